Background: an optimization exercise with open tools, aiming at small area and a short achievable clock period. Do not read the settings as production practice. RTL that was checked went through simulation tests only; none was proved equivalent to the original. Runs are listed by start time; runs that overlapped did not see each other's results, and the first one shown may already differ from the original design. Some runs may be left out. An edit can pass the tests and still lose a function that they never use. The RTL of runs 5 and 7 was laid out without a check of its function. No driver is modelled on the clock port, so clocking that relies on it looks cheaper here than on a real chip. Power and IR drop assume default switching activity.

**design/flow/design.v**
```verilog
module axi_stream_insert_header #(
    parameter DATA_WD = 128,
    parameter DATA_BYTE_WD = DATA_WD / 8
) (
    input clk,
    input rst_n,
    input valid_in,
    input [DATA_WD-1 : 0] data_in,
    input [DATA_BYTE_WD-1 : 0] keep_in,
    input last_in,
    output reg ready_in,
    output reg valid_out,
    output reg [DATA_WD-1 : 0] data_out,
    output reg [DATA_BYTE_WD-1 : 0] keep_out,
    output reg last_out,
    input ready_out,
    input valid_insert,
    input [DATA_WD-1 : 0] header_insert,
    input [DATA_BYTE_WD-1 : 0] keep_insert,
    output reg ready_insert
);
function integer clog2;
input integer n;
begin
    for (clog2 = 0; n > 0; clog2 = clog2 + 1)
        n = n >> 1;
end
endfunction
reg [DATA_WD-1:0] data_in_d;
reg ready_in_d;
wire ready_in_rise;
reg last_in_d;
wire [DATA_WD*2-1:0] header_r;
wire [DATA_WD*2-1:0] data_r;
localparam ZEROS_WD = clog2(DATA_BYTE_WD);
wire [ZEROS_WD-1:0] header_zeros;
reg [ZEROS_WD-1:0] header_zeros_d;
wire [ZEROS_WD-1:0] final_zeros;
wire [ZEROS_WD-1:0] cur_header_zeros;
wire [ZEROS_WD-1:0] total_zeros;
reg [ZEROS_WD-1:0] total_zeros_d;
wire last_fits;
wire [DATA_WD-1 : 0] data_out_header;
wire [DATA_WD-1:0] data_out_payload;
assign ready_in_rise = ready_in & ~ready_in_d;
assign header_r = {header_insert, data_in};
assign data_r = {data_in_d, data_in};
function [ZEROS_WD-1:0] cal_zeros;
    input [DATA_BYTE_WD-1:0] keep;
    integer i;
begin
    cal_zeros = {ZEROS_WD{1'b0}};
    for(i=0; i<DATA_BYTE_WD; i=i+1)begin
        if(~keep[i])
            cal_zeros = cal_zeros + 1'b1;
        else
            cal_zeros = cal_zeros;
    end
end
endfunction
assign header_zeros = $unsigned(cal_zeros(keep_insert));
assign final_zeros = $unsigned(cal_zeros(keep_in));
assign cur_header_zeros = ready_in_rise ? header_zeros : header_zeros_d;
assign total_zeros = final_zeros + cur_header_zeros;
assign last_fits = (total_zeros >= DATA_BYTE_WD);
assign data_out_header = header_r[DATA_WD*2-1-(header_zeros*8) -: DATA_WD];
assign data_out_payload = data_r[DATA_WD*2-1-(header_zeros_d*8) -: DATA_WD];
always @(posedge clk or negedge rst_n) begin 
    if(~rst_n) begin
        ready_in_d <= 0;
    end
    else begin
        ready_in_d <= ready_in;
    end
end
always @(posedge clk or negedge rst_n) begin
    if(~rst_n)
        ready_in <= 0;
    else if(~ready_in & ~valid_out & ready_out & valid_insert & valid_in)			
        ready_in <= 1;
    else if(ready_in & last_in)
        ready_in <= 0;
    else
        ready_in <= ready_in;
end
always @(posedge clk or negedge rst_n) begin 
    if(~rst_n)
        ready_insert <= 0;
    else if (ready_in)
        ready_insert <= 0;
    else if (~valid_out & ready_out & valid_insert & valid_in)
        ready_insert <= 1;
    else
        ready_insert <= ready_insert;
end
always @(posedge clk or negedge rst_n) begin 
    if(~rst_n)
        last_in_d <= 0;
    else if(ready_in)
        last_in_d <= last_in & ~last_fits;
    else
        last_in_d <= 0;
end
always @(posedge clk or negedge rst_n) begin 
    if(~rst_n)
        total_zeros_d <= 0;
    else if(ready_in)
        total_zeros_d <= total_zeros;
    else
        total_zeros_d <= total_zeros_d;
end
always @(posedge clk or negedge rst_n) begin 
    if(~rst_n)
        data_in_d <= 0;
    else if (valid_in)
        data_in_d <= data_in;
    else
        data_in_d <= data_in_d;
end
always @(posedge clk or negedge rst_n) begin 
    if(~rst_n) begin
        data_out <= 0;
        keep_out <= 0;
        last_out <= 0;
        valid_out <= 0;
        header_zeros_d <= 0;
    end
    else if (ready_in_rise) begin
        data_out <= data_out_header;
        valid_out <= 1;
        if (last_in & last_fits) begin
            keep_out <= {DATA_BYTE_WD{1'b1}} << (total_zeros - DATA_BYTE_WD);
            last_out <= 1;
        end
        else begin
            keep_out <= {DATA_BYTE_WD{1'b1}};
            last_out <= 0;
        end
        header_zeros_d <= header_zeros;
    end
    else if (last_in_d) begin
        data_out <= data_out_payload;
        keep_out <= {DATA_BYTE_WD{1'b1}} << total_zeros_d;
        valid_out <= 1;
        last_out <= 1;
    end
    else if(ready_in) begin
        data_out  <= data_out_payload;
        valid_out <= 1;
        if (last_in & last_fits) begin
            keep_out <= {DATA_BYTE_WD{1'b1}} << (total_zeros - DATA_BYTE_WD);
            last_out <= 1;
        end
        else begin
            keep_out <= {DATA_BYTE_WD{1'b1}};
            last_out <= 0;
        end
    end
    else begin
        data_out <= {DATA_WD{1'b0}};
        keep_out <= {DATA_BYTE_WD{1'b0}};
        last_out <= 0;
        valid_out <= 0;
    end
end
endmodule
```
**design/flow/run.sh**
```bash
#!/bin/bash
# synth_recipe.tcl (not shown) runs the flow's synth.tcl, then flattens the netlist and writes it again
# the make line also repeats each setting of config.mk as NAME=value (left out here)
make -C /OpenROAD-flow-scripts/flow DESIGN_CONFIG=/design/flow/config.mk WORK_HOME=/design/flow/orfs CLKGATE_MAP_FILE= SYNTH_SCRIPT=/design/flow/synth_recipe.tcl finish
```
**design/flow/config.mk**
```make
export PLATFORM = sky130hd
export DESIGN_NAME = axi_stream_insert_header
export DESIGN_NICKNAME = axi_stream_insert_header
export VERILOG_FILES = /design/flow/design.v
export SDC_FILE = /design/flow/constraint.sdc
export NUM_CORES = 4
export LEC_CHECK = 0
export CAP_MARGIN = 20
export CORE_MARGIN = 2
export CORE_UTILIZATION = 30
export SETUP_SLACK_MARGIN = 1.0
export SLEW_MARGIN = 20
```
**design/flow/constraint.sdc**
```tcl
create_clock -name core_clock -period 14.0 [get_ports {clk}]
set_input_delay 2.8000 -clock core_clock [delete_from_list [all_inputs] [get_ports {clk}]]
set_output_delay 2.8000 -clock core_clock [all_outputs]
set_load 0.01 [all_outputs]
```
==> impl_metrics.py, run 1 <==
metrics = {
    "timing": {
        "slew_violations": 0,
        "finalSetupViolations": 0,
        "relSlewSlack": 0.185,
        "finClkSkew_ns": 0.0478,
        "hold_violations": 0,
        "fin_crit_ns": 12.59,
        "rsz0062_at_grt": "false",
        "period_share": 0.899,
        "max_freq_ghz": 0.0794,
        "worst_pin_slew_ns": 1.22,
    },
    "detailed_routing": {
        "antenna_left": 0,
        "vias": 41717,
        "first_pass_iters": 6,
        "post_drt_via_cell_ratio": 6.35,
        "first_iter_violations": 5846,
        "wl_per_cell_um": 33.9,
        "route.detailed.drc": 0,
        "finalWirelength_um": 222000,
    },
    "worst_setup_path": {
        "end_kind": "register",
        "r2r_cells": 14,
        "crit_path_top_delay_cell": "o21ai_2",
        "cp_top_family": "compound AO/OA/AOI/OAI gates",
        "required_ns": 14.44,
        "path_buf_inv": 7,
        "cp.depth": 47,
        "max_stage_delay_ns": 0.64,
        "critPathKind": "input port to register",
        "start_kind": "input port",
        "crit_fanout": 9,
        "arrival_ns": 13.03,
    },
    "floorplan": {
        "die_width_um": 357,
        "io_pins": 442,
        "core_area_um2": 124000,
        "start_util": 0.302,
        "die_h_um": 357,
        "die-area_um2": 127000,
        "rows": 129,
    },
    "hold_path": {
        "hp-class": "register to register",
        "whs_path_depth": 2,
    },
    "synthesis": {
        "avgSynthCellArea_um2": 7.99,
        "synth-main-ff-cell": "dfrtp_1",
        "seq_area_frac_synth": 0.193,
        "synth.distinct_cells": 93,
        "ys_warn_count": 1,
        "yosys-top-cells-area": "mux2i_1 22%, dfrtp_1 19%, mux2_2 7.1%",
        "synth_common_cells": "816 x mux2i_1, 598 x nand2_1, 402 x a21oi_1, 301 x nor2_1, 288 x dfrtp_1",
        "yosysTopAreaCellShare": 0.219,
        "synthCells": 4671,
        "syn_area_um2": 37300,
        "async_flop_share": 1.00,
        "synth_nets": 5003,
        "yosysTopAreaCell": "mux2i_1",
        "synth_most_common_cell": "mux2i_1",
        "synth_edf_count": 0,
        "ys_seq_elements": 288,
    },
    "placement": {
        "dp_cells": 6453,
        "dp_hpwl_um": 172000,
        "gp_congestion": 1.06,
        "portBuffers": 441,
    },
    "layout": {
        "final_nets": 5219,
        "area_growth_pct": 22.1,
        "nFillCells": 12818,
        "fin_cells": 6566,
        "drive_gt1_frac": 0.141,
    },
    "grt": {
        "grt_pass1_vias": 39052,
        "grt_usage": 0.335,
        "gr-total-overflow": 0,
        "grt_max_degree": 157,
        "antenna_found_initial": 28,
        "grt_first_pass_wirelength_um": 307000,
    },
    "clock_tree": {
        "cts_tree": "done",
        "clock_sinks": 288,
        "clkLatencyLatePin_ns": 0.65,
        "cts.clk_slew.worst_paths_ns": 0.06,
        "cts_buffers": 40,
        "h-tree-depth": 2,
        "hold_buffers": 0,
        "root_buffer": "clkbuf_16",
        "clock_path_buffers": 3,
    },
    "run": {
        "cap_viol_max_count": 0,
    },
    "run_status": {
        "status": "timing/DRC/antenna clean",
    },
}
==> cell usage in the layout (no fill, tap or decap), drive strengths merged, types with 28 or more instances in the layout <==
cell / netlist / layout
a211oi: 78 / 78
a21oi: 402 / 402
a221o: 35 / 35
a221oi: 28 / 28
a22oi: 54 / 54
a31oi: 63 / 63
and2: 30 / 30
buf: 163 / 177
clkbuf: 279 / 52
clkdlybuf4s50: 0 / 432
dfrtp: 288 / 288
ha: 37 / 37
inv: 48 / 56
mux2: 236 / 236
mux2i: 818 / 818
mux4: 61 / 61
nand2: 599 / 599
nand2b: 28 / 28
nand3: 123 / 123
nor2: 304 / 304
nor2b: 60 / 60
nor3: 58 / 58
o211ai: 61 / 61
o21ai: 314 / 314
o221ai: 59 / 59
o22ai: 108 / 108
xnor2: 77 / 77
xor2: 30 / 30
==> area by class of cell <==
type	count	area (µm²)	share of cell area
Multi-Input combinational cell	3893	28700	0.630
Inverter	48	190	0.00417
Sequential cell	288	7210	0.158
Antenna cell	11	27.5	0.000604
Timing Repair Buffer	616	5970	0.131
Clock inverter	25	298	0.00654
Clock buffer	48	1090	0.0240
Tap cell	1637	2050	0.0450
==> routing by layer <==
metal	vias to the layer above	share of wire	track usage
met2	2766	0.43	0.502
met1	20381	0.39	0.421
met4	16	0.090	0.250
met3	672	0.094	0.0737
met5	-	0.00046	0
li1	17882	-	-
==> worst reg2reg max path, delay by kind of cell (launching register included) <==
family,cells,cell delay [ns]
buffers and inverters,3,1.95
muxes,1,0.45
DFF,1,0.92
AOI/OAI and AO/OA,8,2.26
adders and majority gates,1,0.76
and+or+nand+nor,1,0.06
==> metrics by stage <==
| stage | setup slack (ns) | TNS [ns] | utilization | hold WS, ns | instance area (µm²) |
|---|---|---|---|---|---|
| 3_5_place_dp | -0.154 | -1.05 | 0.353 | 0.508 | 43600 |
| 5_1_grt | 0.895 | 0 | 0.368 | 0.540 | 45500 |
| 2_1_floorplan | 1.02 | 0 | - | 0.472 | 37400 |
| 6_report | 1.41 | 0 | 0.369 | 0.517 | 45600 |
| 4_1_cts | 1.01 | 0 | 0.366 | 0.519 | 45200 |
| 3_3_place_gp | -0.0297 | -0.0363 | 0.353 | 0.492 | 43600 |
==> state kept, by name, summed over array words and instances, names as in the netlist <==
name	count
total_zeros_d	5
ready_in	1
data_out	128
ready_insert	1
keep_out	16
data_in_d	128
last_out	1
header_zeros_d	5
ready_in_d	1
valid_out	1
last_in_d	1
==> worst paths after layout <==
kind | slack (ns) | endpoint | from
worst max-delay path | 1.41 | data_out[96] | keep_insert[0]
worst min-delay path | 0.52 | ready_insert | ready_insert
worst max register to register | 7.41 | data_out[74] | header_zeros_d[0]
worst min register to register | 0.52 | ready_insert | ready_insert
max in group asynchronous | 9.79 | data_out[53] | rst_n
min in group asynchronous | 2.12 | data_in_d[42] | rst_n
==> repair_timing <==
action,4_1_cts,5_1_grt
pin swaps,17,28
gates resized for setup,23,44
endpoints found under the setup margin,70,146
setup buffers,12,15
cloned,0,0
==> kinds of logic (layout without fill, tap and decap cells) <==
kind of cell	Yosys count	after routing	synth area share
other	0	11	0
AOI/OAI and AO/OA	1354	1354	0.229
xor gates and xnor gates	114	114	0.0340
muxes	1115	1115	0.328
and+or+nand+nor	1270	1270	0.149
DFF	288	288	0.193
buffers and inverters	490	737	0.0530
adders and majority gates	40	40	0.0135
Power of run 1 is left out: the tool's default activity adds up to more than one toggle a clock period on the data nets, which glitch-free logic cannot reach.
==> run 2, diff against run 1 <==
==> design/flow/design.v (replaced) <==
module axi_stream_insert_header #(
    parameter DATA_WD = 128,
    parameter DATA_BYTE_WD = DATA_WD / 8
) (
    input clk,
    input rst_n,
    input valid_in,
    input [DATA_WD-1 : 0] data_in,
    input [DATA_BYTE_WD-1 : 0] keep_in,
    input last_in,
    output reg ready_in,
    output reg valid_out,
    output reg [DATA_WD-1 : 0] data_out,
    output reg [DATA_BYTE_WD-1 : 0] keep_out,
    output reg last_out,
    input ready_out,
    input valid_insert,
    input [DATA_WD-1 : 0] header_insert,
    input [DATA_BYTE_WD-1 : 0] keep_insert,
    output reg ready_insert
);
function integer clog2;
input integer n;
begin
    for (clog2 = 0; n > 0; clog2 = clog2 + 1)
        n = n >> 1;
end
endfunction
localparam BW = DATA_BYTE_WD;
localparam ZW = clog2(BW);
function hz_ge;
    input [BW-1:0] keep;
    input integer k;
begin
    if (k <= 0)
        hz_ge = 1'b1;
    else if (k >= BW)
        hz_ge = 1'b0;
    else
        hz_ge = ~keep[BW-k];
end
endfunction
function [ZW-1:0] therm_zeros;
    input [BW-1:0] keep;
    integer i, m;
    reg acc;
begin
    for (i = 0; i < ZW; i = i + 1) begin
        acc = 1'b0;
        for (m = (1 << i); m < BW; m = m + (2 << i))
            acc = acc | (hz_ge(keep, m) & ~hz_ge(keep, m + (1 << i)));
        therm_zeros[i] = acc;
    end
end
endfunction
reg [DATA_WD-1:0] prev;         
reg [ZW-1:0] hz;                
reg [BW-1:0] keep_tail;         
reg pend;                       
wire start = ~ready_in & ~valid_out & ready_out & valid_insert & valid_in;
wire [2*DATA_WD-1:0] win0 = {prev, data_in};
wire [2*DATA_WD-1:0] win1 = hz[3] ? {win0[2*DATA_WD-1-64:0], 64'b0} : win0;
wire [2*DATA_WD-1:0] win2 = hz[2] ? {win1[2*DATA_WD-1-32:0], 32'b0} : win1;
wire [2*DATA_WD-1:0] win3 = hz[1] ? {win2[2*DATA_WD-1-16:0], 16'b0} : win2;
wire [2*DATA_WD-1:0] win4 = hz[0] ? {win3[2*DATA_WD-1-8:0], 8'b0} : win3;
wire [2*BW-1:0] kr0 = {keep_in, keep_in};
wire [2*BW-1:0] kr1 = hz[3] ? {kr0[2*BW-1-8:0], 8'b0} : kr0;
wire [2*BW-1:0] kr2 = hz[2] ? {kr1[2*BW-1-4:0], 4'b0} : kr1;
wire [2*BW-1:0] kr3 = hz[1] ? {kr2[2*BW-1-2:0], 2'b0} : kr2;
wire [2*BW-1:0] kr4 = hz[0] ? {kr3[2*BW-1-1:0], 1'b0} : kr3;
wire [BW-1:0] krot = kr4[2*BW-1:BW];
wire [BW-1:0] hmask = {BW{1'b1}} << hz;
wire spill = krot[BW-1];
always @(posedge clk or negedge rst_n) begin
    if (~rst_n) begin
        ready_in <= 1'b0;
        ready_insert <= 1'b0;
        valid_out <= 1'b0;
        pend <= 1'b0;
    end
    else begin
        ready_in <= start | (ready_in & ~last_in);
        ready_insert <= start;
        valid_out <= ready_in | pend;
        pend <= ready_in & last_in & spill;
    end
end
always @(posedge clk) begin
    if (~ready_in & ~valid_out)
        hz <= therm_zeros(keep_insert);
    prev <= ready_in ? data_in : header_insert;
    data_out <= win4[2*DATA_WD-1:DATA_WD];
    keep_tail <= krot & hmask;
    keep_out <= pend ? keep_tail : (krot | hmask);
    last_out <= pend | (ready_in & last_in & ~spill);
end
endmodule
==> impl_metrics.py, run 2 <==
metrics = {
    "run_status": {
        "status": "timing/DRC/antenna clean",
    },
    "layout": {
        "final_nets": 1768,
        "fin_util": 0.416,
        "area_growth_pct": 37.8,
        "final_common_cell": "clkdlybuf4s50_1",
        "drive_gt1_frac": 0.312,
        "layout_common_cells": "440 x clkdlybuf4s50_1, 289 x dfxtp_1, 227 x mux4_2, 172 x mux2_2, 131 x mux2i_1",
        "reg_top3": "data_out (128), prev (128)",
    },
    "floorplan": {
        "rows": 84,
        "core_area_um2": 52300,
        "start_util": 0.302,
        "die-area_um2": 54500,
        "die_h_um": 234,
        "io_pins": 442,
        "die_width_um": 234,
    },
    "worst_setup_path": {
        "start_kind": "register",
        "end_kind": "primary output",
        "crit_fanout": 18,
        "critPathKind": "register to primary output",
        "cp_top_family": "buffers and inverters",
        "crit_path_top_delay_cell": "clkdlybuf4s50_1",
        "max_stage_delay_ns": 0.60,
        "path_buf_inv": 1,
        "required_ns": 11.20,
        "arrival_ns": 1.73,
        "critical_path.cell_chain": "clkdlybuf4s50_1",
    },
    "synthesis": {
        "synth_most_common_cell": "dfxtp_1",
        "yosysTopAreaCellShare": 0.366,
        "yosysTopAreaCell": "dfxtp_1",
        "yosys-top-cells-area": "dfxtp_1 37%, mux4_2 32%, mux2_2 12%",
        "ys_warn_count": 1,
        "synthCells": 1086,
        "synth.distinct_cells": 49,
        "syn_area_um2": 15800,
        "ys_seq_elements": 297,
        "synth_edf_count": 4,
        "synth_nets": 1380,
        "avgSynthCellArea_um2": 14.6,
        "async_flop_share": 0.0135,
        "synth-main-ff-cell": "dfxtp_1",
        "synth_common_cells": "289 x dfxtp_1, 227 x mux4_2, 172 x mux2_2, 131 x mux2i_1, 40 x buf_2",
        "seq_area_frac_synth": 0.380,
    },
    "timing": {
        "slew_violations": 0,
        "finalSetupViolations": 0,
        "period_share": 0.324,
        "fin_ws_ns": 9.47,
        "worst_pin_slew_ns": 1.18,
        "hold_violations": 0,
        "finClkSkew_ns": 0.0214,
        "rsz0062_at_grt": "false",
        "fin_crit_ns": 4.53,
        "max_freq_ghz": 0.221,
        "relSlewSlack": 0.213,
        "fin_tns_setup_ns": 0,
    },
    "clock_tree": {
        "hold_buffers": 0,
        "cts_setup_buffers": 0,
        "cts_buffers": 37,
        "clkLatencyLatePin_ns": 0.56,
        "root_buffer": "clkbuf_16",
        "h-tree-depth": 2,
        "cts_tree": "done",
        "clock_path_buffers": 3,
        "cts.clk_slew.worst_paths_ns": 0.06,
        "clock_sinks": 297,
        "post_cts_resized": 0,
    },
    "placement": {
        "dp_hpwl_um": 41900,
        "portBuffers": 440,
        "dp_slack_ns": 9.23,
        "gp_congestion": 0.874,
    },
    "power_and_ir_drop": {
        "p_leak_nw": 8.44,
        "pwr-share-seq": 0.351,
        "power_density_nw_per_um2": 141,
        "p_total_mw": 3.07,
        "swShare": 0.300,
        "netSwitchingPower_mw": 0.922,
        "combPwrFrac": 0.347,
        "clkPwrFrac": 0.302,
        "p_int_mw": 2.15,
        "peakVddDrop_v": 0.0000928,
    },
    "detailed_routing": {
        "first_pass_iters": 4,
        "first_iter_violations": 551,
        "post_drt_via_cell_ratio": 5.24,
        "antenna_left": 0,
        "wl_per_cell_um": 25.1,
        "route.detailed.drc": 0,
        "vias": 11491,
        "finalWirelength_um": 55000,
    },
    "grt": {
        "grt_usage": 0.197,
        "grt_pass1_vias": 12038,
        "grt_first_pass_wirelength_um": 78400,
        "antenna_found_initial": 4,
        "gr-total-overflow": 0,
        "grt_max_degree": 158,
    },
    "run": {
        "cap_viol_max_count": 0,
    },
    "hold_path": {
        "hp-class": "register to register",
    },
}
==> run 2: changes by cell type after synthesis, moves of 264 or more <==
cell	change
dfxtp_1	+289
o21ai_0	-264
mux2i_1	-685
dfrtp_1	-284
nor2_1	-277
a21oi_1	-383
nand2_1	-571
==> run 2: power groups by stage <==
| stage | Combinational, mW | Clock (mW) | Sequential (mW) |
|---|---|---|---|
| 6_report | 1.07 | 0.926 | 1.08 |
| 5_1_grt | 1.13 | 0.984 | 1.09 |
| 4_1_cts | 1.09 | 0.955 | 1.08 |
| 3_5_place_dp | 1.08 | 0 | 1.10 |
| 3_3_place_gp | 1.07 | 0 | 1.09 |
| 2_1_floorplan | 0.537 | 0 | 1.12 |
==> run 2: metal layers <==
layer  vias to the layer above  part of all wire  GRT usage
li1                       5099                 -          -
met1                      5926              0.36      0.216
met2                       385              0.54      0.371
met3                        77             0.060     0.0377
met4                         4             0.037     0.0773
met5                         -           0.00053          0
==> run 2: layout make-up <==
type                       instances  area (µm²)
antenna                            2        5.00
clock buffer                      54        1050
sequential                       297        6010
multi-input combinational        676        9180
clock inverter                    12         115
tap                              688         861
fill                            4872       30600
timing repair buffer             450        4520
inverter                          12        45.0
==> run 2: final timing paths <==
path	from	end	slack [ns]	depth (start not counted)
worst max-delay path	ready_in	ready_in	9.47	1
worst min-delay path	keep_tail[15]	keep_out[15]	0.40	1
min in group asynchronous	rst_n	valid_out	2.46	1
worst max register to register	hz[3]	data_out[116]	10.75	6
worst min register to register	keep_tail[15]	keep_out[15]	0.40	1
max in group asynchronous	rst_n	ready_in	11.35	1
==> run 2: logic make-up (layout without fill, tap and decap cells) <==
kind of cell	Yosys count	count (layout)	synth area share
compound gates	75	75	0.0318
buf+inv	113	528	0.0394
flops	297	297	0.380
mux	530	530	0.529
other cells	0	2	0
simple gates	71	71	0.0199
==> run 2: metrics by stage <==
stage | instance area [µm²] | std cells | hold WS [ns]
2_1_floorplan | 15800 | 1086 | 0.386
5_1_grt | 21800 | 2191 | 0.440
6_report | 21800 | 2191 | 0.404
4_1_cts | 21800 | 2189 | 0.411
3_5_place_dp | 20600 | 2123 | 0.396
3_3_place_gp | 20600 | 2123 | 0.400
==> run 2: worst register-to-register path, delay by kind of cell, from the launching register on <==
| kind | cells | cell delay, ns |
|---|---|---|
| buf+inv | 2 | 1.46 |
| compound gates | 1 | 0.05 |
| simple gates | 1 | 0.12 |
| flops | 1 | 0.32 |
| mux | 2 | 1.13 |
==> run 3, diff against run 2 <==
--- a/design/flow/design.v
+++ b/design/flow/design.v
@@ -29,3 +29,3 @@
 localparam BW = DATA_BYTE_WD;
-localparam ZW = clog2(BW);
+localparam ZW = clog2(BW - 1);
 function hz_ge;
@@ -59,3 +59,4 @@
 reg pend;                       
-wire start = ~ready_in & ~valid_out & ready_out & valid_insert & valid_in;
+reg rin;                        
+wire start = ~rin & ~valid_out & ready_out & valid_insert & valid_in;
 wire [2*DATA_WD-1:0] win0 = {prev, data_in};
@@ -76,2 +77,3 @@
         ready_in <= 1'b0;
+        rin <= 1'b0;
         ready_insert <= 1'b0;
@@ -82,5 +84,6 @@
         ready_in <= start | (ready_in & ~last_in);
+        rin <= start | (rin & ~last_in);
         ready_insert <= start;
-        valid_out <= ready_in | pend;
-        pend <= ready_in & last_in & spill;
+        valid_out <= rin | pend;
+        pend <= rin & last_in & spill;
     end
@@ -88,5 +91,5 @@
 always @(posedge clk) begin
-    if (~ready_in & ~valid_out)
+    if (~rin & ~valid_out)
         hz <= therm_zeros(keep_insert);
-    prev <= ready_in ? data_in : header_insert;
+    prev <= rin ? data_in : header_insert;
     data_out <= win4[2*DATA_WD-1:DATA_WD];
@@ -94,3 +97,3 @@
     keep_out <= pend ? keep_tail : (krot | hmask);
-    last_out <= pend | (ready_in & last_in & ~spill);
+    last_out <= pend | (rin & last_in & ~spill);
 end
==> design/flow/flow/run.sh (new file) <==
#!/bin/bash
# Standard ORFS layout, but with plain buf_1 cells as the port buffers.
set -euo pipefail
export BUFFER_PORTS_ARGS="-buffer_cell sky130_fd_sc_hd__buf_1"
bash standard.sh > standard_flow.log 2>&1
==> design/flow/standard.sh (new file) <==
#!/bin/bash
# synth_recipe.tcl (not shown) runs the flow's synth.tcl, then flattens the netlist and writes it again
# the make line also repeats each setting of config.mk as NAME=value (left out here)
make -C /OpenROAD-flow-scripts/flow DESIGN_CONFIG=/design/flow/config.mk WORK_HOME=/design/flow/orfs CLKGATE_MAP_FILE= SYNTH_SCRIPT=/design/flow/synth_recipe.tcl "${@:-finish}"
removed: design/flow/run.sh
==> impl_metrics.py, run 3 <==
metrics = {
    "detailed_routing": {
        "post_drt_via_cell_ratio": 5.23,
        "first_iter_violations": 543,
        "vias": 11466,
        "first_pass_iters": 5,
        "antenna_left": 0,
        "route.detailed.drc": 0,
        "finalWirelength_um": 53200,
        "wl_per_cell_um": 24.2,
    },
    "synthesis": {
        "synth_edf_count": 4,
        "yosysTopAreaCellShare": 0.365,
        "yosysTopAreaCell": "dfxtp_1",
        "synth_most_common_cell": "dfxtp_1",
        "synth_common_cells": "289 x dfxtp_1, 227 x mux4_2, 172 x mux2_2, 131 x mux2i_1, 39 x buf_2",
        "yosys-top-cells-area": "dfxtp_1 37%, mux4_2 32%, mux2_2 12%",
        "synthCells": 1090,
        "ys_seq_elements": 298,
        "synth_nets": 1384,
        "ys_warn_count": 1,
        "synth.distinct_cells": 48,
        "seq_area_frac_synth": 0.381,
        "synth-main-ff-cell": "dfxtp_1",
        "syn_area_um2": 15800,
        "avgSynthCellArea_um2": 14.5,
        "async_flop_share": 0.0168,
    },
    "floorplan": {
        "io_pins": 442,
        "rows": 84,
        "die_width_um": 234,
        "start_util": 0.303,
        "die_h_um": 234,
        "die-area_um2": 54700,
        "core_area_um2": 52300,
    },
    "hold_path": {
        "min_to": "keep_out[15]",
        "hp-start": "keep_tail[15]",
        "whs_path_depth": 1,
        "hp-class": "register to register",
    },
    "placement": {
        "dp_hpwl_um": 40400,
        "dp_cells": 2126,
        "gp_congestion": 0.857,
        "portBuffers": 440,
    },
    "layout": {
        "layout_common_cells": "440 x buf_1, 289 x dfxtp_1, 227 x mux4_2, 172 x mux2_2, 131 x mux2i_1",
        "drive_gt1_frac": 0.313,
        "area_growth_pct": 21.2,
        "fin_cells": 2193,
        "reg_top3": "data_out (128), prev (128)",
        "fin_util": 0.367,
        "final_common_cell": "buf_1",
        "final_nets": 1770,
    },
    "worst_setup_path": {
        "required_ns": 11.20,
        "critical_path.cell_chain": "buf_1",
        "cp.depth": 1,
        "r2r_slack_ns": 11.24,
        "critPathKind": "register to primary output",
        "crit_path_top_delay_cell": "buf_1",
        "r2r_cells": 5,
        "start_kind": "register",
        "arrival_ns": 1.19,
        "max_stage_delay_ns": 0.33,
        "path_buf_inv": 1,
        "cp_top_family": "buffers and inverters",
        "r2r_end": "data_out[114]",
        "r2r_start": "hz[1]",
        "crit_fanout": 1,
        "end_kind": "primary output",
    },
    "timing": {
        "finClkSkew_ns": 0.0189,
        "max_freq_ghz": 0.251,
        "hold_violations": 0,
        "fin_crit_ns": 3.99,
        "finalSetupViolations": 0,
        "fin_tns_setup_ns": 0,
        "rsz0062_at_grt": "false",
        "slew_violations": 0,
        "period_share": 0.285,
        "worst_pin_slew_ns": 1.01,
        "relSlewSlack": 0.328,
    },
    "power_and_ir_drop": {
        "power_density_nw_per_um2": 156,
        "p_total_mw": 2.99,
        "peakVddDrop_v": 0.000102,
        "p_leak_nw": 7.33,
    },
    "clock_tree": {
        "clock_sinks": 298,
        "cts_tree": "done",
        "clock_path_buffers": 3,
        "h-tree-depth": 2,
        "post_cts_resized": 0,
        "hold_buffers": 0,
        "cts_setup_buffers": 0,
        "clkLatencyLatePin_ns": 0.55,
        "cts_buffers": 36,
        "cts.clk_slew.worst_paths_ns": 0.06,
        "root_buffer": "clkbuf_16",
    },
    "run": {
        "cap_viol_max_count": 0,
    },
    "grt": {
        "gr-total-overflow": 0,
        "grt_max_degree": 158,
        "grt_usage": 0.189,
        "antenna_found_initial": 2,
        "grt_pass1_vias": 11675,
        "grt_first_pass_wirelength_um": 75500,
    },
    "run_status": {
        "status": "timing/DRC/antenna clean",
    },
}
[run 3: kinds of logic after synthesis]
| logic type | count (synthesis) | synth area share |
|---|---|---|
| AOI/OAI and AO/OA | 76 | 0.0319 |
| DFF | 298 | 0.381 |
| muxes | 530 | 0.528 |
| buffers and inverters | 115 | 0.0399 |
| and+or+nand+nor | 71 | 0.0197 |
[run 3: worst max-delay path by stage]
| stage | slack [ns] | end | startpoint |
|---|---|---|---|
| 4_1_cts | 9.97 | data_out[58] | data_out[58] |
| 6_report | 10.01 | data_out[58] | data_out[58] |
| 3_3_place_gp | 9.63 | last_out | keep_in[15] |
| 2_1_floorplan | 10.05 | last_out | keep_in[2] |
| 3_5_place_dp | 9.60 | last_out | keep_in[15] |
| 5_1_grt | 9.97 | data_out[56] | data_out[56] |
[run 3: final cells by class]
| type | instances | area (µm²) |
|---|---|---|
| Multi-Input combinational cell | 677 | 9180 |
| Tap cell | 688 | 861 |
| Timing Repair Buffer | 449 | 1770 |
| Antenna cell | 1 | 2.50 |
| Fill cell | 5078 | 33100 |
| Clock inverter | 14 | 234 |
| Sequential cell | 298 | 6030 |
| Inverter | 14 | 52.6 |
| Clock buffer | 52 | 1060 |
[run 3: power breakdown]
part / internal (mW) / switching, mW / total [mW]
sequential: 1.01 / 0.0724 / 1.08
combinational: 0.411 / 0.466 / 0.877
clock: 0.642 / 0.385 / 1.03
total: 2.06 / 0.924 / 2.99
[run 3: layer usage]
metal / track usage / share of wire
met5: 0 / 0
met3: 0.0385 / 0.064
met4: 0.0803 / 0.039
met1: 0.206 / 0.36
met2: 0.353 / 0.54
[run 3: per-stage QoR]
step                      hold slack (ns)  setup WS, ns  cell area [µm²]
after floorplan                     0.386         10.05            15800
after global placement              0.392          9.63            17900
after detailed placement            0.397          9.60            17900
after CTS                           0.411          9.97            19200
after global routing                0.431          9.97            19200
final                               0.409         10.01            19200
==> run 4, diff against run 3 <==
--- a/design/flow/config.mk
+++ b/design/flow/config.mk
@@ -9,3 +9,4 @@
 export CORE_MARGIN = 2
-export CORE_UTILIZATION = 30
+export CORE_UTILIZATION = 50
+export CTS_BUF_LIST = sky130_fd_sc_hd__clkbuf_4 sky130_fd_sc_hd__clkbuf_8
 export SETUP_SLACK_MARGIN = 1.0
==> impl_metrics.py, run 4 <==
metrics = {
    "clock_tree": {
        "post_cts_resized": 0,
        "h-tree-depth": 2,
        "cts.clk_slew.worst_paths_ns": 0.06,
        "cts_setup_buffers": 0,
        "clkLatencyLatePin_ns": 0.61,
        "hold_buffers": 0,
        "clock_sinks": 298,
        "clock_path_buffers": 3,
        "root_buffer": "clkbuf_8",
        "cts_buffers": 53,
        "cts_tree": "done",
    },
    "timing": {
        "finalSetupViolations": 0,
        "rsz0062_at_grt": "false",
        "finClkSkew_ns": 0.0259,
        "whs_ns": 0.409,
        "hold_violations": 0,
        "max_freq_ghz": 0.247,
        "slew_violations": 0,
        "period_share": 0.289,
        "relSlewSlack": 0.340,
        "fin_tns_setup_ns": 0,
        "worst_pin_slew_ns": 0.990,
        "fin_crit_ns": 4.05,
    },
    "synthesis": {
        "seq_area_frac_synth": 0.381,
        "synth.distinct_cells": 48,
        "yosys-top-cells-area": "dfxtp_1 37%, mux4_2 32%, mux2_2 12%",
        "avgSynthCellArea_um2": 14.5,
        "yosysTopAreaCell": "dfxtp_1",
        "synth_common_cells": "289 x dfxtp_1, 227 x mux4_2, 172 x mux2_2, 131 x mux2i_1, 39 x buf_2",
        "ys_seq_elements": 298,
        "synth_nets": 1384,
        "synth-main-ff-cell": "dfxtp_1",
        "yosysTopAreaCellShare": 0.365,
        "synth_most_common_cell": "dfxtp_1",
        "synth_edf_count": 4,
        "synthCells": 1090,
        "async_flop_share": 0.0168,
        "syn_area_um2": 15800,
        "ys_warn_count": 1,
    },
    "floorplan": {
        "core_area_um2": 31400,
        "start_util": 0.505,
        "die-area_um2": 33100,
        "io_pins": 442,
        "die_width_um": 182,
        "die_h_um": 182,
        "rows": 65,
    },
    "worst_setup_path": {
        "critPathKind": "register to primary output",
        "cp_top_family": "flip-flops",
        "critical_path.cell_chain": "buf_1",
        "required_ns": 11.20,
        "end_kind": "primary output",
        "start_kind": "register",
        "max_stage_delay_ns": 0.44,
        "crit_fanout": 1,
        "arrival_ns": 1.25,
        "crit_path_top_delay_cell": "dfxtp_1",
        "path_buf_inv": 1,
    },
    "placement": {
        "portBuffers": 440,
        "dp_cells": 1842,
        "gp_congestion": 0.891,
        "dpl_cell_area_um2": 17500,
        "dp_hpwl_um": 35100,
    },
    "power_and_ir_drop": {
        "peakVddDrop_v": 0.0000981,
        "p_total_mw": 2.78,
        "power_density_nw_per_um2": 149,
        "swShare": 0.309,
        "pwr-share-seq": 0.389,
        "clkPwrFrac": 0.311,
        "p_int_mw": 1.92,
        "netSwitchingPower_mw": 0.860,
        "combPwrFrac": 0.300,
        "p_leak_nw": 7.31,
    },
    "detailed_routing": {
        "post_drt_via_cell_ratio": 5.95,
        "first_iter_violations": 403,
        "antenna_left": 0,
        "first_pass_iters": 5,
        "route.detailed.drc": 0,
        "wl_per_cell_um": 23.8,
        "finalWirelength_um": 46200,
        "vias": 11534,
    },
    "grt": {
        "grt_usage": 0.278,
        "grt_max_degree": 158,
        "grt_first_pass_wirelength_um": 69200,
        "grt_pass1_vias": 11985,
        "gr-total-overflow": 0,
        "antenna_found_initial": 3,
    },
    "layout": {
        "nFillCells": 2672,
        "final_common_cell": "buf_1",
        "final_nets": 1789,
        "area_growth_pct": 18.0,
        "layout_common_cells": "440 x buf_1, 289 x dfxtp_1, 227 x mux4_2, 172 x mux2_2, 131 x mux2i_1",
        "final_area_um2": 18700,
        "fin_cells": 1940,
        "drive_gt1_frac": 0.332,
        "reg_top3": "data_out (128), prev (128)",
    },
    "hold_path": {
        "hp-class": "register to register",
    },
    "run": {
        "cap_viol_max_count": 0,
    },
    "run_status": {
        "status": "timing/DRC/antenna clean",
    },
}
-- run 4: cell counts after synthesis --
Identical to the previous run, type by type.
-- run 4: area by class of cell --
class                      count  area (µm²)  area share
antenna                        3        7.51    0.000402
sequential                   298        6030       0.323
timing repair buffer         451        1760      0.0943
multi-input combinational    677        9180       0.491
clock buffer                  91        1130      0.0606
clock inverter                 4        25.0     0.00134
tap                          402         503      0.0269
inverter                      14        52.6     0.00281
-- run 4: through the flow --
step	worst slack, ns	utilization
3_3_place_gp	9.68	0.558
6_report	9.95	0.596
4_1_cts	9.89	0.595
3_5_place_dp	9.66	0.558
2_1_floorplan	10.05	-
5_1_grt	9.90	0.595
-- run 4: power by group through the flow --
stage | Clock (mW) | Sequential, mW | Combinational, mW
6_report | 0.865 | 1.08 | 0.834
5_1_grt | 0.924 | 1.10 | 0.894
4_1_cts | 0.887 | 1.09 | 0.843
3_5_place_dp | 0 | 1.10 | 0.840
3_3_place_gp | 0 | 1.10 | 0.833
2_1_floorplan | 0 | 1.13 | 0.537
-- run 4: path summary, 6_finish.rpt --
check / endpoint / slack (ns) / start / cells after the start
max: data_out[82] / 9.95 / data_out[82] / 1
min: keep_out[15] / 0.41 / keep_tail[15] / 1
max reg2reg: keep_out[7] / 10.77 / hz[0] / 5
min reg2reg: keep_out[15] / 0.41 / keep_tail[15] / 1
max in group asynchronous: rin / 11.72 / rst_n / 1
min in group asynchronous: valid_out / 2.03 / rst_n / 1
-- run 4: routing by layer --
metal,track usage,share of wire
met1,0.283,0.34
met2,0.517,0.53
met3,0.0710,0.071
met4,0.159,0.055
met5,0,0
-- run 4: cells by family (layout without fill, tap and decap cells) --
| family | after synthesis | in the layout | share of synthesized area |
|---|---|---|---|
| buffers and inverters | 115 | 560 | 0.0399 |
| other | 0 | 3 | 0 |
| and+or+nand+nor | 71 | 71 | 0.0197 |
| AOI/OAI and AO/OA | 76 | 76 | 0.0319 |
| DFF | 298 | 298 | 0.381 |
| muxes | 530 | 530 | 0.528 |
==> run 5, diff against run 4 <==
--- a/design/flow/design.v
+++ b/design/flow/design.v
@@ -57,3 +57,2 @@
 reg [ZW-1:0] hz;                
-reg [BW-1:0] keep_tail;         
 reg pend;                       
@@ -66,10 +65,16 @@
 wire [2*DATA_WD-1:0] win4 = hz[0] ? {win3[2*DATA_WD-1-8:0], 8'b0} : win3;
-wire [2*BW-1:0] kr0 = {keep_in, keep_in};
-wire [2*BW-1:0] kr1 = hz[3] ? {kr0[2*BW-1-8:0], 8'b0} : kr0;
-wire [2*BW-1:0] kr2 = hz[2] ? {kr1[2*BW-1-4:0], 4'b0} : kr1;
-wire [2*BW-1:0] kr3 = hz[1] ? {kr2[2*BW-1-2:0], 2'b0} : kr2;
-wire [2*BW-1:0] kr4 = hz[0] ? {kr3[2*BW-1-1:0], 1'b0} : kr3;
-wire [BW-1:0] krot = kr4[2*BW-1:BW];
-wire [BW-1:0] hmask = {BW{1'b1}} << hz;
-wire spill = krot[BW-1];
+reg [BW-1:0] prevk;
+wire [BW-1:0] curk = {rin, keep_in[BW-2:0] & {(BW-1){rin}}};
+wire [2*BW-1:0] wk0 = {prevk, curk};
+wire [2*BW-1:0] wk1 = hz[3] ? {wk0[2*BW-1-8:0], 8'b0} : wk0;
+wire [2*BW-1:0] wk2 = hz[2] ? {wk1[2*BW-1-4:0], 4'b0} : wk1;
+wire [2*BW-1:0] wk3 = hz[1] ? {wk2[2*BW-1-2:0], 2'b0} : wk2;
+wire [2*BW-1:0] wk4 = hz[0] ? {wk3[2*BW-1-1:0], 1'b0} : wk3;
+reg spill;
+integer k;
+always @(*) begin
+    spill = 1'b1;
+    for (k = 1; k < BW; k = k + 1)
+        spill = spill & ((hz < k) | keep_in[BW-1-k]);
+end
 always @(posedge clk or negedge rst_n) begin
@@ -95,4 +100,4 @@
     data_out <= win4[2*DATA_WD-1:DATA_WD];
-    keep_tail <= krot & hmask;
-    keep_out <= pend ? keep_tail : (krot | hmask);
+    prevk <= keep_in | {BW{~rin}};
+    keep_out <= wk4[2*BW-1:BW];
     last_out <= pend | (rin & last_in & ~spill);
==> design/flow/flow/run.sh (replaced) <==
#!/bin/bash
# The standard ORFS layout (standard.sh), with these changes made through
# ORFS's own hooks and variables:
#  - the port buffers are buf_1 cells, resized after placement (post_gp.tcl)
#  - clock tree synthesis without dummy loads, from clkbuf_8 cells
set -euo pipefail
here=$(pwd)
export BUFFER_PORTS_ARGS="-buffer_cell sky130_fd_sc_hd__buf_1"
export POST_GLOBAL_PLACE_TCL="$here/flow/post_gp.tcl"
export CTS_ARGS="-sink_clustering_enable -repair_clock_nets -dont_use_dummy_load -buf_list sky130_fd_sc_hd__clkbuf_8"
bash standard.sh > standard_flow.log 2>&1
==> design/flow/flow/post_gp.tcl (new file) <==
# Give the output ports a stronger buffer than the buf_1 that buffer_ports inserted.
set out_buf [get_lib_cells sky130_fd_sc_hd__buf_2]
foreach port [get_ports -filter "direction == output"] {
  set net [get_nets -of_objects $port]
  foreach pin [get_pins -of_objects $net -filter "direction == output"] {
    set inst [get_cells -of_objects $pin]
    if {[get_property [get_lib_cells -of_objects $inst] name] == "sky130_fd_sc_hd__buf_1"} {
      replace_cell $inst $out_buf
    }
  }
}
--- a/design/flow/config.mk
+++ b/design/flow/config.mk
@@ -10,3 +10,2 @@
 export CORE_UTILIZATION = 50
-export CTS_BUF_LIST = sky130_fd_sc_hd__clkbuf_4 sky130_fd_sc_hd__clkbuf_8
 export SETUP_SLACK_MARGIN = 1.0
==> impl_metrics.py, run 5 <==
metrics = {
    "synthesis": {
        "yosys-top-cells-area": "dfxtp_1 36%, mux4_2 17%, mux2i_1 13%",
        "yosysTopAreaCell": "dfxtp_1",
        "async_flop_share": 0.0168,
        "yosysTopAreaCellShare": 0.362,
        "synth_most_common_cell": "dfxtp_1",
        "synth-main-ff-cell": "dfxtp_1",
        "seq_area_frac_synth": 0.378,
        "syn_area_um2": 16000,
        "ys_seq_elements": 298,
        "avgSynthCellArea_um2": 11.7,
        "synth_nets": 1663,
        "ys_warn_count": 1,
        "synth_edf_count": 4,
        "synth.distinct_cells": 47,
        "synthCells": 1369,
        "synth_common_cells": "289 x dfxtp_1, 207 x mux2i_1, 179 x mux2_2, 118 x mux4_2, 84 x nand2_1",
    },
    "run_status": {
        "status": "did not finish",
        "error": "[ERROR STA-0100] unsupported object type Port.",
        "failing_step": "3_3_place_gp",
    },
    "floorplan": {
        "start_util": 0.508,
        "die_width_um": 183,
        "die_h_um": 183,
        "rows": 65,
        "io_pins": 442,
    },
    "placement": {
        "portBuffers": 440,
    },
}
run 5: cell types whose count changed after synthesis, moves of 24 or more:
| cell | previous run | this run |
|---|---|---|
| o21ai_1 | 9 | 36 |
| nor2_1 | 24 | 48 |
| nor2b_1 | 1 | 28 |
| inv_1 | 13 | 39 |
| mux2i_1 | 131 | 207 |
| a21oi_1 | 19 | 73 |
| nand2_1 | 27 | 84 |
| mux4_2 | 227 | 118 |
| a211oi_1 | 3 | 34 |
run 5: kinds of logic after synthesis:
family,synth area share
AND/OR/NAND/NOR,0.0575
multiplexers,0.431
buffers and inverters,0.0581
AO/OA/AOI/OAI,0.0755
flip-flops,0.378
==> run 6, diff against run 5 <==
--- a/design/flow/design.v
+++ b/design/flow/design.v
@@ -57,2 +57,3 @@
 reg [ZW-1:0] hz;                
+reg [BW-1:0] keep_tail;         
 reg pend;                       
@@ -65,16 +66,10 @@
 wire [2*DATA_WD-1:0] win4 = hz[0] ? {win3[2*DATA_WD-1-8:0], 8'b0} : win3;
-reg [BW-1:0] prevk;
-wire [BW-1:0] curk = {rin, keep_in[BW-2:0] & {(BW-1){rin}}};
-wire [2*BW-1:0] wk0 = {prevk, curk};
-wire [2*BW-1:0] wk1 = hz[3] ? {wk0[2*BW-1-8:0], 8'b0} : wk0;
-wire [2*BW-1:0] wk2 = hz[2] ? {wk1[2*BW-1-4:0], 4'b0} : wk1;
-wire [2*BW-1:0] wk3 = hz[1] ? {wk2[2*BW-1-2:0], 2'b0} : wk2;
-wire [2*BW-1:0] wk4 = hz[0] ? {wk3[2*BW-1-1:0], 1'b0} : wk3;
-reg spill;
-integer k;
-always @(*) begin
-    spill = 1'b1;
-    for (k = 1; k < BW; k = k + 1)
-        spill = spill & ((hz < k) | keep_in[BW-1-k]);
-end
+wire [2*BW-1:0] kr0 = {keep_in, keep_in};
+wire [2*BW-1:0] kr1 = hz[3] ? {kr0[2*BW-1-8:0], 8'b0} : kr0;
+wire [2*BW-1:0] kr2 = hz[2] ? {kr1[2*BW-1-4:0], 4'b0} : kr1;
+wire [2*BW-1:0] kr3 = hz[1] ? {kr2[2*BW-1-2:0], 2'b0} : kr2;
+wire [2*BW-1:0] kr4 = hz[0] ? {kr3[2*BW-1-1:0], 1'b0} : kr3;
+wire [BW-1:0] krot = kr4[2*BW-1:BW];
+wire [BW-1:0] hmask = {BW{1'b1}} << hz;
+wire spill = krot[BW-1];
 always @(posedge clk or negedge rst_n) begin
@@ -100,4 +95,4 @@
     data_out <= win4[2*DATA_WD-1:DATA_WD];
-    prevk <= keep_in | {BW{~rin}};
-    keep_out <= wk4[2*BW-1:BW];
+    keep_tail <= krot & hmask;
+    keep_out <= pend ? keep_tail : (krot | hmask);
     last_out <= pend | (rin & last_in & ~spill);
==> impl_metrics.py, run 6 <==
metrics = {
    "synthesis": {
        "yosysTopAreaCell": "dfxtp_1",
        "synth_common_cells": "289 x dfxtp_1, 227 x mux4_2, 172 x mux2_2, 131 x mux2i_1, 39 x buf_2",
        "synth_nets": 1384,
        "synth_edf_count": 4,
        "yosys-top-cells-area": "dfxtp_1 37%, mux4_2 32%, mux2_2 12%",
        "syn_area_um2": 15800,
        "seq_area_frac_synth": 0.381,
        "async_flop_share": 0.0168,
        "synth.distinct_cells": 48,
        "ys_seq_elements": 298,
        "synth_most_common_cell": "dfxtp_1",
        "synth-main-ff-cell": "dfxtp_1",
        "ys_warn_count": 1,
        "yosysTopAreaCellShare": 0.365,
        "avgSynthCellArea_um2": 14.5,
        "synthCells": 1090,
    },
    "floorplan": {
        "rows": 65,
        "io_pins": 442,
        "die_width_um": 182,
        "start_util": 0.505,
        "die_h_um": 182,
    },
    "placement": {
        "portBuffers": 440,
    },
    "run_status": {
        "failing_step": "3_3_place_gp",
        "status": "did not finish",
        "error": "[ERROR STA-0100] unsupported object type Port.",
    },
}
[run 6: changes by cell type after synthesis, moves of 15 or more]
| cell | previous run | this run |
|---|---|---|
| a211oi_1 | 34 | 3 |
| a21oi_1 | 73 | 19 |
| buf_6 | 23 | 8 |
| inv_1 | 39 | 13 |
| mux2i_1 | 207 | 131 |
| mux4_2 | 118 | 227 |
| nand2_1 | 84 | 27 |
| nand2b_1 | 19 | 4 |
| nor2_1 | 48 | 24 |
| nor2b_1 | 28 | 1 |
| o21ai_1 | 36 | 9 |
[run 6: kinds of logic after synthesis]
logic type / count (synthesis) / synth area share
flops: 298 / 0.381
simple gates: 71 / 0.0197
buf+inv: 115 / 0.0399
mux: 530 / 0.528
compound gates: 76 / 0.0319
==> run 7, diff against run 6 <==
--- a/design/flow/design.v
+++ b/design/flow/design.v
@@ -57,3 +57,2 @@
 reg [ZW-1:0] hz;                
-reg [BW-1:0] keep_tail;         
 reg pend;                       
@@ -66,10 +65,16 @@
 wire [2*DATA_WD-1:0] win4 = hz[0] ? {win3[2*DATA_WD-1-8:0], 8'b0} : win3;
-wire [2*BW-1:0] kr0 = {keep_in, keep_in};
-wire [2*BW-1:0] kr1 = hz[3] ? {kr0[2*BW-1-8:0], 8'b0} : kr0;
-wire [2*BW-1:0] kr2 = hz[2] ? {kr1[2*BW-1-4:0], 4'b0} : kr1;
-wire [2*BW-1:0] kr3 = hz[1] ? {kr2[2*BW-1-2:0], 2'b0} : kr2;
-wire [2*BW-1:0] kr4 = hz[0] ? {kr3[2*BW-1-1:0], 1'b0} : kr3;
-wire [BW-1:0] krot = kr4[2*BW-1:BW];
-wire [BW-1:0] hmask = {BW{1'b1}} << hz;
-wire spill = krot[BW-1];
+reg [BW-1:0] prevk;
+wire [BW-1:0] curk = {rin, keep_in[BW-2:0] & {(BW-1){rin}}};
+wire [2*BW-1:0] wk0 = {prevk, curk};
+wire [2*BW-1:0] wk1 = hz[3] ? {wk0[2*BW-1-8:0], 8'b0} : wk0;
+wire [2*BW-1:0] wk2 = hz[2] ? {wk1[2*BW-1-4:0], 4'b0} : wk1;
+wire [2*BW-1:0] wk3 = hz[1] ? {wk2[2*BW-1-2:0], 2'b0} : wk2;
+wire [2*BW-1:0] wk4 = hz[0] ? {wk3[2*BW-1-1:0], 1'b0} : wk3;
+reg spill;
+integer k;
+always @(*) begin
+    spill = 1'b1;
+    for (k = 1; k < BW; k = k + 1)
+        spill = spill & ((hz < k) | keep_in[BW-1-k]);
+end
 always @(posedge clk or negedge rst_n) begin
@@ -95,4 +100,4 @@
     data_out <= win4[2*DATA_WD-1:DATA_WD];
-    keep_tail <= krot & hmask;
-    keep_out <= pend ? keep_tail : (krot | hmask);
+    prevk <= keep_in | {BW{~rin}};
+    keep_out <= wk4[2*BW-1:BW];
     last_out <= pend | (rin & last_in & ~spill);
==> design/flow/flow/post_gp.tcl (replaced) <==
# Give the output ports a stronger buffer than the buf_1 that buffer_ports inserted.
set out_buf sky130_fd_sc_hd__buf_2
set n 0
foreach bterm [[ord::get_db_block] getBTerms] {
  if {[$bterm getIoType] != "OUTPUT"} { continue }
  set net [$bterm getNet]
  if {$net == "NULL"} { continue }
  foreach iterm [$net getITerms] {
    if {![$iterm isOutputSignal]} { continue }
    set inst [$iterm getInst]
    if {[[$inst getMaster] getName] == "sky130_fd_sc_hd__buf_1"} {
      replace_cell [get_cells [$inst getName]] [get_lib_cells $out_buf]
      incr n
    }
  }
}
puts "post_gp.tcl: $n output buffers now $out_buf"
==> impl_metrics.py, run 7 <==
metrics = {
    "floorplan": {
        "start_util": 0.508,
        "die_h_um": 183,
        "core_area_um2": 31500,
        "die_width_um": 183,
        "io_pins": 442,
        "rows": 65,
        "die-area_um2": 33400,
    },
    "layout": {
        "multiInputGateArea_um2": 9020,
        "layout_common_cells": "292 x buf_1, 289 x dfxtp_1, 207 x mux2i_1, 179 x mux2_2, 148 x buf_2",
        "area_growth_pct": 15.0,
        "final_nets": 2053,
        "reg_top3": "data_out (128), prev (128)",
        "final_common_cell": "buf_1",
        "fin_util": 0.584,
        "nFillCells": 2801,
        "register_area_um2": 6030,
        "drive_gt1_frac": 0.306,
    },
    "synthesis": {
        "syn_area_um2": 16000,
        "seq_area_frac_synth": 0.378,
        "async_flop_share": 0.0168,
        "yosysTopAreaCellShare": 0.362,
        "yosys-top-cells-area": "dfxtp_1 36%, mux4_2 17%, mux2i_1 13%",
        "yosysTopAreaCell": "dfxtp_1",
        "synth_most_common_cell": "dfxtp_1",
        "synthCells": 1369,
        "synth_nets": 1663,
        "synth.distinct_cells": 47,
        "avgSynthCellArea_um2": 11.7,
        "ys_seq_elements": 298,
        "synth_common_cells": "289 x dfxtp_1, 207 x mux2i_1, 179 x mux2_2, 118 x mux4_2, 84 x nand2_1",
        "synth_edf_count": 4,
        "ys_warn_count": 1,
        "synth-main-ff-cell": "dfxtp_1",
    },
    "placement": {
        "dp_hpwl_um": 43100,
        "portBuffers": 440,
    },
    "power_and_ir_drop": {
        "combPwrFrac": 0.337,
        "peakVddDrop_v": 0.0000721,
        "clkPwrFrac": 0.245,
        "p_total_mw": 2.52,
        "netSwitchingPower_mw": 0.855,
        "swShare": 0.339,
        "power_density_nw_per_um2": 137,
        "p_int_mw": 1.67,
        "p_leak_nw": 8.02,
        "pwr-share-seq": 0.419,
    },
    "grt": {
        "grt_pass1_vias": 11922,
        "antenna_found_initial": 5,
        "grt_max_degree": 176,
        "grt_first_pass_wirelength_um": 77700,
        "grt_usage": 0.319,
        "gr-total-overflow": 0,
    },
    "clock_tree": {
        "root_buffer": "clkbuf_8",
        "cts.clk_slew.worst_paths_ns": 0.06,
        "cts_tree": "done",
        "clock_sinks": 298,
        "post_cts_resized": 0,
        "cts_setup_buffers": 0,
        "clkLatencyLatePin_ns": 0.58,
        "hold_buffers": 0,
        "h-tree-depth": 2,
        "clock_path_buffers": 3,
        "cts_buffers": 49,
    },
    "worst_setup_path": {
        "max_stage_delay_ns": 0.79,
        "cp_top_family": "buffers and inverters",
        "end_kind": "register",
        "required_ns": 14.40,
        "startpoint": "hz[3]",
        "cpMostUsedCell": "buf_4",
        "path_buf_inv": 3,
        "critical_path.cell_chain": "buf_4 > buf_4 > buf_4 > mux4_2 > mux2i_1 > mux2i_1",
        "critPathKind": "register to register",
        "r2r_start": "hz[3]",
        "crit_path_top_delay_cell": "buf_4",
        "r2r_slack_ns": 9.81,
        "start_kind": "register",
        "arrival_ns": 4.59,
        "crit_fanout": 69,
    },
    "timing": {
        "period_share": 0.299,
        "rsz0062_at_grt": "false",
        "max_freq_ghz": 0.239,
        "worst_pin_slew_ns": 1.06,
        "finalSetupViolations": 0,
        "finClkSkew_ns": 0.0522,
        "slew_violations": 0,
        "fin_crit_ns": 4.19,
        "fin_tns_setup_ns": 0,
        "hold_violations": 0,
        "relSlewSlack": 0.294,
    },
    "detailed_routing": {
        "first_iter_violations": 1288,
        "route.detailed.drc": 0,
        "first_pass_iters": 5,
        "vias": 12558,
        "finalWirelength_um": 54500,
        "antenna_left": 0,
        "post_drt_via_cell_ratio": 5.80,
        "wl_per_cell_um": 25.2,
    },
    "run": {
        "cap_viol_max_count": 0,
    },
    "hold_path": {
        "hp-class": "register to register",
        "hp-start": "pend",
    },
    "run_status": {
        "status": "timing/DRC/antenna clean",
    },
}
run 7: cell types whose count changed after synthesis, moves of 15 or more:
cell | before | now
mux4_2 | 227 | 118
mux2i_1 | 131 | 207
nand2_1 | 27 | 84
a21oi_1 | 19 | 73
a211oi_1 | 3 | 34
nor2b_1 | 1 | 28
o21ai_1 | 9 | 36
inv_1 | 13 | 39
nor2_1 | 24 | 48
buf_6 | 8 | 23
nand2b_1 | 4 | 19
run 7: cell type report:
cell class              count  share of cell area
inverters                  45             0.00919
repair buffers            455               0.107
flip-flops and latches    298               0.328
diodes                      5            0.000681
multi-input cells         910               0.491
well taps                 402              0.0274
clock buffers              49              0.0367
run 7: stage by stage:
stage,cells,setup WS (ns),hold slack (ns),instance area (µm²)
after global routing,2164,9.55,0.539,18400
after floorplan,1369,10.14,0.462,16000
after detailed placement,2110,9.68,0.492,17700
after CTS,2159,9.79,0.520,18400
after global placement,2110,9.66,0.498,17500
final,2164,9.81,0.519,18400
run 7: worst paths after layout:
check	end	depth (start not counted)
worst min-delay path	valid_out	1
worst max register to register	data_out[100]	6
worst min register to register	valid_out	1
max in group asynchronous	rin	1
min in group asynchronous	ready_insert	1
worst max-delay path	data_out[100]	6
run 7: cell families (layout without fill, tap and decap cells):
kind of cell           count (synthesis)  after routing  share of synthesized area
muxes                                514            514                      0.431
DFF                                  298            298                      0.378
and+or+nand+nor                      201            201                     0.0575
AOI/OAI and AO/OA                    195            195                     0.0755
buffers and inverters                161            549                     0.0581
other                                  0              5                          0
run 7: routing by layer:
layer | wire length [µm] | track usage | vias up
met2 | 23000 | 0.462 | 636
met3 | 4970 | 0.0580 | 70
met4 | 1130 | 0.0794 | 0
li1 | - | - | 5814
met5 | 0 | 0 | -
met1 | 25400 | 0.491 | 6038
run 7: power by group through the flow:
stage / Clock [mW] / Sequential, mW / Combinational [mW]
CTS: 0.632 / 1.06 / 0.836
finish: 0.618 / 1.06 / 0.849
global placement: 0 / 1.07 / 0.801
global route: 0.662 / 1.07 / 0.899
floorplan: 0 / 1.10 / 0.490
detailed placement: 0 / 1.07 / 0.833
==> run 8, diff against run 7 <==
--- a/design/flow/design.v
+++ b/design/flow/design.v
@@ -57,2 +57,3 @@
 reg [ZW-1:0] hz;                
+reg [BW-1:0] keep_tail;         
 reg pend;                       
@@ -65,16 +66,10 @@
 wire [2*DATA_WD-1:0] win4 = hz[0] ? {win3[2*DATA_WD-1-8:0], 8'b0} : win3;
-reg [BW-1:0] prevk;
-wire [BW-1:0] curk = {rin, keep_in[BW-2:0] & {(BW-1){rin}}};
-wire [2*BW-1:0] wk0 = {prevk, curk};
-wire [2*BW-1:0] wk1 = hz[3] ? {wk0[2*BW-1-8:0], 8'b0} : wk0;
-wire [2*BW-1:0] wk2 = hz[2] ? {wk1[2*BW-1-4:0], 4'b0} : wk1;
-wire [2*BW-1:0] wk3 = hz[1] ? {wk2[2*BW-1-2:0], 2'b0} : wk2;
-wire [2*BW-1:0] wk4 = hz[0] ? {wk3[2*BW-1-1:0], 1'b0} : wk3;
-reg spill;
-integer k;
-always @(*) begin
-    spill = 1'b1;
-    for (k = 1; k < BW; k = k + 1)
-        spill = spill & ((hz < k) | keep_in[BW-1-k]);
-end
+wire [2*BW-1:0] kr0 = {keep_in, keep_in};
+wire [2*BW-1:0] kr1 = hz[3] ? {kr0[2*BW-1-8:0], 8'b0} : kr0;
+wire [2*BW-1:0] kr2 = hz[2] ? {kr1[2*BW-1-4:0], 4'b0} : kr1;
+wire [2*BW-1:0] kr3 = hz[1] ? {kr2[2*BW-1-2:0], 2'b0} : kr2;
+wire [2*BW-1:0] kr4 = hz[0] ? {kr3[2*BW-1-1:0], 1'b0} : kr3;
+wire [BW-1:0] krot = kr4[2*BW-1:BW];
+wire [BW-1:0] hmask = {BW{1'b1}} << hz;
+wire spill = krot[BW-1];
 always @(posedge clk or negedge rst_n) begin
@@ -100,4 +95,4 @@
     data_out <= win4[2*DATA_WD-1:DATA_WD];
-    prevk <= keep_in | {BW{~rin}};
-    keep_out <= wk4[2*BW-1:BW];
+    keep_tail <= krot & hmask;
+    keep_out <= pend ? keep_tail : (krot | hmask);
     last_out <= pend | (rin & last_in & ~spill);
==> impl_metrics.py, run 8 <==
metrics = {
    "worst_setup_path": {
        "critPathKind": "register to primary output",
        "required_ns": 11.20,
        "arrival_ns": 1.16,
        "crit_path_end": "data_out[82]",
        "critical_path.cell_chain": "buf_2",
        "r2r_slack_ns": 10.78,
        "r2r_end": "keep_out[7]",
        "path_buf_inv": 1,
        "r2r_start": "hz[0]",
        "r2r_cells": 5,
        "start_kind": "register",
        "end_kind": "primary output",
        "max_stage_delay_ns": 0.43,
        "crit_path_top_delay_cell": "dfxtp_1",
        "cp.depth": 1,
        "startpoint": "data_out[82]",
        "crit_fanout": 1,
        "cp_top_family": "flip-flops",
    },
    "layout": {
        "layout_common_cells": "292 x buf_1, 289 x dfxtp_1, 227 x mux4_2, 172 x mux2_2, 148 x buf_2",
        "final_area_um2": 18400,
        "register_area_um2": 6030,
        "area_growth_pct": 16.4,
        "multiInputGateArea_um2": 9180,
        "nFillCells": 2641,
        "fin_util": 0.587,
        "drive_gt1_frac": 0.412,
        "final_nets": 1788,
        "reg_top3": "data_out (128), prev (128)",
        "final_common_cell": "buf_1",
    },
    "grt": {
        "gr-total-overflow": 0,
        "antenna_found_initial": 7,
        "grt_max_degree": 158,
        "grt_first_pass_wirelength_um": 68800,
        "grt_usage": 0.275,
        "grt_pass1_vias": 11843,
    },
    "synthesis": {
        "synth_edf_count": 4,
        "yosys-top-cells-area": "dfxtp_1 37%, mux4_2 32%, mux2_2 12%",
        "yosysTopAreaCell": "dfxtp_1",
        "syn_area_um2": 15800,
        "synth_common_cells": "289 x dfxtp_1, 227 x mux4_2, 172 x mux2_2, 131 x mux2i_1, 39 x buf_2",
        "synth_nets": 1384,
        "ys_seq_elements": 298,
        "synth_most_common_cell": "dfxtp_1",
        "avgSynthCellArea_um2": 14.5,
        "synth-main-ff-cell": "dfxtp_1",
        "async_flop_share": 0.0168,
        "synth.distinct_cells": 48,
        "synthCells": 1090,
        "ys_warn_count": 1,
        "seq_area_frac_synth": 0.381,
        "yosysTopAreaCellShare": 0.365,
    },
    "detailed_routing": {
        "antenna_left": 0,
        "post_drt_via_cell_ratio": 6.01,
        "first_pass_iters": 5,
        "wl_per_cell_um": 24.2,
        "finalWirelength_um": 45900,
        "first_iter_violations": 503,
        "vias": 11393,
        "route.detailed.drc": 0,
    },
    "power_and_ir_drop": {
        "power_density_nw_per_um2": 140,
        "p_leak_nw": 7.47,
        "peakVddDrop_v": 0.0000930,
    },
    "timing": {
        "fin_tns_setup_ns": 0,
        "max_freq_ghz": 0.253,
        "relSlewSlack": 0.338,
        "finalSetupViolations": 0,
        "slew_violations": 0,
        "worst_pin_slew_ns": 0.993,
        "whs_ns": 0.403,
        "finClkSkew_ns": 0.0375,
        "rsz0062_at_grt": "false",
        "fin_crit_ns": 3.96,
        "hold_violations": 0,
        "period_share": 0.283,
    },
    "run": {
        "cap_viol_max_count": 0,
    },
    "hold_path": {
        "hp-class": "register to register",
        "hp-start": "keep_tail[15]",
    },
    "clock_tree": {
        "hold_buffers": 0,
        "h-tree-depth": 2,
        "clkLatencyLatePin_ns": 0.57,
        "clock_path_buffers": 3,
        "cts_setup_buffers": 0,
        "cts.clk_slew.worst_paths_ns": 0.05,
        "clock_sinks": 298,
        "post_cts_resized": 0,
        "root_buffer": "clkbuf_8",
        "cts_buffers": 52,
        "cts_tree": "done",
    },
    "placement": {
        "portBuffers": 440,
        "dp_hpwl_um": 34900,
        "dpl_cell_area_um2": 17700,
    },
    "run_status": {
        "status": "timing/DRC/antenna clean",
    },
    "floorplan": {
        "io_pins": 442,
        "start_util": 0.505,
        "core_area_um2": 31400,
        "rows": 65,
        "die_width_um": 182,
        "die_h_um": 182,
        "die-area_um2": 33100,
    },
}
[run 8: cell count changes in the layout (fill, tap and decap cells not counted), moves of 27 or more]
cell and change:
nand2_1 -57, mux2i_1 -76, mux4_2 +109, a21oi_1 -54, nor2b_1 -27, o21ai_1 -27, a211oi_1 -31
[run 8: stage by stage]
stage / power, mW / worst slack, ns / std cells
after floorplan: 1.67 / 10.05 / 1090
after global placement: 1.93 / 9.68 / 1842
after detailed placement: 1.97 / 9.65 / 1842
after CTS: 2.61 / 9.98 / 1894
after global routing: 2.71 / 9.99 / 1895
final: 2.58 / 10.04 / 1897
[run 8: final cells by class]
| class | instances | area share |
|---|---|---|
| Antenna cell | 3 | 0.000407 |
| Clock buffer | 52 | 0.0388 |
| Inverter | 14 | 0.00285 |
| Multi-Input combinational cell | 677 | 0.498 |
| Sequential cell | 298 | 0.327 |
| Tap cell | 402 | 0.0273 |
| Timing Repair Buffer | 451 | 0.106 |
[run 8: logic make-up (layout without fill, tap and decap cells)]
family / count (synthesis) / after routing / synth area share
DFF: 298 / 298 / 0.381
and+or+nand+nor: 71 / 71 / 0.0197
buffers and inverters: 115 / 517 / 0.0399
AOI/OAI and AO/OA: 76 / 76 / 0.0319
muxes: 530 / 530 / 0.528
other: 0 / 3 / 0
[run 8: worst min path at each step]
stage | to | slack, ns | cells after the start
finish | keep_out[15] | 0.40 | 1
global route | keep_out[15] | 0.45 | 1
CTS | keep_out[15] | 0.41 | 1
detailed placement | keep_out[15] | 0.39 | 1
global placement | keep_out[15] | 0.40 | 1
floorplan | keep_out[15] | 0.39 | 1
[run 8: where the power goes]
part | switching, mW | internal, mW
Combinational | 0.424 | 0.438
Sequential | 0.0704 | 1.01
Clock | 0.316 | 0.325
Total | 0.811 | 1.77
[run 8: layer usage]
metal  part of all wire  global-route usage  vias up
met5            0.00087                   0        -
met4              0.051               0.138        8
met3              0.070              0.0690      104
met2               0.54               0.517      465
met1               0.34               0.285     5700
li1                   -                   -     5116
==> run 9, diff against run 8 <==
--- a/design/flow/flow/run.sh
+++ b/design/flow/flow/run.sh
@@ -10,2 +10,3 @@
 export CTS_ARGS="-sink_clustering_enable -repair_clock_nets -dont_use_dummy_load -buf_list sky130_fd_sc_hd__clkbuf_8"
+export POST_CTS_TCL="$here/flow/post_cts.tcl"
 bash standard.sh > standard_flow.log 2>&1
==> design/flow/flow/post_cts.tcl (new file) <==
# Push setup timing past what the 14 ns clock asks for, so that the paths that set
# the achieved period get buffered and sized like critical paths.
repair_timing -setup -setup_margin 10.0 -skip_last_gasp
detailed_placement
check_placement -verbose
==> impl_metrics.py, run 9 <==
metrics = {
    "run_status": {
        "status": "timing/DRC/antenna clean",
    },
    "timing": {
        "worst_pin_slew_ns": 0.993,
        "finalSetupViolations": 0,
        "rsz0062_at_grt": "false",
        "period_share": 0.277,
        "finClkSkew_ns": 0.0375,
        "max_freq_ghz": 0.258,
        "fin_crit_ns": 3.88,
        "fin_tns_setup_ns": 0,
        "slew_violations": 0,
        "relSlewSlack": 0.338,
        "hold_violations": 0,
    },
    "synthesis": {
        "synth-main-ff-cell": "dfxtp_1",
        "synth_most_common_cell": "dfxtp_1",
        "synthCells": 1090,
        "seq_area_frac_synth": 0.381,
        "yosys-top-cells-area": "dfxtp_1 37%, mux4_2 32%, mux2_2 12%",
        "synth_nets": 1384,
        "synth.distinct_cells": 48,
        "synth_edf_count": 4,
        "avgSynthCellArea_um2": 14.5,
        "yosysTopAreaCellShare": 0.365,
        "ys_warn_count": 1,
        "synth_common_cells": "289 x dfxtp_1, 227 x mux4_2, 172 x mux2_2, 131 x mux2i_1, 39 x buf_2",
        "yosysTopAreaCell": "dfxtp_1",
        "ys_seq_elements": 298,
        "async_flop_share": 0.0168,
        "syn_area_um2": 15800,
    },
    "clock_tree": {
        "clock_sinks": 298,
        "clkLatencyLatePin_ns": 0.57,
        "cts_tree": "done",
        "cts.clk_slew.worst_paths_ns": 0.05,
    },
    "worst_setup_path": {
        "cp_top_family": "flip-flops",
        "crit_fanout": 1,
        "crit_path_top_delay_cell": "dfxtp_2",
        "critical_path.cell_chain": "buf_2",
        "arrival_ns": 1.08,
        "required_ns": 11.20,
        "startpoint": "data_out[82]",
        "end_kind": "primary output",
        "start_kind": "register",
        "path_buf_inv": 1,
        "max_stage_delay_ns": 0.38,
        "critPathKind": "register to primary output",
        "r2r_start": "hz[0]",
    },
    "power_and_ir_drop": {
        "power_density_nw_per_um2": 140,
        "p_leak_nw": 7.47,
        "peakVddDrop_v": 0.0000930,
        "p_total_mw": 2.59,
    },
    "layout": {
        "area_growth_pct": 16.4,
        "final_nets": 1788,
        "final_common_cell": "buf_1",
        "drive_gt1_frac": 0.413,
        "layout_common_cells": "292 x buf_1, 288 x dfxtp_1, 227 x mux4_2, 172 x mux2_2, 148 x buf_2",
        "reg_top3": "data_out (128), prev (128)",
    },
    "floorplan": {
        "start_util": 0.505,
        "die-area_um2": 33100,
        "io_pins": 442,
        "rows": 65,
        "die_width_um": 182,
        "die_h_um": 182,
        "core_area_um2": 31400,
    },
    "grt": {
        "grt_usage": 0.275,
        "antenna_found_initial": 7,
        "grt_first_pass_wirelength_um": 68800,
        "grt_pass1_vias": 11843,
        "grt_max_degree": 158,
        "gr-total-overflow": 0,
    },
    "detailed_routing": {
        "route.detailed.drc": 0,
        "first_iter_violations": 503,
        "antenna_left": 0,
        "first_pass_iters": 5,
        "finalWirelength_um": 45900,
        "vias": 11393,
        "wl_per_cell_um": 24.2,
        "post_drt_via_cell_ratio": 6.01,
    },
    "run": {
        "cap_viol_max_count": 0,
    },
    "placement": {
        "portBuffers": 440,
        "dp_hpwl_um": 34900,
    },
    "hold_path": {
        "hp-start": "keep_tail[15]",
        "hp-class": "register to register",
    },
}
==> run 9: routing by layer <==
layer	share of wire	routed length (µm)	GRT usage
met5	0.00087	40	0
met4	0.051	2360	0.138
met3	0.070	3230	0.0690
met2	0.54	24700	0.517
met1	0.34	15600	0.285
==> run 9: report_power, final <==
| part | total, mW | internal [mW] | switching, mW |
|---|---|---|---|
| Combinational | 0.863 | 0.438 | 0.424 |
| Sequential | 1.08 | 1.01 | 0.0704 |
| Clock | 0.641 | 0.325 | 0.316 |
==> run 9: cell families after synthesis <==
group	Yosys count	synth area share
buffers and inverters	115	0.0399
and+or+nand+nor	71	0.0197
muxes	530	0.528
AOI/OAI and AO/OA	76	0.0319
DFF	298	0.381
==> run 9: final cells by class <==
type	instances	area, µm²
fillers	2641	13000
well taps	402	503
inverters	14	52.6
flip-flops and latches	298	6040
repair buffers	451	1950
multi-input cells	677	9180
diodes	3	7.51
clock buffers	52	716
==> run 9: through the flow <==
stage	instances	setup slack [ns]	instance area (µm²)	hold WS, ns	util
after floorplan	1090	10.05	15800	0.386	-
after global placement	1842	9.68	17500	0.397	0.558
after detailed placement	1842	9.65	17700	0.394	0.564
after global routing	1895	10.08	18400	0.448	0.587
final	1897	10.12	18400	0.403	0.587
==> run 9: final timing paths <==
check                                    end  slack [ns]  cells after the start
min in group asynchronous          valid_out        2.10                      1
worst min-delay path            keep_out[15]        0.40                      1
worst min register to register  keep_out[15]        0.40                      1
max in group asynchronous                rin       11.65                      1
worst max-delay path            data_out[82]       10.12                      1
worst max register to register   keep_out[7]       10.78                      5
==> run 10, diff against run 9 <==
==> design/flow/flow/post_cts.tcl (replaced) <==
# Push setup timing past what the 14 ns clock asks for, so that the paths that set
# the achieved period get buffered and sized like critical paths.
repair_timing -setup -setup_margin 10.3 -skip_last_gasp
detailed_placement
check_placement -verbose
==> impl_metrics.py, run 10 <==
metrics = {
    "synthesis": {
        "seq_area_frac_synth": 0.381,
        "ys_seq_elements": 298,
        "synthCells": 1090,
        "async_flop_share": 0.0168,
        "ys_warn_count": 1,
        "avgSynthCellArea_um2": 14.5,
        "synth_common_cells": "289 x dfxtp_1, 227 x mux4_2, 172 x mux2_2, 131 x mux2i_1, 39 x buf_2",
        "syn_area_um2": 15800,
        "synth-main-ff-cell": "dfxtp_1",
        "synth_nets": 1384,
        "synth.distinct_cells": 48,
        "yosysTopAreaCell": "dfxtp_1",
        "yosysTopAreaCellShare": 0.365,
        "synth_most_common_cell": "dfxtp_1",
        "yosys-top-cells-area": "dfxtp_1 37%, mux4_2 32%, mux2_2 12%",
        "synth_edf_count": 4,
    },
    "power_and_ir_drop": {
        "p_total_mw": 2.70,
        "p_leak_nw": 7.67,
        "peakVddDrop_v": 0.0000935,
        "power_density_nw_per_um2": 141,
    },
    "floorplan": {
        "core_area_um2": 31400,
        "rows": 65,
        "die-area_um2": 33100,
        "start_util": 0.505,
        "die_width_um": 182,
        "die_h_um": 182,
        "io_pins": 442,
    },
    "worst_setup_path": {
        "start_kind": "register",
        "path_buf_inv": 1,
        "critical_path.cell_chain": "buf_2",
        "max_stage_delay_ns": 0.38,
        "crit_fanout": 2,
        "critPathKind": "register to primary output",
        "r2r_slack_ns": 10.79,
        "arrival_ns": 1.06,
        "cp_top_family": "flip-flops",
        "end_kind": "primary output",
        "crit_path_top_delay_cell": "dfrtp_1",
        "required_ns": 11.20,
    },
    "grt": {
        "gr-total-overflow": 0,
        "antenna_found_initial": 7,
        "grt_first_pass_wirelength_um": 69600,
        "grt_usage": 0.278,
        "grt_pass1_vias": 11976,
        "grt_max_degree": 158,
    },
    "run": {
        "cap_viol_max_count": 0,
    },
    "detailed_routing": {
        "first_iter_violations": 499,
        "wl_per_cell_um": 24.3,
        "post_drt_via_cell_ratio": 6.03,
        "first_pass_iters": 6,
        "antenna_left": 0,
        "route.detailed.drc": 0,
        "vias": 11454,
        "finalWirelength_um": 46200,
    },
    "layout": {
        "area_growth_pct": 20.8,
        "final_nets": 1788,
        "final_area_um2": 19100,
        "fin_util": 0.610,
        "final_common_cell": "buf_1",
        "nFillCells": 2551,
        "layout_common_cells": "292 x buf_1, 227 x mux4_2, 199 x dfxtp_1, 172 x mux2_2, 130 x mux2i_1",
        "drive_gt1_frac": 0.473,
        "reg_top3": "data_out (128), prev (128)",
        "fin_cells": 1898,
    },
    "timing": {
        "slew_violations": 0,
        "fin_ws_ns": 10.14,
        "finalSetupViolations": 0,
        "whs_ns": 0.405,
        "finClkSkew_ns": 0.0339,
        "period_share": 0.276,
        "hold_violations": 0,
        "fin_crit_ns": 3.86,
        "worst_pin_slew_ns": 1.02,
        "fin_tns_setup_ns": 0,
        "max_freq_ghz": 0.259,
        "rsz0062_at_grt": "false",
        "relSlewSlack": 0.319,
    },
    "run_status": {
        "status": "timing/DRC/antenna clean",
    },
    "clock_tree": {
        "cts.clk_slew.worst_paths_ns": 0.05,
        "cts_tree": "done",
        "clock_sinks": 298,
        "clkLatencyLatePin_ns": 0.57,
    },
    "hold_path": {
        "hp-class": "register to register",
    },
    "placement": {
        "dpl_cell_area_um2": 17700,
        "dp_cells": 1842,
        "dp_slack_ns": 9.65,
        "dp_hpwl_um": 34900,
        "portBuffers": 440,
    },
}
run 10: cell counts after synthesis:
Identical to the previous run, type by type.
run 10: layout make-up:
class | count | area (µm²) | share of cell area
clock buffer | 52 | 716 | 0.0374
sequential | 298 | 6150 | 0.321
inverter | 14 | 52.6 | 0.00275
multi-input combinational | 677 | 9190 | 0.480
tap | 402 | 503 | 0.0263
antenna | 4 | 10.0 | 0.000523
timing repair buffer | 451 | 2520 | 0.132
run 10: cell families (layout without fill, tap and decap cells):
group,after synthesis,after routing,synth area share
other,0,4,0
muxes,530,530,0.528
and+or+nand+nor,71,71,0.0197
DFF,298,298,0.381
buffers and inverters,115,517,0.0399
AOI/OAI and AO/OA,76,76,0.0319
run 10: path summary, 6_finish.rpt:
check,startpoint,endpoint,cells after the start
worst max-delay path,ready_in,ready_in,1
worst min-delay path,keep_tail[15],keep_out[15],1
worst max register to register,hz[0],keep_out[7],5
worst min register to register,keep_tail[15],keep_out[15],1
max in group asynchronous,rst_n,rin,1
min in group asynchronous,rst_n,ready_insert,1
run 10: metal layers:
| layer | global-route usage | share of wire |
|---|---|---|
| met1 | 0.289 | 0.34 |
| met2 | 0.522 | 0.54 |
| met3 | 0.0680 | 0.069 |
| met4 | 0.137 | 0.052 |
| met5 | 0 | 0.00067 |
run 10: where the power goes:
| group | switching (mW) | internal [mW] |
|---|---|---|
| logic | 0.427 | 0.516 |
| registers | 0.0860 | 1.03 |
| clock network | 0.316 | 0.325 |
| total | 0.829 | 1.87 |
==> run 11, diff against run 10 <==
==> design/flow/flow/post_cts.tcl (replaced) <==
# Push setup timing past what the 14 ns clock asks for, so that the paths that set
# the achieved period get buffered and sized like critical paths.
repair_timing -setup -setup_margin 10.0 -skip_last_gasp
detailed_placement
check_placement -verbose
--- a/design/flow/config.mk
+++ b/design/flow/config.mk
@@ -7,2 +7,3 @@
 export LEC_CHECK = 0
+export ABC_AREA = 1
 export CAP_MARGIN = 20
==> impl_metrics.py, run 11 <==
metrics = {
    "synthesis": {
        "avgSynthCellArea_um2": 6.13,
        "synth_common_cells": "1,235 x nand2_1, 329 x nand3_1, 289 x dfxtp_1, 184 x o21ai_0, 88 x clkbuf_1",
        "synthCells": 2536,
        "async_flop_share": 0.0168,
        "yosysTopAreaCellShare": 0.372,
        "yosysTopAreaCell": "dfxtp_1",
        "ys_seq_elements": 298,
        "synth_most_common_cell": "nand2_1",
        "synth_nets": 2830,
        "synth.distinct_cells": 30,
        "synth-main-ff-cell": "dfxtp_1",
        "syn_area_um2": 15600,
        "synth_edf_count": 4,
        "seq_area_frac_synth": 0.388,
        "ys_warn_count": 1,
        "yosys-top-cells-area": "dfxtp_1 37%, nand2_1 30%, nand3_1 11%",
    },
    "layout": {
        "final_common_cell": "nand2_1",
        "area_growth_pct": 15.0,
        "nFillCells": 2971,
        "reg_top3": "data_out (128), prev (128)",
        "drive_gt1_frac": 0.0904,
        "register_area_um2": 6030,
        "final_nets": 3162,
        "final_area_um2": 17900,
        "fin_util": 0.585,
        "antenna_cells": 0,
        "multiInputGateArea_um2": 8490,
        "layout_common_cells": "1,235 x nand2_1, 329 x nand3_1, 292 x buf_1, 289 x dfxtp_1, 184 x o21ai_0",
    },
    "grt": {
        "grt_pass1_vias": 16055,
        "antenna_found_initial": 0,
        "gr-total-overflow": 0,
        "grt_max_degree": 114,
        "grt_usage": 0.407,
        "grt_first_pass_wirelength_um": 99300,
    },
    "floorplan": {
        "die-area_um2": 32500,
        "die_width_um": 180,
        "die_h_um": 180,
        "io_pins": 442,
        "core_area_um2": 30600,
        "rows": 64,
        "start_util": 0.508,
    },
    "run_status": {
        "status": "timing/DRC/antenna clean",
    },
    "clock_tree": {
        "cts_tree": "done",
        "cts.clk_slew.worst_paths_ns": 0.06,
        "clkLatencyLatePin_ns": 0.56,
        "clock_sinks": 298,
    },
    "worst_setup_path": {
        "r2r_start": "hz[3]",
        "startpoint": "hz[3]",
        "end_kind": "register",
        "r2r_slack_ns": 9.76,
        "crit_path_end": "data_out[20]",
        "r2r_cells": 9,
        "required_ns": 14.48,
        "critPathKind": "register to register",
        "crit_fanout": 103,
        "arrival_ns": 4.72,
        "r2r_end": "data_out[20]",
        "start_kind": "register",
    },
    "placement": {
        "dp_hpwl_um": 55000,
        "dpl_cell_area_um2": 17200,
        "portBuffers": 440,
    },
    "timing": {
        "finalSetupViolations": 0,
        "slew_violations": 0,
        "max_freq_ghz": 0.236,
        "relSlewSlack": 0.170,
        "rsz0062_at_grt": "false",
        "whs_ns": 0.413,
        "fin_tns_setup_ns": 0,
        "worst_pin_slew_ns": 1.23,
        "fin_crit_ns": 4.24,
        "hold_violations": 0,
        "period_share": 0.303,
        "finClkSkew_ns": 0.0314,
    },
    "detailed_routing": {
        "first_pass_iters": 6,
        "post_drt_via_cell_ratio": 5.72,
        "route.detailed.drc": 0,
        "first_iter_violations": 2736,
        "wl_per_cell_um": 21.5,
        "finalWirelength_um": 70000,
        "antenna_left": 0,
        "vias": 18647,
    },
    "hold_path": {
        "hp-class": "register to register",
    },
    "power_and_ir_drop": {
        "p_leak_nw": 8.99,
        "power_density_nw_per_um2": 149,
        "peakVddDrop_v": 0.0000741,
    },
    "run": {
        "cap_viol_max_count": 0,
    },
}
-- run 11: changes by cell type in the layout (fill, tap and decap cells not counted), sizes merged, moves of 8 or more --
cell	previous run	this run
nand2	27	1236
nand3	0	329
mux4	227	0
o21ai	17	238
mux2	172	0
mux2i	131	8
nor2	24	78
inv	14	66
or2	1	42
a21oi	19	40
o21a	8	0
-- run 11: worst min-delay path by stage --
stage	startpoint	endpoint	slack, ns	cells after the start
6_report	keep_tail[15]	keep_out[15]	0.41	1
5_1_grt	keep_tail[15]	keep_out[15]	0.42	1
3_5_place_dp	keep_tail[15]	keep_out[15]	0.40	1
3_3_place_gp	keep_tail[15]	keep_out[15]	0.40	1
2_1_floorplan	keep_tail[15]	keep_out[15]	0.39	1
-- run 11: power breakdown --
part           internal, mW  switching [mW]  leakage (nW)  total, mW
registers              1.01          0.0564          2.54       1.07
clock network         0.289           0.306         0.331      0.596
logic                 0.282           0.714          6.13      0.996
total                  1.58            1.08          8.99       2.66
-- run 11: layout make-up --
| type | instances | area share |
|---|---|---|
| inverters | 69 | 0.0152 |
| multi-input cells | 1996 | 0.475 |
| repair buffers | 457 | 0.110 |
| flip-flops and latches | 298 | 0.337 |
| clock buffers | 46 | 0.0354 |
| well taps | 396 | 0.0277 |
-- run 11: critical path, stage by stage (launching register included) --
cell and delay, ns:
edfxtp_1 0.33, buf_4 0.52, buf_4 0.71, buf_4 0.80, nand2_1 0.19, nand2_1 0.11
o21ai_0 0.26, o21ai_0 0.85, nand2_1 0.12, nand2_1 0.10
-- run 11: logic make-up (layout without fill, tap and decap cells) --
logic type,count (synthesis),in the layout,synth area share
flip-flops,298,298,0.388
AND/OR/NAND/NOR,1699,1699,0.446
AO/OA/AOI/OAI,289,289,0.0945
multiplexers,8,8,0.00515
buffers and inverters,242,572,0.0666
-- run 11: layer usage --
metal / global-route usage / share of wire / wire length (µm) / vias up
met4: 0.147 / 0.041 / 2850 / 0
met1: 0.587 / 0.41 / 28800 / 8466
li1: - / - / - / 8690
met3: 0.0643 / 0.12 / 8390 / 151
met2: 0.615 / 0.43 / 30000 / 1340
met5: 0 / 0 / 0 / -
-- run 11: stage by stage --
step	std cells	power (mW)	worst slack, ns
after floorplan	2536	1.63	10.41
after global placement	3215	2.00	9.59
after detailed placement	3215	2.04	9.58
after global routing	3262	2.76	9.75
final	3262	2.66	9.76
==> run 12, diff against run 11 <==
--- a/design/flow/flow/run.sh
+++ b/design/flow/flow/run.sh
@@ -9,3 +9,3 @@
 export POST_GLOBAL_PLACE_TCL="$here/flow/post_gp.tcl"
-export CTS_ARGS="-sink_clustering_enable -repair_clock_nets -dont_use_dummy_load -buf_list sky130_fd_sc_hd__clkbuf_8"
+export CTS_ARGS="-sink_clustering_enable -repair_clock_nets -dont_use_dummy_load -buf_list sky130_fd_sc_hd__clkbuf_8 -sink_clustering_size 16 -sink_clustering_max_diameter 60"
 export POST_CTS_TCL="$here/flow/post_cts.tcl"
--- a/design/flow/config.mk
+++ b/design/flow/config.mk
@@ -7,3 +7,2 @@
 export LEC_CHECK = 0
-export ABC_AREA = 1
 export CAP_MARGIN = 20
==> impl_metrics.py, run 12 <==
metrics = {
    "layout": {
        "layout_common_cells": "292 x buf_1, 288 x dfxtp_1, 227 x mux4_2, 172 x mux2_2, 148 x buf_2",
        "reg_top3": "data_out (128), prev (128)",
        "nFillCells": 2662,
        "multiInputGateArea_um2": 9180,
        "final_common_cell": "buf_1",
        "register_area_um2": 6040,
        "fin_util": 0.577,
        "area_growth_pct": 14.4,
        "drive_gt1_frac": 0.404,
        "final_nets": 1765,
    },
    "grt": {
        "antenna_found_initial": 7,
        "grt_max_degree": 158,
        "gr-total-overflow": 0,
        "grt_usage": 0.271,
        "grt_first_pass_wirelength_um": 67900,
        "grt_pass1_vias": 11570,
    },
    "floorplan": {
        "die_h_um": 182,
        "die_width_um": 182,
        "io_pins": 442,
        "start_util": 0.505,
        "die-area_um2": 33100,
        "rows": 65,
        "core_area_um2": 31400,
    },
    "clock_tree": {
        "cts_tree": "done",
        "clock_sinks": 298,
        "cts.clk_slew.worst_paths_ns": 0.09,
        "clkLatencyLatePin_ns": 0.60,
    },
    "worst_setup_path": {
        "critical_path.cell_chain": "buf_2",
        "critPathKind": "register to primary output",
        "crit_path_top_delay_cell": "dfrtp_1",
        "cp.depth": 1,
        "required_ns": 11.20,
        "r2r_end": "keep_out[7]",
        "crit_path_end": "ready_in",
        "cp_top_family": "flip-flops",
        "end_kind": "primary output",
        "r2r_start": "hz[0]",
        "start_kind": "register",
        "arrival_ns": 1.13,
        "r2r_slack_ns": 10.79,
        "startpoint": "ready_in",
        "path_buf_inv": 1,
        "max_stage_delay_ns": 0.39,
        "crit_fanout": 2,
        "r2r_cells": 5,
    },
    "hold_path": {
        "hp-class": "register to register",
        "hp-start": "keep_tail[15]",
    },
    "power_and_ir_drop": {
        "power_density_nw_per_um2": 133,
        "p_leak_nw": 7.30,
        "peakVddDrop_v": 0.0000805,
    },
    "synthesis": {
        "ys_seq_elements": 298,
        "seq_area_frac_synth": 0.381,
        "ys_warn_count": 1,
        "avgSynthCellArea_um2": 14.5,
        "yosysTopAreaCellShare": 0.365,
        "syn_area_um2": 15800,
        "synth_common_cells": "289 x dfxtp_1, 227 x mux4_2, 172 x mux2_2, 131 x mux2i_1, 39 x buf_2",
        "async_flop_share": 0.0168,
        "synth_edf_count": 4,
        "synth_nets": 1384,
        "synth.distinct_cells": 48,
        "synth-main-ff-cell": "dfxtp_1",
        "synth_most_common_cell": "dfxtp_1",
        "yosysTopAreaCell": "dfxtp_1",
        "yosys-top-cells-area": "dfxtp_1 37%, mux4_2 32%, mux2_2 12%",
        "synthCells": 1090,
    },
    "timing": {
        "period_share": 0.280,
        "finalSetupViolations": 0,
        "slew_violations": 0,
        "fin_tns_setup_ns": 0,
        "finClkSkew_ns": 0.0555,
        "rsz0062_at_grt": "false",
        "hold_violations": 0,
        "relSlewSlack": 0.342,
        "worst_pin_slew_ns": 0.986,
        "fin_crit_ns": 3.93,
        "max_freq_ghz": 0.255,
    },
    "placement": {
        "dp_hpwl_um": 34900,
        "portBuffers": 440,
    },
    "detailed_routing": {
        "post_drt_via_cell_ratio": 6.03,
        "first_pass_iters": 5,
        "first_iter_violations": 471,
        "vias": 11294,
        "antenna_left": 0,
        "finalWirelength_um": 45400,
        "route.detailed.drc": 0,
        "wl_per_cell_um": 24.2,
    },
    "run": {
        "cap_viol_max_count": 0,
    },
    "run_status": {
        "status": "timing/DRC/antenna clean",
    },
}
[run 12: cell type report]
class                   instances  area share
diodes                          3    0.000414
clock buffers                  29      0.0220
inverters                      14     0.00290
multi-input cells             677       0.506
flip-flops and latches        298       0.333
well taps                     402      0.0278
repair buffers                451       0.107
[run 12: worst min-delay path by stage]
| stage | endpoint | slack, ns | depth (start not counted) |
|---|---|---|---|
| floorplan | keep_out[15] | 0.39 | 1 |
| global placement | keep_out[15] | 0.40 | 1 |
| detailed placement | keep_out[15] | 0.39 | 1 |
| global route | keep_out[15] | 0.46 | 1 |
| finish | keep_out[15] | 0.42 | 1 |
[run 12: power breakdown]
group / switching, mW / leakage [nW] / internal (mW) / total, mW
Sequential: 0.0702 / 2.54 / 1.01 / 1.08
Combinational: 0.424 / 4.56 / 0.438 / 0.863
Clock: 0.279 / 0.209 / 0.183 / 0.462
[run 12: worst register-to-register path, cell delays in order, from the launching register on]
cell	delay, ns
edfxtp_1	0.94
buf_4	0.85
mux4_2	0.64
mux2_2	0.30
mux2i_1	0.21
a31oi_1	0.11
[run 12: logic make-up after synthesis]
logic type,synth area share
AO/OA/AOI/OAI,0.0319
buffers and inverters,0.0399
flip-flops,0.381
multiplexers,0.528
AND/OR/NAND/NOR,0.0197
[run 12: metrics by stage]
stage               power, mW  instances  hold slack, ns  worst slack [ns]  cell area [µm²]
global route             2.52       1872           0.458             10.03            18100
global placement         1.93       1842           0.397              9.68            17500
finish                   2.40       1874           0.416             10.07            18100
detailed placement       1.97       1842           0.394              9.65            17700
floorplan                1.67       1090           0.386             10.05            15800
[run 12: routing by layer]
layer  GRT usage  share of wire  wire, µm
met1       0.284           0.34     15600
met2       0.507           0.53     24200
met3      0.0590          0.063      2870
met4       0.142          0.059      2680
met5           0        0.00099        45
==> run 13, diff against run 12 <==
--- a/design/flow/flow/run.sh
+++ b/design/flow/flow/run.sh
@@ -9,3 +9,3 @@
 export POST_GLOBAL_PLACE_TCL="$here/flow/post_gp.tcl"
-export CTS_ARGS="-sink_clustering_enable -repair_clock_nets -dont_use_dummy_load -buf_list sky130_fd_sc_hd__clkbuf_8 -sink_clustering_size 16 -sink_clustering_max_diameter 60"
+export CTS_ARGS="-sink_clustering_enable -repair_clock_nets -dont_use_dummy_load -buf_list sky130_fd_sc_hd__clkbuf_16 -sink_clustering_size 24 -sink_clustering_max_diameter 80"
 export POST_CTS_TCL="$here/flow/post_cts.tcl"
==> impl_metrics.py, run 13 <==
metrics = {
    "run_status": {
        "status": "timing/DRC/antenna clean",
    },
    "synthesis": {
        "syn_area_um2": 15800,
        "synth_common_cells": "289 x dfxtp_1, 227 x mux4_2, 172 x mux2_2, 131 x mux2i_1, 39 x buf_2",
        "avgSynthCellArea_um2": 14.5,
        "synth_nets": 1384,
        "synth-main-ff-cell": "dfxtp_1",
        "synth.distinct_cells": 48,
        "ys_seq_elements": 298,
        "yosys-top-cells-area": "dfxtp_1 37%, mux4_2 32%, mux2_2 12%",
        "synth_fa_ha_area_frac": 0,
        "synth_most_common_cell": "dfxtp_1",
        "seq_area_frac_synth": 0.381,
        "synth_edf_count": 4,
        "yosysTopAreaCellShare": 0.365,
        "synth_compound_area_frac": 0.0319,
        "synth_mux_area_frac": 0.528,
        "yosysTopAreaCell": "dfxtp_1",
        "synthCells": 1090,
        "synth_top_family_by_area": "multiplexers",
        "async_flop_share": 0.0168,
        "synth_xor_area_frac": 0,
        "yosys.area_share.simple": 0.0197,
        "ys_warn_count": 1,
    },
    "layout": {
        "fin_util": 0.579,
        "area_growth_pct": 14.7,
        "final_common_cell": "buf_1",
        "layout_common_cells": "292 x buf_1, 289 x dfxtp_1, 227 x mux4_2, 172 x mux2_2, 148 x buf_2",
        "nFillCells": 2652,
        "final_nets": 1754,
        "drive_gt1_frac": 0.398,
        "reg_top3": "data_out (128), prev (128)",
    },
    "detailed_routing": {
        "route.detailed.drc": 0,
        "finalWirelength_um": 45600,
        "post_drt_via_cell_ratio": 6.05,
        "vias": 11271,
        "antenna_left": 0,
        "first_pass_iters": 4,
        "first_iter_violations": 490,
        "wl_per_cell_um": 24.5,
    },
    "floorplan": {
        "die-area_um2": 33100,
        "die_h_um": 182,
        "io_pins": 442,
        "core_area_um2": 31400,
        "rows": 65,
        "start_util": 0.505,
        "die_width_um": 182,
    },
    "timing": {
        "fin_tns_setup_ns": 0,
        "hold_violations": 0,
        "rsz0062_at_grt": "false",
        "worst_pin_slew_ns": 0.976,
        "fin_crit_ns": 3.93,
        "relSlewSlack": 0.349,
        "max_freq_ghz": 0.255,
        "period_share": 0.280,
        "slew_violations": 0,
        "finalSetupViolations": 0,
        "finClkSkew_ns": 0.0475,
    },
    "worst_setup_path": {
        "path_buf_inv": 1,
        "startpoint": "data_out[82]",
        "crit_fanout": 1,
        "r2r_start": "hz[0]",
        "critical_path.cell_chain": "buf_2",
        "cp_top_family": "flip-flops",
        "required_ns": 11.20,
        "max_stage_delay_ns": 0.45,
        "critPathKind": "register to primary output",
        "arrival_ns": 1.13,
        "end_kind": "primary output",
        "crit_path_top_delay_cell": "dfxtp_1",
        "start_kind": "register",
    },
    "clock_tree": {
        "cts_tree": "done",
        "clkLatencyLatePin_ns": 0.51,
        "clock_sinks": 298,
        "cts.clk_slew.worst_paths_ns": 0.09,
    },
    "grt": {
        "grt_pass1_vias": 11521,
        "grt_max_degree": 158,
        "gr-total-overflow": 0,
        "antenna_found_initial": 8,
        "grt_usage": 0.272,
        "grt_first_pass_wirelength_um": 68000,
    },
    "hold_path": {
        "hp-class": "register to register",
        "hp-start": "keep_tail[15]",
    },
    "placement": {
        "portBuffers": 440,
        "dp_hpwl_um": 34900,
    },
    "power_and_ir_drop": {
        "p_leak_nw": 7.32,
        "power_density_nw_per_um2": 135,
        "peakVddDrop_v": 0.0000901,
    },
    "run": {
        "cap_viol_max_count": 0,
    },
}
## run 13: cell counts after synthesis
No cell type changed its count.
## run 13: final timing paths
kind | endpoint | slack (ns) | cells past startpoint
max | data_out[82] | 10.07 | 1
min | keep_out[15] | 0.41 | 1
max reg2reg | keep_out[7] | 10.78 | 5
min reg2reg | keep_out[15] | 0.41 | 1
max in group asynchronous | rin | 11.63 | 1
min in group asynchronous | pend | 2.13 | 1
## run 13: per-layer routing
layer  global-route usage  up-vias  wire length [µm]
met1                0.285     5656             15300
met3               0.0604      105              3190
met4                0.141       10              2710
met2                0.509      455             24300
li1                     -     5045                 -
met5                    0        -                56
## run 13: cells by family (layout without fill, tap and decap cells)
kind of cell,after synthesis,count (layout)
and+or+nand+nor,71,71
muxes,530,530
other,0,2
buffers and inverters,115,483
AOI/OAI and AO/OA,76,76
DFF,298,298
## run 13: stage by stage
stage               total power [mW]  hold slack (ns)  worst slack (ns)  std cells  instance area [µm²]
floorplan                       1.67            0.386             10.05       1090                15800
global placement                1.93            0.397              9.68       1842                17500
detailed placement              1.97            0.394              9.65       1842                17700
global route                    2.57            0.453             10.03       1861                18200
finish                          2.45            0.413             10.07       1862                18200
## run 13: final cells by class
type | instances | area [µm²] | share of cell area
clock buffer | 18 | 450 | 0.0248
timing repair buffer | 451 | 1950 | 0.107
tap | 402 | 503 | 0.0277
multi-input combinational | 677 | 9180 | 0.505
inverter | 14 | 52.6 | 0.00289
antenna | 2 | 5.00 | 0.000275
sequential | 298 | 6030 | 0.332
## run 13: report_power, final
group / internal, mW / leakage, nW / switching (mW)
Clock: 0.230 / 0.222 / 0.280
Sequential: 1.01 / 2.54 / 0.0705
Combinational: 0.438 / 4.56 / 0.425
==> run 14, diff against run 13 <==
--- a/design/flow/flow/run.sh
+++ b/design/flow/flow/run.sh
@@ -9,3 +9,4 @@
 export POST_GLOBAL_PLACE_TCL="$here/flow/post_gp.tcl"
-export CTS_ARGS="-sink_clustering_enable -repair_clock_nets -dont_use_dummy_load -buf_list sky130_fd_sc_hd__clkbuf_16 -sink_clustering_size 24 -sink_clustering_max_diameter 80"
+export CTS_ARGS="-sink_clustering_enable -repair_clock_nets -dont_use_dummy_load -buf_list sky130_fd_sc_hd__clkbuf_8"
+export POST_FLOORPLAN_TCL="$here/flow/post_fp.tcl"
 export POST_CTS_TCL="$here/flow/post_cts.tcl"
==> design/flow/flow/post_fp.tcl (new file) <==
# Cap the fanout that repair_design leaves on any net, so that the few nets with a
# very large fanout (the byte-shift selects) get balanced buffer trees.
set_max_fanout 16 [current_design]
==> impl_metrics.py, run 14 <==
metrics = {
    "run_status": {
        "status": "timing/DRC/antenna clean",
    },
    "timing": {
        "worst_pin_slew_ns": 0.694,
        "whs_ns": 0.411,
        "fin_crit_ns": 3.89,
        "relSlewSlack": 0.537,
        "period_share": 0.278,
        "fin_ws_ns": 10.11,
        "hold_violations": 0,
        "rsz0062_at_grt": "false",
        "finalSetupViolations": 0,
        "fin_tns_setup_ns": 0,
        "slew_violations": 0,
        "max_freq_ghz": 0.257,
        "finClkSkew_ns": 0.0266,
    },
    "layout": {
        "register_area_um2": 6030,
        "layout_common_cells": "292 x buf_1, 289 x dfxtp_1, 227 x mux4_2, 172 x mux2_2, 148 x buf_2",
        "final_common_cell": "buf_1",
        "nFillCells": 2680,
        "drive_gt1_frac": 0.432,
        "reg_top3": "data_out (128), prev (128)",
        "multiInputGateArea_um2": 9180,
        "area_growth_pct": 18.6,
        "final_nets": 1841,
    },
    "detailed_routing": {
        "finalWirelength_um": 47300,
        "vias": 11700,
        "antenna_left": 0,
        "route.detailed.drc": 0,
        "first_pass_iters": 5,
        "first_iter_violations": 582,
        "wl_per_cell_um": 24.3,
        "post_drt_via_cell_ratio": 6.01,
    },
    "worst_setup_path": {
        "max_stage_delay_ns": 0.36,
        "crit_path_top_delay_cell": "dfxtp_1",
        "end_kind": "primary output",
        "arrival_ns": 1.09,
        "r2r_cells": 8,
        "cp_top_family": "flip-flops",
        "path_buf_inv": 1,
        "start_kind": "register",
        "critical_path.cell_chain": "buf_2",
        "r2r_slack_ns": 10.64,
        "r2r_start": "hz[3]",
        "r2r_end": "data_out[76]",
        "critPathKind": "register to primary output",
        "required_ns": 11.20,
        "crit_fanout": 1,
    },
    "grt": {
        "gr-total-overflow": 0,
        "antenna_found_initial": 6,
        "grt_pass1_vias": 12103,
        "grt_max_degree": 17,
        "grt_usage": 0.283,
        "grt_first_pass_wirelength_um": 69900,
    },
    "run": {
        "cap_viol_max_count": 0,
    },
    "power_and_ir_drop": {
        "swShare": 0.315,
        "p_total_mw": 2.59,
        "power_density_nw_per_um2": 138,
        "combPwrFrac": 0.343,
        "p_leak_nw": 7.70,
        "clkPwrFrac": 0.239,
        "netSwitchingPower_mw": 0.817,
        "p_int_mw": 1.78,
        "peakVddDrop_v": 0.0000772,
        "pwr-share-seq": 0.418,
    },
    "synthesis": {
        "ys_warn_count": 1,
        "yosysTopAreaCellShare": 0.365,
        "syn_area_um2": 15800,
        "synth_nets": 1384,
        "yosys-top-cells-area": "dfxtp_1 37%, mux4_2 32%, mux2_2 12%",
        "avgSynthCellArea_um2": 14.5,
        "synth_common_cells": "289 x dfxtp_1, 227 x mux4_2, 172 x mux2_2, 131 x mux2i_1, 39 x buf_2",
        "synth-main-ff-cell": "dfxtp_1",
        "synthCells": 1090,
        "async_flop_share": 0.0168,
        "yosysTopAreaCell": "dfxtp_1",
        "synth_most_common_cell": "dfxtp_1",
        "ys_seq_elements": 298,
        "synth.distinct_cells": 48,
        "synth_edf_count": 4,
        "seq_area_frac_synth": 0.381,
    },
    "hold_path": {
        "hp-class": "register to register",
        "whs_path_depth": 1,
        "min_to": "keep_out[15]",
        "hp-start": "keep_tail[15]",
    },
    "floorplan": {
        "die_h_um": 182,
        "rows": 65,
        "io_pins": 442,
        "die_width_um": 182,
        "start_util": 0.505,
        "die-area_um2": 33100,
        "core_area_um2": 31400,
    },
    "placement": {
        "dp_hpwl_um": 38400,
        "dp_slack_ns": 9.68,
        "portBuffers": 440,
    },
    "clock_tree": {
        "cts_tree": "done",
        "clkLatencyLatePin_ns": 0.57,
        "clock_sinks": 298,
        "cts.clk_slew.worst_paths_ns": 0.05,
    },
}
==> run 14: kinds of logic (layout without fill, tap and decap cells) <==
family	after synthesis	after routing	share of synthesized area
and+or+nand+nor	71	71	0.0197
buffers and inverters	115	570	0.0399
AOI/OAI and AO/OA	76	76	0.0319
DFF	298	298	0.381
other	0	1	0
muxes	530	530	0.528
==> run 14: power by group through the flow <==
stage                     Combinational (mW)  Sequential [mW]  Clock, mW
final                                  0.889             1.08      0.619
after global routing                   0.947             1.10      0.671
after detailed placement               0.891             1.10          0
after global placement                 0.854             1.10          0
after floorplan                        0.537             1.13          0
==> run 14: how the worst max path moves through the flow <==
stage | from | to | slack, ns | depth (start not counted)
2_1_floorplan | keep_in[2] | last_out | 10.05 | 4
3_3_place_gp | keep_in[15] | last_out | 9.65 | 5
3_5_place_dp | keep_in[15] | last_out | 9.68 | 5
5_1_grt | data_out[82] | data_out[82] | 10.07 | 1
6_report | data_out[82] | data_out[82] | 10.11 | 1
==> run 14: layout make-up <==
cell class | instances | area share
multi-input combinational | 677 | 0.489
sequential | 298 | 0.321
timing repair buffer | 506 | 0.124
clock buffer | 50 | 0.0366
tap | 402 | 0.0268
inverter | 14 | 0.00280
antenna | 1 | 0.000133
==> run 14: metal layers <==
metal | track usage | routed length, µm | vias up
met4 | 0.142 | 2460 | 8
met5 | 0 | 51 | -
met3 | 0.0598 | 3030 | 112
met1 | 0.298 | 16500 | 5897
li1 | - | - | 5211
met2 | 0.531 | 25300 | 472
==> run 14: per-stage QoR <==
stage	cells	cell area, µm²	utilization
floorplan	1090	15800	-
global placement	1897	17900	0.571
detailed placement	1897	18100	0.576
global route	1948	18800	0.598
finish	1948	18800	0.598
==> run 15, diff against run 14 <==
--- a/design/flow/config.mk
+++ b/design/flow/config.mk
@@ -7,2 +7,3 @@
 export LEC_CHECK = 0
+export ABC_AREA = 1
 export CAP_MARGIN = 20
==> impl_metrics.py, run 15 <==
metrics = {
    "synthesis": {
        "yosysTopAreaCellShare": 0.372,
        "synthCells": 2536,
        "async_flop_share": 0.0168,
        "synth_edf_count": 4,
        "yosysTopAreaCell": "dfxtp_1",
        "seq_area_frac_synth": 0.388,
        "yosys-top-cells-area": "dfxtp_1 37%, nand2_1 30%, nand3_1 11%",
        "synth.distinct_cells": 30,
        "synth-main-ff-cell": "dfxtp_1",
        "synth_most_common_cell": "nand2_1",
        "ys_warn_count": 1,
        "syn_area_um2": 15600,
        "avgSynthCellArea_um2": 6.13,
        "synth_common_cells": "1,235 x nand2_1, 329 x nand3_1, 289 x dfxtp_1, 184 x o21ai_0, 88 x clkbuf_1",
        "synth_nets": 2830,
        "ys_seq_elements": 298,
    },
    "placement": {
        "portBuffers": 440,
        "dp_hpwl_um": 59500,
        "dpl_cell_area_um2": 18000,
    },
    "detailed_routing": {
        "wl_per_cell_um": 21.3,
        "vias": 19099,
        "finalWirelength_um": 71400,
        "first_iter_violations": 2897,
        "route.met2.wl_um": 30500,
        "maxUsedRoutingLayer": "met4",
        "route.detailed.drc": 0,
        "antenna_left": 0,
        "met1_length_um": 29000,
        "route.met3.wl_um": 8290,
        "post_drt_via_cell_ratio": 5.68,
        "first_pass_iters": 6,
    },
    "grt": {
        "grt_max_degree": 17,
        "gr-total-overflow": 0,
        "grt_first_pass_wirelength_um": 103000,
        "antenna_found_initial": 2,
        "grt_usage": 0.420,
        "grt_pass1_vias": 17114,
    },
    "layout": {
        "final_common_cell": "nand2_1",
        "fin_util": 0.608,
        "drive_gt1_frac": 0.119,
        "area_growth_pct": 19.6,
        "reg_top3": "data_out (128), prev (128)",
        "final_nets": 3260,
        "layout_common_cells": "1,235 x nand2_1, 329 x nand3_1, 292 x buf_1, 289 x dfxtp_1, 183 x o21ai_0",
        "final_area_um2": 18600,
    },
    "timing": {
        "max_freq_ghz": 0.242,
        "rsz0062_at_grt": "false",
        "finClkSkew_ns": 0.0604,
        "relSlewSlack": 0.157,
        "fin_tns_setup_ns": 0,
        "period_share": 0.295,
        "hold_violations": 0,
        "slew_violations": 0,
        "fin_crit_ns": 4.13,
        "finalSetupViolations": 0,
        "worst_pin_slew_ns": 1.25,
    },
    "floorplan": {
        "die_width_um": 180,
        "die-area_um2": 32500,
        "io_pins": 442,
        "start_util": 0.508,
        "rows": 64,
        "die_h_um": 180,
        "core_area_um2": 30600,
    },
    "clock_tree": {
        "clkLatencyLatePin_ns": 0.58,
        "cts.clk_slew.worst_paths_ns": 0.06,
        "cts_tree": "done",
        "clock_sinks": 298,
    },
    "power_and_ir_drop": {
        "swShare": 0.403,
        "p_int_mw": 1.61,
        "combPwrFrac": 0.389,
        "power_density_nw_per_um2": 145,
        "p_leak_nw": 9.47,
        "pwr-share-seq": 0.395,
        "clkPwrFrac": 0.216,
        "netSwitchingPower_mw": 1.09,
        "peakVddDrop_v": 0.0000939,
    },
    "worst_setup_path": {
        "arrival_ns": 4.54,
        "crit_fanout": 3,
        "end_kind": "register",
        "critPathKind": "input port to register",
        "required_ns": 14.41,
        "start_kind": "input port",
    },
    "run_status": {
        "status": "timing/DRC/antenna clean",
    },
    "run": {
        "cap_viol_max_count": 0,
    },
    "hold_path": {
        "hp-class": "register to register",
    },
}
run 15: per-stage QoR:
stage | hold WS, ns | setup slack, ns | total power, mW | std cells
final | 0.427 | 9.87 | 2.70 | 3361
after global routing | 0.451 | 9.99 | 2.81 | 3360
after detailed placement | 0.405 | 9.51 | 2.09 | 3315
after global placement | 0.394 | 9.52 | 2.05 | 3315
after floorplan | 0.393 | 10.41 | 1.63 | 2536
run 15: cell families (layout without fill, tap and decap cells):
family / count (synthesis) / after routing / share of synthesized area
mux: 8 / 8 / 0.00515
simple gates: 1699 / 1699 / 0.446
buf+inv: 242 / 670 / 0.0666
compound gates: 289 / 289 / 0.0945
flops: 298 / 298 / 0.388
other cells: 0 / 1 / 0
run 15: area by class of cell:
| cell class | count | area (µm²) |
|---|---|---|
| fillers | 2820 | 12000 |
| clock buffers | 45 | 619 |
| diodes | 1 | 2.50 |
| multi-input cells | 1996 | 8490 |
| inverters | 69 | 259 |
| flip-flops and latches | 298 | 6030 |
| repair buffers | 556 | 2710 |
| well taps | 396 | 495 |
run 15: worst paths after layout:
kind / start / endpoint / slack, ns / depth (start not counted)
max: data_in[126] / data_out[22] / 9.87 / 7
min reg2reg: keep_tail[15] / keep_out[15] / 0.43 / 1
max in group asynchronous: rst_n / pend / 11.62 / 1
min in group asynchronous: rst_n / ready_insert / 2.11 / 1
min: keep_tail[15] / keep_out[15] / 0.43 / 1
max reg2reg: hz[3] / data_out[9] / 10.68 / 14
run 15: per-layer routing:
layer / vias to the layer above / track usage
met5: - / 0
met4: 0 / 0.189
met3: 180 / 0.0655
met2: 1352 / 0.641
met1: 8668 / 0.588
li1: 8899 / -
run 15: power groups by stage:
| stage | sequential (mW) | clock (mW) | combinational (mW) |
|---|---|---|---|
| 3_5_place_dp | 1.08 | 0 | 1.01 |
| 3_3_place_gp | 1.08 | 0 | 0.975 |
| 6_report | 1.07 | 0.584 | 1.05 |
| 2_1_floorplan | 1.12 | 0 | 0.505 |
| 5_1_grt | 1.08 | 0.617 | 1.12 |
run 15: critical path, cell delays in order:
cell     delay (ns)
buf_1          0.12
nand2_1        0.10
nand2_1        0.05
o21ai_0        0.64
o21ai_0        0.51
nand2_1        0.20
nand2_1        0.12
==> run 16, diff against run 15 <==
--- a/design/flow/design.v
+++ b/design/flow/design.v
@@ -57,3 +57,2 @@
 reg [ZW-1:0] hz;                
-reg [BW-1:0] keep_tail;         
 reg pend;                       
@@ -66,10 +65,50 @@
 wire [2*DATA_WD-1:0] win4 = hz[0] ? {win3[2*DATA_WD-1-8:0], 8'b0} : win3;
-wire [2*BW-1:0] kr0 = {keep_in, keep_in};
-wire [2*BW-1:0] kr1 = hz[3] ? {kr0[2*BW-1-8:0], 8'b0} : kr0;
-wire [2*BW-1:0] kr2 = hz[2] ? {kr1[2*BW-1-4:0], 4'b0} : kr1;
-wire [2*BW-1:0] kr3 = hz[1] ? {kr2[2*BW-1-2:0], 2'b0} : kr2;
-wire [2*BW-1:0] kr4 = hz[0] ? {kr3[2*BW-1-1:0], 1'b0} : kr3;
-wire [BW-1:0] krot = kr4[2*BW-1:BW];
-wire [BW-1:0] hmask = {BW{1'b1}} << hz;
-wire spill = krot[BW-1];
+wire [BW-1:0] kin = {1'b1, keep_in[BW-2:0]};
+wire [BW:0] hz_at;
+genvar g;
+generate
+    for (g = 0; g <= BW; g = g + 1) begin : g_hz_at
+        assign hz_at[g] = (hz >= g);
+    end
+endgenerate
+function fz_ge;
+    input [BW-1:0] keep;
+    input integer m;
+begin
+    if (m <= 0)
+        fz_ge = 1'b1;
+    else if (m >= BW)
+        fz_ge = 1'b0;
+    else
+        fz_ge = ~keep[m-1];
+end
+endfunction
+function [ZW-1:0] fz_of;
+    input [BW-1:0] keep;
+    integer i, m;
+    reg acc;
+begin
+    for (i = 0; i < ZW; i = i + 1) begin
+        acc = 1'b0;
+        for (m = (1 << i); m < BW; m = m + (2 << i))
+            acc = acc | (fz_ge(keep, m) & ~fz_ge(keep, m + (1 << i)));
+        fz_of[i] = acc;
+    end
+end
+endfunction
+reg [ZW-1:0] fzd;               
+wire [ZW-1:0] tz = hz + fzd;    
+reg [BW-1:0] keep_cur;
+reg spill;
+integer b, k;
+always @(*) begin
+    for (b = 0; b < BW; b = b + 1) begin
+        keep_cur[b] = 1'b1;
+        for (k = b + 1; k < BW; k = k + 1)
+            keep_cur[b] = keep_cur[b] & (~hz_at[k] | kin[b+BW-k]);
+    end
+    spill = 1'b1;
+    for (k = 1; k < BW; k = k + 1)
+        spill = spill & (~hz_at[k] | kin[BW-1-k]);
+end
 always @(posedge clk or negedge rst_n) begin
@@ -95,4 +134,4 @@
     data_out <= win4[2*DATA_WD-1:DATA_WD];
-    keep_tail <= krot & hmask;
-    keep_out <= pend ? keep_tail : (krot | hmask);
+    fzd <= fz_of(keep_in);
+    keep_out <= pend ? ({BW{1'b1}} << tz) : keep_cur;
     last_out <= pend | (rin & last_in & ~spill);
--- a/design/flow/flow/run.sh
+++ b/design/flow/flow/run.sh
@@ -9,4 +9,3 @@
 export POST_GLOBAL_PLACE_TCL="$here/flow/post_gp.tcl"
-export CTS_ARGS="-sink_clustering_enable -repair_clock_nets -dont_use_dummy_load -buf_list sky130_fd_sc_hd__clkbuf_8"
-export POST_FLOORPLAN_TCL="$here/flow/post_fp.tcl"
+export CTS_ARGS="-sink_clustering_enable -repair_clock_nets -dont_use_dummy_load -buf_list sky130_fd_sc_hd__clkbuf_8 -sink_clustering_size 16 -sink_clustering_max_diameter 60"
 export POST_CTS_TCL="$here/flow/post_cts.tcl"
--- a/design/flow/config.mk
+++ b/design/flow/config.mk
@@ -7,3 +7,2 @@
 export LEC_CHECK = 0
-export ABC_AREA = 1
 export CAP_MARGIN = 20
removed: design/flow/flow/post_fp.tcl
==> impl_metrics.py, run 16 <==
metrics = {
    "run_status": {
        "status": "timing/DRC/antenna clean",
    },
    "synthesis": {
        "ys_warn_count": 1,
        "yosys.area_share.simple": 0.0476,
        "syn_area_um2": 15400,
        "seq_area_frac_synth": 0.374,
        "avgSynthCellArea_um2": 12.5,
        "synth_mux_area_frac": 0.434,
        "ys_seq_elements": 285,
        "synth_top_family_by_area": "multiplexers",
        "synth.distinct_cells": 62,
        "async_flop_share": 0.0175,
        "yosys-top-cells-area": "dfxtp_1 36%, mux4_2 29%, mux2_2 10%",
        "yosysTopAreaCell": "dfxtp_1",
        "synth-main-ff-cell": "dfxtp_1",
        "synth_common_cells": "276 x dfxtp_1, 200 x mux4_2, 138 x mux2_2, 103 x a21oi_1, 72 x nor2_1",
        "synth_compound_area_frac": 0.0913,
        "synth_nets": 1534,
        "yosysTopAreaCellShare": 0.358,
        "synthCells": 1236,
        "synth_fa_ha_area_frac": 0.00438,
        "synth_edf_count": 4,
        "synth_xor_area_frac": 0.00170,
        "synth_most_common_cell": "dfxtp_1",
    },
    "clock_tree": {
        "cts.clk_slew.worst_paths_ns": 0.10,
        "clkLatencyLatePin_ns": 0.60,
        "clock_sinks": 285,
        "cts_tree": "done",
    },
    "power_and_ir_drop": {
        "netSwitchingPower_mw": 0.752,
        "power_density_nw_per_um2": 127,
        "swShare": 0.334,
        "p_total_mw": 2.25,
        "clkPwrFrac": 0.203,
        "combPwrFrac": 0.349,
        "p_int_mw": 1.50,
        "pwr-share-seq": 0.448,
        "peakVddDrop_v": 0.0000817,
        "p_leak_nw": 6.79,
    },
    "floorplan": {
        "die-area_um2": 32300,
        "start_util": 0.506,
        "die_width_um": 180,
        "rows": 64,
        "core_area_um2": 30500,
        "io_pins": 442,
        "die_h_um": 180,
    },
    "grt": {
        "grt.met1_usage": 0.472,
        "gr-max-usage-layer": "met1",
        "grt_use_met2": 0.417,
        "grt_first_pass_wirelength_um": 75200,
        "grt_pass1_vias": 11847,
        "antenna_found_initial": 10,
        "grt_usage": 0.304,
        "grt_max_degree": 140,
        "gr-total-overflow": 0,
        "grt_use_met3": 0.0788,
    },
    "timing": {
        "fin_tns_setup_ns": 0,
        "fin_ws_ns": 10.02,
        "relSlewSlack": 0.355,
        "max_freq_ghz": 0.251,
        "fin_crit_ns": 3.98,
        "slew_violations": 0,
        "finalSetupViolations": 0,
        "worst_pin_slew_ns": 0.967,
        "finClkSkew_ns": 0.0471,
        "rsz0062_at_grt": "false",
        "hold_violations": 0,
        "period_share": 0.284,
    },
    "layout": {
        "reg_top3": "data_out (128), prev (128), keep_out (15)",
        "layout_common_cells": "291 x buf_1, 276 x dfxtp_1, 200 x mux4_2, 147 x buf_2, 138 x mux2_2",
        "fin_util": 0.579,
        "final_common_cell": "buf_1",
        "area_growth_pct": 14.6,
        "drive_gt1_frac": 0.335,
        "final_nets": 1898,
        "final_area_um2": 17700,
    },
    "detailed_routing": {
        "first_pass_iters": 5,
        "first_iter_violations": 1125,
        "antenna_left": 0,
        "finalWirelength_um": 49700,
        "post_drt_via_cell_ratio": 6.16,
        "vias": 12336,
        "route.detailed.drc": 0,
        "wl_per_cell_um": 24.8,
    },
    "worst_setup_path": {
        "start_kind": "input port",
        "path_buf_inv": 2,
        "critPathKind": "input port to register",
        "required_ns": 14.47,
        "arrival_ns": 4.46,
        "end_kind": "register",
        "critical_path.cell_chain": "buf_1 > inv_1 > o21ai_0 > o2111ai_1 > a22o_1 > nor4_2 > o21ai_0",
        "cp_top_family": "compound AO/OA/AOI/OAI gates",
        "max_stage_delay_ns": 0.36,
        "crit_fanout": 10,
        "crit_path_top_delay_cell": "nor4_2",
        "cpMostUsedCell": "o21ai_0",
    },
    "placement": {
        "dp_hpwl_um": 37900,
        "dpl_cell_area_um2": 17200,
        "portBuffers": 438,
        "dp_slack_ns": 9.46,
    },
    "hold_path": {
        "hp-class": "register to register",
    },
    "run": {
        "cap_viol_max_count": 0,
    },
}
-- run 16: per-layer routing --
| layer | vias up | wire, µm |
|---|---|---|
| met1 | 6073 | 22500 |
| met4 | 2 | 1460 |
| met5 | - | 16 |
| met2 | 689 | 20700 |
| li1 | 5489 | - |
| met3 | 83 | 5010 |
-- run 16: final cells by class --
class                      count  area, µm²
fill                        2669      12800
antenna                        9       22.5
timing repair buffer         450       1950
multi-input combinational    810       8940
inverter                      24       92.6
tap                          396        495
clock buffer                  29        399
sequential                   285       5770
-- run 16: power groups by stage --
stage | logic, mW | clock network, mW | registers, mW
global placement | 0.744 | 0 | 1.03
detailed placement | 0.776 | 0 | 1.03
floorplan | 0.466 | 0 | 1.05
finish | 0.787 | 0.457 | 1.01
global route | 0.839 | 0.497 | 1.02
-- run 16: tightest hold or removal path, cell delays in order, from the launching register on --
cell	delay, ns
dfrtp_1	0.38
inv_1	0.05
o21ai_0	0.06
-- run 16: path summary, 6_finish.rpt --
path	from	to	cells past startpoint	slack, ns
max	keep_in[10]	last_out	7	10.02
min	ready_in	ready_in	2	0.53
max reg2reg	hz[2]	data_out[119]	8	10.08
min reg2reg	ready_in	ready_in	2	0.53
max in group asynchronous	rst_n	rin	1	11.71
min in group asynchronous	rst_n	valid_out	1	2.04
-- run 16: logic make-up after synthesis --
family                   Yosys count
AO/OA/AOI/OAI                    233
XOR/XNOR                           3
adder cells (fa/ha/maj)            5
buffers and inverters            141
flip-flops                       285
multiplexers                     400
other                              1
AND/OR/NAND/NOR                  168
-- run 16: metrics by stage --
stage | hold WS [ns] | std cells
6_report | 0.525 | 2003
5_1_grt | 0.570 | 2001
3_5_place_dp | 0.514 | 1965
3_3_place_gp | 0.511 | 1965
2_1_floorplan | 0.543 | 1236
==> run 17, diff against run 16 <==
--- a/design/flow/config.mk
+++ b/design/flow/config.mk
@@ -9,3 +9,3 @@
 export CORE_MARGIN = 2
-export CORE_UTILIZATION = 50
+export CORE_UTILIZATION = 70
 export SETUP_SLACK_MARGIN = 1.0
==> impl_metrics.py, run 17 <==
metrics = {
    "run_status": {
        "status": "timing/DRC/antenna clean",
    },
    "floorplan": {
        "die-area_um2": 23200,
        "die_h_um": 152,
        "core_area_um2": 21800,
        "start_util": 0.709,
        "die_width_um": 152,
        "io_pins": 442,
        "rows": 54,
    },
    "placement": {
        "dp_hpwl_um": 36500,
        "portBuffers": 438,
        "dpl_cell_area_um2": 17100,
    },
    "layout": {
        "area_growth_pct": 13.0,
        "final_nets": 1894,
        "final_common_cell": "buf_1",
        "drive_gt1_frac": 0.335,
        "multiInputGateArea_um2": 8940,
        "register_area_um2": 5770,
        "reg_top3": "data_out (128), prev (128), keep_out (15)",
        "layout_common_cells": "288 x buf_1, 276 x dfxtp_1, 200 x mux4_2, 147 x buf_2, 138 x mux2_2",
        "final_area_um2": 17400,
        "nFillCells": 1376,
        "fin_util": 0.802,
    },
    "detailed_routing": {
        "first_pass_iters": 6,
        "antenna_left": 0,
        "first_iter_violations": 1641,
        "finalWirelength_um": 48200,
        "wl_per_cell_um": 25.6,
        "route.detailed.drc": 0,
        "vias": 12950,
        "post_drt_via_cell_ratio": 6.88,
    },
    "synthesis": {
        "yosysTopAreaCell": "dfxtp_1",
        "ys_seq_elements": 285,
        "synth_top_family_by_area": "multiplexers",
        "syn_area_um2": 15400,
        "async_flop_share": 0.0175,
        "synth_nets": 1534,
        "synthCells": 1236,
        "avgSynthCellArea_um2": 12.5,
        "synth-main-ff-cell": "dfxtp_1",
        "synth_fa_ha_area_frac": 0.00438,
        "synth_edf_count": 4,
        "yosys.area_share.simple": 0.0476,
        "yosysTopAreaCellShare": 0.358,
        "synth_most_common_cell": "dfxtp_1",
        "synth_common_cells": "276 x dfxtp_1, 200 x mux4_2, 138 x mux2_2, 103 x a21oi_1, 72 x nor2_1",
        "ys_warn_count": 1,
        "yosys-top-cells-area": "dfxtp_1 36%, mux4_2 29%, mux2_2 10%",
        "synth_xor_area_frac": 0.00170,
        "synth_compound_area_frac": 0.0913,
        "synth.distinct_cells": 62,
        "synth_mux_area_frac": 0.434,
        "seq_area_frac_synth": 0.374,
    },
    "worst_setup_path": {
        "crit_fanout": 14,
        "critPathKind": "input port to register",
        "start_kind": "input port",
        "required_ns": 14.43,
        "r2r_start": "hz[2]",
        "end_kind": "register",
        "r2r_cells": 8,
        "r2r_end": "data_out[112]",
        "arrival_ns": 4.52,
        "r2r_slack_ns": 9.92,
    },
    "timing": {
        "slew_violations": 0,
        "hold_violations": 0,
        "finClkSkew_ns": 0.0247,
        "relSlewSlack": 0.305,
        "rsz0062_at_grt": "false",
        "fin_tns_setup_ns": 0,
        "worst_pin_slew_ns": 1.04,
        "max_freq_ghz": 0.244,
        "period_share": 0.292,
        "finalSetupViolations": 0,
        "fin_crit_ns": 4.09,
    },
    "grt": {
        "gr-total-overflow": 0,
        "grt_pass1_vias": 12312,
        "antenna_found_initial": 8,
        "grt_usage": 0.405,
        "grt_max_degree": 91,
        "grt_first_pass_wirelength_um": 72100,
    },
    "clock_tree": {
        "clock_sinks": 285,
        "clkLatencyLatePin_ns": 0.58,
        "cts.clk_slew.worst_paths_ns": 0.08,
        "cts_tree": "done",
    },
    "hold_path": {
        "whs_path_depth": 2,
        "hp-start": "ready_in",
        "min_to": "ready_in",
        "hp-class": "register to register",
    },
    "run": {
        "cap_viol_max_count": 0,
    },
    "power_and_ir_drop": {
        "peakVddDrop_v": 0.0000813,
        "power_density_nw_per_um2": 127,
        "p_leak_nw": 6.75,
    },
}
[run 17: cell counts after synthesis]
Identical to the previous run, type by type.
[run 17: logic make-up (layout without fill, tap and decap cells)]
group | count (synthesis) | in the layout
AOI/OAI and AO/OA | 233 | 233
xor gates and xnor gates | 3 | 3
adders and majority gates | 5 | 5
buffers and inverters | 141 | 499
DFF | 285 | 285
muxes | 400 | 400
other | 1 | 9
and+or+nand+nor | 168 | 168
[run 17: per-layer routing]
| metal | wire, µm | track usage |
|---|---|---|
| met1 | 17500 | 0.572 |
| met2 | 21400 | 0.594 |
| met5 | 71 | 0 |
| met4 | 2020 | 0.142 |
| met3 | 7240 | 0.140 |
[run 17: layout make-up]
cell class                 count  share of cell area
multi-input combinational    810               0.513
sequential                   285               0.331
timing repair buffer         452               0.112
clock buffer                  23              0.0182
inverter                      24             0.00524
antenna                        8             0.00115
tap                          280              0.0201
[run 17: per-stage QoR]
step | power [mW] | std cells | hold WS, ns | setup slack [ns]
after floorplan | 1.52 | 1236 | 0.543 | 9.92
final | 2.21 | 1882 | 0.549 | 9.91
after detailed placement | 1.79 | 1851 | 0.544 | 9.32
after global placement | 1.75 | 1851 | 0.513 | 9.35
after global routing | 2.28 | 1881 | 0.627 | 9.65
[run 17: report_power, final]
part,switching (mW),total (mW),internal [mW]
combinational,0.415,0.785,0.370
clock,0.262,0.409,0.147
sequential,0.0664,1.01,0.947
total,0.743,2.21,1.46
[run 17: how the worst max path moves through the flow]
stage / from / to / slack [ns] / cells past startpoint
floorplan: keep_in[10] / last_out / 9.92 / 7
global placement: keep_in[10] / last_out / 9.35 / 7
detailed placement: keep_in[10] / last_out / 9.32 / 7
global route: hz[2] / data_out[116] / 9.65 / 8
finish: keep_in[11] / last_out / 9.91 / 6
[run 17: worst max-delay path, cell delays in order]
cell and delay [ns]:
buf_1 0.52, nand2_1 0.23, nor3_1 0.26, o22ai_1 0.14
nor4_2 0.41, o21ai_0 0.16
==> run 18, diff against run 17 <==
==> design/flow/flow/run.sh (replaced) <==
#!/bin/bash
# The standard ORFS layout (standard.sh), with these changes made through
# ORFS's own hooks and variables:
#  - the port buffers are buf_1 cells; the output ones become buf_2 after global
#    placement (post_gp.tcl)
#  - clock tree synthesis without dummy loads, from clkbuf_8 cells in larger clusters
#  - repair_timing after CTS and after global routing aims at a setup slack of
#    FLOW_FLOW_MARGIN ns (margin.tcl)
set -euo pipefail
here=$(pwd)
export FLOW_FLOW_MARGIN=10.1
export BUFFER_PORTS_ARGS="-buffer_cell sky130_fd_sc_hd__buf_1"
export POST_GLOBAL_PLACE_TCL="$here/flow/post_gp.tcl"
export CTS_ARGS="-sink_clustering_enable -repair_clock_nets -dont_use_dummy_load -buf_list sky130_fd_sc_hd__clkbuf_8 -sink_clustering_size 16 -sink_clustering_max_diameter 60"
export PRE_CTS_TCL="$here/flow/margin.tcl"
export PRE_GLOBAL_ROUTE_TCL="$here/flow/margin.tcl"
bash standard.sh > standard_flow.log 2>&1
==> design/flow/flow/margin.tcl (new file) <==
# Have this step's repair_timing aim at a setup slack of FLOW_FLOW_MARGIN ns
# instead of the configured margin, so that the paths that set the achieved
# period get sized and buffered as critical paths.
set ::env(SETUP_SLACK_MARGIN) $::env(FLOW_FLOW_MARGIN)
--- a/design/flow/config.mk
+++ b/design/flow/config.mk
@@ -9,3 +9,3 @@
 export CORE_MARGIN = 2
-export CORE_UTILIZATION = 70
+export CORE_UTILIZATION = 50
 export SETUP_SLACK_MARGIN = 1.0
removed: design/flow/flow/post_cts.tcl
==> impl_metrics.py, run 18 <==
metrics = {
    "worst_setup_path": {
        "crit_path_top_delay_cell": "dfrtp_1",
        "cp_top_family": "flip-flops",
        "r2r_slack_ns": 10.45,
        "arrival_ns": 1.14,
        "required_ns": 11.20,
        "r2r_cells": 8,
        "start_kind": "register",
        "r2r_start": "hz[2]",
        "r2r_end": "data_out[111]",
        "critical_path.cell_chain": "buf_2",
        "critPathKind": "register to primary output",
        "crit_fanout": 2,
        "end_kind": "primary output",
        "path_buf_inv": 1,
        "max_stage_delay_ns": 0.39,
    },
    "timing": {
        "worst_pin_slew_ns": 0.972,
        "rsz0062_at_grt": "true",
        "max_freq_ghz": 0.254,
        "finalSetupViolations": 0,
        "fin_crit_ns": 3.94,
        "slew_violations": 0,
        "relSlewSlack": 0.352,
        "period_share": 0.281,
        "hold_violations": 0,
        "whs_ns": 0.525,
        "finClkSkew_ns": 0.0450,
        "fin_tns_setup_ns": 0,
    },
    "detailed_routing": {
        "route.met2.wl_um": 20800,
        "antenna_left": 0,
        "route.met3.wl_um": 4860,
        "finalWirelength_um": 49900,
        "met1_length_um": 22700,
        "post_drt_via_cell_ratio": 6.17,
        "first_iter_violations": 1070,
        "first_pass_iters": 5,
        "maxUsedRoutingLayer": "met5",
        "wl_per_cell_um": 24.9,
        "route.detailed.drc": 0,
        "vias": 12352,
    },
    "power_and_ir_drop": {
        "pwr-share-seq": 0.446,
        "netSwitchingPower_mw": 0.756,
        "p_leak_nw": 6.88,
        "combPwrFrac": 0.355,
        "clkPwrFrac": 0.199,
        "p_total_mw": 2.29,
        "peakVddDrop_v": 0.0000815,
        "p_int_mw": 1.53,
        "swShare": 0.331,
        "power_density_nw_per_um2": 128,
    },
    "clock_tree": {
        "cts_tree": "done",
        "cts.clk_slew.worst_paths_ns": 0.10,
        "hold_buffers": 0,
        "cts_buffers": 29,
        "cts_setup_buffers": 0,
        "clock_sinks": 285,
        "clkLatencyLatePin_ns": 0.60,
        "post_cts_resized": 62,
    },
    "placement": {
        "dp_hpwl_um": 37900,
        "portBuffers": 438,
    },
    "grt": {
        "antenna_found_initial": 10,
        "grt_first_pass_wirelength_um": 75300,
        "grt_pass1_vias": 11839,
        "grt_max_degree": 140,
        "gr-total-overflow": 0,
        "grt_usage": 0.304,
    },
    "synthesis": {
        "synth_edf_count": 4,
        "yosysTopAreaCellShare": 0.358,
        "synthCells": 1236,
        "synth_common_cells": "276 x dfxtp_1, 200 x mux4_2, 138 x mux2_2, 103 x a21oi_1, 72 x nor2_1",
        "synth_most_common_cell": "dfxtp_1",
        "async_flop_share": 0.0175,
        "syn_area_um2": 15400,
        "yosysTopAreaCell": "dfxtp_1",
        "ys_warn_count": 1,
        "avgSynthCellArea_um2": 12.5,
        "synth_nets": 1534,
        "synth-main-ff-cell": "dfxtp_1",
        "synth.distinct_cells": 62,
        "ys_seq_elements": 285,
        "seq_area_frac_synth": 0.374,
        "yosys-top-cells-area": "dfxtp_1 36%, mux4_2 29%, mux2_2 10%",
    },
    "floorplan": {
        "start_util": 0.506,
        "io_pins": 442,
        "rows": 64,
        "core_area_um2": 30500,
        "die_width_um": 180,
        "die_h_um": 180,
        "die-area_um2": 32300,
    },
    "hold_path": {
        "hp-class": "register to register",
        "whs_path_depth": 2,
        "hp-start": "ready_in",
        "min_to": "ready_in",
    },
    "layout": {
        "drive_gt1_frac": 0.365,
        "nFillCells": 2640,
        "final_common_cell": "buf_1",
        "layout_common_cells": "286 x buf_1, 233 x dfxtp_1, 200 x mux4_2, 138 x mux2_2, 113 x buf_2",
        "final_nets": 1898,
        "reg_top3": "data_out (128), prev (128), keep_out (15)",
        "area_growth_pct": 16.3,
    },
    "run": {
        "cap_viol_max_count": 0,
    },
    "run_status": {
        "status": "timing/DRC/antenna clean",
    },
}
-- run 18: cell counts after synthesis --
No cell type changed its count.
-- run 18: kinds of logic after synthesis --
family / count (synthesis) / synth area share
adder cells (fa/ha/maj): 5 / 0.00438
XOR/XNOR: 3 / 0.00170
buffers and inverters: 141 / 0.0463
other: 1 / 0.000243
AND/OR/NAND/NOR: 168 / 0.0476
flip-flops: 285 / 0.374
AO/OA/AOI/OAI: 233 / 0.0913
multiplexers: 400 / 0.434
-- run 18: cell type report --
type	count	area [µm²]	share of cell area
Antenna cell	9	22.5	0.00126
Clock buffer	29	399	0.0222
Timing Repair Buffer	450	2160	0.120
Tap cell	396	495	0.0276
Sequential cell	285	5830	0.325
Inverter	24	92.6	0.00516
Multi-Input combinational cell	810	8940	0.498
-- run 18: how the worst max path moves through the flow --
stage / startpoint / depth (start not counted) / to
final: valid_out / 1 / valid_out
after global routing: valid_out / 1 / valid_out
after CTS: valid_out / 1 / valid_out
after detailed placement: keep_in[10] / 7 / last_out
after global placement: keep_in[10] / 7 / last_out
after floorplan: keep_in[10] / 7 / last_out
-- run 18: stage by stage --
step	area, µm²	util	worst slack [ns]	cells
6_report	17900	0.588	10.06	2003
4_1_cts	17800	0.585	10.03	1994
5_1_grt	17900	0.588	10.01	2001
3_3_place_gp	17100	0.559	9.43	1965
3_5_place_dp	17200	0.565	9.46	1965
2_1_floorplan	15400	-	9.92	1236
-- run 18: power groups by stage --
stage | clock network, mW | logic, mW | registers (mW)
floorplan | 0 | 0.466 | 1.05
detailed placement | 0 | 0.776 | 1.03
global route | 0.497 | 0.864 | 1.03
finish | 0.456 | 0.813 | 1.02
global placement | 0 | 0.744 | 1.03
CTS | 0.468 | 0.797 | 1.02
-- run 18: worst register-to-register path: stages (launching register included) --
cell and delay (ns):
edfxtp_1 0.34, buf_6 0.47, buf_6 0.59, clkbuf_8 0.67, mux2_2 0.47, a21oi_1 0.22
nor2_1 0.06, a21oi_1 0.43, mux2i_1 0.17
-- run 18: per-layer routing --
metal | GRT usage | vias up
li1 | - | 5492
met1 | 0.473 | 6066
met2 | 0.418 | 700
met3 | 0.0758 | 92
met4 | 0.0878 | 2
met5 | 0 | -
==> run 19, diff against run 18 <==
--- a/design/flow/flow/run.sh
+++ b/design/flow/flow/run.sh
@@ -10,3 +10,3 @@
 here=$(pwd)
-export FLOW_FLOW_MARGIN=10.1
+export FLOW_FLOW_MARGIN=10.2
 export BUFFER_PORTS_ARGS="-buffer_cell sky130_fd_sc_hd__buf_1"
==> impl_metrics.py, run 19 <==
metrics = {
    "worst_setup_path": {
        "critical_path.cell_chain": "buf_2",
        "end_kind": "primary output",
        "crit_fanout": 2,
        "crit_path_top_delay_cell": "dfrtp_1",
        "r2r_cells": 8,
        "cp.depth": 1,
        "cp_top_family": "flip-flops",
        "path_buf_inv": 1,
        "r2r_start": "hz[2]",
        "r2r_end": "data_out[104]",
        "r2r_slack_ns": 10.55,
        "start_kind": "register",
        "startpoint": "valid_out",
        "arrival_ns": 1.14,
        "max_stage_delay_ns": 0.39,
        "required_ns": 11.20,
        "critPathKind": "register to primary output",
    },
    "power_and_ir_drop": {
        "netSwitchingPower_mw": 0.773,
        "clkPwrFrac": 0.193,
        "pwr-share-seq": 0.439,
        "combPwrFrac": 0.367,
        "power_density_nw_per_um2": 128,
        "p_leak_nw": 7.05,
        "peakVddDrop_v": 0.0000813,
        "p_int_mw": 1.60,
        "swShare": 0.326,
    },
    "hold_path": {
        "whs_path_depth": 2,
        "hp-start": "ready_in",
        "hp-class": "register to register",
        "min_to": "ready_in",
    },
    "clock_tree": {
        "cts_buffers": 29,
        "clkLatencyLatePin_ns": 0.61,
        "cts_setup_buffers": 0,
        "cts.clk_slew.worst_paths_ns": 0.10,
        "hold_buffers": 0,
        "cts_tree": "done",
        "clock_sinks": 285,
    },
    "grt": {
        "grt_pass1_vias": 11900,
        "antenna_found_initial": 7,
        "grt_usage": 0.306,
        "grt_max_degree": 140,
        "gr-total-overflow": 0,
        "grt_first_pass_wirelength_um": 75700,
    },
    "timing": {
        "rsz0062_at_grt": "true",
        "max_freq_ghz": 0.254,
        "worst_pin_slew_ns": 0.975,
        "period_share": 0.282,
        "relSlewSlack": 0.350,
        "fin_crit_ns": 3.94,
        "finClkSkew_ns": 0.0464,
        "slew_violations": 0,
        "hold_violations": 0,
        "fin_tns_setup_ns": 0,
        "fin_ws_ns": 10.06,
        "finalSetupViolations": 0,
    },
    "synthesis": {
        "ys_seq_elements": 285,
        "syn_area_um2": 15400,
        "ys_warn_count": 1,
        "yosysTopAreaCell": "dfxtp_1",
        "synth-main-ff-cell": "dfxtp_1",
        "synthCells": 1236,
        "seq_area_frac_synth": 0.374,
        "synth_nets": 1534,
        "yosys-top-cells-area": "dfxtp_1 36%, mux4_2 29%, mux2_2 10%",
        "avgSynthCellArea_um2": 12.5,
        "synth_most_common_cell": "dfxtp_1",
        "synth_edf_count": 4,
        "yosysTopAreaCellShare": 0.358,
        "synth_common_cells": "276 x dfxtp_1, 200 x mux4_2, 138 x mux2_2, 103 x a21oi_1, 72 x nor2_1",
        "async_flop_share": 0.0175,
        "synth.distinct_cells": 62,
    },
    "layout": {
        "final_nets": 1898,
        "drive_gt1_frac": 0.407,
        "reg_top3": "data_out (128), prev (128), keep_out (15)",
        "area_growth_pct": 19.8,
        "final_common_cell": "buf_1",
        "nFillCells": 2576,
        "layout_common_cells": "282 x buf_1, 200 x mux4_2, 172 x dfxtp_1, 138 x mux2_2, 106 x buf_6",
    },
    "run_status": {
        "status": "timing/DRC/antenna clean",
    },
    "detailed_routing": {
        "vias": 12329,
        "first_iter_violations": 1142,
        "post_drt_via_cell_ratio": 6.16,
        "wl_per_cell_um": 25.1,
        "first_pass_iters": 5,
        "route.detailed.drc": 0,
        "finalWirelength_um": 50200,
        "antenna_left": 0,
    },
    "floorplan": {
        "core_area_um2": 30500,
        "io_pins": 442,
        "rows": 64,
        "start_util": 0.506,
        "die_h_um": 180,
        "die-area_um2": 32300,
        "die_width_um": 180,
    },
    "placement": {
        "dp_slack_ns": 9.46,
        "dp_hpwl_um": 37900,
        "portBuffers": 438,
    },
    "run": {
        "cap_viol_max_count": 0,
    },
}
## run 19: cell counts after synthesis
No cell type changed its count.
## run 19: how the worst max path moves through the flow
stage | endpoint | slack, ns
detailed placement | last_out | 9.46
CTS | valid_out | 10.03
floorplan | last_out | 9.92
global route | valid_out | 10.01
global placement | last_out | 9.43
finish | valid_out | 10.06
## run 19: stage by stage
step           std cells  hold slack [ns]  power (mW)  instance area (µm²)  utilization
2_1_floorplan       1236            0.543        1.52                15400            -
4_1_cts             1994            0.531        2.34                18300        0.599
6_report            2001            0.525        2.37                18500        0.606
3_5_place_dp        1965            0.514        1.80                17200        0.565
3_3_place_gp        1965            0.511        1.77                17100        0.559
5_1_grt             1998            0.570        2.47                18500        0.606
## run 19: kinds of logic after synthesis
kind of cell | synth area share
mux | 0.434
flops | 0.374
simple gates | 0.0476
xor+xnor | 0.00170
fa+ha+maj | 0.00438
compound gates | 0.0913
buf+inv | 0.0463
other cells | 0.000243
## run 19: timing repair
item / in CTS / in global routing
gates resized for setup: 189 / 60
endpoints found under the setup margin: 232 / 199
hold endpoints to repair: 0 / 0
## run 19: area by class of cell
class,instances,area [µm²],share of cell area
sequential,285,5910,0.320
timing repair buffer,450,2620,0.142
antenna,7,17.5,0.000948
clock buffer,29,399,0.0216
tap,396,495,0.0268
multi-input combinational,810,8950,0.484
inverter,24,92.6,0.00501
## run 19: power groups by stage
| stage | clock (mW) | sequential [mW] | combinational (mW) |
|---|---|---|---|
| finish | 0.458 | 1.04 | 0.869 |
| global route | 0.498 | 1.05 | 0.920 |
| CTS | 0.468 | 1.03 | 0.842 |
| detailed placement | 0 | 1.03 | 0.776 |
| global placement | 0 | 1.03 | 0.744 |
| floorplan | 0 | 1.05 | 0.466 |
## run 19: per-layer routing
metal | GRT usage | wire (µm) | up-vias
li1 | - | - | 5492
met1 | 0.483 | 23200 | 6088
met2 | 0.423 | 21100 | 672
met3 | 0.0602 | 4380 | 75
met4 | 0.0862 | 1460 | 2
met5 | 0 | 16 | -
==> run 20, diff against run 19 <==
--- a/design/flow/flow/run.sh
+++ b/design/flow/flow/run.sh
@@ -3,2 +3,4 @@
 # ORFS's own hooks and variables:
+#  - synthesis is the standard synthesis with an area-oriented ABC mapping
+#    script (synth_abc.tcl, abc_map.script)
 #  - the port buffers are buf_1 cells; the output ones become buf_2 after global
@@ -10,3 +12,5 @@
 here=$(pwd)
-export FLOW_FLOW_MARGIN=10.2
+export FLOW_STD_SYNTH="$here/synth_recipe.tcl"
+export FLOW_ABC_SCRIPT="$here/flow/abc_map.script"
+export FLOW_FLOW_MARGIN=10.1
 export BUFFER_PORTS_ARGS="-buffer_cell sky130_fd_sc_hd__buf_1"
@@ -16,2 +20,2 @@
 export PRE_GLOBAL_ROUTE_TCL="$here/flow/margin.tcl"
-bash standard.sh > standard_flow.log 2>&1
+bash standard.sh SYNTH_SCRIPT="$here/flow/synth_abc.tcl" finish > standard_flow.log 2>&1
==> design/flow/flow/abc_map.script (new file) <==
&get -n
&st
&dch
&nf
&put
==> design/flow/flow/synth_abc.tcl (new file) <==
# The standard synthesis (synth_recipe.tcl, sourced below), with one change:
# ABC maps the logic with flow/abc_map.script (an area-oriented &nf mapping)
# instead of ORFS's abc_speed.script. Flip-flops are mapped before ABC runs, so
# the registers, their names and cell types are those of the standard synthesis.
proc abc {args} {
  set i [lsearch -exact $args -script]
  if {$i >= 0} {
    lset args [expr {$i + 1}] $::env(FLOW_ABC_SCRIPT)
  }
  yosys abc {*}$args
}
source $::env(FLOW_STD_SYNTH)
==> impl_metrics.py, run 20 <==
metrics = {
    "clock_tree": {
        "cts_tree": "done",
        "clock_sinks": 285,
        "cts_buffers": 28,
        "cts.clk_slew.worst_paths_ns": 0.10,
        "hold_buffers": 0,
        "clkLatencyLatePin_ns": 0.61,
        "cts_setup_buffers": 0,
    },
    "timing": {
        "finClkSkew_ns": 0.0846,
        "relSlewSlack": 0.260,
        "worst_pin_slew_ns": 1.10,
        "hold_violations": 0,
        "period_share": 0.279,
        "slew_violations": 0,
        "fin_crit_ns": 3.91,
        "finalSetupViolations": 0,
        "max_freq_ghz": 0.256,
        "fin_tns_setup_ns": 0,
        "rsz0062_at_grt": "true",
    },
    "detailed_routing": {
        "antenna_left": 0,
        "wl_per_cell_um": 20.3,
        "finalWirelength_um": 45900,
        "route.detailed.drc": 0,
        "first_iter_violations": 933,
        "first_pass_iters": 6,
        "post_drt_via_cell_ratio": 5.69,
        "vias": 12903,
    },
    "layout": {
        "drive_gt1_frac": 0.134,
        "antenna_cells": 0,
        "nFillCells": 2555,
        "multiInputGateArea_um2": 8060,
        "area_growth_pct": 22.0,
        "layout_common_cells": "289 x buf_1, 243 x dfxtp_1, 240 x mux2_1, 151 x nor2_1, 133 x o21ai_0",
        "final_common_cell": "buf_1",
        "final_nets": 2189,
        "register_area_um2": 5820,
        "reg_top3": "data_out (128), prev (128), keep_out (15)",
        "final_area_um2": 17000,
    },
    "hold_path": {
        "hp-class": "register to register",
        "hp-start": "ready_in",
    },
    "synthesis": {
        "synth_nets": 1704,
        "seq_area_frac_synth": 0.413,
        "synth_common_cells": "276 x dfxtp_1, 240 x mux2_1, 153 x nor2_1, 134 x o21ai_0, 122 x mux2i_1",
        "synth_edf_count": 4,
        "async_flop_share": 0.0175,
        "yosys-top-cells-area": "dfxtp_1 40%, mux2_1 19%, mux2i_1 8.7%",
        "synth_most_common_cell": "dfxtp_1",
        "ys_warn_count": 1,
        "yosysTopAreaCell": "dfxtp_1",
        "syn_area_um2": 14000,
        "synth-main-ff-cell": "dfxtp_1",
        "synth.distinct_cells": 44,
        "synthCells": 1406,
        "yosysTopAreaCellShare": 0.396,
        "ys_seq_elements": 285,
        "avgSynthCellArea_um2": 9.93,
    },
    "grt": {
        "grt_usage": 0.301,
        "gr-total-overflow": 0,
        "antenna_found_initial": 1,
        "grt_first_pass_wirelength_um": 68400,
        "grt_max_degree": 200,
        "grt_pass1_vias": 12250,
    },
    "power_and_ir_drop": {
        "power_density_nw_per_um2": 128,
        "p_leak_nw": 6.98,
        "peakVddDrop_v": 0.0000647,
    },
    "worst_setup_path": {
        "end_kind": "primary output",
        "r2r_start": "hz[2]",
        "required_ns": 11.20,
        "crit_path_top_delay_cell": "dfxtp_2",
        "cp_top_family": "flip-flops",
        "max_stage_delay_ns": 0.38,
        "crit_fanout": 1,
        "critPathKind": "register to primary output",
        "start_kind": "register",
        "critical_path.cell_chain": "buf_6",
        "startpoint": "data_out[60]",
        "path_buf_inv": 1,
        "arrival_ns": 1.11,
        "r2r_slack_ns": 10.58,
    },
    "placement": {
        "dp_hpwl_um": 32300,
        "dpl_cell_area_um2": 16400,
        "portBuffers": 438,
    },
    "floorplan": {
        "die_width_um": 171,
        "rows": 61,
        "start_util": 0.505,
        "core_area_um2": 27600,
        "io_pins": 442,
        "die-area_um2": 29300,
        "die_h_um": 171,
    },
    "run": {
        "cap_viol_max_count": 0,
    },
    "run_status": {
        "status": "timing/DRC/antenna clean",
    },
}
-- run 20: final timing paths --
path,endpoint,cells past startpoint
max,data_out[60],1
min,ready_in,2
max reg2reg,last_out,8
min reg2reg,ready_in,2
max in group asynchronous,rin,1
min in group asynchronous,pend,1
-- run 20: through the flow --
step	util	power, mW	instances	setup WS [ns]	hold WS, ns
6_report	0.616	2.18	2267	10.09	0.514
5_1_grt	0.616	2.30	2267	10.06	0.555
4_1_cts	0.614	2.18	2267	10.07	0.518
3_5_place_dp	0.594	1.71	2238	9.26	0.507
3_3_place_gp	0.588	1.69	2238	9.22	0.508
2_1_floorplan	-	1.47	1406	5.91	0.490
-- run 20: repair_timing --
| item | in CTS | in global routing |
|---|---|---|
| gates resized for setup | 45 | 30 |
| endpoints found under the setup margin | 57 | 34 |
| gates cloned | 1 | 0 |
| pin swaps | 1 | 0 |
-- run 20: area by class of cell --
type / instances / area share
clock buffer: 28 / 0.0226
inverter: 45 / 0.0101
multi-input combinational: 1076 / 0.473
sequential: 285 / 0.342
tap: 378 / 0.0278
timing repair buffer: 455 / 0.125
-- run 20: power by group --
group	internal [mW]	switching, mW
Combinational	0.313	0.412
Sequential	0.950	0.0592
Clock	0.177	0.270
-- run 20: cell families after synthesis --
group / Yosys count / synth area share
AND/OR/NAND/NOR: 309 / 0.0904
buffers and inverters: 46 / 0.0126
multiplexers: 379 / 0.308
flip-flops: 285 / 0.413
adder cells (fa/ha/maj): 4 / 0.00412
AO/OA/AOI/OAI: 378 / 0.168
other: 1 / 0.000269
XOR/XNOR: 4 / 0.00251
-- run 20: routing by layer --
| metal | part of all wire | GRT usage |
|---|---|---|
| met1 | 0.42 | 0.391 |
| met5 | 0.00028 | 0 |
| met3 | 0.086 | 0.0662 |
| met2 | 0.46 | 0.494 |
| met4 | 0.034 | 0.102 |
==> run 21, diff against run 20 <==
--- a/design/flow/design.v
+++ b/design/flow/design.v
@@ -100,11 +100,11 @@
 wire [ZW-1:0] tz = hz + fzd;    
-reg [BW-1:0] keep_cur;
+wire [2*BW-1:0] kw0 = {{BW{1'b1}}, kin};
+wire [2*BW-1:0] kw1 = hz[3] ? {kw0[2*BW-1-8:0], 8'b0} : kw0;
+wire [2*BW-1:0] kw2 = hz[2] ? {kw1[2*BW-1-4:0], 4'b0} : kw1;
+wire [2*BW-1:0] kw3 = hz[1] ? {kw2[2*BW-1-2:0], 2'b0} : kw2;
+wire [2*BW-1:0] kw4 = hz[0] ? {kw3[2*BW-1-1:0], 1'b0} : kw3;
+wire [BW-1:0] keep_cur = kw4[2*BW-1:BW];
 reg spill;
-integer b, k;
+integer k;
 always @(*) begin
-    for (b = 0; b < BW; b = b + 1) begin
-        keep_cur[b] = 1'b1;
-        for (k = b + 1; k < BW; k = k + 1)
-            keep_cur[b] = keep_cur[b] & (~hz_at[k] | kin[b+BW-k]);
-    end
     spill = 1'b1;
--- a/design/flow/flow/run.sh
+++ b/design/flow/flow/run.sh
@@ -3,4 +3,2 @@
 # ORFS's own hooks and variables:
-#  - synthesis is the standard synthesis with an area-oriented ABC mapping
-#    script (synth_abc.tcl, abc_map.script)
 #  - the port buffers are buf_1 cells; the output ones become buf_2 after global
@@ -12,4 +10,2 @@
 here=$(pwd)
-export FLOW_STD_SYNTH="$here/synth_recipe.tcl"
-export FLOW_ABC_SCRIPT="$here/flow/abc_map.script"
 export FLOW_FLOW_MARGIN=10.1
@@ -20,2 +16,2 @@
 export PRE_GLOBAL_ROUTE_TCL="$here/flow/margin.tcl"
-bash standard.sh SYNTH_SCRIPT="$here/flow/synth_abc.tcl" finish > standard_flow.log 2>&1
+bash standard.sh > standard_flow.log 2>&1
removed: design/flow/flow/abc_map.script
removed: design/flow/flow/synth_abc.tcl
==> impl_metrics.py, run 21 <==
metrics = {
    "hold_path": {
        "hp-class": "register to register",
    },
    "worst_setup_path": {
        "arrival_ns": 1.13,
        "critPathKind": "register to primary output",
        "required_ns": 11.20,
        "critical_path.cell_chain": "buf_2",
        "end_kind": "primary output",
        "cp_top_family": "flip-flops",
        "crit_path_top_delay_cell": "dfrtp_1",
        "path_buf_inv": 1,
        "start_kind": "register",
        "max_stage_delay_ns": 0.39,
        "crit_fanout": 2,
    },
    "timing": {
        "worst_pin_slew_ns": 0.995,
        "fin_ws_ns": 10.07,
        "finalSetupViolations": 0,
        "rsz0062_at_grt": "true",
        "slew_violations": 0,
        "fin_crit_ns": 3.93,
        "relSlewSlack": 0.336,
        "hold_violations": 0,
        "period_share": 0.281,
        "fin_tns_setup_ns": 0,
        "max_freq_ghz": 0.254,
        "finClkSkew_ns": 0.0634,
        "whs_ns": 0.568,
    },
    "clock_tree": {
        "clkLatencyLatePin_ns": 0.60,
        "cts_buffers": 29,
        "clock_sinks": 285,
        "cts_tree": "done",
        "cts.clk_slew.worst_paths_ns": 0.10,
    },
    "power_and_ir_drop": {
        "pwr-share-seq": 0.447,
        "p_int_mw": 1.53,
        "clkPwrFrac": 0.201,
        "p_leak_nw": 6.78,
        "swShare": 0.326,
        "p_total_mw": 2.28,
        "peakVddDrop_v": 0.0000794,
        "netSwitchingPower_mw": 0.743,
        "power_density_nw_per_um2": 129,
        "combPwrFrac": 0.352,
    },
    "synthesis": {
        "syn_area_um2": 15300,
        "synth_nets": 1375,
        "avgSynthCellArea_um2": 14.2,
        "yosys-top-cells-area": "dfxtp_1 36%, mux4_2 34%, mux2_2 10%",
        "seq_area_frac_synth": 0.378,
        "synth_most_common_cell": "dfxtp_1",
        "synth.distinct_cells": 56,
        "synth_edf_count": 4,
        "ys_seq_elements": 285,
        "synthCells": 1077,
        "synth_common_cells": "276 x dfxtp_1, 228 x mux4_2, 137 x mux2_2, 83 x mux2i_1, 41 x buf_2",
        "async_flop_share": 0.0175,
        "synth-main-ff-cell": "dfxtp_1",
        "yosysTopAreaCell": "dfxtp_1",
        "ys_warn_count": 1,
        "yosysTopAreaCellShare": 0.362,
    },
    "layout": {
        "fin_util": 0.591,
        "layout_common_cells": "291 x buf_1, 246 x dfxtp_1, 228 x mux4_2, 137 x mux2_2, 129 x buf_2",
        "area_growth_pct": 15.8,
        "final_common_cell": "buf_1",
        "drive_gt1_frac": 0.404,
        "final_area_um2": 17700,
        "final_nets": 1758,
        "reg_top3": "data_out (128), prev (128), keep_out (15)",
        "fin_cells": 1854,
    },
    "floorplan": {
        "die_h_um": 179,
        "io_pins": 442,
        "rows": 63,
        "die_width_um": 179,
        "die-area_um2": 31900,
        "core_area_um2": 29900,
        "start_util": 0.511,
    },
    "placement": {
        "dp_hpwl_um": 36300,
        "dpl_cell_area_um2": 17100,
        "dp_slack_ns": 9.76,
        "dp_cells": 1819,
        "portBuffers": 438,
    },
    "grt": {
        "grt_max_degree": 148,
        "antenna_found_initial": 6,
        "grt_use_met2": 0.413,
        "grt_first_pass_wirelength_um": 69400,
        "grt_use_met3": 0.0662,
        "grt.met1_usage": 0.468,
        "grt_usage": 0.295,
        "gr-total-overflow": 0,
        "grt_pass1_vias": 10928,
        "gr-max-usage-layer": "met1",
    },
    "detailed_routing": {
        "finalWirelength_um": 47700,
        "first_iter_violations": 965,
        "wl_per_cell_um": 25.7,
        "post_drt_via_cell_ratio": 6.17,
        "vias": 11431,
        "antenna_left": 0,
        "route.detailed.drc": 0,
        "first_pass_iters": 5,
    },
    "run": {
        "cap_viol_max_count": 0,
    },
    "run_status": {
        "status": "timing/DRC/antenna clean",
    },
}
-- run 21: cells by family (layout without fill, tap and decap cells) --
family / count (synthesis) / count (layout) / share of synthesized area
AO/OA/AOI/OAI: 117 / 117 / 0.0486
XOR/XNOR: 3 / 3 / 0.00172
adder cells (fa/ha/maj): 5 / 5 / 0.00443
buffers and inverters: 120 / 501 / 0.0442
flip-flops: 285 / 285 / 0.378
multiplexers: 448 / 448 / 0.492
other: 1 / 7 / 0.000246
AND/OR/NAND/NOR: 98 / 98 / 0.0302
-- run 21: final cells by class --
cell class	instances	area, µm²
antenna	6	15.0
clock buffer	29	399
fill	2480	12200
inverter	21	80.1
multi-input combinational	672	8810
sequential	285	5820
tap	390	488
timing repair buffer	451	2050
-- run 21: per-layer routing --
| metal | share of wire | up-vias |
|---|---|---|
| met5 | 0.00057 | - |
| met4 | 0.020 | 4 |
| met3 | 0.097 | 52 |
| met2 | 0.42 | 599 |
| met1 | 0.46 | 5759 |
| li1 | - | 5017 |
-- run 21: timing repair --
action                                  4_1_cts  5_1_grt
buffers inserted                              0        0
resized for setup                            30       22
hold buffers                                  0        0
gates cloned                                  0        0
endpoints found under the setup margin       22       26
-- run 21: path summary, 6_finish.rpt --
check,end,start,cells after the start,slack [ns]
worst min register to register,ready_in,ready_in,2,0.57
worst max register to register,keep_out[4],hz[2],6,10.81
worst min-delay path,ready_in,ready_in,2,0.57
max in group asynchronous,rin,rst_n,1,11.74
min in group asynchronous,ready_insert,rst_n,1,2.03
worst max-delay path,valid_out,valid_out,1,10.07
-- run 21: power by group through the flow --
stage          combinational (mW)  sequential [mW]  clock [mW]
3_5_place_dp                0.781             1.03           0
5_1_grt                     0.856             1.03       0.495
2_1_floorplan               0.467             1.06           0
6_report                    0.801             1.02       0.458
4_1_cts                     0.791             1.01       0.469
3_3_place_gp                0.747             1.03           0
==> run 22, diff against run 21 <==
--- a/design/flow/flow/run.sh
+++ b/design/flow/flow/run.sh
@@ -13,3 +13,3 @@
 export POST_GLOBAL_PLACE_TCL="$here/flow/post_gp.tcl"
-export CTS_ARGS="-sink_clustering_enable -repair_clock_nets -dont_use_dummy_load -buf_list sky130_fd_sc_hd__clkbuf_8 -sink_clustering_size 16 -sink_clustering_max_diameter 60"
+export CTS_ARGS="-sink_clustering_enable -repair_clock_nets -dont_use_dummy_load -buf_list sky130_fd_sc_hd__clkbuf_8 -root_buf sky130_fd_sc_hd__clkbuf_16 -sink_clustering_size 16 -sink_clustering_max_diameter 60"
 export PRE_CTS_TCL="$here/flow/margin.tcl"
==> impl_metrics.py, run 22 <==
metrics = {
    "synthesis": {
        "synth-main-ff-cell": "dfxtp_1",
        "synthCells": 1077,
        "yosysTopAreaCell": "dfxtp_1",
        "yosysTopAreaCellShare": 0.362,
        "yosys-top-cells-area": "dfxtp_1 36%, mux4_2 34%, mux2_2 10%",
        "avgSynthCellArea_um2": 14.2,
        "synth_nets": 1375,
        "ys_seq_elements": 285,
        "synth_most_common_cell": "dfxtp_1",
        "ys_warn_count": 1,
        "synth.distinct_cells": 56,
        "syn_area_um2": 15300,
        "seq_area_frac_synth": 0.378,
        "async_flop_share": 0.0175,
        "synth_edf_count": 4,
        "synth_common_cells": "276 x dfxtp_1, 228 x mux4_2, 137 x mux2_2, 83 x mux2i_1, 41 x buf_2",
    },
    "worst_setup_path": {
        "required_ns": 11.20,
        "arrival_ns": 1.06,
        "end_kind": "primary output",
        "cp_top_family": "flip-flops",
        "crit_fanout": 1,
        "start_kind": "register",
        "crit_path_top_delay_cell": "dfxtp_1",
        "path_buf_inv": 1,
        "critPathKind": "register to primary output",
        "critical_path.cell_chain": "buf_2",
        "max_stage_delay_ns": 0.39,
    },
    "detailed_routing": {
        "antenna_left": 0,
        "finalWirelength_um": 47700,
        "first_pass_iters": 5,
        "wl_per_cell_um": 25.7,
        "first_iter_violations": 942,
        "vias": 11458,
        "post_drt_via_cell_ratio": 6.17,
        "route.detailed.drc": 0,
    },
    "run": {
        "cap_viol_max_count": 0,
    },
    "clock_tree": {
        "cts_setup_buffers": 0,
        "cts.clk_slew.worst_paths_ns": 0.10,
        "cts_buffers": 29,
        "cts_tree": "done",
        "clock_sinks": 285,
        "clkLatencyLatePin_ns": 0.52,
        "hold_buffers": 0,
    },
    "timing": {
        "fin_tns_setup_ns": 0,
        "rsz0062_at_grt": "true",
        "hold_violations": 0,
        "max_freq_ghz": 0.259,
        "worst_pin_slew_ns": 0.998,
        "slew_violations": 0,
        "period_share": 0.275,
        "finClkSkew_ns": 0.0658,
        "fin_crit_ns": 3.86,
        "relSlewSlack": 0.335,
        "finalSetupViolations": 0,
    },
    "placement": {
        "portBuffers": 438,
        "dp_hpwl_um": 36300,
        "dp_cells": 1819,
    },
    "floorplan": {
        "start_util": 0.511,
        "io_pins": 442,
        "die_h_um": 179,
        "die-area_um2": 31900,
        "core_area_um2": 29900,
        "rows": 63,
        "die_width_um": 179,
    },
    "run_status": {
        "status": "timing/DRC/antenna clean",
    },
    "grt": {
        "grt_pass1_vias": 10900,
        "grt_first_pass_wirelength_um": 69400,
        "gr-total-overflow": 0,
        "antenna_found_initial": 6,
        "grt_max_degree": 148,
        "grt_usage": 0.295,
    },
    "power_and_ir_drop": {
        "p_total_mw": 2.28,
        "peakVddDrop_v": 0.0000796,
        "p_leak_nw": 6.77,
        "power_density_nw_per_um2": 130,
    },
    "layout": {
        "area_growth_pct": 15.1,
        "fin_cells": 1856,
        "layout_common_cells": "291 x buf_1, 272 x dfxtp_1, 228 x mux4_2, 147 x buf_2, 137 x mux2_2",
        "final_nets": 1758,
        "reg_top3": "data_out (128), prev (128), keep_out (15)",
        "final_common_cell": "buf_1",
        "drive_gt1_frac": 0.386,
    },
    "hold_path": {
        "hp-class": "register to register",
    },
}
[run 22: cell counts after synthesis]
No cell type changed its count.
[run 22: timing repair]
action,4_1_cts,5_1_grt
gates resized for setup,4,0
hold endpoints to repair,0,0
setup endpoints to repair,4,1
gates cloned,0,0
[run 22: per-layer routing]
layer / up-vias / wire [µm] / GRT usage
li1: 5025 / - / -
met1: 5734 / 21800 / 0.468
met2: 641 / 20000 / 0.413
met3: 54 / 4950 / 0.0666
met4: 4 / 919 / 0.0596
met5: - / 24 / 0
[run 22: cell families (layout without fill, tap and decap cells)]
kind of cell               after synthesis  count (layout)  synth area share
adders and majority gates                5               5           0.00443
muxes                                  448             448             0.492
DFF                                    285             285             0.378
xor gates and xnor gates                 3               3           0.00172
and+or+nand+nor                         98              98            0.0302
AOI/OAI and AO/OA                      117             117            0.0486
buffers and inverters                  120             501            0.0442
other                                    1               9          0.000246
[run 22: worst reg2reg max path, stage by stage, from the launching register on]
cell and delay [ns]:
edfxtp_1 0.32, buf_4 0.61, buf_12 0.69, ha_1 0.49, xor2_1 0.58, o21a_1 0.24
o221ai_1 0.13
[run 22: stage by stage]
stage	setup slack, ns	utilization	hold WS [ns]	area, µm²
finish	10.14	0.588	0.568	17600
global route	10.10	0.587	0.590	17500
CTS	10.12	0.587	0.569	17500
detailed placement	9.76	0.572	0.560	17100
global placement	9.78	0.566	0.512	16900
floorplan	10.09	-	0.549	15300
[run 22: worst paths after layout]
kind	slack (ns)	cells after the start	to	start
worst max-delay path	10.14	1	data_out[30]	data_out[30]
worst min-delay path	0.57	2	ready_in	ready_in
worst max register to register	10.81	6	keep_out[4]	hz[2]
worst min register to register	0.57	2	ready_in	ready_in
max in group asynchronous	11.66	1	rin	rst_n
min in group asynchronous	2.11	1	ready_insert	rst_n
[run 22: report_power, final]
part / leakage, nW / total, mW / internal [mW] / switching (mW)
Sequential: 2.43 / 1.01 / 0.951 / 0.0611
Combinational: 4.11 / 0.789 / 0.384 / 0.405
Clock: 0.224 / 0.480 / 0.204 / 0.276
Total: 6.77 / 2.28 / 1.54 / 0.742
[run 22: layout make-up]
type	count	area, µm²
Timing Repair Buffer	451	1950
Inverter	21	80.1
Multi-Input combinational cell	672	8810
Sequential cell	285	5780
Fill cell	2489	12300
Tap cell	390	488
Antenna cell	8	20.0
Clock buffer	29	433
==> run 23, diff against run 22 <==
--- a/design/flow/flow/run.sh
+++ b/design/flow/flow/run.sh
@@ -3,2 +3,4 @@
 # ORFS's own hooks and variables:
+#  - synthesis is the standard synthesis with an area-oriented ABC mapping
+#    script (synth_abc.tcl, abc_map.script)
 #  - the port buffers are buf_1 cells; the output ones become buf_2 after global
@@ -10,2 +12,4 @@
 here=$(pwd)
+export FLOW_STD_SYNTH="$here/synth_recipe.tcl"
+export FLOW_ABC_SCRIPT="$here/flow/abc_map.script"
 export FLOW_FLOW_MARGIN=10.1
@@ -16,2 +20,2 @@
 export PRE_GLOBAL_ROUTE_TCL="$here/flow/margin.tcl"
-bash standard.sh > standard_flow.log 2>&1
+bash standard.sh SYNTH_SCRIPT="$here/flow/synth_abc.tcl" finish > standard_flow.log 2>&1
==> design/flow/flow/abc_map.script (new file) <==
&get -n
&st
&dch
&nf
&put
==> design/flow/flow/synth_abc.tcl (new file) <==
# The standard synthesis (synth_recipe.tcl, sourced below), with one change:
# ABC maps the logic with flow/abc_map.script (an area-oriented &nf mapping)
# instead of ORFS's abc_speed.script. Flip-flops are mapped before ABC runs, so
# the registers, their names and cell types are those of the standard synthesis.
proc abc {args} {
  set i [lsearch -exact $args -script]
  if {$i >= 0} {
    lset args [expr {$i + 1}] $::env(FLOW_ABC_SCRIPT)
  }
  yosys abc {*}$args
}
source $::env(FLOW_STD_SYNTH)
==> impl_metrics.py, run 23 <==
metrics = {
    "run_status": {
        "status": "timing/DRC/antenna clean",
    },
    "timing": {
        "slew_violations": 0,
        "finClkSkew_ns": 0.0372,
        "fin_ws_ns": 9.76,
        "max_freq_ghz": 0.236,
        "hold_violations": 0,
        "finalSetupViolations": 0,
        "relSlewSlack": 0.223,
        "fin_tns_setup_ns": 0,
        "period_share": 0.303,
        "worst_pin_slew_ns": 1.16,
        "fin_crit_ns": 4.24,
        "rsz0062_at_grt": "true",
    },
    "worst_setup_path": {
        "r2r_cells": 8,
        "critPathKind": "input port to register",
        "crit_path_end": "pend",
        "r2r_start": "hz[3]",
        "r2r_slack_ns": 10.48,
        "r2r_end": "keep_out[1]",
        "end_kind": "register",
        "startpoint": "keep_in[13]",
        "arrival_ns": 4.65,
        "required_ns": 14.41,
        "start_kind": "input port",
        "crit_fanout": 2,
    },
    "synthesis": {
        "avgSynthCellArea_um2": 9.55,
        "synth-main-ff-cell": "dfxtp_1",
        "async_flop_share": 0.0175,
        "synth_edf_count": 4,
        "yosysTopAreaCellShare": 0.404,
        "synth_most_common_cell": "dfxtp_1",
        "yosys-top-cells-area": "dfxtp_1 40%, mux2_1 15%, o21ai_0 9.0%",
        "synth_fa_ha_area_frac": 0.00421,
        "synthCells": 1431,
        "synth_top_family_by_area": "multiplexers",
        "synth_xor_area_frac": 0.00320,
        "ys_warn_count": 1,
        "ys_seq_elements": 285,
        "syn_area_um2": 13700,
        "yosysTopAreaCell": "dfxtp_1",
        "yosys.area_share.simple": 0.0948,
        "synth_common_cells": "276 x dfxtp_1, 245 x o21ai_0, 186 x mux2_1, 181 x nand2_1, 122 x mux2i_1",
        "synth.distinct_cells": 47,
        "seq_area_frac_synth": 0.422,
        "synth_mux_area_frac": 0.267,
        "synth_compound_area_frac": 0.196,
        "synth_nets": 1729,
    },
    "layout": {
        "area_growth_pct": 21.3,
        "final_area_um2": 16600,
        "final_nets": 2210,
        "reg_top3": "data_out (128), prev (128), keep_out (15)",
        "layout_common_cells": "288 x buf_1, 276 x dfxtp_1, 244 x o21ai_0, 186 x mux2_1, 181 x nand2_1",
        "final_common_cell": "buf_1",
        "drive_gt1_frac": 0.116,
    },
    "grt": {
        "grt_usage": 0.293,
        "antenna_found_initial": 9,
        "grt_first_pass_wirelength_um": 65800,
        "grt_pass1_vias": 12180,
        "grt_max_degree": 193,
        "gr-total-overflow": 0,
    },
    "placement": {
        "dpl_cell_area_um2": 16100,
        "dp_hpwl_um": 30400,
        "dp_slack_ns": 8.92,
        "portBuffers": 438,
    },
    "floorplan": {
        "die-area_um2": 28700,
        "die_width_um": 169,
        "die_h_um": 169,
        "start_util": 0.509,
        "io_pins": 442,
        "core_area_um2": 26900,
        "rows": 60,
    },
    "detailed_routing": {
        "route.detailed.drc": 0,
        "post_drt_via_cell_ratio": 5.67,
        "wl_per_cell_um": 19.3,
        "vias": 12830,
        "first_pass_iters": 6,
        "finalWirelength_um": 43700,
        "first_iter_violations": 1021,
        "antenna_left": 0,
    },
    "clock_tree": {
        "cts_tree": "done",
        "clkLatencyLatePin_ns": 0.51,
        "cts_buffers": 25,
        "cts.clk_slew.worst_paths_ns": 0.09,
        "hold_buffers": 0,
        "clock_sinks": 285,
    },
    "run": {
        "cap_viol_max_count": 0,
    },
    "hold_path": {
        "hp-class": "register to register",
    },
    "power_and_ir_drop": {
        "power_density_nw_per_um2": 128,
        "p_leak_nw": 6.82,
        "peakVddDrop_v": 0.0000843,
    },
}
run 23: how the worst min path moves through the flow:
| stage | startpoint | cells after the start | slack (ns) | endpoint |
|---|---|---|---|---|
| floorplan | ready_in | 2 | 0.54 | ready_in |
| global placement | ready_in | 2 | 0.51 | ready_in |
| detailed placement | ready_in | 2 | 0.51 | ready_in |
| CTS | ready_in | 2 | 0.52 | ready_in |
| global route | ready_in | 2 | 0.54 | ready_in |
| finish | ready_in | 2 | 0.52 | ready_in |
run 23: per-stage QoR:
step           hold slack [ns]  utilization  total power, mW  instances
2_1_floorplan            0.544            -             1.45       1431
3_3_place_gp             0.507        0.592             1.66       2223
3_5_place_dp             0.509        0.599             1.68       2223
4_1_cts                  0.524        0.615             2.13       2251
5_1_grt                  0.543        0.616             2.24       2256
6_report                 0.518        0.617             2.12       2262
run 23: cells by family after synthesis:
logic type      after synthesis
compound gates              455
xor+xnor                      5
fa+ha+maj                     4
buf+inv                      42
flops                       285
mux                         323
other cells                   1
simple gates                316
run 23: area by class of cell:
cell class | count | area [µm²]
Antenna cell | 11 | 27.5
Clock buffer | 25 | 378
Fill cell | 2491 | 10300
Inverter | 41 | 166
Multi-Input combinational cell | 1104 | 7780
Sequential cell | 285 | 5770
Tap cell | 341 | 427
Timing Repair Buffer | 455 | 2020
run 23: report_power, final:
group          total [mW]  internal, mW  switching (mW)
Combinational       0.684         0.276           0.408
Clock               0.444         0.180           0.264
Sequential          0.992         0.944          0.0475
Total                2.12          1.40           0.720
run 23: per-layer routing:
metal / routed length [µm] / part of all wire / global-route usage / up-vias
met1: 18600 / 0.43 / 0.377 / 5928
met2: 20100 / 0.46 / 0.478 / 503
li1: - / - / - / 6312
met4: 1290 / 0.029 / 0.104 / 2
met5: 13 / 0.00030 / 0 / -
met3: 3670 / 0.084 / 0.0742 / 85
run 23: timing repair:
item | in CTS | in global routing
gates resized for setup | 16 | 4
pin swaps | 6 | 5
setup buffers | 3 | 0
setup endpoints to repair | 9 | 6
endpoints found under the hold margin | 0 | 0
run 23: worst max-delay path: stages:
cell	delay (ns)
buf_8	0.08
clkinv_4	0.04
a222oi_1	0.30
o2111ai_1	0.14
or4_1	0.43
or4_4	0.51
nor4_4	0.17
and3_1	0.18
==> run 24, diff against run 23 <==
==> design/flow/flow/abc_map.script (replaced) <==
strash
dch
map -a
topo
==> impl_metrics.py, run 24 <==
metrics = {
    "run_status": {
        "status": "timing/DRC/antenna clean",
    },
    "power_and_ir_drop": {
        "peakVddDrop_v": 0.0000859,
        "pwr-share-seq": 0.457,
        "power_density_nw_per_um2": 133,
        "netSwitchingPower_mw": 0.780,
        "swShare": 0.355,
        "p_int_mw": 1.42,
        "clkPwrFrac": 0.218,
        "p_leak_nw": 7.58,
        "combPwrFrac": 0.325,
    },
    "detailed_routing": {
        "route.detailed.drc": 0,
        "wl_per_cell_um": 18.6,
        "first_iter_violations": 1076,
        "post_drt_via_cell_ratio": 5.53,
        "finalWirelength_um": 48000,
        "first_pass_iters": 5,
        "vias": 14282,
        "antenna_left": 0,
    },
    "synthesis": {
        "synthCells": 1748,
        "synth_edf_count": 4,
        "ys_seq_elements": 285,
        "synth.distinct_cells": 31,
        "yosysTopAreaCellShare": 0.407,
        "async_flop_share": 0.0175,
        "synth_most_common_cell": "nand2_1",
        "seq_area_frac_synth": 0.425,
        "yosys-top-cells-area": "dfxtp_1 41%, nand2_1 16%, mux2i_1 15%",
        "avgSynthCellArea_um2": 7.77,
        "ys_warn_count": 1,
        "synth-main-ff-cell": "dfxtp_1",
        "synth_nets": 2046,
        "synth_common_cells": "586 x nand2_1, 276 x dfxtp_1, 266 x o21ai_0, 202 x mux2i_1, 105 x nor2_1",
        "yosysTopAreaCell": "dfxtp_1",
        "syn_area_um2": 13600,
    },
    "layout": {
        "fin_util": 0.615,
        "drive_gt1_frac": 0.108,
        "final_nets": 2532,
        "area_growth_pct": 21.4,
        "final_common_cell": "nand2_1",
        "layout_common_cells": "586 x nand2_1, 291 x buf_1, 276 x dfxtp_1, 266 x o21ai_0, 202 x mux2i_1",
        "reg_top3": "data_out (128), prev (128), keep_out (15)",
    },
    "grt": {
        "grt_first_pass_wirelength_um": 72300,
        "gr-total-overflow": 0,
        "grt_usage": 0.322,
        "grt_pass1_vias": 13362,
        "antenna_found_initial": 10,
        "grt_max_degree": 144,
    },
    "timing": {
        "relSlewSlack": 0.241,
        "fin_crit_ns": 3.87,
        "fin_ws_ns": 10.13,
        "rsz0062_at_grt": "true",
        "slew_violations": 0,
        "period_share": 0.276,
        "worst_pin_slew_ns": 1.14,
        "fin_tns_setup_ns": 0,
        "finalSetupViolations": 0,
        "hold_violations": 0,
        "max_freq_ghz": 0.259,
        "finClkSkew_ns": 0.0526,
    },
    "worst_setup_path": {
        "r2r_cells": 8,
        "arrival_ns": 1.07,
        "critical_path.cell_chain": "buf_2",
        "crit_fanout": 2,
        "max_stage_delay_ns": 0.39,
        "cp.depth": 1,
        "end_kind": "primary output",
        "crit_path_top_delay_cell": "dfrtp_1",
        "required_ns": 11.20,
        "cp_top_family": "flip-flops",
        "critPathKind": "register to primary output",
        "path_buf_inv": 1,
        "start_kind": "register",
    },
    "clock_tree": {
        "cts_setup_buffers": 0,
        "cts_tree": "done",
        "post_cts_resized": 0,
        "cts_buffers": 29,
        "clock_sinks": 285,
        "clkLatencyLatePin_ns": 0.53,
        "cts.clk_slew.worst_paths_ns": 0.10,
        "hold_buffers": 0,
    },
    "placement": {
        "dp_slack_ns": 9.74,
        "portBuffers": 438,
        "dp_hpwl_um": 33200,
    },
    "floorplan": {
        "core_area_um2": 26800,
        "die_h_um": 169,
        "io_pins": 442,
        "die_width_um": 169,
        "start_util": 0.507,
        "die-area_um2": 28500,
        "rows": 60,
    },
    "hold_path": {
        "hp-class": "register to register",
        "whs_path_depth": 2,
    },
    "run": {
        "cap_viol_max_count": 0,
    },
}
## run 24: changes by cell type after synthesis, moves of 16 or more
cell | before | now
nand2_1 | 181 | 586
mux2_1 | 186 | 0
mux2i_1 | 122 | 202
a221oi_1 | 4 | 47
clkinv_1 | 41 | 80
or2_2 | 0 | 31
a22oi_1 | 60 | 36
a21oi_1 | 72 | 50
o21ai_0 | 245 | 266
nor2_1 | 87 | 105
o211ai_1 | 17 | 1
## run 24: power by group through the flow
stage                     sequential (mW)  clock [mW]  combinational [mW]
after floorplan                      1.10           0               0.361
after global placement               1.02           0               0.673
after detailed placement             1.02           0               0.706
after CTS                            1.01       0.488               0.708
after global routing                 1.02       0.516               0.788
final                                1.01       0.479               0.715
## run 24: final timing paths
kind	start	end	slack, ns
min	ready_in	ready_in	0.53
max in group asynchronous	rst_n	rin	11.68
max	ready_in	ready_in	10.13
max reg2reg	hz[0]	keep_out[0]	10.77
min in group asynchronous	rst_n	ready_in	2.09
min reg2reg	ready_in	ready_in	0.53
## run 24: final cells by class
cell class	instances	area (µm²)
repair buffers	456	1980
fillers	2634	10300
flip-flops and latches	285	5770
diodes	8	20.0
multi-input cells	1382	7550
clock buffers	29	433
inverters	80	308
well taps	341	427
## run 24: logic make-up (layout without fill, tap and decap cells)
group / after synthesis / count (layout) / share of synthesized area
AND/OR/NAND/NOR: 739 / 739 / 0.212
AO/OA/AOI/OAI: 434 / 434 / 0.186
flip-flops: 285 / 285 / 0.425
multiplexers: 202 / 202 / 0.149
buffers and inverters: 81 / 565 / 0.0227
adder cells (fa/ha/maj): 4 / 4 / 0.00424
XOR/XNOR: 2 / 2 / 0.00129
other: 1 / 9 / 0.000276
## run 24: stage by stage
stage / cells / hold WS, ns / area [µm²] / power, mW
6_report: 2581 / 0.529 / 16500 / 2.20
5_1_grt: 2580 / 0.576 / 16500 / 2.32
4_1_cts: 2573 / 0.532 / 16500 / 2.20
3_5_place_dp: 2544 / 0.517 / 16000 / 1.73
3_3_place_gp: 2544 / 0.507 / 15800 / 1.70
2_1_floorplan: 1748 / 0.510 / 13600 / 1.46
## run 24: per-layer routing
layer	global-route usage	up-vias	share of wire
met3	0.0610	103	0.081
met2	0.536	630	0.46
li1	-	7038	-
met4	0.130	4	0.035
met1	0.411	6507	0.42
met5	0	-	0.00060
==> run 25, diff against run 24 <==
--- a/design/flow/flow/synth_abc.tcl
+++ b/design/flow/flow/synth_abc.tcl
@@ -1,3 +1,3 @@
 # The standard synthesis (synth_recipe.tcl, sourced below), with one change:
-# ABC maps the logic with flow/abc_map.script (an area-oriented &nf mapping)
+# ABC maps the logic with flow/abc_map.script (an area-oriented mapping: strash; dch; map -a)
 # instead of ORFS's abc_speed.script. Flip-flops are mapped before ABC runs, so
==> impl_metrics.py, run 25 <==
metrics = {
    "grt": {
        "grt_usage": 0.322,
        "gr-total-overflow": 0,
        "antenna_found_initial": 10,
        "grt_max_degree": 144,
        "grt_pass1_vias": 13362,
        "grt_first_pass_wirelength_um": 72300,
    },
    "layout": {
        "fin_util": 0.615,
        "final_common_cell": "nand2_1",
        "area_growth_pct": 21.4,
        "drive_gt1_frac": 0.108,
        "final_nets": 2532,
        "layout_common_cells": "586 x nand2_1, 291 x buf_1, 276 x dfxtp_1, 266 x o21ai_0, 202 x mux2i_1",
        "fin_cells": 2581,
        "reg_top3": "data_out (128), prev (128), keep_out (15)",
    },
    "worst_setup_path": {
        "arrival_ns": 1.07,
        "crit_path_top_delay_cell": "dfrtp_1",
        "cp_top_family": "flip-flops",
        "required_ns": 11.20,
        "end_kind": "primary output",
        "max_stage_delay_ns": 0.39,
        "crit_fanout": 2,
        "r2r_end": "keep_out[0]",
        "r2r_slack_ns": 10.77,
        "critical_path.cell_chain": "buf_2",
        "start_kind": "register",
        "r2r_start": "hz[0]",
        "path_buf_inv": 1,
        "r2r_cells": 8,
        "critPathKind": "register to primary output",
    },
    "timing": {
        "finClkSkew_ns": 0.0526,
        "finalSetupViolations": 0,
        "max_freq_ghz": 0.259,
        "hold_violations": 0,
        "fin_crit_ns": 3.87,
        "period_share": 0.276,
        "worst_pin_slew_ns": 1.14,
        "rsz0062_at_grt": "true",
        "whs_ns": 0.529,
        "fin_tns_setup_ns": 0,
        "slew_violations": 0,
        "relSlewSlack": 0.241,
    },
    "synthesis": {
        "yosysTopAreaCellShare": 0.407,
        "synthCells": 1748,
        "yosys-top-cells-area": "dfxtp_1 41%, nand2_1 16%, mux2i_1 15%",
        "synth-main-ff-cell": "dfxtp_1",
        "synth_common_cells": "586 x nand2_1, 276 x dfxtp_1, 266 x o21ai_0, 202 x mux2i_1, 105 x nor2_1",
        "synth_edf_count": 4,
        "synth_most_common_cell": "nand2_1",
        "syn_area_um2": 13600,
        "avgSynthCellArea_um2": 7.77,
        "async_flop_share": 0.0175,
        "synth.distinct_cells": 31,
        "ys_warn_count": 1,
        "ys_seq_elements": 285,
        "yosysTopAreaCell": "dfxtp_1",
        "synth_nets": 2046,
        "seq_area_frac_synth": 0.425,
    },
    "run_status": {
        "status": "timing/DRC/antenna clean",
    },
    "clock_tree": {
        "cts_tree": "done",
        "clkLatencyLatePin_ns": 0.53,
        "hold_buffers": 0,
        "cts_setup_buffers": 0,
        "cts_buffers": 29,
        "post_cts_resized": 0,
        "cts.clk_slew.worst_paths_ns": 0.10,
        "clock_sinks": 285,
    },
    "detailed_routing": {
        "first_iter_violations": 1076,
        "antenna_left": 0,
        "finalWirelength_um": 48000,
        "route.detailed.drc": 0,
        "wl_per_cell_um": 18.6,
        "first_pass_iters": 5,
        "vias": 14282,
        "post_drt_via_cell_ratio": 5.53,
    },
    "floorplan": {
        "rows": 60,
        "start_util": 0.507,
        "core_area_um2": 26800,
        "die_h_um": 169,
        "die-area_um2": 28500,
        "die_width_um": 169,
        "io_pins": 442,
    },
    "placement": {
        "dp_cells": 2544,
        "dp_hpwl_um": 33200,
        "portBuffers": 438,
    },
    "run": {
        "cap_viol_max_count": 0,
    },
    "power_and_ir_drop": {
        "power_density_nw_per_um2": 133,
        "p_total_mw": 2.20,
        "peakVddDrop_v": 0.0000859,
        "p_leak_nw": 7.58,
    },
    "hold_path": {
        "hp-class": "register to register",
        "min_to": "ready_in",
        "hp-start": "ready_in",
        "whs_path_depth": 2,
    },
}
==> run 25: cell counts after synthesis <==
Identical to the previous run, type by type.
==> run 25: through the flow <==
| step | area, µm² | setup WS (ns) |
|---|---|---|
| 2_1_floorplan | 13600 | 5.87 |
| 3_3_place_gp | 15800 | 9.75 |
| 3_5_place_dp | 16000 | 9.74 |
| 4_1_cts | 16500 | 10.12 |
| 5_1_grt | 16500 | 10.10 |
| 6_report | 16500 | 10.13 |
==> run 25: area by class of cell <==
cell class,count,area (µm²)
multi-input cells,1382,7550
fillers,2634,10300
repair buffers,456,1980
well taps,341,427
inverters,80,308
flip-flops and latches,285,5770
diodes,8,20.0
clock buffers,29,433
==> run 25: worst max path at each step <==
stage                            from     endpoint  cells after the start  slack (ns)
after floorplan                 hz[2]  keep_out[6]                      9        5.87
after global placement    data_in[61]  data_out[5]                      8        9.75
after detailed placement  data_in[60]  data_out[4]                      8        9.74
after CTS                    ready_in     ready_in                      1       10.12
after global routing        valid_out    valid_out                      1       10.10
final                        ready_in     ready_in                      1       10.13
==> run 25: logic make-up after synthesis <==
group	after synthesis	share of synthesized area
XOR/XNOR	2	0.00129
AO/OA/AOI/OAI	434	0.186
flip-flops	285	0.425
adder cells (fa/ha/maj)	4	0.00424
buffers and inverters	81	0.0227
AND/OR/NAND/NOR	739	0.212
multiplexers	202	0.149
other	1	0.000276
==> run 25: worst min-delay path: stages (launching register included) <==
cell	delay, ns
dfrtp_1	0.39
clkinv_1	0.04
o21ai_0	0.06
==> run 25: power by group <==
group          leakage [nW]  total (mW)  internal, mW  switching (mW)
registers              2.43        1.01         0.956          0.0500
clock network         0.224       0.479         0.204           0.274
logic                  4.93       0.715         0.260           0.455
==> run 25: metal layers <==
metal / wire, µm / global-route usage
met3: 3870 / 0.0610
met2: 22300 / 0.536
met4: 1700 / 0.130
met5: 29 / 0
met1: 20100 / 0.411
==> run 26, diff against run 25 <==
--- a/design/flow/design.v
+++ b/design/flow/design.v
@@ -66,9 +66,2 @@
 wire [BW-1:0] kin = {1'b1, keep_in[BW-2:0]};
-wire [BW:0] hz_at;
-genvar g;
-generate
-    for (g = 0; g <= BW; g = g + 1) begin : g_hz_at
-        assign hz_at[g] = (hz >= g);
-    end
-endgenerate
 function fz_ge;
@@ -106,9 +99,3 @@
 wire [BW-1:0] keep_cur = kw4[2*BW-1:BW];
-reg spill;
-integer k;
-always @(*) begin
-    spill = 1'b1;
-    for (k = 1; k < BW; k = k + 1)
-        spill = spill & (~hz_at[k] | kin[BW-1-k]);
-end
+wire spill = kw4[BW-1];
 always @(posedge clk or negedge rst_n) begin
==> impl_metrics.py, run 26 <==
metrics = {
    "timing": {
        "hold_violations": 0,
        "period_share": 0.275,
        "fin_crit_ns": 3.84,
        "rsz0062_at_grt": "false",
        "finalSetupViolations": 0,
        "fin_tns_setup_ns": 0,
        "slew_violations": 0,
        "relSlewSlack": 0.292,
        "max_freq_ghz": 0.260,
        "finClkSkew_ns": 0.0436,
        "worst_pin_slew_ns": 1.06,
    },
    "floorplan": {
        "rows": 60,
        "die_width_um": 170,
        "die-area_um2": 28900,
        "core_area_um2": 27000,
        "die_h_um": 170,
        "start_util": 0.511,
        "io_pins": 442,
    },
    "synthesis": {
        "synth_most_common_cell": "nand2_1",
        "yosysTopAreaCell": "dfxtp_1",
        "seq_area_frac_synth": 0.418,
        "synth_edf_count": 4,
        "synth.distinct_cells": 30,
        "ys_seq_elements": 285,
        "synth_common_cells": "521 x nand2_1, 289 x mux2i_1, 276 x dfxtp_1, 247 x o21ai_0, 109 x a21oi_1",
        "synth-main-ff-cell": "dfxtp_1",
        "yosysTopAreaCellShare": 0.400,
        "syn_area_um2": 13800,
        "synth_nets": 2021,
        "avgSynthCellArea_um2": 8.01,
        "synthCells": 1723,
        "async_flop_share": 0.0175,
        "yosys-top-cells-area": "dfxtp_1 40%, mux2i_1 21%, nand2_1 14%",
        "ys_warn_count": 1,
    },
    "grt": {
        "grt_usage": 0.291,
        "grt_pass1_vias": 13115,
        "grt_max_degree": 242,
        "gr-total-overflow": 0,
        "antenna_found_initial": 9,
        "grt_first_pass_wirelength_um": 67300,
    },
    "worst_setup_path": {
        "r2r_end": "pend",
        "path_buf_inv": 1,
        "start_kind": "register",
        "crit_fanout": 1,
        "required_ns": 11.20,
        "arrival_ns": 1.04,
        "critPathKind": "register to primary output",
        "cp_top_family": "flip-flops",
        "r2r_slack_ns": 10.63,
        "max_stage_delay_ns": 0.38,
        "r2r_cells": 9,
        "critical_path.cell_chain": "buf_2",
        "r2r_start": "hz[2]",
        "end_kind": "primary output",
        "crit_path_top_delay_cell": "dfxtp_1",
    },
    "clock_tree": {
        "cts_buffers": 27,
        "cts_setup_buffers": 0,
        "cts.clk_slew.worst_paths_ns": 0.09,
        "clkLatencyLatePin_ns": 0.53,
        "hold_buffers": 0,
        "clock_sinks": 285,
        "cts_tree": "done",
        "post_cts_resized": 0,
    },
    "layout": {
        "final_nets": 2501,
        "nFillCells": 2612,
        "layout_common_cells": "521 x nand2_1, 291 x buf_1, 289 x mux2i_1, 276 x dfxtp_1, 247 x o21ai_0",
        "reg_top3": "data_out (128), prev (128), keep_out (15)",
        "final_common_cell": "nand2_1",
        "multiInputGateArea_um2": 7710,
        "register_area_um2": 5770,
        "area_growth_pct": 20.4,
        "drive_gt1_frac": 0.0936,
        "final_area_um2": 16600,
    },
    "hold_path": {
        "hp-class": "register to register",
        "min_to": "ready_in",
        "hp-start": "ready_in",
        "whs_path_depth": 2,
    },
    "detailed_routing": {
        "route.detailed.drc": 0,
        "post_drt_via_cell_ratio": 5.42,
        "finalWirelength_um": 43700,
        "first_iter_violations": 977,
        "vias": 13826,
        "first_pass_iters": 5,
        "wl_per_cell_um": 17.1,
        "antenna_left": 0,
    },
    "run_status": {
        "status": "timing/DRC/antenna clean",
    },
    "placement": {
        "portBuffers": 438,
        "dpl_cell_area_um2": 16200,
        "dp_hpwl_um": 31000,
    },
    "power_and_ir_drop": {
        "combPwrFrac": 0.343,
        "netSwitchingPower_mw": 0.814,
        "peakVddDrop_v": 0.0000833,
        "pwr-share-seq": 0.453,
        "swShare": 0.358,
        "power_density_nw_per_um2": 137,
        "p_leak_nw": 7.81,
        "clkPwrFrac": 0.204,
        "p_int_mw": 1.46,
    },
    "run": {
        "cap_viol_max_count": 0,
    },
}
-- run 26: cell count changes in the layout (fill, tap and decap cells not counted), moves of 4 or more --
cell | previous run | this run
a21oi_1 | 50 | 109
a221oi_1 | 45 | 0
a22o_2 | 0 | 8
a22oi_1 | 36 | 13
buf_4 | 17 | 12
mux2i_1 | 202 | 289
nand2_1 | 586 | 521
nand3_1 | 10 | 3
nor2_4 | 4 | 0
o211ai_1 | 1 | 10
o21ai_0 | 266 | 247
o311ai_0 | 0 | 8
or2_2 | 31 | 2
-- run 26: kinds of logic (layout without fill, tap and decap cells) --
logic type,Yosys count,after routing,share of synthesized area
AO/OA/AOI/OAI,429,429,0.171
XOR/XNOR,2,2,0.00127
flip-flops,285,285,0.418
other,1,8,0.000272
buffers and inverters,84,562,0.0231
multiplexers,289,289,0.210
adder cells (fa/ha/maj),4,4,0.00417
AND/OR/NAND/NOR,629,629,0.173
-- run 26: worst max-delay path by stage --
stage | from | endpoint | slack (ns) | cells after the start
2_1_floorplan | hz[3] | pend | 4.15 | 7
3_3_place_gp | keep_in[11] | pend | 9.76 | 8
3_5_place_dp | keep_in[11] | pend | 9.74 | 8
4_1_cts | valid_out | valid_out | 10.16 | 1
5_1_grt | valid_out | valid_out | 10.11 | 1
6_report | data_out[111] | data_out[111] | 10.16 | 1
-- run 26: power groups by stage --
stage,Combinational (mW),Sequential (mW),Clock (mW)
floorplan,0.416,1.15,0
global placement,0.736,1.05,0
detailed placement,0.775,1.05,0
CTS,0.777,1.03,0.473
global route,0.866,1.04,0.503
finish,0.780,1.03,0.463
-- run 26: cell type report --
type                            instances  area share
Antenna cell                            7     0.00105
Clock buffer                           27      0.0244
Inverter                               83      0.0192
Multi-Input combinational cell       1354       0.464
Sequential cell                       285       0.348
Tap cell                              341      0.0257
Timing Repair Buffer                  452       0.118
-- run 26: stage by stage --
stage          power [mW]  worst slack (ns)  std cells   util  hold WS (ns)
3_5_place_dp         1.82              9.74       2514  0.599         0.474
2_1_floorplan        1.56              4.15       1723      -         0.513
3_3_place_gp         1.79              9.76       2514  0.592         0.465
6_report             2.27             10.16       2549  0.615         0.499
5_1_grt              2.41             10.11       2546  0.614         0.539
4_1_cts              2.28             10.16       2541  0.614         0.498
-- run 26: per-layer routing --
layer,wire [µm],GRT usage,vias to the layer above,share of wire
li1,-,-,6935,-
met1,19000,0.370,6305,0.44
met2,20200,0.493,492,0.46
met3,3040,0.0549,90,0.070
met4,1430,0.103,4,0.033
met5,30,0,-,0.00069
==> run 27, diff against run 26 <==
==> design/flow/flow/abc_map.script (replaced) <==
strash
dch
amap
topo
==> impl_metrics.py, run 27 <==
metrics = {
    "run_status": {
        "status": "timing/DRC/antenna clean",
    },
    "synthesis": {
        "ys_seq_elements": 285,
        "syn_area_um2": 12400,
        "synth-main-ff-cell": "dfxtp_1",
        "synth_edf_count": 4,
        "yosys-top-cells-area": "dfxtp_1 45%, o22ai_1 14%, o22a_1 14%",
        "synth_compound_area_frac": 0.452,
        "synth_fa_ha_area_frac": 0.00464,
        "yosys.area_share.simple": 0.0547,
        "synth_xor_area_frac": 0,
        "synthCells": 1317,
        "async_flop_share": 0.0175,
        "synth_nets": 1615,
        "seq_area_frac_synth": 0.465,
        "synth_common_cells": "286 x o22ai_1, 276 x dfxtp_1, 204 x o22a_1, 88 x nor2_1, 80 x a22o_1",
        "synth_mux_area_frac": 0,
        "yosysTopAreaCellShare": 0.445,
        "ys_warn_count": 1,
        "avgSynthCellArea_um2": 9.42,
        "synth.distinct_cells": 32,
        "yosysTopAreaCell": "dfxtp_1",
        "synth_top_family_by_area": "compound AO/OA/AOI/OAI gates",
        "synth_most_common_cell": "o22ai_1",
    },
    "grt": {
        "grt_max_degree": 119,
        "grt_first_pass_wirelength_um": 64300,
        "antenna_found_initial": 9,
        "gr-total-overflow": 0,
        "grt_usage": 0.302,
        "grt_pass1_vias": 12155,
    },
    "layout": {
        "fin_util": 0.624,
        "layout_common_cells": "291 x buf_1, 286 x o22ai_1, 276 x dfxtp_1, 204 x o22a_1, 147 x buf_2",
        "final_nets": 2094,
        "final_common_cell": "buf_1",
        "area_growth_pct": 22.3,
        "nFillCells": 2288,
        "reg_top3": "data_out (128), prev (128), keep_out (15)",
        "drive_gt1_frac": 0.108,
    },
    "power_and_ir_drop": {
        "netSwitchingPower_mw": 0.788,
        "combPwrFrac": 0.359,
        "p_leak_nw": 5.88,
        "peakVddDrop_v": 0.000101,
        "pwr-share-seq": 0.445,
        "power_density_nw_per_um2": 151,
        "p_total_mw": 2.28,
        "clkPwrFrac": 0.196,
        "p_int_mw": 1.50,
        "swShare": 0.345,
    },
    "timing": {
        "hold_violations": 0,
        "fin_tns_setup_ns": 0,
        "fin_crit_ns": 3.85,
        "relSlewSlack": 0.252,
        "worst_pin_slew_ns": 1.12,
        "finClkSkew_ns": 0.0305,
        "max_freq_ghz": 0.260,
        "rsz0062_at_grt": "false",
        "period_share": 0.275,
        "finalSetupViolations": 0,
        "whs_ns": 0.493,
        "slew_violations": 0,
    },
    "hold_path": {
        "min_to": "ready_in",
        "whs_path_depth": 2,
        "hp-class": "register to register",
        "hp-start": "ready_in",
    },
    "detailed_routing": {
        "first_iter_violations": 1165,
        "post_drt_via_cell_ratio": 6.19,
        "vias": 13145,
        "first_pass_iters": 5,
        "antenna_left": 0,
        "wl_per_cell_um": 19.7,
        "finalWirelength_um": 41900,
        "route.detailed.drc": 0,
    },
    "worst_setup_path": {
        "critPathKind": "register to primary output",
        "crit_path_top_delay_cell": "dfrtp_1",
        "r2r_end": "data_out[63]",
        "critical_path.cell_chain": "buf_2",
        "r2r_start": "hz[3]",
        "r2r_cells": 6,
        "end_kind": "primary output",
        "required_ns": 11.20,
        "max_stage_delay_ns": 0.40,
        "crit_fanout": 2,
        "cp_top_family": "flip-flops",
        "path_buf_inv": 1,
        "r2r_slack_ns": 11.02,
        "arrival_ns": 1.05,
        "start_kind": "register",
    },
    "floorplan": {
        "die_h_um": 162,
        "start_util": 0.510,
        "rows": 57,
        "die_width_um": 162,
        "io_pins": 442,
        "die-area_um2": 26100,
        "core_area_um2": 24300,
    },
    "clock_tree": {
        "hold_buffers": 0,
        "cts.clk_slew.worst_paths_ns": 0.10,
        "cts_tree": "done",
        "cts_setup_buffers": 0,
        "clock_sinks": 285,
        "cts_buffers": 26,
        "post_cts_resized": 0,
        "clkLatencyLatePin_ns": 0.51,
    },
    "placement": {
        "dp_hpwl_um": 29000,
        "portBuffers": 438,
    },
    "run": {
        "cap_viol_max_count": 0,
    },
}
[run 27: changes by cell type in the layout (fill, tap and decap cells not counted), sizes merged, moves of 55 or more]
cell / previous run / this run
o22a: 0 / 204
o21ai: 247 / 69
a22o: 8 / 80
nand2: 521 / 68
a21oi: 109 / 54
mux2i: 289 / 0
o22ai: 17 / 286
[run 27: logic make-up (layout without fill, tap and decap cells)]
| kind of cell | count (synthesis) | after routing |
|---|---|---|
| other cells | 1 | 8 |
| simple gates | 174 | 174 |
| fa+ha+maj | 4 | 4 |
| compound gates | 777 | 777 |
| flops | 285 | 285 |
| buf+inv | 76 | 553 |
[run 27: final cells by class]
cell class / count / area, µm² / share of cell area
well taps: 324 / 405 / 0.0267
flip-flops and latches: 285 / 5770 / 0.380
inverters: 75 / 299 / 0.0197
multi-input cells: 956 / 6350 / 0.419
repair buffers: 452 / 1940 / 0.128
diodes: 7 / 17.5 / 0.00115
clock buffers: 26 / 392 / 0.0258
[run 27: per-stage QoR]
stage,cells,cell area (µm²),setup WS [ns]
6_report,2125,15200,10.15
5_1_grt,2123,15200,10.11
4_1_cts,2118,15200,10.13
3_5_place_dp,2092,14800,9.92
3_3_place_gp,2092,14600,9.89
2_1_floorplan,1317,12400,4.60
[run 27: worst max path at each step]
stage	from	endpoint	slack (ns)	depth (start not counted)
6_report	ready_in	ready_in	10.15	1
5_1_grt	ready_in	ready_in	10.11	1
2_1_floorplan	hz[3]	last_out	4.60	7
3_3_place_gp	keep_in[11]	keep_out[4]	9.89	6
3_5_place_dp	keep_in[13]	last_out	9.92	7
4_1_cts	ready_in	ready_in	10.13	1
[run 27: layer usage]
| metal | track usage | up-vias | share of wire |
|---|---|---|---|
| met5 | 0 | - | 0.0010 |
| li1 | - | 6434 | - |
| met2 | 0.503 | 521 | 0.47 |
| met1 | 0.391 | 6107 | 0.43 |
| met3 | 0.0639 | 77 | 0.075 |
| met4 | 0.103 | 6 | 0.032 |
[run 27: worst register-to-register path: cells and delay by family (launching register included)]
family                 cells  cell delay [ns]
AOI/OAI and AO/OA          4             1.02
buffers and inverters      2             1.42
DFF                        1             0.47
[run 27: power groups by stage]
stage	Combinational, mW	Clock (mW)	Sequential (mW)
2_1_floorplan	0.450	0	1.12
3_3_place_gp	0.777	0	1.03
3_5_place_dp	0.807	0	1.03
4_1_cts	0.813	0.456	1.02
5_1_grt	0.889	0.488	1.03
6_report	0.820	0.449	1.02
==> run 28, diff against run 27 <==
--- a/design/flow/flow/synth_abc.tcl
+++ b/design/flow/flow/synth_abc.tcl
@@ -1,3 +1,3 @@
 # The standard synthesis (synth_recipe.tcl, sourced below), with one change:
-# ABC maps the logic with flow/abc_map.script (an area-oriented mapping: strash; dch; map -a)
+# ABC maps the logic with flow/abc_map.script (an area-oriented mapping: strash; dch; amap)
 # instead of ORFS's abc_speed.script. Flip-flops are mapped before ABC runs, so
==> impl_metrics.py, run 28 <==
metrics = {
    "floorplan": {
        "die-area_um2": 26100,
        "io_pins": 442,
        "die_width_um": 162,
        "start_util": 0.510,
        "rows": 57,
        "die_h_um": 162,
        "core_area_um2": 24300,
    },
    "synthesis": {
        "seq_area_frac_synth": 0.465,
        "async_flop_share": 0.0175,
        "synth_nets": 1615,
        "synthCells": 1317,
        "synth.distinct_cells": 32,
        "synth_edf_count": 4,
        "ys_seq_elements": 285,
        "avgSynthCellArea_um2": 9.42,
        "syn_area_um2": 12400,
        "yosys-top-cells-area": "dfxtp_1 45%, o22ai_1 14%, o22a_1 14%",
        "yosysTopAreaCell": "dfxtp_1",
        "synth-main-ff-cell": "dfxtp_1",
        "ys_warn_count": 1,
        "synth_most_common_cell": "o22ai_1",
        "synth_common_cells": "286 x o22ai_1, 276 x dfxtp_1, 204 x o22a_1, 88 x nor2_1, 80 x a22o_1",
        "yosysTopAreaCellShare": 0.445,
    },
    "worst_setup_path": {
        "required_ns": 11.20,
        "arrival_ns": 1.05,
        "critPathKind": "register to primary output",
        "end_kind": "primary output",
        "path_buf_inv": 1,
        "cp_top_family": "flip-flops",
        "crit_path_top_delay_cell": "dfrtp_1",
        "critical_path.cell_chain": "buf_2",
        "crit_fanout": 2,
        "start_kind": "register",
        "r2r_slack_ns": 11.02,
        "max_stage_delay_ns": 0.40,
    },
    "clock_tree": {
        "post_cts_resized": 0,
        "cts_buffers": 26,
        "cts.clk_slew.worst_paths_ns": 0.10,
        "cts_setup_buffers": 0,
        "clock_sinks": 285,
        "hold_buffers": 0,
        "cts_tree": "done",
        "clkLatencyLatePin_ns": 0.51,
    },
    "timing": {
        "relSlewSlack": 0.252,
        "slew_violations": 0,
        "rsz0062_at_grt": "false",
        "fin_crit_ns": 3.85,
        "whs_ns": 0.493,
        "finClkSkew_ns": 0.0305,
        "period_share": 0.275,
        "hold_violations": 0,
        "fin_tns_setup_ns": 0,
        "worst_pin_slew_ns": 1.12,
        "max_freq_ghz": 0.260,
        "finalSetupViolations": 0,
    },
    "layout": {
        "area_growth_pct": 22.3,
        "multiInputGateArea_um2": 6350,
        "drive_gt1_frac": 0.108,
        "register_area_um2": 5770,
        "final_nets": 2094,
        "reg_top3": "data_out (128), prev (128), keep_out (15)",
        "layout_common_cells": "291 x buf_1, 286 x o22ai_1, 276 x dfxtp_1, 204 x o22a_1, 147 x buf_2",
        "nFillCells": 2288,
        "final_common_cell": "buf_1",
        "fin_util": 0.624,
    },
    "run": {
        "cap_viol_max_count": 0,
    },
    "detailed_routing": {
        "first_iter_violations": 1165,
        "first_pass_iters": 5,
        "antenna_left": 0,
        "wl_per_cell_um": 19.7,
        "finalWirelength_um": 41900,
        "route.detailed.drc": 0,
        "post_drt_via_cell_ratio": 6.19,
        "vias": 13145,
    },
    "power_and_ir_drop": {
        "peakVddDrop_v": 0.000101,
        "power_density_nw_per_um2": 151,
        "p_total_mw": 2.28,
        "p_leak_nw": 5.88,
    },
    "grt": {
        "antenna_found_initial": 9,
        "gr-total-overflow": 0,
        "grt_usage": 0.302,
        "grt_max_degree": 119,
        "grt_first_pass_wirelength_um": 64300,
        "grt_pass1_vias": 12155,
    },
    "run_status": {
        "status": "timing/DRC/antenna clean",
    },
    "placement": {
        "portBuffers": 438,
        "dp_hpwl_um": 29000,
    },
    "hold_path": {
        "hp-class": "register to register",
    },
}
run 28: cell counts in the layout (fill, tap and decap cells not counted):
Identical to the previous run, type by type.
run 28: metal layers:
layer / GRT usage / up-vias / wire [µm]
li1: - / 6434 / -
met1: 0.391 / 6107 / 17900
met2: 0.503 / 521 / 19500
met3: 0.0639 / 77 / 3130
met4: 0.103 / 6 / 1340
met5: 0 / - / 43
run 28: logic make-up after synthesis:
kind of cell               Yosys count  synth area share
AOI/OAI and AO/OA                  777             0.452
adders and majority gates            4           0.00464
buffers and inverters               76            0.0233
DFF                                285             0.465
other                                1          0.000302
and+or+nand+nor                    174            0.0547
run 28: through the flow:
stage | setup WS (ns) | area, µm² | std cells
final | 10.15 | 15200 | 2125
after global routing | 10.11 | 15200 | 2123
after global placement | 9.89 | 14600 | 2092
after floorplan | 4.60 | 12400 | 1317
after detailed placement | 9.92 | 14800 | 2092
after CTS | 10.13 | 15200 | 2118
run 28: final timing paths:
path / startpoint / end / cells past startpoint
setup / recovery: ready_in / ready_in / 1
hold / removal: ready_in / ready_in / 2
setup reg to reg: hz[3] / data_out[63] / 6
hold reg to reg: ready_in / ready_in / 2
max in group asynchronous: rst_n / rin / 1
min in group asynchronous: rst_n / ready_insert / 1
run 28: area by class of cell:
class / count / share of cell area
Antenna cell: 7 / 0.00115
Clock buffer: 26 / 0.0258
Inverter: 75 / 0.0197
Multi-Input combinational cell: 956 / 0.419
Sequential cell: 285 / 0.380
Tap cell: 324 / 0.0267
Timing Repair Buffer: 452 / 0.128
run 28: where the power goes:
part / leakage [nW] / switching [mW] / total [mW] / internal [mW]
Clock: 0.202 / 0.263 / 0.449 / 0.186
Sequential: 2.43 / 0.0501 / 1.02 / 0.966
Combinational: 3.25 / 0.476 / 0.820 / 0.344
==> run 29, diff against run 28 <==
--- a/design/flow/flow/run.sh
+++ b/design/flow/flow/run.sh
@@ -16,3 +16,2 @@
 export BUFFER_PORTS_ARGS="-buffer_cell sky130_fd_sc_hd__buf_1"
-export POST_GLOBAL_PLACE_TCL="$here/flow/post_gp.tcl"
 export CTS_ARGS="-sink_clustering_enable -repair_clock_nets -dont_use_dummy_load -buf_list sky130_fd_sc_hd__clkbuf_8 -root_buf sky130_fd_sc_hd__clkbuf_16 -sink_clustering_size 16 -sink_clustering_max_diameter 60"
removed: design/flow/flow/post_gp.tcl
==> impl_metrics.py, run 29 <==
metrics = {
    "synthesis": {
        "synthCells": 1317,
        "ys_seq_elements": 285,
        "yosysTopAreaCell": "dfxtp_1",
        "seq_area_frac_synth": 0.465,
        "synth_nets": 1615,
        "syn_area_um2": 12400,
        "synth_most_common_cell": "o22ai_1",
        "yosys-top-cells-area": "dfxtp_1 45%, o22ai_1 14%, o22a_1 14%",
        "async_flop_share": 0.0175,
        "synth.distinct_cells": 32,
        "ys_warn_count": 1,
        "synth_edf_count": 4,
        "synth-main-ff-cell": "dfxtp_1",
        "yosysTopAreaCellShare": 0.445,
        "synth_common_cells": "286 x o22ai_1, 276 x dfxtp_1, 204 x o22a_1, 88 x nor2_1, 80 x a22o_1",
        "avgSynthCellArea_um2": 9.42,
    },
    "detailed_routing": {
        "first_iter_violations": 1113,
        "finalWirelength_um": 41800,
        "route.detailed.drc": 0,
        "antenna_left": 0,
        "first_pass_iters": 5,
        "post_drt_via_cell_ratio": 6.17,
        "vias": 13144,
        "wl_per_cell_um": 19.6,
    },
    "grt": {
        "grt_pass1_vias": 12032,
        "grt_usage": 0.303,
        "antenna_found_initial": 10,
        "grt_max_degree": 119,
        "grt_first_pass_wirelength_um": 64200,
        "gr-total-overflow": 0,
    },
    "run": {
        "cap_viol_max_count": 0,
    },
    "power_and_ir_drop": {
        "clkPwrFrac": 0.198,
        "p_int_mw": 1.47,
        "p_total_mw": 2.26,
        "peakVddDrop_v": 0.0000971,
        "power_density_nw_per_um2": 150,
        "p_leak_nw": 5.47,
        "netSwitchingPower_mw": 0.790,
        "combPwrFrac": 0.351,
        "swShare": 0.350,
        "pwr-share-seq": 0.451,
    },
    "worst_setup_path": {
        "end_kind": "primary output",
        "arrival_ns": 1.08,
        "critical_path.cell_chain": "buf_1",
        "required_ns": 11.20,
        "start_kind": "register",
        "crit_fanout": 1,
        "cp_top_family": "flip-flops",
        "max_stage_delay_ns": 0.31,
        "crit_path_top_delay_cell": "dfxtp_1",
        "path_buf_inv": 1,
        "critPathKind": "register to primary output",
    },
    "floorplan": {
        "core_area_um2": 24300,
        "die_h_um": 162,
        "io_pins": 442,
        "die-area_um2": 26100,
        "die_width_um": 162,
        "start_util": 0.510,
        "rows": 57,
    },
    "placement": {
        "portBuffers": 438,
        "dp_hpwl_um": 28900,
        "gp_congestion": 0.913,
        "dp_slack_ns": 9.93,
    },
    "layout": {
        "drive_gt1_frac": 0.0284,
        "final_common_cell": "buf_1",
        "area_growth_pct": 21.1,
        "final_nets": 2095,
        "layout_common_cells": "434 x buf_1, 286 x o22ai_1, 276 x dfxtp_1, 204 x o22a_1, 88 x nor2_1",
        "reg_top3": "data_out (128), prev (128), keep_out (15)",
    },
    "timing": {
        "slew_violations": 0,
        "finClkSkew_ns": 0.0367,
        "max_freq_ghz": 0.258,
        "fin_crit_ns": 3.88,
        "hold_violations": 0,
        "whs_ns": 0.501,
        "fin_tns_setup_ns": 0,
        "worst_pin_slew_ns": 1.06,
        "fin_ws_ns": 10.12,
        "relSlewSlack": 0.297,
        "period_share": 0.277,
        "rsz0062_at_grt": "false",
        "finalSetupViolations": 0,
    },
    "clock_tree": {
        "clkLatencyLatePin_ns": 0.52,
        "cts_buffers": 26,
        "cts.clk_slew.worst_paths_ns": 0.09,
        "hold_buffers": 0,
        "cts_tree": "done",
        "clock_sinks": 285,
    },
    "hold_path": {
        "hp-class": "register to register",
    },
    "run_status": {
        "status": "timing/DRC/antenna clean",
    },
}
-- run 29: metal layers --
layer | share of wire | routed length, µm | global-route usage | up-vias
met4 | 0.031 | 1290 | 0.106 | 4
li1 | - | - | - | 6432
met3 | 0.082 | 3420 | 0.0663 | 73
met1 | 0.42 | 17500 | 0.391 | 6065
met5 | 0.00067 | 28 | 0 | -
met2 | 0.47 | 19600 | 0.504 | 570
-- run 29: through the flow --
| step | utilization | instance area, µm² | instances |
|---|---|---|---|
| 6_report | 0.618 | 15000 | 2129 |
| 5_1_grt | 0.618 | 15000 | 2125 |
| 4_1_cts | 0.616 | 15000 | 2118 |
| 3_5_place_dp | 0.600 | 14600 | 2092 |
| 3_3_place_gp | 0.600 | 14600 | 2092 |
| 2_1_floorplan | - | 12400 | 1317 |
-- run 29: kinds of logic after synthesis --
kind of cell / after synthesis / share of synthesized area
flip-flops: 285 / 0.465
AND/OR/NAND/NOR: 174 / 0.0547
other: 1 / 0.000302
adder cells (fa/ha/maj): 4 / 0.00464
buffers and inverters: 76 / 0.0233
AO/OA/AOI/OAI: 777 / 0.452
-- run 29: final timing paths --
path | start | to | slack, ns | cells after the start
max | data_out[43] | data_out[43] | 10.12 | 1
min in group asynchronous | rst_n | valid_out | 2.13 | 1
min | ready_in | ready_in | 0.50 | 2
max in group asynchronous | rst_n | rin | 11.60 | 1
min reg2reg | ready_in | ready_in | 0.50 | 2
max reg2reg | hz[3] | data_out[39] | 10.97 | 6
-- run 29: power by group through the flow --
stage	clock network, mW	registers (mW)	logic, mW
4_1_cts	0.458	1.02	0.784
6_report	0.448	1.02	0.793
2_1_floorplan	0	1.12	0.450
5_1_grt	0.490	1.03	0.864
3_3_place_gp	0	1.03	0.777
3_5_place_dp	0	1.04	0.779
-- run 29: cell type report --
class                   count  area, µm²
inverters                  75        299
well taps                 324        405
repair buffers            453       1790
multi-input cells         956       6350
clock buffers              26        392
flip-flops and latches    285       5770
fillers                  2295       9290
diodes                     10       25.0
-- run 29: tightest hold or removal path, cell delays in order, from the launching register on --
cell	delay (ns)
dfrtp_1	0.37
nand2_1	0.05
nand2_1	0.05
-- run 29: repair_timing --
| action | CTS | global route |
|---|---|---|
| setup endpoints to repair | 1 | 3 |
| buffers inserted | 0 | 0 |
| resized for setup | 1 | 3 |
==> run 30, diff against run 29 <==
==> design/flow/flow/abc_map.script (replaced) <==
strash
dch
amap -Q 0.1
topo
==> impl_metrics.py, run 30 <==
metrics = {
    "run_status": {
        "status": "timing/DRC/antenna clean",
    },
    "layout": {
        "final_common_cell": "buf_1",
        "drive_gt1_frac": 0.0316,
        "reg_top3": "data_out (128), prev (128), keep_out (15)",
        "layout_common_cells": "434 x buf_1, 306 x o22ai_1, 274 x dfxtp_1, 211 x o22a_1, 136 x a22o_1",
        "area_growth_pct": 21.3,
        "final_nets": 1944,
        "final_area_um2": 14800,
    },
    "worst_setup_path": {
        "arrival_ns": 1.08,
        "r2r_start": "hz[2]",
        "r2r_slack_ns": 10.89,
        "crit_fanout": 1,
        "r2r_end": "data_out[2]",
        "end_kind": "primary output",
        "r2r_cells": 7,
        "critical_path.cell_chain": "buf_1",
        "start_kind": "register",
        "crit_path_top_delay_cell": "dfxtp_1",
        "cp_top_family": "flip-flops",
        "max_stage_delay_ns": 0.40,
        "path_buf_inv": 1,
        "critPathKind": "register to primary output",
        "required_ns": 11.20,
    },
    "synthesis": {
        "yosys-top-cells-area": "dfxtp_1 45%, o22ai_1 16%, o22a_1 15%",
        "synth_nets": 1465,
        "synth-main-ff-cell": "dfxtp_1",
        "yosysTopAreaCellShare": 0.451,
        "avgSynthCellArea_um2": 10.5,
        "yosysTopAreaCell": "dfxtp_1",
        "synth_common_cells": "306 x o22ai_1, 276 x dfxtp_1, 211 x o22a_1, 136 x a22o_1, 29 x nor2_1",
        "ys_seq_elements": 285,
        "ys_warn_count": 1,
        "synth_edf_count": 4,
        "syn_area_um2": 12200,
        "synth_most_common_cell": "o22ai_1",
        "synthCells": 1167,
        "synth.distinct_cells": 36,
        "seq_area_frac_synth": 0.472,
        "async_flop_share": 0.0175,
    },
    "clock_tree": {
        "clock_sinks": 285,
        "cts.clk_slew.worst_paths_ns": 0.08,
        "hold_buffers": 0,
        "cts_buffers": 26,
        "cts_tree": "done",
        "clkLatencyLatePin_ns": 0.52,
    },
    "power_and_ir_drop": {
        "swShare": 0.349,
        "power_density_nw_per_um2": 154,
        "netSwitchingPower_mw": 0.798,
        "p_int_mw": 1.49,
        "clkPwrFrac": 0.198,
        "combPwrFrac": 0.351,
        "peakVddDrop_v": 0.000120,
        "pwr-share-seq": 0.450,
        "p_leak_nw": 5.37,
    },
    "floorplan": {
        "die_width_um": 160,
        "die_h_um": 160,
        "start_util": 0.506,
        "core_area_um2": 24200,
        "die-area_um2": 25700,
        "io_pins": 442,
        "rows": 57,
    },
    "hold_path": {
        "whs_path_depth": 2,
        "min_to": "ready_in",
        "hp-class": "register to register",
        "hp-start": "ready_in",
    },
    "placement": {
        "portBuffers": 438,
        "dp_hpwl_um": 29300,
        "dp_slack_ns": 9.89,
        "dpl_cell_area_um2": 14400,
        "gp_congestion": 0.889,
    },
    "timing": {
        "hold_violations": 0,
        "finalSetupViolations": 0,
        "finClkSkew_ns": 0.0381,
        "slew_violations": 0,
        "rsz0062_at_grt": "false",
        "fin_ws_ns": 10.12,
        "worst_pin_slew_ns": 1.06,
        "fin_tns_setup_ns": 0,
        "period_share": 0.277,
        "max_freq_ghz": 0.258,
        "fin_crit_ns": 3.88,
        "relSlewSlack": 0.294,
    },
    "detailed_routing": {
        "route.detailed.drc": 0,
        "first_pass_iters": 5,
        "vias": 12774,
        "wl_per_cell_um": 21.4,
        "first_iter_violations": 1020,
        "post_drt_via_cell_ratio": 6.46,
        "finalWirelength_um": 42200,
        "antenna_left": 0,
    },
    "grt": {
        "grt.met1_usage": 0.393,
        "grt_pass1_vias": 12014,
        "grt_use_met3": 0.0775,
        "grt_usage": 0.311,
        "grt_max_degree": 195,
        "antenna_found_initial": 12,
        "gr-max-usage-layer": "met2",
        "grt_use_met2": 0.513,
        "gr-total-overflow": 0,
        "grt_first_pass_wirelength_um": 64800,
    },
    "run": {
        "cap_viol_max_count": 0,
    },
}
run 30: cell types whose count changed in the layout (fill, tap and decap cells not counted), moves of 19 or more:
cell       before  now
a21oi_1        54   20
clkinv_1       70   23
a22o_1         80  136
o2bb2ai_1       0   19
nor2_1         88   29
nand2_1        68   10
o22ai_1       286  306
o21ai_0        69   13
run 30: cells by family after synthesis:
kind of cell / Yosys count / synth area share
AO/OA/AOI/OAI: 800 / 0.498
adder cells (fa/ha/maj): 4 / 0.00470
buffers and inverters: 29 / 0.00920
flip-flops: 285 / 0.472
other: 1 / 0.000306
AND/OR/NAND/NOR: 48 / 0.0162
run 30: repair_timing:
action                     4_1_cts  5_1_grt
setup endpoints to repair        3        3
resized for setup                3        3
buffers inserted                 0        0
run 30: power by group through the flow:
stage | Combinational, mW | Sequential, mW | Clock [mW]
after floorplan | 0.456 | 1.12 | 0
after global placement | 0.786 | 1.04 | 0
after detailed placement | 0.789 | 1.04 | 0
after CTS | 0.794 | 1.03 | 0.462
after global routing | 0.872 | 1.04 | 0.493
final | 0.802 | 1.03 | 0.452
run 30: worst max path at each step:
stage / from / end / slack [ns] / depth (start not counted)
final: data_out[28] / data_out[28] / 10.12 / 1
after global routing: data_out[107] / data_out[107] / 10.10 / 1
after CTS: data_out[11] / data_out[11] / 10.11 / 1
after detailed placement: keep_in[9] / keep_out[0] / 9.89 / 6
after global placement: keep_in[9] / keep_out[0] / 9.93 / 6
after floorplan: hz[3] / keep_out[2] / 4.59 / 7
run 30: metrics by stage:
step / cells / power, mW / hold slack [ns] / utilization
after global placement: 1942 / 1.83 / 0.475 / 0.596
after global routing: 1970 / 2.40 / 0.513 / 0.613
after detailed placement: 1942 / 1.83 / 0.476 / 0.596
final: 1977 / 2.28 / 0.489 / 0.614
after CTS: 1968 / 2.28 / 0.498 / 0.613
after floorplan: 1167 / 1.58 / 0.508 / -
run 30: final cells by class:
class,count,area (µm²)
antenna,9,22.5
clock buffer,26,392
inverter,28,123
sequential,285,5780
timing repair buffer,452,1770
tap,324,405
multi-input combinational,853,6350
fill,2213,9330
run 30: per-layer routing:
layer	vias up	routed length, µm
met5	-	85
met4	12	1530
met3	103	3650
met2	529	19600
met1	5999	17300
li1	6131	-
==> run 31, diff against run 30 <==
==> design/flow/flow/abc_map.script (replaced) <==
strash
dch
amap
topo
--- a/design/flow/config.mk
+++ b/design/flow/config.mk
@@ -9,3 +9,3 @@
 export CORE_MARGIN = 2
-export CORE_UTILIZATION = 50
+export CORE_UTILIZATION = 60
 export SETUP_SLACK_MARGIN = 1.0
==> impl_metrics.py, run 31 <==
metrics = {
    "synthesis": {
        "avgSynthCellArea_um2": 9.42,
        "yosys-top-cells-area": "dfxtp_1 45%, o22ai_1 14%, o22a_1 14%",
        "synthCells": 1317,
        "synth.distinct_cells": 32,
        "syn_area_um2": 12400,
        "yosysTopAreaCellShare": 0.445,
        "ys_warn_count": 1,
        "synth_edf_count": 4,
        "synth_common_cells": "286 x o22ai_1, 276 x dfxtp_1, 204 x o22a_1, 88 x nor2_1, 80 x a22o_1",
        "synth-main-ff-cell": "dfxtp_1",
        "async_flop_share": 0.0175,
        "seq_area_frac_synth": 0.465,
        "synth_most_common_cell": "o22ai_1",
        "yosysTopAreaCell": "dfxtp_1",
        "synth_nets": 1615,
        "ys_seq_elements": 285,
    },
    "placement": {
        "dp_cells": 2037,
        "gp_congestion": 0.906,
        "portBuffers": 438,
        "dpl_cell_area_um2": 14500,
        "dp_slack_ns": 9.96,
        "dp_hpwl_um": 28500,
    },
    "timing": {
        "slew_violations": 0,
        "finalSetupViolations": 0,
        "worst_pin_slew_ns": 1.11,
        "finClkSkew_ns": 0.0477,
        "fin_ws_ns": 10.13,
        "period_share": 0.277,
        "hold_violations": 0,
        "whs_ns": 0.513,
        "max_freq_ghz": 0.258,
        "rsz0062_at_grt": "true",
        "relSlewSlack": 0.259,
        "fin_crit_ns": 3.87,
        "fin_tns_setup_ns": 0,
    },
    "floorplan": {
        "rows": 52,
        "core_area_um2": 20300,
        "die_width_um": 148,
        "die_h_um": 148,
        "io_pins": 442,
        "start_util": 0.611,
        "die-area_um2": 21900,
    },
    "worst_setup_path": {
        "start_kind": "register",
        "max_stage_delay_ns": 0.42,
        "arrival_ns": 1.07,
        "cp_top_family": "flip-flops",
        "critPathKind": "register to primary output",
        "crit_path_top_delay_cell": "dfrtp_1",
        "required_ns": 11.20,
        "crit_fanout": 2,
        "path_buf_inv": 1,
        "critical_path.cell_chain": "clkbuf_2",
        "end_kind": "primary output",
    },
    "grt": {
        "grt_usage": 0.356,
        "antenna_found_initial": 4,
        "grt_pass1_vias": 12267,
        "grt_first_pass_wirelength_um": 63400,
        "gr-total-overflow": 0,
        "grt_max_degree": 196,
    },
    "clock_tree": {
        "post_cts_resized": 4,
        "clock_sinks": 285,
        "cts_buffers": 24,
        "hold_buffers": 0,
        "cts_setup_buffers": 0,
        "cts.clk_slew.worst_paths_ns": 0.10,
        "clkLatencyLatePin_ns": 0.51,
        "cts_tree": "done",
    },
    "detailed_routing": {
        "first_pass_iters": 7,
        "first_iter_violations": 1009,
        "wl_per_cell_um": 20.3,
        "finalWirelength_um": 41900,
        "antenna_left": 0,
        "vias": 13479,
        "post_drt_via_cell_ratio": 6.53,
        "route.detailed.drc": 0,
    },
    "power_and_ir_drop": {
        "peakVddDrop_v": 0.000121,
        "p_leak_nw": 5.45,
        "p_int_mw": 1.46,
        "netSwitchingPower_mw": 0.799,
        "swShare": 0.354,
        "combPwrFrac": 0.351,
        "pwr-share-seq": 0.457,
        "p_total_mw": 2.26,
        "power_density_nw_per_um2": 151,
        "clkPwrFrac": 0.192,
    },
    "layout": {
        "layout_common_cells": "429 x buf_1, 286 x o22ai_1, 276 x dfxtp_1, 204 x o22a_1, 88 x nor2_1",
        "final_area_um2": 14900,
        "fin_util": 0.734,
        "drive_gt1_frac": 0.0290,
        "area_growth_pct": 20.1,
        "nFillCells": 1654,
        "final_nets": 2091,
        "final_common_cell": "buf_1",
        "reg_top3": "data_out (128), prev (128), keep_out (15)",
        "fin_cells": 2065,
    },
    "run": {
        "cap_viol_max_count": 0,
    },
    "hold_path": {
        "hp-class": "register to register",
    },
    "run_status": {
        "status": "timing/DRC/antenna clean",
    },
}
## run 31: worst paths after layout
path	from	endpoint	slack, ns	cells past startpoint
max	valid_out	valid_out	10.13	1
min	ready_in	ready_in	0.51	2
max reg2reg	hz[3]	data_out[45]	10.45	7
min reg2reg	ready_in	ready_in	0.51	2
max in group asynchronous	rst_n	rin	11.61	1
min in group asynchronous	rst_n	ready_insert	2.13	1
## run 31: metal layers
layer | part of all wire | track usage | up-vias
li1 | - | - | 6408
met1 | 0.41 | 0.461 | 6284
met2 | 0.46 | 0.590 | 677
met3 | 0.090 | 0.0719 | 108
met4 | 0.039 | 0.137 | 2
met5 | 0.00031 | 0 | -
## run 31: logic make-up after synthesis
family | count (synthesis) | synth area share
buffers and inverters | 76 | 0.0233
AO/OA/AOI/OAI | 777 | 0.452
other | 1 | 0.000302
adder cells (fa/ha/maj) | 4 | 0.00464
AND/OR/NAND/NOR | 174 | 0.0547
flip-flops | 285 | 0.465
## run 31: cell type report
| cell class | instances | area [µm²] | area share |
|---|---|---|---|
| clock buffer | 24 | 364 | 0.0244 |
| tap | 270 | 338 | 0.0227 |
| inverter | 75 | 297 | 0.0199 |
| multi-input combinational | 956 | 6350 | 0.426 |
| timing repair buffer | 451 | 1770 | 0.118 |
| sequential | 285 | 5770 | 0.388 |
| antenna | 4 | 10.0 | 0.000672 |
## run 31: power by group through the flow
stage,sequential [mW],clock (mW),combinational [mW]
4_1_cts,1.03,0.435,0.779
3_5_place_dp,1.05,0,0.771
6_report,1.03,0.432,0.792
2_1_floorplan,1.12,0,0.450
5_1_grt,1.04,0.465,0.856
3_3_place_gp,1.05,0,0.764
==> run 32, diff against run 31 <==
--- a/design/flow/flow/run.sh
+++ b/design/flow/flow/run.sh
@@ -14,3 +14,3 @@
 export FLOW_ABC_SCRIPT="$here/flow/abc_map.script"
-export FLOW_FLOW_MARGIN=10.1
+export FLOW_FLOW_MARGIN=10.2
 export BUFFER_PORTS_ARGS="-buffer_cell sky130_fd_sc_hd__buf_1"
==> design/flow/flow/abc_map.script (replaced) <==
strash
dch
amap -Q 0.1
topo
--- a/design/flow/config.mk
+++ b/design/flow/config.mk
@@ -9,3 +9,3 @@
 export CORE_MARGIN = 2
-export CORE_UTILIZATION = 60
+export CORE_UTILIZATION = 50
 export SETUP_SLACK_MARGIN = 1.0
==> impl_metrics.py, run 32 <==
metrics = {
    "run_status": {
        "status": "timing/DRC/antenna clean",
    },
    "timing": {
        "finalSetupViolations": 0,
        "period_share": 0.275,
        "finClkSkew_ns": 0.0404,
        "slew_violations": 0,
        "hold_violations": 0,
        "rsz0062_at_grt": "true",
        "fin_ws_ns": 10.15,
        "fin_crit_ns": 3.85,
        "relSlewSlack": 0.298,
        "max_freq_ghz": 0.260,
        "fin_tns_setup_ns": 0,
        "worst_pin_slew_ns": 1.05,
    },
    "clock_tree": {
        "cts_buffers": 26,
        "cts_setup_buffers": 0,
        "clock_sinks": 285,
        "cts.clk_slew.worst_paths_ns": 0.09,
        "cts_tree": "done",
        "clkLatencyLatePin_ns": 0.52,
    },
    "detailed_routing": {
        "first_iter_violations": 1005,
        "route.detailed.drc": 0,
        "post_drt_via_cell_ratio": 6.47,
        "finalWirelength_um": 42400,
        "first_pass_iters": 7,
        "wl_per_cell_um": 21.4,
        "vias": 12784,
        "antenna_left": 0,
    },
    "worst_setup_path": {
        "r2r_end": "data_out[2]",
        "r2r_cells": 7,
        "end_kind": "primary output",
        "r2r_start": "hz[2]",
        "r2r_slack_ns": 10.90,
        "arrival_ns": 1.05,
        "start_kind": "register",
        "startpoint": "valid_out",
        "cp_top_family": "flip-flops",
        "max_stage_delay_ns": 0.41,
        "critical_path.cell_chain": "clkbuf_2",
        "crit_path_end": "valid_out",
        "critPathKind": "register to primary output",
        "path_buf_inv": 1,
        "crit_path_top_delay_cell": "dfrtp_1",
        "required_ns": 11.20,
        "cp.depth": 1,
        "crit_fanout": 2,
    },
    "floorplan": {
        "core_area_um2": 24200,
        "die_width_um": 160,
        "start_util": 0.506,
        "die-area_um2": 25700,
        "io_pins": 442,
        "rows": 57,
        "die_h_um": 160,
    },
    "power_and_ir_drop": {
        "power_density_nw_per_um2": 154,
        "netSwitchingPower_mw": 0.805,
        "p_total_mw": 2.36,
        "swShare": 0.340,
        "peakVddDrop_v": 0.000120,
        "p_int_mw": 1.56,
        "pwr-share-seq": 0.441,
        "combPwrFrac": 0.368,
        "clkPwrFrac": 0.191,
        "p_leak_nw": 5.83,
    },
    "grt": {
        "grt_usage": 0.312,
        "grt_first_pass_wirelength_um": 65000,
        "grt_pass1_vias": 12020,
        "gr-total-overflow": 0,
        "antenna_found_initial": 12,
        "grt_max_degree": 195,
    },
    "synthesis": {
        "synthCells": 1167,
        "yosys-top-cells-area": "dfxtp_1 45%, o22ai_1 16%, o22a_1 15%",
        "syn_area_um2": 12200,
        "seq_area_frac_synth": 0.472,
        "synth-main-ff-cell": "dfxtp_1",
        "ys_seq_elements": 285,
        "avgSynthCellArea_um2": 10.5,
        "synth_nets": 1465,
        "yosysTopAreaCell": "dfxtp_1",
        "async_flop_share": 0.0175,
        "yosysTopAreaCellShare": 0.451,
        "synth_common_cells": "306 x o22ai_1, 276 x dfxtp_1, 211 x o22a_1, 136 x a22o_1, 29 x nor2_1",
        "synth_most_common_cell": "o22ai_1",
        "synth_edf_count": 4,
        "ys_warn_count": 1,
        "synth.distinct_cells": 36,
    },
    "placement": {
        "dp_slack_ns": 9.89,
        "gp_congestion": 0.889,
        "dpl_cell_area_um2": 14400,
        "portBuffers": 438,
        "dp_hpwl_um": 29300,
    },
    "run": {
        "cap_viol_max_count": 0,
    },
    "layout": {
        "final_area_um2": 15400,
        "area_growth_pct": 25.7,
        "drive_gt1_frac": 0.137,
        "final_common_cell": "buf_1",
        "fin_util": 0.636,
        "register_area_um2": 5850,
        "nFillCells": 2124,
        "reg_top3": "data_out (128), prev (128), keep_out (15)",
        "multiInputGateArea_um2": 6350,
        "final_nets": 1944,
        "layout_common_cells": "312 x buf_1, 306 x o22ai_1, 222 x dfxtp_1, 211 x o22a_1, 136 x a22o_1",
    },
    "hold_path": {
        "hp-class": "register to register",
    },
}
[run 32: power groups by stage]
stage	combinational [mW]	clock [mW]	sequential (mW)
detailed placement	0.789	0	1.04
CTS	0.829	0.462	1.03
global placement	0.786	0	1.04
finish	0.869	0.452	1.04
floorplan	0.456	0	1.12
global route	0.938	0.493	1.06
[run 32: kinds of logic after synthesis]
group                    share of synthesized area
AO/OA/AOI/OAI                                0.498
flip-flops                                   0.472
adder cells (fa/ha/maj)                    0.00470
other                                     0.000306
AND/OR/NAND/NOR                             0.0162
buffers and inverters                      0.00920
[run 32: timing repair]
item,4_1_cts,5_1_grt
hold buffers,0,0
endpoints found under the setup margin,102,81
cloned,0,0
pin swaps,0,0
gates resized for setup,153,98
[run 32: worst min-delay path by stage]
stage / startpoint / depth (start not counted) / to / slack [ns]
after floorplan: ready_in / 2 / ready_in / 0.51
final: ready_in / 2 / ready_in / 0.49
after global placement: ready_in / 2 / ready_in / 0.47
after global routing: ready_in / 2 / ready_in / 0.51
after CTS: ready_in / 2 / ready_in / 0.50
after detailed placement: ready_in / 2 / ready_in / 0.48
[run 32: layout make-up]
type,count,share of cell area
Tap cell,324,0.0263
Antenna cell,9,0.00146
Clock buffer,26,0.0255
Timing Repair Buffer,452,0.145
Inverter,28,0.00797
Multi-Input combinational cell,853,0.413
Sequential cell,285,0.380
[run 32: stage by stage]
| step | hold slack (ns) | instances |
|---|---|---|
| 5_1_grt | 0.514 | 1970 |
| 3_3_place_gp | 0.475 | 1942 |
| 2_1_floorplan | 0.508 | 1167 |
| 6_report | 0.490 | 1977 |
| 4_1_cts | 0.498 | 1968 |
| 3_5_place_dp | 0.476 | 1942 |
[run 32: per-layer routing]
layer	wire length, µm	vias to the layer above	GRT usage
met5	85	-	0
met4	1370	12	0.118
met3	3600	97	0.0754
met2	19900	549	0.517
met1	17400	5998	0.395
li1	-	6128	-
[run 32: worst register-to-register path, stage by stage (launching register included)]
cell and delay (ns):
edfxtp_1 0.35, buf_4 0.36, inv_6 0.54, buf_4 0.87, a221oi_1 0.18, a21oi_1 0.25, o22ai_1 0.15, o22ai_1 0.31
==> run 33, diff against run 32 <==
--- a/design/flow/flow/run.sh
+++ b/design/flow/flow/run.sh
@@ -14,3 +14,3 @@
 export FLOW_ABC_SCRIPT="$here/flow/abc_map.script"
-export FLOW_FLOW_MARGIN=10.2
+export FLOW_FLOW_MARGIN=10.5
 export BUFFER_PORTS_ARGS="-buffer_cell sky130_fd_sc_hd__buf_1"
==> impl_metrics.py, run 33 <==
metrics = {
    "run_status": {
        "status": "timing/DRC/antenna clean",
    },
    "synthesis": {
        "seq_area_frac_synth": 0.472,
        "yosysTopAreaCell": "dfxtp_1",
        "synth_edf_count": 4,
        "synth_fa_ha_area_frac": 0.00470,
        "yosysTopAreaCellShare": 0.451,
        "async_flop_share": 0.0175,
        "synth_nets": 1465,
        "synth_top_family_by_area": "compound AO/OA/AOI/OAI gates",
        "synth_most_common_cell": "o22ai_1",
        "ys_warn_count": 1,
        "yosys.area_share.simple": 0.0162,
        "synth_common_cells": "306 x o22ai_1, 276 x dfxtp_1, 211 x o22a_1, 136 x a22o_1, 29 x nor2_1",
        "yosys-top-cells-area": "dfxtp_1 45%, o22ai_1 16%, o22a_1 15%",
        "synth.distinct_cells": 36,
        "synth_xor_area_frac": 0,
        "avgSynthCellArea_um2": 10.5,
        "ys_seq_elements": 285,
        "syn_area_um2": 12200,
        "synth-main-ff-cell": "dfxtp_1",
        "synth_compound_area_frac": 0.498,
        "synthCells": 1167,
        "synth_mux_area_frac": 0,
    },
    "grt": {
        "grt_first_pass_wirelength_um": 65800,
        "gr-total-overflow": 0,
        "antenna_found_initial": 13,
        "grt_max_degree": 195,
        "grt_pass1_vias": 12137,
        "grt_usage": 0.315,
    },
    "worst_setup_path": {
        "r2r_slack_ns": 10.87,
        "max_stage_delay_ns": 0.41,
        "start_kind": "register",
        "required_ns": 11.20,
        "end_kind": "primary output",
        "critical_path.cell_chain": "clkbuf_2",
        "crit_fanout": 2,
        "cp_top_family": "flip-flops",
        "r2r_cells": 7,
        "path_buf_inv": 1,
        "arrival_ns": 1.06,
        "crit_path_top_delay_cell": "dfrtp_1",
        "critPathKind": "register to primary output",
        "r2r_start": "hz[2]",
        "r2r_end": "data_out[2]",
    },
    "power_and_ir_drop": {
        "peakVddDrop_v": 0.0000984,
        "combPwrFrac": 0.380,
        "swShare": 0.336,
        "netSwitchingPower_mw": 0.821,
        "clkPwrFrac": 0.186,
        "pwr-share-seq": 0.434,
        "p_int_mw": 1.62,
        "p_leak_nw": 6.05,
        "power_density_nw_per_um2": 153,
    },
    "floorplan": {
        "die-area_um2": 25700,
        "io_pins": 442,
        "start_util": 0.506,
        "die_width_um": 160,
        "rows": 57,
        "die_h_um": 160,
        "core_area_um2": 24200,
    },
    "timing": {
        "whs_ns": 0.497,
        "max_freq_ghz": 0.259,
        "hold_violations": 0,
        "finalSetupViolations": 0,
        "worst_pin_slew_ns": 1.08,
        "fin_tns_setup_ns": 0,
        "period_share": 0.276,
        "rsz0062_at_grt": "true",
        "fin_crit_ns": 3.86,
        "relSlewSlack": 0.281,
        "slew_violations": 0,
        "finClkSkew_ns": 0.0421,
    },
    "placement": {
        "portBuffers": 438,
        "gp_congestion": 0.889,
        "dpl_cell_area_um2": 14400,
        "dp_cells": 1942,
        "dp_hpwl_um": 29300,
    },
    "detailed_routing": {
        "post_drt_via_cell_ratio": 6.46,
        "first_iter_violations": 854,
        "route.detailed.drc": 0,
        "first_pass_iters": 5,
        "wl_per_cell_um": 21.6,
        "finalWirelength_um": 42800,
        "vias": 12771,
        "antenna_left": 0,
    },
    "clock_tree": {
        "cts_tree": "done",
        "cts_setup_buffers": 0,
        "cts_buffers": 26,
        "hold_buffers": 0,
        "cts.clk_slew.worst_paths_ns": 0.10,
        "clkLatencyLatePin_ns": 0.52,
        "clock_sinks": 285,
    },
    "layout": {
        "drive_gt1_frac": 0.193,
        "final_nets": 1944,
        "layout_common_cells": "300 x o22ai_1, 287 x buf_1, 211 x o22a_1, 169 x dfxtp_1, 136 x a22o_1",
        "reg_top3": "data_out (128), prev (128), keep_out (15)",
        "area_growth_pct": 30.1,
        "final_common_cell": "o22ai_1",
        "fin_util": 0.659,
        "fin_cells": 1977,
        "final_area_um2": 15900,
    },
    "hold_path": {
        "hp-start": "ready_in",
        "hp-class": "register to register",
        "min_to": "ready_in",
        "whs_path_depth": 2,
    },
    "run": {
        "cap_viol_max_count": 0,
    },
}
## run 33: cell types whose count changed in the layout (fill, tap and decap cells not counted), sizes merged
cell and change:
clkbuf -19, inv +1, clkinv -1, buf +19
## run 33: area by class of cell
class | instances | area, µm²
fillers | 2055 | 8250
multi-input cells | 853 | 6430
flip-flops and latches | 285 | 5920
repair buffers | 452 | 2630
well taps | 324 | 405
clock buffers | 26 | 392
inverters | 28 | 124
diodes | 9 | 22.5
## run 33: worst max-delay path by stage
stage	startpoint	endpoint	slack, ns	depth (start not counted)
after floorplan	hz[3]	keep_out[2]	4.59	7
after global placement	keep_in[9]	keep_out[0]	9.93	6
after detailed placement	keep_in[9]	keep_out[0]	9.89	6
after CTS	valid_out	valid_out	10.13	1
after global routing	valid_out	valid_out	10.11	1
final	valid_out	valid_out	10.14	1
## run 33: per-stage QoR
stage	setup WS, ns	power, mW
finish	10.14	2.44
CTS	10.13	2.41
global route	10.11	2.57
detailed placement	9.89	1.83
floorplan	4.59	1.58
global placement	9.93	1.83
## run 33: power by group through the flow
stage	logic [mW]	clock network, mW	registers, mW
global placement	0.786	0	1.04
detailed placement	0.789	0	1.04
finish	0.927	0.455	1.06
floorplan	0.456	0	1.12
global route	0.998	0.494	1.07
CTS	0.897	0.462	1.05
## run 33: cell families (layout without fill, tap and decap cells)
logic type | after synthesis | after routing
simple gates | 48 | 48
other cells | 1 | 10
compound gates | 800 | 800
flops | 285 | 285
buf+inv | 29 | 506
fa+ha+maj | 4 | 4
## run 33: layer usage
metal / global-route usage / wire (µm)
met1: 0.397 / 17500
met2: 0.524 / 20200
met3: 0.0767 / 3500
met4: 0.120 / 1530
met5: 0 / 83
## run 33: timing repair
action	in CTS	in global routing
gates cloned	0	0
pin swaps	2	4
gates resized for setup	354	63
setup endpoints to repair	150	157
==> run 34, diff against run 33 <==
--- a/design/flow/flow/run.sh
+++ b/design/flow/flow/run.sh
@@ -14,3 +14,3 @@
 export FLOW_ABC_SCRIPT="$here/flow/abc_map.script"
-export FLOW_FLOW_MARGIN=10.5
+export FLOW_FLOW_MARGIN=10.0
 export BUFFER_PORTS_ARGS="-buffer_cell sky130_fd_sc_hd__buf_1"
==> impl_metrics.py, run 34 <==
metrics = {
    "detailed_routing": {
        "first_iter_violations": 997,
        "wl_per_cell_um": 21.4,
        "post_drt_via_cell_ratio": 6.48,
        "first_pass_iters": 6,
        "vias": 12816,
        "finalWirelength_um": 42200,
        "antenna_left": 0,
        "route.detailed.drc": 0,
    },
    "placement": {
        "gp_congestion": 0.889,
        "dpl_cell_area_um2": 14400,
        "dp_cells": 1942,
        "dp_hpwl_um": 29300,
        "dp_slack_ns": 9.89,
        "portBuffers": 438,
    },
    "timing": {
        "finalSetupViolations": 0,
        "rsz0062_at_grt": "false",
        "slew_violations": 0,
        "max_freq_ghz": 0.256,
        "hold_violations": 0,
        "relSlewSlack": 0.298,
        "fin_crit_ns": 3.90,
        "whs_ns": 0.490,
        "fin_tns_setup_ns": 0,
        "worst_pin_slew_ns": 1.05,
        "period_share": 0.279,
        "finClkSkew_ns": 0.0390,
        "fin_ws_ns": 10.10,
    },
    "synthesis": {
        "ys_warn_count": 1,
        "yosysTopAreaCellShare": 0.451,
        "syn_area_um2": 12200,
        "yosysTopAreaCell": "dfxtp_1",
        "synth_xor_area_frac": 0,
        "synth.distinct_cells": 36,
        "yosys.area_share.simple": 0.0162,
        "async_flop_share": 0.0175,
        "synth-main-ff-cell": "dfxtp_1",
        "synth_fa_ha_area_frac": 0.00470,
        "synth_compound_area_frac": 0.498,
        "ys_seq_elements": 285,
        "seq_area_frac_synth": 0.472,
        "synth_top_family_by_area": "compound AO/OA/AOI/OAI gates",
        "synth_nets": 1465,
        "avgSynthCellArea_um2": 10.5,
        "yosys-top-cells-area": "dfxtp_1 45%, o22ai_1 16%, o22a_1 15%",
        "synthCells": 1167,
        "synth_most_common_cell": "o22ai_1",
        "synth_mux_area_frac": 0,
        "synth_common_cells": "306 x o22ai_1, 276 x dfxtp_1, 211 x o22a_1, 136 x a22o_1, 29 x nor2_1",
        "synth_edf_count": 4,
    },
    "layout": {
        "fin_util": 0.614,
        "area_growth_pct": 21.2,
        "fin_cells": 1977,
        "final_common_cell": "buf_1",
        "drive_gt1_frac": 0.0280,
        "reg_top3": "data_out (128), prev (128), keep_out (15)",
        "final_area_um2": 14800,
        "final_nets": 1944,
        "layout_common_cells": "438 x buf_1, 306 x o22ai_1, 276 x dfxtp_1, 211 x o22a_1, 136 x a22o_1",
    },
    "grt": {
        "grt_first_pass_wirelength_um": 64800,
        "gr-total-overflow": 0,
        "grt_max_degree": 195,
        "grt_usage": 0.311,
        "grt_pass1_vias": 12014,
        "antenna_found_initial": 12,
    },
    "hold_path": {
        "min_to": "ready_in",
        "hp-start": "ready_in",
        "hp-class": "register to register",
        "whs_path_depth": 2,
    },
    "power_and_ir_drop": {
        "peakVddDrop_v": 0.000120,
        "power_density_nw_per_um2": 154,
        "combPwrFrac": 0.351,
        "p_int_mw": 1.48,
        "p_leak_nw": 5.36,
        "p_total_mw": 2.28,
        "clkPwrFrac": 0.198,
        "swShare": 0.349,
        "netSwitchingPower_mw": 0.796,
        "pwr-share-seq": 0.451,
    },
    "floorplan": {
        "core_area_um2": 24200,
        "die-area_um2": 25700,
        "die_h_um": 160,
        "rows": 57,
        "die_width_um": 160,
        "io_pins": 442,
        "start_util": 0.506,
    },
    "clock_tree": {
        "cts_buffers": 26,
        "cts_setup_buffers": 0,
        "cts.clk_slew.worst_paths_ns": 0.10,
        "clkLatencyLatePin_ns": 0.52,
        "cts_tree": "done",
        "clock_sinks": 285,
        "hold_buffers": 0,
        "post_cts_resized": 0,
    },
    "worst_setup_path": {
        "r2r_slack_ns": 10.89,
        "critical_path.cell_chain": "buf_1",
        "r2r_end": "data_out[2]",
        "max_stage_delay_ns": 0.33,
        "crit_path_top_delay_cell": "dfxtp_1",
        "required_ns": 11.20,
        "path_buf_inv": 1,
        "arrival_ns": 1.10,
        "r2r_cells": 7,
        "r2r_start": "hz[2]",
        "cp_top_family": "flip-flops",
        "crit_fanout": 1,
        "critPathKind": "register to primary output",
        "start_kind": "register",
        "end_kind": "primary output",
    },
    "run": {
        "cap_viol_max_count": 0,
    },
    "run_status": {
        "status": "timing/DRC/antenna clean",
    },
}
[run 34: cell types whose count changed in the layout (fill, tap and decap cells not counted), moves of 4 or more]
cell | previous run | this run
buf_1 | 287 | 438
buf_6 | 109 | 1
dfxtp_1 | 169 | 276
dfxtp_2 | 104 | 0
buf_2 | 36 | 0
clkbuf_2 | 7 | 0
o22ai_1 | 300 | 306
o22ai_2 | 6 | 0
o32ai_1 | 0 | 4
o32ai_2 | 4 | 0
[run 34: worst max-delay path by stage]
stage                        startpoint       endpoint  slack, ns  cells past startpoint
after global placement       keep_in[9]    keep_out[0]       9.93                      6
after floorplan                   hz[3]    keep_out[2]       4.59                      7
after detailed placement     keep_in[9]    keep_out[0]       9.89                      6
after global routing       data_out[99]   data_out[99]      10.05                      1
final                     data_out[103]  data_out[103]      10.10                      1
after CTS                 data_out[103]  data_out[103]      10.07                      1
[run 34: power by group through the flow]
| stage | sequential [mW] | clock, mW | combinational (mW) |
|---|---|---|---|
| final | 1.03 | 0.451 | 0.801 |
| after global routing | 1.04 | 0.493 | 0.871 |
| after CTS | 1.03 | 0.462 | 0.794 |
| after detailed placement | 1.04 | 0 | 0.789 |
| after global placement | 1.04 | 0 | 0.786 |
| after floorplan | 1.12 | 0 | 0.456 |
[run 34: cell type report]
| type | count | area (µm²) |
|---|---|---|
| Multi-Input combinational cell | 853 | 6350 |
| Sequential cell | 285 | 5770 |
| Antenna cell | 9 | 22.5 |
| Timing Repair Buffer | 452 | 1770 |
| Fill cell | 2209 | 9340 |
| Inverter | 28 | 123 |
| Tap cell | 324 | 405 |
| Clock buffer | 26 | 392 |
[run 34: logic make-up after synthesis]
| kind of cell | count (synthesis) |
|---|---|
| compound gates | 800 |
| flops | 285 |
| simple gates | 48 |
| buf+inv | 29 |
| fa+ha+maj | 4 |
| other cells | 1 |
[run 34: metal layers]
layer,up-vias,wire length (µm),track usage
met5,-,85,0
met4,12,1540,0.120
met3,107,3670,0.0775
met2,547,19600,0.513
met1,6024,17300,0.393
li1,6126,-,-
[run 34: worst reg2reg max path: stages (launching register included)]
cell,delay [ns]
edfxtp_1,0.35
buf_4,0.36
inv_6,0.54
buf_4,0.87
a221oi_1,0.18
a21oi_1,0.25
o22ai_1,0.14
o22ai_1,0.31
==> run 35, diff against run 34 <==
--- a/design/flow/flow/run.sh
+++ b/design/flow/flow/run.sh
@@ -14,3 +14,3 @@
 export FLOW_ABC_SCRIPT="$here/flow/abc_map.script"
-export FLOW_FLOW_MARGIN=10.0
+export FLOW_FLOW_MARGIN=9.9
 export BUFFER_PORTS_ARGS="-buffer_cell sky130_fd_sc_hd__buf_1"
==> impl_metrics.py, run 35 <==
metrics = {
    "layout": {
        "drive_gt1_frac": 0.0280,
        "final_nets": 1944,
        "reg_top3": "data_out (128), prev (128), keep_out (15)",
        "final_common_cell": "buf_1",
        "layout_common_cells": "438 x buf_1, 306 x o22ai_1, 276 x dfxtp_1, 211 x o22a_1, 136 x a22o_1",
        "area_growth_pct": 21.2,
        "final_area_um2": 14800,
        "nFillCells": 2209,
    },
    "placement": {
        "dp_hpwl_um": 29300,
        "gp_congestion": 0.889,
        "portBuffers": 438,
        "dpl_cell_area_um2": 14400,
    },
    "clock_tree": {
        "cts_buffers": 26,
        "clock_sinks": 285,
        "post_cts_resized": 0,
        "clkLatencyLatePin_ns": 0.52,
        "hold_buffers": 0,
        "cts_setup_buffers": 0,
        "cts.clk_slew.worst_paths_ns": 0.10,
        "cts_tree": "done",
    },
    "timing": {
        "hold_violations": 0,
        "slew_violations": 0,
        "rsz0062_at_grt": "false",
        "fin_crit_ns": 3.90,
        "fin_tns_setup_ns": 0,
        "relSlewSlack": 0.298,
        "finalSetupViolations": 0,
        "max_freq_ghz": 0.256,
        "whs_ns": 0.490,
        "period_share": 0.279,
        "worst_pin_slew_ns": 1.05,
        "finClkSkew_ns": 0.0390,
    },
    "synthesis": {
        "seq_area_frac_synth": 0.472,
        "ys_warn_count": 1,
        "syn_area_um2": 12200,
        "ys_seq_elements": 285,
        "avgSynthCellArea_um2": 10.5,
        "synth.distinct_cells": 36,
        "synth_nets": 1465,
        "synth_most_common_cell": "o22ai_1",
        "async_flop_share": 0.0175,
        "yosys-top-cells-area": "dfxtp_1 45%, o22ai_1 16%, o22a_1 15%",
        "yosysTopAreaCellShare": 0.451,
        "synth_edf_count": 4,
        "synthCells": 1167,
        "yosysTopAreaCell": "dfxtp_1",
        "synth_common_cells": "306 x o22ai_1, 276 x dfxtp_1, 211 x o22a_1, 136 x a22o_1, 29 x nor2_1",
        "synth-main-ff-cell": "dfxtp_1",
    },
    "hold_path": {
        "hp-class": "register to register",
        "hp-start": "ready_in",
    },
    "detailed_routing": {
        "first_iter_violations": 997,
        "post_drt_via_cell_ratio": 6.48,
        "antenna_left": 0,
        "vias": 12816,
        "route.detailed.drc": 0,
        "first_pass_iters": 6,
        "wl_per_cell_um": 21.4,
        "finalWirelength_um": 42200,
    },
    "worst_setup_path": {
        "start_kind": "register",
        "crit_fanout": 1,
        "max_stage_delay_ns": 0.33,
        "startpoint": "data_out[103]",
        "end_kind": "primary output",
        "path_buf_inv": 1,
        "r2r_start": "hz[2]",
        "required_ns": 11.20,
        "critical_path.cell_chain": "buf_1",
        "critPathKind": "register to primary output",
        "cp_top_family": "flip-flops",
        "arrival_ns": 1.10,
        "crit_path_top_delay_cell": "dfxtp_1",
    },
    "power_and_ir_drop": {
        "p_leak_nw": 5.36,
        "peakVddDrop_v": 0.000120,
        "p_total_mw": 2.28,
        "power_density_nw_per_um2": 154,
    },
    "run_status": {
        "status": "timing/DRC/antenna clean",
    },
    "run": {
        "cap_viol_max_count": 0,
    },
    "floorplan": {
        "start_util": 0.506,
        "die_h_um": 160,
        "die_width_um": 160,
        "die-area_um2": 25700,
        "rows": 57,
        "core_area_um2": 24200,
        "io_pins": 442,
    },
    "grt": {
        "antenna_found_initial": 12,
        "gr-total-overflow": 0,
        "grt_pass1_vias": 12014,
        "grt_usage": 0.311,
        "grt_first_pass_wirelength_um": 64800,
        "grt_max_degree": 195,
    },
}
[run 35: final cells by class]
class                   count  area (µm²)  share of cell area
well taps                 324         405              0.0273
multi-input cells         853        6350               0.428
inverters                  28         123             0.00826
flip-flops and latches    285        5770               0.389
clock buffers              26         392              0.0264
repair buffers            452        1770               0.119
diodes                      9        22.5             0.00152
[run 35: worst min-delay path, cell delays in order, from the launching register on]
cell and delay, ns:
dfrtp_1 0.35, nand2_1 0.05, nand2_1 0.05
[run 35: cells by family after synthesis]
kind of cell | Yosys count | synth area share
AOI/OAI and AO/OA | 800 | 0.498
adders and majority gates | 4 | 0.00470
buffers and inverters | 29 | 0.00920
DFF | 285 | 0.472
other | 1 | 0.000306
and+or+nand+nor | 48 | 0.0162
[run 35: final timing paths]
path                                  to  slack (ns)  depth (start not counted)
setup / recovery           data_out[103]       10.10                          1
hold / removal                  ready_in        0.49                          2
setup reg to reg             data_out[2]       10.89                          7
hold reg to reg                 ready_in        0.49                          2
max in group asynchronous            rin       11.57                          1
min in group asynchronous      valid_out        2.14                          1
[run 35: through the flow]
stage	cells	utilization	setup slack [ns]
global placement	1942	0.596	9.93
finish	1977	0.614	10.10
detailed placement	1942	0.596	9.89
global route	1970	0.613	10.05
CTS	1968	0.613	10.07
floorplan	1167	-	4.59
[run 35: layer usage]
layer,global-route usage,up-vias,share of wire
met4,0.120,12,0.036
met5,0,-,0.0020
met2,0.513,547,0.47
met1,0.393,6024,0.41
li1,-,6126,-
met3,0.0775,107,0.087
[run 35: report_power, final]
part / leakage (nW) / total, mW / internal (mW) / switching [mW]
registers: 2.43 / 1.03 / 0.967 / 0.0611
clock network: 0.202 / 0.451 / 0.186 / 0.265
logic: 2.73 / 0.801 / 0.331 / 0.470
total: 5.36 / 2.28 / 1.48 / 0.796
==> run 36, diff against run 35 <==
--- a/design/flow/flow/run.sh
+++ b/design/flow/flow/run.sh
@@ -5,4 +5,3 @@
 #    script (synth_abc.tcl, abc_map.script)
-#  - the port buffers are buf_1 cells; the output ones become buf_2 after global
-#    placement (post_gp.tcl)
+#  - the port buffers are buf_1 cells
 #  - clock tree synthesis without dummy loads, from clkbuf_8 cells in larger clusters
@@ -14,3 +13,3 @@
 export FLOW_ABC_SCRIPT="$here/flow/abc_map.script"
-export FLOW_FLOW_MARGIN=9.9
+export FLOW_FLOW_MARGIN=10.1
 export BUFFER_PORTS_ARGS="-buffer_cell sky130_fd_sc_hd__buf_1"
--- a/design/flow/flow/synth_abc.tcl
+++ b/design/flow/flow/synth_abc.tcl
@@ -1,3 +1,3 @@
 # The standard synthesis (synth_recipe.tcl, sourced below), with one change:
-# ABC maps the logic with flow/abc_map.script (an area-oriented mapping: strash; dch; amap)
+# ABC maps the logic with flow/abc_map.script (an area-oriented mapping: strash; dch; amap -Q 0.1)
 # instead of ORFS's abc_speed.script. Flip-flops are mapped before ABC runs, so
==> impl_metrics.py, run 36 <==
metrics = {
    "run_status": {
        "status": "timing/DRC/antenna clean",
    },
    "worst_setup_path": {
        "cp_top_family": "flip-flops",
        "critPathKind": "register to primary output",
        "arrival_ns": 1.08,
        "end_kind": "primary output",
        "max_stage_delay_ns": 0.40,
        "crit_fanout": 1,
        "critical_path.cell_chain": "buf_1",
        "path_buf_inv": 1,
        "crit_path_top_delay_cell": "dfxtp_1",
        "required_ns": 11.20,
        "start_kind": "register",
    },
    "run": {
        "cap_viol_max_count": 0,
    },
    "layout": {
        "reg_top3": "data_out (128), prev (128), keep_out (15)",
        "nFillCells": 2213,
        "final_common_cell": "buf_1",
        "layout_common_cells": "434 x buf_1, 306 x o22ai_1, 274 x dfxtp_1, 211 x o22a_1, 136 x a22o_1",
        "drive_gt1_frac": 0.0316,
        "area_growth_pct": 21.3,
        "final_nets": 1944,
    },
    "synthesis": {
        "synth_most_common_cell": "o22ai_1",
        "synth_mux_area_frac": 0,
        "synth_edf_count": 4,
        "yosys.area_share.simple": 0.0162,
        "synth_compound_area_frac": 0.498,
        "async_flop_share": 0.0175,
        "ys_seq_elements": 285,
        "synth_fa_ha_area_frac": 0.00470,
        "yosysTopAreaCell": "dfxtp_1",
        "seq_area_frac_synth": 0.472,
        "synth_common_cells": "306 x o22ai_1, 276 x dfxtp_1, 211 x o22a_1, 136 x a22o_1, 29 x nor2_1",
        "yosys-top-cells-area": "dfxtp_1 45%, o22ai_1 16%, o22a_1 15%",
        "avgSynthCellArea_um2": 10.5,
        "synth_xor_area_frac": 0,
        "ys_warn_count": 1,
        "yosysTopAreaCellShare": 0.451,
        "synth_top_family_by_area": "compound AO/OA/AOI/OAI gates",
        "synth-main-ff-cell": "dfxtp_1",
        "syn_area_um2": 12200,
        "synth.distinct_cells": 36,
        "synth_nets": 1465,
        "synthCells": 1167,
    },
    "floorplan": {
        "rows": 57,
        "io_pins": 442,
        "die_h_um": 160,
        "start_util": 0.506,
        "core_area_um2": 24200,
        "die-area_um2": 25700,
        "die_width_um": 160,
    },
    "detailed_routing": {
        "route.detailed.drc": 0,
        "wl_per_cell_um": 21.4,
        "first_iter_violations": 1020,
        "antenna_left": 0,
        "vias": 12774,
        "post_drt_via_cell_ratio": 6.46,
        "first_pass_iters": 5,
        "finalWirelength_um": 42200,
    },
    "clock_tree": {
        "cts_buffers": 26,
        "cts_tree": "done",
        "clkLatencyLatePin_ns": 0.52,
        "cts.clk_slew.worst_paths_ns": 0.08,
        "clock_sinks": 285,
        "cts_setup_buffers": 0,
    },
    "grt": {
        "grt_max_degree": 195,
        "antenna_found_initial": 12,
        "grt_first_pass_wirelength_um": 64800,
        "grt_pass1_vias": 12014,
        "grt_usage": 0.311,
        "gr-total-overflow": 0,
    },
    "placement": {
        "dp_hpwl_um": 29300,
        "gp_congestion": 0.889,
        "portBuffers": 438,
    },
    "timing": {
        "rsz0062_at_grt": "false",
        "slew_violations": 0,
        "worst_pin_slew_ns": 1.06,
        "finalSetupViolations": 0,
        "fin_crit_ns": 3.88,
        "hold_violations": 0,
        "max_freq_ghz": 0.258,
        "whs_ns": 0.489,
        "finClkSkew_ns": 0.0381,
        "period_share": 0.277,
        "relSlewSlack": 0.294,
        "fin_tns_setup_ns": 0,
    },
    "power_and_ir_drop": {
        "peakVddDrop_v": 0.000120,
        "power_density_nw_per_um2": 154,
        "p_leak_nw": 5.37,
    },
    "hold_path": {
        "hp-class": "register to register",
    },
}
==> run 36: cell counts after synthesis <==
Identical to the previous run, type by type.
==> run 36: area by class of cell <==
cell class                      count  area, µm²  share of cell area
Antenna cell                        9       22.5             0.00152
Timing Repair Buffer              452       1770               0.119
Inverter                           28        123             0.00826
Multi-Input combinational cell    853       6350               0.428
Tap cell                          324        405              0.0273
Sequential cell                   285       5780               0.389
Clock buffer                       26        392              0.0264
==> run 36: layer usage <==
metal  track usage  part of all wire
met1         0.393              0.41
met2         0.513              0.47
met3        0.0775             0.086
met4         0.120             0.036
met5             0            0.0020
==> run 36: worst paths after layout <==
path,startpoint,end,slack [ns],depth (start not counted)
worst min-delay path,ready_in,ready_in,0.49,2
worst min register to register,ready_in,ready_in,0.49,2
worst max register to register,hz[2],data_out[2],10.89,7
max in group asynchronous,rst_n,rin,11.58,1
worst max-delay path,data_out[28],data_out[28],10.12,1
min in group asynchronous,rst_n,valid_out,2.14,1
==> run 36: where the power goes <==
group	internal (mW)	switching, mW
Sequential	0.967	0.0611
Clock	0.186	0.266
Combinational	0.332	0.470
==> run 36: stage by stage <==
step / setup WS (ns) / cell area (µm²) / total power [mW] / cells / utilization
detailed placement: 9.89 / 14400 / 1.83 / 1942 / 0.596
global placement: 9.93 / 14400 / 1.83 / 1942 / 0.596
finish: 10.12 / 14800 / 2.28 / 1977 / 0.614
global route: 10.10 / 14800 / 2.40 / 1970 / 0.613
CTS: 10.11 / 14800 / 2.28 / 1968 / 0.613
floorplan: 4.59 / 12200 / 1.58 / 1167 / -
==> run 36: cells by family (layout without fill, tap and decap cells) <==
| logic type | after synthesis | after routing |
|---|---|---|
| fa+ha+maj | 4 | 4 |
| compound gates | 800 | 800 |
| buf+inv | 29 | 506 |
| simple gates | 48 | 48 |
| other cells | 1 | 10 |
| flops | 285 | 285 |
==> run 36: timing repair <==
action,in CTS,in global routing
endpoints found under the setup margin,3,3
pin swaps,0,0
hold buffers,0,0
gates resized for setup,3,3
==> run 37, diff against run 36 <==
--- a/design/flow/flow/run.sh
+++ b/design/flow/flow/run.sh
@@ -13,2 +13,3 @@
 export FLOW_ABC_SCRIPT="$here/flow/abc_map.script"
+export FLOW_ABC_DONT_USE="sky130_fd_sc_hd__o22a_1 sky130_fd_sc_hd__o22a_2 sky130_fd_sc_hd__o22a_4 sky130_fd_sc_hd__a22o_1 sky130_fd_sc_hd__a22o_2 sky130_fd_sc_hd__a22o_4"
 export FLOW_FLOW_MARGIN=10.1
--- a/design/flow/flow/synth_abc.tcl
+++ b/design/flow/flow/synth_abc.tcl
@@ -9,2 +9,5 @@
   }
+  foreach cell $::env(FLOW_ABC_DONT_USE) {
+    lappend args -dont_use $cell
+  }
   yosys abc {*}$args
==> impl_metrics.py, run 37 <==
metrics = {
    "placement": {
        "dp_hpwl_um": 28500,
        "gp_congestion": 0.893,
        "dp_slack_ns": 9.87,
        "portBuffers": 438,
    },
    "timing": {
        "period_share": 0.277,
        "finClkSkew_ns": 0.0474,
        "slew_violations": 0,
        "fin_tns_setup_ns": 0,
        "fin_ws_ns": 10.13,
        "finalSetupViolations": 0,
        "fin_crit_ns": 3.87,
        "worst_pin_slew_ns": 1.10,
        "relSlewSlack": 0.266,
        "rsz0062_at_grt": "false",
        "hold_violations": 0,
        "max_freq_ghz": 0.258,
        "whs_ns": 0.482,
    },
    "grt": {
        "antenna_found_initial": 8,
        "grt_pass1_vias": 12198,
        "grt_first_pass_wirelength_um": 63800,
        "gr-total-overflow": 0,
        "grt_usage": 0.308,
        "grt_max_degree": 201,
    },
    "worst_setup_path": {
        "critical_path.cell_chain": "buf_1",
        "crit_path_top_delay_cell": "dfxtp_1",
        "end_kind": "primary output",
        "arrival_ns": 1.07,
        "path_buf_inv": 1,
        "cp_top_family": "flip-flops",
        "crit_fanout": 1,
        "critPathKind": "register to primary output",
        "start_kind": "register",
        "required_ns": 11.20,
        "max_stage_delay_ns": 0.32,
    },
    "synthesis": {
        "yosysTopAreaCellShare": 0.461,
        "synth_nets": 1607,
        "ys_warn_count": 1,
        "synth-main-ff-cell": "dfxtp_1",
        "yosys-top-cells-area": "dfxtp_1 46%, o22ai_1 32%, clkinv_1 5.1%",
        "seq_area_frac_synth": 0.482,
        "synth.distinct_cells": 34,
        "yosysTopAreaCell": "dfxtp_1",
        "synth_common_cells": "608 x o22ai_1, 276 x dfxtp_1, 164 x clkinv_1, 55 x a2bb2oi_1, 38 x nor2_1",
        "synth_most_common_cell": "o22ai_1",
        "synthCells": 1309,
        "avgSynthCellArea_um2": 9.15,
        "async_flop_share": 0.0175,
        "synth_edf_count": 4,
        "ys_seq_elements": 285,
        "syn_area_um2": 12000,
    },
    "run_status": {
        "status": "timing/DRC/antenna clean",
    },
    "floorplan": {
        "io_pins": 442,
        "core_area_um2": 23500,
        "die_width_um": 159,
        "die_h_um": 159,
        "die-area_um2": 25200,
        "start_util": 0.510,
        "rows": 56,
    },
    "detailed_routing": {
        "vias": 13192,
        "antenna_left": 0,
        "finalWirelength_um": 41000,
        "post_drt_via_cell_ratio": 6.25,
        "route.detailed.drc": 0,
        "first_pass_iters": 5,
        "wl_per_cell_um": 19.4,
        "first_iter_violations": 946,
    },
    "power_and_ir_drop": {
        "p_leak_nw": 4.82,
        "power_density_nw_per_um2": 153,
        "peakVddDrop_v": 0.0000963,
        "p_total_mw": 2.22,
    },
    "layout": {
        "area_growth_pct": 21.4,
        "drive_gt1_frac": 0.0263,
        "reg_top3": "data_out (128), prev (128), keep_out (15)",
        "layout_common_cells": "608 x o22ai_1, 435 x buf_1, 276 x dfxtp_1, 159 x clkinv_1, 55 x a2bb2oi_1",
        "final_nets": 2084,
        "final_common_cell": "o22ai_1",
        "fin_util": 0.620,
    },
    "hold_path": {
        "hp-class": "register to register",
    },
    "clock_tree": {
        "hold_buffers": 0,
        "cts_tree": "done",
        "cts.clk_slew.worst_paths_ns": 0.10,
        "clock_sinks": 285,
        "post_cts_resized": 0,
        "clkLatencyLatePin_ns": 0.52,
        "cts_buffers": 25,
        "cts_setup_buffers": 0,
    },
    "run": {
        "cap_viol_max_count": 0,
    },
}
-- run 37: changes by cell type in the layout (fill, tap and decap cells not counted), sizes merged, moves of 15 or more --
cell	previous run	this run
a2bb2oi	15	55
o22a	211	0
o22ai	306	608
a22o	136	0
clkinv	23	160
a221oi	26	11
-- run 37: cell type report --
type | instances | area, µm²
Antenna cell | 7 | 17.5
Clock buffer | 25 | 378
Fill cell | 2214 | 8930
Inverter | 164 | 632
Multi-Input combinational cell | 859 | 5580
Sequential cell | 285 | 5770
Tap cell | 319 | 399
Timing Repair Buffer | 451 | 1760
-- run 37: power breakdown --
group,internal [mW],switching [mW]
combinational,0.279,0.472
clock,0.180,0.260
sequential,0.966,0.0607
-- run 37: worst paths after layout --
kind / start / to / slack (ns) / cells past startpoint
max in group asynchronous: rst_n / rin / 11.60 / 1
min in group asynchronous: rst_n / ready_insert / 2.14 / 1
max: data_out[117] / data_out[117] / 10.13 / 1
min reg2reg: ready_in / ready_in / 0.48 / 2
max reg2reg: hz[3] / keep_out[3] / 10.44 / 8
min: ready_in / ready_in / 0.48 / 2
-- run 37: per-layer routing --
metal | up-vias | GRT usage | wire [µm]
li1 | 6434 | - | -
met1 | 6028 | 0.396 | 16900
met2 | 626 | 0.505 | 19100
met3 | 102 | 0.0643 | 3330
met4 | 2 | 0.123 | 1600
met5 | - | 0 | 11
-- run 37: cell families after synthesis --
kind of cell,share of synthesized area
fa+ha+maj,0.00481
simple gates,0.0185
compound gates,0.443
buf+inv,0.0520
other cells,0.000313
flops,0.482
-- run 37: per-stage QoR --
step           instances  area [µm²]
5_1_grt             2109       14500
4_1_cts             2103       14500
3_5_place_dp        2078       14100
6_report            2110       14500
3_3_place_gp        2078       14100
2_1_floorplan       1309       12000
==> run 38, diff against run 37 <==
--- a/design/flow/flow/run.sh
+++ b/design/flow/flow/run.sh
@@ -4,5 +4,6 @@
 #  - synthesis is the standard synthesis with an area-oriented ABC mapping
-#    script (synth_abc.tcl, abc_map.script)
+#    script and a smaller cell list for ABC (synth_abc.tcl, abc_map.script)
 #  - the port buffers are buf_1 cells
-#  - clock tree synthesis without dummy loads, from clkbuf_8 cells in larger clusters
+#  - clock tree synthesis without dummy loads, from a clkbuf_16 root and clkbuf_8
+#    cells in larger clusters
 #  - repair_timing after CTS and after global routing aims at a setup slack of
==> design/flow/flow/synth_abc.tcl (replaced) <==
# The standard synthesis (synth_recipe.tcl, sourced below), with one change:
# ABC maps the logic with flow/abc_map.script (an area-oriented mapping: strash; dch;
# amap -Q 0.1) instead of ORFS's abc_speed.script, and without the cells listed in
# FLOW_ABC_DONT_USE (o22a and a22o, so that the byte-shift muxes map to o22ai).
# Flip-flops are mapped before ABC runs, so the registers, their names and cell
# types are those of the standard synthesis.
proc abc {args} {
  set i [lsearch -exact $args -script]
  if {$i >= 0} {
    lset args [expr {$i + 1}] $::env(FLOW_ABC_SCRIPT)
  }
  foreach cell $::env(FLOW_ABC_DONT_USE) {
    lappend args -dont_use $cell
  }
  yosys abc {*}$args
}
source $::env(FLOW_STD_SYNTH)
==> impl_metrics.py, run 38 <==
metrics = {
    "detailed_routing": {
        "antenna_left": 0,
        "vias": 13192,
        "first_iter_violations": 946,
        "route.detailed.drc": 0,
        "wl_per_cell_um": 19.4,
        "post_drt_via_cell_ratio": 6.25,
        "first_pass_iters": 5,
        "finalWirelength_um": 41000,
    },
    "clock_tree": {
        "clock_sinks": 285,
        "cts.clk_slew.worst_paths_ns": 0.10,
        "hold_buffers": 0,
        "cts_setup_buffers": 0,
        "clkLatencyLatePin_ns": 0.52,
        "cts_buffers": 25,
        "cts_tree": "done",
    },
    "worst_setup_path": {
        "r2r_slack_ns": 10.44,
        "cp_top_family": "flip-flops",
        "required_ns": 11.20,
        "r2r_end": "keep_out[3]",
        "path_buf_inv": 1,
        "startpoint": "data_out[117]",
        "max_stage_delay_ns": 0.32,
        "end_kind": "primary output",
        "critical_path.cell_chain": "buf_1",
        "r2r_start": "hz[3]",
        "start_kind": "register",
        "crit_fanout": 1,
        "crit_path_top_delay_cell": "dfxtp_1",
        "arrival_ns": 1.07,
        "r2r_cells": 8,
        "critPathKind": "register to primary output",
    },
    "timing": {
        "rsz0062_at_grt": "false",
        "max_freq_ghz": 0.258,
        "slew_violations": 0,
        "fin_crit_ns": 3.87,
        "relSlewSlack": 0.266,
        "period_share": 0.277,
        "hold_violations": 0,
        "fin_tns_setup_ns": 0,
        "worst_pin_slew_ns": 1.10,
        "fin_ws_ns": 10.13,
        "finalSetupViolations": 0,
        "finClkSkew_ns": 0.0474,
    },
    "synthesis": {
        "synth_nets": 1607,
        "syn_area_um2": 12000,
        "synth-main-ff-cell": "dfxtp_1",
        "synth_common_cells": "608 x o22ai_1, 276 x dfxtp_1, 164 x clkinv_1, 55 x a2bb2oi_1, 38 x nor2_1",
        "async_flop_share": 0.0175,
        "ys_warn_count": 1,
        "avgSynthCellArea_um2": 9.15,
        "synthCells": 1309,
        "yosys-top-cells-area": "dfxtp_1 46%, o22ai_1 32%, clkinv_1 5.1%",
        "seq_area_frac_synth": 0.482,
        "synth_most_common_cell": "o22ai_1",
        "yosysTopAreaCellShare": 0.461,
        "synth_edf_count": 4,
        "yosysTopAreaCell": "dfxtp_1",
        "synth.distinct_cells": 34,
        "ys_seq_elements": 285,
    },
    "layout": {
        "final_common_cell": "o22ai_1",
        "reg_top3": "data_out (128), prev (128), keep_out (15)",
        "nFillCells": 2214,
        "area_growth_pct": 21.4,
        "layout_common_cells": "608 x o22ai_1, 435 x buf_1, 276 x dfxtp_1, 159 x clkinv_1, 55 x a2bb2oi_1",
        "final_nets": 2084,
        "drive_gt1_frac": 0.0263,
    },
    "grt": {
        "grt_use_met3": 0.0643,
        "gr-max-usage-layer": "met2",
        "grt_usage": 0.308,
        "antenna_found_initial": 8,
        "grt_use_met2": 0.505,
        "grt_max_degree": 201,
        "gr-total-overflow": 0,
        "grt.met1_usage": 0.396,
        "grt_pass1_vias": 12198,
        "grt_first_pass_wirelength_um": 63800,
    },
    "run": {
        "cap_viol_max_count": 0,
    },
    "run_status": {
        "status": "timing/DRC/antenna clean",
    },
    "placement": {
        "dp_slack_ns": 9.87,
        "dp_hpwl_um": 28500,
        "portBuffers": 438,
        "gp_congestion": 0.893,
    },
    "hold_path": {
        "hp-class": "register to register",
        "hp-start": "ready_in",
        "min_to": "ready_in",
        "whs_path_depth": 2,
    },
    "floorplan": {
        "core_area_um2": 23500,
        "die-area_um2": 25200,
        "start_util": 0.510,
        "die_width_um": 159,
        "io_pins": 442,
        "die_h_um": 159,
        "rows": 56,
    },
    "power_and_ir_drop": {
        "p_leak_nw": 4.82,
        "peakVddDrop_v": 0.0000963,
        "power_density_nw_per_um2": 153,
    },
}
==> run 38: cell counts in the layout (fill, tap and decap cells not counted) <==
No cell type changed its count.
==> run 38: stage by stage <==
step | total power [mW] | hold WS, ns | area (µm²) | utilization | std cells
floorplan | 1.54 | 0.508 | 12000 | - | 1309
global placement | 1.78 | 0.459 | 14100 | 0.603 | 2078
detailed placement | 1.78 | 0.461 | 14100 | 0.603 | 2078
CTS | 2.22 | 0.486 | 14500 | 0.619 | 2103
global route | 2.34 | 0.523 | 14500 | 0.620 | 2109
finish | 2.22 | 0.482 | 14500 | 0.620 | 2110
==> run 38: layout make-up <==
cell class                 instances  area (µm²)  area share
sequential                       285        5770       0.397
clock buffer                      25         378      0.0260
multi-input combinational        859        5580       0.384
antenna                            7        17.5     0.00120
inverter                         164         632      0.0434
timing repair buffer             451        1760       0.121
tap                              319         399      0.0274
==> run 38: cell families (layout without fill, tap and decap cells) <==
| family | count (synthesis) | after routing | share of synthesized area |
|---|---|---|---|
| other | 1 | 8 | 0.000313 |
| DFF | 285 | 285 | 0.482 |
| and+or+nand+nor | 55 | 55 | 0.0185 |
| AOI/OAI and AO/OA | 799 | 799 | 0.443 |
| adders and majority gates | 4 | 4 | 0.00481 |
| buffers and inverters | 165 | 640 | 0.0520 |
==> run 38: how the worst max path moves through the flow <==
| stage | end | slack, ns | depth (start not counted) |
|---|---|---|---|
| 5_1_grt | data_out[117] | 10.10 | 1 |
| 2_1_floorplan | data_out[102] | 4.58 | 5 |
| 3_3_place_gp | last_out | 9.91 | 6 |
| 3_5_place_dp | last_out | 9.87 | 6 |
| 6_report | data_out[117] | 10.13 | 1 |
| 4_1_cts | data_out[13] | 10.11 | 1 |
==> run 38: timing repair <==
action                                  CTS  global route
hold endpoints to repair                  0             0
resized for setup                         0             3
endpoints found under the setup margin    0             3
==> run 38: power breakdown <==
group          total [mW]  switching [mW]  internal, mW
clock               0.440           0.260         0.180
sequential           1.03          0.0607         0.966
combinational       0.751           0.472         0.279
total                2.22           0.794          1.42
==> run 38: routing by layer <==
layer / vias to the layer above / part of all wire
met5: - / 0.00027
met4: 2 / 0.039
met3: 102 / 0.081
met2: 626 / 0.47
met1: 6028 / 0.41
li1: 6434 / -
==> run 39, diff against run 38 <==
--- a/design/flow/config.mk
+++ b/design/flow/config.mk
@@ -9,3 +9,3 @@
 export CORE_MARGIN = 2
-export CORE_UTILIZATION = 50
+export CORE_UTILIZATION = 55
 export SETUP_SLACK_MARGIN = 1.0
==> impl_metrics.py, run 39 <==
metrics = {
    "detailed_routing": {
        "vias": 13324,
        "first_pass_iters": 5,
        "wl_per_cell_um": 20.2,
        "route.detailed.drc": 0,
        "finalWirelength_um": 41700,
        "post_drt_via_cell_ratio": 6.46,
        "first_iter_violations": 834,
        "antenna_left": 0,
    },
    "synthesis": {
        "yosys-top-cells-area": "dfxtp_1 46%, o22ai_1 32%, clkinv_1 5.1%",
        "synth-main-ff-cell": "dfxtp_1",
        "synth.distinct_cells": 34,
        "synth_nets": 1607,
        "synthCells": 1309,
        "yosysTopAreaCellShare": 0.461,
        "yosysTopAreaCell": "dfxtp_1",
        "synth_common_cells": "608 x o22ai_1, 276 x dfxtp_1, 164 x clkinv_1, 55 x a2bb2oi_1, 38 x nor2_1",
        "synth_edf_count": 4,
        "synth_most_common_cell": "o22ai_1",
        "ys_warn_count": 1,
        "seq_area_frac_synth": 0.482,
        "async_flop_share": 0.0175,
        "syn_area_um2": 12000,
        "avgSynthCellArea_um2": 9.15,
        "ys_seq_elements": 285,
    },
    "timing": {
        "rsz0062_at_grt": "true",
        "fin_crit_ns": 3.87,
        "whs_ns": 0.519,
        "max_freq_ghz": 0.259,
        "finalSetupViolations": 0,
        "hold_violations": 0,
        "period_share": 0.276,
        "worst_pin_slew_ns": 1.12,
        "relSlewSlack": 0.254,
        "fin_tns_setup_ns": 0,
        "slew_violations": 0,
        "finClkSkew_ns": 0.0300,
    },
    "clock_tree": {
        "cts.clk_slew.worst_paths_ns": 0.10,
        "cts_tree": "done",
        "clock_sinks": 285,
        "clkLatencyLatePin_ns": 0.51,
        "cts_buffers": 23,
    },
    "worst_setup_path": {
        "crit_fanout": 1,
        "start_kind": "register",
        "cp_top_family": "flip-flops",
        "critical_path.cell_chain": "buf_1",
        "r2r_start": "hz[3]",
        "required_ns": 11.20,
        "arrival_ns": 1.07,
        "max_stage_delay_ns": 0.39,
        "r2r_end": "keep_out[4]",
        "crit_path_top_delay_cell": "dfxtp_1",
        "path_buf_inv": 1,
        "end_kind": "primary output",
        "r2r_slack_ns": 10.78,
        "critPathKind": "register to primary output",
        "r2r_cells": 7,
    },
    "power_and_ir_drop": {
        "p_leak_nw": 4.83,
        "power_density_nw_per_um2": 153,
        "peakVddDrop_v": 0.000101,
    },
    "placement": {
        "gp_congestion": 0.895,
        "dp_hpwl_um": 28700,
        "portBuffers": 438,
    },
    "hold_path": {
        "hp-class": "register to register",
        "min_to": "ready_in",
        "whs_path_depth": 2,
        "hp-start": "ready_in",
    },
    "floorplan": {
        "start_util": 0.564,
        "die-area_um2": 23000,
        "rows": 53,
        "io_pins": 442,
        "core_area_um2": 21200,
        "die_width_um": 152,
        "die_h_um": 152,
    },
    "grt": {
        "grt_first_pass_wirelength_um": 63000,
        "gr-total-overflow": 0,
        "grt_pass1_vias": 12184,
        "antenna_found_initial": 2,
        "grt_max_degree": 121,
        "grt_usage": 0.344,
    },
    "layout": {
        "reg_top3": "data_out (128), prev (128), keep_out (15)",
        "area_growth_pct": 20.8,
        "final_nets": 2084,
        "final_common_cell": "o22ai_1",
        "layout_common_cells": "608 x o22ai_1, 431 x buf_1, 275 x dfxtp_1, 159 x clkinv_1, 55 x a2bb2oi_1",
        "drive_gt1_frac": 0.0291,
    },
    "run": {
        "cap_viol_max_count": 0,
    },
    "run_status": {
        "status": "timing/DRC/antenna clean",
    },
}
## run 39: cell counts after synthesis
Identical to the previous run, type by type.
## run 39: timing repair
item | 4_1_cts | 5_1_grt
endpoints found under the setup margin | 0 | 8
hold buffers | 0 | 0
resized for setup | 0 | 8
buffers inserted | 0 | 0
## run 39: worst max path at each step
stage / start / to / cells past startpoint
after floorplan: hz[3] / data_out[102] / 5
after global routing: data_out[29] / data_out[29] / 1
after CTS: data_out[32] / data_out[32] / 1
after global placement: keep_in[9] / keep_out[0] / 6
final: data_out[37] / data_out[37] / 1
after detailed placement: keep_in[9] / keep_out[0] / 6
## run 39: per-stage QoR
stage                     instances  setup WS [ns]   util  power [mW]  area [µm²]
after floorplan                1309           4.58      -        1.54       12000
after CTS                      2058          10.10  0.680        2.20       14400
final                          2061          10.13  0.682        2.21       14500
after global placement         2035           9.89  0.664        1.77       14100
after global routing           2059          10.09  0.682        2.33       14500
after detailed placement       2035           9.86  0.664        1.78       14100
## run 39: cells by family (layout without fill, tap and decap cells)
group,count (synthesis),count (layout),synth area share
AO/OA/AOI/OAI,799,799,0.443
adder cells (fa/ha/maj),4,4,0.00481
buffers and inverters,165,640,0.0520
flip-flops,285,285,0.482
other,1,3,0.000313
AND/OR/NAND/NOR,55,55,0.0185
## run 39: area by class of cell
class                           instances  area (µm²)
Sequential cell                       285        5780
Fill cell                            1883        6750
Antenna cell                            2        5.00
Timing Repair Buffer                  453        1780
Tap cell                              275         344
Multi-Input combinational cell        859        5580
Clock buffer                           23         350
Inverter                              164         629
## run 39: power breakdown
group	switching [mW]	internal [mW]	leakage (nW)	total, mW
Clock	0.257	0.168	0.181	0.424
Combinational	0.474	0.280	2.22	0.754
Sequential	0.0619	0.966	2.43	1.03
Total	0.793	1.41	4.83	2.21
## run 39: routing by layer
layer	vias to the layer above	track usage	wire length [µm]
met1	6153	0.440	16700
met3	111	0.0802	4030
met5	-	0	18
met4	2	0.156	2000
met2	637	0.556	18900
li1	6421	-	-
==> run 40, diff against run 39 <==
--- a/design/flow/flow/run.sh
+++ b/design/flow/flow/run.sh
@@ -17,2 +17,3 @@
 export BUFFER_PORTS_ARGS="-buffer_cell sky130_fd_sc_hd__buf_1"
+export POST_GLOBAL_PLACE_TCL="$here/flow/post_gp.tcl"
 export CTS_ARGS="-sink_clustering_enable -repair_clock_nets -dont_use_dummy_load -buf_list sky130_fd_sc_hd__clkbuf_8 -root_buf sky130_fd_sc_hd__clkbuf_16 -sink_clustering_size 16 -sink_clustering_max_diameter 60"
==> design/flow/flow/post_gp.tcl (new file) <==
# Give the output ports a stronger buffer than the buf_1 that buffer_ports inserted.
set out_buf sky130_fd_sc_hd__buf_2
set n 0
foreach bterm [[ord::get_db_block] getBTerms] {
  if {[$bterm getIoType] != "OUTPUT"} { continue }
  set net [$bterm getNet]
  if {$net == "NULL"} { continue }
  foreach iterm [$net getITerms] {
    if {![$iterm isOutputSignal]} { continue }
    set inst [$iterm getInst]
    if {[[$inst getMaster] getName] == "sky130_fd_sc_hd__buf_1"} {
      replace_cell [get_cells [$inst getName]] [get_lib_cells $out_buf]
      incr n
    }
  }
}
puts "post_gp.tcl: $n output buffers now $out_buf"
--- a/design/flow/config.mk
+++ b/design/flow/config.mk
@@ -9,3 +9,3 @@
 export CORE_MARGIN = 2
-export CORE_UTILIZATION = 55
+export CORE_UTILIZATION = 50
 export SETUP_SLACK_MARGIN = 1.0
==> impl_metrics.py, run 40 <==
metrics = {
    "power_and_ir_drop": {
        "peakVddDrop_v": 0.0000885,
        "p_leak_nw": 5.21,
        "netSwitchingPower_mw": 0.789,
        "power_density_nw_per_um2": 152,
        "combPwrFrac": 0.349,
        "pwr-share-seq": 0.458,
        "swShare": 0.353,
        "clkPwrFrac": 0.193,
        "p_int_mw": 1.45,
    },
    "detailed_routing": {
        "antenna_left": 0,
        "route.detailed.drc": 0,
        "first_pass_iters": 5,
        "post_drt_via_cell_ratio": 6.24,
        "finalWirelength_um": 41300,
        "vias": 13155,
        "wl_per_cell_um": 19.6,
        "first_iter_violations": 889,
    },
    "synthesis": {
        "yosysTopAreaCell": "dfxtp_1",
        "seq_area_frac_synth": 0.482,
        "synth-main-ff-cell": "dfxtp_1",
        "yosys-top-cells-area": "dfxtp_1 46%, o22ai_1 32%, clkinv_1 5.1%",
        "avgSynthCellArea_um2": 9.15,
        "synth_edf_count": 4,
        "synth_most_common_cell": "o22ai_1",
        "synth.distinct_cells": 34,
        "ys_seq_elements": 285,
        "async_flop_share": 0.0175,
        "synth_nets": 1607,
        "ys_warn_count": 1,
        "synth_common_cells": "608 x o22ai_1, 276 x dfxtp_1, 164 x clkinv_1, 55 x a2bb2oi_1, 38 x nor2_1",
        "syn_area_um2": 12000,
        "yosysTopAreaCellShare": 0.461,
        "synthCells": 1309,
    },
    "worst_setup_path": {
        "required_ns": 11.20,
        "end_kind": "primary output",
        "start_kind": "register",
        "cp_top_family": "flip-flops",
        "max_stage_delay_ns": 0.39,
        "critPathKind": "register to primary output",
        "path_buf_inv": 1,
        "crit_path_top_delay_cell": "dfxtp_1",
        "critical_path.cell_chain": "buf_2",
        "arrival_ns": 1.05,
        "crit_fanout": 1,
    },
    "run_status": {
        "status": "timing/DRC/antenna clean",
    },
    "run": {
        "cap_viol_max_count": 0,
    },
    "layout": {
        "reg_top3": "data_out (128), prev (128), keep_out (15)",
        "area_growth_pct": 22.8,
        "layout_common_cells": "608 x o22ai_1, 291 x buf_1, 276 x dfxtp_1, 159 x clkinv_1, 147 x buf_2",
        "fin_cells": 2109,
        "final_common_cell": "o22ai_1",
        "final_nets": 2083,
        "drive_gt1_frac": 0.107,
    },
    "clock_tree": {
        "clkLatencyLatePin_ns": 0.50,
        "cts_buffers": 24,
        "hold_buffers": 0,
        "cts_tree": "done",
        "cts.clk_slew.worst_paths_ns": 0.10,
        "post_cts_resized": 0,
        "cts_setup_buffers": 0,
        "clock_sinks": 285,
    },
    "placement": {
        "portBuffers": 438,
        "dp_cells": 2078,
        "dp_hpwl_um": 28600,
    },
    "timing": {
        "slew_violations": 0,
        "fin_tns_setup_ns": 0,
        "rsz0062_at_grt": "false",
        "period_share": 0.275,
        "max_freq_ghz": 0.260,
        "finalSetupViolations": 0,
        "worst_pin_slew_ns": 1.10,
        "relSlewSlack": 0.269,
        "hold_violations": 0,
        "finClkSkew_ns": 0.0351,
        "fin_crit_ns": 3.85,
    },
    "grt": {
        "antenna_found_initial": 7,
        "grt_pass1_vias": 12131,
        "gr-total-overflow": 0,
        "grt_max_degree": 201,
        "grt_usage": 0.310,
        "grt_first_pass_wirelength_um": 64300,
    },
    "hold_path": {
        "hp-class": "register to register",
    },
    "floorplan": {
        "io_pins": 442,
        "die-area_um2": 25200,
        "rows": 56,
        "core_area_um2": 23500,
        "die_width_um": 159,
        "start_util": 0.510,
        "die_h_um": 159,
    },
}
[run 40: worst paths after layout]
check                           cells after the start          start  slack (ns)            end
worst max-delay path                                1  data_out[108]       10.15  data_out[108]
worst min-delay path                                2       ready_in        0.48       ready_in
worst max register to register                      8          hz[3]       10.53    keep_out[3]
worst min register to register                      2       ready_in        0.48       ready_in
max in group asynchronous                           1          rst_n       11.60            rin
min in group asynchronous                           1          rst_n        2.15   ready_insert
[run 40: power groups by stage]
stage | sequential [mW] | clock, mW | combinational (mW)
2_1_floorplan | 1.12 | 0 | 0.412
3_3_place_gp | 1.04 | 0 | 0.735
3_5_place_dp | 1.04 | 0 | 0.768
4_1_cts | 1.02 | 0.442 | 0.771
5_1_grt | 1.04 | 0.474 | 0.847
6_report | 1.02 | 0.432 | 0.779
[run 40: layout make-up]
class,count,area [µm²]
antenna,7,17.5
multi-input combinational,859,5580
inverter,164,632
tap,319,399
clock buffer,24,364
timing repair buffer,451,1940
fill,2193,8760
sequential,285,5770
[run 40: logic make-up (layout without fill, tap and decap cells)]
kind of cell,count (synthesis),after routing,synth area share
AOI/OAI and AO/OA,799,799,0.443
adders and majority gates,4,4,0.00481
buffers and inverters,165,639,0.0520
DFF,285,285,0.482
other,1,8,0.000313
and+or+nand+nor,55,55,0.0185
[run 40: metal layers]
metal / routed length (µm) / track usage / up-vias
li1: - / - / 6442
met1: 17100 / 0.404 / 5997
met2: 19300 / 0.517 / 639
met3: 3510 / 0.0580 / 75
met4: 1310 / 0.106 / 2
met5: 14 / 0 / -
[run 40: metrics by stage]
| stage | power (mW) | area [µm²] | worst slack (ns) | hold slack [ns] | util |
|---|---|---|---|---|---|
| after detailed placement | 1.81 | 14300 | 9.92 | 0.459 | 0.610 |
| after global routing | 2.36 | 14700 | 10.13 | 0.538 | 0.627 |
| final | 2.24 | 14700 | 10.15 | 0.478 | 0.627 |
| after CTS | 2.24 | 14700 | 10.13 | 0.483 | 0.626 |
| after floorplan | 1.54 | 12000 | 4.58 | 0.508 | - |
| after global placement | 1.78 | 14100 | 9.91 | 0.459 | 0.603 |
==> run 41, diff against run 40 <==
--- a/design/flow/flow/run.sh
+++ b/design/flow/flow/run.sh
@@ -14,6 +14,5 @@
 export FLOW_ABC_SCRIPT="$here/flow/abc_map.script"
-export FLOW_ABC_DONT_USE="sky130_fd_sc_hd__o22a_1 sky130_fd_sc_hd__o22a_2 sky130_fd_sc_hd__o22a_4 sky130_fd_sc_hd__a22o_1 sky130_fd_sc_hd__a22o_2 sky130_fd_sc_hd__a22o_4"
+export FLOW_ABC_DONT_USE="sky130_fd_sc_hd__o22a_1 sky130_fd_sc_hd__o22a_2 sky130_fd_sc_hd__o22a_4 sky130_fd_sc_hd__a22o_1 sky130_fd_sc_hd__a22o_2 sky130_fd_sc_hd__a22o_4 sky130_fd_sc_hd__o2bb2ai_1 sky130_fd_sc_hd__o2bb2ai_2 sky130_fd_sc_hd__o2bb2ai_4 sky130_fd_sc_hd__a2bb2oi_1 sky130_fd_sc_hd__a2bb2oi_2 sky130_fd_sc_hd__a2bb2oi_4"
 export FLOW_FLOW_MARGIN=10.1
 export BUFFER_PORTS_ARGS="-buffer_cell sky130_fd_sc_hd__buf_1"
-export POST_GLOBAL_PLACE_TCL="$here/flow/post_gp.tcl"
 export CTS_ARGS="-sink_clustering_enable -repair_clock_nets -dont_use_dummy_load -buf_list sky130_fd_sc_hd__clkbuf_8 -root_buf sky130_fd_sc_hd__clkbuf_16 -sink_clustering_size 16 -sink_clustering_max_diameter 60"
removed: design/flow/flow/post_gp.tcl
==> impl_metrics.py, run 41 <==
metrics = {
    "floorplan": {
        "die_width_um": 159,
        "die_h_um": 159,
        "die-area_um2": 25200,
        "io_pins": 442,
        "rows": 56,
        "core_area_um2": 23500,
        "start_util": 0.509,
    },
    "layout": {
        "final_nets": 2153,
        "reg_top3": "data_out (128), prev (128), keep_out (15)",
        "register_area_um2": 5780,
        "nFillCells": 2260,
        "drive_gt1_frac": 0.0286,
        "area_growth_pct": 21.5,
        "final_common_cell": "o22ai_1",
        "fin_util": 0.619,
        "fin_cells": 2178,
        "multiInputGateArea_um2": 5580,
        "layout_common_cells": "613 x o22ai_1, 432 x buf_1, 275 x dfxtp_1, 154 x clkinv_1, 73 x nor2_1",
    },
    "power_and_ir_drop": {
        "power_density_nw_per_um2": 153,
        "p_int_mw": 1.42,
        "p_leak_nw": 4.90,
        "peakVddDrop_v": 0.0000731,
        "netSwitchingPower_mw": 0.802,
        "combPwrFrac": 0.338,
        "pwr-share-seq": 0.462,
        "swShare": 0.361,
        "clkPwrFrac": 0.200,
    },
    "hold_path": {
        "hp-class": "register to register",
    },
    "timing": {
        "period_share": 0.277,
        "slew_violations": 0,
        "finalSetupViolations": 0,
        "fin_tns_setup_ns": 0,
        "worst_pin_slew_ns": 1.10,
        "finClkSkew_ns": 0.0572,
        "whs_ns": 0.521,
        "relSlewSlack": 0.268,
        "hold_violations": 0,
        "fin_crit_ns": 3.88,
        "max_freq_ghz": 0.258,
        "rsz0062_at_grt": "false",
    },
    "synthesis": {
        "ys_warn_count": 1,
        "synth_most_common_cell": "o22ai_1",
        "avgSynthCellArea_um2": 8.69,
        "syn_area_um2": 12000,
        "synth_edf_count": 4,
        "synthCells": 1376,
        "synth_nets": 1674,
        "synth-main-ff-cell": "dfxtp_1",
        "yosysTopAreaCellShare": 0.462,
        "synth.distinct_cells": 33,
        "seq_area_frac_synth": 0.483,
        "ys_seq_elements": 285,
        "yosys-top-cells-area": "dfxtp_1 46%, o22ai_1 32%, clkinv_1 5.0%",
        "async_flop_share": 0.0175,
        "yosysTopAreaCell": "dfxtp_1",
        "synth_common_cells": "613 x o22ai_1, 276 x dfxtp_1, 159 x clkinv_1, 73 x nor2_1, 67 x a21oi_1",
    },
    "worst_setup_path": {
        "crit_path_top_delay_cell": "dfxtp_1",
        "path_buf_inv": 1,
        "start_kind": "register",
        "max_stage_delay_ns": 0.32,
        "arrival_ns": 1.08,
        "crit_fanout": 1,
        "required_ns": 11.20,
        "end_kind": "primary output",
        "cp_top_family": "flip-flops",
        "critical_path.cell_chain": "buf_1",
        "critPathKind": "register to primary output",
    },
    "detailed_routing": {
        "first_pass_iters": 5,
        "post_drt_via_cell_ratio": 6.19,
        "route.detailed.drc": 0,
        "vias": 13475,
        "wl_per_cell_um": 19.2,
        "antenna_left": 0,
        "first_iter_violations": 1066,
        "finalWirelength_um": 41900,
    },
    "clock_tree": {
        "cts_buffers": 25,
        "clock_sinks": 285,
        "cts_tree": "done",
        "cts.clk_slew.worst_paths_ns": 0.10,
        "clkLatencyLatePin_ns": 0.52,
        "cts_setup_buffers": 0,
    },
    "run_status": {
        "status": "timing/DRC/antenna clean",
    },
    "grt": {
        "gr-total-overflow": 0,
        "grt.met1_usage": 0.422,
        "antenna_found_initial": 5,
        "gr-max-usage-layer": "met2",
        "grt_max_degree": 112,
        "grt_first_pass_wirelength_um": 62500,
        "grt_use_met2": 0.496,
        "grt_use_met3": 0.0623,
        "grt_pass1_vias": 11820,
        "grt_usage": 0.311,
    },
    "placement": {
        "dp_cells": 2147,
        "portBuffers": 438,
        "gp_congestion": 0.877,
        "dp_hpwl_um": 28500,
    },
    "run": {
        "cap_viol_max_count": 0,
    },
}
[run 41: tightest hold or removal path, cell delays in order, from the launching register on]
cell and delay (ns):
dfrtp_1 0.36, nand2_1 0.06, nand2_1 0.07
[run 41: path summary, 6_finish.rpt]
check	start	to	slack, ns	cells past startpoint
max	data_out[52]	data_out[52]	10.12	1
min	ready_in	ready_in	0.52	2
max reg2reg	hz[3]	keep_out[3]	10.62	8
min reg2reg	ready_in	ready_in	0.52	2
max in group asynchronous	rst_n	ready_insert	11.57	1
min in group asynchronous	rst_n	rin	2.12	1
[run 41: repair_timing]
action / CTS / global route
setup endpoints to repair: 1 / 6
gates resized for setup: 1 / 6
pin swaps: 0 / 0
hold buffers: 0 / 0
[run 41: metrics by stage]
step                power (mW)  area (µm²)  setup slack (ns)
floorplan                 1.53       12000              4.50
global placement          1.77       14100              9.90
detailed placement        1.78       14100              9.90
CTS                       2.21       14500             10.11
global route              2.34       14500             10.10
finish                    2.22       14500             10.12
[run 41: kinds of logic after synthesis]
kind of cell | synth area share
AND/OR/NAND/NOR | 0.0397
XOR/XNOR | 0.00220
buffers and inverters | 0.0505
AO/OA/AOI/OAI | 0.420
flip-flops | 0.483
adder cells (fa/ha/maj) | 0.00481
other | 0.000314
[run 41: power groups by stage]
| stage | clock network (mW) | registers, mW | logic [mW] |
|---|---|---|---|
| 2_1_floorplan | 0 | 1.12 | 0.407 |
| 3_3_place_gp | 0 | 1.04 | 0.729 |
| 3_5_place_dp | 0 | 1.04 | 0.734 |
| 4_1_cts | 0.452 | 1.02 | 0.739 |
| 5_1_grt | 0.480 | 1.04 | 0.826 |
| 6_report | 0.443 | 1.03 | 0.750 |
[run 41: per-layer routing]
metal | vias to the layer above | share of wire
met5 | - | 0.00031
met4 | 2 | 0.031
met3 | 77 | 0.085
met2 | 659 | 0.46
met1 | 6191 | 0.43
li1 | 6546 | -
[run 41: cell type report]
class	count	share of cell area
flip-flops and latches	285	0.398
multi-input cells	931	0.384
repair buffers	453	0.121
inverters	159	0.0421
well taps	319	0.0275
clock buffers	25	0.0260
diodes	6	0.00103
==> run 42, diff against run 41 <==
--- a/design/flow/flow/run.sh
+++ b/design/flow/flow/run.sh
@@ -14,3 +14,3 @@
 export FLOW_ABC_SCRIPT="$here/flow/abc_map.script"
-export FLOW_ABC_DONT_USE="sky130_fd_sc_hd__o22a_1 sky130_fd_sc_hd__o22a_2 sky130_fd_sc_hd__o22a_4 sky130_fd_sc_hd__a22o_1 sky130_fd_sc_hd__a22o_2 sky130_fd_sc_hd__a22o_4 sky130_fd_sc_hd__o2bb2ai_1 sky130_fd_sc_hd__o2bb2ai_2 sky130_fd_sc_hd__o2bb2ai_4 sky130_fd_sc_hd__a2bb2oi_1 sky130_fd_sc_hd__a2bb2oi_2 sky130_fd_sc_hd__a2bb2oi_4"
+export FLOW_ABC_DONT_USE="sky130_fd_sc_hd__o22a_1 sky130_fd_sc_hd__o22a_2 sky130_fd_sc_hd__o22a_4 sky130_fd_sc_hd__a22o_1 sky130_fd_sc_hd__a22o_2 sky130_fd_sc_hd__a22o_4"
 export FLOW_FLOW_MARGIN=10.1
--- a/design/flow/config.mk
+++ b/design/flow/config.mk
@@ -10,2 +10,3 @@
 export CORE_UTILIZATION = 50
+export PLACE_DENSITY = 0.75
 export SETUP_SLACK_MARGIN = 1.0
==> impl_metrics.py, run 42 <==
metrics = {
    "run_status": {
        "status": "timing/DRC/antenna clean",
    },
    "synthesis": {
        "yosys-top-cells-area": "dfxtp_1 46%, o22ai_1 32%, clkinv_1 5.1%",
        "synth_most_common_cell": "o22ai_1",
        "yosysTopAreaCellShare": 0.461,
        "synth.distinct_cells": 34,
        "avgSynthCellArea_um2": 9.15,
        "synth_edf_count": 4,
        "async_flop_share": 0.0175,
        "yosysTopAreaCell": "dfxtp_1",
        "ys_seq_elements": 285,
        "ys_warn_count": 1,
        "synth-main-ff-cell": "dfxtp_1",
        "seq_area_frac_synth": 0.482,
        "syn_area_um2": 12000,
        "synth_nets": 1607,
        "synth_common_cells": "608 x o22ai_1, 276 x dfxtp_1, 164 x clkinv_1, 55 x a2bb2oi_1, 38 x nor2_1",
        "synthCells": 1309,
    },
    "worst_setup_path": {
        "max_stage_delay_ns": 0.33,
        "arrival_ns": 1.07,
        "crit_path_top_delay_cell": "dfxtp_1",
        "crit_fanout": 1,
        "path_buf_inv": 1,
        "required_ns": 11.20,
        "critPathKind": "register to primary output",
        "critical_path.cell_chain": "buf_1",
        "startpoint": "data_out[45]",
        "start_kind": "register",
        "cp_top_family": "flip-flops",
        "r2r_start": "hz[3]",
        "end_kind": "primary output",
    },
    "power_and_ir_drop": {
        "combPwrFrac": 0.338,
        "p_int_mw": 1.42,
        "power_density_nw_per_um2": 153,
        "peakVddDrop_v": 0.0000954,
        "clkPwrFrac": 0.197,
        "swShare": 0.358,
        "pwr-share-seq": 0.464,
        "netSwitchingPower_mw": 0.794,
        "p_leak_nw": 4.83,
    },
    "layout": {
        "final_area_um2": 14500,
        "drive_gt1_frac": 0.0275,
        "final_common_cell": "o22ai_1",
        "area_growth_pct": 21.3,
        "final_nets": 2084,
        "antenna_cells": 0,
        "reg_top3": "data_out (128), prev (128), keep_out (15)",
        "layout_common_cells": "608 x o22ai_1, 433 x buf_1, 276 x dfxtp_1, 159 x clkinv_1, 55 x a2bb2oi_1",
    },
    "clock_tree": {
        "clock_sinks": 285,
        "cts_tree": "done",
        "cts_buffers": 25,
        "hold_buffers": 0,
        "cts.clk_slew.worst_paths_ns": 0.10,
        "clkLatencyLatePin_ns": 0.51,
    },
    "timing": {
        "rsz0062_at_grt": "false",
        "max_freq_ghz": 0.258,
        "fin_tns_setup_ns": 0,
        "hold_violations": 0,
        "relSlewSlack": 0.243,
        "period_share": 0.277,
        "worst_pin_slew_ns": 1.14,
        "finalSetupViolations": 0,
        "fin_crit_ns": 3.87,
        "finClkSkew_ns": 0.0452,
        "slew_violations": 0,
    },
    "placement": {
        "gp_congestion": 0.903,
        "portBuffers": 438,
        "dp_hpwl_um": 28600,
        "dpl_cell_area_um2": 14100,
    },
    "detailed_routing": {
        "post_drt_via_cell_ratio": 6.37,
        "route.detailed.drc": 0,
        "wl_per_cell_um": 19.7,
        "first_iter_violations": 1135,
        "vias": 13396,
        "finalWirelength_um": 41500,
        "first_pass_iters": 7,
        "antenna_left": 0,
    },
    "floorplan": {
        "io_pins": 442,
        "die_h_um": 159,
        "start_util": 0.510,
        "rows": 56,
        "die_width_um": 159,
        "die-area_um2": 25200,
        "core_area_um2": 23500,
    },
    "grt": {
        "antenna_found_initial": 0,
        "grt_usage": 0.306,
        "grt_pass1_vias": 12051,
        "grt_first_pass_wirelength_um": 63400,
        "grt_max_degree": 201,
        "gr-total-overflow": 0,
    },
    "hold_path": {
        "hp-class": "register to register",
        "hp-start": "ready_in",
    },
    "run": {
        "cap_viol_max_count": 0,
    },
}
==> run 42: cell count changes after synthesis, sizes merged, moves of 19 or more <==
cell	before	now
a21oi	67	26
a2bb2oi	0	55
nand2	42	9
nor2	73	38
o21ai	52	17
o2bb2ai	0	19
==> run 42: worst paths after layout <==
| path | endpoint | slack, ns | cells after the start |
|---|---|---|---|
| worst max-delay path | data_out[45] | 10.13 | 1 |
| worst min-delay path | ready_in | 0.51 | 2 |
| max in group asynchronous | rin | 11.60 | 1 |
| min in group asynchronous | rin | 2.14 | 1 |
| worst min register to register | ready_in | 0.51 | 2 |
| worst max register to register | data_out[59] | 10.43 | 7 |
==> run 42: metrics by stage <==
| step | util | power (mW) | cells | setup slack (ns) | hold slack [ns] |
|---|---|---|---|---|---|
| floorplan | - | 1.54 | 1309 | 4.58 | 0.508 |
| global placement | 0.602 | 1.77 | 2078 | 9.88 | 0.459 |
| detailed placement | 0.602 | 1.78 | 2078 | 9.86 | 0.476 |
| CTS | 0.619 | 2.22 | 2103 | 10.11 | 0.500 |
| global route | 0.619 | 2.33 | 2103 | 10.10 | 0.550 |
| finish | 0.619 | 2.22 | 2103 | 10.13 | 0.512 |
==> run 42: power by group through the flow <==
stage / sequential, mW / clock [mW] / combinational [mW]
6_report: 1.03 / 0.438 / 0.751
5_1_grt: 1.04 / 0.475 / 0.816
4_1_cts: 1.03 / 0.446 / 0.740
3_5_place_dp: 1.05 / 0 / 0.736
3_3_place_gp: 1.05 / 0 / 0.729
2_1_floorplan: 1.12 / 0 / 0.412
==> run 42: metal layers <==
layer | GRT usage | vias up | part of all wire
met5 | 0 | - | 0
met3 | 0.0551 | 116 | 0.089
met4 | 0.131 | 0 | 0.047
li1 | - | 6429 | -
met1 | 0.398 | 6120 | 0.41
met2 | 0.502 | 731 | 0.46
==> run 42: layout make-up <==
| cell class | count | area (µm²) |
|---|---|---|
| Timing Repair Buffer | 451 | 1760 |
| Inverter | 164 | 629 |
| Clock buffer | 25 | 378 |
| Fill cell | 2177 | 8940 |
| Sequential cell | 285 | 5770 |
| Multi-Input combinational cell | 859 | 5580 |
| Tap cell | 319 | 399 |
==> run 42: what timing repair did <==
item                                   in CTS  in global routing
resized for setup                           1                  4
buffers inserted                            0                  0
setup endpoints to repair                   1                  4
endpoints found under the hold margin       0                  0
==> run 42: logic make-up (layout without fill, tap and decap cells) <==
logic type / Yosys count / count (layout) / share of synthesized area
buf+inv: 165 / 640 / 0.0520
flops: 285 / 285 / 0.482
other cells: 1 / 1 / 0.000313
simple gates: 55 / 55 / 0.0185
compound gates: 799 / 799 / 0.443
fa+ha+maj: 4 / 4 / 0.00481
==> run 42: worst min-delay path: stages (launching register included) <==
cell and delay (ns):
dfrtp_1 0.37, nand2_1 0.06, nand2_1 0.06
==> run 43, diff against run 42 <==
--- a/design/flow/config.mk
+++ b/design/flow/config.mk
@@ -10,3 +10,3 @@
 export CORE_UTILIZATION = 50
-export PLACE_DENSITY = 0.75
+export GPL_ROUTABILITY_DRIVEN = 0
 export SETUP_SLACK_MARGIN = 1.0
==> impl_metrics.py, run 43 <==
metrics = {
    "run_status": {
        "status": "timing/DRC/antenna clean",
    },
    "floorplan": {
        "rows": 56,
        "start_util": 0.510,
        "die-area_um2": 25200,
        "core_area_um2": 23500,
        "die_width_um": 159,
        "io_pins": 442,
        "die_h_um": 159,
    },
    "clock_tree": {
        "clkLatencyLatePin_ns": 0.52,
        "cts_buffers": 25,
        "cts_setup_buffers": 0,
        "cts.clk_slew.worst_paths_ns": 0.10,
        "cts_tree": "done",
        "clock_sinks": 285,
    },
    "placement": {
        "portBuffers": 438,
        "dp_cells": 2078,
        "dp_hpwl_um": 28500,
    },
    "worst_setup_path": {
        "critical_path.cell_chain": "buf_1",
        "cp.depth": 1,
        "required_ns": 11.20,
        "crit_fanout": 1,
        "path_buf_inv": 1,
        "max_stage_delay_ns": 0.32,
        "crit_path_top_delay_cell": "dfxtp_1",
        "arrival_ns": 1.07,
        "r2r_cells": 8,
        "end_kind": "primary output",
        "critPathKind": "register to primary output",
        "cp_top_family": "flip-flops",
        "start_kind": "register",
    },
    "synthesis": {
        "synth_most_common_cell": "o22ai_1",
        "synth.distinct_cells": 34,
        "syn_area_um2": 12000,
        "synth-main-ff-cell": "dfxtp_1",
        "synth_nets": 1607,
        "synth_common_cells": "608 x o22ai_1, 276 x dfxtp_1, 164 x clkinv_1, 55 x a2bb2oi_1, 38 x nor2_1",
        "synth_fa_ha_area_frac": 0.00481,
        "seq_area_frac_synth": 0.482,
        "synth_mux_area_frac": 0,
        "yosys-top-cells-area": "dfxtp_1 46%, o22ai_1 32%, clkinv_1 5.1%",
        "synthCells": 1309,
        "yosysTopAreaCell": "dfxtp_1",
        "avgSynthCellArea_um2": 9.15,
        "synth_xor_area_frac": 0,
        "synth_compound_area_frac": 0.443,
        "ys_warn_count": 1,
        "synth_edf_count": 4,
        "ys_seq_elements": 285,
        "yosys.area_share.simple": 0.0185,
        "async_flop_share": 0.0175,
        "synth_top_family_by_area": "compound AO/OA/AOI/OAI gates",
        "yosysTopAreaCellShare": 0.461,
    },
    "power_and_ir_drop": {
        "swShare": 0.358,
        "peakVddDrop_v": 0.0000963,
        "p_leak_nw": 4.82,
        "netSwitchingPower_mw": 0.794,
        "p_int_mw": 1.42,
        "pwr-share-seq": 0.463,
        "clkPwrFrac": 0.198,
        "combPwrFrac": 0.339,
        "power_density_nw_per_um2": 153,
    },
    "detailed_routing": {
        "route.detailed.drc": 0,
        "first_pass_iters": 5,
        "vias": 13192,
        "first_iter_violations": 946,
        "post_drt_via_cell_ratio": 6.25,
        "antenna_left": 0,
        "finalWirelength_um": 41000,
        "wl_per_cell_um": 19.4,
    },
    "grt": {
        "grt_max_degree": 201,
        "grt_first_pass_wirelength_um": 63800,
        "grt_pass1_vias": 12198,
        "gr-total-overflow": 0,
        "antenna_found_initial": 8,
        "grt_usage": 0.308,
    },
    "timing": {
        "rsz0062_at_grt": "false",
        "worst_pin_slew_ns": 1.10,
        "fin_tns_setup_ns": 0,
        "slew_violations": 0,
        "max_freq_ghz": 0.258,
        "fin_crit_ns": 3.87,
        "finClkSkew_ns": 0.0474,
        "finalSetupViolations": 0,
        "period_share": 0.277,
        "hold_violations": 0,
        "relSlewSlack": 0.266,
    },
    "layout": {
        "reg_top3": "data_out (128), prev (128), keep_out (15)",
        "layout_common_cells": "608 x o22ai_1, 435 x buf_1, 276 x dfxtp_1, 159 x clkinv_1, 55 x a2bb2oi_1",
        "drive_gt1_frac": 0.0263,
        "fin_cells": 2110,
        "area_growth_pct": 21.4,
        "final_nets": 2084,
        "final_common_cell": "o22ai_1",
    },
    "hold_path": {
        "whs_path_depth": 2,
        "hp-class": "register to register",
    },
    "run": {
        "cap_viol_max_count": 0,
    },
}
run 43: cell counts after synthesis:
Identical to the previous run, type by type.
run 43: final timing paths:
path / startpoint / endpoint / slack [ns]
setup / recovery: data_out[117] / data_out[117] / 10.13
hold / removal: ready_in / ready_in / 0.48
hold reg to reg: ready_in / ready_in / 0.48
max in group asynchronous: rst_n / rin / 11.60
min in group asynchronous: rst_n / ready_insert / 2.14
setup reg to reg: hz[3] / keep_out[3] / 10.44
run 43: metal layers:
layer / vias to the layer above / track usage / wire length [µm]
met4: 2 / 0.123 / 1600
li1: 6434 / - / -
met1: 6028 / 0.396 / 16900
met3: 102 / 0.0643 / 3330
met5: - / 0 / 11
met2: 626 / 0.505 / 19100
run 43: through the flow:
step / utilization / setup WS [ns] / total power [mW] / hold slack, ns / cell area, µm²
3_3_place_gp: 0.603 / 9.91 / 1.78 / 0.459 / 14100
3_5_place_dp: 0.603 / 9.87 / 1.78 / 0.461 / 14100
6_report: 0.620 / 10.13 / 2.22 / 0.482 / 14500
2_1_floorplan: - / 4.58 / 1.54 / 0.508 / 12000
4_1_cts: 0.619 / 10.11 / 2.22 / 0.486 / 14500
5_1_grt: 0.620 / 10.10 / 2.34 / 0.523 / 14500
run 43: area by class of cell:
cell class	instances	area (µm²)
flip-flops and latches	285	5770
fillers	2214	8930
multi-input cells	859	5580
well taps	319	399
repair buffers	451	1760
inverters	164	632
clock buffers	25	378
diodes	7	17.5
run 43: power by group through the flow:
stage / Sequential, mW / Combinational [mW] / Clock, mW
2_1_floorplan: 1.12 / 0.412 / 0
3_3_place_gp: 1.04 / 0.735 / 0
3_5_place_dp: 1.04 / 0.739 / 0
4_1_cts: 1.03 / 0.743 / 0.451
5_1_grt: 1.04 / 0.820 / 0.479
6_report: 1.03 / 0.751 / 0.440
run 43: repair_timing:
action,in CTS,in global routing
hold buffers,0,0
gates resized for setup,0,3
setup endpoints to repair,0,3
run 43: kinds of logic (layout without fill, tap and decap cells):
family / after synthesis / count (layout)
buffers and inverters: 165 / 640
adder cells (fa/ha/maj): 4 / 4
AND/OR/NAND/NOR: 55 / 55
AO/OA/AOI/OAI: 799 / 799
other: 1 / 8
flip-flops: 285 / 285
==> run 44, diff against run 43 <==
--- a/design/flow/design.v
+++ b/design/flow/design.v
@@ -59,4 +59,5 @@
 reg rin;                        
+reg first;                      
 wire start = ~rin & ~valid_out & ready_out & valid_insert & valid_in;
-wire [2*DATA_WD-1:0] win0 = {prev, data_in};
+wire [2*DATA_WD-1:0] win0 = {first ? header_insert : prev, data_in};
 wire [2*DATA_WD-1:0] win1 = hz[3] ? {win0[2*DATA_WD-1-64:0], 64'b0} : win0;
@@ -119,3 +120,4 @@
         hz <= therm_zeros(keep_insert);
-    prev <= rin ? data_in : header_insert;
+    first <= start;
+    prev <= data_in;
     data_out <= win4[2*DATA_WD-1:DATA_WD];
--- a/design/flow/config.mk
+++ b/design/flow/config.mk
@@ -10,3 +10,3 @@
 export CORE_UTILIZATION = 50
-export GPL_ROUTABILITY_DRIVEN = 0
+export PLACE_DENSITY = 0.75
 export SETUP_SLACK_MARGIN = 1.0
==> impl_metrics.py, run 44 <==
metrics = {
    "run_status": {
        "status": "timing/DRC/antenna clean",
    },
    "synthesis": {
        "synth_compound_area_frac": 0.462,
        "synth_fa_ha_area_frac": 0.00487,
        "ys_seq_elements": 286,
        "synth.distinct_cells": 34,
        "async_flop_share": 0.0175,
        "yosys.area_share.simple": 0.0235,
        "synth_edf_count": 4,
        "synth_nets": 1514,
        "syn_area_um2": 11800,
        "synth_most_common_cell": "o22ai_1",
        "synthCells": 1216,
        "synth_xor_area_frac": 0,
        "synth_mux_area_frac": 0,
        "yosys-top-cells-area": "dfxtp_1 47%, o22ai_1 27%, o2bb2ai_1 7.4%",
        "synth-main-ff-cell": "dfxtp_1",
        "seq_area_frac_synth": 0.490,
        "ys_warn_count": 1,
        "avgSynthCellArea_um2": 9.71,
        "yosysTopAreaCell": "dfxtp_1",
        "yosysTopAreaCellShare": 0.469,
        "synth_top_family_by_area": "compound AO/OA/AOI/OAI gates",
        "synth_common_cells": "519 x o22ai_1, 277 x dfxtp_1, 100 x o2bb2ai_1, 57 x clkinv_1, 42 x nor2_1",
    },
    "timing": {
        "fin_tns_setup_ns": 0,
        "hold_violations": 0,
        "relSlewSlack": 0.324,
        "fin_crit_ns": 3.86,
        "rsz0062_at_grt": "false",
        "finClkSkew_ns": 0.0538,
        "period_share": 0.276,
        "whs_ns": 0.494,
        "slew_violations": 0,
        "max_freq_ghz": 0.259,
        "finalSetupViolations": 0,
        "worst_pin_slew_ns": 1.01,
    },
    "detailed_routing": {
        "first_iter_violations": 887,
        "antenna_left": 0,
        "vias": 12881,
        "route.detailed.drc": 0,
        "post_drt_via_cell_ratio": 6.40,
        "first_pass_iters": 5,
        "finalWirelength_um": 41100,
        "wl_per_cell_um": 20.4,
    },
    "worst_setup_path": {
        "cp_top_family": "flip-flops",
        "r2r_start": "hz[3]",
        "r2r_slack_ns": 10.57,
        "end_kind": "primary output",
        "crit_path_top_delay_cell": "dfxtp_1",
        "r2r_end": "data_out[121]",
        "critPathKind": "register to primary output",
        "crit_fanout": 1,
        "max_stage_delay_ns": 0.40,
        "start_kind": "register",
        "required_ns": 11.20,
        "r2r_cells": 7,
        "path_buf_inv": 1,
        "arrival_ns": 1.06,
        "critical_path.cell_chain": "buf_1",
    },
    "clock_tree": {
        "clock_sinks": 286,
        "cts.clk_slew.worst_paths_ns": 0.09,
        "cts_tree": "done",
        "cts_buffers": 25,
        "clkLatencyLatePin_ns": 0.51,
        "cts_setup_buffers": 0,
    },
    "layout": {
        "nFillCells": 2140,
        "layout_common_cells": "519 x o22ai_1, 436 x buf_1, 276 x dfxtp_1, 100 x o2bb2ai_1, 52 x clkinv_1",
        "drive_gt1_frac": 0.0278,
        "multiInputGateArea_um2": 5800,
        "area_growth_pct": 21.6,
        "reg_top3": "data_out (128), prev (128), keep_out (15)",
        "final_area_um2": 14400,
        "register_area_um2": 5790,
        "fin_util": 0.616,
        "final_common_cell": "o22ai_1",
        "final_nets": 1992,
    },
    "placement": {
        "dp_hpwl_um": 28500,
        "dpl_cell_area_um2": 14000,
        "gp_congestion": 0.900,
        "portBuffers": 438,
    },
    "hold_path": {
        "hp-class": "register to register",
        "hp-start": "ready_in",
        "min_to": "ready_in",
        "whs_path_depth": 2,
    },
    "grt": {
        "gr-total-overflow": 0,
        "grt_first_pass_wirelength_um": 61200,
        "grt_max_degree": 127,
        "antenna_found_initial": 4,
        "grt_usage": 0.307,
        "grt_pass1_vias": 11477,
    },
    "power_and_ir_drop": {
        "peakVddDrop_v": 0.0000925,
        "p_leak_nw": 4.75,
        "power_density_nw_per_um2": 149,
        "p_total_mw": 2.14,
    },
    "floorplan": {
        "io_pins": 442,
        "core_area_um2": 23300,
        "start_util": 0.506,
        "rows": 56,
        "die_h_um": 158,
        "die-area_um2": 24900,
        "die_width_um": 158,
    },
    "run": {
        "cap_viol_max_count": 0,
    },
}
==> run 44: changes by cell type after synthesis, moves of 7 or more <==
cell and delta:
a221oi_1 +9, nand2_1 +14, o21ai_0 +9, a22oi_1 +7, a21o_1 +8, o2bb2ai_1 +81
o22ai_1 -89, clkinv_1 -107, a2bb2oi_1 -25
==> run 44: power breakdown <==
group          leakage (nW)  total, mW  internal [mW]  switching (mW)
Clock                 0.195      0.440          0.180           0.261
Combinational          2.11      0.719          0.263           0.455
Sequential             2.44      0.983          0.941          0.0417
==> run 44: area by class of cell <==
| cell class | count | area share |
|---|---|---|
| multi-input combinational | 872 | 0.404 |
| sequential | 286 | 0.403 |
| timing repair buffer | 452 | 0.122 |
| tap | 319 | 0.0278 |
| clock buffer | 25 | 0.0263 |
| inverter | 57 | 0.0161 |
| antenna | 3 | 0.000522 |
==> run 44: how the worst max path moves through the flow <==
stage | startpoint | cells after the start | endpoint | slack (ns)
final | data_out[121] | 1 | data_out[121] | 10.14
after global routing | data_out[87] | 1 | data_out[87] | 10.10
after CTS | data_out[121] | 1 | data_out[121] | 10.11
after detailed placement | keep_in[10] | 6 | last_out | 9.83
after global placement | keep_in[10] | 6 | last_out | 9.89
after floorplan | hz[3] | 5 | data_out[70] | 4.96
==> run 44: metrics by stage <==
stage	setup WS [ns]	instances
2_1_floorplan	4.96	1216
3_3_place_gp	9.89	1986
3_5_place_dp	9.83	1986
4_1_cts	10.11	2011
5_1_grt	10.10	2014
6_report	10.14	2014
==> run 44: what timing repair did <==
item	4_1_cts	5_1_grt
hold buffers	0	0
resized for setup	0	2
endpoints found under the setup margin	0	2
==> run 44: cells by family after synthesis <==
family          count (synthesis)
other cells                     1
compound gates                796
fa+ha+maj                       4
flops                         286
buf+inv                        58
simple gates                   71
==> run 44: routing by layer <==
layer  vias to the layer above  share of wire  track usage
li1                       6222              -            -
met1                      5937           0.40        0.386
met4                         0          0.039        0.119
met5                         -              0            0
met3                        94          0.087       0.0673
met2                       628           0.47        0.515
==> run 45, diff against run 44 <==
--- a/design/flow/config.mk
+++ b/design/flow/config.mk
@@ -10,3 +10,2 @@
 export CORE_UTILIZATION = 50
-export PLACE_DENSITY = 0.75
 export SETUP_SLACK_MARGIN = 1.0
==> impl_metrics.py, run 45 <==
metrics = {
    "placement": {
        "dp_cells": 1987,
        "dpl_cell_area_um2": 14000,
        "portBuffers": 438,
        "dp_hpwl_um": 28500,
        "dp_slack_ns": 9.80,
        "gp_congestion": 0.893,
    },
    "timing": {
        "finalSetupViolations": 0,
        "rsz0062_at_grt": "false",
        "fin_crit_ns": 3.86,
        "max_freq_ghz": 0.259,
        "fin_ws_ns": 10.14,
        "worst_pin_slew_ns": 0.968,
        "hold_violations": 0,
        "slew_violations": 0,
        "fin_tns_setup_ns": 0,
        "whs_ns": 0.534,
        "relSlewSlack": 0.355,
        "finClkSkew_ns": 0.0513,
        "period_share": 0.276,
    },
    "detailed_routing": {
        "post_drt_via_cell_ratio": 6.31,
        "first_pass_iters": 5,
        "route.detailed.drc": 0,
        "first_iter_violations": 849,
        "antenna_left": 0,
        "wl_per_cell_um": 20.6,
        "vias": 12744,
        "finalWirelength_um": 41700,
    },
    "floorplan": {
        "core_area_um2": 23300,
        "die-area_um2": 24900,
        "die_width_um": 158,
        "die_h_um": 158,
        "io_pins": 442,
        "start_util": 0.506,
        "rows": 56,
    },
    "layout": {
        "area_growth_pct": 21.8,
        "nFillCells": 2264,
        "fin_util": 0.616,
        "final_area_um2": 14400,
        "fin_cells": 2019,
        "reg_top3": "data_out (128), prev (128), keep_out (15)",
        "drive_gt1_frac": 0.0296,
        "layout_common_cells": "519 x o22ai_1, 433 x buf_1, 276 x dfxtp_1, 100 x o2bb2ai_1, 52 x clkinv_1",
        "final_common_cell": "o22ai_1",
        "final_nets": 1992,
    },
    "synthesis": {
        "synth_edf_count": 4,
        "ys_warn_count": 1,
        "async_flop_share": 0.0175,
        "yosysTopAreaCell": "dfxtp_1",
        "seq_area_frac_synth": 0.490,
        "synth_nets": 1514,
        "ys_seq_elements": 286,
        "yosysTopAreaCellShare": 0.469,
        "avgSynthCellArea_um2": 9.71,
        "syn_area_um2": 11800,
        "synth.distinct_cells": 34,
        "yosys-top-cells-area": "dfxtp_1 47%, o22ai_1 27%, o2bb2ai_1 7.4%",
        "synth_common_cells": "519 x o22ai_1, 277 x dfxtp_1, 100 x o2bb2ai_1, 57 x clkinv_1, 42 x nor2_1",
        "synth-main-ff-cell": "dfxtp_1",
        "synth_most_common_cell": "o22ai_1",
        "synthCells": 1216,
    },
    "grt": {
        "grt_first_pass_wirelength_um": 62100,
        "gr-total-overflow": 0,
        "antenna_found_initial": 4,
        "grt_pass1_vias": 11551,
        "grt_usage": 0.312,
        "grt_max_degree": 166,
    },
    "clock_tree": {
        "clock_sinks": 286,
        "cts_buffers": 24,
        "cts.clk_slew.worst_paths_ns": 0.10,
        "cts_tree": "done",
        "clkLatencyLatePin_ns": 0.52,
    },
    "power_and_ir_drop": {
        "clkPwrFrac": 0.204,
        "p_leak_nw": 4.76,
        "p_total_mw": 2.14,
        "combPwrFrac": 0.337,
        "netSwitchingPower_mw": 0.762,
        "swShare": 0.356,
        "peakVddDrop_v": 0.000133,
        "p_int_mw": 1.38,
        "power_density_nw_per_um2": 149,
        "pwr-share-seq": 0.459,
    },
    "worst_setup_path": {
        "path_buf_inv": 1,
        "start_kind": "register",
        "crit_fanout": 2,
        "arrival_ns": 1.06,
        "required_ns": 11.20,
        "critical_path.cell_chain": "buf_2",
        "crit_path_top_delay_cell": "dfrtp_1",
        "cp_top_family": "flip-flops",
        "critPathKind": "register to primary output",
        "max_stage_delay_ns": 0.39,
        "end_kind": "primary output",
    },
    "run": {
        "cap_viol_max_count": 0,
    },
    "hold_path": {
        "hp-class": "register to register",
    },
    "run_status": {
        "status": "timing/DRC/antenna clean",
    },
}
-- run 45: cell counts after synthesis --
No cell type changed its count.
-- run 45: layer usage --
| metal | wire length, µm | GRT usage | vias up |
|---|---|---|---|
| li1 | - | - | 6238 |
| met2 | 19300 | 0.507 | 487 |
| met4 | 1240 | 0.113 | 0 |
| met5 | 0 | 0 | - |
| met1 | 17600 | 0.405 | 5952 |
| met3 | 3500 | 0.0736 | 67 |
-- run 45: repair_timing --
| item | 4_1_cts | 5_1_grt |
|---|---|---|
| setup buffers | 0 | 0 |
| gates resized for setup | 2 | 3 |
| setup endpoints to repair | 2 | 3 |
| hold buffers | 0 | 0 |
-- run 45: path summary, 6_finish.rpt --
| kind | depth (start not counted) | slack, ns | end | startpoint |
|---|---|---|---|---|
| min in group asynchronous | 1 | 2.11 | ready_in | rst_n |
| max | 1 | 10.14 | ready_in | ready_in |
| min | 2 | 0.53 | ready_in | ready_in |
| max in group asynchronous | 1 | 11.64 | valid_out | rst_n |
| min reg2reg | 2 | 0.53 | ready_in | ready_in |
| max reg2reg | 8 | 10.99 | keep_out[13] | hz[3] |
-- run 45: kinds of logic after synthesis --
group           synth area share
buf+inv                   0.0187
fa+ha+maj                0.00487
compound gates             0.462
other cells             0.000317
simple gates              0.0235
flops                      0.490
-- run 45: worst min-delay path, stage by stage, from the launching register on --
cell     delay (ns)
dfrtp_1        0.36
nand2_1        0.08
nand2_1        0.07
-- run 45: final cells by class --
type	instances	area, µm²	share of cell area
diodes	8	20.0	0.00139
multi-input cells	872	5800	0.403
clock buffers	24	364	0.0253
repair buffers	453	1770	0.123
flip-flops and latches	286	5790	0.403
well taps	319	399	0.0278
inverters	57	234	0.0163
-- run 45: power groups by stage --
stage / Sequential, mW / Clock (mW) / Combinational [mW]
floorplan: 1.08 / 0 / 0.393
global placement: 0.999 / 0 / 0.705
finish: 0.983 / 0.437 / 0.722
CTS: 0.982 / 0.444 / 0.712
detailed placement: 1.00 / 0 / 0.708
global route: 0.993 / 0.472 / 0.791

static timing again, ports no longer ideal:
Ports are ideal in the flow. The routed layouts listed here were re-timed in OpenROAD. Step 1: set_driving_cell puts a clkbuf_16 on clk and a buf_2 on each other input, an assumption about the parent block. Step 2, shift: input delay + t, output delay - t, t = (earliest + latest rising clock arrival at the registers) / 2. This alone moves slack from input paths to output paths. Slacks: ideal ports / drivers / drivers and shift; pairs: ideal ports / drivers.
run | t (ns) | slack for setup (ns) | worst slew at a driven data input, ns
run 1 | 0.705 | 1.410 / 1.471 / 0.766 | 0.20
run 2 | 0.602 | 9.471 / 9.415 / 9.172 | 0.11
run 3 | 0.597 | 10.012 / 9.956 / 9.599 | 0.09
run 4 | 0.648 | 9.954 / 9.907 / 9.646 | 0.11
run 7 | 0.608 | 9.809 / 9.809 / 9.597 | 0.09
run 8 | 0.604 | 10.044 / 9.996 / 9.621 | 0.10
run 9 | 0.604 | 10.124 / 10.076 / 9.621 | 0.10
run 10 | 0.601 | 10.140 / 10.094 / 9.667 | 0.11
run 11 | 0.597 | 9.759 / 9.759 / 9.405 | 0.08
run 12 | 0.619 | 10.073 / 10.023 / 9.657 | 0.11
run 13 | 0.543 | 10.074 / 10.025 / 9.647 | 0.11
run 14 | 0.601 | 10.111 / 10.062 / 9.616 | 0.12
run 15 | 0.601 | 9.866 / 9.897 / 9.295 | 0.07
run 16 | 0.626 | 10.017 / 9.992 / 9.413 | 0.09
run 17 | 0.617 | 9.910 / 9.916 / 9.313 | 0.09
run 18 | 0.627 | 10.062 / 10.015 / 9.542 | 0.09
run 19 | 0.632 | 10.059 / 10.010 / 9.657 | 0.09
run 20 | 0.618 | 10.090 / 10.042 / 9.551 | 0.10
run 21 | 0.614 | 10.069 / 10.021 / 9.720 | 0.11
run 22 | 0.540 | 10.144 / 10.092 / 9.739 | 0.11
run 23 | 0.548 | 9.759 / 9.742 / 9.193 | 0.09
run 24 | 0.560 | 10.132 / 10.079 / 9.711 | 0.09
run 25 | 0.560 | 10.132 / 10.079 / 9.711 | 0.09
run 26 | 0.547 | 10.155 / 10.106 / 9.710 | 0.09
run 27 | 0.542 | 10.152 / 10.103 / 9.880 | 0.09
run 28 | 0.542 | 10.152 / 10.103 / 9.880 | 0.09
run 29 | 0.550 | 10.124 / 10.075 / 9.871 | 0.09
run 30 | 0.548 | 10.121 / 10.071 / 9.849 | 0.10
run 31 | 0.538 | 10.129 / 10.079 / 9.889 | 0.09
run 32 | 0.546 | 10.153 / 10.103 / 9.857 | 0.10
run 33 | 0.547 | 10.140 / 10.091 / 10.018 | 0.10
run 34 | 0.547 | 10.100 / 10.050 / 9.886 | 0.10
run 35 | 0.547 | 10.100 / 10.050 / 9.886 | 0.10
run 36 | 0.548 | 10.121 / 10.071 / 9.849 | 0.10
run 37 | 0.537 | 10.128 / 10.081 / 9.861 | 0.11
run 38 | 0.537 | 10.128 / 10.081 / 9.861 | 0.11
run 39 | 0.538 | 10.133 / 10.083 / 9.809 | 0.10
run 40 | 0.532 | 10.152 / 10.103 / 9.906 | 0.11
run 41 | 0.542 | 10.123 / 10.075 / 9.850 | 0.10
run 42 | 0.538 | 10.128 / 10.081 / 9.810 | 0.09
run 43 | 0.537 | 10.128 / 10.081 / 9.861 | 0.11
run 44 | 0.530 | 10.136 / 10.088 / 9.848 | 0.13
run 45 | 0.542 | 10.137 / 10.085 / 9.761 | 0.10
After both steps setup and hold are still met in every run listed. The setup slack of run 1, which loses most, moves by +0.061 ns with the drivers and by -0.644 ns with both steps.
